Context: an optimization exercise on an open-source flow, tuned for small area, a short achievable clock period and few clock cycles per item. The choices shown serve that exercise and are no tape-out recipe.
At most, simulation tests tie the RTL to the original design; equivalence was not proved.
The runs stand in the order in which they began. Some may have run side by side, so a run need not build on the results above it, and the first need not be the original design.
Not every run is shown, and edits may drop behaviour that the tests do not exercise.
The RTL of runs 18 and 21 was laid out without a check of its function.
Power is estimated from default activity; no workload was simulated.

## constraint.sdc

```tcl
create_clock -name core_clock -period 6.0 [get_ports {clock}]
set_input_delay 1.2000 -clock core_clock [delete_from_list [all_inputs] [get_ports {clock}]]
set_output_delay 1.2000 -clock core_clock [all_outputs]
set_load 0.01 [all_outputs]
```

## config.mk

```make
export PLATFORM = sky130hd
export DESIGN_NAME = accumulator_multiplier
export DESIGN_NICKNAME = accumulator_multiplier
export VERILOG_FILES = /design/flow/design.v
export SDC_FILE = /design/flow/constraint.sdc
export NUM_CORES = 4
export LEC_CHECK = 0
export CAP_MARGIN = 20
export CORE_MARGIN = 2
export CORE_UTILIZATION = 40
export SLEW_MARGIN = 20
```

## design.v

```verilog
module full_adder
(
    input logic a, b, c_in,
    output logic g, p, sum, c_out
);
assign g = a & b;
assign p = a ^ b;
assign sum = p ^ c_in;
assign c_out = g | (p & c_in);
endmodule
module carrysave_adder#(parameter N=8)
(
    input logic[N-1:0] a, b, c,
    output logic[N-1:0] sum, carry
);
generate
    genvar i;
    for(i = 0; i < N; i++) begin: gen_adders
        full_adder full_adder
        (
            .a(a[i]),
            .b(b[i]),
            .c_in(c[i]),
            .sum(sum[i]),
            .c_out(carry[i])
        );
    end: gen_adders
endgenerate
endmodule
module lookaheadcarry_unit#(parameter N=4)
(
    input logic[N-1:0] g, p,
    input c_in,
    output logic[N-1:0] c_out,
    output logic GG, PG
);
logic[N:0] gen;
assign gen = {g, c_in};
assign PG = &p;
logic[N-1:0] prop_gens;
assign prop_gens[0] = g[N-1];
assign GG = |prop_gens;
generate
    genvar i;
    genvar j;
    for(i = 0; i < N; i++) begin: carries
        logic[i+1:0] prop_carry;
        assign prop_carry[0] = gen[i+1];
        for(j = 0; j < i+1; j++) begin: props
            assign prop_carry[j+1] = &p[i:j] & gen[j];
        end: props
        assign c_out[i] = |prop_carry;
    end: carries
    for(i = 0; i < N-1; i++) begin: group_gen
        assign prop_gens[i+1] = &p[N-1:i+1] & g[i];
    end: group_gen
endgenerate
endmodule
module carrylookahead_adder#(parameter N=4, LEVELS=2)
(
    input logic[N**LEVELS-1:0] a, b,
    input logic c_in,
    output logic[N**LEVELS-1:0] sum,
    output logic c_out
);
localparam size = N**LEVELS;
logic[size-1:0] g[LEVELS:0];
logic[size-1:0] p[LEVELS:0];
logic[size:0] carry[LEVELS:0];
assign c_out = carry[LEVELS-1][N];
generate
    genvar i;
    genvar j;
    for(i = 0; i < size; i++) begin: adders
        full_adder fa
        (
            .a(a[i]),
            .b(b[i]),
            .c_in(carry[0][i]),
            .g(g[0][i]),
            .p(p[0][i]),
            .sum(sum[i]),
            .c_out()
        );
    end: adders
    for(i = 0; i < LEVELS+1; i++) begin: carry_in
        assign carry[i][0] = c_in;
    end: carry_in
    for(i = 1; i < LEVELS+1; i++) begin: level
        for(j = 0; j < size / (N**i); j++) begin: lookahead
            lookaheadcarry_unit #(.N(N)) lcu
            (
                .g(g[i-1][j*N+N-1:j*N]),
                .p(p[i-1][j*N+N-1:j*N]),
                .c_in(carry[i][j]),
                .c_out(carry[i-1][j*N+N:j*N+1]),
                .GG(g[i][j]),
                .PG(p[i][j])
            );
        end: lookahead
    end: level
endgenerate
endmodule
module accumulator#(parameter N=16)
(
    input logic clock, reset,
    input logic[N-1:0] in,
    output logic[N-1:0] out
);
logic cla_carry[N:0];
assign cla_carry[0] = 0;
logic[N-1:0] u, v;
logic[N-1:0] u_reg;
logic[N:0] v_reg;
carrysave_adder #(.N(N)) csa
(
    .a(in),
    .b(u_reg),
    .c(v_reg[N-1:0]),
    .sum(u),
    .carry(v)
);
carrylookahead_adder #(.N(4), .LEVELS($clog2(N)/2 + $clog2(N)%2)) cla
(
    .a(u_reg),
    .b(v_reg),
    .c_in(0),
    .sum(out),
    .c_out()
);
always_ff @(posedge clock, posedge reset) begin
    if(reset) begin
        u_reg <= 0;
        v_reg <= 0;
    end
    else begin
        u_reg <= u;
        v_reg <= {v, 1'b0};
    end
end
endmodule
module accumulator_multiplier#(parameter N=32)
(
    input logic clock, reset,
    input logic[N-1:0] multiplicand, multiplier,
    output logic[N*2-1:0] out,
    output logic done
);
logic[$clog2(N+1)-1:0] count;
logic[N*2-1:0] to_add;
assign to_add = (count < N && multiplier[count[$clog2(N)-1:0]])? multiplicand << count : 0;
accumulator #(.N(N*2)) accumulator
(
    .clock(clock),
    .reset(reset),
    .in(to_add),
    .out(out)
);
always_ff @(posedge clock, posedge reset) begin
    if(reset) begin
        count <= 0;
        done <= 0;
    end
    else if(count != N) begin
        count <= count + 1;
        done <= 0;
    end
    else begin
        count <= count;
        done <= 1;
    end
end
endmodule
```

## run.sh

```bash
#!/bin/bash
# synth_recipe.tcl (not shown) runs the flow's synth.tcl, then flattens the netlist and writes it again
# the make line also repeats each setting of config.mk as NAME=value (left out here)
make -C /OpenROAD-flow-scripts/flow DESIGN_CONFIG=/design/flow/config.mk WORK_HOME=/design/flow/orfs CLKGATE_MAP_FILE= SYNTH_SCRIPT=/design/flow/synth_recipe.tcl finish
```

==> results of run 1 <==
==> kinds of logic (layout without fill, tap and decap cells) <==
logic type | after synthesis | in the layout | share of synthesized area (%)
buffers and inverters | 135 | 205 | 7.48
XOR/XNOR | 55 | 55 | 4.69
multiplexers | 63 | 63 | 9.87
AND/OR/NAND/NOR | 278 | 278 | 12.3
flip-flops | 134 | 134 | 32.7
adder cells (fa/ha/maj) | 132 | 132 | 21.0
AO/OA/AOI/OAI | 194 | 194 | 12.0
==> worst paths after layout <==
kind                       cells after the start  slack (ns)                   from               endpoint
setup / recovery                              11        1.01  accumulator.v_reg[15]                out[63]
hold / removal                                 1        0.50   accumulator.u_reg[0]   accumulator.u_reg[0]
setup reg to reg                               9        2.59               count[1]  accumulator.u_reg[32]
hold reg to reg                                1        0.50   accumulator.u_reg[0]   accumulator.u_reg[0]
max in group asynchronous                      3        3.86                  reset   accumulator.v_reg[1]
min in group asynchronous                      2        1.28                  reset  accumulator.u_reg[35]
==> critical path, stage by stage (launching register included) <==
cell,delay (ns)
dfrtp_1,0.40
ha_1,0.36
a21o_1,0.20
o21bai_1,0.16
o32ai_1,0.33
a21oi_2,0.14
a21oi_2,0.31
o21a_2,0.29
o211ai_1,0.20
a2111oi_0,0.40
nor3b_1,0.09
clkdlybuf4s50_1,0.48
==> power by group through the flow <==
stage | Combinational [mW] | Clock, mW | Sequential, mW
floorplan | 1.13 | 0 | 1.25
global placement | 1.48 | 0 | 1.30
detailed placement | 1.49 | 0 | 1.30
CTS | 1.51 | 0.983 | 1.29
global route | 1.66 | 1.02 | 1.32
finish | 1.48 | 0.961 | 1.29
==> routing by layer <==
layer / wire length, µm / global-route usage, %
met1: 10700 / 26.2
met2: 10400 / 27.3
met3: 1460 / 3.74
met4: 268 / 5.18
met5: 0 / 0
==> cell usage in the layout (no fill, tap or decap), types with 8 or more instances in the layout <==
cell type / netlist / final
inv_1: 33 / 32
nor2b_1: 16 / 16
fa_1: 67 / 67
a211oi_1: 17 / 17
clkdlybuf4s50_1: 0 / 130
mux2i_1: 27 / 27
ha_1: 65 / 65
nand2_1: 88 / 88
o21bai_1: 10 / 10
mux4_2: 30 / 30
o21ai_1: 8 / 8
a21oi_1: 59 / 59
a22oi_1: 9 / 9
nand3_1: 17 / 17
xor2_1: 22 / 22
o21ai_0: 30 / 30
a31oi_1: 9 / 9
dfrtp_1: 134 / 131
and2_1: 9 / 9
nor2_1: 101 / 101
nor3_1: 9 / 9
xnor2_1: 33 / 33
clkbuf_16: 0 / 17
a21o_1: 9 / 9
==> area by class of cell <==
type                    instances  area (µm²)
repair buffers                138        1370
inverters                      36         138
fillers                      2328       13200
well taps                     330         413
clock inverters                10        72.6
clock buffers                  21         470
flip-flops and latches        134        3360
multi-input cells             722        6150
==> flow_metrics.env, run 1 <==
export IMPL_status="complete, no violations"
export IMPL_drive_above_1_share_pct=8.77
export IMPL_fin_crit_ns=4.99
export IMPL_power_frac_seq_pct=34.5
export IMPL_dpl_cell_count=1360
export IMPL_peakVddDrop_uv=188
export IMPL_p_sw_mw=1.27
export IMPL_crit_arrival_ns=3.79
export IMPL_period_share_pct=83.2
export IMPL_die_h_um=164
export IMPL_max_slew_margin_pct=46.5
export IMPL_firstDrtPassIters=5
export IMPL_cts_clk_slew_worst_paths_ns=0.06
export IMPL_skew_ns=0.0130
export IMPL_worst_pin_slew_ns=0.803
export IMPL_ios=131
export IMPL_grt_pass1_vias=7390
export IMPL_rsz0062_at_grt="no"
export IMPL_internal_power_mw=2.45
export IMPL_path_max_fanout=6
export IMPL_clockBufferDepth=2
export IMPL_preCtsSetupSlack_ns=1.43
export IMPL_grt_max_degree=74
export IMPL_vias=7321
export IMPL_drc_errors=0
export IMPL_power_density_nw_per_um2=311
export IMPL_postLayoutCellArea_um2=12000
export IMPL_ys_ff_latch=134
export IMPL_start_kind="register"
export IMPL_p_leak_nw=5.23
export IMPL_syn_to_final_growth_pct=16.6
export IMPL_synth_edff_count=0
export IMPL_antenna_cells=0
export IMPL_final_util_pct=47.5
export IMPL_cts_resized=0
export IMPL_async_flop_share_pct=100
export IMPL_slew_viol_final=0
export IMPL_largest_reg_flops=64
export IMPL_final_hold_viol_count=0
export IMPL_grt_pass1_wl_mm=37.7
export IMPL_syn_inst=991
export IMPL_ys_types=59
export IMPL_wl_per_cell_um=16.4
export IMPL_fin_nets=1247
export IMPL_core_um2=25200
export IMPL_cts_hold_buf=0
export IMPL_die_width_um=164
export IMPL_cts_tree="yes"
export IMPL_rows=58
export IMPL_critPathRequiredTime_ns=4.80
export IMPL_drt_total_wl_mm=22.8
export IMPL_synth_most_common_cell="dfrtp_1"
export IMPL_critPathCaptureType="primary output"
export IMPL_criticalPathCategory="register to primary output"
export IMPL_hpwl_mm=18.4
export IMPL_fin_total_pwr_mw=3.73
export IMPL_p_comb_share_pct=39.7
export IMPL_timing_final_ws_setup_ns=1.01
export IMPL_fin_cells=1391
export IMPL_clock_latency_ns=0.43
export IMPL_synth_nets=1189
export IMPL_gp_congestion=0.837
export IMPL_p_sw_share_pct=34.2
export IMPL_hp_class="register to register"
export IMPL_place_area_um2=11400
export IMPL_antenna_found_initial=0
export IMPL_finalSetupViolations=0
export IMPL_synth_area_leaders="dfrtp_1, fa_1, ha_1"
export IMPL_yosysWarningCount=10
export IMPL_synth_area_leader_cell="dfrtp_1"
export IMPL_die_area_um2=27000
export IMPL_seq_area_frac_synth_pct=32.7
export IMPL_final_setup_tns_ns=0
export IMPL_overflow=0
export IMPL_initial_utilization_pct=40.8
export IMPL_antenna_left=0
export IMPL_track_usage_pct=18.0
export IMPL_cts_sinks=134
export IMPL_synth_main_ff_cell="dfrtp_1"
export IMPL_htreeDepth=4
export IMPL_synth_commonest_cells="dfrtp_1, nor2_1, nand2_1"
export IMPL_yosysTopAreaCellShare_pct=32.7
export IMPL_syn_cell_area_um2=10300
export IMPL_numCtsBuffers=17
export IMPL_viasPerCell=5.26
export IMPL_port_buffers=130
export IMPL_drt_iter0_drc=404
export IMPL_cts_root_buf="clkbuf_16"
export IMPL_power_share_clock_pct=25.8
export IMPL_cts_setup_buffers=0
export IMPL_syn_area_per_cell_um2=10.4
export IMPL_maxCapViolations=0
export IMPL_whs_ns=0.501
export IMPL_fmax_mhz=200
Testbench counts, summed over its fixed seeds: cycles 84,000, items 2,400.
==> run 2: too many edits to list; what changed since run 1 <==
design.v: 173 -> 1946 lines; modules unchanged: 0
  accumulator_multiplier: edited, 32 -> 1946 lines, shown in part
  removed: full_adder, carrysave_adder, lookaheadcarry_unit, carrylookahead_adder, accumulator
==> module accumulator_multiplier, changes in run 2, first 95 of 1973 lines <==
@@ -1,32 +1,1946 @@
-module accumulator_multiplier#(parameter N=32)
+module accumulator_multiplier
 (
     input logic clock, reset,
-    input logic[N-1:0] multiplicand, multiplier,
-    output logic[N*2-1:0] out,
+    input logic [31:0] multiplicand, multiplier,
+    output logic [63:0] out,
     output logic done
 );
-logic[$clog2(N+1)-1:0] count;
-logic[N*2-1:0] to_add;
-assign to_add = (count < N && multiplier[count[$clog2(N)-1:0]])? multiplicand << count : 0;
-accumulator #(.N(N*2)) accumulator
-(
-    .clock(clock),
-    .reset(reset),
-    .in(to_add),
-    .out(out)
-);
-always_ff @(posedge clock, posedge reset) begin
-    if(reset) begin
-        count <= 0;
-        done <= 0;
-    end
-    else if(count != N) begin
-        count <= count + 1;
-        done <= 0;
-    end
-    else begin
-        count <= count;
-        done <= 1;
-    end
+logic r_pp_0_0;
+logic r_neg_0;
+logic r_pp_0_1;
+logic r_s929;
+logic r_neg_1;
+logic r_c930;
+logic r_s931;
+logic r_c932;
+logic r_s933;
+logic r_c934;
+logic r_s935;
+logic r_c936;
+logic r_s937;
+logic r_c938;
+logic r_s939;
+logic r_c940;
+logic r_s941;
+logic r_c942;
+logic r_s943;
+logic r_c944;
+logic r_s945;
+logic r_c946;
+logic r_s947;
+logic r_c948;
+logic r_s949;
+logic r_c950;
+logic r_s951;
+logic r_c952;
+logic r_s953;
+logic r_c954;
+logic r_s955;
+logic r_c956;
+logic r_s957;
+logic r_c958;
+logic r_s959;
+logic r_c960;
+logic r_s961;
+logic r_c962;
+logic r_s963;
+logic r_c964;
+logic r_s965;
+logic r_c966;
+logic r_s967;
+logic r_c968;
+logic r_s969;
+logic r_c970;
+logic r_s971;
+logic r_c972;
+logic r_s973;
+logic r_c974;
+logic r_s975;
+logic r_c976;
+logic r_s977;
+logic r_c978;
+logic r_s979;
+logic r_c980;
+logic r_s981;
+logic r_c982;
+logic r_s983;
+logic r_c984;
+logic r_s985;
--- a/config.mk
+++ b/config.mk
@@ -6,4 +6,5 @@
 export NUM_CORES = 4
 export LEC_CHECK = 0
+export ABC_AREA = 1
 export CAP_MARGIN = 20
 export CORE_MARGIN = 2
==> run 2 against run 1 <==
Compared with the run above:
- synthesized area grew to 3.0 times the previous value
- non-clock buffer count is 200 higher
- worst setup slack worse by 0.80 ns
- fmax is 14% lower
- synthesized cell count grew to 4.0 times the previous value
- flip-flop and latch count is 7 lower
- routed wire length grew to 4.9 times the previous value
- critical path depth is 6 higher
- global-route usage is 10 points higher
- still clean
==> flow_metrics.env, run 2 <==
export IMPL_synth_area_leader_cell="fa_1"
export IMPL_cts_root_buf="clkbuf_16"
export IMPL_syn_cell_area_um2=30500
export IMPL_final_setup_tns_ns=0
export IMPL_ys_ff_latch=127
export IMPL_ys_types=38
export IMPL_port_buffers=130
export IMPL_criticalPathCategory="input pin to register"
export IMPL_synth_most_common_cell="inv_1"
export IMPL_critPathCaptureType="register"
export IMPL_ios=131
export IMPL_cts_sinks=127
export IMPL_synth_area_leaders="fa_1, xor2_1, inv_1"
export IMPL_postLayoutCellArea_um2=34300
export IMPL_gp_congestion=0.944
export IMPL_initial_utilization_pct=40.3
export IMPL_critPathRequiredTime_ns=6.29
export IMPL_cts_hold_buf=0
export IMPL_clockBufferDepth=2
export IMPL_async_flop_share_pct=0
export IMPL_drt_iter0_drc=3095
export IMPL_vias=27000
export IMPL_whs_ns=1.34
export IMPL_crit_arrival_ns=6.09
export IMPL_cts_tree="yes"
export IMPL_wl_per_cell_um=21.8
export IMPL_synth_main_ff_cell="dfxtp_1"
export IMPL_grt_max_degree=45
export IMPL_htreeDepth=4
export IMPL_layout_commonest_cell="inv_1"
export IMPL_seqCellArea_um2=2540
export IMPL_die_h_um=280
export IMPL_fin_nets=4724
export IMPL_hpwl_mm=91.0
export IMPL_viasPerCell=5.32
export IMPL_firstDrtPassIters=6
export IMPL_place_area_um2=33700
export IMPL_rows=101
export IMPL_final_hold_viol_count=0
export IMPL_fillers=7509
export IMPL_core_um2=75700
export IMPL_slew_viol_final=0
export IMPL_max_slew_margin_pct=52.8
export IMPL_worst_pin_slew_ns=0.707
export IMPL_fmax_mhz=173
export IMPL_grt_pass1_wl_mm=167
export IMPL_drt_total_wl_mm=111
export IMPL_finalSetupViolations=0
export IMPL_synth_commonest_cells="inv_1, nand2_1, xor2_1"
export IMPL_multi_input_area_um2=23400
export IMPL_cts_clk_slew_worst_paths_ns=0.07
export IMPL_synth_nets=4625
export IMPL_die_area_um2=78500
export IMPL_yosysTopAreaCellShare_pct=29.8
export IMPL_cts_setup_buffers=0
export IMPL_antenna_found_initial=1
export IMPL_synth_edff_count=0
export IMPL_antenna_cells=0
export IMPL_start_kind="input pin"
export IMPL_rsz0062_at_grt="no"
export IMPL_drive_above_1_share_pct=8.79
export IMPL_numCtsBuffers=17
export IMPL_syn_inst=3985
export IMPL_overflow=0
export IMPL_maxCapViolations=0
export IMPL_period_share_pct=96.6
export IMPL_drc_errors=0
export IMPL_grt_pass1_vias=26300
export IMPL_syn_to_final_growth_pct=12.3
export IMPL_yosysWarningCount=1
export IMPL_fin_crit_ns=5.79
export IMPL_syn_area_per_cell_um2=7.66
export IMPL_antenna_left=0
export IMPL_path_max_fanout=6
export IMPL_die_width_um=280
export IMPL_cts_resized=0
export IMPL_track_usage_pct=28.1
export IMPL_final_cell_mix="inv_1, nand2_1, xor2_1, fa_1, o22ai_1"
export IMPL_seq_area_frac_synth_pct=8.33
export IMPL_status="complete, no violations"
export IMPL_hp_class="input pin to register"
[run 2: path summary, 6_finish.rpt]
check | startpoint | end | slack, ns | cells past startpoint
min | multiplier[31] | r_s1051 | 1.34 | 4
max | multiplier[7] | r_s1001 | 0.21 | 17
[run 2: per-layer routing]
layer | up-vias | GRT usage (%) | share of wire (%)
li1 | 12400 | - | -
met1 | 13000 | 40.0 | 43
met2 | 1423 | 43.6 | 44
met3 | 153 | 5.25 | 9.9
met4 | 2 | 7.49 | 2.8
met5 | - | 0 | 0.014
[run 2: critical path, cell delays in order]
cell,delay (ns)
clkdlybuf4s50_1,0.57
or2_1,0.33
nor2_1,0.12
nor2_2,0.08
buf_4,0.17
o22ai_1,0.32
xor2_1,0.15
fa_1,0.56
inv_1,0.08
fa_1,0.50
inv_1,0.05
fa_1,0.48
inv_1,0.05
fa_1,0.41
fa_1,0.51
inv_1,0.05
fa_1,0.45
[run 2: cells by family after synthesis]
group                    share of synthesized area, %
AND/OR/NAND/NOR                                  13.5
buffers and inverters                            15.0
flip-flops                                       8.33
adder cells (fa/ha/maj)                          34.7
XOR/XNOR                                         15.6
AO/OA/AOI/OAI                                    12.7
multiplexers                                   0.0328
[run 2: cell type report]
class	instances	area share [%]
clock buffer	18	1.28
clock inverter	14	0.423
inverter	882	9.66
multi-input combinational	2718	68.3
sequential	127	7.42
tap	978	3.57
timing repair buffer	338	9.35
[run 2: per-stage QoR]
step / cells / util, % / worst slack [ns]
after floorplan: 3985 / - / 0.653
after global placement: 5043 / 44.5 / -0.180
after detailed placement: 5043 / 44.5 / -0.186
after CTS: 5075 / 45.3 / 0.261
after global routing: 5075 / 45.3 / 0.108
final: 5075 / 45.3 / 0.207
Testbench counts for the RTL of run 2, summed over its fixed seeds: cycles 4,800, items 2,400.
Power of run 2 is not shown: the default activity estimate is doubtful for this run.
==> run 3, diff against run 2 <==
==> flow/run.sh (new file) <==
#!/bin/bash
# Own layout flow: the standard flow, except that Yosys's generic "abc -fast"
# pre-mapping inside synth is skipped (synth -noabc). That pre-mapping scrambles
# the full-adder structure of the multiplier tree, so extract_fa then maps the
# adders with an inverter on nearly every pin. The final ABC mapping, the
# register set and every later step are the standard flow's own (standard.sh).
set -euo pipefail
cd "$(dirname "$0")/.."
sed '1s/-noshare/-noshare -noabc/' synth_recipe.tcl > flow_synth.tcl
sed 's#/synth_recipe\.tcl#/flow_synth.tcl#g' standard.sh > flow_standard.sh
grep -q flow_synth.tcl flow_standard.sh
bash flow_standard.sh synth > flow_synth.log 2>&1
bash flow_standard.sh > flow_layout.log 2>&1
test -s out/final.def
==> standard.sh (new file) <==
#!/bin/bash
# synth_recipe.tcl (not shown) runs the flow's synth.tcl, then flattens the netlist and writes it again
# the make line also repeats each setting of config.mk as NAME=value (left out here)
make -C /OpenROAD-flow-scripts/flow DESIGN_CONFIG=/design/flow/config.mk WORK_HOME=/design/flow/orfs CLKGATE_MAP_FILE= SYNTH_SCRIPT=/design/flow/synth_recipe.tcl "${@:-finish}"
removed: run.sh
==> run 3 against run 2 <==
Compared with the run above:
- still clean on timing, DRC and antenna
- cell count is 11% lower
- final area is 7.5% lower
- synthesized cell count decreased by 12%
- critical path depth decreased by 8
- core utilization down 0.14 points
- non-clock buffer count is 57 lower
- critical endpoint is now r_s995
==> flow_metrics.env, run 3 <==
export IMPL_cts_clk_slew_worst_paths_ns=0.08
export IMPL_start_kind="input pin"
export IMPL_crit_arrival_ns=5.70
export IMPL_fin_nets=4221
export IMPL_overflow=0
export IMPL_status="complete, no violations"
export IMPL_grt_pass1_wl_mm=157
export IMPL_critPathRequiredTime_ns=6.33
export IMPL_synth_most_common_cell="nand2_1"
export IMPL_die_width_um=271
export IMPL_path_cells="clkdlybuf4s50_1, inv_1, o21ai_0, fa_1, fa_1, fa_1, fa_1, fa_1, fa_1"
export IMPL_cpPeakStageDelay_ns=0.70
export IMPL_yosysTopAreaCellShare_pct=32.7
export IMPL_htreeDepth=4
export IMPL_die_h_um=271
export IMPL_synth_area_leaders="fa_1, xor2_1, o22ai_1"
export IMPL_cts_resized=0
export IMPL_viasPerCell=5.57
export IMPL_drt_total_wl_mm=104
export IMPL_worstSetupStartpoint="multiplicand[31]"
export IMPL_ios=131
export IMPL_rows=97
export IMPL_cp_common_cell="fa_1"
export IMPL_finalSetupViolations=0
export IMPL_syn_area_per_cell_um2=8.09
export IMPL_drive_above_1_share_pct=7.44
export IMPL_critPathCaptureType="register"
export IMPL_core_um2=70300
export IMPL_syn_inst=3522
export IMPL_grt_pass1_vias=25300
export IMPL_drt_iter0_drc=2431
export IMPL_final_setup_tns_ns=0
export IMPL_cts_root_buf="clkbuf_16"
export IMPL_max_slew_margin_pct=41.3
export IMPL_synth_main_ff_cell="dfxtp_1"
export IMPL_syn_cell_area_um2=28500
export IMPL_hpwl_mm=82.2
export IMPL_seq_area_frac_synth_pct=8.92
export IMPL_synth_edff_count=0
export IMPL_fin_crit_ns=5.36
export IMPL_ys_types=29
export IMPL_fmax_mhz=186
export IMPL_layout_commonest_cell="nand2_1"
export IMPL_synth_nets=4181
export IMPL_crit_cells=9
export IMPL_firstDrtPassIters=5
export IMPL_track_usage_pct=28.4
export IMPL_final_cell_mix="nand2_1, xor2_1, o22ai_1, inv_1, fa_1"
export IMPL_criticalPathCategory="input pin to register"
export IMPL_wl_per_cell_um=23.0
export IMPL_synth_commonest_cells="nand2_1, xor2_1, o22ai_1"
export IMPL_clockBufferDepth=2
export IMPL_grt_max_degree=36
export IMPL_cts_sinks=127
export IMPL_crit_family="adder cells"
export IMPL_synth_area_leader_cell="fa_1"
export IMPL_yosysWarningCount=1
export IMPL_crit_buf_inv=2
export IMPL_worst_pin_slew_ns=0.880
export IMPL_cts_setup_buffers=0
export IMPL_ys_ff_latch=127
export IMPL_async_flop_share_pct=0
export IMPL_initial_utilization_pct=40.6
export IMPL_antenna_found_initial=0
export IMPL_cts_hold_buf=0
export IMPL_numCtsBuffers=17
export IMPL_slew_viol_final=0
export IMPL_final_hold_viol_count=0
export IMPL_crit_slowest_cell="fa_1"
export IMPL_syn_to_final_growth_pct=11.3
export IMPL_period_share_pct=89.4
export IMPL_gp_congestion=0.984
export IMPL_hp_class="input pin to register"
export IMPL_maxCapViolations=0
export IMPL_rsz0062_at_grt="no"
export IMPL_antenna_left=0
export IMPL_path_max_fanout=16
export IMPL_cts_tree="yes"
export IMPL_port_buffers=130
export IMPL_vias=25100
export IMPL_drc_errors=0
export IMPL_crit_end="r_s995"
export IMPL_die_area_um2=73400
[run 3: final cells by class]
class	instances	area, µm²
Fill cell	6979	38500
Multi-Input combinational cell	2640	23000
Sequential cell	127	2540
Timing Repair Buffer	281	2530
Inverter	495	1860
Tap cell	940	1180
Clock buffer	17	425
Clock inverter	14	159
Antenna cell	1	2.50
[run 3: how the worst min path moves through the flow]
stage | start | to | slack [ns] | cells after the start
floorplan | multiplier[1] | r_neg_0 | 1.23 | 0
global placement | multiplier[3] | r_neg_1 | 1.60 | 2
detailed placement | multiplier[3] | r_neg_1 | 1.59 | 2
CTS | multiplier[3] | r_neg_1 | 1.09 | 2
finish | multiplier[3] | r_neg_1 | 1.10 | 2
global route | multiplier[3] | r_neg_1 | 1.10 | 2
[run 3: cell families after synthesis]
group / count (synthesis) / synth area share [%]
and+or+nand+nor: 925 / 13.2
buffers and inverters: 755 / 10.5
adders and majority gates: 593 / 38.3
AOI/OAI and AO/OA: 578 / 12.4
xor gates and xnor gates: 544 / 16.7
DFF: 127 / 8.92
[run 3: metal layers]
layer  routed length [µm]  global-route usage, %
met2                46600                   44.5
met1                41600                   37.2
met4                 4570                   12.0
met3                10900                   7.06
met5                  166                  0.329
[run 3: per-stage QoR]
stage / instance area (µm²) / hold slack [ns] / utilization (%) / std cells / worst slack [ns]
after floorplan: 28500 / 1.23 / - / 3522 / 0.910
after global placement: 31100 / 1.60 / 44.3 / 4483 / 0.260
after detailed placement: 31100 / 1.59 / 44.3 / 4483 / 0.228
after CTS: 31700 / 1.09 / 45.1 / 4514 / 0.716
after global routing: 31700 / 1.10 / 45.1 / 4514 / 0.530
final: 31700 / 1.10 / 45.1 / 4515 / 0.635
Power of run 3 is not shown: the default activity estimate is doubtful for this run.
==> run 4: too many edits to list; what changed since run 3 <==
design.v: 1946 -> 2378 lines; modules unchanged: 0
  accumulator_multiplier: edited, 1946 -> 2378 lines, shown in part
==> module accumulator_multiplier, changes in run 4, first 49 of 2459 lines <==
@@ -6,9 +6,9 @@
     output logic done
 );
-logic r_pp_0_0;
 logic r_neg_0;
+logic r_pp_0_0;
 logic r_pp_0_1;
 logic r_s929;
-logic r_neg_1;
+logic r_pp_1_0;
 logic r_c930;
 logic r_s931;
@@ -757,22 +757,22 @@
 wire pp_16_30 = multiplicand[30] & multiplier[31];
 wire pp_16_31 = multiplicand[31] & multiplier[31];
-wire s1 = pp_0_24 ^ pp_1_22;
-wire c2 = pp_0_24 & pp_1_22;
+wire s1 = neg_12 ^ pp_0_24;
+wire c2 = neg_12 & pp_0_24;
 wire s3 = pp_0_25 ^ pp_1_23;
 wire c4 = pp_0_25 & pp_1_23;
-wire s5 = pp_0_26 ^ pp_1_24 ^ pp_2_22;
-wire c6 = (pp_0_26 & pp_1_24) | (pp_0_26 & pp_2_22) | (pp_1_24 & pp_2_22);
-wire s7 = pp_3_20 ^ pp_4_18;
-wire c8 = pp_3_20 & pp_4_18;
+wire s5 = neg_13 ^ pp_0_26 ^ pp_1_24;
+wire c6 = (neg_13 & pp_0_26) | (neg_13 & pp_1_24) | (pp_0_26 & pp_1_24);
+wire s7 = pp_2_22 ^ pp_3_20;
+wire c8 = pp_2_22 & pp_3_20;
 wire s9 = pp_0_27 ^ pp_1_25 ^ pp_2_23;
 wire c10 = (pp_0_27 & pp_1_25) | (pp_0_27 & pp_2_23) | (pp_1_25 & pp_2_23);
 wire s11 = pp_3_21 ^ pp_4_19;
 wire c12 = pp_3_21 & pp_4_19;
-wire s13 = pp_0_28 ^ pp_1_26 ^ pp_2_24;
-wire c14 = (pp_0_28 & pp_1_26) | (pp_0_28 & pp_2_24) | (pp_1_26 & pp_2_24);
-wire s15 = pp_3_22 ^ pp_4_20 ^ pp_5_18;
-wire c16 = (pp_3_22 & pp_4_20) | (pp_3_22 & pp_5_18) | (pp_4_20 & pp_5_18);
-wire s17 = pp_6_16 ^ pp_7_14;
-wire c18 = pp_6_16 & pp_7_14;
+wire s13 = neg_14 ^ pp_0_28 ^ pp_1_26;
+wire c14 = (neg_14 & pp_0_28) | (neg_14 & pp_1_26) | (pp_0_28 & pp_1_26);
+wire s15 = pp_2_24 ^ pp_3_22 ^ pp_4_20;
+wire c16 = (pp_2_24 & pp_3_22) | (pp_2_24 & pp_4_20) | (pp_3_22 & pp_4_20);
+wire s17 = pp_5_18 ^ pp_6_16;
+wire c18 = pp_5_18 & pp_6_16;
 wire s19 = pp_0_29 ^ pp_1_27 ^ pp_2_25;
 wire c20 = (pp_0_29 & pp_1_27) | (pp_0_29 & pp_2_25) | (pp_1_27 & pp_2_25);
@@ -781,12 +781,12 @@
 wire s23 = pp_6_17 ^ pp_7_15;
==> flow/run.sh (replaced) <==
#!/bin/bash
# Own layout flow: the standard flow (standard.sh) with two changes.
# 1. Yosys's generic "abc -fast" pre-mapping inside synth is skipped (synth -noabc).
#    It scrambles the full-adder structure of the multiplier tree, so extract_fa then
#    maps the adders with an inverter on nearly every pin. The final ABC mapping and
#    the register set are the standard synthesis's.
# 2. The port buffers are buf_2 cells instead of the slow clkdlybuf4s50_1 that
#    buffer_ports picks by default; every port still gets its buffer.
set -euo pipefail
cd "$(dirname "$0")/.."
sed '1s/-noshare/-noshare -noabc/' synth_recipe.tcl > flow_synth.tcl
sed 's#/synth_recipe\.tcl#/flow_synth.tcl#g' standard.sh > flow_standard.sh
grep -q flow_synth.tcl flow_standard.sh
EXTRA=(BUFFER_PORTS_ARGS="-buffer_cell sky130_fd_sc_hd__buf_2")
bash flow_standard.sh "${EXTRA[@]}" synth > flow_synth.log 2>&1
bash flow_standard.sh "${EXTRA[@]}" finish > flow_layout.log 2>&1
test -s out/final.def
--- a/config.mk
+++ b/config.mk
@@ -10,3 +10,4 @@
 export CORE_MARGIN = 2
 export CORE_UTILIZATION = 40
+export SETUP_SLACK_MARGIN = 2.0
 export SLEW_MARGIN = 20
==> run 4 against run 3 <==
Compared with the run above:
- still clean
- critical path depth grew 5
- core utilization grew 8.1 points
- non-clock buffer count grew 166
- flip-flop and latch count is the same
- largest cell class unchanged
- highest routed layer unchanged
==> flow_metrics.env, run 4 <==
export IMPL_die_area_um2=65900
export IMPL_yosys_area_share_adder_pct=44.7
export IMPL_use_met2_pct=46.2
export IMPL_async_flop_share_pct=0
export IMPL_grt_pass1_vias=23400
export IMPL_final_setup_tns_ns=0
export IMPL_synth_nets=3270
export IMPL_final_cell_mix="xor2_1, o22ai_1, fa_1, fa_2, buf_4"
export IMPL_viasPerCell=6.00
export IMPL_power_share_clock_pct=5.8
export IMPL_rsz0062_at_grt="yes"
export IMPL_busiest_layer="met2"
export IMPL_fin_nets=3421
export IMPL_critPathRequiredTime_ns=6.37
export IMPL_syn_cell_area_um2=25500
export IMPL_ios=131
export IMPL_core_um2=63100
export IMPL_wl_per_cell_um=26.3
export IMPL_grt_pass1_wl_mm=144
export IMPL_internal_power_mw=10.2
export IMPL_rows=92
export IMPL_power_density_nw_per_um2=574
export IMPL_cpPeakStageDelay_ns=0.59
export IMPL_synthXorXnorAreaFrac_pct=18.9
export IMPL_antenna_left=0
export IMPL_htreeDepth=4
export IMPL_finalSetupViolations=0
export IMPL_cts_sinks=127
export IMPL_layout_commonest_cell="xor2_1"
export IMPL_gp_congestion=0.948
export IMPL_synth_simple_gate_area_share_pct=4.10
export IMPL_use_met1_pct=36.0
export IMPL_die_h_um=257
export IMPL_cp_common_cell="fa_2"
export IMPL_yosysWarningCount=1
export IMPL_peakVddDrop_uv=583
export IMPL_syn_area_per_cell_um2=9.86
export IMPL_overflow=0
export IMPL_crit_buf_inv=4
export IMPL_cts_root_buf="clkbuf_16"
export IMPL_path_max_fanout=6
export IMPL_vias=21600
export IMPL_grt_max_degree=37
export IMPL_synth_edff_count=0
export IMPL_hp_class="input pin to register"
export IMPL_crit_family="adder cells"
export IMPL_max_slew_margin_pct=46.7
export IMPL_final_hold_viol_count=0
export IMPL_status="complete, no violations"
export IMPL_initial_utilization_pct=40.5
export IMPL_crit_arrival_ns=5.05
export IMPL_synth_area_leader_cell="fa_1"
export IMPL_criticalPathCategory="input pin to register"
export IMPL_use_met3_pct=7.10
export IMPL_drc_errors=0
export IMPL_p_sw_mw=9.04
export IMPL_synth_mux_area_share_pct=0
export IMPL_antenna_found_initial=1
export IMPL_synth_area_leaders="fa_1, xor2_1, o22ai_1"
export IMPL_synth_commonest_cells="xor2_1, fa_1, o22ai_1"
export IMPL_fmax_mhz=214
export IMPL_crit_slowest_cell="fa_2"
export IMPL_cts_tree="yes"
export IMPL_yosysTopAreaCellShare_pct=39.1
export IMPL_synth_most_common_cell="xor2_1"
export IMPL_firstDrtPassIters=5
export IMPL_clockBufferDepth=2
export IMPL_fin_crit_ns=4.68
export IMPL_period_share_pct=77.9
export IMPL_drive_above_1_share_pct=41.5
export IMPL_syn_to_final_growth_pct=31.5
export IMPL_worst_pin_slew_ns=0.796
export IMPL_p_leak_nw=13.7
export IMPL_syn_inst=2590
export IMPL_p_comb_share_pct=83.8
export IMPL_fin_total_pwr_mw=19.3
export IMPL_maxCapViolations=0
export IMPL_ys_ff_latch=127
export IMPL_drt_iter0_drc=2169
export IMPL_final_util_pct=53.3
export IMPL_numCtsBuffers=17
export IMPL_synth_main_ff_cell="dfxtp_1"
export IMPL_path_cells="buf_12, nand2_4, inv_2, nor2_4, inv_4, o22ai_4, xor2_2, fa_1, inv_1, fa_2, fa_2, fa_2, fa_2, fa_2"
export IMPL_die_width_um=257
export IMPL_drt_total_wl_mm=94.7
export IMPL_p_sw_share_pct=46.9
export IMPL_power_frac_seq_pct=10.4
export IMPL_ys_types=37
export IMPL_hpwl_mm=65.4
export IMPL_cts_hold_buf=0
export IMPL_track_usage_pct=28.8
export IMPL_slew_viol_final=0
export IMPL_cts_clk_slew_worst_paths_ns=0.07
export IMPL_seq_area_frac_synth_pct=9.95
export IMPL_port_buffers=130
export IMPL_synth_compound_area_share_pct=14.0
export IMPL_start_kind="input pin"
export IMPL_critPathCaptureType="register"
export IMPL_synth_top_family_by_area="adder cells"
run 4: cell types whose count changed in the layout (fill, tap and decap cells not counted), moves of 55 or more:
cell,delta
buf_2,+65
buf_6,+114
clkdlybuf4s50_1,-114
fa_1,-174
fa_2,+208
inv_1,-383
nand2_1,-577
nand3_1,-55
nor2_1,-100
o22ai_1,-123
o22ai_2,+80
xor2_2,+55
run 4: area by class of cell:
| cell class | instances | area, µm² |
|---|---|---|
| fill | 5418 | 29500 |
| multi-input combinational | 1972 | 24100 |
| timing repair buffer | 447 | 4330 |
| sequential | 127 | 2580 |
| tap | 846 | 1060 |
| inverter | 169 | 803 |
| clock buffer | 19 | 453 |
| clock inverter | 13 | 160 |
| timing repair inverter | 7 | 66.3 |
| antenna | 1 | 2.50 |
run 4: final timing paths:
| check | endpoint | depth (start not counted) | from | slack [ns] |
|---|---|---|---|---|
| min | r_neg_0 | 1 | multiplier[1] | 0.87 |
| max | r_s997 | 14 | multiplier[3] | 1.32 |
run 4: logic make-up after synthesis:
logic type                 after synthesis
buffers and inverters                  493
AOI/OAI and AO/OA                      574
and+or+nand+nor                        232
adders and majority gates              614
xor gates and xnor gates               550
DFF                                    127
run 4: metal layers:
layer	vias to the layer above	wire length (µm)
li1	8864	-
met1	11100	35200
met2	1345	45300
met3	326	9090
met4	2	5040
met5	-	11
run 4: power by group through the flow:
stage                     combinational [mW]  sequential (mW)  clock, mW
after floorplan                         10.5             1.81          0
after global placement                  13.2             1.90          0
after detailed placement                13.6             1.90          0
after CTS                               15.6             1.97       1.15
after global routing                    18.1             2.04       1.18
final                                   16.2             2.00       1.13
run 4: repair_timing:
item / in CTS / in global routing
setup endpoints to repair: 130 / 131
buffers inserted: 151 / 30
resized for setup: 561 / 201
cloned: 14 / 1
pin swaps: 202 / 103
run 4: through the flow:
stage	instances	hold slack, ns	setup slack (ns)	instance area, µm²
floorplan	2590	1.23	1.04	27200
global placement	3372	1.44	0.406	27700
detailed placement	3372	1.45	0.384	27700
CTS	3569	0.844	1.38	32300
global route	3600	0.859	1.25	33600
finish	3601	0.874	1.32	33600
Testbench counts for the RTL of run 4, summed over its fixed seeds: cycles 4,800, items 2,400.
==> run 5, diff against run 4 <==
--- a/config.mk
+++ b/config.mk
@@ -10,4 +10,4 @@
 export CORE_MARGIN = 2
 export CORE_UTILIZATION = 40
-export SETUP_SLACK_MARGIN = 2.0
-export SLEW_MARGIN = 20
+export SETUP_SLACK_MARGIN = 1.0
+export SLEW_MARGIN = 70
==> run 5 against run 4 <==
Compared with the run above:
- still clean on timing, DRC and antenna
- core utilization fell by 9.0 points
- flip-flop and latch count did not move
- final area is 17% lower
- cell count fell by 4.6%
- fmax shrank 4.8%
- hold slack gained 0.023 ns
- largest cell class unchanged
==> flow_metrics.env, run 5 <==
export IMPL_status="complete, no violations"
export IMPL_peakVddDrop_uv=320
export IMPL_syn_cell_area_um2=25500
export IMPL_seq_area_frac_synth_pct=9.95
export IMPL_syn_to_final_growth_pct=9.28
export IMPL_cts_sinks=127
export IMPL_ys_ff_latch=127
export IMPL_syn_inst=2590
export IMPL_final_hold_viol_count=0
export IMPL_p_comb_share_pct=80.8
export IMPL_internal_power_mw=8.00
export IMPL_synth_area_leaders="fa_1, xor2_1, o22ai_1"
export IMPL_cts_clk_slew_worst_paths_ns=0.06
export IMPL_yosysWarningCount=1
export IMPL_antenna_found_initial=6
export IMPL_final_setup_tns_ns=0
export IMPL_drt_total_wl_mm=84.4
export IMPL_layout_commonest_cell="xor2_1"
export IMPL_path_max_fanout=15
export IMPL_crit_family="adder cells"
export IMPL_critPathRequiredTime_ns=6.37
export IMPL_cpPeakStageDelay_ns=0.57
export IMPL_start_kind="input pin"
export IMPL_fmax_mhz=203
export IMPL_async_flop_share_pct=0
export IMPL_preCtsSetupSlack_ns=0.448
export IMPL_power_density_nw_per_um2=564
export IMPL_criticalPathCategory="input pin to register"
export IMPL_vias=20400
export IMPL_cts_tree="yes"
export IMPL_ios=131
export IMPL_grt_max_degree=34
export IMPL_cts_root_buf="clkbuf_16"
export IMPL_crit_arrival_ns=5.28
export IMPL_fin_crit_ns=4.91
export IMPL_die_width_um=257
export IMPL_max_slew_margin_pct=68.7
export IMPL_crit_slowest_cell="fa_1"
export IMPL_rsz0062_at_grt="no"
export IMPL_firstDrtPassIters=8
export IMPL_wl_met1_mm=30.9
export IMPL_synth_area_leader_cell="fa_1"
export IMPL_synth_nets=3270
export IMPL_synth_main_ff_cell="dfxtp_1"
export IMPL_hold_end="r_neg_0"
export IMPL_dr_wl_met3_mm=8.75
export IMPL_slew_viol_final=0
export IMPL_finalSetupViolations=0
export IMPL_wl_per_cell_um=24.6
export IMPL_holdCritStartpoint="multiplier[1]"
export IMPL_die_area_um2=65900
export IMPL_core_um2=63100
export IMPL_ys_types=37
export IMPL_cp_common_cell="fa_1"
export IMPL_grt_pass1_vias=21700
export IMPL_initial_utilization_pct=40.5
export IMPL_drive_above_1_share_pct=16.6
export IMPL_antenna_left=0
export IMPL_port_buffers=130
export IMPL_yosysTopAreaCellShare_pct=39.1
export IMPL_final_cell_mix="xor2_1, fa_1, o22ai_1, buf_4, nand2_1"
export IMPL_synth_commonest_cells="xor2_1, fa_1, o22ai_1"
export IMPL_highest_layer="met5"
export IMPL_grt_pass1_wl_mm=131
export IMPL_drc_errors=0
export IMPL_crit_buf_inv=2
export IMPL_worst_pin_slew_ns=0.468
export IMPL_viasPerCell=5.94
export IMPL_track_usage_pct=26.2
export IMPL_drt_iter0_drc=2289
export IMPL_gp_congestion=0.989
export IMPL_power_frac_seq_pct=11.9
export IMPL_p_leak_nw=12.1
export IMPL_maxCapViolations=0
export IMPL_p_sw_share_pct=49.2
export IMPL_hpwl_mm=65.9
export IMPL_rows=92
export IMPL_overflow=0
export IMPL_fin_nets=3252
export IMPL_p_sw_mw=7.75
export IMPL_power_share_clock_pct=7.3
export IMPL_synth_edff_count=0
export IMPL_hp_class="input pin to register"
export IMPL_die_h_um=257
export IMPL_synth_most_common_cell="xor2_1"
export IMPL_hold_depth=1
export IMPL_critPathCaptureType="register"
export IMPL_period_share_pct=81.9
export IMPL_numCtsBuffers=17
export IMPL_path_cells="buf_2, nor2_1, nor2_1, inv_2, o22ai_1, xor2_1, fa_1, fa_1, fa_1, fa_1, fa_1, fa_1"
export IMPL_timing_final_ws_setup_ns=1.09
export IMPL_dr_wl_met2_mm=40.6
export IMPL_syn_area_per_cell_um2=9.86
export IMPL_clockBufferDepth=2
export IMPL_htreeDepth=4
-- run 5: cell counts after synthesis --
Identical to the previous run, type by type.
-- run 5: worst max-delay path by stage --
stage,startpoint,endpoint,slack [ns],cells after the start
floorplan,multiplier[3],r_s995,0.99,14
global placement,multiplier[15],r_s993,0.46,12
detailed placement,multiplier[7],r_s1005,0.45,13
CTS,multiplier[5],r_s981,1.07,13
global route,multiplier[5],r_s1001,1.01,13
finish,multiplier[1],r_s983,1.09,12
-- run 5: routing by layer --
metal,vias up,track usage [%]
li1,8551,-
met1,10300,32.2
met4,2,12.6
met3,251,6.94
met5,-,0
met2,1288,42.8
-- run 5: kinds of logic (layout without fill, tap and decap cells) --
logic type	count (synthesis)	in the layout	synth area share [%]
AO/OA/AOI/OAI	574	574	14.0
XOR/XNOR	550	550	18.9
adder cells (fa/ha/maj)	614	614	44.7
buffers and inverters	493	488	8.34
flip-flops	127	127	9.95
other	0	3	0
AND/OR/NAND/NOR	232	232	4.10
-- run 5: cell type report --
type | count | area [µm²]
Inverter | 169 | 647
Multi-Input combinational cell | 1970 | 21100
Clock inverter | 14 | 204
Timing Repair Buffer | 287 | 1900
Antenna cell | 3 | 7.51
Tap cell | 846 | 1060
Fill cell | 6106 | 35200
Clock buffer | 18 | 429
Sequential cell | 127 | 2540
-- run 5: stage by stage --
stage               hold slack [ns]  instances  instance area, µm²  utilization, %  power [mW]
global route                  0.883       3432               27900            44.3        17.9
detailed placement             1.39       3394               27200            43.1        14.9
floorplan                      1.23       2590               25600               -        11.8
CTS                           0.853       3426               27800            44.1        16.2
global placement               1.38       3392               27000            42.8        14.6
finish                        0.897       3434               27900            44.3        15.8
-- run 5: repair_timing --
item / in CTS / in global routing
pin swaps: 0 / 2
hold buffers: 0 / 0
resized for setup: 1 / 12
cloned: 0 / 0
setup buffers: 0 / 3
setup endpoints to repair: 1 / 24
-- run 5: power by group through the flow --
stage | logic (mW) | registers [mW] | clock network (mW)
after floorplan | 10.0 | 1.81 | 0
after global placement | 12.7 | 1.88 | 0
after detailed placement | 13.0 | 1.89 | 0
after CTS | 13.1 | 1.88 | 1.20
after global routing | 14.7 | 1.92 | 1.23
final | 12.7 | 1.87 | 1.16
==> run 6, diff against run 5 <==
--- a/config.mk
+++ b/config.mk
@@ -11,3 +11,3 @@
 export CORE_UTILIZATION = 40
 export SETUP_SLACK_MARGIN = 1.0
-export SLEW_MARGIN = 70
+export SLEW_MARGIN = 50
==> run 6 against run 5 <==
Compared with the run above:
- die area unchanged
- still clean
- non-clock buffer count is 7 higher
- core utilization is 0.066 points lower
- highest routed layer is now met4
- sequential power barely moved
- flip-flop and latch count unchanged
- final area fell by 0.15%
- worst setup slack worse by 0.035 ns
- first-iteration DRC count down 1.5%
==> flow_metrics.env, run 6 <==
export IMPL_grt_pass1_wl_mm=130
export IMPL_gp_congestion=0.989
export IMPL_async_flop_share_pct=0
export IMPL_fillers=6099
export IMPL_whs_ns=0.878
export IMPL_finalSetupViolations=0
export IMPL_yosysTopAreaCellShare_pct=39.1
export IMPL_cts_root_buf="clkbuf_16"
export IMPL_htreeDepth=4
export IMPL_yosysWarningCount=1
export IMPL_power_density_nw_per_um2=565
export IMPL_synth_area_leader_cell="fa_1"
export IMPL_maxCapViolations=0
export IMPL_die_area_um2=65900
export IMPL_viasPerCell=5.95
export IMPL_drive_above_1_share_pct=15.9
export IMPL_multi_input_area_um2=21000
export IMPL_numCtsBuffers=17
export IMPL_cts_clk_slew_worst_paths_ns=0.06
export IMPL_antenna_left=0
export IMPL_synth_commonest_cells="xor2_1, fa_1, o22ai_1"
export IMPL_use_met1_pct=32.0
export IMPL_syn_to_final_growth_pct=9.12
export IMPL_wl_per_cell_um=24.6
export IMPL_grt_max_degree=34
export IMPL_worst_pin_slew_ns=0.779
export IMPL_use_met2_pct=42.3
export IMPL_synth_most_common_cell="xor2_1"
export IMPL_syn_cell_area_um2=25500
export IMPL_drt_total_wl_mm=84.6
export IMPL_fin_total_pwr_mw=15.7
export IMPL_antenna_found_initial=5
export IMPL_layout_commonest_cell="xor2_1"
export IMPL_max_slew_margin_pct=48.0
export IMPL_cts_tree="yes"
export IMPL_seq_area_frac_synth_pct=9.95
export IMPL_final_hold_viol_count=0
export IMPL_crit_arrival_ns=5.31
export IMPL_synth_area_leaders="fa_1, xor2_1, o22ai_1"
export IMPL_period_share_pct=82.5
export IMPL_vias=20500
export IMPL_ys_types=37
export IMPL_overflow=0
export IMPL_hpwl_mm=65.7
export IMPL_critPathCaptureType="register"
export IMPL_syn_inst=2590
export IMPL_peakVddDrop_uv=351
export IMPL_final_util_pct=44.2
export IMPL_ios=131
export IMPL_die_h_um=257
export IMPL_rows=92
export IMPL_drc_errors=0
export IMPL_firstDrtPassIters=6
export IMPL_fmax_mhz=202
export IMPL_fin_nets=3259
export IMPL_path_max_fanout=10
export IMPL_preCtsSetupSlack_ns=0.431
export IMPL_p_leak_nw=12.1
export IMPL_status="complete, no violations"
export IMPL_timing_final_ws_setup_ns=1.05
export IMPL_initial_utilization_pct=40.5
export IMPL_synth_main_ff_cell="dfxtp_1"
export IMPL_fin_crit_ns=4.95
export IMPL_grt_pass1_vias=21700
export IMPL_ys_ff_latch=127
export IMPL_track_usage_pct=26.1
export IMPL_critPathRequiredTime_ns=6.36
export IMPL_start_kind="input pin"
export IMPL_synth_edff_count=0
export IMPL_die_width_um=257
export IMPL_cts_sinks=127
export IMPL_final_cell_mix="xor2_1, fa_1, o22ai_1, buf_4, inv_1"
export IMPL_use_met3_pct=7.06
export IMPL_rsz0062_at_grt="yes"
export IMPL_synth_nets=3270
export IMPL_hp_class="input pin to register"
export IMPL_final_setup_tns_ns=0
export IMPL_port_buffers=130
export IMPL_clockBufferDepth=2
export IMPL_syn_area_per_cell_um2=9.86
export IMPL_criticalPathCategory="input pin to register"
export IMPL_busiest_layer="met2"
export IMPL_core_um2=63100
export IMPL_slew_viol_final=0
export IMPL_seqCellArea_um2=2540
export IMPL_drt_iter0_drc=2255
-- run 6: cell counts after synthesis --
No cell type changed its count.
-- run 6: what timing repair did --
| action | 4_1_cts | 5_1_grt |
|---|---|---|
| pin swaps | 0 | 2 |
| hold buffers | 0 | 0 |
| endpoints found under the setup margin | 2 | 34 |
| gates cloned | 0 | 0 |
| setup buffers | 3 | 11 |
| gates resized for setup | 3 | 23 |
-- run 6: final cells by class --
type	instances	area share (%)
flip-flops and latches	127	9.12
diodes	3	0.0269
clock inverters	12	0.651
repair buffers	294	6.94
inverters	169	2.34
well taps	846	3.80
clock buffers	19	1.62
multi-input cells	1970	75.5
-- run 6: cells by family after synthesis --
| kind of cell | count (synthesis) | synth area share (%) |
|---|---|---|
| XOR/XNOR | 550 | 18.9 |
| AND/OR/NAND/NOR | 232 | 4.10 |
| buffers and inverters | 493 | 8.34 |
| flip-flops | 127 | 9.95 |
| adder cells (fa/ha/maj) | 614 | 44.7 |
| AO/OA/AOI/OAI | 574 | 14.0 |
-- run 6: worst paths after layout --
kind | to | cells after the start | from
setup / recovery | r_s983 | 11 | multiplier[3]
hold / removal | r_neg_0 | 1 | multiplier[1]
-- run 6: worst max-delay path, stage by stage --
cell and delay [ns]:
buf_2 0.13, inv_1 0.10, o21ai_2 0.55, o22ai_1 0.17, xor2_1 0.24, fa_1 0.50
fa_1 0.56, fa_1 0.46, fa_1 0.40, fa_1 0.56, fa_1 0.42
-- run 6: stage by stage --
step	cell area (µm²)	std cells
after global placement	27000	3392
after CTS	27700	3426
after floorplan	25600	2590
after global routing	27900	3437
final	27900	3440
after detailed placement	27000	3392
-- run 6: power breakdown --
group	total, mW	switching [mW]	internal (mW)
Sequential	1.87	0.276	1.59
Combinational	12.7	7.01	5.71
Clock	1.15	0.432	0.714
-- run 6: per-layer routing --
metal	part of all wire, %	vias up
met5	0	-
met2	48	1311
met1	37	10300
met3	10	286
li1	-	8568
met4	5.0	0
==> run 7, diff against run 6 <==
--- a/config.mk
+++ b/config.mk
@@ -9,5 +9,5 @@
 export CAP_MARGIN = 20
 export CORE_MARGIN = 2
-export CORE_UTILIZATION = 40
+export CORE_UTILIZATION = 65
 export SETUP_SLACK_MARGIN = 1.0
-export SLEW_MARGIN = 50
+export SLEW_MARGIN = 20
==> run 7 against run 6 <==
Compared with the run above:
- clock-buffer cell count up 2
- final area is 1.9% lower
- cell count fell by 10%
- critical path depth is 2 higher
- still clean on timing, DRC and antenna
- die area decreased by 38%
- critical path type unchanged
- core utilization is 26 points higher
- sequential power hardly changed
==> flow_metrics.env, run 7 <==
export IMPL_status="complete, no violations"
export IMPL_synth_nets=3270
export IMPL_ys_types=37
export IMPL_synth_edff_count=0
export IMPL_drive_above_1_share_pct=15.0
export IMPL_drt_iter0_drc=2660
export IMPL_numCtsBuffers=17
export IMPL_maxCapViolations=0
export IMPL_ys_ff_latch=127
export IMPL_async_flop_share_pct=0
export IMPL_power_frac_seq_pct=11.7
export IMPL_hpwl_mm=62.5
export IMPL_worst_pin_slew_ns=1.17
export IMPL_p_comb_share_pct=80.9
export IMPL_drt_total_wl_mm=82.3
export IMPL_fin_nets=3243
export IMPL_slew_viol_final=0
export IMPL_vias=20600
export IMPL_syn_to_final_growth_pct=7.02
export IMPL_peakVddDrop_uv=670
export IMPL_power_share_clock_pct=7.4
export IMPL_p_leak_nw=12.1
export IMPL_rsz0062_at_grt="yes"
export IMPL_initial_utilization_pct=66.0
export IMPL_synth_most_common_cell="xor2_1"
export IMPL_synth_area_leaders="fa_1, xor2_1, o22ai_1"
export IMPL_cts_sinks=127
export IMPL_die_area_um2=40900
export IMPL_viasPerCell=6.66
export IMPL_fin_crit_ns=4.98
export IMPL_power_density_nw_per_um2=594
export IMPL_ios=131
export IMPL_cts_root_buf="clkbuf_16"
export IMPL_criticalPathCategory="input pin to register"
export IMPL_layout_commonest_cell="xor2_1"
export IMPL_syn_cell_area_um2=25500
export IMPL_gp_congestion=0.967
export IMPL_cts_tree="yes"
export IMPL_yosysWarningCount=1
export IMPL_crit_arrival_ns=5.36
export IMPL_critPathRequiredTime_ns=6.38
export IMPL_fillers=3003
export IMPL_internal_power_mw=8.18
export IMPL_overflow=0
export IMPL_synth_main_ff_cell="dfxtp_1"
export IMPL_grt_pass1_wl_mm=127
export IMPL_dpl_cell_count=3048
export IMPL_p_sw_mw=8.06
export IMPL_die_h_um=202
export IMPL_syn_area_per_cell_um2=9.86
export IMPL_fmax_mhz=201
export IMPL_wl_per_cell_um=26.6
export IMPL_period_share_pct=83.0
export IMPL_yosysTopAreaCellShare_pct=39.1
export IMPL_die_width_um=202
export IMPL_path_max_fanout=9
export IMPL_firstDrtPassIters=6
export IMPL_cts_clk_slew_worst_paths_ns=0.07
export IMPL_hp_class="input pin to register"
export IMPL_syn_inst=2590
export IMPL_antenna_found_initial=2
export IMPL_htreeDepth=4
export IMPL_final_cell_mix="xor2_1, fa_1, o22ai_1, inv_1, buf_4"
export IMPL_final_hold_viol_count=0
export IMPL_antenna_left=0
export IMPL_critPathCaptureType="register"
export IMPL_synth_commonest_cells="xor2_1, fa_1, o22ai_1"
export IMPL_clockBufferDepth=2
export IMPL_rows=72
export IMPL_grt_max_degree=63
export IMPL_p_sw_share_pct=49.6
export IMPL_finalSetupViolations=0
export IMPL_drc_errors=0
export IMPL_core_um2=38700
export IMPL_seq_area_frac_synth_pct=9.95
export IMPL_grt_pass1_vias=21300
export IMPL_track_usage_pct=41.7
export IMPL_fin_cells=3095
export IMPL_port_buffers=130
export IMPL_synth_area_leader_cell="fa_1"
export IMPL_start_kind="input pin"
export IMPL_final_setup_tns_ns=0
export IMPL_max_slew_margin_pct=22.1
run 7: cell counts after synthesis:
Identical to the previous run, type by type.
run 7: kinds of logic after synthesis:
group                      count (synthesis)  synth area share, %
adders and majority gates                614                 44.7
AOI/OAI and AO/OA                        574                 14.0
DFF                                      127                 9.95
buffers and inverters                    493                 8.34
xor gates and xnor gates                 550                 18.9
and+or+nand+nor                          232                 4.10
run 7: power by group through the flow:
stage	registers (mW)	logic, mW	clock network, mW
6_report	1.90	13.2	1.20
3_3_place_gp	1.90	12.3	0
3_5_place_dp	1.91	12.9	0
4_1_cts	1.90	13.2	1.21
2_1_floorplan	1.81	10.0	0
5_1_grt	1.95	14.8	1.24
run 7: layout make-up:
type                    instances  area, µm²  share of cell area [%]
clock inverters                11        179                   0.654
multi-input cells            1970      21000                    76.9
repair buffers                278       1820                    6.67
inverters                     169        657                    2.40
clock buffers                  21        470                    1.72
flip-flops and latches        127       2540                    9.30
well taps                     518        648                    2.37
diodes                          1       2.50                 0.00915
run 7: worst paths after layout:
path,startpoint,to,slack (ns),depth (start not counted)
setup / recovery,multiplier[15],r_s1005,1.02,13
hold / removal,multiplier[1],r_neg_0,0.90,1
run 7: what timing repair did:
| item | in CTS | in global routing |
|---|---|---|
| setup endpoints to repair | 4 | 31 |
| hold buffers | 0 | 0 |
| pin swaps | 0 | 1 |
| setup buffers | 6 | 8 |
| cloned | 0 | 0 |
| gates resized for setup | 2 | 22 |
run 7: through the flow:
step | hold WS (ns) | utilization, % | worst slack (ns) | cell area [µm²] | total power [mW]
after detailed placement | 1.39 | 68.4 | 0.445 | 26500 | 14.8
after floorplan | 1.23 | - | 0.995 | 25600 | 11.8
final | 0.901 | 70.6 | 1.02 | 27300 | 16.2
after global routing | 0.868 | 70.6 | 0.968 | 27300 | 18.0
after CTS | 0.861 | 70.2 | 1.01 | 27200 | 16.3
after global placement | 1.39 | 68.4 | 0.553 | 26500 | 14.2
run 7: metal layers:
metal	global-route usage (%)	vias to the layer above	wire, µm	part of all wire (%)
met2	60.1	1583	35100	43
li1	-	8534	-	-
met4	19.3	0	4030	4.9
met5	0	-	0	0
met3	9.84	271	10400	13
met1	60.0	10200	32700	40
run 7: critical path, stage by stage:
cell,delay [ns]
buf_2,0.20
nor2_1,0.15
nor2_1,0.24
clkinvlp_4,0.14
buf_4,0.18
o22ai_1,0.21
xor2_1,0.34
ha_1,0.33
fa_1,0.46
fa_1,0.45
fa_1,0.46
fa_1,0.57
fa_1,0.43
==> run 8, diff against run 7 <==
--- a/config.mk
+++ b/config.mk
@@ -10,4 +10,4 @@
 export CORE_MARGIN = 2
 export CORE_UTILIZATION = 65
-export SETUP_SLACK_MARGIN = 1.0
+export SETUP_SLACK_MARGIN = 1.3
 export SLEW_MARGIN = 20
==> run 8 against run 7 <==
Compared with the run above:
- still clean on timing, DRC and antenna
- critical path depth shrank 1
- fmax grew 5.7%
- final area grew 5.4%
- combinational power grew 3%
- first-iteration DRC count shrank 3.0%
- cell count grew 1.2%
- die area is the same
- routed wire length grew 6.8%
- hold slack gained 0.18 ns
- non-clock buffer count grew 34
- worst setup slack gained 0.27 ns
- critical endpoint is now r_s987
- highest routed layer is now met5
==> flow_metrics.env, run 8 <==
export IMPL_cpPeakStageDelay_ns=0.58
export IMPL_cp_common_cell="fa_1"
export IMPL_overflow=0
export IMPL_timing_final_ws_setup_ns=1.29
export IMPL_hp_class="input pin to register"
export IMPL_die_area_um2=40900
export IMPL_rows=72
export IMPL_port_buffers=130
export IMPL_gp_congestion=0.984
export IMPL_rsz0062_at_grt="yes"
export IMPL_drive_above_1_share_pct=22.0
export IMPL_viasPerCell=6.79
export IMPL_seq_area_frac_synth_pct=9.95
export IMPL_fin_crit_ns=4.71
export IMPL_final_setup_tns_ns=0
export IMPL_hpwl_mm=62.9
export IMPL_die_h_um=202
export IMPL_syn_inst=2590
export IMPL_cts_root_buf="clkbuf_16"
export IMPL_path_cells="clkbuf_4, nor2_4, o21ai_4, buf_12, o22ai_2, xor2_1, fa_1, fa_1, fa_1, fa_2, fa_1, fa_2"
export IMPL_critPathRequiredTime_ns=6.34
export IMPL_syn_area_per_cell_um2=9.86
export IMPL_antenna_left=0
export IMPL_worstSetupStartpoint="multiplier[1]"
export IMPL_syn_cell_area_um2=25500
export IMPL_numCtsBuffers=17
export IMPL_synth_commonest_cells="xor2_1, fa_1, o22ai_1"
export IMPL_cts_tree="yes"
export IMPL_preCtsSetupSlack_ns=0.335
export IMPL_status="complete, no violations"
export IMPL_fillers=2831
export IMPL_cts_hold_buf=0
export IMPL_crit_arrival_ns=5.05
export IMPL_ios=131
export IMPL_critPathCaptureType="register"
export IMPL_synth_main_ff_cell="dfxtp_1"
export IMPL_p_leak_nw=12.5
export IMPL_async_flop_share_pct=0
export IMPL_crit_end="r_s987"
export IMPL_grt_pass1_vias=21800
export IMPL_drt_total_wl_mm=87.9
export IMPL_maxCapViolations=0
export IMPL_yosysTopAreaCellShare_pct=39.1
export IMPL_crit_cells=12
export IMPL_htreeDepth=4
export IMPL_vias=21300
export IMPL_power_density_nw_per_um2=577
export IMPL_synth_area_leader_cell="fa_1"
export IMPL_drc_errors=0
export IMPL_wl_per_cell_um=28.1
export IMPL_finalSetupViolations=0
export IMPL_crit_slowest_cell="fa_1"
export IMPL_path_max_fanout=7
export IMPL_fmax_mhz=212
export IMPL_initial_utilization_pct=66.0
export IMPL_synth_edff_count=0
export IMPL_crit_family="adder cells"
export IMPL_ys_types=37
export IMPL_ys_ff_latch=127
export IMPL_period_share_pct=78.5
export IMPL_layout_commonest_cell="xor2_1"
export IMPL_worst_pin_slew_ns=0.956
export IMPL_fin_nets=3280
export IMPL_antenna_found_initial=5
export IMPL_clockBufferDepth=2
export IMPL_criticalPathCategory="input pin to register"
export IMPL_die_width_um=202
export IMPL_synth_nets=3270
export IMPL_synth_most_common_cell="xor2_1"
export IMPL_syn_to_final_growth_pct=12.8
export IMPL_synth_area_leaders="fa_1, xor2_1, o22ai_1"
export IMPL_grt_pass1_wl_mm=131
export IMPL_cts_clk_slew_worst_paths_ns=0.07
export IMPL_final_util_pct=74.4
export IMPL_track_usage_pct=42.8
export IMPL_firstDrtPassIters=6
export IMPL_final_hold_viol_count=0
export IMPL_crit_buf_inv=2
export IMPL_cts_sinks=127
export IMPL_core_um2=38700
export IMPL_slew_viol_final=0
export IMPL_yosysWarningCount=1
export IMPL_peakVddDrop_uv=553
export IMPL_start_kind="input pin"
export IMPL_max_slew_margin_pct=36.2
export IMPL_grt_max_degree=40
export IMPL_final_cell_mix="xor2_1, fa_1, o22ai_1, buf_4, inv_1"
export IMPL_drt_iter0_drc=2581
==> run 8: changes by cell type in the layout (fill, tap and decap cells not counted), moves of 16 or more <==
cell | previous run | this run
nor2_1 | 42 | 26
fa_1 | 498 | 457
o22ai_1 | 493 | 452
o22ai_2 | 3 | 40
inv_1 | 156 | 131
fa_2 | 1 | 42
buf_6 | 3 | 21
==> run 8: worst min-delay path by stage <==
stage                startpoint  endpoint  slack, ns  cells after the start
3_3_place_gp   multiplicand[30]   r_s1051       1.55                      4
4_1_cts        multiplicand[30]   r_s1051       1.09                      4
5_1_grt           multiplier[3]  r_pp_1_0       1.09                      3
3_5_place_dp   multiplicand[30]   r_s1051       1.56                      4
2_1_floorplan     multiplier[1]   r_neg_0       1.23                      0
6_report          multiplier[3]  r_pp_1_0       1.08                      3
==> run 8: layer usage <==
layer  up-vias  track usage [%]  part of all wire [%]  wire length, µm
li1       8602                -                     -                -
met1     10500             59.5                    38            33200
met2      1759             62.3                    43            37800
met3       351             12.8                    14            12300
met4         8             18.7                   5.0             4360
met5         -                0                  0.12              108
==> run 8: what timing repair did <==
action	in CTS	in global routing
setup buffers	16	29
gates cloned	2	6
gates resized for setup	48	131
setup endpoints to repair	62	43
pin swaps	8	37
==> run 8: logic make-up (layout without fill, tap and decap cells) <==
group           Yosys count  in the layout  share of synthesized area (%)
compound gates          574            574                           14.0
xor+xnor                550            550                           18.9
fa+ha+maj               614            614                           44.7
buf+inv                 493            516                           8.34
flops                   127            127                           9.95
other cells               0              1                              0
simple gates            232            232                           4.10
==> run 8: cell type report <==
cell class	count	area, µm²	area share (%)
multi-input combinational	1970	21800	75.6
timing repair inverter	3	23.8	0.0825
antenna	1	2.50	0.00868
clock buffer	21	470	1.63
timing repair buffer	312	2490	8.63
clock inverter	11	128	0.443
sequential	127	2540	8.82
inverter	169	732	2.54
tap	518	648	2.25
==> run 8: power breakdown <==
| group | leakage [nW] | internal (mW) | total [mW] | switching (mW) |
|---|---|---|---|---|
| clock network | 0.286 | 0.647 | 1.12 | 0.475 |
| logic | 11.1 | 6.14 | 13.6 | 7.47 |
| registers | 1.07 | 1.59 | 1.90 | 0.309 |
==> run 8: stage by stage <==
stage | cell area [µm²] | cells | power [mW] | hold slack (ns)
3_3_place_gp | 26900 | 3046 | 14.4 | 1.55
2_1_floorplan | 26300 | 2590 | 12.1 | 1.23
5_1_grt | 28800 | 3131 | 18.3 | 1.09
3_5_place_dp | 26900 | 3046 | 15.1 | 1.56
6_report | 28800 | 3132 | 16.6 | 1.08
4_1_cts | 27900 | 3096 | 16.4 | 1.09
==> run 8: tightest hold or removal path: stages <==
cell    delay (ns)
buf_6         0.12
inv_2         0.10
xor2_1        0.08
==> run 9, diff against run 8 <==
--- a/config.mk
+++ b/config.mk
@@ -9,5 +9,5 @@
 export CAP_MARGIN = 20
 export CORE_MARGIN = 2
-export CORE_UTILIZATION = 65
-export SETUP_SLACK_MARGIN = 1.3
+export CORE_UTILIZATION = 40
+export SETUP_SLACK_MARGIN = 1.0
 export SLEW_MARGIN = 20
==> run 9 against run 8 <==
Compared with the run above:
- cell count is 9.8% higher
- combinational power fell by 7%
- largest cell class unchanged
- total power is 6.1% lower
- non-clock buffer count shrank 21
- fmax is 4.7% lower
- still clean
- via count is 3.8% lower
- critical path type unchanged
==> flow_metrics.env, run 9 <==
export IMPL_die_area_um2=65900
export IMPL_async_flop_share_pct=0
export IMPL_final_hold_viol_count=0
export IMPL_fmax_mhz=202
export IMPL_fillers=6143
export IMPL_criticalPathCategory="input pin to register"
export IMPL_initial_utilization_pct=40.5
export IMPL_drive_above_1_share_pct=15.6
export IMPL_die_width_um=257
export IMPL_status="complete, no violations"
export IMPL_synth_area_leader_cell="fa_1"
export IMPL_fin_nets=3257
export IMPL_seq_area_frac_synth_pct=9.95
export IMPL_grt_max_degree=34
export IMPL_slew_viol_final=0
export IMPL_yosysWarningCount=1
export IMPL_ys_types=37
export IMPL_crit_buf_inv=3
export IMPL_whs_ns=0.879
export IMPL_start_kind="input pin"
export IMPL_core_um2=63100
export IMPL_cts_clk_slew_worst_paths_ns=0.06
export IMPL_postLayoutCellArea_um2=27800
export IMPL_wl_met1_mm=31.7
export IMPL_p_leak_nw=12.1
export IMPL_peakVddDrop_uv=333
export IMPL_power_density_nw_per_um2=562
export IMPL_viasPerCell=5.95
export IMPL_critPathRequiredTime_ns=6.37
export IMPL_numCtsBuffers=17
export IMPL_rsz0062_at_grt="no"
export IMPL_p_sw_share_pct=49.4
export IMPL_cts_hold_buf=0
export IMPL_final_cell_mix="xor2_1, fa_1, o22ai_1, inv_1, buf_4"
export IMPL_cts_tree="yes"
export IMPL_path_cells="buf_2, nand2_1, inv_1, nor2_4, clkinvlp_4, o22ai_1, xor2_1, fa_1, fa_1, fa_1, fa_1, fa_1, fa_1"
export IMPL_cpPeakStageDelay_ns=0.57
export IMPL_drt_iter0_drc=2103
export IMPL_synth_nets=3270
export IMPL_synth_area_leaders="fa_1, xor2_1, o22ai_1"
export IMPL_synth_main_ff_cell="dfxtp_1"
export IMPL_period_share_pct=82.4
export IMPL_path_max_fanout=5
export IMPL_ys_ff_latch=127
export IMPL_synth_edff_count=0
export IMPL_hp_class="input pin to register"
export IMPL_rows=92
export IMPL_ios=131
export IMPL_grt_pass1_vias=21500
export IMPL_port_buffers=130
export IMPL_finalSetupViolations=0
export IMPL_overflow=0
export IMPL_maxCapViolations=0
export IMPL_dr_wl_met3_mm=8.37
export IMPL_wl_per_cell_um=24.7
export IMPL_firstDrtPassIters=9
export IMPL_drc_errors=0
export IMPL_p_comb_share_pct=81.2
export IMPL_syn_area_per_cell_um2=9.86
export IMPL_htreeDepth=4
export IMPL_highest_layer="met5"
export IMPL_gp_congestion=0.989
export IMPL_hpwl_mm=65.7
export IMPL_crit_arrival_ns=5.31
export IMPL_cp_common_cell="fa_1"
export IMPL_synth_most_common_cell="xor2_1"
export IMPL_fin_crit_ns=4.94
export IMPL_max_slew_margin_pct=30.8
export IMPL_die_h_um=257
export IMPL_syn_to_final_growth_pct=8.81
export IMPL_place_area_um2=27000
export IMPL_dr_wl_met2_mm=40.0
export IMPL_cts_root_buf="clkbuf_16"
export IMPL_grt_pass1_wl_mm=131
export IMPL_final_setup_tns_ns=0
export IMPL_worst_pin_slew_ns=1.04
export IMPL_crit_family="adder cells"
export IMPL_antenna_found_initial=4
export IMPL_antenna_left=0
export IMPL_track_usage_pct=26.2
export IMPL_layout_commonest_cell="xor2_1"
export IMPL_syn_cell_area_um2=25500
export IMPL_synth_commonest_cells="xor2_1, fa_1, o22ai_1"
export IMPL_yosysTopAreaCellShare_pct=39.1
export IMPL_crit_slowest_cell="fa_1"
export IMPL_cts_sinks=127
export IMPL_syn_inst=2590
export IMPL_vias=20500
export IMPL_internal_power_mw=7.91
export IMPL_power_frac_seq_pct=12.0
export IMPL_power_share_clock_pct=6.8
export IMPL_drt_total_wl_mm=84.8
export IMPL_critPathCaptureType="register"
export IMPL_p_sw_mw=7.72
export IMPL_clockBufferDepth=2
export IMPL_fin_total_pwr_mw=15.6
## run 9: changes by cell type in the layout (fill, tap and decap cells not counted), sizes merged
cell,change
clkinvlp,-7
bufbuf,-1
clkinv,+1
clkbuf,-7
inv,+5
diode,+2
buf,-15
## run 9: final timing paths
path	slack, ns	cells after the start	start	to
hold / removal	0.88	1	multiplier[1]	r_neg_0
setup / recovery	1.06	13	multiplier[1]	r_s983
## run 9: kinds of logic after synthesis
family | after synthesis | share of synthesized area [%]
xor gates and xnor gates | 550 | 18.9
AOI/OAI and AO/OA | 574 | 14.0
and+or+nand+nor | 232 | 4.10
adders and majority gates | 614 | 44.7
DFF | 127 | 9.95
buffers and inverters | 493 | 8.34
## run 9: final cells by class
type	instances	area (µm²)	area share, %
antenna	3	7.51	0.0270
timing repair inverter	1	7.51	0.0270
multi-input combinational	1970	21000	75.7
clock buffer	19	453	1.63
tap	846	1060	3.81
inverter	169	648	2.33
timing repair buffer	291	1910	6.88
sequential	127	2540	9.15
clock inverter	12	134	0.482
## run 9: per-layer routing
metal | vias up | track usage, %
met2 | 1288 | 42.3
met1 | 10300 | 32.7
met4 | 2 | 13.5
met5 | - | 0
li1 | 8566 | -
met3 | 304 | 6.09
## run 9: through the flow
stage          worst slack, ns  utilization [%]  cells
3_5_place_dp             0.412             42.8   3392
5_1_grt                   1.01             44.1   3437
3_3_place_gp             0.458             42.8   3392
4_1_cts                   1.02             43.8   3426
2_1_floorplan            0.995                -   2590
6_report                  1.06             44.1   3438
## run 9: power by group through the flow
stage	Sequential (mW)	Clock [mW]	Combinational, mW
global placement	1.88	0	12.7
floorplan	1.81	0	10.0
global route	1.92	1.13	14.7
finish	1.87	1.07	12.7
CTS	1.88	1.11	13.1
detailed placement	1.89	0	13.0
## run 9: timing repair
| item | CTS | global route |
|---|---|---|
| pin swaps | 0 | 2 |
| setup buffers | 3 | 8 |
| endpoints found under the setup margin | 9 | 37 |
| resized for setup | 3 | 26 |
| cloned | 0 | 1 |
==> run 10, diff against run 9 <==
--- a/flow/run.sh
+++ b/flow/run.sh
@@ -5,5 +5,5 @@
 #    maps the adders with an inverter on nearly every pin. The final ABC mapping and
 #    the register set are the standard synthesis's.
-# 2. The port buffers are buf_2 cells instead of the slow clkdlybuf4s50_1 that
+# 2. The port buffers are buf_1 cells instead of the slow clkdlybuf4s50_1 that
 #    buffer_ports picks by default; every port still gets its buffer.
 set -euo pipefail
@@ -12,5 +12,5 @@
 sed 's#/synth_recipe\.tcl#/flow_synth.tcl#g' standard.sh > flow_standard.sh
 grep -q flow_synth.tcl flow_standard.sh
-EXTRA=(BUFFER_PORTS_ARGS="-buffer_cell sky130_fd_sc_hd__buf_2")
+EXTRA=(BUFFER_PORTS_ARGS="-buffer_cell sky130_fd_sc_hd__buf_1")
 bash flow_standard.sh "${EXTRA[@]}" synth > flow_synth.log 2>&1
 bash flow_standard.sh "${EXTRA[@]}" finish > flow_layout.log 2>&1
==> run 10 against run 9 <==
Compared with the run above:
- combinational power about the same
- still clean on timing, DRC and antenna
- cell count down 0.35%
- critical path depth up 1
- routed wire length up 1.8%
- largest power group unchanged
- core utilization down 0.41 points
- clock-buffer cell count down 1
- hold slack better by 0.077 ns
- synthesized area unchanged
- flip-flop and latch count unchanged
- non-clock buffer count down 9
- final area down 0.94%
- sequential share of layout area up 0.087 points
==> flow_metrics.env, run 10 <==
export IMPL_synth_area_leaders="fa_1, xor2_1, o22ai_1"
export IMPL_gp_congestion=0.979
export IMPL_rsz0062_at_grt="yes"
export IMPL_cts_tree="yes"
export IMPL_cts_root_buf="clkbuf_16"
export IMPL_slew_viol_final=0
export IMPL_final_util_pct=43.7
export IMPL_drive_above_1_share_pct=10.7
export IMPL_grt_max_degree=40
export IMPL_cpPeakStageDelay_ns=0.54
export IMPL_period_share_pct=82.0
export IMPL_synth_main_ff_cell="dfxtp_1"
export IMPL_start_kind="input pin"
export IMPL_core_um2=63100
export IMPL_critPathCaptureType="register"
export IMPL_ys_ff_latch=127
export IMPL_p_sw_mw=7.81
export IMPL_grt_pass1_wl_mm=133
export IMPL_crit_buf_inv=4
export IMPL_syn_inst=2590
export IMPL_criticalPathCategory="input pin to register"
export IMPL_power_frac_seq_pct=12.1
export IMPL_drt_iter0_drc=2020
export IMPL_peakVddDrop_uv=345
export IMPL_path_cells="buf_2, nand2_1, inv_1, nor2_1, inv_1, buf_6, o22ai_1, xor2_1, fa_1, fa_1, fa_1, fa_1, fa_1, fa_1"
export IMPL_worst_pin_slew_ns=0.941
export IMPL_final_setup_tns_ns=0
export IMPL_synth_edff_count=0
export IMPL_antenna_found_initial=3
export IMPL_power_share_clock_pct=6.8
export IMPL_die_h_um=257
export IMPL_syn_to_final_growth_pct=7.79
export IMPL_port_buffers=130
export IMPL_seq_area_frac_synth_pct=9.95
export IMPL_firstDrtPassIters=6
export IMPL_antenna_cells=0
export IMPL_fmax_mhz=203
export IMPL_hold_end="r_pp_0_0"
export IMPL_numCtsBuffers=17
export IMPL_status="complete, no violations"
export IMPL_syn_cell_area_um2=25500
export IMPL_finalSetupViolations=0
export IMPL_internal_power_mw=7.64
export IMPL_htreeDepth=4
export IMPL_crit_slowest_cell="fa_1"
export IMPL_overflow=0
export IMPL_cp_common_cell="fa_1"
export IMPL_ios=131
export IMPL_syn_area_per_cell_um2=9.86
export IMPL_rows=92
export IMPL_vias=20300
export IMPL_maxCapViolations=0
export IMPL_yosysWarningCount=1
export IMPL_layout_commonest_cell="xor2_1"
export IMPL_ys_types=37
export IMPL_max_slew_margin_pct=37.2
export IMPL_p_sw_share_pct=50.6
export IMPL_crit_family="adder cells"
export IMPL_hold_depth=3
export IMPL_fillers=6158
export IMPL_cts_clk_slew_worst_paths_ns=0.07
export IMPL_crit_arrival_ns=5.31
export IMPL_cts_sinks=127
export IMPL_die_area_um2=65900
export IMPL_drc_errors=0
export IMPL_synth_nets=3270
export IMPL_dpl_cell_count=3392
export IMPL_holdCritStartpoint="multiplier[0]"
export IMPL_antenna_left=0
export IMPL_synth_commonest_cells="xor2_1, fa_1, o22ai_1"
export IMPL_viasPerCell=5.93
export IMPL_async_flop_share_pct=0
export IMPL_power_density_nw_per_um2=561
export IMPL_fin_total_pwr_mw=15.5
export IMPL_final_cell_mix="xor2_1, fa_1, o22ai_1, inv_1, buf_4"
export IMPL_synth_area_leader_cell="fa_1"
export IMPL_path_max_fanout=21
export IMPL_fin_nets=3247
export IMPL_hpwl_mm=66.0
export IMPL_fin_cells=3426
export IMPL_final_hold_viol_count=0
export IMPL_track_usage_pct=26.7
export IMPL_hp_class="input pin to register"
export IMPL_p_leak_nw=11.8
export IMPL_clockBufferDepth=2
export IMPL_critPathRequiredTime_ns=6.39
export IMPL_wl_per_cell_um=25.2
export IMPL_grt_pass1_vias=21800
export IMPL_initial_utilization_pct=40.5
export IMPL_postLayoutCellArea_um2=27500
export IMPL_place_area_um2=26900
export IMPL_drt_total_wl_mm=86.3
export IMPL_yosysTopAreaCellShare_pct=39.1
export IMPL_fin_crit_ns=4.92
export IMPL_synth_most_common_cell="xor2_1"
export IMPL_p_comb_share_pct=81.1
export IMPL_die_width_um=257
==> run 10: cell counts after synthesis <==
No cell type changed its count.
==> run 10: worst max path at each step <==
stage	startpoint	cells past startpoint	endpoint	slack (ns)
after global routing	multiplier[11]	14	r_s991	0.99
after CTS	multiplier[15]	12	r_s991	1.02
after global placement	multiplier[9]	13	r_s983	0.46
after floorplan	multiplier[3]	14	r_s995	0.99
after detailed placement	multiplier[9]	13	r_s983	0.43
final	multiplier[11]	14	r_s991	1.08
==> run 10: logic make-up after synthesis <==
group                      after synthesis  share of synthesized area [%]
adders and majority gates              614                           44.7
AOI/OAI and AO/OA                      574                           14.0
xor gates and xnor gates               550                           18.9
buffers and inverters                  493                           8.34
and+or+nand+nor                        232                           4.10
DFF                                    127                           9.95
==> run 10: area by class of cell <==
class	instances	area, µm²	share of cell area [%]
multi-input cells	1970	21000	76.3
flip-flops and latches	127	2540	9.23
repair buffers	282	1720	6.25
well taps	846	1060	3.84
inverters	169	637	2.31
clock buffers	18	429	1.56
clock inverters	14	138	0.500
==> run 10: what timing repair did <==
action / CTS / global route
pin swaps: 0 / 5
hold buffers: 0 / 0
cloned: 0 / 0
setup endpoints to repair: 4 / 31
gates resized for setup: 4 / 23
setup buffers: 0 / 2
hold endpoints to repair: 0 / 0
==> run 10: power by group through the flow <==
stage	clock network [mW]	registers [mW]	logic, mW
floorplan	0	1.81	10.0
global placement	0	1.88	12.5
detailed placement	0	1.89	12.8
CTS	1.08	1.88	12.8
global route	1.11	1.92	14.5
finish	1.05	1.87	12.5
==> run 10: layer usage <==
layer | wire, µm | GRT usage, % | vias up
li1 | - | - | 8534
met1 | 32700 | 33.4 | 10300
met2 | 41000 | 42.9 | 1206
met3 | 7840 | 6.50 | 314
met4 | 4750 | 13.9 | 6
met5 | 26 | 0 | -
==> run 10: tightest hold or removal path: stages <==
cell	delay, ns
buf_1	0.09
nand2_1	0.07
xor2_1	0.06
==> run 10: through the flow <==
stage	setup slack (ns)	hold slack, ns
floorplan	0.995	1.23
global placement	0.455	1.47
detailed placement	0.427	1.49
CTS	1.02	0.938
global route	0.990	0.961
finish	1.08	0.957
==> run 11, diff against run 10 <==
--- a/flow/run.sh
+++ b/flow/run.sh
@@ -5,5 +5,5 @@
 #    maps the adders with an inverter on nearly every pin. The final ABC mapping and
 #    the register set are the standard synthesis's.
-# 2. The port buffers are buf_1 cells instead of the slow clkdlybuf4s50_1 that
+# 2. The port buffers are buf_2 cells instead of the slow clkdlybuf4s50_1 that
 #    buffer_ports picks by default; every port still gets its buffer.
 set -euo pipefail
@@ -12,5 +12,5 @@
 sed 's#/synth_recipe\.tcl#/flow_synth.tcl#g' standard.sh > flow_standard.sh
 grep -q flow_synth.tcl flow_standard.sh
-EXTRA=(BUFFER_PORTS_ARGS="-buffer_cell sky130_fd_sc_hd__buf_1")
+EXTRA=(BUFFER_PORTS_ARGS="-buffer_cell sky130_fd_sc_hd__buf_2")
 bash flow_standard.sh "${EXTRA[@]}" synth > flow_synth.log 2>&1
 bash flow_standard.sh "${EXTRA[@]}" finish > flow_layout.log 2>&1
--- a/config.mk
+++ b/config.mk
@@ -10,4 +10,5 @@
 export CORE_MARGIN = 2
 export CORE_UTILIZATION = 40
+export CTS_BUF_LIST = sky130_fd_sc_hd__clkbuf_4 sky130_fd_sc_hd__clkbuf_8
 export SETUP_SLACK_MARGIN = 1.0
 export SLEW_MARGIN = 20
==> run 11 against run 10 <==
Compared with the run above:
- first-iteration DRC count is 5.1% higher
- synthesized area stayed put
- die area stayed put
- via count is 0.89% higher
- fmax is 0.98% lower
- final area is 0.10% lower
- core utilization hardly changed
- worst setup slack worse by 0.049 ns
- clock power is 24% lower
- largest power group unchanged
- highest routed layer unchanged
==> flow_metrics.env, run 11 <==
export IMPL_drt_total_wl_mm=84.6
export IMPL_synth_area_leaders="fa_1, xor2_1, o22ai_1"
export IMPL_path_cells="buf_2, nand2_1, inv_1, nor2_1, clkinvlp_4, o22ai_1, xor2_1, fa_1, fa_1, fa_1, fa_1, fa_1, fa_1"
export IMPL_worst_pin_slew_ns=1.07
export IMPL_crit_arrival_ns=5.42
export IMPL_viasPerCell=5.97
export IMPL_synth_nets=3270
export IMPL_syn_cell_area_um2=25500
export IMPL_p_leak_nw=12.0
export IMPL_worstSetupStartpoint="multiplier[1]"
export IMPL_cpPeakStageDelay_ns=0.57
export IMPL_fin_nets=3250
export IMPL_peakVddDrop_uv=291
export IMPL_synth_most_common_cell="xor2_1"
export IMPL_slew_viol_final=0
export IMPL_layout_commonest_cell="xor2_1"
export IMPL_path_max_fanout=9
export IMPL_antenna_found_initial=4
export IMPL_fmax_mhz=201
export IMPL_synth_main_ff_cell="dfxtp_1"
export IMPL_grt_pass1_vias=21500
export IMPL_ios=131
export IMPL_maxCapViolations=0
export IMPL_overflow=0
export IMPL_seq_area_frac_synth_pct=9.95
export IMPL_grt_max_degree=34
export IMPL_die_width_um=257
export IMPL_crit_cells=13
export IMPL_start_kind="input pin"
export IMPL_htreeDepth=4
export IMPL_crit_end="r_s983"
export IMPL_antenna_left=0
export IMPL_ys_types=37
export IMPL_wl_per_cell_um=24.7
export IMPL_cp_common_cell="fa_1"
export IMPL_synth_edff_count=0
export IMPL_postLayoutCellArea_um2=27500
export IMPL_firstDrtPassIters=8
export IMPL_timing_final_ws_setup_ns=1.03
export IMPL_numCtsBuffers=17
export IMPL_final_hold_viol_count=0
export IMPL_die_h_um=257
export IMPL_synth_commonest_cells="xor2_1, fa_1, o22ai_1"
export IMPL_status="complete, no violations"
export IMPL_drive_above_1_share_pct=14.9
export IMPL_core_um2=63100
export IMPL_yosysWarningCount=1
export IMPL_drc_errors=0
export IMPL_hp_class="input pin to register"
export IMPL_critPathRequiredTime_ns=6.45
export IMPL_async_flop_share_pct=0
export IMPL_crit_buf_inv=3
export IMPL_vias=20500
export IMPL_crit_family="adder cells"
export IMPL_grt_pass1_wl_mm=131
export IMPL_criticalPathCategory="input pin to register"
export IMPL_ys_ff_latch=127
export IMPL_gp_congestion=0.989
export IMPL_port_buffers=130
export IMPL_track_usage_pct=26.1
export IMPL_final_setup_tns_ns=0
export IMPL_cts_hold_buf=0
export IMPL_synth_area_leader_cell="fa_1"
export IMPL_rows=92
export IMPL_fillers=6174
export IMPL_critPathCaptureType="register"
export IMPL_hpwl_mm=65.7
export IMPL_final_util_pct=43.6
export IMPL_fin_crit_ns=4.97
export IMPL_final_cell_mix="xor2_1, fa_1, o22ai_1, inv_1, buf_4"
export IMPL_rsz0062_at_grt="no"
export IMPL_syn_to_final_growth_pct=7.67
export IMPL_yosysTopAreaCellShare_pct=39.1
export IMPL_syn_inst=2590
export IMPL_period_share_pct=82.8
export IMPL_fin_total_pwr_mw=15.4
export IMPL_cts_clk_slew_worst_paths_ns=0.08
export IMPL_finalSetupViolations=0
export IMPL_max_slew_margin_pct=28.4
export IMPL_place_area_um2=27000
export IMPL_drt_iter0_drc=2124
export IMPL_die_area_um2=65900
export IMPL_crit_slowest_cell="fa_1"
export IMPL_cts_sinks=127
export IMPL_syn_area_per_cell_um2=9.86
export IMPL_cts_tree="yes"
export IMPL_preCtsSetupSlack_ns=0.412
export IMPL_power_density_nw_per_um2=558
export IMPL_initial_utilization_pct=40.5
export IMPL_cts_root_buf="clkbuf_8"
export IMPL_clockBufferDepth=2
run 11: area by class of cell:
type | instances | area (µm²) | share of cell area, %
flip-flops and latches | 127 | 2540 | 9.24
diodes | 2 | 5.00 | 0.0182
clock inverters | 12 | 134 | 0.487
inverters | 169 | 646 | 2.35
multi-input cells | 1970 | 21000 | 76.3
repair buffers | 285 | 1880 | 6.82
clock buffers | 19 | 262 | 0.951
well taps | 846 | 1060 | 3.85
run 11: kinds of logic (layout without fill, tap and decap cells):
kind of cell / after synthesis / in the layout / synth area share (%)
other: 0 / 2 / 0
buffers and inverters: 493 / 485 / 8.34
and+or+nand+nor: 232 / 232 / 4.10
AOI/OAI and AO/OA: 574 / 574 / 14.0
xor gates and xnor gates: 550 / 550 / 18.9
adders and majority gates: 614 / 614 / 44.7
DFF: 127 / 127 / 9.95
run 11: routing by layer:
metal  share of wire, %  wire length, µm  vias up  global-route usage, %
li1                   -                -     8550                      -
met1                 38            31800    10400                   32.4
met2                 47            40100     1300                   42.5
met3                9.9             8340      289                   6.94
met4                5.1             4310        2                   11.5
met5              0.017               14        -                      0
run 11: worst min-delay path by stage:
| stage | startpoint | to | slack, ns | cells past startpoint |
|---|---|---|---|---|
| finish | multiplier[1] | r_neg_0 | 0.80 | 1 |
| global route | multiplier[1] | r_neg_0 | 0.77 | 1 |
| CTS | multiplier[1] | r_neg_0 | 0.74 | 1 |
| detailed placement | multiplier[1] | r_neg_0 | 1.38 | 1 |
| global placement | multiplier[1] | r_neg_0 | 1.38 | 1 |
| floorplan | multiplier[1] | r_neg_0 | 1.23 | 0 |
run 11: metrics by stage:
step / std cells / hold WS [ns]
after floorplan: 2590 / 1.23
after global placement: 3392 / 1.38
after detailed placement: 3392 / 1.38
after CTS: 3423 / 0.735
after global routing: 3429 / 0.774
final: 3430 / 0.796
run 11: timing repair:
action                     in CTS  in global routing
setup endpoints to repair       0                 25
gates resized for setup         0                 12
buffers inserted                0                  5
run 11: power breakdown:
| group | switching, mW | total, mW | internal (mW) |
|---|---|---|---|
| registers | 0.274 | 1.87 | 1.59 |
| logic | 7.00 | 12.7 | 5.70 |
| clock network | 0.403 | 0.793 | 0.390 |
| total | 7.68 | 15.4 | 7.68 |
--- run 12: outline of the changes from run 11 ---
design.v: 2378 -> 2354 lines; modules unchanged: 0
  accumulator_multiplier: edited, 2378 -> 2354 lines, shown in part
==> module accumulator_multiplier, changes in run 12, first 81 of 2243 lines <==
@@ -9,35 +9,9 @@
 logic r_pp_0_0;
 logic r_pp_0_1;
-logic r_s929;
-logic r_pp_1_0;
-logic r_c930;
-logic r_s931;
-logic r_c932;
-logic r_s933;
-logic r_c934;
-logic r_s935;
-logic r_c936;
-logic r_s937;
-logic r_c938;
-logic r_s939;
-logic r_c940;
-logic r_s941;
-logic r_c942;
-logic r_s943;
-logic r_c944;
-logic r_s945;
-logic r_c946;
-logic r_s947;
-logic r_c948;
-logic r_s949;
-logic r_c950;
-logic r_s951;
-logic r_c952;
-logic r_s953;
-logic r_c954;
-logic r_s955;
-logic r_c956;
-logic r_s957;
-logic r_c958;
+logic r_s1;
+logic r_s363;
+logic r_s603;
+logic r_s767;
+logic r_s887;
 logic r_s959;
 logic r_c960;
@@ -128,9 +102,23 @@
 logic r_s1045;
 logic r_c1046;
+logic r_s949;
 logic r_s1047;
 logic r_c1048;
+logic r_s951;
 logic r_s1049;
 logic r_c1050;
+logic r_s953;
 logic r_s1051;
+logic r_c1052;
+logic r_s881;
+logic r_s955;
+logic r_s883;
+logic r_c956;
+logic r_s957;
+logic r_s765;
+logic r_c958;
+logic r_s885;
+logic r_s601;
+logic r_c886;
 wire one_0 = multiplier[0] ^ 1'b0;
 wire two_0 = (multiplier[1] & ~multiplier[0] & ~1'b0) | (~multiplier[1] & multiplier[0] & 1'b0);
@@ -757,1091 +745,1065 @@
 wire pp_16_30 = multiplicand[30] & multiplier[31];
 wire pp_16_31 = multiplicand[31] & multiplier[31];
-wire s1 = neg_12 ^ pp_0_24;
-wire c2 = neg_12 & pp_0_24;
-wire s3 = pp_0_25 ^ pp_1_23;
-wire c4 = pp_0_25 & pp_1_23;
-wire s5 = neg_13 ^ pp_0_26 ^ pp_1_24;
-wire c6 = (neg_13 & pp_0_26) | (neg_13 & pp_1_24) | (pp_0_26 & pp_1_24);
-wire s7 = pp_2_22 ^ pp_3_20;
-wire c8 = pp_2_22 & pp_3_20;
-wire s9 = pp_0_27 ^ pp_1_25 ^ pp_2_23;
-wire c10 = (pp_0_27 & pp_1_25) | (pp_0_27 & pp_2_23) | (pp_1_25 & pp_2_23);
-wire s11 = pp_3_21 ^ pp_4_19;
-wire c12 = pp_3_21 & pp_4_19;
-wire s13 = neg_14 ^ pp_0_28 ^ pp_1_26;
--- a/flow/run.sh
+++ b/flow/run.sh
@@ -5,5 +5,5 @@
 #    maps the adders with an inverter on nearly every pin. The final ABC mapping and
 #    the register set are the standard synthesis's.
-# 2. The port buffers are buf_2 cells instead of the slow clkdlybuf4s50_1 that
+# 2. The port buffers are buf_1 cells instead of the slow clkdlybuf4s50_1 that
 #    buffer_ports picks by default; every port still gets its buffer.
 set -euo pipefail
@@ -12,5 +12,5 @@
 sed 's#/synth_recipe\.tcl#/flow_synth.tcl#g' standard.sh > flow_standard.sh
 grep -q flow_synth.tcl flow_standard.sh
-EXTRA=(BUFFER_PORTS_ARGS="-buffer_cell sky130_fd_sc_hd__buf_2")
+EXTRA=(BUFFER_PORTS_ARGS="-buffer_cell sky130_fd_sc_hd__buf_1")
 bash flow_standard.sh "${EXTRA[@]}" synth > flow_synth.log 2>&1
 bash flow_standard.sh "${EXTRA[@]}" finish > flow_layout.log 2>&1
--- a/config.mk
+++ b/config.mk
@@ -10,5 +10,4 @@
 export CORE_MARGIN = 2
 export CORE_UTILIZATION = 40
-export CTS_BUF_LIST = sky130_fd_sc_hd__clkbuf_4 sky130_fd_sc_hd__clkbuf_8
-export SETUP_SLACK_MARGIN = 1.0
+export SETUP_SLACK_MARGIN = 0.8
 export SLEW_MARGIN = 20
==> run 12 against run 11 <==
Compared with the run above:
- clock power increased by 29%
- total power increased by 5.8%
- worst setup slack got worse by 0.20 ns
- core utilization increased by 0.20 points
- highest routed layer is now met4
- global-route usage increased by 1.4 points
- still clean on timing, DRC and antenna
- sequential power decreased by 3%
- synthesized area decreased by 1.8%
- cell count decreased by 1.7%
- die area decreased by 1.8%
- non-clock buffer count decreased by 22
==> flow_metrics.env, run 12 <==
export IMPL_crit_slowest_cell="fa_1"
export IMPL_critPathCaptureType="register"
export IMPL_synth_nets=3240
export IMPL_antenna_left=0
export IMPL_final_cell_mix="xor2_1, o22ai_1, fa_1, inv_1, nand2_1"
export IMPL_finalSetupViolations=0
export IMPL_syn_inst=2565
export IMPL_final_hold_viol_count=0
export IMPL_internal_power_mw=8.00
export IMPL_fillers=5847
export IMPL_holdCritStartpoint="multiplier[0]"
export IMPL_track_usage_pct=27.5
export IMPL_max_slew_margin_pct=43.1
export IMPL_crit_family="adder cells"
export IMPL_slew_viol_final=0
export IMPL_grt_pass1_vias=21800
export IMPL_cts_sinks=115
export IMPL_cpPeakStageDelay_ns=0.58
export IMPL_power_share_clock_pct=6.3
export IMPL_synth_commonest_cells="xor2_1, fa_1, o22ai_1"
export IMPL_async_flop_share_pct=0
export IMPL_path_cells="clkbuf_2, inv_1, o21ai_2, buf_12, o22ai_1, xor2_1, fa_1, fa_1, fa_1, fa_1, fa_1, fa_1"
export IMPL_antenna_found_initial=0
export IMPL_rows=91
export IMPL_yosysWarningCount=1
export IMPL_grt_pass1_wl_mm=132
export IMPL_ys_types=32
export IMPL_drc_errors=0
export IMPL_seq_area_frac_synth_pct=9.18
export IMPL_crit_buf_inv=3
export IMPL_drt_total_wl_mm=86.5
export IMPL_vias=20300
export IMPL_clockBufferDepth=2
export IMPL_ios=131
export IMPL_hp_class="input pin to register"
export IMPL_worst_pin_slew_ns=0.852
export IMPL_fin_crit_ns=5.17
export IMPL_die_width_um=254
export IMPL_numCtsBuffers=17
export IMPL_p_leak_nw=11.5
export IMPL_synth_area_leaders="fa_1, xor2_1, o22ai_1"
export IMPL_period_share_pct=86.1
export IMPL_viasPerCell=6.02
export IMPL_preCtsSetupSlack_ns=0.142
export IMPL_core_um2=61800
export IMPL_ys_ff_latch=115
export IMPL_p_sw_share_pct=50.8
export IMPL_hpwl_mm=62.6
export IMPL_initial_utilization_pct=40.6
export IMPL_timing_final_ws_setup_ns=0.833
export IMPL_p_sw_mw=8.26
export IMPL_synth_most_common_cell="xor2_1"
export IMPL_p_comb_share_pct=82.6
export IMPL_peakVddDrop_uv=406
export IMPL_status="complete, no violations"
export IMPL_critPathRequiredTime_ns=6.37
export IMPL_cp_common_cell="fa_1"
export IMPL_worstSetupStartpoint="multiplier[11]"
export IMPL_criticalPathCategory="input pin to register"
export IMPL_maxCapViolations=0
export IMPL_power_frac_seq_pct=11.1
export IMPL_fin_nets=3198
export IMPL_htreeDepth=4
export IMPL_yosysTopAreaCellShare_pct=39.7
export IMPL_drt_iter0_drc=2602
export IMPL_port_buffers=130
export IMPL_cts_root_buf="clkbuf_16"
export IMPL_rsz0062_at_grt="yes"
export IMPL_wl_per_cell_um=25.6
export IMPL_grt_max_degree=65
export IMPL_die_h_um=254
export IMPL_cts_clk_slew_worst_paths_ns=0.06
export IMPL_overflow=0
export IMPL_synth_area_leader_cell="fa_1"
export IMPL_seqCellArea_um2=2300
export IMPL_syn_cell_area_um2=25100
export IMPL_cts_tree="yes"
export IMPL_crit_arrival_ns=5.54
export IMPL_start_kind="input pin"
export IMPL_cts_hold_buf=0
export IMPL_firstDrtPassIters=8
export IMPL_path_max_fanout=12
export IMPL_syn_area_per_cell_um2=9.78
export IMPL_gp_congestion=0.959
export IMPL_synth_main_ff_cell="dfxtp_1"
export IMPL_multi_input_area_um2=20800
export IMPL_synth_edff_count=0
export IMPL_syn_to_final_growth_pct=7.95
export IMPL_final_setup_tns_ns=0
export IMPL_drive_above_1_share_pct=8.95
export IMPL_power_density_nw_per_um2=600
export IMPL_fmax_mhz=194
export IMPL_antenna_cells=0
export IMPL_layout_commonest_cell="xor2_1"
export IMPL_die_area_um2=64700
-- run 12: changes by cell type after synthesis, moves of 6 or more --
cell      before  now
buf_2         32   47
clkbuf_1     206  193
dfxtp_1      127  115
nand2_1      141  151
a21oi_1       37   29
nor2_1        47   53
-- run 12: final cells by class --
class / count / area share, %
multi-input cells: 1956 / 76.8
flip-flops and latches: 115 / 8.50
repair buffers: 263 / 6.37
well taps: 837 / 3.87
inverters: 170 / 2.37
clock buffers: 18 / 1.62
clock inverters: 14 / 0.471
-- run 12: timing repair --
item | CTS | global route
setup endpoints to repair | 16 | 34
resized for setup | 1 | 21
buffers inserted | 0 | 1
pin swaps | 0 | 1
-- run 12: path summary, 6_finish.rpt --
| check | end | cells past startpoint |
|---|---|---|
| hold / removal | r_pp_0_0 | 3 |
| setup / recovery | r_s1007 | 12 |
-- run 12: cell families (layout without fill, tap and decap cells) --
logic type | Yosys count | in the layout | synth area share [%]
XOR/XNOR | 549 | 549 | 19.2
adder cells (fa/ha/maj) | 609 | 609 | 45.2
AND/OR/NAND/NOR | 236 | 236 | 3.90
AO/OA/AOI/OAI | 562 | 562 | 13.9
buffers and inverters | 494 | 465 | 8.58
flip-flops | 115 | 115 | 9.18
-- run 12: through the flow --
stage / utilization [%] / std cells / area [µm²] / hold WS, ns / power, mW
finish: 43.8 / 3373 / 27100 / 1.07 / 16.3
global route: 43.8 / 3373 / 27100 / 1.05 / 18.5
CTS: 43.6 / 3372 / 27000 / 1.03 / 16.5
detailed placement: 42.7 / 3340 / 26400 / 1.57 / 15.3
global placement: 42.7 / 3340 / 26400 / 1.58 / 14.8
floorplan: - / 2565 / 25100 / 1.23 / 11.8
-- run 12: layer usage --
| layer | GRT usage [%] | wire length [µm] |
|---|---|---|
| met1 | 33.8 | 31800 |
| met5 | 0 | 0 |
| met2 | 42.6 | 39300 |
| met3 | 8.13 | 9610 |
| met4 | 16.6 | 5770 |
-- run 12: power by group through the flow --
stage / Sequential (mW) / Clock [mW] / Combinational [mW]
final: 1.81 / 1.02 / 13.4
after global routing: 1.85 / 1.08 / 15.5
after CTS: 1.80 / 1.06 / 13.6
after detailed placement: 1.82 / 0 / 13.5
after global placement: 1.81 / 0 / 13.0
after floorplan: 1.73 / 0 / 10.1
-- run 12: tightest hold or removal path: stages --
cell and delay, ns:
buf_1 0.12, nand2_1 0.09, xor2_1 0.10
Testbench counts for the RTL of run 12, summed over its fixed seeds: cycles 4,800, items 2,400.
==> run 13, diff against run 12 <==
--- a/config.mk
+++ b/config.mk
@@ -10,4 +10,4 @@
 export CORE_MARGIN = 2
 export CORE_UTILIZATION = 40
-export SETUP_SLACK_MARGIN = 0.8
+export SETUP_SLACK_MARGIN = 1.0
 export SLEW_MARGIN = 20
==> run 13 against run 12 <==
Compared with the run above:
- critical path depth did not move
- largest cell class unchanged
- combinational power shrank 4%
- total power fell by 4.0%
- via count up 1.4%
- final area grew 0.32%
- worst setup slack gained 0.17 ns
- non-clock buffer count up 3
- clock power barely moved
- still clean
==> flow_metrics.env, run 13 <==
export IMPL_grt_pass1_wl_mm=135
export IMPL_grt_max_degree=46
export IMPL_port_buffers=130
export IMPL_place_area_um2=26400
export IMPL_postLayoutCellArea_um2=27200
export IMPL_worstSetupStartpoint="multiplier[15]"
export IMPL_synth_edff_count=0
export IMPL_antenna_left=0
export IMPL_htreeDepth=4
export IMPL_hold_depth=3
export IMPL_start_kind="input pin"
export IMPL_seq_area_frac_synth_pct=9.18
export IMPL_worst_pin_slew_ns=0.747
export IMPL_p_comb_share_pct=82.0
export IMPL_crit_slowest_cell="fa_1"
export IMPL_drt_iter0_drc=2576
export IMPL_viasPerCell=6.10
export IMPL_cts_clk_slew_worst_paths_ns=0.06
export IMPL_gp_congestion=0.955
export IMPL_overflow=0
export IMPL_seqCellArea_um2=2300
export IMPL_critPathCaptureType="register"
export IMPL_path_cells="clkbuf_2, inv_1, o21ai_2, buf_4, o22ai_1, xor2_1, fa_1, fa_1, fa_1, fa_1, fa_1, fa_1"
export IMPL_rows=91
export IMPL_numCtsBuffers=17
export IMPL_die_area_um2=64700
export IMPL_synth_area_leaders="fa_1, xor2_1, o22ai_1"
export IMPL_crit_buf_inv=3
export IMPL_cp_common_cell="fa_1"
export IMPL_final_util_pct=43.9
export IMPL_multi_input_area_um2=20800
export IMPL_syn_to_final_growth_pct=8.30
export IMPL_synth_most_common_cell="xor2_1"
export IMPL_crit_family="adder cells"
export IMPL_yosysWarningCount=1
export IMPL_vias=20600
export IMPL_path_max_fanout=13
export IMPL_fillers=5893
export IMPL_synth_main_ff_cell="dfxtp_1"
export IMPL_status="complete, no violations"
export IMPL_async_flop_share_pct=0
export IMPL_syn_inst=2565
export IMPL_holdCritStartpoint="multiplier[0]"
export IMPL_maxCapViolations=0
export IMPL_p_sw_mw=7.73
export IMPL_final_cell_mix="xor2_1, o22ai_1, fa_1, inv_1, nand2_1"
export IMPL_ys_ff_latch=115
export IMPL_power_density_nw_per_um2=574
export IMPL_cts_tree="yes"
export IMPL_syn_cell_area_um2=25100
export IMPL_finalSetupViolations=0
export IMPL_max_slew_margin_pct=50.0
export IMPL_antenna_found_initial=5
export IMPL_ys_types=32
export IMPL_yosysTopAreaCellShare_pct=39.7
export IMPL_slew_viol_final=0
export IMPL_drc_errors=0
export IMPL_cts_sinks=115
export IMPL_cts_hold_buf=0
export IMPL_dpl_cell_count=3342
export IMPL_synth_area_leader_cell="fa_1"
export IMPL_ios=131
export IMPL_grt_pass1_vias=22200
export IMPL_hp_class="input pin to register"
export IMPL_core_um2=61800
export IMPL_criticalPathCategory="input pin to register"
export IMPL_syn_area_per_cell_um2=9.78
export IMPL_whs_ns=1.07
export IMPL_power_share_clock_pct=6.7
export IMPL_wl_per_cell_um=26.0
export IMPL_synth_commonest_cells="xor2_1, fa_1, o22ai_1"
export IMPL_initial_utilization_pct=40.6
export IMPL_clockBufferDepth=2
export IMPL_crit_cells=12
export IMPL_internal_power_mw=7.87
export IMPL_hpwl_mm=64.8
export IMPL_peakVddDrop_uv=418
export IMPL_power_frac_seq_pct=11.3
export IMPL_drive_above_1_share_pct=9.81
export IMPL_final_setup_tns_ns=0
export IMPL_cts_root_buf="clkbuf_16"
export IMPL_firstDrtPassIters=9
export IMPL_synth_nets=3240
export IMPL_critPathRequiredTime_ns=6.37
export IMPL_fin_nets=3201
export IMPL_die_h_um=254
export IMPL_final_hold_viol_count=0
export IMPL_fin_cells=3380
export IMPL_cpPeakStageDelay_ns=0.58
export IMPL_crit_arrival_ns=5.36
export IMPL_drt_total_wl_mm=87.8
export IMPL_layout_commonest_cell="xor2_1"
export IMPL_period_share_pct=83.3
export IMPL_fmax_mhz=200
export IMPL_rsz0062_at_grt="yes"
export IMPL_p_sw_share_pct=49.6
export IMPL_die_width_um=254
export IMPL_track_usage_pct=27.9
export IMPL_p_leak_nw=11.5
export IMPL_fin_crit_ns=5.00
run 13: cell counts after synthesis:
Identical to the previous run, type by type.
run 13: kinds of logic (layout without fill, tap and decap cells):
kind of cell             Yosys count  count (layout)  share of synthesized area, %
AND/OR/NAND/NOR                  236             236                          3.90
adder cells (fa/ha/maj)          609             609                          45.2
buffers and inverters            494             468                          8.58
flip-flops                       115             115                          9.18
AO/OA/AOI/OAI                    562             562                          13.9
other                              0               4                             0
XOR/XNOR                         549             549                          19.2
run 13: final cells by class:
| cell class | instances | share of cell area [%] |
|---|---|---|
| antenna | 4 | 0.0368 |
| clock buffer | 21 | 1.73 |
| clock inverter | 11 | 0.465 |
| multi-input combinational | 1956 | 76.7 |
| tap | 837 | 3.85 |
| inverter | 170 | 2.35 |
| sequential | 115 | 8.47 |
| timing repair buffer | 266 | 6.42 |
run 13: metal layers:
layer | GRT usage, % | vias up | part of all wire [%]
met3 | 8.52 | 345 | 12
met2 | 42.0 | 1508 | 44
li1 | - | 8403 | -
met1 | 35.5 | 10300 | 38
met4 | 16.3 | 4 | 5.7
met5 | 0 | - | 0.14
run 13: through the flow:
| step | power [mW] | setup WS [ns] |
|---|---|---|
| 6_report | 15.6 | 1.00 |
| 5_1_grt | 18.0 | 0.963 |
| 4_1_cts | 16.0 | 1.01 |
| 3_5_place_dp | 14.8 | 0.400 |
| 3_3_place_gp | 14.5 | 0.452 |
| 2_1_floorplan | 11.8 | 0.993 |
run 13: worst min-delay path: stages:
cell,delay [ns]
buf_1,0.12
nand2_1,0.09
xor2_1,0.09
run 13: worst paths after layout:
check | slack [ns] | end
worst max-delay path | 1.00 | r_s1015
worst min-delay path | 1.07 | r_pp_0_0
run 13: repair_timing:
| item | in CTS | in global routing |
|---|---|---|
| pin swaps | 0 | 10 |
| gates resized for setup | 2 | 42 |
| setup endpoints to repair | 5 | 46 |
| buffers inserted | 0 | 2 |
run 13: power by group through the flow:
stage,registers (mW),logic [mW],clock network (mW)
after floorplan,1.73,10.1,0
after global placement,1.78,12.7,0
after detailed placement,1.79,13.0,0
after CTS,1.78,13.2,1.08
after global routing,1.81,15.1,1.10
final,1.77,12.8,1.04
==> run 14, diff against run 13 <==
--- a/flow/run.sh
+++ b/flow/run.sh
@@ -12,5 +12,5 @@
 sed 's#/synth_recipe\.tcl#/flow_synth.tcl#g' standard.sh > flow_standard.sh
 grep -q flow_synth.tcl flow_standard.sh
-EXTRA=(BUFFER_PORTS_ARGS="-buffer_cell sky130_fd_sc_hd__buf_1")
+EXTRA=(BUFFER_PORTS_ARGS="-buffer_cell sky130_fd_sc_hd__buf_1" RECOVER_POWER=100)
 bash flow_standard.sh "${EXTRA[@]}" synth > flow_synth.log 2>&1
 bash flow_standard.sh "${EXTRA[@]}" finish > flow_layout.log 2>&1
==> run 14 against run 13 <==
Compared with the run above:
- cell count stayed put
- final area fell by 0.29%
- die area stayed put
- critical endpoint unchanged
- largest cell class unchanged
==> flow_metrics.env, run 14 <==
export IMPL_status="complete, no violations"
export IMPL_async_flop_share_pct=0
export IMPL_numCtsBuffers=17
export IMPL_power_density_nw_per_um2=575
export IMPL_fin_total_pwr_mw=15.6
export IMPL_hp_class="input pin to register"
export IMPL_rows=91
export IMPL_final_util_pct=43.8
export IMPL_synth_nets=3240
export IMPL_slew_viol_final=0
export IMPL_synth_commonest_cells="xor2_1, fa_1, o22ai_1"
export IMPL_fin_cells=3380
export IMPL_period_share_pct=90.9
export IMPL_overflow=0
export IMPL_synthXorXnorAreaFrac_pct=19.2
export IMPL_crit_arrival_ns=5.82
export IMPL_rsz0062_at_grt="yes"
export IMPL_syn_to_final_growth_pct=7.98
export IMPL_drive_above_1_share_pct=9.06
export IMPL_yosys_area_share_adder_pct=45.2
export IMPL_postLayoutCellArea_um2=27100
export IMPL_fillers=5912
export IMPL_firstDrtPassIters=6
export IMPL_worst_pin_slew_ns=1.17
export IMPL_yosysWarningCount=1
export IMPL_htreeDepth=4
export IMPL_drc_errors=0
export IMPL_grt_max_degree=46
export IMPL_port_buffers=130
export IMPL_synth_most_common_cell="xor2_1"
export IMPL_die_width_um=254
export IMPL_ys_ff_latch=115
export IMPL_cts_tree="yes"
export IMPL_antenna_left=0
export IMPL_max_slew_margin_pct=22.0
export IMPL_vias=20600
export IMPL_yosysTopAreaCellShare_pct=39.7
export IMPL_cts_sinks=115
export IMPL_drt_total_wl_mm=87.9
export IMPL_synth_area_leader_cell="fa_1"
export IMPL_cts_clk_slew_worst_paths_ns=0.06
export IMPL_fmax_mhz=183
export IMPL_grt_pass1_vias=22200
export IMPL_final_setup_tns_ns=0
export IMPL_dpl_cell_count=3342
export IMPL_p_leak_nw=11.5
export IMPL_syn_cell_area_um2=25100
export IMPL_maxCapViolations=0
export IMPL_initial_utilization_pct=40.6
export IMPL_peakVddDrop_uv=418
export IMPL_syn_area_per_cell_um2=9.78
export IMPL_multi_input_area_um2=20800
export IMPL_synth_edff_count=0
export IMPL_ios=131
export IMPL_cts_root_buf="clkbuf_16"
export IMPL_criticalPathCategory="input pin to register"
export IMPL_place_area_um2=26400
export IMPL_gp_congestion=0.955
export IMPL_seq_area_frac_synth_pct=9.18
export IMPL_critPathRequiredTime_ns=6.37
export IMPL_die_area_um2=64700
export IMPL_synth_mux_area_share_pct=0
export IMPL_hpwl_mm=64.8
export IMPL_syn_inst=2565
export IMPL_synth_top_family_by_area="adder cells"
export IMPL_antenna_found_initial=5
export IMPL_viasPerCell=6.10
export IMPL_cts_hold_buf=0
export IMPL_synth_main_ff_cell="dfxtp_1"
export IMPL_finalSetupViolations=0
export IMPL_critPathCaptureType="register"
export IMPL_ys_types=32
export IMPL_final_hold_viol_count=0
export IMPL_final_cell_mix="xor2_1, fa_1, o22ai_1, inv_1, nand2_1"
export IMPL_drt_iter0_drc=2637
export IMPL_fin_nets=3201
export IMPL_synth_area_leaders="fa_1, xor2_1, o22ai_1"
export IMPL_synth_compound_area_share_pct=13.9
export IMPL_grt_pass1_wl_mm=135
export IMPL_track_usage_pct=27.9
export IMPL_path_max_fanout=13
export IMPL_core_um2=61800
export IMPL_seqCellArea_um2=2300
export IMPL_wl_per_cell_um=26.0
export IMPL_layout_commonest_cell="xor2_1"
export IMPL_synth_simple_gate_area_share_pct=3.90
export IMPL_die_h_um=254
export IMPL_start_kind="input pin"
export IMPL_fin_crit_ns=5.45
export IMPL_clockBufferDepth=2
[run 14: report_power, final]
part	switching, mW	internal (mW)	total [mW]
sequential	0.219	1.55	1.77
clock	0.402	0.639	1.04
combinational	7.10	5.66	12.8
total	7.72	7.85	15.6
[run 14: kinds of logic (layout without fill, tap and decap cells)]
| group | after synthesis | count (layout) |
|---|---|---|
| adder cells (fa/ha/maj) | 609 | 609 |
| AO/OA/AOI/OAI | 562 | 562 |
| other | 0 | 4 |
| AND/OR/NAND/NOR | 236 | 236 |
| flip-flops | 115 | 115 |
| XOR/XNOR | 549 | 549 |
| buffers and inverters | 494 | 468 |
[run 14: final timing paths]
check	slack [ns]	depth (start not counted)	from	end
hold / removal	1.07	3	multiplier[0]	r_pp_0_0
setup / recovery	0.55	12	multiplier[15]	r_s1015
[run 14: routing by layer]
layer | share of wire (%) | up-vias | track usage, %
met5 | 0.14 | - | 0
met4 | 5.8 | 4 | 16.3
met3 | 12 | 362 | 8.52
met2 | 44 | 1563 | 42.0
met1 | 38 | 10300 | 35.5
li1 | - | 8401 | -
[run 14: cell type report]
class | instances | share of cell area, %
antenna | 4 | 0.0369
timing repair buffer | 266 | 6.32
sequential | 115 | 8.50
clock buffer | 21 | 1.74
clock inverter | 11 | 0.466
multi-input combinational | 1956 | 76.7
tap | 837 | 3.87
inverter | 170 | 2.36
[run 14: stage by stage]
stage	worst slack (ns)	hold WS, ns
floorplan	0.993	1.23
global placement	0.452	1.55
detailed placement	0.400	1.55
CTS	1.01	1.01
global route	0.486	1.04
finish	0.546	1.07
[run 14: worst max-delay path: stages]
cell and delay [ns]:
clkbuf_2 0.23, inv_1 0.19, o21ai_2 0.24, clkbuf_1 0.66
o22ai_1 0.17, xor2_1 0.21, fa_1 0.59, fa_1 0.49
fa_1 0.42, fa_1 0.47, fa_1 0.54, fa_1 0.40
[run 14: repair_timing]
item,4_1_cts,5_1_grt
endpoints found under the setup margin,5,46
setup buffers,0,2
gates resized for setup,2,42
pin swaps,0,10
==> run 15, diff against run 14 <==
--- a/flow/run.sh
+++ b/flow/run.sh
@@ -12,5 +12,5 @@
 sed 's#/synth_recipe\.tcl#/flow_synth.tcl#g' standard.sh > flow_standard.sh
 grep -q flow_synth.tcl flow_standard.sh
-EXTRA=(BUFFER_PORTS_ARGS="-buffer_cell sky130_fd_sc_hd__buf_1" RECOVER_POWER=100)
+EXTRA=(BUFFER_PORTS_ARGS="-buffer_cell sky130_fd_sc_hd__buf_1")
 bash flow_standard.sh "${EXTRA[@]}" synth > flow_synth.log 2>&1
 bash flow_standard.sh "${EXTRA[@]}" finish > flow_layout.log 2>&1
--- a/config.mk
+++ b/config.mk
@@ -9,5 +9,6 @@
 export CAP_MARGIN = 20
 export CORE_MARGIN = 2
-export CORE_UTILIZATION = 40
+export CORE_UTILIZATION = 55
+export CTS_BUF_LIST = sky130_fd_sc_hd__clkbuf_4 sky130_fd_sc_hd__clkbuf_8
 export SETUP_SLACK_MARGIN = 1.0
 export SLEW_MARGIN = 20
==> run 15 against run 14 <==
Compared with the run above:
- fmax grew 9.9%
- die area shrank 27%
- cell count shrank 6.7%
- clock-buffer cell count shrank 2
- largest power group unchanged
- largest cell class unchanged
- sequential share of layout area is essentially flat
- via count is essentially flat
- critical path type unchanged
==> flow_metrics.env, run 15 <==
export IMPL_status="complete, no violations"
export IMPL_cp_common_cell="fa_1"
export IMPL_maxCapViolations=0
export IMPL_preCtsSetupSlack_ns=0.227
export IMPL_async_flop_share_pct=0
export IMPL_track_usage_pct=38.3
export IMPL_finalSetupViolations=0
export IMPL_synth_main_ff_cell="dfxtp_1"
export IMPL_numCtsBuffers=17
export IMPL_grt_pass1_wl_mm=134
export IMPL_syn_area_per_cell_um2=9.78
export IMPL_die_area_um2=47300
export IMPL_vias=20600
export IMPL_synth_area_leaders="fa_1, xor2_1, o22ai_1"
export IMPL_dpl_cell_count=3106
export IMPL_viasPerCell=6.54
export IMPL_drc_errors=0
export IMPL_synth_area_leader_cell="fa_1"
export IMPL_port_buffers=130
export IMPL_hp_class="input pin to register"
export IMPL_final_util_pct=59.6
export IMPL_grt_max_degree=50
export IMPL_crit_buf_inv=2
export IMPL_layout_commonest_cell="xor2_1"
export IMPL_criticalPathCategory="input pin to register"
export IMPL_syn_to_final_growth_pct=7.40
export IMPL_drt_total_wl_mm=87.8
export IMPL_period_share_pct=82.7
export IMPL_drt_iter0_drc=2468
export IMPL_power_density_nw_per_um2=586
export IMPL_rsz0062_at_grt="yes"
export IMPL_path_max_fanout=23
export IMPL_cts_hold_buf=0
export IMPL_fillers=3920
export IMPL_hpwl_mm=64.2
export IMPL_die_h_um=218
export IMPL_timing_final_ws_setup_ns=1.04
export IMPL_grt_pass1_vias=22100
export IMPL_yosysWarningCount=1
export IMPL_rows=78
export IMPL_fmax_mhz=202
export IMPL_slew_viol_final=0
export IMPL_yosysTopAreaCellShare_pct=39.7
export IMPL_cpPeakStageDelay_ns=0.55
export IMPL_core_um2=45200
export IMPL_final_setup_tns_ns=0
export IMPL_postLayoutCellArea_um2=26900
export IMPL_fin_nets=3216
export IMPL_fin_crit_ns=4.96
export IMPL_synth_nets=3240
export IMPL_wl_per_cell_um=27.8
export IMPL_critPathCaptureType="register"
export IMPL_syn_cell_area_um2=25100
export IMPL_die_width_um=218
export IMPL_final_cell_mix="xor2_1, o22ai_1, fa_1, inv_1, nand2_1"
export IMPL_synth_most_common_cell="xor2_1"
export IMPL_initial_utilization_pct=55.5
export IMPL_syn_inst=2565
export IMPL_antenna_found_initial=4
export IMPL_fin_cells=3155
export IMPL_max_slew_margin_pct=51.5
export IMPL_clockBufferDepth=2
export IMPL_cts_sinks=115
export IMPL_start_kind="input pin"
export IMPL_htreeDepth=4
export IMPL_antenna_left=0
export IMPL_peakVddDrop_uv=543
export IMPL_cts_clk_slew_worst_paths_ns=0.08
export IMPL_cts_root_buf="clkbuf_8"
export IMPL_final_hold_viol_count=0
export IMPL_path_cells="clkbuf_2, nor2_1, o21ai_4, buf_12, o22ai_1, xor2_1, fa_1, fa_1, fa_1, fa_1, fa_1, fa_1"
export IMPL_place_area_um2=26100
export IMPL_ios=131
export IMPL_ys_types=32
export IMPL_crit_arrival_ns=5.42
export IMPL_p_leak_nw=11.6
export IMPL_ys_ff_latch=115
export IMPL_crit_cells=12
export IMPL_seq_area_frac_synth_pct=9.18
export IMPL_cts_tree="yes"
export IMPL_drive_above_1_share_pct=10.1
export IMPL_synth_edff_count=0
export IMPL_overflow=0
export IMPL_gp_congestion=0.989
export IMPL_crit_family="adder cells"
export IMPL_critPathRequiredTime_ns=6.46
export IMPL_crit_slowest_cell="fa_1"
export IMPL_worst_pin_slew_ns=0.727
export IMPL_synth_commonest_cells="xor2_1, fa_1, o22ai_1"
export IMPL_hold_depth=3
export IMPL_firstDrtPassIters=6
## run 15: logic make-up after synthesis
logic type / after synthesis / share of synthesized area, %
and+or+nand+nor: 236 / 3.90
buffers and inverters: 494 / 8.58
AOI/OAI and AO/OA: 562 / 13.9
DFF: 115 / 9.18
adders and majority gates: 609 / 45.2
xor gates and xnor gates: 549 / 19.2
## run 15: worst paths after layout
| kind | start | end | slack [ns] |
|---|---|---|---|
| worst max-delay path | multiplier[27] | r_s1025 | 1.04 |
| worst min-delay path | multiplier[0] | r_pp_0_0 | 0.98 |
## run 15: through the flow
stage	hold WS, ns	power [mW]
after floorplan	1.23	11.8
after global placement	1.56	14.5
after detailed placement	1.56	15.0
after CTS	0.914	16.0
after global routing	0.955	17.9
final	0.976	15.8
## run 15: what timing repair did
action | CTS | global route
buffers inserted | 2 | 13
cloned | 0 | 1
hold endpoints to repair | 0 | 0
endpoints found under the setup margin | 23 | 46
pin swaps | 0 | 7
resized for setup | 4 | 34
## run 15: final cells by class
cell class	instances	area, µm²	area share, %
Sequential cell	115	2300	8.54
Multi-Input combinational cell	1957	20800	77.3
Clock buffer	19	262	0.970
Antenna cell	2	5.00	0.0186
Clock inverter	12	228	0.845
Inverter	170	649	2.41
Timing Repair Buffer	280	1910	7.08
Tap cell	600	751	2.79
## run 15: power breakdown
part	switching, mW	internal, mW	leakage [nW]	total [mW]
Sequential	0.225	1.55	0.968	1.77
Combinational	7.26	5.82	10.4	13.1
Clock	0.385	0.556	0.231	0.942
Total	7.87	7.92	11.6	15.8
## run 15: per-layer routing
layer / wire [µm] / vias up / track usage, %
li1: - / 8437 / -
met1: 33700 / 10300 / 51.3
met2: 37800 / 1583 / 55.3
met5: 41 / - / 0
met3: 11100 / 336 / 11.5
met4: 5190 / 6 / 21.5
==> run 16, diff against run 15 <==
--- a/config.mk
+++ b/config.mk
@@ -9,6 +9,5 @@
 export CAP_MARGIN = 20
 export CORE_MARGIN = 2
-export CORE_UTILIZATION = 55
-export CTS_BUF_LIST = sky130_fd_sc_hd__clkbuf_4 sky130_fd_sc_hd__clkbuf_8
-export SETUP_SLACK_MARGIN = 1.0
+export CORE_UTILIZATION = 40
+export SETUP_SLACK_MARGIN = 1.15
 export SLEW_MARGIN = 20
==> run 16 against run 15 <==
Compared with the run above:
- worst setup slack better by 0.043 ns
- via count up 1.2%
- critical path depth up 3
- routed wire length up 2.9%
- die area up 37%
- non-clock buffer count up 30
- sequential share of layout area down 0.51 points
- flip-flop and latch count unchanged
- highest routed layer is now met4
==> flow_metrics.env, run 16 <==
export IMPL_yosysTopAreaCellShare_pct=39.7
export IMPL_cts_hold_buf=0
export IMPL_crit_arrival_ns=5.29
export IMPL_path_max_fanout=5
export IMPL_critPathCaptureType="register"
export IMPL_postLayoutCellArea_um2=28700
export IMPL_track_usage_pct=28.5
export IMPL_overflow=0
export IMPL_maxCapViolations=0
export IMPL_rows=91
export IMPL_ys_types=32
export IMPL_finalSetupViolations=0
export IMPL_final_hold_viol_count=0
export IMPL_preCtsSetupSlack_ns=0.261
export IMPL_path_cells="buf_8, buf_8, nand2_4, inv_2, nor2_4, clkinvlp_4, buf_6, o22ai_4, xor2_2, fa_2, fa_2, fa_2, fa_2, fa_1, fa_1"
export IMPL_core_um2=61800
export IMPL_final_setup_tns_ns=0
export IMPL_power_density_nw_per_um2=567
export IMPL_hold_end="r_pp_0_0"
export IMPL_cts_tree="yes"
export IMPL_ys_ff_latch=115
export IMPL_cts_root_buf="clkbuf_16"
export IMPL_yosysWarningCount=1
export IMPL_crit_slowest_cell="fa_1"
export IMPL_fin_nets=3246
export IMPL_critPathRequiredTime_ns=6.37
export IMPL_worst_pin_slew_ns=0.746
export IMPL_rsz0062_at_grt="yes"
export IMPL_synth_edff_count=0
export IMPL_async_flop_share_pct=0
export IMPL_p_leak_nw=12.0
export IMPL_clockBufferDepth=2
export IMPL_cts_clk_slew_worst_paths_ns=0.05
export IMPL_initial_utilization_pct=40.6
export IMPL_synth_area_leader_cell="fa_1"
export IMPL_synth_area_leaders="fa_1, xor2_1, o22ai_1"
export IMPL_die_area_um2=64700
export IMPL_synth_main_ff_cell="dfxtp_1"
export IMPL_peakVddDrop_uv=443
export IMPL_firstDrtPassIters=6
export IMPL_hold_depth=3
export IMPL_syn_area_per_cell_um2=9.78
export IMPL_synth_commonest_cells="xor2_1, fa_1, o22ai_1"
export IMPL_crit_buf_inv=5
export IMPL_wl_per_cell_um=26.4
export IMPL_start_kind="input pin"
export IMPL_place_area_um2=26800
export IMPL_syn_to_final_growth_pct=14.2
export IMPL_slew_viol_final=0
export IMPL_hpwl_mm=65.0
export IMPL_htreeDepth=4
export IMPL_layout_commonest_cell="xor2_1"
export IMPL_fin_cells=3423
export IMPL_port_buffers=130
export IMPL_grt_pass1_wl_mm=136
export IMPL_dpl_cell_count=3334
export IMPL_fmax_mhz=203
export IMPL_drt_iter0_drc=2741
export IMPL_seq_area_frac_synth_pct=9.18
export IMPL_die_width_um=254
export IMPL_grt_pass1_vias=22100
export IMPL_crit_family="adder cells"
export IMPL_ios=131
export IMPL_drt_total_wl_mm=90.4
export IMPL_holdCritStartpoint="multiplier[0]"
export IMPL_cp_common_cell="fa_2"
export IMPL_syn_inst=2565
export IMPL_drc_errors=0
export IMPL_synth_most_common_cell="xor2_1"
export IMPL_whs_ns=1.05
export IMPL_cts_sinks=115
export IMPL_gp_congestion=0.952
export IMPL_max_slew_margin_pct=50.3
export IMPL_grt_max_degree=63
export IMPL_period_share_pct=82.0
export IMPL_hp_class="input pin to register"
export IMPL_die_h_um=254
export IMPL_viasPerCell=6.10
export IMPL_final_cell_mix="xor2_1, o22ai_1, fa_1, inv_1, nand2_1"
export IMPL_vias=20900
export IMPL_fin_crit_ns=4.92
export IMPL_antenna_left=0
export IMPL_numCtsBuffers=17
export IMPL_criticalPathCategory="input pin to register"
export IMPL_cpPeakStageDelay_ns=0.57
export IMPL_antenna_found_initial=2
export IMPL_timing_final_ws_setup_ns=1.08
export IMPL_drive_above_1_share_pct=17.4
export IMPL_status="complete, no violations"
export IMPL_syn_cell_area_um2=25100
export IMPL_synth_nets=3240
## run 16: changes by cell type in the layout (fill, tap and decap cells not counted), sizes merged
cell / previous run / this run
inv: 168 / 160
buf: 265 / 292
clkbuf: 34 / 36
clkinv: 1 / 7
clkinvlp: 7 / 13
bufbuf: 0 / 1
bufinv: 6 / 4
o21ai: 17 / 16
## run 16: cells by family (layout without fill, tap and decap cells)
| family | count (synthesis) | in the layout | synth area share, % |
|---|---|---|---|
| adder cells (fa/ha/maj) | 609 | 609 | 45.2 |
| AO/OA/AOI/OAI | 562 | 562 | 13.9 |
| XOR/XNOR | 549 | 549 | 19.2 |
| buffers and inverters | 494 | 513 | 8.58 |
| AND/OR/NAND/NOR | 236 | 236 | 3.90 |
| flip-flops | 115 | 115 | 9.18 |
| other | 0 | 2 | 0 |
## run 16: per-stage QoR
| stage | total power, mW | utilization [%] |
|---|---|---|
| after global placement | 14.8 | 43.3 |
| after global routing | 18.7 | 46.4 |
| after detailed placement | 15.2 | 43.3 |
| after CTS | 16.5 | 45.0 |
| after floorplan | 12.0 | - |
| final | 16.2 | 46.4 |
## run 16: worst min-delay path, delay by kind of cell
family                 cells  cell delay (ns)
AND/OR/NAND/NOR            1             0.08
buffers and inverters      1             0.11
XOR/XNOR                   1             0.08
## run 16: final cells by class
class / instances / area [µm²]
Fill cell: 5736 / 33200
Multi-Input combinational cell: 1956 / 21400
Timing Repair Buffer: 310 / 2580
Sequential cell: 115 / 2300
Tap cell: 837 / 1050
Inverter: 170 / 683
Clock buffer: 19 / 453
Clock inverter: 13 / 181
Timing Repair inverter: 1 / 7.51
Antenna cell: 2 / 5.00
## run 16: worst max-delay path by stage
stage                        start       to  slack, ns  depth (start not counted)
floorplan           multiplier[15]  r_s1017       1.06                         14
CTS                 multiplier[12]   r_s993       1.13                         15
detailed placement   multiplier[7]   r_s997       0.26                         12
finish               multiplier[1]  r_s1001       1.08                         15
global route         multiplier[1]  r_s1001       1.00                         15
global placement    multiplier[25]  r_s1021       0.30                         12
## run 16: report_power, final
part | internal (mW) | switching, mW
combinational | 6.03 | 7.33
sequential | 1.55 | 0.220
clock | 0.711 | 0.416
total | 8.29 | 7.96
## run 16: what timing repair did
item	CTS	global route
gates resized for setup	42	118
gates cloned	2	2
setup buffers	20	31
setup endpoints to repair	68	58
pin swaps	9	61
## run 16: layer usage
metal,vias to the layer above,GRT usage (%),part of all wire (%)
met5,-,0,0
met1,10600,36.4,38
met4,0,15.7,5.5
met3,327,7.22,11
li1,8495,-,-
met2,1511,44.2,46
==> run 17, diff against run 16 <==
--- a/design.v
+++ b/design.v
@@ -14,108 +14,130 @@
 logic r_s767;
 logic r_s887;
-logic r_s959;
-logic r_c960;
-logic r_s961;
-logic r_c962;
-logic r_s963;
-logic r_c964;
-logic r_s965;
-logic r_c966;
-logic r_s967;
-logic r_c968;
-logic r_s969;
-logic r_c970;
-logic r_s971;
-logic r_c972;
-logic r_s973;
-logic r_c974;
-logic r_s975;
-logic r_c976;
-logic r_s977;
-logic r_c978;
-logic r_s979;
-logic r_c980;
-logic r_s981;
-logic r_c982;
-logic r_s983;
-logic r_c984;
-logic r_s985;
-logic r_c986;
-logic r_s987;
-logic r_c988;
-logic r_s989;
-logic r_c990;
-logic r_s991;
-logic r_c992;
-logic r_s993;
-logic r_c994;
-logic r_s995;
-logic r_c996;
-logic r_s997;
-logic r_c998;
-logic r_s999;
-logic r_c1000;
-logic r_s1001;
-logic r_c1002;
-logic r_s1003;
-logic r_c1004;
-logic r_s1005;
-logic r_c1006;
-logic r_s1007;
-logic r_c1008;
-logic r_s1009;
-logic r_c1010;
-logic r_s1011;
-logic r_c1012;
-logic r_s1013;
-logic r_c1014;
-logic r_s1015;
-logic r_c1016;
-logic r_s1017;
-logic r_c1018;
-logic r_s1019;
-logic r_c1020;
-logic r_s1021;
-logic r_c1022;
-logic r_s1023;
-logic r_c1024;
-logic r_s1025;
-logic r_c1026;
-logic r_s1027;
-logic r_c1028;
-logic r_s1029;
-logic r_c1030;
-logic r_s1031;
-logic r_c1032;
-logic r_s1033;
-logic r_c1034;
-logic r_s1035;
-logic r_c1036;
-logic r_s1037;
-logic r_c1038;
-logic r_s1039;
-logic r_c1040;
-logic r_s1041;
-logic r_c1042;
-logic r_s1043;
-logic r_c1044;
-logic r_s1045;
-logic r_c1046;
+logic r_c888;
+logic r_c366;
+logic r_s367;
+logic r_c368;
+logic r_s369;
+logic r_s371;
+logic r_s605;
+logic r_c606;
+logic r_s607;
+logic r_c608;
+logic r_s609;
+logic r_c610;
+logic r_s611;
+logic r_c612;
+logic r_s769;
+logic r_c770;
+logic r_s771;
+logic r_c772;
+logic r_s773;
+logic r_c774;
+logic r_s775;
+logic r_c776;
+logic r_s777;
+logic r_c778;
+logic r_s779;
+logic r_s889;
+logic r_c780;
+logic r_c890;
+logic r_s891;
+logic r_c892;
+logic r_s893;
+logic r_c894;
+logic r_s895;
+logic r_c896;
+logic r_s897;
+logic r_c898;
+logic r_s899;
+logic r_c900;
+logic r_s901;
+logic r_c902;
+logic r_s903;
+logic r_c904;
+logic r_s905;
+logic r_c906;
+logic r_s907;
+logic r_c800;
+logic r_c908;
+logic r_s909;
+logic r_s805;
+logic r_c910;
+logic r_s911;
+logic r_s809;
+logic r_c912;
+logic r_s913;
+logic r_s813;
+logic r_c914;
+logic r_s915;
+logic r_s819;
+logic r_c916;
+logic r_s917;
+logic r_s821;
+logic r_c918;
+logic r_s919;
+logic r_s827;
+logic r_c920;
+logic r_s921;
+logic r_s831;
+logic r_c922;
+logic r_s923;
+logic r_s835;
+logic r_c924;
+logic r_s925;
+logic r_s839;
+logic r_c926;
+logic r_s927;
+logic r_s841;
+logic r_c928;
+logic r_s929;
+logic r_s847;
+logic r_c930;
+logic r_s931;
+logic r_c848;
+logic r_c932;
+logic r_s933;
+logic r_s853;
+logic r_c934;
+logic r_s935;
+logic r_c936;
+logic r_s937;
+logic r_c856;
+logic r_c938;
+logic r_s939;
+logic r_c940;
+logic r_s941;
+logic r_s861;
+logic r_c942;
+logic r_s943;
+logic r_c944;
+logic r_s945;
+logic r_s865;
+logic r_c946;
+logic r_s947;
+logic r_c948;
+logic r_c868;
+logic r_s869;
+logic r_c870;
+logic r_s871;
 logic r_s949;
-logic r_s1047;
-logic r_c1048;
+logic r_c950;
+logic r_c874;
+logic r_s875;
 logic r_s951;
-logic r_s1049;
-logic r_c1050;
+logic r_c952;
+logic r_c878;
+logic r_s879;
 logic r_s953;
-logic r_s1051;
-logic r_c1052;
+logic r_c954;
+logic r_c758;
+logic r_s759;
 logic r_s881;
 logic r_s955;
-logic r_s883;
 logic r_c956;
+logic r_s883;
 logic r_s957;
-logic r_s765;
 logic r_c958;
+logic r_s765;
 logic r_s885;
 logic r_s601;
@@ -1703,98 +1725,98 @@
 wire s957 = c598 ^ s599 ^ c884;
 wire c958 = (c598 & s599) | (c598 & c884) | (s599 & c884);
-wire s959 = c366 ^ s367 ^ c888;
-wire c960 = (c366 & s367) | (c366 & c888) | (s367 & c888);
-wire s961 = c368 ^ s369;
-wire c962 = c368 & s369;
-wire s963 = s371 ^ s605;
-wire c964 = s371 & s605;
-wire s965 = c606 ^ s607;
-wire c966 = c606 & s607;
-wire s967 = c608 ^ s609;
-wire c968 = c608 & s609;
-wire s969 = c610 ^ s611;
-wire c970 = c610 & s611;
-wire s971 = c612 ^ s769;
-wire c972 = c612 & s769;
-wire s973 = c770 ^ s771;
-wire c974 = c770 & s771;
-wire s975 = c772 ^ s773;
-wire c976 = c772 & s773;
-wire s977 = c774 ^ s775;
-wire c978 = c774 & s775;
-wire s979 = c776 ^ s777;
-wire c980 = c776 & s777;
-wire s981 = c778 ^ s779;
-wire c982 = c778 & s779;
-wire s983 = c780 ^ s889;
-wire c984 = c780 & s889;
-wire s985 = c890 ^ s891;
-wire c986 = c890 & s891;
-wire s987 = c892 ^ s893;
-wire c988 = c892 & s893;
-wire s989 = c894 ^ s895;
-wire c990 = c894 & s895;
-wire s991 = c896 ^ s897;
-wire c992 = c896 & s897;
-wire s993 = c898 ^ s899;
-wire c994 = c898 & s899;
-wire s995 = c900 ^ s901;
-wire c996 = c900 & s901;
-wire s997 = c902 ^ s903;
-wire c998 = c902 & s903;
-wire s999 = c904 ^ s905;
-wire c1000 = c904 & s905;
-wire s1001 = c800 ^ s907 ^ c906;
-wire c1002 = (c800 & s907) | (c800 & c906) | (s907 & c906);
-wire s1003 = s805 ^ c908 ^ s909;
-wire c1004 = (s805 & c908) | (s805 & s909) | (c908 & s909);
-wire s1005 = s809 ^ c910 ^ s911;
-wire c1006 = (s809 & c910) | (s809 & s911) | (c910 & s911);
-wire s1007 = s813 ^ c912 ^ s913;
-wire c1008 = (s813 & c912) | (s813 & s913) | (c912 & s913);
-wire s1009 = s819 ^ c914 ^ s915;
-wire c1010 = (s819 & c914) | (s819 & s915) | (c914 & s915);
-wire s1011 = s821 ^ c916 ^ s917;
-wire c1012 = (s821 & c916) | (s821 & s917) | (c916 & s917);
-wire s1013 = s827 ^ c918 ^ s919;
-wire c1014 = (s827 & c918) | (s827 & s919) | (c918 & s919);
-wire s1015 = s831 ^ c920 ^ s921;
-wire c1016 = (s831 & c920) | (s831 & s921) | (c920 & s921);
-wire s1017 = s835 ^ c922 ^ s923;
-wire c1018 = (s835 & c922) | (s835 & s923) | (c922 & s923);
-wire s1019 = s839 ^ c924 ^ s925;
-wire c1020 = (s839 & c924) | (s839 & s925) | (c924 & s925);
-wire s1021 = s841 ^ c926 ^ s927;
-wire c1022 = (s841 & c926) | (s841 & s927) | (c926 & s927);
-wire s1023 = s847 ^ c928 ^ s929;
-wire c1024 = (s847 & c928) | (s847 & s929) | (c928 & s929);
-wire s1025 = c848 ^ c930 ^ s931;
-wire c1026 = (c848 & c930) | (c848 & s931) | (c930 & s931);
-wire s1027 = s853 ^ c932 ^ s933;
-wire c1028 = (s853 & c932) | (s853 & s933) | (c932 & s933);
-wire s1029 = c934 ^ s935;
-wire c1030 = c934 & s935;
-wire s1031 = c856 ^ s937 ^ c936;
-wire c1032 = (c856 & s937) | (c856 & c936) | (s937 & c936);
-wire s1033 = c938 ^ s939;
-wire c1034 = c938 & s939;
-wire s1035 = s861 ^ c940 ^ s941;
-wire c1036 = (s861 & c940) | (s861 & s941) | (c940 & s941);
-wire s1037 = c942 ^ s943;
-wire c1038 = c942 & s943;
-wire s1039 = s865 ^ c944 ^ s945;
-wire c1040 = (s865 & c944) | (s865 & s945) | (c944 & s945);
-wire s1041 = c946 ^ s947;
-wire c1042 = c946 & s947;
-wire s1043 = c868 ^ s869 ^ c948;
-wire c1044 = (c868 & s869) | (c868 & c948) | (s869 & c948);
-wire s1045 = c870 ^ s871;
-wire c1046 = c870 & s871;
-wire s1047 = c874 ^ s875 ^ c950;
-wire c1048 = (c874 & s875) | (c874 & c950) | (s875 & c950);
-wire s1049 = c878 ^ s879 ^ c952;
-wire c1050 = (c878 & s879) | (c878 & c952) | (s879 & c952);
-wire s1051 = c758 ^ s759 ^ c954;
-wire c1052 = (c758 & s759) | (c758 & c954) | (s759 & c954);
+wire s959 = r_c888 ^ r_c366 ^ r_s367;
+wire c960 = (r_c888 & r_c366) | (r_c888 & r_s367) | (r_c366 & r_s367);
+wire s961 = r_c368 ^ r_s369;
+wire c962 = r_c368 & r_s369;
+wire s963 = r_s371 ^ r_s605;
+wire c964 = r_s371 & r_s605;
+wire s965 = r_c606 ^ r_s607;
+wire c966 = r_c606 & r_s607;
+wire s967 = r_c608 ^ r_s609;
+wire c968 = r_c608 & r_s609;
+wire s969 = r_c610 ^ r_s611;
+wire c970 = r_c610 & r_s611;
+wire s971 = r_c612 ^ r_s769;
+wire c972 = r_c612 & r_s769;
+wire s973 = r_c770 ^ r_s771;
+wire c974 = r_c770 & r_s771;
+wire s975 = r_c772 ^ r_s773;
+wire c976 = r_c772 & r_s773;
+wire s977 = r_c774 ^ r_s775;
+wire c978 = r_c774 & r_s775;
+wire s979 = r_c776 ^ r_s777;
+wire c980 = r_c776 & r_s777;
+wire s981 = r_c778 ^ r_s779;
+wire c982 = r_c778 & r_s779;
+wire s983 = r_s889 ^ r_c780;
+wire c984 = r_s889 & r_c780;
+wire s985 = r_c890 ^ r_s891;
+wire c986 = r_c890 & r_s891;
+wire s987 = r_c892 ^ r_s893;
+wire c988 = r_c892 & r_s893;
+wire s989 = r_c894 ^ r_s895;
+wire c990 = r_c894 & r_s895;
+wire s991 = r_c896 ^ r_s897;
+wire c992 = r_c896 & r_s897;
+wire s993 = r_c898 ^ r_s899;
+wire c994 = r_c898 & r_s899;
+wire s995 = r_c900 ^ r_s901;
+wire c996 = r_c900 & r_s901;
+wire s997 = r_c902 ^ r_s903;
+wire c998 = r_c902 & r_s903;
+wire s999 = r_c904 ^ r_s905;
+wire c1000 = r_c904 & r_s905;
+wire s1001 = r_c906 ^ r_s907 ^ r_c800;
+wire c1002 = (r_c906 & r_s907) | (r_c906 & r_c800) | (r_s907 & r_c800);
+wire s1003 = r_c908 ^ r_s909 ^ r_s805;
+wire c1004 = (r_c908 & r_s909) | (r_c908 & r_s805) | (r_s909 & r_s805);
+wire s1005 = r_c910 ^ r_s911 ^ r_s809;
+wire c1006 = (r_c910 & r_s911) | (r_c910 & r_s809) | (r_s911 & r_s809);
+wire s1007 = r_c912 ^ r_s913 ^ r_s813;
+wire c1008 = (r_c912 & r_s913) | (r_c912 & r_s813) | (r_s913 & r_s813);
+wire s1009 = r_c914 ^ r_s915 ^ r_s819;
+wire c1010 = (r_c914 & r_s915) | (r_c914 & r_s819) | (r_s915 & r_s819);
+wire s1011 = r_c916 ^ r_s917 ^ r_s821;
+wire c1012 = (r_c916 & r_s917) | (r_c916 & r_s821) | (r_s917 & r_s821);
+wire s1013 = r_c918 ^ r_s919 ^ r_s827;
+wire c1014 = (r_c918 & r_s919) | (r_c918 & r_s827) | (r_s919 & r_s827);
+wire s1015 = r_c920 ^ r_s921 ^ r_s831;
+wire c1016 = (r_c920 & r_s921) | (r_c920 & r_s831) | (r_s921 & r_s831);
+wire s1017 = r_c922 ^ r_s923 ^ r_s835;
+wire c1018 = (r_c922 & r_s923) | (r_c922 & r_s835) | (r_s923 & r_s835);
+wire s1019 = r_c924 ^ r_s925 ^ r_s839;
+wire c1020 = (r_c924 & r_s925) | (r_c924 & r_s839) | (r_s925 & r_s839);
+wire s1021 = r_c926 ^ r_s927 ^ r_s841;
+wire c1022 = (r_c926 & r_s927) | (r_c926 & r_s841) | (r_s927 & r_s841);
+wire s1023 = r_c928 ^ r_s929 ^ r_s847;
+wire c1024 = (r_c928 & r_s929) | (r_c928 & r_s847) | (r_s929 & r_s847);
+wire s1025 = r_c930 ^ r_s931 ^ r_c848;
+wire c1026 = (r_c930 & r_s931) | (r_c930 & r_c848) | (r_s931 & r_c848);
+wire s1027 = r_c932 ^ r_s933 ^ r_s853;
+wire c1028 = (r_c932 & r_s933) | (r_c932 & r_s853) | (r_s933 & r_s853);
+wire s1029 = r_c934 ^ r_s935;
+wire c1030 = r_c934 & r_s935;
+wire s1031 = r_c936 ^ r_s937 ^ r_c856;
+wire c1032 = (r_c936 & r_s937) | (r_c936 & r_c856) | (r_s937 & r_c856);
+wire s1033 = r_c938 ^ r_s939;
+wire c1034 = r_c938 & r_s939;
+wire s1035 = r_c940 ^ r_s941 ^ r_s861;
+wire c1036 = (r_c940 & r_s941) | (r_c940 & r_s861) | (r_s941 & r_s861);
+wire s1037 = r_c942 ^ r_s943;
+wire c1038 = r_c942 & r_s943;
+wire s1039 = r_c944 ^ r_s945 ^ r_s865;
+wire c1040 = (r_c944 & r_s945) | (r_c944 & r_s865) | (r_s945 & r_s865);
+wire s1041 = r_c946 ^ r_s947;
+wire c1042 = r_c946 & r_s947;
+wire s1043 = r_c948 ^ r_c868 ^ r_s869;
+wire c1044 = (r_c948 & r_c868) | (r_c948 & r_s869) | (r_c868 & r_s869);
+wire s1045 = r_c870 ^ r_s871;
+wire c1046 = r_c870 & r_s871;
+wire s1047 = r_c950 ^ r_c874 ^ r_s875;
+wire c1048 = (r_c950 & r_c874) | (r_c950 & r_s875) | (r_c874 & r_s875);
+wire s1049 = r_c952 ^ r_c878 ^ r_s879;
+wire c1050 = (r_c952 & r_c878) | (r_c952 & r_s879) | (r_c878 & r_s879);
+wire s1051 = r_c954 ^ r_c758 ^ r_s759;
+wire c1052 = (r_c954 & r_c758) | (r_c954 & r_s759) | (r_c758 & r_s759);
 always_ff @(posedge clock) begin
     r_neg_0 <= neg_0;
@@ -1806,114 +1828,136 @@
     r_s767 <= s767;
     r_s887 <= s887;
-    r_s959 <= s959;
-    r_c960 <= c960;
-    r_s961 <= s961;
-    r_c962 <= c962;
-    r_s963 <= s963;
-    r_c964 <= c964;
-    r_s965 <= s965;
-    r_c966 <= c966;
-    r_s967 <= s967;
-    r_c968 <= c968;
-    r_s969 <= s969;
-    r_c970 <= c970;
-    r_s971 <= s971;
-    r_c972 <= c972;
-    r_s973 <= s973;
-    r_c974 <= c974;
-    r_s975 <= s975;
-    r_c976 <= c976;
-    r_s977 <= s977;
-    r_c978 <= c978;
-    r_s979 <= s979;
-    r_c980 <= c980;
-    r_s981 <= s981;
-    r_c982 <= c982;
-    r_s983 <= s983;
-    r_c984 <= c984;
-    r_s985 <= s985;
-    r_c986 <= c986;
-    r_s987 <= s987;
-    r_c988 <= c988;
-    r_s989 <= s989;
-    r_c990 <= c990;
-    r_s991 <= s991;
-    r_c992 <= c992;
-    r_s993 <= s993;
-    r_c994 <= c994;
-    r_s995 <= s995;
-    r_c996 <= c996;
-    r_s997 <= s997;
-    r_c998 <= c998;
-    r_s999 <= s999;
-    r_c1000 <= c1000;
-    r_s1001 <= s1001;
-    r_c1002 <= c1002;
-    r_s1003 <= s1003;
-    r_c1004 <= c1004;
-    r_s1005 <= s1005;
-    r_c1006 <= c1006;
-    r_s1007 <= s1007;
-    r_c1008 <= c1008;
-    r_s1009 <= s1009;
-    r_c1010 <= c1010;
-    r_s1011 <= s1011;
-    r_c1012 <= c1012;
-    r_s1013 <= s1013;
-    r_c1014 <= c1014;
-    r_s1015 <= s1015;
-    r_c1016 <= c1016;
-    r_s1017 <= s1017;
-    r_c1018 <= c1018;
-    r_s1019 <= s1019;
-    r_c1020 <= c1020;
-    r_s1021 <= s1021;
-    r_c1022 <= c1022;
-    r_s1023 <= s1023;
-    r_c1024 <= c1024;
-    r_s1025 <= s1025;
-    r_c1026 <= c1026;
-    r_s1027 <= s1027;
-    r_c1028 <= c1028;
-    r_s1029 <= s1029;
-    r_c1030 <= c1030;
-    r_s1031 <= s1031;
-    r_c1032 <= c1032;
-    r_s1033 <= s1033;
-    r_c1034 <= c1034;
-    r_s1035 <= s1035;
-    r_c1036 <= c1036;
-    r_s1037 <= s1037;
-    r_c1038 <= c1038;
-    r_s1039 <= s1039;
-    r_c1040 <= c1040;
-    r_s1041 <= s1041;
-    r_c1042 <= c1042;
-    r_s1043 <= s1043;
-    r_c1044 <= c1044;
-    r_s1045 <= s1045;
-    r_c1046 <= c1046;
+    r_c888 <= c888;
+    r_c366 <= c366;
+    r_s367 <= s367;
+    r_c368 <= c368;
+    r_s369 <= s369;
+    r_s371 <= s371;
+    r_s605 <= s605;
+    r_c606 <= c606;
+    r_s607 <= s607;
+    r_c608 <= c608;
+    r_s609 <= s609;
+    r_c610 <= c610;
+    r_s611 <= s611;
+    r_c612 <= c612;
+    r_s769 <= s769;
+    r_c770 <= c770;
+    r_s771 <= s771;
+    r_c772 <= c772;
+    r_s773 <= s773;
+    r_c774 <= c774;
+    r_s775 <= s775;
+    r_c776 <= c776;
+    r_s777 <= s777;
+    r_c778 <= c778;
+    r_s779 <= s779;
+    r_s889 <= s889;
+    r_c780 <= c780;
+    r_c890 <= c890;
+    r_s891 <= s891;
+    r_c892 <= c892;
+    r_s893 <= s893;
+    r_c894 <= c894;
+    r_s895 <= s895;
+    r_c896 <= c896;
+    r_s897 <= s897;
+    r_c898 <= c898;
+    r_s899 <= s899;
+    r_c900 <= c900;
+    r_s901 <= s901;
+    r_c902 <= c902;
+    r_s903 <= s903;
+    r_c904 <= c904;
+    r_s905 <= s905;
+    r_c906 <= c906;
+    r_s907 <= s907;
+    r_c800 <= c800;
+    r_c908 <= c908;
+    r_s909 <= s909;
+    r_s805 <= s805;
+    r_c910 <= c910;
+    r_s911 <= s911;
+    r_s809 <= s809;
+    r_c912 <= c912;
+    r_s913 <= s913;
+    r_s813 <= s813;
+    r_c914 <= c914;
+    r_s915 <= s915;
+    r_s819 <= s819;
+    r_c916 <= c916;
+    r_s917 <= s917;
+    r_s821 <= s821;
+    r_c918 <= c918;
+    r_s919 <= s919;
+    r_s827 <= s827;
+    r_c920 <= c920;
+    r_s921 <= s921;
+    r_s831 <= s831;
+    r_c922 <= c922;
+    r_s923 <= s923;
+    r_s835 <= s835;
+    r_c924 <= c924;
+    r_s925 <= s925;
+    r_s839 <= s839;
+    r_c926 <= c926;
+    r_s927 <= s927;
+    r_s841 <= s841;
+    r_c928 <= c928;
+    r_s929 <= s929;
+    r_s847 <= s847;
+    r_c930 <= c930;
+    r_s931 <= s931;
+    r_c848 <= c848;
+    r_c932 <= c932;
+    r_s933 <= s933;
+    r_s853 <= s853;
+    r_c934 <= c934;
+    r_s935 <= s935;
+    r_c936 <= c936;
+    r_s937 <= s937;
+    r_c856 <= c856;
+    r_c938 <= c938;
+    r_s939 <= s939;
+    r_c940 <= c940;
+    r_s941 <= s941;
+    r_s861 <= s861;
+    r_c942 <= c942;
+    r_s943 <= s943;
+    r_c944 <= c944;
+    r_s945 <= s945;
+    r_s865 <= s865;
+    r_c946 <= c946;
+    r_s947 <= s947;
+    r_c948 <= c948;
+    r_c868 <= c868;
+    r_s869 <= s869;
+    r_c870 <= c870;
+    r_s871 <= s871;
     r_s949 <= s949;
-    r_s1047 <= s1047;
-    r_c1048 <= c1048;
+    r_c950 <= c950;
+    r_c874 <= c874;
+    r_s875 <= s875;
     r_s951 <= s951;
-    r_s1049 <= s1049;
-    r_c1050 <= c1050;
+    r_c952 <= c952;
+    r_c878 <= c878;
+    r_s879 <= s879;
     r_s953 <= s953;
-    r_s1051 <= s1051;
-    r_c1052 <= c1052;
+    r_c954 <= c954;
+    r_c758 <= c758;
+    r_s759 <= s759;
     r_s881 <= s881;
     r_s955 <= s955;
-    r_s883 <= s883;
     r_c956 <= c956;
+    r_s883 <= s883;
     r_s957 <= s957;
-    r_s765 <= s765;
     r_c958 <= c958;
+    r_s765 <= s765;
     r_s885 <= s885;
     r_s601 <= s601;
     r_c886 <= c886;
 end
-wire [63:0] row_x = {r_s601, r_s885, r_s765, r_s957, r_s883, r_s955, r_c1052, r_s1051, r_c1050, r_s1049, r_c1048, r_s1047, r_c1046, r_c1044, r_c1042, r_c1040, r_c1038, r_c1036, r_c1034, r_c1032, r_c1030, r_c1028, r_c1026, r_c1024, r_c1022, r_c1020, r_c1018, r_c1016, r_c1014, r_c1012, r_c1010, r_c1008, r_c1006, r_c1004, r_c1002, r_c1000, r_c998, r_c996, r_c994, r_c992, r_c990, r_c988, r_c986, r_c984, r_c982, r_c980, r_c978, r_c976, r_c974, r_c972, r_c970, r_c968, r_c966, r_c964, r_c962, r_c960, r_s959, r_s887, r_s767, r_s603, r_s363, r_s1, r_pp_0_1, r_neg_0};
-wire [63:0] row_y = {r_c886, 1'b0, r_c958, 1'b0, r_c956, 1'b0, r_s881, 1'b0, r_s953, 1'b0, r_s951, 1'b0, r_s949, r_s1045, r_s1043, r_s1041, r_s1039, r_s1037, r_s1035, r_s1033, r_s1031, r_s1029, r_s1027, r_s1025, r_s1023, r_s1021, r_s1019, r_s1017, r_s1015, r_s1013, r_s1011, r_s1009, r_s1007, r_s1005, r_s1003, r_s1001, r_s999, r_s997, r_s995, r_s993, r_s991, r_s989, r_s987, r_s985, r_s983, r_s981, r_s979, r_s977, r_s975, r_s973, r_s971, r_s969, r_s967, r_s965, r_s963, r_s961, 1'b0, 1'b0, 1'b0, 1'b0, 1'b0, 1'b0, 1'b0, r_pp_0_0};
+wire [63:0] row_x = {r_s601, r_s885, r_c958, r_s957, r_c956, r_s955, c1052, s1051, c1050, s1049, c1048, s1047, c1046, c1044, c1042, c1040, c1038, c1036, c1034, c1032, c1030, c1028, c1026, c1024, c1022, c1020, c1018, c1016, c1014, c1012, c1010, c1008, c1006, c1004, c1002, c1000, c998, c996, c994, c992, c990, c988, c986, c984, c982, c980, c978, c976, c974, c972, c970, c968, c966, c964, c962, c960, s959, r_s887, r_s767, r_s603, r_s363, r_s1, r_pp_0_1, r_neg_0};
+wire [63:0] row_y = {r_c886, 1'b0, r_s765, 1'b0, r_s883, 1'b0, r_s881, 1'b0, r_s953, 1'b0, r_s951, 1'b0, r_s949, s1045, s1043, s1041, s1039, s1037, s1035, s1033, s1031, s1029, s1027, s1025, s1023, s1021, s1019, s1017, s1015, s1013, s1011, s1009, s1007, s1005, s1003, s1001, s999, s997, s995, s993, s991, s989, s987, s985, s983, s981, s979, s977, s975, s973, s971, s969, s967, s965, s963, s961, 1'b0, 1'b0, 1'b0, 1'b0, 1'b0, 1'b0, 1'b0, r_pp_0_0};
 wire cpa_g0 = row_x[0] & row_y[0];
 wire cpa_p0 = row_x[0] ^ row_y[0];
--- a/config.mk
+++ b/config.mk
@@ -10,4 +10,4 @@
 export CORE_MARGIN = 2
 export CORE_UTILIZATION = 40
-export SETUP_SLACK_MARGIN = 1.15
+export SETUP_SLACK_MARGIN = 1.0
 export SLEW_MARGIN = 20
==> run 17 against run 16 <==
Compared with the run above:
- worst setup slack gained 0.024 ns
- critical path depth shrank 4
- clock power is essentially flat
- first-iteration DRC count shrank 6.0%
- synthesized area grew 1.8%
- total power grew 0.67%
- flip-flop and latch count grew 22
- critical endpoint is now r_s935
- clock-buffer cell count shrank 2
- routed wire length shrank 6.0%
==> flow_metrics.env, run 17 <==
export IMPL_htreeDepth=4
export IMPL_rows=92
export IMPL_synth_compound_area_share_pct=13.7
export IMPL_synth_nets=3260
export IMPL_async_flop_share_pct=0
export IMPL_port_buffers=130
export IMPL_fmax_mhz=204
export IMPL_period_share_pct=81.6
export IMPL_track_usage_pct=25.9
export IMPL_maxCapViolations=0
export IMPL_clockBufferDepth=2
export IMPL_die_width_um=257
export IMPL_cp_common_cell="fa_1"
export IMPL_final_util_pct=43.4
export IMPL_core_um2=63100
export IMPL_critPathCaptureType="register"
export IMPL_crit_slowest_cell="o21ai_2"
export IMPL_synth_mux_area_share_pct=0
export IMPL_max_slew_margin_pct=32.5
export IMPL_criticalPathCategory="input pin to register"
export IMPL_synth_top_family_by_area="adder cells"
export IMPL_timing_final_ws_setup_ns=1.11
export IMPL_postLayoutCellArea_um2=27400
export IMPL_crit_buf_inv=3
export IMPL_antenna_left=0
export IMPL_peakVddDrop_uv=279
export IMPL_die_h_um=257
export IMPL_ys_types=34
export IMPL_crit_arrival_ns=5.27
export IMPL_initial_utilization_pct=40.5
export IMPL_synth_simple_gate_area_share_pct=3.98
export IMPL_status="complete, no violations"
export IMPL_final_setup_tns_ns=0
export IMPL_drt_total_wl_mm=84.9
export IMPL_numCtsBuffers=17
export IMPL_hpwl_mm=61.8
export IMPL_grt_pass1_wl_mm=129
export IMPL_synth_area_leader_cell="fa_1"
export IMPL_crit_family="adder cells"
export IMPL_hp_class="input pin to register"
export IMPL_yosysTopAreaCellShare_pct=39.0
export IMPL_fin_crit_ns=4.89
export IMPL_gp_congestion=1.05
export IMPL_p_leak_nw=11.7
export IMPL_grt_pass1_vias=21300
export IMPL_path_cells="clkbuf_2, inv_1, o21ai_2, buf_4, o22ai_1, xor2_1, fa_1, fa_1, fa_1, fa_1, fa_1"
export IMPL_drt_iter0_drc=2577
export IMPL_crit_cells=11
export IMPL_slew_viol_final=0
export IMPL_viasPerCell=6.03
export IMPL_grt_max_degree=49
export IMPL_synth_main_ff_cell="dfxtp_1"
export IMPL_cts_sinks=137
export IMPL_fin_nets=3211
export IMPL_preCtsSetupSlack_ns=0.650
export IMPL_vias=20500
export IMPL_yosysWarningCount=1
export IMPL_antenna_found_initial=2
export IMPL_cts_root_buf="clkbuf_16"
export IMPL_synth_area_leaders="fa_1, xor2_1, o22ai_1"
export IMPL_cts_clk_slew_worst_paths_ns=0.06
export IMPL_seq_area_frac_synth_pct=10.7
export IMPL_syn_area_per_cell_um2=9.88
export IMPL_syn_to_final_growth_pct=7.28
export IMPL_firstDrtPassIters=7
export IMPL_fin_total_pwr_mw=16.4
export IMPL_start_kind="input pin"
export IMPL_critPathRequiredTime_ns=6.37
export IMPL_finalSetupViolations=0
export IMPL_final_cell_mix="xor2_1, o22ai_1, fa_1, inv_1, nand2_1"
export IMPL_layout_commonest_cell="xor2_1"
export IMPL_place_area_um2=26700
export IMPL_drive_above_1_share_pct=8.87
export IMPL_die_area_um2=65900
export IMPL_overflow=0
export IMPL_cts_hold_buf=0
export IMPL_ios=131
export IMPL_ys_ff_latch=137
export IMPL_cts_tree="yes"
export IMPL_cpPeakStageDelay_ns=0.66
export IMPL_syn_cell_area_um2=25500
export IMPL_syn_inst=2585
export IMPL_synth_most_common_cell="xor2_1"
export IMPL_synthXorXnorAreaFrac_pct=18.8
export IMPL_final_hold_viol_count=0
export IMPL_rsz0062_at_grt="yes"
export IMPL_crit_end="r_s935"
export IMPL_drc_errors=0
export IMPL_power_density_nw_per_um2=597
export IMPL_worst_pin_slew_ns=1.01
export IMPL_synth_edff_count=0
export IMPL_synth_commonest_cells="xor2_1, fa_1, o22ai_1"
export IMPL_yosys_area_share_adder_pct=44.4
export IMPL_path_max_fanout=18
export IMPL_wl_per_cell_um=25.0
export IMPL_worstSetupStartpoint="multiplier[25]"
[run 17: cell types whose count changed in the layout (fill, tap and decap cells not counted), moves of 21 or more]
cell     change
o22ai_1     +43
fa_1        +76
fa_2        -76
o22ai_2     -42
inv_1       +25
dfxtp_1     +21
buf_12      -39
[run 17: how the worst min path moves through the flow]
stage / start / end / slack (ns) / cells after the start
finish: multiplier[1] / r_neg_0 / 0.85 / 1
global route: multiplier[1] / r_neg_0 / 0.84 / 1
CTS: multiplier[1] / r_neg_0 / 0.82 / 1
detailed placement: multiplier[1] / r_neg_0 / 1.35 / 1
global placement: multiplier[1] / r_neg_0 / 1.35 / 1
floorplan: multiplier[1] / r_neg_0 / 1.23 / 0
[run 17: logic make-up after synthesis]
family,after synthesis
adders and majority gates,609
AOI/OAI and AO/OA,561
xor gates and xnor gates,549
buffers and inverters,493
and+or+nand+nor,236
DFF,137
[run 17: power by group]
part           internal, mW  switching (mW)  leakage, nW  total, mW
Sequential             1.64           0.218         1.16       1.86
Clock                 0.660           0.487        0.295       1.15
Combinational          5.62            7.74         10.2       13.4
[run 17: layout make-up]
type	count	area, µm²
tap	846	1060
fill	6126	35700
multi-input combinational	1955	20800
inverter	169	634
timing repair buffer	256	1560
clock buffer	17	425
sequential	137	2740
clock inverter	14	189
antenna	1	2.50
[run 17: layer usage]
layer  vias up  track usage (%)  share of wire, %  routed length, µm
met1     10300             34.5                39              33200
met4         2             11.3               4.4               3730
met2      1407             39.5                45              38300
li1       8448                -                 -                  -
met5         -                0             0.015                 13
met3       268             6.92                11               9750
[run 17: metrics by stage]
stage	hold WS, ns	instances
after floorplan	1.23	2585
after global placement	1.35	3362
after detailed placement	1.35	3362
after CTS	0.818	3393
after global routing	0.836	3395
final	0.853	3395
[run 17: repair_timing]
item,4_1_cts,5_1_grt
gates cloned,0,0
resized for setup,3,11
endpoints found under the setup margin,5,6
buffers inserted,0,1
pin swaps,0,2
Testbench counts for the RTL of run 17, summed over its fixed seeds: cycles 4,800, items 2,400.
==> run 18, diff against run 17 <==
--- a/design.v
+++ b/design.v
@@ -2152,244 +2152,388 @@
 wire cpa_G32 = cpa_g63 | (cpa_p63 & cpa_g62);
 wire cpa_P32 = cpa_p63 & cpa_p62;
-wire cpa_G33 = cpa_G2 | (cpa_P2 & cpa_G1);
-wire cpa_P33 = cpa_P2 & cpa_P1;
-wire cpa_G34 = cpa_G4 | (cpa_P4 & cpa_G3);
-wire cpa_P34 = cpa_P4 & cpa_P3;
-wire cpa_G35 = cpa_G6 | (cpa_P6 & cpa_G5);
-wire cpa_P35 = cpa_P6 & cpa_P5;
-wire cpa_G36 = cpa_G8 | (cpa_P8 & cpa_G7);
-wire cpa_P36 = cpa_P8 & cpa_P7;
-wire cpa_G37 = cpa_G10 | (cpa_P10 & cpa_G9);
-wire cpa_P37 = cpa_P10 & cpa_P9;
-wire cpa_G38 = cpa_G12 | (cpa_P12 & cpa_G11);
-wire cpa_P38 = cpa_P12 & cpa_P11;
-wire cpa_G39 = cpa_G14 | (cpa_P14 & cpa_G13);
-wire cpa_P39 = cpa_P14 & cpa_P13;
-wire cpa_G40 = cpa_G16 | (cpa_P16 & cpa_G15);
-wire cpa_P40 = cpa_P16 & cpa_P15;
-wire cpa_G41 = cpa_G18 | (cpa_P18 & cpa_G17);
-wire cpa_P41 = cpa_P18 & cpa_P17;
-wire cpa_G42 = cpa_G20 | (cpa_P20 & cpa_G19);
-wire cpa_P42 = cpa_P20 & cpa_P19;
-wire cpa_G43 = cpa_G22 | (cpa_P22 & cpa_G21);
-wire cpa_P43 = cpa_P22 & cpa_P21;
-wire cpa_G44 = cpa_G24 | (cpa_P24 & cpa_G23);
-wire cpa_P44 = cpa_P24 & cpa_P23;
-wire cpa_G45 = cpa_G26 | (cpa_P26 & cpa_G25);
-wire cpa_P45 = cpa_P26 & cpa_P25;
-wire cpa_G46 = cpa_G28 | (cpa_P28 & cpa_G27);
-wire cpa_P46 = cpa_P28 & cpa_P27;
-wire cpa_G47 = cpa_G30 | (cpa_P30 & cpa_G29);
-wire cpa_P47 = cpa_P30 & cpa_P29;
-wire cpa_G48 = cpa_G32 | (cpa_P32 & cpa_G31);
-wire cpa_P48 = cpa_P32 & cpa_P31;
-wire cpa_G49 = cpa_G34 | (cpa_P34 & cpa_G33);
-wire cpa_P49 = cpa_P34 & cpa_P33;
-wire cpa_G50 = cpa_G36 | (cpa_P36 & cpa_G35);
-wire cpa_P50 = cpa_P36 & cpa_P35;
-wire cpa_G51 = cpa_G38 | (cpa_P38 & cpa_G37);
-wire cpa_P51 = cpa_P38 & cpa_P37;
-wire cpa_G52 = cpa_G40 | (cpa_P40 & cpa_G39);
-wire cpa_P52 = cpa_P40 & cpa_P39;
-wire cpa_G53 = cpa_G42 | (cpa_P42 & cpa_G41);
-wire cpa_P53 = cpa_P42 & cpa_P41;
-wire cpa_G54 = cpa_G44 | (cpa_P44 & cpa_G43);
-wire cpa_P54 = cpa_P44 & cpa_P43;
-wire cpa_G55 = cpa_G46 | (cpa_P46 & cpa_G45);
-wire cpa_P55 = cpa_P46 & cpa_P45;
-wire cpa_G56 = cpa_G48 | (cpa_P48 & cpa_G47);
-wire cpa_P56 = cpa_P48 & cpa_P47;
-wire cpa_G57 = cpa_G50 | (cpa_P50 & cpa_G49);
-wire cpa_P57 = cpa_P50 & cpa_P49;
-wire cpa_G58 = cpa_G52 | (cpa_P52 & cpa_G51);
-wire cpa_P58 = cpa_P52 & cpa_P51;
-wire cpa_G59 = cpa_G54 | (cpa_P54 & cpa_G53);
-wire cpa_P59 = cpa_P54 & cpa_P53;
-wire cpa_G60 = cpa_G56 | (cpa_P56 & cpa_G55);
-wire cpa_P60 = cpa_P56 & cpa_P55;
-wire cpa_G61 = cpa_G58 | (cpa_P58 & cpa_G57);
-wire cpa_P61 = cpa_P58 & cpa_P57;
-wire cpa_G62 = cpa_G60 | (cpa_P60 & cpa_G59);
-wire cpa_P62 = cpa_P60 & cpa_P59;
-wire cpa_G63 = cpa_G62 | (cpa_P62 & cpa_G61);
-wire cpa_P63 = cpa_P62 & cpa_P61;
-wire cpa_G64 = cpa_G59 | (cpa_P59 & cpa_G61);
-wire cpa_P64 = cpa_P59 & cpa_P61;
-wire cpa_G65 = cpa_G51 | (cpa_P51 & cpa_G57);
-wire cpa_P65 = cpa_P51 & cpa_P57;
-wire cpa_G66 = cpa_G53 | (cpa_P53 & cpa_G61);
-wire cpa_P66 = cpa_P53 & cpa_P61;
-wire cpa_G67 = cpa_G55 | (cpa_P55 & cpa_G64);
-wire cpa_P67 = cpa_P55 & cpa_P64;
-wire cpa_G68 = cpa_G35 | (cpa_P35 & cpa_G49);
-wire cpa_P68 = cpa_P35 & cpa_P49;
-wire cpa_G69 = cpa_G37 | (cpa_P37 & cpa_G57);
-wire cpa_P69 = cpa_P37 & cpa_P57;
-wire cpa_G70 = cpa_G39 | (cpa_P39 & cpa_G65);
-wire cpa_P70 = cpa_P39 & cpa_P65;
-wire cpa_G71 = cpa_G41 | (cpa_P41 & cpa_G61);
-wire cpa_P71 = cpa_P41 & cpa_P61;
-wire cpa_G72 = cpa_G43 | (cpa_P43 & cpa_G66);
-wire cpa_P72 = cpa_P43 & cpa_P66;
-wire cpa_G73 = cpa_G45 | (cpa_P45 & cpa_G64);
-wire cpa_P73 = cpa_P45 & cpa_P64;
-wire cpa_G74 = cpa_G47 | (cpa_P47 & cpa_G67);
-wire cpa_P74 = cpa_P47 & cpa_P67;
-wire cpa_G75 = cpa_G3 | (cpa_P3 & cpa_G33);
-wire cpa_P75 = cpa_P3 & cpa_P33;
-wire cpa_G76 = cpa_G5 | (cpa_P5 & cpa_G49);
-wire cpa_P76 = cpa_P5 & cpa_P49;
-wire cpa_G77 = cpa_G7 | (cpa_P7 & cpa_G68);
-wire cpa_P77 = cpa_P7 & cpa_P68;
-wire cpa_G78 = cpa_G9 | (cpa_P9 & cpa_G57);
-wire cpa_P78 = cpa_P9 & cpa_P57;
-wire cpa_G79 = cpa_G11 | (cpa_P11 & cpa_G69);
-wire cpa_P79 = cpa_P11 & cpa_P69;
-wire cpa_G80 = cpa_G13 | (cpa_P13 & cpa_G65);
-wire cpa_P80 = cpa_P13 & cpa_P65;
-wire cpa_G81 = cpa_G15 | (cpa_P15 & cpa_G70);
-wire cpa_P81 = cpa_P15 & cpa_P70;
-wire cpa_G82 = cpa_G17 | (cpa_P17 & cpa_G61);
-wire cpa_P82 = cpa_P17 & cpa_P61;
-wire cpa_G83 = cpa_G19 | (cpa_P19 & cpa_G71);
-wire cpa_P83 = cpa_P19 & cpa_P71;
-wire cpa_G84 = cpa_G21 | (cpa_P21 & cpa_G66);
-wire cpa_P84 = cpa_P21 & cpa_P66;
-wire cpa_G85 = cpa_G23 | (cpa_P23 & cpa_G72);
-wire cpa_P85 = cpa_P23 & cpa_P72;
-wire cpa_G86 = cpa_G25 | (cpa_P25 & cpa_G64);
-wire cpa_P86 = cpa_P25 & cpa_P64;
-wire cpa_G87 = cpa_G27 | (cpa_P27 & cpa_G73);
-wire cpa_P87 = cpa_P27 & cpa_P73;
-wire cpa_G88 = cpa_G29 | (cpa_P29 & cpa_G67);
-wire cpa_P88 = cpa_P29 & cpa_P67;
-wire cpa_G89 = cpa_G31 | (cpa_P31 & cpa_G74);
-wire cpa_P89 = cpa_P31 & cpa_P74;
-wire cpa_G90 = cpa_g2 | (cpa_p2 & cpa_G1);
-wire cpa_P90 = cpa_p2 & cpa_P1;
-wire cpa_G91 = cpa_g4 | (cpa_p4 & cpa_G33);
-wire cpa_P91 = cpa_p4 & cpa_P33;
-wire cpa_G92 = cpa_g6 | (cpa_p6 & cpa_G75);
-wire cpa_P92 = cpa_p6 & cpa_P75;
-wire cpa_G93 = cpa_g8 | (cpa_p8 & cpa_G49);
-wire cpa_P93 = cpa_p8 & cpa_P49;
-wire cpa_G94 = cpa_g10 | (cpa_p10 & cpa_G76);
-wire cpa_P94 = cpa_p10 & cpa_P76;
-wire cpa_G95 = cpa_g12 | (cpa_p12 & cpa_G68);
-wire cpa_P95 = cpa_p12 & cpa_P68;
-wire cpa_G96 = cpa_g14 | (cpa_p14 & cpa_G77);
-wire cpa_P96 = cpa_p14 & cpa_P77;
-wire cpa_G97 = cpa_g16 | (cpa_p16 & cpa_G57);
-wire cpa_P97 = cpa_p16 & cpa_P57;
-wire cpa_G98 = cpa_g18 | (cpa_p18 & cpa_G78);
-wire cpa_P98 = cpa_p18 & cpa_P78;
-wire cpa_G99 = cpa_g20 | (cpa_p20 & cpa_G69);
-wire cpa_P99 = cpa_p20 & cpa_P69;
-wire cpa_G100 = cpa_g22 | (cpa_p22 & cpa_G79);
-wire cpa_P100 = cpa_p22 & cpa_P79;
-wire cpa_G101 = cpa_g24 | (cpa_p24 & cpa_G65);
-wire cpa_P101 = cpa_p24 & cpa_P65;
-wire cpa_G102 = cpa_g26 | (cpa_p26 & cpa_G80);
-wire cpa_P102 = cpa_p26 & cpa_P80;
-wire cpa_G103 = cpa_g28 | (cpa_p28 & cpa_G70);
-wire cpa_P103 = cpa_p28 & cpa_P70;
-wire cpa_G104 = cpa_g30 | (cpa_p30 & cpa_G81);
-wire cpa_P104 = cpa_p30 & cpa_P81;
-wire cpa_G105 = cpa_g32 | (cpa_p32 & cpa_G61);
-wire cpa_P105 = cpa_p32 & cpa_P61;
-wire cpa_G106 = cpa_g34 | (cpa_p34 & cpa_G82);
-wire cpa_P106 = cpa_p34 & cpa_P82;
-wire cpa_G107 = cpa_g36 | (cpa_p36 & cpa_G71);
-wire cpa_P107 = cpa_p36 & cpa_P71;
-wire cpa_G108 = cpa_g38 | (cpa_p38 & cpa_G83);
-wire cpa_P108 = cpa_p38 & cpa_P83;
-wire cpa_G109 = cpa_g40 | (cpa_p40 & cpa_G66);
-wire cpa_P109 = cpa_p40 & cpa_P66;
-wire cpa_G110 = cpa_g42 | (cpa_p42 & cpa_G84);
-wire cpa_P110 = cpa_p42 & cpa_P84;
-wire cpa_G111 = cpa_g44 | (cpa_p44 & cpa_G72);
-wire cpa_P111 = cpa_p44 & cpa_P72;
-wire cpa_G112 = cpa_g46 | (cpa_p46 & cpa_G85);
-wire cpa_P112 = cpa_p46 & cpa_P85;
-wire cpa_G113 = cpa_g48 | (cpa_p48 & cpa_G64);
-wire cpa_P113 = cpa_p48 & cpa_P64;
-wire cpa_G114 = cpa_g50 | (cpa_p50 & cpa_G86);
-wire cpa_P114 = cpa_p50 & cpa_P86;
-wire cpa_G115 = cpa_g52 | (cpa_p52 & cpa_G73);
-wire cpa_P115 = cpa_p52 & cpa_P73;
-wire cpa_G116 = cpa_g54 | (cpa_p54 & cpa_G87);
-wire cpa_P116 = cpa_p54 & cpa_P87;
-wire cpa_G117 = cpa_g56 | (cpa_p56 & cpa_G67);
-wire cpa_P117 = cpa_p56 & cpa_P67;
-wire cpa_G118 = cpa_g58 | (cpa_p58 & cpa_G88);
-wire cpa_P118 = cpa_p58 & cpa_P88;
-wire cpa_G119 = cpa_g60 | (cpa_p60 & cpa_G74);
-wire cpa_P119 = cpa_p60 & cpa_P74;
-wire cpa_G120 = cpa_g62 | (cpa_p62 & cpa_G89);
-wire cpa_P120 = cpa_p62 & cpa_P89;
+wire cpa_G33 = cpa_g2 | (cpa_p2 & cpa_G1);
+wire cpa_P33 = cpa_p2 & cpa_P1;
+wire cpa_G34 = cpa_G2 | (cpa_P2 & cpa_G1);
+wire cpa_P34 = cpa_P2 & cpa_P1;
+wire cpa_G35 = cpa_g6 | (cpa_p6 & cpa_G3);
+wire cpa_P35 = cpa_p6 & cpa_P3;
+wire cpa_G36 = cpa_G4 | (cpa_P4 & cpa_G3);
+wire cpa_P36 = cpa_P4 & cpa_P3;
+wire cpa_G37 = cpa_g10 | (cpa_p10 & cpa_G5);
+wire cpa_P37 = cpa_p10 & cpa_P5;
+wire cpa_G38 = cpa_G6 | (cpa_P6 & cpa_G5);
+wire cpa_P38 = cpa_P6 & cpa_P5;
+wire cpa_G39 = cpa_g14 | (cpa_p14 & cpa_G7);
+wire cpa_P39 = cpa_p14 & cpa_P7;
+wire cpa_G40 = cpa_G8 | (cpa_P8 & cpa_G7);
+wire cpa_P40 = cpa_P8 & cpa_P7;
+wire cpa_G41 = cpa_g18 | (cpa_p18 & cpa_G9);
+wire cpa_P41 = cpa_p18 & cpa_P9;
+wire cpa_G42 = cpa_G10 | (cpa_P10 & cpa_G9);
+wire cpa_P42 = cpa_P10 & cpa_P9;
+wire cpa_G43 = cpa_g22 | (cpa_p22 & cpa_G11);
+wire cpa_P43 = cpa_p22 & cpa_P11;
+wire cpa_G44 = cpa_G12 | (cpa_P12 & cpa_G11);
+wire cpa_P44 = cpa_P12 & cpa_P11;
+wire cpa_G45 = cpa_g26 | (cpa_p26 & cpa_G13);
+wire cpa_P45 = cpa_p26 & cpa_P13;
+wire cpa_G46 = cpa_G14 | (cpa_P14 & cpa_G13);
+wire cpa_P46 = cpa_P14 & cpa_P13;
+wire cpa_G47 = cpa_g30 | (cpa_p30 & cpa_G15);
+wire cpa_P47 = cpa_p30 & cpa_P15;
+wire cpa_G48 = cpa_G16 | (cpa_P16 & cpa_G15);
+wire cpa_P48 = cpa_P16 & cpa_P15;
+wire cpa_G49 = cpa_g34 | (cpa_p34 & cpa_G17);
+wire cpa_P49 = cpa_p34 & cpa_P17;
+wire cpa_G50 = cpa_G18 | (cpa_P18 & cpa_G17);
+wire cpa_P50 = cpa_P18 & cpa_P17;
+wire cpa_G51 = cpa_g38 | (cpa_p38 & cpa_G19);
+wire cpa_P51 = cpa_p38 & cpa_P19;
+wire cpa_G52 = cpa_G20 | (cpa_P20 & cpa_G19);
+wire cpa_P52 = cpa_P20 & cpa_P19;
+wire cpa_G53 = cpa_g42 | (cpa_p42 & cpa_G21);
+wire cpa_P53 = cpa_p42 & cpa_P21;
+wire cpa_G54 = cpa_G22 | (cpa_P22 & cpa_G21);
+wire cpa_P54 = cpa_P22 & cpa_P21;
+wire cpa_G55 = cpa_g46 | (cpa_p46 & cpa_G23);
+wire cpa_P55 = cpa_p46 & cpa_P23;
+wire cpa_G56 = cpa_G24 | (cpa_P24 & cpa_G23);
+wire cpa_P56 = cpa_P24 & cpa_P23;
+wire cpa_G57 = cpa_g50 | (cpa_p50 & cpa_G25);
+wire cpa_P57 = cpa_p50 & cpa_P25;
+wire cpa_G58 = cpa_G26 | (cpa_P26 & cpa_G25);
+wire cpa_P58 = cpa_P26 & cpa_P25;
+wire cpa_G59 = cpa_g54 | (cpa_p54 & cpa_G27);
+wire cpa_P59 = cpa_p54 & cpa_P27;
+wire cpa_G60 = cpa_G28 | (cpa_P28 & cpa_G27);
+wire cpa_P60 = cpa_P28 & cpa_P27;
+wire cpa_G61 = cpa_g58 | (cpa_p58 & cpa_G29);
+wire cpa_P61 = cpa_p58 & cpa_P29;
+wire cpa_G62 = cpa_G30 | (cpa_P30 & cpa_G29);
+wire cpa_P62 = cpa_P30 & cpa_P29;
+wire cpa_G63 = cpa_g62 | (cpa_p62 & cpa_G31);
+wire cpa_P63 = cpa_p62 & cpa_P31;
+wire cpa_G64 = cpa_G32 | (cpa_P32 & cpa_G31);
+wire cpa_P64 = cpa_P32 & cpa_P31;
+wire cpa_G65 = cpa_g4 | (cpa_p4 & cpa_G34);
+wire cpa_P65 = cpa_p4 & cpa_P34;
+wire cpa_G66 = cpa_G3 | (cpa_P3 & cpa_G34);
+wire cpa_P66 = cpa_P3 & cpa_P34;
+wire cpa_G67 = cpa_G35 | (cpa_P35 & cpa_G34);
+wire cpa_P67 = cpa_P35 & cpa_P34;
+wire cpa_G68 = cpa_G36 | (cpa_P36 & cpa_G34);
+wire cpa_P68 = cpa_P36 & cpa_P34;
+wire cpa_G69 = cpa_g12 | (cpa_p12 & cpa_G38);
+wire cpa_P69 = cpa_p12 & cpa_P38;
+wire cpa_G70 = cpa_G7 | (cpa_P7 & cpa_G38);
+wire cpa_P70 = cpa_P7 & cpa_P38;
+wire cpa_G71 = cpa_G39 | (cpa_P39 & cpa_G38);
+wire cpa_P71 = cpa_P39 & cpa_P38;
+wire cpa_G72 = cpa_G40 | (cpa_P40 & cpa_G38);
+wire cpa_P72 = cpa_P40 & cpa_P38;
+wire cpa_G73 = cpa_g20 | (cpa_p20 & cpa_G42);
+wire cpa_P73 = cpa_p20 & cpa_P42;
+wire cpa_G74 = cpa_G11 | (cpa_P11 & cpa_G42);
+wire cpa_P74 = cpa_P11 & cpa_P42;
+wire cpa_G75 = cpa_G43 | (cpa_P43 & cpa_G42);
+wire cpa_P75 = cpa_P43 & cpa_P42;
+wire cpa_G76 = cpa_G44 | (cpa_P44 & cpa_G42);
+wire cpa_P76 = cpa_P44 & cpa_P42;
+wire cpa_G77 = cpa_g28 | (cpa_p28 & cpa_G46);
+wire cpa_P77 = cpa_p28 & cpa_P46;
+wire cpa_G78 = cpa_G15 | (cpa_P15 & cpa_G46);
+wire cpa_P78 = cpa_P15 & cpa_P46;
+wire cpa_G79 = cpa_G47 | (cpa_P47 & cpa_G46);
+wire cpa_P79 = cpa_P47 & cpa_P46;
+wire cpa_G80 = cpa_G48 | (cpa_P48 & cpa_G46);
+wire cpa_P80 = cpa_P48 & cpa_P46;
+wire cpa_G81 = cpa_g36 | (cpa_p36 & cpa_G50);
+wire cpa_P81 = cpa_p36 & cpa_P50;
+wire cpa_G82 = cpa_G19 | (cpa_P19 & cpa_G50);
+wire cpa_P82 = cpa_P19 & cpa_P50;
+wire cpa_G83 = cpa_G51 | (cpa_P51 & cpa_G50);
+wire cpa_P83 = cpa_P51 & cpa_P50;
+wire cpa_G84 = cpa_G52 | (cpa_P52 & cpa_G50);
+wire cpa_P84 = cpa_P52 & cpa_P50;
+wire cpa_G85 = cpa_g44 | (cpa_p44 & cpa_G54);
+wire cpa_P85 = cpa_p44 & cpa_P54;
+wire cpa_G86 = cpa_G23 | (cpa_P23 & cpa_G54);
+wire cpa_P86 = cpa_P23 & cpa_P54;
+wire cpa_G87 = cpa_G55 | (cpa_P55 & cpa_G54);
+wire cpa_P87 = cpa_P55 & cpa_P54;
+wire cpa_G88 = cpa_G56 | (cpa_P56 & cpa_G54);
+wire cpa_P88 = cpa_P56 & cpa_P54;
+wire cpa_G89 = cpa_g52 | (cpa_p52 & cpa_G58);
+wire cpa_P89 = cpa_p52 & cpa_P58;
+wire cpa_G90 = cpa_G27 | (cpa_P27 & cpa_G58);
+wire cpa_P90 = cpa_P27 & cpa_P58;
+wire cpa_G91 = cpa_G59 | (cpa_P59 & cpa_G58);
+wire cpa_P91 = cpa_P59 & cpa_P58;
+wire cpa_G92 = cpa_G60 | (cpa_P60 & cpa_G58);
+wire cpa_P92 = cpa_P60 & cpa_P58;
+wire cpa_G93 = cpa_g60 | (cpa_p60 & cpa_G62);
+wire cpa_P93 = cpa_p60 & cpa_P62;
+wire cpa_G94 = cpa_G31 | (cpa_P31 & cpa_G62);
+wire cpa_P94 = cpa_P31 & cpa_P62;
+wire cpa_G95 = cpa_G63 | (cpa_P63 & cpa_G62);
+wire cpa_P95 = cpa_P63 & cpa_P62;
+wire cpa_G96 = cpa_G64 | (cpa_P64 & cpa_G62);
+wire cpa_P96 = cpa_P64 & cpa_P62;
+wire cpa_G97 = cpa_g8 | (cpa_p8 & cpa_G68);
+wire cpa_P97 = cpa_p8 & cpa_P68;
+wire cpa_G98 = cpa_G5 | (cpa_P5 & cpa_G68);
+wire cpa_P98 = cpa_P5 & cpa_P68;
+wire cpa_G99 = cpa_G37 | (cpa_P37 & cpa_G68);
+wire cpa_P99 = cpa_P37 & cpa_P68;
+wire cpa_G100 = cpa_G38 | (cpa_P38 & cpa_G68);
+wire cpa_P100 = cpa_P38 & cpa_P68;
+wire cpa_G101 = cpa_G69 | (cpa_P69 & cpa_G68);
+wire cpa_P101 = cpa_P69 & cpa_P68;
+wire cpa_G102 = cpa_G70 | (cpa_P70 & cpa_G68);
+wire cpa_P102 = cpa_P70 & cpa_P68;
+wire cpa_G103 = cpa_G71 | (cpa_P71 & cpa_G68);
+wire cpa_P103 = cpa_P71 & cpa_P68;
+wire cpa_G104 = cpa_G72 | (cpa_P72 & cpa_G68);
+wire cpa_P104 = cpa_P72 & cpa_P68;
+wire cpa_G105 = cpa_g24 | (cpa_p24 & cpa_G76);
+wire cpa_P105 = cpa_p24 & cpa_P76;
+wire cpa_G106 = cpa_G13 | (cpa_P13 & cpa_G76);
+wire cpa_P106 = cpa_P13 & cpa_P76;
+wire cpa_G107 = cpa_G45 | (cpa_P45 & cpa_G76);
+wire cpa_P107 = cpa_P45 & cpa_P76;
+wire cpa_G108 = cpa_G46 | (cpa_P46 & cpa_G76);
+wire cpa_P108 = cpa_P46 & cpa_P76;
+wire cpa_G109 = cpa_G77 | (cpa_P77 & cpa_G76);
+wire cpa_P109 = cpa_P77 & cpa_P76;
+wire cpa_G110 = cpa_G78 | (cpa_P78 & cpa_G76);
+wire cpa_P110 = cpa_P78 & cpa_P76;
+wire cpa_G111 = cpa_G79 | (cpa_P79 & cpa_G76);
+wire cpa_P111 = cpa_P79 & cpa_P76;
+wire cpa_G112 = cpa_G80 | (cpa_P80 & cpa_G76);
+wire cpa_P112 = cpa_P80 & cpa_P76;
+wire cpa_G113 = cpa_g40 | (cpa_p40 & cpa_G84);
+wire cpa_P113 = cpa_p40 & cpa_P84;
+wire cpa_G114 = cpa_G21 | (cpa_P21 & cpa_G84);
+wire cpa_P114 = cpa_P21 & cpa_P84;
+wire cpa_G115 = cpa_G53 | (cpa_P53 & cpa_G84);
+wire cpa_P115 = cpa_P53 & cpa_P84;
+wire cpa_G116 = cpa_G54 | (cpa_P54 & cpa_G84);
+wire cpa_P116 = cpa_P54 & cpa_P84;
+wire cpa_G117 = cpa_G85 | (cpa_P85 & cpa_G84);
+wire cpa_P117 = cpa_P85 & cpa_P84;
+wire cpa_G118 = cpa_G86 | (cpa_P86 & cpa_G84);
+wire cpa_P118 = cpa_P86 & cpa_P84;
+wire cpa_G119 = cpa_G87 | (cpa_P87 & cpa_G84);
+wire cpa_P119 = cpa_P87 & cpa_P84;
+wire cpa_G120 = cpa_G88 | (cpa_P88 & cpa_G84);
+wire cpa_P120 = cpa_P88 & cpa_P84;
+wire cpa_G121 = cpa_g56 | (cpa_p56 & cpa_G92);
+wire cpa_P121 = cpa_p56 & cpa_P92;
+wire cpa_G122 = cpa_G29 | (cpa_P29 & cpa_G92);
+wire cpa_P122 = cpa_P29 & cpa_P92;
+wire cpa_G123 = cpa_G61 | (cpa_P61 & cpa_G92);
+wire cpa_P123 = cpa_P61 & cpa_P92;
+wire cpa_G124 = cpa_G62 | (cpa_P62 & cpa_G92);
+wire cpa_P124 = cpa_P62 & cpa_P92;
+wire cpa_G125 = cpa_G93 | (cpa_P93 & cpa_G92);
+wire cpa_P125 = cpa_P93 & cpa_P92;
+wire cpa_G126 = cpa_G94 | (cpa_P94 & cpa_G92);
+wire cpa_P126 = cpa_P94 & cpa_P92;
+wire cpa_G127 = cpa_G95 | (cpa_P95 & cpa_G92);
+wire cpa_P127 = cpa_P95 & cpa_P92;
+wire cpa_G128 = cpa_G96 | (cpa_P96 & cpa_G92);
+wire cpa_P128 = cpa_P96 & cpa_P92;
+wire cpa_G129 = cpa_g16 | (cpa_p16 & cpa_G104);
+wire cpa_P129 = cpa_p16 & cpa_P104;
+wire cpa_G130 = cpa_G9 | (cpa_P9 & cpa_G104);
+wire cpa_P130 = cpa_P9 & cpa_P104;
+wire cpa_G131 = cpa_G41 | (cpa_P41 & cpa_G104);
+wire cpa_P131 = cpa_P41 & cpa_P104;
+wire cpa_G132 = cpa_G42 | (cpa_P42 & cpa_G104);
+wire cpa_P132 = cpa_P42 & cpa_P104;
+wire cpa_G133 = cpa_G73 | (cpa_P73 & cpa_G104);
+wire cpa_P133 = cpa_P73 & cpa_P104;
+wire cpa_G134 = cpa_G74 | (cpa_P74 & cpa_G104);
+wire cpa_P134 = cpa_P74 & cpa_P104;
+wire cpa_G135 = cpa_G75 | (cpa_P75 & cpa_G104);
+wire cpa_P135 = cpa_P75 & cpa_P104;
+wire cpa_G136 = cpa_G76 | (cpa_P76 & cpa_G104);
+wire cpa_P136 = cpa_P76 & cpa_P104;
+wire cpa_G137 = cpa_G105 | (cpa_P105 & cpa_G104);
+wire cpa_P137 = cpa_P105 & cpa_P104;
+wire cpa_G138 = cpa_G106 | (cpa_P106 & cpa_G104);
+wire cpa_P138 = cpa_P106 & cpa_P104;
+wire cpa_G139 = cpa_G107 | (cpa_P107 & cpa_G104);
+wire cpa_P139 = cpa_P107 & cpa_P104;
+wire cpa_G140 = cpa_G108 | (cpa_P108 & cpa_G104);
+wire cpa_P140 = cpa_P108 & cpa_P104;
+wire cpa_G141 = cpa_G109 | (cpa_P109 & cpa_G104);
+wire cpa_P141 = cpa_P109 & cpa_P104;
+wire cpa_G142 = cpa_G110 | (cpa_P110 & cpa_G104);
+wire cpa_P142 = cpa_P110 & cpa_P104;
+wire cpa_G143 = cpa_G111 | (cpa_P111 & cpa_G104);
+wire cpa_P143 = cpa_P111 & cpa_P104;
+wire cpa_G144 = cpa_G112 | (cpa_P112 & cpa_G104);
+wire cpa_P144 = cpa_P112 & cpa_P104;
+wire cpa_G145 = cpa_g48 | (cpa_p48 & cpa_G120);
+wire cpa_P145 = cpa_p48 & cpa_P120;
+wire cpa_G146 = cpa_G25 | (cpa_P25 & cpa_G120);
+wire cpa_P146 = cpa_P25 & cpa_P120;
+wire cpa_G147 = cpa_G57 | (cpa_P57 & cpa_G120);
+wire cpa_P147 = cpa_P57 & cpa_P120;
+wire cpa_G148 = cpa_G58 | (cpa_P58 & cpa_G120);
+wire cpa_P148 = cpa_P58 & cpa_P120;
+wire cpa_G149 = cpa_G89 | (cpa_P89 & cpa_G120);
+wire cpa_P149 = cpa_P89 & cpa_P120;
+wire cpa_G150 = cpa_G90 | (cpa_P90 & cpa_G120);
+wire cpa_P150 = cpa_P90 & cpa_P120;
+wire cpa_G151 = cpa_G91 | (cpa_P91 & cpa_G120);
+wire cpa_P151 = cpa_P91 & cpa_P120;
+wire cpa_G152 = cpa_G92 | (cpa_P92 & cpa_G120);
+wire cpa_P152 = cpa_P92 & cpa_P120;
+wire cpa_G153 = cpa_G121 | (cpa_P121 & cpa_G120);
+wire cpa_P153 = cpa_P121 & cpa_P120;
+wire cpa_G154 = cpa_G122 | (cpa_P122 & cpa_G120);
+wire cpa_P154 = cpa_P122 & cpa_P120;
+wire cpa_G155 = cpa_G123 | (cpa_P123 & cpa_G120);
+wire cpa_P155 = cpa_P123 & cpa_P120;
+wire cpa_G156 = cpa_G124 | (cpa_P124 & cpa_G120);
+wire cpa_P156 = cpa_P124 & cpa_P120;
+wire cpa_G157 = cpa_G125 | (cpa_P125 & cpa_G120);
+wire cpa_P157 = cpa_P125 & cpa_P120;
+wire cpa_G158 = cpa_G126 | (cpa_P126 & cpa_G120);
+wire cpa_P158 = cpa_P126 & cpa_P120;
+wire cpa_G159 = cpa_G127 | (cpa_P127 & cpa_G120);
+wire cpa_P159 = cpa_P127 & cpa_P120;
+wire cpa_G160 = cpa_G128 | (cpa_P128 & cpa_G120);
+wire cpa_P160 = cpa_P128 & cpa_P120;
+wire cpa_G161 = cpa_g32 | (cpa_p32 & cpa_G144);
+wire cpa_P161 = cpa_p32 & cpa_P144;
+wire cpa_G162 = cpa_G17 | (cpa_P17 & cpa_G144);
+wire cpa_P162 = cpa_P17 & cpa_P144;
+wire cpa_G163 = cpa_G49 | (cpa_P49 & cpa_G144);
+wire cpa_P163 = cpa_P49 & cpa_P144;
+wire cpa_G164 = cpa_G50 | (cpa_P50 & cpa_G144);
+wire cpa_P164 = cpa_P50 & cpa_P144;
+wire cpa_G165 = cpa_G81 | (cpa_P81 & cpa_G144);
+wire cpa_P165 = cpa_P81 & cpa_P144;
+wire cpa_G166 = cpa_G82 | (cpa_P82 & cpa_G144);
+wire cpa_P166 = cpa_P82 & cpa_P144;
+wire cpa_G167 = cpa_G83 | (cpa_P83 & cpa_G144);
+wire cpa_P167 = cpa_P83 & cpa_P144;
+wire cpa_G168 = cpa_G84 | (cpa_P84 & cpa_G144);
+wire cpa_P168 = cpa_P84 & cpa_P144;
+wire cpa_G169 = cpa_G113 | (cpa_P113 & cpa_G144);
+wire cpa_P169 = cpa_P113 & cpa_P144;
+wire cpa_G170 = cpa_G114 | (cpa_P114 & cpa_G144);
+wire cpa_P170 = cpa_P114 & cpa_P144;
+wire cpa_G171 = cpa_G115 | (cpa_P115 & cpa_G144);
+wire cpa_P171 = cpa_P115 & cpa_P144;
+wire cpa_G172 = cpa_G116 | (cpa_P116 & cpa_G144);
+wire cpa_P172 = cpa_P116 & cpa_P144;
+wire cpa_G173 = cpa_G117 | (cpa_P117 & cpa_G144);
+wire cpa_P173 = cpa_P117 & cpa_P144;
+wire cpa_G174 = cpa_G118 | (cpa_P118 & cpa_G144);
+wire cpa_P174 = cpa_P118 & cpa_P144;
+wire cpa_G175 = cpa_G119 | (cpa_P119 & cpa_G144);
+wire cpa_P175 = cpa_P119 & cpa_P144;
+wire cpa_G176 = cpa_G120 | (cpa_P120 & cpa_G144);
+wire cpa_P176 = cpa_P120 & cpa_P144;
+wire cpa_G177 = cpa_G145 | (cpa_P145 & cpa_G144);
+wire cpa_P177 = cpa_P145 & cpa_P144;
+wire cpa_G178 = cpa_G146 | (cpa_P146 & cpa_G144);
+wire cpa_P178 = cpa_P146 & cpa_P144;
+wire cpa_G179 = cpa_G147 | (cpa_P147 & cpa_G144);
+wire cpa_P179 = cpa_P147 & cpa_P144;
+wire cpa_G180 = cpa_G148 | (cpa_P148 & cpa_G144);
+wire cpa_P180 = cpa_P148 & cpa_P144;
+wire cpa_G181 = cpa_G149 | (cpa_P149 & cpa_G144);
+wire cpa_P181 = cpa_P149 & cpa_P144;
+wire cpa_G182 = cpa_G150 | (cpa_P150 & cpa_G144);
+wire cpa_P182 = cpa_P150 & cpa_P144;
+wire cpa_G183 = cpa_G151 | (cpa_P151 & cpa_G144);
+wire cpa_P183 = cpa_P151 & cpa_P144;
+wire cpa_G184 = cpa_G152 | (cpa_P152 & cpa_G144);
+wire cpa_P184 = cpa_P152 & cpa_P144;
+wire cpa_G185 = cpa_G153 | (cpa_P153 & cpa_G144);
+wire cpa_P185 = cpa_P153 & cpa_P144;
+wire cpa_G186 = cpa_G154 | (cpa_P154 & cpa_G144);
+wire cpa_P186 = cpa_P154 & cpa_P144;
+wire cpa_G187 = cpa_G155 | (cpa_P155 & cpa_G144);
+wire cpa_P187 = cpa_P155 & cpa_P144;
+wire cpa_G188 = cpa_G156 | (cpa_P156 & cpa_G144);
+wire cpa_P188 = cpa_P156 & cpa_P144;
+wire cpa_G189 = cpa_G157 | (cpa_P157 & cpa_G144);
+wire cpa_P189 = cpa_P157 & cpa_P144;
+wire cpa_G190 = cpa_G158 | (cpa_P158 & cpa_G144);
+wire cpa_P190 = cpa_P158 & cpa_P144;
+wire cpa_G191 = cpa_G159 | (cpa_P159 & cpa_G144);
+wire cpa_P191 = cpa_P159 & cpa_P144;
+wire cpa_G192 = cpa_G160 | (cpa_P160 & cpa_G144);
+wire cpa_P192 = cpa_P160 & cpa_P144;
 wire cpa_s0 = cpa_p0;
 wire cpa_s1 = cpa_p1 ^ cpa_g0;
 wire cpa_s2 = cpa_p2 ^ cpa_G1;
-wire cpa_s3 = cpa_p3 ^ cpa_G90;
-wire cpa_s4 = cpa_p4 ^ cpa_G33;
-wire cpa_s5 = cpa_p5 ^ cpa_G91;
-wire cpa_s6 = cpa_p6 ^ cpa_G75;
-wire cpa_s7 = cpa_p7 ^ cpa_G92;
-wire cpa_s8 = cpa_p8 ^ cpa_G49;
-wire cpa_s9 = cpa_p9 ^ cpa_G93;
-wire cpa_s10 = cpa_p10 ^ cpa_G76;
-wire cpa_s11 = cpa_p11 ^ cpa_G94;
-wire cpa_s12 = cpa_p12 ^ cpa_G68;
-wire cpa_s13 = cpa_p13 ^ cpa_G95;
-wire cpa_s14 = cpa_p14 ^ cpa_G77;
-wire cpa_s15 = cpa_p15 ^ cpa_G96;
-wire cpa_s16 = cpa_p16 ^ cpa_G57;
-wire cpa_s17 = cpa_p17 ^ cpa_G97;
-wire cpa_s18 = cpa_p18 ^ cpa_G78;
-wire cpa_s19 = cpa_p19 ^ cpa_G98;
-wire cpa_s20 = cpa_p20 ^ cpa_G69;
-wire cpa_s21 = cpa_p21 ^ cpa_G99;
-wire cpa_s22 = cpa_p22 ^ cpa_G79;
-wire cpa_s23 = cpa_p23 ^ cpa_G100;
-wire cpa_s24 = cpa_p24 ^ cpa_G65;
-wire cpa_s25 = cpa_p25 ^ cpa_G101;
-wire cpa_s26 = cpa_p26 ^ cpa_G80;
-wire cpa_s27 = cpa_p27 ^ cpa_G102;
-wire cpa_s28 = cpa_p28 ^ cpa_G70;
-wire cpa_s29 = cpa_p29 ^ cpa_G103;
-wire cpa_s30 = cpa_p30 ^ cpa_G81;
-wire cpa_s31 = cpa_p31 ^ cpa_G104;
-wire cpa_s32 = cpa_p32 ^ cpa_G61;
-wire cpa_s33 = cpa_p33 ^ cpa_G105;
-wire cpa_s34 = cpa_p34 ^ cpa_G82;
-wire cpa_s35 = cpa_p35 ^ cpa_G106;
-wire cpa_s36 = cpa_p36 ^ cpa_G71;
-wire cpa_s37 = cpa_p37 ^ cpa_G107;
-wire cpa_s38 = cpa_p38 ^ cpa_G83;
-wire cpa_s39 = cpa_p39 ^ cpa_G108;
-wire cpa_s40 = cpa_p40 ^ cpa_G66;
-wire cpa_s41 = cpa_p41 ^ cpa_G109;
-wire cpa_s42 = cpa_p42 ^ cpa_G84;
-wire cpa_s43 = cpa_p43 ^ cpa_G110;
-wire cpa_s44 = cpa_p44 ^ cpa_G72;
-wire cpa_s45 = cpa_p45 ^ cpa_G111;
-wire cpa_s46 = cpa_p46 ^ cpa_G85;
-wire cpa_s47 = cpa_p47 ^ cpa_G112;
-wire cpa_s48 = cpa_p48 ^ cpa_G64;
-wire cpa_s49 = cpa_p49 ^ cpa_G113;
-wire cpa_s50 = cpa_p50 ^ cpa_G86;
-wire cpa_s51 = cpa_p51 ^ cpa_G114;
-wire cpa_s52 = cpa_p52 ^ cpa_G73;
-wire cpa_s53 = cpa_p53 ^ cpa_G115;
-wire cpa_s54 = cpa_p54 ^ cpa_G87;
-wire cpa_s55 = cpa_p55 ^ cpa_G116;
-wire cpa_s56 = cpa_p56 ^ cpa_G67;
-wire cpa_s57 = cpa_p57 ^ cpa_G117;
-wire cpa_s58 = cpa_p58 ^ cpa_G88;
-wire cpa_s59 = cpa_p59 ^ cpa_G118;
-wire cpa_s60 = cpa_p60 ^ cpa_G74;
-wire cpa_s61 = cpa_p61 ^ cpa_G119;
-wire cpa_s62 = cpa_p62 ^ cpa_G89;
-wire cpa_s63 = cpa_p63 ^ cpa_G120;
+wire cpa_s3 = cpa_p3 ^ cpa_G33;
+wire cpa_s4 = cpa_p4 ^ cpa_G34;
+wire cpa_s5 = cpa_p5 ^ cpa_G65;
+wire cpa_s6 = cpa_p6 ^ cpa_G66;
+wire cpa_s7 = cpa_p7 ^ cpa_G67;
+wire cpa_s8 = cpa_p8 ^ cpa_G68;
+wire cpa_s9 = cpa_p9 ^ cpa_G97;
+wire cpa_s10 = cpa_p10 ^ cpa_G98;
+wire cpa_s11 = cpa_p11 ^ cpa_G99;
+wire cpa_s12 = cpa_p12 ^ cpa_G100;
+wire cpa_s13 = cpa_p13 ^ cpa_G101;
+wire cpa_s14 = cpa_p14 ^ cpa_G102;
+wire cpa_s15 = cpa_p15 ^ cpa_G103;
+wire cpa_s16 = cpa_p16 ^ cpa_G104;
+wire cpa_s17 = cpa_p17 ^ cpa_G129;
+wire cpa_s18 = cpa_p18 ^ cpa_G130;
+wire cpa_s19 = cpa_p19 ^ cpa_G131;
+wire cpa_s20 = cpa_p20 ^ cpa_G132;
+wire cpa_s21 = cpa_p21 ^ cpa_G133;
+wire cpa_s22 = cpa_p22 ^ cpa_G134;
+wire cpa_s23 = cpa_p23 ^ cpa_G135;
+wire cpa_s24 = cpa_p24 ^ cpa_G136;
+wire cpa_s25 = cpa_p25 ^ cpa_G137;
+wire cpa_s26 = cpa_p26 ^ cpa_G138;
+wire cpa_s27 = cpa_p27 ^ cpa_G139;
+wire cpa_s28 = cpa_p28 ^ cpa_G140;
+wire cpa_s29 = cpa_p29 ^ cpa_G141;
+wire cpa_s30 = cpa_p30 ^ cpa_G142;
+wire cpa_s31 = cpa_p31 ^ cpa_G143;
+wire cpa_s32 = cpa_p32 ^ cpa_G144;
+wire cpa_s33 = cpa_p33 ^ cpa_G161;
+wire cpa_s34 = cpa_p34 ^ cpa_G162;
+wire cpa_s35 = cpa_p35 ^ cpa_G163;
+wire cpa_s36 = cpa_p36 ^ cpa_G164;
+wire cpa_s37 = cpa_p37 ^ cpa_G165;
+wire cpa_s38 = cpa_p38 ^ cpa_G166;
+wire cpa_s39 = cpa_p39 ^ cpa_G167;
+wire cpa_s40 = cpa_p40 ^ cpa_G168;
+wire cpa_s41 = cpa_p41 ^ cpa_G169;
+wire cpa_s42 = cpa_p42 ^ cpa_G170;
+wire cpa_s43 = cpa_p43 ^ cpa_G171;
+wire cpa_s44 = cpa_p44 ^ cpa_G172;
+wire cpa_s45 = cpa_p45 ^ cpa_G173;
+wire cpa_s46 = cpa_p46 ^ cpa_G174;
+wire cpa_s47 = cpa_p47 ^ cpa_G175;
+wire cpa_s48 = cpa_p48 ^ cpa_G176;
+wire cpa_s49 = cpa_p49 ^ cpa_G177;
+wire cpa_s50 = cpa_p50 ^ cpa_G178;
+wire cpa_s51 = cpa_p51 ^ cpa_G179;
+wire cpa_s52 = cpa_p52 ^ cpa_G180;
+wire cpa_s53 = cpa_p53 ^ cpa_G181;
+wire cpa_s54 = cpa_p54 ^ cpa_G182;
+wire cpa_s55 = cpa_p55 ^ cpa_G183;
+wire cpa_s56 = cpa_p56 ^ cpa_G184;
+wire cpa_s57 = cpa_p57 ^ cpa_G185;
+wire cpa_s58 = cpa_p58 ^ cpa_G186;
+wire cpa_s59 = cpa_p59 ^ cpa_G187;
+wire cpa_s60 = cpa_p60 ^ cpa_G188;
+wire cpa_s61 = cpa_p61 ^ cpa_G189;
+wire cpa_s62 = cpa_p62 ^ cpa_G190;
+wire cpa_s63 = cpa_p63 ^ cpa_G191;
 assign out = {cpa_s63, cpa_s62, cpa_s61, cpa_s60, cpa_s59, cpa_s58, cpa_s57, cpa_s56, cpa_s55, cpa_s54, cpa_s53, cpa_s52, cpa_s51, cpa_s50, cpa_s49, cpa_s48, cpa_s47, cpa_s46, cpa_s45, cpa_s44, cpa_s43, cpa_s42, cpa_s41, cpa_s40, cpa_s39, cpa_s38, cpa_s37, cpa_s36, cpa_s35, cpa_s34, cpa_s33, cpa_s32, cpa_s31, cpa_s30, cpa_s29, cpa_s28, cpa_s27, cpa_s26, cpa_s25, cpa_s24, cpa_s23, cpa_s22, cpa_s21, cpa_s20, cpa_s19, cpa_s18, cpa_s17, cpa_s16, cpa_s15, cpa_s14, cpa_s13, cpa_s12, cpa_s11, cpa_s10, cpa_s9, cpa_s8, cpa_s7, cpa_s6, cpa_s5, cpa_s4, cpa_s3, cpa_s2, cpa_s1, cpa_s0};
 logic started;
==> run 18 against run 17 <==
Compared with the run above:
- still clean on timing, DRC and antenna
- routed wire length increased by 2.5%
- final area increased by 3.0%
- sequential share of layout area shrank 0.29 points
- non-clock buffer count fell by 5
- synthesized area up 4.0%
- die area up 3.9%
- clock-buffer cell count grew 1
- hold slack improved by 0.14 ns
- critical path type unchanged
==> flow_metrics.env, run 18 <==
export IMPL_status="complete, no violations"
export IMPL_synth_simple_gate_area_share_pct=7.67
export IMPL_core_um2=65700
export IMPL_seq_area_frac_synth_pct=10.3
export IMPL_dpl_cell_count=3700
export IMPL_die_width_um=262
export IMPL_fin_nets=3505
export IMPL_yosysTopAreaCellShare_pct=36.0
export IMPL_port_buffers=130
export IMPL_track_usage_pct=26.0
export IMPL_synth_area_leaders="fa_1, xor2_1, o22ai_1"
export IMPL_rows=94
export IMPL_synth_area_leader_cell="fa_1"
export IMPL_syn_to_final_growth_pct=6.20
export IMPL_synth_most_common_cell="xor2_1"
export IMPL_synth_mux_area_share_pct=0
export IMPL_overflow=0
export IMPL_finalSetupViolations=0
export IMPL_syn_cell_area_um2=26600
export IMPL_timing_final_ws_setup_ns=1.15
export IMPL_fin_cells=3732
export IMPL_drive_above_1_share_pct=7.81
export IMPL_critPathCaptureType="register"
export IMPL_fin_crit_ns=4.85
export IMPL_layout_commonest_cell="xor2_1"
export IMPL_final_setup_tns_ns=0
export IMPL_criticalPathCategory="input pin to register"
export IMPL_syn_area_per_cell_um2=9.11
export IMPL_hpwl_mm=63.5
export IMPL_clockBufferDepth=2
export IMPL_wl_per_cell_um=23.3
export IMPL_initial_utilization_pct=40.4
export IMPL_drc_errors=0
export IMPL_crit_end="r_s935"
export IMPL_drt_iter0_drc=2587
export IMPL_yosysWarningCount=1
export IMPL_synth_commonest_cells="xor2_1, o22ai_1, fa_1"
export IMPL_die_area_um2=68500
export IMPL_final_cell_mix="xor2_1, o22ai_1, fa_1, nand2_1, inv_1"
export IMPL_critPathRequiredTime_ns=6.35
export IMPL_grt_pass1_vias=22000
export IMPL_worst_pin_slew_ns=0.898
export IMPL_synthXorXnorAreaFrac_pct=18.0
export IMPL_grt_pass1_wl_mm=135
export IMPL_synth_nets=3564
export IMPL_cts_setup_buffers=0
export IMPL_path_max_fanout=20
export IMPL_cts_root_buf="clkbuf_16"
export IMPL_die_h_um=262
export IMPL_vias=21500
export IMPL_synth_compound_area_share_pct=13.8
export IMPL_yosys_area_share_adder_pct=41.0
export IMPL_synth_top_family_by_area="adder cells"
export IMPL_max_slew_margin_pct=40.1
export IMPL_crit_arrival_ns=5.20
export IMPL_cts_tree="yes"
export IMPL_drt_total_wl_mm=87.1
export IMPL_antenna_found_initial=1
export IMPL_maxCapViolations=0
export IMPL_ys_ff_latch=137
export IMPL_synth_edff_count=0
export IMPL_ys_types=36
export IMPL_hp_class="input pin to register"
export IMPL_ios=131
export IMPL_final_hold_viol_count=0
export IMPL_rsz0062_at_grt="no"
export IMPL_start_kind="input pin"
export IMPL_gp_congestion=0.965
export IMPL_final_util_pct=42.9
export IMPL_period_share_pct=80.9
export IMPL_slew_viol_final=0
export IMPL_syn_inst=2915
export IMPL_synth_main_ff_cell="dfxtp_1"
export IMPL_antenna_cells=0
export IMPL_htreeDepth=4
export IMPL_cts_clk_slew_worst_paths_ns=0.06
export IMPL_numCtsBuffers=17
export IMPL_antenna_left=0
export IMPL_async_flop_share_pct=0
export IMPL_preCtsSetupSlack_ns=0.687
export IMPL_cts_hold_buf=0
export IMPL_grt_max_degree=47
export IMPL_firstDrtPassIters=9
export IMPL_worstSetupStartpoint="multiplier[29]"
export IMPL_viasPerCell=5.76
export IMPL_fmax_mhz=206
export IMPL_cts_sinks=137
run 18: kinds of logic after synthesis:
group	count (synthesis)
and+or+nand+nor	494
xor gates and xnor gates	545
buffers and inverters	563
DFF	137
AOI/OAI and AO/OA	593
adders and majority gates	583
run 18: per-layer routing:
metal	track usage, %	part of all wire (%)	routed length (µm)
met5	0.208	0.010	9
met2	38.9	44	37900
met1	35.5	41	35800
met3	7.54	11	9920
met4	10.2	3.9	3400
run 18: how the worst min path moves through the flow:
stage / cells after the start / from / to
2_1_floorplan: 0 / multiplier[1] / r_neg_0
3_3_place_gp: 3 / multiplier[0] / r_pp_0_0
3_5_place_dp: 3 / multiplier[0] / r_pp_0_0
4_1_cts: 3 / multiplier[0] / r_pp_0_0
5_1_grt: 3 / multiplier[0] / r_pp_0_0
6_report: 3 / multiplier[0] / r_pp_0_0
run 18: critical path: stages:
cell      delay, ns
clkbuf_2       0.11
inv_1          0.10
o21ai_2        0.73
buf_4          0.41
o22ai_1        0.12
xor2_1         0.24
fa_1           0.46
fa_1           0.46
fa_1           0.40
fa_1           0.54
fa_1           0.41
run 18: through the flow:
stage / cell area [µm²] / hold WS, ns
final: 28200 / 0.994
after global routing: 28200 / 1.00
after CTS: 28200 / 0.970
after detailed placement: 27600 / 1.48
after global placement: 27600 / 1.49
after floorplan: 26600 / 1.23
run 18: area by class of cell:
class                   count  area [µm²]
clock buffers              18         429
clock inverters            13         154
fillers                  6391       37500
inverters                 234         878
multi-input cells        2215       21400
flip-flops and latches    137        2740
well taps                 864        1080
repair buffers            251        1500
run 18: timing repair:
item	in CTS	in global routing
resized for setup	0	2
endpoints found under the setup margin	0	3
hold endpoints to repair	0	0
Power of run 18 is not shown: the default activity estimate is doubtful for this run.
==> run 19, diff against run 18 <==
==> design.v: back to that of run 17 <==
--- a/config.mk
+++ b/config.mk
@@ -10,4 +10,4 @@
 export CORE_MARGIN = 2
 export CORE_UTILIZATION = 40
-export SETUP_SLACK_MARGIN = 1.0
+export SETUP_SLACK_MARGIN = 1.2
 export SLEW_MARGIN = 20
==> run 19 against run 18 <==
Compared with the run above:
- sequential share of layout area rose by 0.22 points
- clock-buffer cell count fell by 1
- synthesized area fell by 3.9%
- critical path depth did not move
- core utilization rose by 0.87 points
- routed wire length fell by 2.6%
- non-clock buffer count rose by 9
- flip-flop and latch count did not move
- hold slack got worse by 0.14 ns
- first-iteration DRC count rose by 4.9%
- final area fell by 2.1%
- critical path type unchanged
==> flow_metrics.env, run 19 <==
export IMPL_preCtsSetupSlack_ns=0.650
export IMPL_die_h_um=257
export IMPL_peakVddDrop_uv=278
export IMPL_seq_area_frac_synth_pct=10.7
export IMPL_timing_final_ws_setup_ns=1.24
export IMPL_cts_root_buf="clkbuf_16"
export IMPL_hold_depth=1
export IMPL_wl_per_cell_um=25.0
export IMPL_die_width_um=257
export IMPL_track_usage_pct=25.9
export IMPL_start_kind="input pin"
export IMPL_multi_input_area_um2=20900
export IMPL_firstDrtPassIters=7
export IMPL_syn_inst=2585
export IMPL_criticalPathCategory="input pin to register"
export IMPL_numCtsBuffers=17
export IMPL_cts_sinks=137
export IMPL_drc_errors=0
export IMPL_synth_edff_count=0
export IMPL_worst_pin_slew_ns=0.984
export IMPL_synth_area_leaders="fa_1, xor2_1, o22ai_1"
export IMPL_whs_ns=0.854
export IMPL_grt_pass1_vias=21400
export IMPL_syn_area_per_cell_um2=9.88
export IMPL_period_share_pct=79.4
export IMPL_holdCritStartpoint="multiplier[1]"
export IMPL_ios=131
export IMPL_antenna_found_initial=1
export IMPL_rows=92
export IMPL_fmax_mhz=210
export IMPL_final_util_pct=43.8
export IMPL_hp_class="input pin to register"
export IMPL_die_area_um2=65900
export IMPL_seqCellArea_um2=2750
export IMPL_final_hold_viol_count=0
export IMPL_final_setup_tns_ns=0
export IMPL_maxCapViolations=0
export IMPL_overflow=0
export IMPL_hold_end="r_neg_0"
export IMPL_ys_ff_latch=137
export IMPL_rsz0062_at_grt="yes"
export IMPL_grt_max_degree=49
export IMPL_cts_hold_buf=0
export IMPL_yosysTopAreaCellShare_pct=39.0
export IMPL_core_um2=63100
export IMPL_layout_commonest_cell="xor2_1"
export IMPL_syn_cell_area_um2=25500
export IMPL_viasPerCell=6.01
export IMPL_synth_commonest_cells="xor2_1, fa_1, o22ai_1"
export IMPL_synth_main_ff_cell="dfxtp_1"
export IMPL_final_cell_mix="xor2_1, o22ai_1, fa_1, inv_1, nand2_1"
export IMPL_power_density_nw_per_um2=607
export IMPL_crit_arrival_ns=5.16
export IMPL_port_buffers=130
export IMPL_hpwl_mm=61.8
export IMPL_async_flop_share_pct=0
export IMPL_synth_most_common_cell="xor2_1"
export IMPL_drive_above_1_share_pct=10.1
export IMPL_yosysWarningCount=1
export IMPL_initial_utilization_pct=40.5
export IMPL_htreeDepth=4
export IMPL_drt_total_wl_mm=84.8
export IMPL_finalSetupViolations=0
export IMPL_grt_pass1_wl_mm=130
export IMPL_p_leak_nw=11.7
export IMPL_synth_nets=3260
export IMPL_cts_tree="yes"
export IMPL_antenna_left=0
export IMPL_gp_congestion=1.05
export IMPL_critPathRequiredTime_ns=6.40
export IMPL_fillers=6125
export IMPL_clockBufferDepth=2
export IMPL_fin_crit_ns=4.76
export IMPL_fin_nets=3215
export IMPL_cts_clk_slew_worst_paths_ns=0.06
export IMPL_vias=20400
export IMPL_syn_to_final_growth_pct=8.13
export IMPL_slew_viol_final=0
export IMPL_max_slew_margin_pct=34.4
export IMPL_status="complete, no violations"
export IMPL_ys_types=34
export IMPL_drt_iter0_drc=2715
export IMPL_critPathCaptureType="register"
export IMPL_path_max_fanout=15
export IMPL_synth_area_leader_cell="fa_1"
## run 19: final cells by class
| cell class | count | area share, % |
|---|---|---|
| flip-flops and latches | 137 | 9.94 |
| inverters | 169 | 2.30 |
| diodes | 1 | 0.00906 |
| clock inverters | 14 | 0.684 |
| clock buffers | 17 | 1.54 |
| well taps | 846 | 3.83 |
| multi-input cells | 1955 | 75.8 |
| repair buffers | 260 | 5.85 |
## run 19: critical path, stage by stage
cell and delay (ns):
buf_2 0.32, inv_1 0.23, o21ai_2 0.20, buf_4 0.25, o22ai_1 0.13, xor2_1 0.22
fa_1 0.49, fa_1 0.43, fa_1 0.48, fa_1 0.49, fa_1 0.69
## run 19: worst max-delay path by stage
stage	from	to	slack [ns]	cells after the start
detailed placement	multiplier[25]	r_s935	0.65	11
floorplan	multiplier[3]	r_s905	1.26	12
global placement	multiplier[3]	r_s915	0.72	12
global route	r_c910	out[63]	1.16	19
finish	multiplier[11]	r_s915	1.24	11
CTS	r_c912	out[47]	1.21	16
## run 19: what timing repair did
item / CTS / global route
gates resized for setup: 21 / 42
pin swaps: 5 / 12
endpoints found under the setup margin: 25 / 43
setup buffers: 2 / 3
## run 19: cell families (layout without fill, tap and decap cells)
family / Yosys count / in the layout / share of synthesized area (%)
other cells: 0 / 1 / 0
fa+ha+maj: 609 / 609 / 44.4
xor+xnor: 549 / 549 / 18.8
simple gates: 236 / 236 / 3.98
compound gates: 561 / 561 / 13.7
flops: 137 / 137 / 10.7
buf+inv: 493 / 460 / 8.33
## run 19: report_power, final
group          total, mW  switching (mW)  internal, mW
clock               1.15           0.488         0.660
combinational       13.8            7.92          5.84
sequential          1.86           0.221          1.64
total               16.8            8.63          8.14
## run 19: metrics by stage
step	instance area (µm²)	cells	power [mW]
after global routing	27600	3399	18.7
after global placement	26700	3362	14.9
after detailed placement	26700	3362	15.2
after floorplan	25500	2585	12.5
after CTS	27500	3395	16.8
final	27600	3399	16.8
## run 19: routing by layer
| layer | global-route usage (%) | part of all wire, % | wire (µm) |
|---|---|---|---|
| met5 | 0 | 0 | 0 |
| met4 | 11.5 | 4.6 | 3910 |
| met3 | 6.87 | 12 | 9910 |
| met2 | 39.6 | 45 | 38300 |
| met1 | 34.5 | 39 | 32700 |
Testbench counts for the RTL of run 19, summed over its fixed seeds: cycles 4,800, items 2,400.
==> run 20, diff against run 19 <==
--- a/config.mk
+++ b/config.mk
@@ -10,4 +10,4 @@
 export CORE_MARGIN = 2
 export CORE_UTILIZATION = 40
-export SETUP_SLACK_MARGIN = 1.2
+export SETUP_SLACK_MARGIN = 1.4
 export SLEW_MARGIN = 20
==> run 20 against run 19 <==
Compared with the run above:
- via count up 3.0%
- sequential power about the same
- synthesized cell count unchanged
- total power up 5.0%
- flip-flop and latch count unchanged
- worst setup slack better by 0.16 ns
- synthesized area unchanged
- clock power down 4%
- combinational power up 7%
- critical endpoint is now r_s921
- critical path depth up 2
- global-route usage up 1.3 points
==> flow_metrics.env, run 20 <==
export IMPL_seq_area_frac_synth_pct=10.7
export IMPL_dpl_cell_count=3342
export IMPL_cpPeakStageDelay_ns=0.53
export IMPL_core_um2=63100
export IMPL_ios=131
export IMPL_postLayoutCellArea_um2=28700
export IMPL_cts_clk_slew_worst_paths_ns=0.06
export IMPL_critPathCaptureType="register"
export IMPL_cts_sinks=137
export IMPL_crit_arrival_ns=4.97
export IMPL_synth_area_leader_cell="fa_1"
export IMPL_finalSetupViolations=0
export IMPL_synth_most_common_cell="xor2_1"
export IMPL_crit_slowest_cell="fa_2"
export IMPL_criticalPathCategory="input pin to register"
export IMPL_overflow=0
export IMPL_cp_common_cell="fa_1"
export IMPL_ys_ff_latch=137
export IMPL_place_area_um2=26600
export IMPL_firstDrtPassIters=6
export IMPL_vias=21000
export IMPL_cts_tree="yes"
export IMPL_fmax_mhz=217
export IMPL_port_buffers=130
export IMPL_htreeDepth=4
export IMPL_worst_pin_slew_ns=0.886
export IMPL_slew_viol_final=0
export IMPL_critPathRequiredTime_ns=6.36
export IMPL_path_max_fanout=15
export IMPL_grt_pass1_wl_mm=136
export IMPL_ys_types=34
export IMPL_path_cells="buf_2, buf_8, nor2_1, nor2_2, clkinvlp_4, buf_12, o22ai_2, xor2_2, fa_2, fa_1, fa_1, fa_1, fa_1"
export IMPL_max_slew_margin_pct=40.8
export IMPL_synth_commonest_cells="xor2_1, fa_1, o22ai_1"
export IMPL_rows=92
export IMPL_rsz0062_at_grt="yes"
export IMPL_grt_pass1_vias=22100
export IMPL_synth_nets=3260
export IMPL_status="complete, no violations"
export IMPL_synth_area_leaders="fa_1, xor2_1, o22ai_1"
export IMPL_yosysWarningCount=1
export IMPL_viasPerCell=6.14
export IMPL_final_cell_mix="xor2_1, o22ai_1, fa_1, inv_1, dfxtp_1"
export IMPL_peakVddDrop_uv=802
export IMPL_wl_per_cell_um=26.4
export IMPL_initial_utilization_pct=40.5
export IMPL_syn_to_final_growth_pct=12.3
export IMPL_drc_errors=0
export IMPL_track_usage_pct=27.2
export IMPL_syn_area_per_cell_um2=9.88
export IMPL_synth_edff_count=0
export IMPL_final_util_pct=45.5
export IMPL_hold_depth=3
export IMPL_fin_nets=3239
export IMPL_syn_cell_area_um2=25500
export IMPL_cts_hold_buf=0
export IMPL_fin_crit_ns=4.61
export IMPL_cts_root_buf="clkbuf_16"
export IMPL_drt_total_wl_mm=90.3
export IMPL_drt_iter0_drc=2672
export IMPL_final_hold_viol_count=0
export IMPL_maxCapViolations=0
export IMPL_power_density_nw_per_um2=614
export IMPL_start_kind="input pin"
export IMPL_die_h_um=257
export IMPL_drive_above_1_share_pct=15.5
export IMPL_yosysTopAreaCellShare_pct=39.0
export IMPL_fin_cells=3425
export IMPL_hp_class="input pin to register"
export IMPL_numCtsBuffers=17
export IMPL_die_area_um2=65900
export IMPL_antenna_left=0
export IMPL_clockBufferDepth=2
export IMPL_async_flop_share_pct=0
export IMPL_hpwl_mm=62.5
export IMPL_gp_congestion=0.922
export IMPL_period_share_pct=76.8
export IMPL_final_setup_tns_ns=0
export IMPL_syn_inst=2585
export IMPL_synth_main_ff_cell="dfxtp_1"
export IMPL_die_width_um=257
export IMPL_layout_commonest_cell="xor2_1"
export IMPL_antenna_found_initial=2
export IMPL_p_leak_nw=12.0
export IMPL_grt_max_degree=65
-- run 20: per-layer routing --
layer	share of wire (%)	up-vias	track usage, %	wire [µm]
li1	-	8498	-	-
met5	0.012	-	0	11
met2	44	1642	41.4	39700
met4	6.6	2	15.8	5950
met1	36	10500	34.1	33000
met3	13	384	8.71	11700
-- run 20: final cells by class --
class | count | area (µm²)
Timing Repair inverter | 2 | 15.0
Multi-Input combinational cell | 1956 | 21400
Sequential cell | 137 | 2740
Inverter | 169 | 659
Clock inverter | 14 | 174
Clock buffer | 18 | 429
Tap cell | 846 | 1060
Timing Repair Buffer | 281 | 2170
Fill cell | 6009 | 34400
Antenna cell | 2 | 5.00
-- run 20: report_power, final --
| group | internal, mW | switching (mW) | leakage, nW |
|---|---|---|---|
| combinational | 6.57 | 8.08 | 10.6 |
| sequential | 1.64 | 0.222 | 1.16 |
| clock | 0.652 | 0.451 | 0.288 |
-- run 20: final timing paths --
check / endpoint / from / slack [ns]
hold / removal: r_pp_0_0 / multiplier[0] / 1.05
setup / recovery: r_s921 / multiplier[1] / 1.39
-- run 20: timing repair --
item                       4_1_cts  5_1_grt
cloned                           3        4
setup endpoints to repair       94       91
setup buffers                   12       30
pin swaps                       12       47
gates resized for setup         87      152
-- run 20: cell families (layout without fill, tap and decap cells) --
family / after synthesis / count (layout) / share of synthesized area [%]
buffers and inverters: 493 / 484 / 8.33
adders and majority gates: 609 / 609 / 44.4
AOI/OAI and AO/OA: 561 / 562 / 13.7
and+or+nand+nor: 236 / 236 / 3.98
other: 0 / 2 / 0
DFF: 137 / 137 / 10.7
xor gates and xnor gates: 549 / 549 / 18.8
-- run 20: critical path: cells and delay by family --
kind | cells | cell delay, ns
XOR/XNOR | 1 | 0.25
AND/OR/NAND/NOR | 2 | 0.27
buffers and inverters | 4 | 0.67
AO/OA/AOI/OAI | 1 | 0.18
adder cells (fa/ha/maj) | 5 | 2.39
-- run 20: stage by stage --
stage	power, mW	worst slack [ns]	hold slack, ns
finish	17.6	1.39	1.05
CTS	17.1	1.26	1.00
global route	19.7	1.22	1.05
floorplan	12.5	1.38	1.23
global placement	14.8	0.466	1.56
detailed placement	15.2	0.460	1.55
==> run 21, diff against run 20 <==
--- a/design.v
+++ b/design.v
@@ -13,6 +13,7 @@
 logic r_s603;
 logic r_s767;
-logic r_s887;
-logic r_c888;
+logic r_c768;
+logic r_s7;
+logic r_s365;
 logic r_c366;
 logic r_s367;
@@ -27,6 +28,6 @@
 logic r_c610;
 logic r_s611;
-logic r_c612;
 logic r_s769;
+logic r_c612;
 logic r_c770;
 logic r_s771;
@@ -39,108 +40,143 @@
 logic r_c778;
 logic r_s779;
-logic r_s889;
 logic r_c780;
-logic r_c890;
-logic r_s891;
-logic r_c892;
-logic r_s893;
-logic r_c894;
-logic r_s895;
-logic r_c896;
-logic r_s897;
-logic r_c898;
-logic r_s899;
-logic r_c900;
-logic r_s901;
-logic r_c902;
-logic r_s903;
-logic r_c904;
-logic r_s905;
-logic r_c906;
-logic r_s907;
+logic r_s781;
+logic r_c626;
+logic r_s627;
+logic r_c782;
+logic r_s783;
+logic r_s629;
+logic r_c784;
+logic r_s785;
+logic r_s631;
+logic r_c786;
+logic r_s787;
+logic r_s635;
+logic r_c788;
+logic r_s789;
+logic r_s639;
+logic r_c790;
+logic r_s791;
+logic r_s643;
+logic r_c792;
+logic r_s793;
+logic r_s647;
+logic r_c794;
+logic r_s795;
+logic r_s651;
+logic r_c796;
+logic r_s797;
+logic r_s799;
+logic r_c798;
 logic r_c800;
-logic r_c908;
-logic r_s909;
+logic r_s801;
+logic r_s803;
+logic r_c802;
+logic r_c804;
 logic r_s805;
-logic r_c910;
-logic r_s911;
+logic r_s807;
+logic r_c806;
+logic r_c808;
 logic r_s809;
-logic r_c912;
-logic r_s913;
+logic r_s811;
+logic r_c810;
+logic r_c812;
 logic r_s813;
-logic r_c914;
-logic r_s915;
+logic r_s815;
+logic r_c814;
+logic r_c816;
+logic r_s817;
 logic r_s819;
-logic r_c916;
-logic r_s917;
+logic r_c818;
+logic r_c820;
 logic r_s821;
-logic r_c918;
-logic r_s919;
+logic r_s823;
+logic r_c822;
+logic r_c824;
+logic r_s825;
 logic r_s827;
-logic r_c920;
-logic r_s921;
+logic r_c826;
+logic r_c828;
+logic r_s829;
 logic r_s831;
-logic r_c922;
-logic r_s923;
+logic r_c830;
+logic r_c832;
+logic r_s833;
 logic r_s835;
-logic r_c924;
-logic r_s925;
+logic r_c834;
+logic r_c836;
+logic r_s837;
 logic r_s839;
-logic r_c926;
-logic r_s927;
+logic r_c838;
+logic r_c840;
 logic r_s841;
-logic r_c928;
-logic r_s929;
+logic r_s843;
+logic r_c842;
+logic r_c844;
+logic r_s845;
 logic r_s847;
-logic r_c930;
-logic r_s931;
+logic r_c846;
 logic r_c848;
-logic r_c932;
-logic r_s933;
+logic r_s849;
+logic r_s851;
+logic r_c850;
+logic r_c852;
 logic r_s853;
-logic r_c934;
-logic r_s935;
-logic r_c936;
-logic r_s937;
+logic r_s721;
+logic r_c854;
+logic r_s855;
+logic r_s725;
 logic r_c856;
-logic r_c938;
-logic r_s939;
-logic r_c940;
-logic r_s941;
+logic r_s857;
+logic r_c726;
+logic r_s729;
+logic r_c858;
+logic r_s859;
+logic r_s733;
+logic r_c860;
 logic r_s861;
-logic r_c942;
-logic r_s943;
-logic r_c944;
-logic r_s945;
+logic r_c734;
+logic r_s735;
+logic r_c862;
+logic r_s863;
+logic r_s739;
+logic r_c864;
 logic r_s865;
-logic r_c946;
-logic r_s947;
-logic r_c948;
+logic r_c740;
+logic r_s741;
+logic r_c866;
+logic r_s867;
+logic r_s743;
 logic r_c868;
 logic r_s869;
 logic r_c870;
 logic r_s871;
-logic r_s949;
-logic r_c950;
+logic r_c872;
+logic r_s873;
+logic r_s749;
 logic r_c874;
 logic r_s875;
-logic r_s951;
-logic r_c952;
+logic r_c876;
+logic r_s877;
+logic r_s753;
 logic r_c878;
 logic r_s879;
-logic r_s953;
-logic r_c954;
+logic r_c880;
+logic r_c756;
+logic r_s757;
 logic r_c758;
 logic r_s759;
 logic r_s881;
-logic r_s955;
-logic r_c956;
+logic r_c882;
+logic r_c762;
+logic r_s763;
 logic r_s883;
-logic r_s957;
-logic r_c958;
+logic r_c884;
+logic r_c598;
+logic r_s599;
 logic r_s765;
 logic r_s885;
-logic r_s601;
 logic r_c886;
+logic r_s601;
 wire one_0 = multiplier[0] ^ 1'b0;
 wire two_0 = (multiplier[1] & ~multiplier[0] & ~1'b0) | (~multiplier[1] & multiplier[0] & 1'b0);
@@ -1653,78 +1689,78 @@
 wire s885 = c360 ^ s361 ^ c766;
 wire c886 = (c360 & s361) | (c360 & c766) | (s361 & c766);
-wire s887 = s7 ^ s365 ^ c768;
-wire c888 = (s7 & s365) | (s7 & c768) | (s365 & c768);
-wire s889 = c626 ^ s627 ^ s781;
-wire c890 = (c626 & s627) | (c626 & s781) | (s627 & s781);
-wire s891 = s629 ^ c782 ^ s783;
-wire c892 = (s629 & c782) | (s629 & s783) | (c782 & s783);
-wire s893 = s631 ^ c784 ^ s785;
-wire c894 = (s631 & c784) | (s631 & s785) | (c784 & s785);
-wire s895 = s635 ^ c786 ^ s787;
-wire c896 = (s635 & c786) | (s635 & s787) | (c786 & s787);
-wire s897 = s639 ^ c788 ^ s789;
-wire c898 = (s639 & c788) | (s639 & s789) | (c788 & s789);
-wire s899 = s643 ^ c790 ^ s791;
-wire c900 = (s643 & c790) | (s643 & s791) | (c790 & s791);
-wire s901 = s647 ^ c792 ^ s793;
-wire c902 = (s647 & c792) | (s647 & s793) | (c792 & s793);
-wire s903 = s651 ^ c794 ^ s795;
-wire c904 = (s651 & c794) | (s651 & s795) | (c794 & s795);
-wire s905 = s797 ^ c796 ^ s799;
-wire c906 = (s797 & c796) | (s797 & s799) | (c796 & s799);
-wire s907 = c798 ^ s803 ^ s801;
-wire c908 = (c798 & s803) | (c798 & s801) | (s803 & s801);
-wire s909 = c804 ^ c802 ^ s807;
-wire c910 = (c804 & c802) | (c804 & s807) | (c802 & s807);
-wire s911 = c808 ^ s811 ^ c806;
-wire c912 = (c808 & s811) | (c808 & c806) | (s811 & c806);
-wire s913 = c812 ^ s815 ^ c810;
-wire c914 = (c812 & s815) | (c812 & c810) | (s815 & c810);
-wire s915 = c816 ^ s817 ^ c814;
-wire c916 = (c816 & s817) | (c816 & c814) | (s817 & c814);
-wire s917 = c818 ^ s823 ^ c820;
-wire c918 = (c818 & s823) | (c818 & c820) | (s823 & c820);
-wire s919 = c824 ^ s825 ^ c822;
-wire c920 = (c824 & s825) | (c824 & c822) | (s825 & c822);
-wire s921 = c826 ^ s829 ^ c828;
-wire c922 = (c826 & s829) | (c826 & c828) | (s829 & c828);
-wire s923 = c830 ^ s833 ^ c832;
-wire c924 = (c830 & s833) | (c830 & c832) | (s833 & c832);
-wire s925 = c834 ^ s837 ^ c836;
-wire c926 = (c834 & s837) | (c834 & c836) | (s837 & c836);
-wire s927 = c838 ^ s843 ^ c840;
-wire c928 = (c838 & s843) | (c838 & c840) | (s843 & c840);
-wire s929 = c844 ^ s845 ^ c842;
-wire c930 = (c844 & s845) | (c844 & c842) | (s845 & c842);
-wire s931 = s851 ^ c846 ^ s849;
-wire c932 = (s851 & c846) | (s851 & s849) | (c846 & s849);
-wire s933 = s721 ^ c852 ^ c850;
-wire c934 = (s721 & c852) | (s721 & c850) | (c852 & c850);
-wire s935 = s725 ^ c854 ^ s855;
-wire c936 = (s725 & c854) | (s725 & s855) | (c854 & s855);
-wire s937 = c726 ^ s729 ^ s857;
-wire c938 = (c726 & s729) | (c726 & s857) | (s729 & s857);
-wire s939 = s733 ^ c858 ^ s859;
-wire c940 = (s733 & c858) | (s733 & s859) | (c858 & s859);
-wire s941 = c734 ^ s735 ^ c860;
-wire c942 = (c734 & s735) | (c734 & c860) | (s735 & c860);
-wire s943 = s739 ^ c862 ^ s863;
-wire c944 = (s739 & c862) | (s739 & s863) | (c862 & s863);
-wire s945 = c740 ^ s741 ^ c864;
-wire c946 = (c740 & s741) | (c740 & c864) | (s741 & c864);
-wire s947 = s743 ^ c866 ^ s867;
-wire c948 = (s743 & c866) | (s743 & s867) | (c866 & s867);
-wire s949 = s749 ^ s873 ^ c872;
-wire c950 = (s749 & s873) | (s749 & c872) | (s873 & c872);
-wire s951 = s753 ^ s877 ^ c876;
-wire c952 = (s753 & s877) | (s753 & c876) | (s877 & c876);
-wire s953 = c756 ^ s757 ^ c880;
-wire c954 = (c756 & s757) | (c756 & c880) | (s757 & c880);
-wire s955 = c762 ^ s763 ^ c882;
-wire c956 = (c762 & s763) | (c762 & c882) | (s763 & c882);
-wire s957 = c598 ^ s599 ^ c884;
-wire c958 = (c598 & s599) | (c598 & c884) | (s599 & c884);
-wire s959 = r_c888 ^ r_c366 ^ r_s367;
-wire c960 = (r_c888 & r_c366) | (r_c888 & r_s367) | (r_c366 & r_s367);
+wire s887 = r_c768 ^ r_s7 ^ r_s365;
+wire c888 = (r_c768 & r_s7) | (r_c768 & r_s365) | (r_s7 & r_s365);
+wire s889 = r_c780 ^ r_s781 ^ r_c626;
+wire c890 = (r_c780 & r_s781) | (r_c780 & r_c626) | (r_s781 & r_c626);
+wire s891 = r_c782 ^ r_s783 ^ r_s629;
+wire c892 = (r_c782 & r_s783) | (r_c782 & r_s629) | (r_s783 & r_s629);
+wire s893 = r_c784 ^ r_s785 ^ r_s631;
+wire c894 = (r_c784 & r_s785) | (r_c784 & r_s631) | (r_s785 & r_s631);
+wire s895 = r_c786 ^ r_s787 ^ r_s635;
+wire c896 = (r_c786 & r_s787) | (r_c786 & r_s635) | (r_s787 & r_s635);
+wire s897 = r_c788 ^ r_s789 ^ r_s639;
+wire c898 = (r_c788 & r_s789) | (r_c788 & r_s639) | (r_s789 & r_s639);
+wire s899 = r_c790 ^ r_s791 ^ r_s643;
+wire c900 = (r_c790 & r_s791) | (r_c790 & r_s643) | (r_s791 & r_s643);
+wire s901 = r_c792 ^ r_s793 ^ r_s647;
+wire c902 = (r_c792 & r_s793) | (r_c792 & r_s647) | (r_s793 & r_s647);
+wire s903 = r_c794 ^ r_s795 ^ r_s651;
+wire c904 = (r_c794 & r_s795) | (r_c794 & r_s651) | (r_s795 & r_s651);
+wire s905 = r_c796 ^ r_s797 ^ r_s799;
+wire c906 = (r_c796 & r_s797) | (r_c796 & r_s799) | (r_s797 & r_s799);
+wire s907 = r_c798 ^ r_c800 ^ r_s801;
+wire c908 = (r_c798 & r_c800) | (r_c798 & r_s801) | (r_c800 & r_s801);
+wire s909 = r_c802 ^ r_c804 ^ r_s805;
+wire c910 = (r_c802 & r_c804) | (r_c802 & r_s805) | (r_c804 & r_s805);
+wire s911 = r_c806 ^ r_c808 ^ r_s809;
+wire c912 = (r_c806 & r_c808) | (r_c806 & r_s809) | (r_c808 & r_s809);
+wire s913 = r_c810 ^ r_c812 ^ r_s813;
+wire c914 = (r_c810 & r_c812) | (r_c810 & r_s813) | (r_c812 & r_s813);
+wire s915 = r_c814 ^ r_c816 ^ r_s817;
+wire c916 = (r_c814 & r_c816) | (r_c814 & r_s817) | (r_c816 & r_s817);
+wire s917 = r_c818 ^ r_c820 ^ r_s821;
+wire c918 = (r_c818 & r_c820) | (r_c818 & r_s821) | (r_c820 & r_s821);
+wire s919 = r_c822 ^ r_c824 ^ r_s825;
+wire c920 = (r_c822 & r_c824) | (r_c822 & r_s825) | (r_c824 & r_s825);
+wire s921 = r_c826 ^ r_c828 ^ r_s829;
+wire c922 = (r_c826 & r_c828) | (r_c826 & r_s829) | (r_c828 & r_s829);
+wire s923 = r_c830 ^ r_c832 ^ r_s833;
+wire c924 = (r_c830 & r_c832) | (r_c830 & r_s833) | (r_c832 & r_s833);
+wire s925 = r_c834 ^ r_c836 ^ r_s837;
+wire c926 = (r_c834 & r_c836) | (r_c834 & r_s837) | (r_c836 & r_s837);
+wire s927 = r_c838 ^ r_c840 ^ r_s841;
+wire c928 = (r_c838 & r_c840) | (r_c838 & r_s841) | (r_c840 & r_s841);
+wire s929 = r_c842 ^ r_c844 ^ r_s845;
+wire c930 = (r_c842 & r_c844) | (r_c842 & r_s845) | (r_c844 & r_s845);
+wire s931 = r_c846 ^ r_c848 ^ r_s849;
+wire c932 = (r_c846 & r_c848) | (r_c846 & r_s849) | (r_c848 & r_s849);
+wire s933 = r_c850 ^ r_c852 ^ r_s853;
+wire c934 = (r_c850 & r_c852) | (r_c850 & r_s853) | (r_c852 & r_s853);
+wire s935 = r_c854 ^ r_s855 ^ r_s725;
+wire c936 = (r_c854 & r_s855) | (r_c854 & r_s725) | (r_s855 & r_s725);
+wire s937 = r_c856 ^ r_s857 ^ r_c726;
+wire c938 = (r_c856 & r_s857) | (r_c856 & r_c726) | (r_s857 & r_c726);
+wire s939 = r_c858 ^ r_s859 ^ r_s733;
+wire c940 = (r_c858 & r_s859) | (r_c858 & r_s733) | (r_s859 & r_s733);
+wire s941 = r_c860 ^ r_s861 ^ r_c734;
+wire c942 = (r_c860 & r_s861) | (r_c860 & r_c734) | (r_s861 & r_c734);
+wire s943 = r_c862 ^ r_s863 ^ r_s739;
+wire c944 = (r_c862 & r_s863) | (r_c862 & r_s739) | (r_s863 & r_s739);
+wire s945 = r_c864 ^ r_s865 ^ r_c740;
+wire c946 = (r_c864 & r_s865) | (r_c864 & r_c740) | (r_s865 & r_c740);
+wire s947 = r_c866 ^ r_s867 ^ r_s743;
+wire c948 = (r_c866 & r_s867) | (r_c866 & r_s743) | (r_s867 & r_s743);
+wire s949 = r_c872 ^ r_s873 ^ r_s749;
+wire c950 = (r_c872 & r_s873) | (r_c872 & r_s749) | (r_s873 & r_s749);
+wire s951 = r_c876 ^ r_s877 ^ r_s753;
+wire c952 = (r_c876 & r_s877) | (r_c876 & r_s753) | (r_s877 & r_s753);
+wire s953 = r_c880 ^ r_c756 ^ r_s757;
+wire c954 = (r_c880 & r_c756) | (r_c880 & r_s757) | (r_c756 & r_s757);
+wire s955 = r_c882 ^ r_c762 ^ r_s763;
+wire c956 = (r_c882 & r_c762) | (r_c882 & r_s763) | (r_c762 & r_s763);
+wire s957 = r_c884 ^ r_c598 ^ r_s599;
+wire c958 = (r_c884 & r_c598) | (r_c884 & r_s599) | (r_c598 & r_s599);
+wire s959 = r_c366 ^ r_s367 ^ c888;
+wire c960 = (r_c366 & r_s367) | (r_c366 & c888) | (r_s367 & c888);
 wire s961 = r_c368 ^ r_s369;
 wire c962 = r_c368 & r_s369;
@@ -1737,6 +1773,6 @@
 wire s969 = r_c610 ^ r_s611;
 wire c970 = r_c610 & r_s611;
-wire s971 = r_c612 ^ r_s769;
-wire c972 = r_c612 & r_s769;
+wire s971 = r_s769 ^ r_c612;
+wire c972 = r_s769 & r_c612;
 wire s973 = r_c770 ^ r_s771;
 wire c974 = r_c770 & r_s771;
@@ -1749,74 +1785,74 @@
 wire s981 = r_c778 ^ r_s779;
 wire c982 = r_c778 & r_s779;
-wire s983 = r_s889 ^ r_c780;
-wire c984 = r_s889 & r_c780;
-wire s985 = r_c890 ^ r_s891;
-wire c986 = r_c890 & r_s891;
-wire s987 = r_c892 ^ r_s893;
-wire c988 = r_c892 & r_s893;
-wire s989 = r_c894 ^ r_s895;
-wire c990 = r_c894 & r_s895;
-wire s991 = r_c896 ^ r_s897;
-wire c992 = r_c896 & r_s897;
-wire s993 = r_c898 ^ r_s899;
-wire c994 = r_c898 & r_s899;
-wire s995 = r_c900 ^ r_s901;
-wire c996 = r_c900 & r_s901;
-wire s997 = r_c902 ^ r_s903;
-wire c998 = r_c902 & r_s903;
-wire s999 = r_c904 ^ r_s905;
-wire c1000 = r_c904 & r_s905;
-wire s1001 = r_c906 ^ r_s907 ^ r_c800;
-wire c1002 = (r_c906 & r_s907) | (r_c906 & r_c800) | (r_s907 & r_c800);
-wire s1003 = r_c908 ^ r_s909 ^ r_s805;
-wire c1004 = (r_c908 & r_s909) | (r_c908 & r_s805) | (r_s909 & r_s805);
-wire s1005 = r_c910 ^ r_s911 ^ r_s809;
-wire c1006 = (r_c910 & r_s911) | (r_c910 & r_s809) | (r_s911 & r_s809);
-wire s1007 = r_c912 ^ r_s913 ^ r_s813;
-wire c1008 = (r_c912 & r_s913) | (r_c912 & r_s813) | (r_s913 & r_s813);
-wire s1009 = r_c914 ^ r_s915 ^ r_s819;
-wire c1010 = (r_c914 & r_s915) | (r_c914 & r_s819) | (r_s915 & r_s819);
-wire s1011 = r_c916 ^ r_s917 ^ r_s821;
-wire c1012 = (r_c916 & r_s917) | (r_c916 & r_s821) | (r_s917 & r_s821);
-wire s1013 = r_c918 ^ r_s919 ^ r_s827;
-wire c1014 = (r_c918 & r_s919) | (r_c918 & r_s827) | (r_s919 & r_s827);
-wire s1015 = r_c920 ^ r_s921 ^ r_s831;
-wire c1016 = (r_c920 & r_s921) | (r_c920 & r_s831) | (r_s921 & r_s831);
-wire s1017 = r_c922 ^ r_s923 ^ r_s835;
-wire c1018 = (r_c922 & r_s923) | (r_c922 & r_s835) | (r_s923 & r_s835);
-wire s1019 = r_c924 ^ r_s925 ^ r_s839;
-wire c1020 = (r_c924 & r_s925) | (r_c924 & r_s839) | (r_s925 & r_s839);
-wire s1021 = r_c926 ^ r_s927 ^ r_s841;
-wire c1022 = (r_c926 & r_s927) | (r_c926 & r_s841) | (r_s927 & r_s841);
-wire s1023 = r_c928 ^ r_s929 ^ r_s847;
-wire c1024 = (r_c928 & r_s929) | (r_c928 & r_s847) | (r_s929 & r_s847);
-wire s1025 = r_c930 ^ r_s931 ^ r_c848;
-wire c1026 = (r_c930 & r_s931) | (r_c930 & r_c848) | (r_s931 & r_c848);
-wire s1027 = r_c932 ^ r_s933 ^ r_s853;
-wire c1028 = (r_c932 & r_s933) | (r_c932 & r_s853) | (r_s933 & r_s853);
-wire s1029 = r_c934 ^ r_s935;
-wire c1030 = r_c934 & r_s935;
-wire s1031 = r_c936 ^ r_s937 ^ r_c856;
-wire c1032 = (r_c936 & r_s937) | (r_c936 & r_c856) | (r_s937 & r_c856);
-wire s1033 = r_c938 ^ r_s939;
-wire c1034 = r_c938 & r_s939;
-wire s1035 = r_c940 ^ r_s941 ^ r_s861;
-wire c1036 = (r_c940 & r_s941) | (r_c940 & r_s861) | (r_s941 & r_s861);
-wire s1037 = r_c942 ^ r_s943;
-wire c1038 = r_c942 & r_s943;
-wire s1039 = r_c944 ^ r_s945 ^ r_s865;
-wire c1040 = (r_c944 & r_s945) | (r_c944 & r_s865) | (r_s945 & r_s865);
-wire s1041 = r_c946 ^ r_s947;
-wire c1042 = r_c946 & r_s947;
-wire s1043 = r_c948 ^ r_c868 ^ r_s869;
-wire c1044 = (r_c948 & r_c868) | (r_c948 & r_s869) | (r_c868 & r_s869);
+wire s983 = r_s627 ^ s889;
+wire c984 = r_s627 & s889;
+wire s985 = c890 ^ s891;
+wire c986 = c890 & s891;
+wire s987 = c892 ^ s893;
+wire c988 = c892 & s893;
+wire s989 = c894 ^ s895;
+wire c990 = c894 & s895;
+wire s991 = c896 ^ s897;
+wire c992 = c896 & s897;
+wire s993 = c898 ^ s899;
+wire c994 = c898 & s899;
+wire s995 = c900 ^ s901;
+wire c996 = c900 & s901;
+wire s997 = c902 ^ s903;
+wire c998 = c902 & s903;
+wire s999 = c904 ^ s905;
+wire c1000 = c904 & s905;
+wire s1001 = r_s803 ^ c906 ^ s907;
+wire c1002 = (r_s803 & c906) | (r_s803 & s907) | (c906 & s907);
+wire s1003 = r_s807 ^ c908 ^ s909;
+wire c1004 = (r_s807 & c908) | (r_s807 & s909) | (c908 & s909);
+wire s1005 = r_s811 ^ c910 ^ s911;
+wire c1006 = (r_s811 & c910) | (r_s811 & s911) | (c910 & s911);
+wire s1007 = r_s815 ^ c912 ^ s913;
+wire c1008 = (r_s815 & c912) | (r_s815 & s913) | (c912 & s913);
+wire s1009 = r_s819 ^ c914 ^ s915;
+wire c1010 = (r_s819 & c914) | (r_s819 & s915) | (c914 & s915);
+wire s1011 = r_s823 ^ c916 ^ s917;
+wire c1012 = (r_s823 & c916) | (r_s823 & s917) | (c916 & s917);
+wire s1013 = r_s827 ^ c918 ^ s919;
+wire c1014 = (r_s827 & c918) | (r_s827 & s919) | (c918 & s919);
+wire s1015 = r_s831 ^ c920 ^ s921;
+wire c1016 = (r_s831 & c920) | (r_s831 & s921) | (c920 & s921);
+wire s1017 = r_s835 ^ c922 ^ s923;
+wire c1018 = (r_s835 & c922) | (r_s835 & s923) | (c922 & s923);
+wire s1019 = r_s839 ^ c924 ^ s925;
+wire c1020 = (r_s839 & c924) | (r_s839 & s925) | (c924 & s925);
+wire s1021 = r_s843 ^ c926 ^ s927;
+wire c1022 = (r_s843 & c926) | (r_s843 & s927) | (c926 & s927);
+wire s1023 = r_s847 ^ c928 ^ s929;
+wire c1024 = (r_s847 & c928) | (r_s847 & s929) | (c928 & s929);
+wire s1025 = r_s851 ^ c930 ^ s931;
+wire c1026 = (r_s851 & c930) | (r_s851 & s931) | (c930 & s931);
+wire s1027 = r_s721 ^ c932 ^ s933;
+wire c1028 = (r_s721 & c932) | (r_s721 & s933) | (c932 & s933);
+wire s1029 = c934 ^ s935;
+wire c1030 = c934 & s935;
+wire s1031 = r_s729 ^ c936 ^ s937;
+wire c1032 = (r_s729 & c936) | (r_s729 & s937) | (c936 & s937);
+wire s1033 = c938 ^ s939;
+wire c1034 = c938 & s939;
+wire s1035 = r_s735 ^ c940 ^ s941;
+wire c1036 = (r_s735 & c940) | (r_s735 & s941) | (c940 & s941);
+wire s1037 = c942 ^ s943;
+wire c1038 = c942 & s943;
+wire s1039 = r_s741 ^ c944 ^ s945;
+wire c1040 = (r_s741 & c944) | (r_s741 & s945) | (c944 & s945);
+wire s1041 = c946 ^ s947;
+wire c1042 = c946 & s947;
+wire s1043 = r_c868 ^ r_s869 ^ c948;
+wire c1044 = (r_c868 & r_s869) | (r_c868 & c948) | (r_s869 & c948);
 wire s1045 = r_c870 ^ r_s871;
 wire c1046 = r_c870 & r_s871;
-wire s1047 = r_c950 ^ r_c874 ^ r_s875;
-wire c1048 = (r_c950 & r_c874) | (r_c950 & r_s875) | (r_c874 & r_s875);
-wire s1049 = r_c952 ^ r_c878 ^ r_s879;
-wire c1050 = (r_c952 & r_c878) | (r_c952 & r_s879) | (r_c878 & r_s879);
-wire s1051 = r_c954 ^ r_c758 ^ r_s759;
-wire c1052 = (r_c954 & r_c758) | (r_c954 & r_s759) | (r_c758 & r_s759);
+wire s1047 = r_c874 ^ r_s875 ^ c950;
+wire c1048 = (r_c874 & r_s875) | (r_c874 & c950) | (r_s875 & c950);
+wire s1049 = r_c878 ^ r_s879 ^ c952;
+wire c1050 = (r_c878 & r_s879) | (r_c878 & c952) | (r_s879 & c952);
+wire s1051 = r_c758 ^ r_s759 ^ c954;
+wire c1052 = (r_c758 & r_s759) | (r_c758 & c954) | (r_s759 & c954);
 always_ff @(posedge clock) begin
     r_neg_0 <= neg_0;
@@ -1827,6 +1863,7 @@
     r_s603 <= s603;
     r_s767 <= s767;
-    r_s887 <= s887;
-    r_c888 <= c888;
+    r_c768 <= c768;
+    r_s7 <= s7;
+    r_s365 <= s365;
     r_c366 <= c366;
     r_s367 <= s367;
@@ -1841,6 +1878,6 @@
     r_c610 <= c610;
     r_s611 <= s611;
-    r_c612 <= c612;
     r_s769 <= s769;
+    r_c612 <= c612;
     r_c770 <= c770;
     r_s771 <= s771;
@@ -1853,111 +1890,146 @@
     r_c778 <= c778;
     r_s779 <= s779;
-    r_s889 <= s889;
     r_c780 <= c780;
-    r_c890 <= c890;
-    r_s891 <= s891;
-    r_c892 <= c892;
-    r_s893 <= s893;
-    r_c894 <= c894;
-    r_s895 <= s895;
-    r_c896 <= c896;
-    r_s897 <= s897;
-    r_c898 <= c898;
-    r_s899 <= s899;
-    r_c900 <= c900;
-    r_s901 <= s901;
-    r_c902 <= c902;
-    r_s903 <= s903;
-    r_c904 <= c904;
-    r_s905 <= s905;
-    r_c906 <= c906;
-    r_s907 <= s907;
+    r_s781 <= s781;
+    r_c626 <= c626;
+    r_s627 <= s627;
+    r_c782 <= c782;
+    r_s783 <= s783;
+    r_s629 <= s629;
+    r_c784 <= c784;
+    r_s785 <= s785;
+    r_s631 <= s631;
+    r_c786 <= c786;
+    r_s787 <= s787;
+    r_s635 <= s635;
+    r_c788 <= c788;
+    r_s789 <= s789;
+    r_s639 <= s639;
+    r_c790 <= c790;
+    r_s791 <= s791;
+    r_s643 <= s643;
+    r_c792 <= c792;
+    r_s793 <= s793;
+    r_s647 <= s647;
+    r_c794 <= c794;
+    r_s795 <= s795;
+    r_s651 <= s651;
+    r_c796 <= c796;
+    r_s797 <= s797;
+    r_s799 <= s799;
+    r_c798 <= c798;
     r_c800 <= c800;
-    r_c908 <= c908;
-    r_s909 <= s909;
+    r_s801 <= s801;
+    r_s803 <= s803;
+    r_c802 <= c802;
+    r_c804 <= c804;
     r_s805 <= s805;
-    r_c910 <= c910;
-    r_s911 <= s911;
+    r_s807 <= s807;
+    r_c806 <= c806;
+    r_c808 <= c808;
     r_s809 <= s809;
-    r_c912 <= c912;
-    r_s913 <= s913;
+    r_s811 <= s811;
+    r_c810 <= c810;
+    r_c812 <= c812;
     r_s813 <= s813;
-    r_c914 <= c914;
-    r_s915 <= s915;
+    r_s815 <= s815;
+    r_c814 <= c814;
+    r_c816 <= c816;
+    r_s817 <= s817;
     r_s819 <= s819;
-    r_c916 <= c916;
-    r_s917 <= s917;
+    r_c818 <= c818;
+    r_c820 <= c820;
     r_s821 <= s821;
-    r_c918 <= c918;
-    r_s919 <= s919;
+    r_s823 <= s823;
+    r_c822 <= c822;
+    r_c824 <= c824;
+    r_s825 <= s825;
     r_s827 <= s827;
-    r_c920 <= c920;
-    r_s921 <= s921;
+    r_c826 <= c826;
+    r_c828 <= c828;
+    r_s829 <= s829;
     r_s831 <= s831;
-    r_c922 <= c922;
-    r_s923 <= s923;
+    r_c830 <= c830;
+    r_c832 <= c832;
+    r_s833 <= s833;
     r_s835 <= s835;
-    r_c924 <= c924;
-    r_s925 <= s925;
+    r_c834 <= c834;
+    r_c836 <= c836;
+    r_s837 <= s837;
     r_s839 <= s839;
-    r_c926 <= c926;
-    r_s927 <= s927;
+    r_c838 <= c838;
+    r_c840 <= c840;
     r_s841 <= s841;
-    r_c928 <= c928;
-    r_s929 <= s929;
+    r_s843 <= s843;
+    r_c842 <= c842;
+    r_c844 <= c844;
+    r_s845 <= s845;
     r_s847 <= s847;
-    r_c930 <= c930;
-    r_s931 <= s931;
+    r_c846 <= c846;
     r_c848 <= c848;
-    r_c932 <= c932;
-    r_s933 <= s933;
+    r_s849 <= s849;
+    r_s851 <= s851;
+    r_c850 <= c850;
+    r_c852 <= c852;
     r_s853 <= s853;
-    r_c934 <= c934;
-    r_s935 <= s935;
-    r_c936 <= c936;
-    r_s937 <= s937;
+    r_s721 <= s721;
+    r_c854 <= c854;
+    r_s855 <= s855;
+    r_s725 <= s725;
     r_c856 <= c856;
-    r_c938 <= c938;
-    r_s939 <= s939;
-    r_c940 <= c940;
-    r_s941 <= s941;
+    r_s857 <= s857;
+    r_c726 <= c726;
+    r_s729 <= s729;
+    r_c858 <= c858;
+    r_s859 <= s859;
+    r_s733 <= s733;
+    r_c860 <= c860;
     r_s861 <= s861;
-    r_c942 <= c942;
-    r_s943 <= s943;
-    r_c944 <= c944;
-    r_s945 <= s945;
+    r_c734 <= c734;
+    r_s735 <= s735;
+    r_c862 <= c862;
+    r_s863 <= s863;
+    r_s739 <= s739;
+    r_c864 <= c864;
     r_s865 <= s865;
-    r_c946 <= c946;
-    r_s947 <= s947;
-    r_c948 <= c948;
+    r_c740 <= c740;
+    r_s741 <= s741;
+    r_c866 <= c866;
+    r_s867 <= s867;
+    r_s743 <= s743;
     r_c868 <= c868;
     r_s869 <= s869;
     r_c870 <= c870;
     r_s871 <= s871;
-    r_s949 <= s949;
-    r_c950 <= c950;
+    r_c872 <= c872;
+    r_s873 <= s873;
+    r_s749 <= s749;
     r_c874 <= c874;
     r_s875 <= s875;
-    r_s951 <= s951;
-    r_c952 <= c952;
+    r_c876 <= c876;
+    r_s877 <= s877;
+    r_s753 <= s753;
     r_c878 <= c878;
     r_s879 <= s879;
-    r_s953 <= s953;
-    r_c954 <= c954;
+    r_c880 <= c880;
+    r_c756 <= c756;
+    r_s757 <= s757;
     r_c758 <= c758;
     r_s759 <= s759;
     r_s881 <= s881;
-    r_s955 <= s955;
-    r_c956 <= c956;
+    r_c882 <= c882;
+    r_c762 <= c762;
+    r_s763 <= s763;
     r_s883 <= s883;
-    r_s957 <= s957;
-    r_c958 <= c958;
+    r_c884 <= c884;
+    r_c598 <= c598;
+    r_s599 <= s599;
     r_s765 <= s765;
     r_s885 <= s885;
-    r_s601 <= s601;
     r_c886 <= c886;
+    r_s601 <= s601;
 end
-wire [63:0] row_x = {r_s601, r_s885, r_c958, r_s957, r_c956, r_s955, c1052, s1051, c1050, s1049, c1048, s1047, c1046, c1044, c1042, c1040, c1038, c1036, c1034, c1032, c1030, c1028, c1026, c1024, c1022, c1020, c1018, c1016, c1014, c1012, c1010, c1008, c1006, c1004, c1002, c1000, c998, c996, c994, c992, c990, c988, c986, c984, c982, c980, c978, c976, c974, c972, c970, c968, c966, c964, c962, c960, s959, r_s887, r_s767, r_s603, r_s363, r_s1, r_pp_0_1, r_neg_0};
-wire [63:0] row_y = {r_c886, 1'b0, r_s765, 1'b0, r_s883, 1'b0, r_s881, 1'b0, r_s953, 1'b0, r_s951, 1'b0, r_s949, s1045, s1043, s1041, s1039, s1037, s1035, s1033, s1031, s1029, s1027, s1025, s1023, s1021, s1019, s1017, s1015, s1013, s1011, s1009, s1007, s1005, s1003, s1001, s999, s997, s995, s993, s991, s989, s987, s985, s983, s981, s979, s977, s975, s973, s971, s969, s967, s965, s963, s961, 1'b0, 1'b0, 1'b0, 1'b0, 1'b0, 1'b0, 1'b0, r_pp_0_0};
+wire [63:0] row_x = {r_c886, r_s885, r_s765, s957, r_s883, s955, c1052, s1051, c1050, s1049, c1048, s1047, c1046, c1044, c1042, c1040, c1038, c1036, c1034, c1032, c1030, c1028, c1026, c1024, c1022, c1020, c1018, c1016, c1014, c1012, c1010, c1008, c1006, c1004, c1002, c1000, c998, c996, c994, c992, c990, c988, c986, c984, c982, c980, c978, c976, c974, c972, c970, c968, c966, c964, c962, c960, s959, s887, r_s767, r_s603, r_s363, r_s1, r_pp_0_1, r_neg_0};
+wire [63:0] row_y = {r_s601, 1'b0, c958, 1'b0, c956, 1'b0, r_s881, 1'b0, s953, 1'b0, s951, 1'b0, s949, s1045, s1043, s1041, s1039, s1037, s1035, s1033, s1031, s1029, s1027, s1025, s1023, s1021, s1019, s1017, s1015, s1013, s1011, s1009, s1007, s1005, s1003, s1001, s999, s997, s995, s993, s991, s989, s987, s985, s983, s981, s979, s977, s975, s973, s971, s969, s967, s965, s963, s961, 1'b0, 1'b0, 1'b0, 1'b0, 1'b0, 1'b0, 1'b0, r_pp_0_0};
 wire cpa_g0 = row_x[0] & row_y[0];
 wire cpa_p0 = row_x[0] ^ row_y[0];
==> run 21 against run 20 <==
Compared with the run above:
- global-route usage fell by 0.67 points
- synthesized cell count rose by 1.4%
- core utilization fell by 0.94 points
- clock-buffer cell count rose by 2
- cell count rose by 0.23%
- synthesized area rose by 2.8%
- critical endpoint is now out[63]
- first-iteration DRC count fell by 15%
- non-clock buffer count fell by 35
- flip-flop and latch count rose by 36
- worst setup slack got worse by 0.44 ns
==> flow_metrics.env, run 21 <==
export IMPL_postLayoutCellArea_um2=28800
export IMPL_port_buffers=130
export IMPL_synth_most_common_cell="xor2_1"
export IMPL_yosysWarningCount=1
export IMPL_dr_wl_met3_mm=10.4
export IMPL_wl_per_cell_um=25.7
export IMPL_finalSetupViolations=0
export IMPL_ys_types=33
export IMPL_layout_commonest_cell="xor2_1"
export IMPL_cts_sinks=173
export IMPL_drt_iter0_drc=2282
export IMPL_initial_utilization_pct=40.6
export IMPL_period_share_pct=84.1
export IMPL_grt_pass1_wl_mm=135
export IMPL_final_cell_mix="xor2_1, o22ai_1, fa_1, dfxtp_1, inv_1"
export IMPL_grt_max_degree=65
export IMPL_track_usage_pct=26.6
export IMPL_worst_pin_slew_ns=1.14
export IMPL_fmax_mhz=198
export IMPL_drc_errors=0
export IMPL_syn_inst=2620
export IMPL_drive_above_1_share_pct=13.3
export IMPL_syn_to_final_growth_pct=9.71
export IMPL_yosysTopAreaCellShare_pct=37.9
export IMPL_grt_pass1_vias=22500
export IMPL_path_max_fanout=4
export IMPL_synth_nets=3295
export IMPL_crit_arrival_ns=3.85
export IMPL_drt_total_wl_mm=88.3
export IMPL_antenna_found_initial=7
export IMPL_critPathCaptureType="primary output"
export IMPL_gp_congestion=0.959
export IMPL_status="complete, no violations"
export IMPL_fillers=6193
export IMPL_die_area_um2=67700
export IMPL_clockBufferDepth=2
export IMPL_hpwl_mm=63.2
export IMPL_start_kind="register"
export IMPL_ys_ff_latch=173
export IMPL_core_um2=64700
export IMPL_die_h_um=260
export IMPL_wl_met1_mm=33.0
export IMPL_rsz0062_at_grt="yes"
export IMPL_highest_layer="met5"
export IMPL_seq_area_frac_synth_pct=13.2
export IMPL_synth_area_leader_cell="fa_1"
export IMPL_criticalPathCategory="register to primary output"
export IMPL_hold_depth=3
export IMPL_slew_viol_final=0
export IMPL_place_area_um2=27200
export IMPL_fin_nets=3237
export IMPL_cts_tree="yes"
export IMPL_synth_main_ff_cell="dfxtp_1"
export IMPL_vias=20700
export IMPL_numCtsBuffers=17
export IMPL_ios=131
export IMPL_async_flop_share_pct=0
export IMPL_antenna_left=0
export IMPL_synth_area_leaders="fa_1, xor2_1, dfxtp_1"
export IMPL_dr_wl_met2_mm=39.3
export IMPL_syn_cell_area_um2=26300
export IMPL_whs_ns=1.04
export IMPL_cts_hold_buf=0
export IMPL_seqCellArea_um2=3470
export IMPL_overflow=0
export IMPL_synth_edff_count=0
export IMPL_rows=93
export IMPL_syn_area_per_cell_um2=10.0
export IMPL_final_setup_tns_ns=0
export IMPL_maxCapViolations=0
export IMPL_max_slew_margin_pct=24.0
export IMPL_viasPerCell=6.04
export IMPL_final_hold_viol_count=0
export IMPL_hp_class="input pin to register"
export IMPL_htreeDepth=4
export IMPL_multi_input_area_um2=21400
export IMPL_cts_root_buf="clkbuf_16"
export IMPL_fin_crit_ns=5.05
export IMPL_die_width_um=260
export IMPL_cts_clk_slew_worst_paths_ns=0.07
export IMPL_critPathRequiredTime_ns=4.80
export IMPL_synth_commonest_cells="xor2_1, fa_1, o22ai_1"
export IMPL_firstDrtPassIters=6
-- run 21: what timing repair did --
item | CTS | global route
setup buffers | 12 | 13
gates resized for setup | 136 | 70
pin swaps | 25 | 28
setup endpoints to repair | 46 | 89
-- run 21: worst max-delay path, cell delays in order (launching register included) --
cell     delay, ns
dfxtp_1       0.32
fa_1          0.55
fa_1          0.46
ha_4          0.25
a21o_1        0.17
nor2_2        0.13
nand2_2       0.10
a21oi_4       0.18
nand2_8       0.11
nand2_4       0.11
nand2_8       0.08
nand2_4       0.08
nand2_4       0.07
nand2_4       0.08
nand2_4       0.06
nand2_2       0.06
nand2_2       0.06
ha_4          0.16
xnor2_2       0.15
buf_4         0.15
-- run 21: logic make-up after synthesis --
kind of cell,Yosys count,synth area share (%)
adders and majority gates,609,43.2
DFF,173,13.2
and+or+nand+nor,240,3.90
buffers and inverters,492,8.13
xor gates and xnor gates,553,18.4
AOI/OAI and AO/OA,553,13.1
-- run 21: through the flow --
step	cells	util, %	setup WS, ns
after floorplan	2620	-	1.59
after global placement	3373	42.0	0.959
after detailed placement	3373	42.0	0.862
after CTS	3417	43.9	0.758
after global routing	3430	44.5	0.756
final	3433	44.5	0.954
-- run 21: final cells by class --
cell class                 instances  area share, %
antenna                            3         0.0261
clock buffer                      20           1.55
clock inverter                    12          0.473
inverter                         169           2.22
multi-input combinational       1955           74.2
sequential                       173           12.0
tap                              855           3.71
timing repair buffer             246           5.74
-- run 21: worst paths after layout --
kind | start | end | slack, ns
worst max-delay path | r_c810 | out[63] | 0.95
worst min-delay path | multiplier[0] | r_pp_0_0 | 1.04
-- run 21: layer usage --
metal,vias to the layer above,track usage (%)
met3,372,8.86
met2,1458,40.1
met5,-,0
li1,8508,-
met1,10400,33.1
met4,6,15.7
Power of run 21 is not shown: the default activity estimate is doubtful for this run.
==> run 22, diff against run 21 <==
==> design.v: back to that of run 17 <==
--- a/config.mk
+++ b/config.mk
@@ -10,4 +10,4 @@
 export CORE_MARGIN = 2
 export CORE_UTILIZATION = 40
-export SETUP_SLACK_MARGIN = 1.4
+export SETUP_SLACK_MARGIN = 1.3
 export SLEW_MARGIN = 20
==> run 22 against run 21 <==
Compared with the run above:
- highest routed layer unchanged
- via count decreased by 0.45%
- clock-buffer cell count decreased by 3
- sequential share of layout area down 2.2 points
- fmax up 6.8%
- largest cell class unchanged
- flip-flop and latch count shrank 36
- hold slack got worse by 0.088 ns
==> flow_metrics.env, run 22 <==
export IMPL_cts_sinks=137
export IMPL_fmax_mhz=212
export IMPL_initial_utilization_pct=40.5
export IMPL_cts_tree="yes"
export IMPL_syn_to_final_growth_pct=9.92
export IMPL_crit_arrival_ns=3.53
export IMPL_synth_nets=3260
export IMPL_wl_met1_mm=33.6
export IMPL_die_area_um2=65900
export IMPL_final_cell_mix="xor2_1, o22ai_1, fa_1, inv_1, nand2_1"
export IMPL_viasPerCell=6.04
export IMPL_rsz0062_at_grt="yes"
export IMPL_fin_crit_ns=4.73
export IMPL_criticalPathCategory="register to primary output"
export IMPL_cts_clk_slew_worst_paths_ns=0.08
export IMPL_wl_per_cell_um=25.5
export IMPL_power_frac_seq_pct=10.8
export IMPL_grt_pass1_vias=22100
export IMPL_yosysTopAreaCellShare_pct=39.0
export IMPL_start_kind="register"
export IMPL_syn_area_per_cell_um2=9.88
export IMPL_vias=20600
export IMPL_fillers=6033
export IMPL_port_buffers=130
export IMPL_final_setup_tns_ns=0
export IMPL_peakVddDrop_uv=333
export IMPL_period_share_pct=78.8
export IMPL_core_um2=63100
export IMPL_finalSetupViolations=0
export IMPL_async_flop_share_pct=0
export IMPL_maxCapViolations=0
export IMPL_drt_iter0_drc=2588
export IMPL_critPathCaptureType="primary output"
export IMPL_ios=131
export IMPL_seq_area_frac_synth_pct=10.7
export IMPL_dr_wl_met3_mm=9.93
export IMPL_power_share_clock_pct=6.6
export IMPL_p_comb_share_pct=82.5
export IMPL_critPathRequiredTime_ns=4.80
export IMPL_hpwl_mm=62.3
export IMPL_internal_power_mw=8.53
export IMPL_final_hold_viol_count=0
export IMPL_htreeDepth=4
export IMPL_firstDrtPassIters=6
export IMPL_gp_congestion=1.02
export IMPL_path_max_fanout=4
export IMPL_ys_types=34
export IMPL_antenna_left=0
export IMPL_yosysWarningCount=1
export IMPL_clockBufferDepth=2
export IMPL_layout_commonest_cell="xor2_1"
export IMPL_grt_pass1_wl_mm=133
export IMPL_synth_main_ff_cell="dfxtp_1"
export IMPL_slew_viol_final=0
export IMPL_p_sw_share_pct=50.7
export IMPL_synth_commonest_cells="xor2_1, fa_1, o22ai_1"
export IMPL_worst_pin_slew_ns=0.980
export IMPL_antenna_cells=0
export IMPL_hp_class="input pin to register"
export IMPL_power_density_nw_per_um2=616
export IMPL_ys_ff_latch=137
export IMPL_syn_cell_area_um2=25500
export IMPL_fin_nets=3230
export IMPL_dpl_cell_count=3358
export IMPL_numCtsBuffers=17
export IMPL_highest_layer="met5"
export IMPL_fin_total_pwr_mw=17.3
export IMPL_syn_inst=2585
export IMPL_synth_most_common_cell="xor2_1"
export IMPL_fin_cells=3413
export IMPL_rows=92
export IMPL_overflow=0
export IMPL_status="complete, no violations"
export IMPL_p_sw_mw=8.77
export IMPL_drt_total_wl_mm=86.9
export IMPL_max_slew_margin_pct=34.6
export IMPL_antenna_found_initial=1
export IMPL_worstSetupStartpoint="r_s913"
export IMPL_drive_above_1_share_pct=12.3
export IMPL_track_usage_pct=26.7
export IMPL_die_width_um=257
export IMPL_cts_root_buf="clkbuf_16"
export IMPL_crit_end="out[63]"
export IMPL_dr_wl_met2_mm=38.9
export IMPL_synth_area_leader_cell="fa_1"
export IMPL_drc_errors=0
export IMPL_synth_edff_count=0
export IMPL_synth_area_leaders="fa_1, xor2_1, o22ai_1"
export IMPL_die_h_um=257
export IMPL_grt_max_degree=61
export IMPL_p_leak_nw=11.9
-- run 22: cell count changes in the layout (fill, tap and decap cells not counted), moves of 6 or more --
cell and delta:
a21oi_1 +8, buf_4 +16, fa_1 +10, ha_1 +6
nand2_1 +15, nand2_2 -12, dfxtp_1 -38, buf_6 -11
fa_2 -10, ha_4 -7, buf_2 -10, buf_1 +22
buf_12 +7
-- run 22: logic make-up (layout without fill, tap and decap cells) --
group	count (synthesis)	in the layout	synth area share (%)
xor gates and xnor gates	549	549	18.8
AOI/OAI and AO/OA	561	561	13.7
and+or+nand+nor	236	236	3.98
adders and majority gates	609	609	44.4
buffers and inverters	493	475	8.33
DFF	137	137	10.7
-- run 22: area by class of cell --
| class | count | area [µm²] | share of cell area (%) |
|---|---|---|---|
| multi-input combinational | 1955 | 21100 | 75.3 |
| clock inverter | 14 | 185 | 0.660 |
| inverter | 169 | 637 | 2.27 |
| tap | 846 | 1060 | 3.77 |
| timing repair buffer | 275 | 1880 | 6.71 |
| sequential | 137 | 2750 | 9.79 |
| clock buffer | 17 | 425 | 1.52 |
-- run 22: what timing repair did --
item,4_1_cts,5_1_grt
buffers inserted,5,18
hold buffers,0,0
cloned,0,1
setup endpoints to repair,76,74
pin swaps,14,22
resized for setup,68,64
-- run 22: metrics by stage --
| step | utilization [%] | setup WS (ns) | hold slack [ns] | area [µm²] |
|---|---|---|---|---|
| 6_report | 44.5 | 1.27 | 0.956 | 28100 |
| 5_1_grt | 44.5 | 1.17 | 0.989 | 28100 |
| 4_1_cts | 43.8 | 1.19 | 0.926 | 27600 |
| 3_5_place_dp | 42.4 | 0.547 | 1.47 | 26700 |
| 3_3_place_gp | 42.4 | 0.504 | 1.47 | 26700 |
| 2_1_floorplan | - | 1.29 | 1.23 | 25500 |
-- run 22: how the worst min path moves through the flow --
stage | end | depth (start not counted) | from | slack (ns)
2_1_floorplan | r_neg_0 | 0 | multiplier[1] | 1.23
3_3_place_gp | r_pp_0_0 | 3 | multiplier[0] | 1.47
5_1_grt | r_pp_0_0 | 3 | multiplier[0] | 0.99
6_report | r_pp_0_0 | 3 | multiplier[0] | 0.96
4_1_cts | r_pp_0_0 | 3 | multiplier[0] | 0.93
3_5_place_dp | r_pp_0_0 | 3 | multiplier[0] | 1.47
-- run 22: layer usage --
metal  global-route usage [%]  vias to the layer above
met1                     34.8                    10400
met2                     40.6                     1394
li1                         -                     8482
met4                     13.5                        2
met3                     7.41                      307
met5                        0                        -
-- run 22: critical path, cell delays in order (launching register included) --
cell,delay (ns)
dfxtp_2,0.33
fa_2,0.62
ha_4,0.22
a21o_1,0.18
nor2_4,0.13
nand2_2,0.07
a21oi_4,0.18
nand2_8,0.12
buf_6,0.14
nand2_4,0.07
nand2_8,0.08
nand2_4,0.08
nand2_4,0.07
nand2_4,0.08
nand2_4,0.06
nand2_2,0.06
nand2_2,0.06
ha_4,0.16
xnor2_2,0.12
buf_2,0.14
-- run 22: power by group through the flow --
stage / Clock, mW / Sequential [mW] / Combinational (mW)
after floorplan: 0 / 1.82 / 10.7
after global placement: 0 / 1.88 / 12.9
after detailed placement: 0 / 1.89 / 13.3
after CTS: 1.18 / 1.87 / 14.1
after global routing: 1.21 / 1.93 / 16.2
final: 1.15 / 1.87 / 14.3
Testbench counts for the RTL of run 22, summed over its fixed seeds: cycles 4,800, items 2,400.
==> run 23, diff against run 22 <==
--- a/config.mk
+++ b/config.mk
@@ -10,4 +10,5 @@
 export CORE_MARGIN = 2
 export CORE_UTILIZATION = 40
+export CTS_BUF_LIST = sky130_fd_sc_hd__clkbuf_4 sky130_fd_sc_hd__clkbuf_8
 export SETUP_SLACK_MARGIN = 1.3
 export SLEW_MARGIN = 20
==> run 23 against run 22 <==
Compared with the run above:
- via count grew 0.59%
- first-iteration DRC count increased by 2.4%
- still clean
- critical path depth did not move
- hold slack lost 0.088 ns
==> flow_metrics.env, run 23 <==
export IMPL_synth_edff_count=0
export IMPL_synth_mux_area_share_pct=0
export IMPL_status="complete, no violations"
export IMPL_worst_pin_slew_ns=0.982
export IMPL_grt_pass1_wl_mm=133
export IMPL_grt_max_degree=61
export IMPL_hp_class="input pin to register"
export IMPL_fin_nets=3231
export IMPL_rows=92
export IMPL_critPathCaptureType="primary output"
export IMPL_drive_above_1_share_pct=13.3
export IMPL_final_hold_viol_count=0
export IMPL_cts_tree="yes"
export IMPL_crit_arrival_ns=3.67
export IMPL_yosysWarningCount=1
export IMPL_cts_sinks=137
export IMPL_ys_ff_latch=137
export IMPL_synth_most_common_cell="xor2_1"
export IMPL_busiest_layer="met2"
export IMPL_layout_commonest_cell="xor2_1"
export IMPL_hold_end="r_pp_0_0"
export IMPL_syn_to_final_growth_pct=9.90
export IMPL_cts_root_buf="clkbuf_8"
export IMPL_hold_depth=3
export IMPL_firstDrtPassIters=7
export IMPL_cp_common_cell="nand2_8"
export IMPL_yosys_area_share_adder_pct=44.4
export IMPL_synth_nets=3260
export IMPL_rsz0062_at_grt="yes"
export IMPL_core_um2=63100
export IMPL_drt_total_wl_mm=86.8
export IMPL_synth_simple_gate_area_share_pct=3.98
export IMPL_overflow=0
export IMPL_antenna_found_initial=1
export IMPL_path_cells="fa_2, ha_4, a21o_1, nor2_4, nand2_2, a21oi_4, nand2_8, buf_6, nand2_4, nand2_8, nand2_8, nand2_8, nand2_4, nand2_4, nand2_2, nand2_2, ha_4, xnor2_2, buf_2"
export IMPL_antenna_left=0
export IMPL_criticalPathCategory="register to primary output"
export IMPL_synth_area_leaders="fa_1, xor2_1, o22ai_1"
export IMPL_synth_top_family_by_area="adder cells"
export IMPL_fmax_mhz=205
export IMPL_crit_family="adder cells"
export IMPL_numCtsBuffers=17
export IMPL_syn_cell_area_um2=25500
export IMPL_die_width_um=257
export IMPL_use_met2_pct=40.9
export IMPL_track_usage_pct=26.7
export IMPL_cts_hold_buf=0
export IMPL_period_share_pct=81.1
export IMPL_path_max_fanout=4
export IMPL_hpwl_mm=62.3
export IMPL_htreeDepth=4
export IMPL_final_setup_tns_ns=0
export IMPL_grt_pass1_vias=22100
export IMPL_crit_buf_inv=2
export IMPL_slew_viol_final=0
export IMPL_die_h_um=257
export IMPL_viasPerCell=6.07
export IMPL_initial_utilization_pct=40.5
export IMPL_die_area_um2=65900
export IMPL_ys_types=34
export IMPL_use_met1_pct=34.8
export IMPL_seq_area_frac_synth_pct=10.7
export IMPL_vias=20700
export IMPL_start_kind="register"
export IMPL_syn_inst=2585
export IMPL_maxCapViolations=0
export IMPL_gp_congestion=1.02
export IMPL_cts_clk_slew_worst_paths_ns=0.11
export IMPL_synth_area_leader_cell="fa_1"
export IMPL_clockBufferDepth=2
export IMPL_syn_area_per_cell_um2=9.88
export IMPL_crit_slowest_cell="fa_2"
export IMPL_synth_commonest_cells="xor2_1, fa_1, o22ai_1"
export IMPL_port_buffers=130
export IMPL_final_cell_mix="xor2_1, o22ai_1, fa_1, inv_1, nand2_1"
export IMPL_postLayoutCellArea_um2=28100
export IMPL_cpPeakStageDelay_ns=0.63
export IMPL_wl_per_cell_um=25.4
export IMPL_synth_main_ff_cell="dfxtp_1"
export IMPL_fin_crit_ns=4.87
export IMPL_ios=131
export IMPL_synthXorXnorAreaFrac_pct=18.8
export IMPL_critPathRequiredTime_ns=4.80
export IMPL_use_met3_pct=7.29
export IMPL_drc_errors=0
export IMPL_drt_iter0_drc=2649
export IMPL_yosysTopAreaCellShare_pct=39.0
export IMPL_synth_compound_area_share_pct=13.7
export IMPL_finalSetupViolations=0
export IMPL_place_area_um2=26700
export IMPL_holdCritStartpoint="multiplier[0]"
export IMPL_async_flop_share_pct=0
export IMPL_max_slew_margin_pct=34.5
[run 23: layout make-up]
type	instances	area (µm²)
Sequential cell	137	2750
Inverter	169	638
Clock inverter	14	185
Clock buffer	17	234
Fill cell	6031	35000
Multi-Input combinational cell	1955	21300
Timing Repair Buffer	276	1930
Tap cell	846	1060
Antenna cell	1	2.50
[run 23: kinds of logic after synthesis]
group           count (synthesis)
xor+xnor                      549
buf+inv                       493
simple gates                  236
flops                         137
compound gates                561
fa+ha+maj                     609
[run 23: timing repair]
| action | in CTS | in global routing |
|---|---|---|
| gates resized for setup | 114 | 46 |
| setup endpoints to repair | 47 | 76 |
| pin swaps | 17 | 11 |
| setup buffers | 8 | 17 |
[run 23: worst max path at each step]
| stage | startpoint | cells after the start | slack [ns] | endpoint |
|---|---|---|---|---|
| CTS | r_s805 | 16 | 1.08 | out[39] |
| global placement | multiplier[17] | 11 | 0.50 | r_s935 |
| global route | r_c912 | 19 | 1.05 | out[63] |
| detailed placement | multiplier[19] | 11 | 0.55 | r_s931 |
| floorplan | multiplier[9] | 12 | 1.29 | r_s905 |
| finish | r_c912 | 19 | 1.13 | out[63] |
[run 23: metrics by stage]
stage	setup slack, ns	hold WS, ns	util [%]	cells
final	1.13	0.868	44.5	3415
after global routing	1.05	0.893	44.5	3414
after CTS	1.08	0.795	43.9	3397
after detailed placement	0.547	1.47	42.4	3358
after global placement	0.504	1.47	42.4	3357
after floorplan	1.29	1.23	-	2585
[run 23: layer usage]
layer / share of wire, % / wire length [µm] / vias to the layer above
li1: - / - / 8474
met1: 38 / 32900 / 10500
met2: 45 / 39300 / 1458
met3: 12 / 10200 / 298
met4: 5.1 / 4390 / 2
met5: 0.018 / 16 / -
Power of run 23 is not shown: the default activity estimate is doubtful for this run.
==> run 24, diff against run 23 <==
--- a/config.mk
+++ b/config.mk
@@ -9,6 +9,5 @@
 export CAP_MARGIN = 20
 export CORE_MARGIN = 2
-export CORE_UTILIZATION = 40
-export CTS_BUF_LIST = sky130_fd_sc_hd__clkbuf_4 sky130_fd_sc_hd__clkbuf_8
+export CORE_UTILIZATION = 70
 export SETUP_SLACK_MARGIN = 1.3
 export SLEW_MARGIN = 20
==> run 24 against run 23 <==
Compared with the run above:
- still clean on timing, DRC and antenna
- first-iteration DRC count up 37%
- highest routed layer unchanged
- worst setup slack improved by 0.20 ns
- sequential share of layout area rose by 0.23 points
- hold slack improved by 0.18 ns
- final area fell by 2.5%
- critical path type is now input pin to register
==> flow_metrics.env, run 24 <==
export IMPL_gp_congestion=0.976
export IMPL_final_cell_mix="xor2_1, o22ai_1, fa_1, inv_1, nand2_1"
export IMPL_seq_area_frac_synth_pct=10.7
export IMPL_path_max_fanout=19
export IMPL_rsz0062_at_grt="yes"
export IMPL_syn_cell_area_um2=25500
export IMPL_final_util_pct=76.6
export IMPL_die_area_um2=38000
export IMPL_hp_class="input pin to register"
export IMPL_synth_most_common_cell="xor2_1"
export IMPL_core_um2=35700
export IMPL_worst_pin_slew_ns=0.920
export IMPL_wl_per_cell_um=28.4
export IMPL_fin_nets=3222
export IMPL_cts_tree="yes"
export IMPL_layout_commonest_cell="xor2_1"
export IMPL_synth_main_ff_cell="dfxtp_1"
export IMPL_drt_iter0_drc=3622
export IMPL_overflow=0
export IMPL_drc_errors=0
export IMPL_max_slew_margin_pct=38.6
export IMPL_maxCapViolations=0
export IMPL_initial_utilization_pct=71.5
export IMPL_cts_root_buf="clkbuf_16"
export IMPL_slew_viol_final=0
export IMPL_antenna_found_initial=8
export IMPL_crit_arrival_ns=5.01
export IMPL_cp_common_cell="fa_1"
export IMPL_period_share_pct=77.7
export IMPL_ios=131
export IMPL_fin_crit_ns=4.66
export IMPL_worstSetupStartpoint="multiplicand[17]"
export IMPL_ys_types=34
export IMPL_synth_edff_count=0
export IMPL_antenna_left=0
export IMPL_viasPerCell=7.15
export IMPL_clockBufferDepth=2
export IMPL_crit_slowest_cell="inv_1"
export IMPL_hpwl_mm=59.0
export IMPL_async_flop_share_pct=0
export IMPL_syn_to_final_growth_pct=7.20
export IMPL_path_cells="buf_1, inv_1, buf_12, o22ai_1, xor2_1, fa_1, fa_1, fa_1, fa_1, fa_1"
export IMPL_grt_max_degree=34
export IMPL_firstDrtPassIters=14
export IMPL_rows=69
export IMPL_synth_area_leader_cell="fa_1"
export IMPL_cts_clk_slew_worst_paths_ns=0.07
export IMPL_hold_depth=3
export IMPL_grt_pass1_wl_mm=131
export IMPL_synth_area_leaders="fa_1, xor2_1, o22ai_1"
export IMPL_criticalPathCategory="input pin to register"
export IMPL_cts_sinks=137
export IMPL_critPathCaptureType="register"
export IMPL_final_setup_tns_ns=0
export IMPL_numCtsBuffers=17
export IMPL_grt_pass1_vias=22400
export IMPL_syn_area_per_cell_um2=9.88
export IMPL_htreeDepth=4
export IMPL_yosysWarningCount=1
export IMPL_syn_inst=2585
export IMPL_start_kind="input pin"
export IMPL_synth_nets=3260
export IMPL_drt_total_wl_mm=85.7
export IMPL_track_usage_pct=46.3
export IMPL_drive_above_1_share_pct=10.9
export IMPL_critPathRequiredTime_ns=6.35
export IMPL_final_hold_viol_count=0
export IMPL_cpPeakStageDelay_ns=0.62
export IMPL_port_buffers=130
export IMPL_finalSetupViolations=0
export IMPL_die_h_um=195
export IMPL_yosysTopAreaCellShare_pct=39.0
export IMPL_fmax_mhz=214
export IMPL_crit_end="r_s935"
export IMPL_synth_commonest_cells="xor2_1, fa_1, o22ai_1"
export IMPL_vias=21600
export IMPL_ys_ff_latch=137
export IMPL_die_width_um=195
export IMPL_status="complete, no violations"
-- run 24: changes by cell type in the layout (fill, tap and decap cells not counted), sizes merged --
cell / change
clkinvlp: +9
inv: -9
buf: -7
clkbuf: -2
clkinv: +1
diode: +1
-- run 24: cell type report --
| type | instances | area, µm² |
|---|---|---|
| repair buffers | 266 | 1790 |
| flip-flops and latches | 137 | 2740 |
| repair inverters | 1 | 7.51 |
| well taps | 461 | 577 |
| multi-input cells | 1955 | 21000 |
| fillers | 2456 | 8360 |
| diodes | 2 | 5.00 |
| clock buffers | 18 | 439 |
| inverters | 169 | 672 |
| clock inverters | 14 | 184 |
-- run 24: how the worst min path moves through the flow --
stage | startpoint | to | slack, ns
2_1_floorplan | multiplier[1] | r_neg_0 | 1.23
3_3_place_gp | multiplier[0] | r_pp_0_0 | 1.53
3_5_place_dp | multiplier[0] | r_pp_0_0 | 1.52
4_1_cts | multiplier[0] | r_pp_0_0 | 1.02
5_1_grt | multiplier[0] | r_pp_0_0 | 1.04
6_report | multiplier[0] | r_pp_0_0 | 1.05
-- run 24: routing by layer --
metal	wire length (µm)	GRT usage [%]	vias to the layer above
met3	13900	20.0	601
met5	177	0.383	-
li1	-	-	8468
met4	5820	23.7	14
met2	36200	66.6	2090
met1	29700	59.6	10400
-- run 24: what timing repair did --
action / 4_1_cts / 5_1_grt
gates cloned: 1 / 0
setup endpoints to repair: 47 / 64
pin swaps: 1 / 28
hold endpoints to repair: 0 / 0
resized for setup: 13 / 76
setup buffers: 3 / 26
hold buffers: 0 / 0
-- run 24: stage by stage --
stage,hold slack [ns],instances,setup slack [ns],instance area [µm²]
floorplan,1.23,2585,1.29,25500
global placement,1.53,2959,0.559,26100
detailed placement,1.52,2959,0.478,26100
CTS,1.02,2995,1.31,26800
global route,1.04,3021,1.21,27400
finish,1.05,3023,1.34,27400
-- run 24: critical path: cells and delay by family --
family,cells,cell delay [ns]
adder cells (fa/ha/maj),5,2.47
AO/OA/AOI/OAI,1,0.12
buffers and inverters,3,1.02
XOR/XNOR,1,0.19
-- run 24: kinds of logic after synthesis --
| logic type | count (synthesis) | share of synthesized area (%) |
|---|---|---|
| AO/OA/AOI/OAI | 561 | 13.7 |
| XOR/XNOR | 549 | 18.8 |
| adder cells (fa/ha/maj) | 609 | 44.4 |
| AND/OR/NAND/NOR | 236 | 3.98 |
| flip-flops | 137 | 10.7 |
| buffers and inverters | 493 | 8.33 |
Power of run 24 is not shown: the default activity estimate is doubtful for this run.
==> run 25, diff against run 24 <==
--- a/config.mk
+++ b/config.mk
@@ -9,5 +9,5 @@
 export CAP_MARGIN = 20
 export CORE_MARGIN = 2
-export CORE_UTILIZATION = 70
-export SETUP_SLACK_MARGIN = 1.3
+export CORE_UTILIZATION = 60
+export SETUP_SLACK_MARGIN = 1.45
 export SLEW_MARGIN = 20
==> run 25 against run 24 <==
Compared with the run above:
- final area is 2.8% higher
- die area increased by 16%
- fmax is 1.9% higher
- still clean on timing, DRC and antenna
- flip-flop and latch count did not move
- sequential share of layout area is 0.26 points lower
- cell count rose by 3.1%
- core utilization decreased by 9.5 points
- hold slack got worse by 0.022 ns
- routed wire length increased by 2.8%
- worst setup slack improved by 0.089 ns
==> flow_metrics.env, run 25 <==
export IMPL_status="complete, no violations"
export IMPL_p_comb_share_pct=82.9
export IMPL_drive_above_1_share_pct=14.6
export IMPL_grt_pass1_wl_mm=132
export IMPL_preCtsSetupSlack_ns=0.757
export IMPL_final_cell_mix="xor2_1, o22ai_1, fa_1, inv_1, dfxtp_1"
export IMPL_syn_area_per_cell_um2=9.88
export IMPL_antenna_found_initial=7
export IMPL_syn_inst=2585
export IMPL_ys_ff_latch=137
export IMPL_syn_cell_area_um2=25500
export IMPL_period_share_pct=76.2
export IMPL_overflow=0
export IMPL_worst_pin_slew_ns=1.12
export IMPL_core_um2=41900
export IMPL_p_leak_nw=12.0
export IMPL_fin_cells=3116
export IMPL_path_max_fanout=5
export IMPL_cts_sinks=137
export IMPL_viasPerCell=6.71
export IMPL_cts_hold_buf=0
export IMPL_grt_max_degree=51
export IMPL_seqCellArea_um2=2750
export IMPL_fmax_mhz=219
export IMPL_whs_ns=1.02
export IMPL_slew_viol_final=0
export IMPL_drc_errors=0
export IMPL_ys_types=34
export IMPL_final_util_pct=67.1
export IMPL_firstDrtPassIters=8
export IMPL_crit_arrival_ns=3.37
export IMPL_die_area_um2=44200
export IMPL_grt_pass1_vias=21800
export IMPL_rsz0062_at_grt="yes"
export IMPL_fin_crit_ns=4.57
export IMPL_dpl_cell_count=3041
export IMPL_seq_area_frac_synth_pct=10.7
export IMPL_die_width_um=210
export IMPL_gp_congestion=0.918
export IMPL_criticalPathCategory="register to primary output"
export IMPL_fin_nets=3237
export IMPL_finalSetupViolations=0
export IMPL_htreeDepth=4
export IMPL_power_density_nw_per_um2=613
export IMPL_synth_main_ff_cell="dfxtp_1"
export IMPL_async_flop_share_pct=0
export IMPL_yosysTopAreaCellShare_pct=39.0
export IMPL_final_setup_tns_ns=0
export IMPL_synth_most_common_cell="xor2_1"
export IMPL_hpwl_mm=60.6
export IMPL_port_buffers=130
export IMPL_hp_class="input pin to register"
export IMPL_track_usage_pct=40.6
export IMPL_cts_root_buf="clkbuf_16"
export IMPL_synth_area_leader_cell="fa_1"
export IMPL_initial_utilization_pct=60.9
export IMPL_max_slew_margin_pct=25.2
export IMPL_synth_edff_count=0
export IMPL_ios=131
export IMPL_timing_final_ws_setup_ns=1.43
export IMPL_fin_total_pwr_mw=17.3
export IMPL_antenna_left=0
export IMPL_place_area_um2=26300
export IMPL_p_sw_share_pct=50.0
export IMPL_maxCapViolations=0
export IMPL_postLayoutCellArea_um2=28100
export IMPL_power_share_clock_pct=6.2
export IMPL_fillers=3369
export IMPL_layout_commonest_cell="xor2_1"
export IMPL_wl_per_cell_um=28.3
export IMPL_peakVddDrop_uv=686
export IMPL_power_frac_seq_pct=10.9
export IMPL_yosysWarningCount=1
export IMPL_cts_clk_slew_worst_paths_ns=0.06
export IMPL_numCtsBuffers=17
export IMPL_syn_to_final_growth_pct=10.2
export IMPL_rows=75
export IMPL_vias=20900
export IMPL_synth_nets=3260
export IMPL_die_h_um=210
export IMPL_multi_input_area_um2=21300
export IMPL_start_kind="register"
export IMPL_synth_area_leaders="fa_1, xor2_1, o22ai_1"
export IMPL_critPathCaptureType="primary output"
export IMPL_drt_total_wl_mm=88.2
export IMPL_final_hold_viol_count=0
export IMPL_hold_depth=3
export IMPL_synth_commonest_cells="xor2_1, fa_1, o22ai_1"
export IMPL_drt_iter0_drc=2690
export IMPL_internal_power_mw=8.63
export IMPL_critPathRequiredTime_ns=4.80
export IMPL_cts_tree="yes"
export IMPL_clockBufferDepth=2
export IMPL_p_sw_mw=8.62
[run 25: cell counts after synthesis]
No cell type changed its count.
[run 25: layer usage]
layer	wire, µm	track usage (%)
met1	34000	55.7
met2	37600	59.0
met3	11600	12.1
met4	4840	19.6
met5	38	0
[run 25: cell families (layout without fill, tap and decap cells)]
| kind of cell | after synthesis | in the layout | share of synthesized area [%] |
|---|---|---|---|
| other | 0 | 4 | 0 |
| AO/OA/AOI/OAI | 561 | 562 | 13.7 |
| adder cells (fa/ha/maj) | 609 | 609 | 44.4 |
| XOR/XNOR | 549 | 549 | 18.8 |
| buffers and inverters | 493 | 480 | 8.33 |
| AND/OR/NAND/NOR | 236 | 236 | 3.98 |
| flip-flops | 137 | 137 | 10.7 |
[run 25: layout make-up]
| type | count | share of cell area, % |
|---|---|---|
| timing repair inverter | 1 | 0.0267 |
| inverter | 169 | 2.37 |
| clock buffer | 22 | 1.72 |
| sequential | 137 | 9.76 |
| clock inverter | 8 | 0.338 |
| antenna | 4 | 0.0356 |
| tap | 539 | 2.40 |
| timing repair buffer | 280 | 7.65 |
| multi-input combinational | 1956 | 75.7 |
[run 25: timing repair]
item | in CTS | in global routing
gates resized for setup | 69 | 132
pin swaps | 16 | 32
setup buffers | 5 | 30
cloned | 1 | 5
endpoints found under the setup margin | 60 | 93
[run 25: final timing paths]
kind / start / endpoint / slack [ns]
setup / recovery: r_s813 / out[63] / 1.43
hold / removal: multiplier[0] / r_pp_0_0 / 1.02
[run 25: power groups by stage]
stage | combinational (mW) | clock, mW | sequential (mW)
after CTS | 13.8 | 1.10 | 1.89
after global routing | 16.0 | 1.12 | 1.93
final | 14.3 | 1.07 | 1.88
after detailed placement | 13.1 | 0 | 1.89
after global placement | 12.6 | 0 | 1.89
after floorplan | 10.7 | 0 | 1.82
[run 25: worst max-delay path: stages, from the launching register on]
cell and delay, ns:
dfxtp_2 0.32, fa_2 0.60, ha_4 0.22, a21o_1 0.15, nor2_1 0.12, nand2_1 0.10, a21oi_4 0.18, nand2_8 0.11
nand2_4 0.11, nand2_8 0.08, nand2_4 0.09, nand2_4 0.07, nand2_2 0.08, nand2_2 0.06, nand2_2 0.06, nand2_2 0.06
ha_4 0.16, xnor2_2 0.12, buf_2 0.15
==> run 26, diff against run 25 <==
--- a/config.mk
+++ b/config.mk
@@ -10,4 +10,4 @@
 export CORE_MARGIN = 2
 export CORE_UTILIZATION = 60
-export SETUP_SLACK_MARGIN = 1.45
+export SETUP_SLACK_MARGIN = 1.3
 export SLEW_MARGIN = 20
==> run 26 against run 25 <==
Compared with the run above:
- worst setup slack worse by 0.066 ns
- flip-flop and latch count did not move
- critical path depth shrank 3
- largest power group unchanged
- highest routed layer unchanged
==> flow_metrics.env, run 26 <==
export IMPL_vias=20600
export IMPL_drc_errors=0
export IMPL_wl_per_cell_um=27.5
export IMPL_timing_final_ws_setup_ns=1.36
export IMPL_final_setup_tns_ns=0
export IMPL_status="complete, no violations"
export IMPL_drive_above_1_share_pct=11.0
export IMPL_path_cells="fa_1, ha_4, nand2_2, nand2_2, inv_2, nor2_2, nor2_2, nand2_1, a21oi_2, nand2_4, buf_4, buf_4, a31o_2, fa_2, buf_1"
export IMPL_whs_ns=1.07
export IMPL_crit_cells=15
export IMPL_antenna_left=0
export IMPL_place_area_um2=26300
export IMPL_grt_pass1_vias=21400
export IMPL_slew_viol_final=0
export IMPL_die_width_um=210
export IMPL_hp_class="input pin to register"
export IMPL_grt_max_degree=64
export IMPL_core_um2=41900
export IMPL_power_density_nw_per_um2=597
export IMPL_cts_root_buf="clkbuf_16"
export IMPL_synth_nets=3260
export IMPL_cts_sinks=137
export IMPL_syn_cell_area_um2=25500
export IMPL_htreeDepth=4
export IMPL_maxCapViolations=0
export IMPL_crit_slowest_cell="fa_1"
export IMPL_peakVddDrop_uv=666
export IMPL_cpPeakStageDelay_ns=0.60
export IMPL_syn_area_per_cell_um2=9.88
export IMPL_initial_utilization_pct=60.9
export IMPL_clockBufferDepth=2
export IMPL_p_leak_nw=11.8
export IMPL_worstSetupStartpoint="r_c908"
export IMPL_hpwl_mm=61.0
export IMPL_yosysTopAreaCellShare_pct=39.0
export IMPL_criticalPathCategory="register to primary output"
export IMPL_layout_commonest_cell="xor2_1"
export IMPL_yosysWarningCount=1
export IMPL_cts_tree="yes"
export IMPL_firstDrtPassIters=6
export IMPL_finalSetupViolations=0
export IMPL_async_flop_share_pct=0
export IMPL_die_area_um2=44200
export IMPL_final_cell_mix="xor2_1, o22ai_1, fa_1, inv_1, nand2_1"
export IMPL_crit_arrival_ns=3.44
export IMPL_synth_commonest_cells="xor2_1, fa_1, o22ai_1"
export IMPL_viasPerCell=6.63
export IMPL_multi_input_area_um2=21000
export IMPL_ys_types=34
export IMPL_hold_depth=3
export IMPL_gp_congestion=0.964
export IMPL_start_kind="register"
export IMPL_path_max_fanout=4
export IMPL_synth_main_ff_cell="dfxtp_1"
export IMPL_synth_edff_count=0
export IMPL_crit_family="adder cells"
export IMPL_track_usage_pct=39.7
export IMPL_period_share_pct=77.3
export IMPL_antenna_found_initial=5
export IMPL_seq_area_frac_synth_pct=10.7
export IMPL_port_buffers=130
export IMPL_crit_end="out[34]"
export IMPL_final_hold_viol_count=0
export IMPL_crit_buf_inv=4
export IMPL_die_h_um=210
export IMPL_postLayoutCellArea_um2=27500
export IMPL_rows=75
export IMPL_grt_pass1_wl_mm=130
export IMPL_critPathCaptureType="primary output"
export IMPL_ios=131
export IMPL_syn_to_final_growth_pct=7.63
export IMPL_synth_area_leader_cell="fa_1"
export IMPL_syn_inst=2585
export IMPL_fmax_mhz=216
export IMPL_critPathRequiredTime_ns=4.80
export IMPL_fin_nets=3226
export IMPL_holdCritStartpoint="multiplier[0]"
export IMPL_seqCellArea_um2=2740
export IMPL_overflow=0
export IMPL_worst_pin_slew_ns=1.00
export IMPL_fillers=3462
export IMPL_drt_total_wl_mm=85.3
export IMPL_numCtsBuffers=17
export IMPL_preCtsSetupSlack_ns=0.539
export IMPL_rsz0062_at_grt="yes"
export IMPL_fin_crit_ns=4.64
export IMPL_drt_iter0_drc=2375
export IMPL_synth_most_common_cell="xor2_1"
export IMPL_cts_clk_slew_worst_paths_ns=0.06
export IMPL_max_slew_margin_pct=33.2
export IMPL_synth_area_leaders="fa_1, xor2_1, o22ai_1"
export IMPL_ys_ff_latch=137
-- run 26: cell count changes in the layout (fill, tap and decap cells not counted), moves of 12 or more --
cell | before | now
fa_2 | 18 | 4
buf_1 | 88 | 106
buf_6 | 23 | 8
buf_12 | 25 | 11
fa_1 | 479 | 493
buf_2 | 17 | 5
buf_4 | 105 | 119
-- run 26: kinds of logic (layout without fill, tap and decap cells) --
family | count (synthesis) | after routing | share of synthesized area (%)
AOI/OAI and AO/OA | 561 | 561 | 13.7
xor gates and xnor gates | 549 | 549 | 18.8
adders and majority gates | 609 | 609 | 44.4
buffers and inverters | 493 | 472 | 8.33
DFF | 137 | 137 | 10.7
other | 0 | 4 | 0
and+or+nand+nor | 236 | 236 | 3.98
-- run 26: layer usage --
layer  part of all wire (%)  routed length, µm  vias to the layer above  track usage (%)
met5                  0.020                 17                        -                0
met4                    5.4               4570                        4             20.1
met3                     12              10600                      299             11.9
met2                     43              36800                     1505             58.0
met1                     39              33300                    10300             53.9
li1                       -                  -                     8485                -
-- run 26: report_power, final --
group	switching, mW	leakage (nW)	total [mW]	internal, mW
registers	0.227	1.16	1.87	1.64
logic	7.63	10.3	13.4	5.78
clock network	0.431	0.307	1.15	0.714
-- run 26: area by class of cell --
cell class / count / share of cell area (%)
clock buffers: 21 / 1.67
inverters: 169 / 2.36
repair inverters: 1 / 0.0273
multi-input cells: 1955 / 76.4
diodes: 4 / 0.0364
well taps: 539 / 2.45
flip-flops and latches: 137 / 9.98
clock inverters: 11 / 0.614
repair buffers: 270 / 6.48
-- run 26: worst min path at each step --
stage | to | slack [ns]
2_1_floorplan | r_neg_0 | 1.23
3_3_place_gp | r_pp_0_0 | 1.55
3_5_place_dp | r_pp_0_0 | 1.56
4_1_cts | r_pp_0_0 | 1.03
5_1_grt | r_pp_0_0 | 1.07
6_report | r_pp_0_0 | 1.07
-- run 26: through the flow --
stage / power, mW / std cells / util [%]
detailed placement: 14.8 / 3045 / 62.6
global placement: 14.5 / 3045 / 62.6
CTS: 16.2 / 3082 / 64.5
floorplan: 12.5 / 2585 / -
global route: 18.5 / 3103 / 65.5
finish: 16.4 / 3107 / 65.5
-- run 26: what timing repair did --
item                                   CTS  global route
pin swaps                                3            22
hold buffers                             0             0
gates resized for setup                 19            76
cloned                                   0             1
setup endpoints to repair               52            79
setup buffers                            5            19
endpoints found under the hold margin    0             0

==> afterwards: timing with drivers on the ports <==
The flow's constraints put no driver on any port. The routed layouts listed below were extracted and timed again, unchanged, in two steps. Step 1: set_driving_cell puts a clkbuf_16 on clock and a buf_2 on each other input, an assumption about the parent block. Step 2 also shifts input and output timing later by t, the mid clock arrival at the registers, as if the neighbouring blocks saw the same clock. Three values: ideal, step 1, step 2; two values: the first two.
run	t, ns	slack for setup (ns)	latest minus earliest clock arrival (ns)	slew at the worst register clock pin (ns)	worst data-port slew with drivers (ns)
run 1	0.472	1.009 / 0.961 / 1.432	0.013 / 0.013	0.06 / 0.06	0.04
run 2	0.478	0.207 / 0.238 / -0.240	0.015 / 0.014	0.07 / 0.07	0.12
run 3	0.522	0.635 / 0.674 / 0.153	0.026 / 0.025	0.08 / 0.08	0.06
run 4	0.554	1.324 / 1.327 / 0.772	0.018 / 0.019	0.07 / 0.07	0.08
run 5	0.551	1.086 / 1.009 / 0.458	0.018 / 0.018	0.07 / 0.07	0.16
run 6	0.551	1.051 / 0.960 / 0.409	0.026 / 0.026	0.07 / 0.07	0.17
run 7	0.567	1.019 / 1.018 / 0.452	0.017 / 0.017	0.07 / 0.07	0.10
run 8	0.531	1.288 / 1.302 / 0.771	0.018 / 0.018	0.08 / 0.08	0.11
run 9	0.558	1.058 / 0.999 / 0.441	0.013 / 0.014	0.07 / 0.07	0.17
run 10	0.562	1.080 / 0.951 / 0.389	0.014 / 0.014	0.07 / 0.07	0.19
run 11	0.633	1.031 / 0.956 / 0.323	0.027 / 0.027	0.10 / 0.10	0.16
run 12	0.562	0.833 / 0.840 / 0.278	0.028 / 0.028	0.07 / 0.07	0.08
run 13	0.556	1.002 / 1.044 / 0.487	0.028 / 0.027	0.06 / 0.06	0.10
run 14	0.557	0.546 / 0.587 / 0.029	0.028 / 0.029	0.06 / 0.06	0.10
run 15	0.633	1.039 / 1.028 / 0.395	0.022 / 0.022	0.09 / 0.09	0.10
run 16	0.563	1.083 / 1.112 / 0.549	0.011 / 0.012	0.06 / 0.06	0.09
run 17	0.562	1.106 / 1.100 / 0.577	0.029 / 0.029	0.09 / 0.09	0.14
run 18	0.542	1.147 / 1.159 / 0.617	0.016 / 0.017	0.07 / 0.07	0.12
run 19	0.554	1.236 / 1.254 / 0.699	0.029 / 0.029	0.09 / 0.09	0.14
run 20	0.557	1.395 / 1.336 / 0.878	0.023 / 0.023	0.07 / 0.07	0.12
run 21	0.550	0.954 / 0.890 / 0.907	0.021 / 0.021	0.07 / 0.07	0.14
run 22	0.552	1.275 / 1.217 / 0.818	0.017 / 0.017	0.08 / 0.08	0.10
run 23	0.619	1.133 / 1.080 / 0.762	0.031 / 0.031	0.11 / 0.11	0.10
run 24	0.528	1.337 / 1.327 / 0.817	0.013 / 0.013	0.07 / 0.07	0.11
run 25	0.546	1.425 / 1.366 / 0.876	0.017 / 0.017	0.07 / 0.07	0.13
run 26	0.552	1.360 / 1.299 / 0.804	0.014 / 0.014	0.06 / 0.06	0.11
Met with ideal ports but missed after step 2: setup timing in run 2. The setup slack of run 11, which loses most, moves by -0.075 ns with the drivers and by -0.708 ns with both steps.
